From an optimization exercise on the open Yosys and OpenROAD flow, aimed at small area and a short achievable clock period; shortcuts taken in it are not production practice. At most, simulation tests tie the RTL to the original design; equivalence was not proved. The runs stand in the order in which they began. Some may have run side by side, so a run need not build on the results above it, and the first need not be the original design. Some runs may be left out. An edit can pass the tests and still lose a function that they never use. No functional check of the RTL was part of runs 7, 10, 12, 19 to 21, 25, 27, 28 and 30. The clock input has no modelled driver; a real chip could not lean on it and would need a root buffer or a full tree. Power is estimated from default activity; no workload was simulated.

==> design/flow/design.v <==
module booth_mult_top (
  input  wire        clk,
  input  wire [15:0] x,
  input  wire [15:0] y,
  output reg  [31:0] p
);
  reg  [15:0] x_q, y_q;
  wire [31:0] p_d;
  always @(posedge clk) begin
    x_q <= x;
    y_q <= y;
    p   <= p_d;
  end
  booth_mult u_mult (.p(p_d), .x(x_q), .y(y_q));
endmodule

`timescale 1ns/1ps
module booth_mult (p, x, y);
parameter width=16;
parameter N = 16/2;
input	[width-1:0]		x, y;
output	[width+width-1:0]	p;
  reg [2:0] cc[N-1:0];
  reg [width+1:0] pp[N-1:0];
  reg [width+width-1:0] spp[N-1:0];
  reg [width+width-1:0] prod;
  wire [width:0] inv_x;
  integer kk,ii;
assign inv_x = {~x[width-1],~x}+1;
always @ (x or y or inv_x)
begin
  cc[0] = {y[1],y[0],1'b0};
  for(kk=1;kk<N;kk=kk+1)
    cc[kk] = {y[2*kk+1],y[2*kk],y[2*kk-1]};
  for(kk=0;kk<N;kk=kk+1)
  begin
    case(cc[kk]) 
      3'b001 , 3'b010 : pp[kk] = {x[width-1],x[width-1],x};
      3'b011 : pp[kk] = {x[width-1],x,1'b0};
      3'b100 : pp[kk] = {inv_x,1'b0};
      3'b101 , 3'b110 : pp[kk] = {inv_x[width],inv_x};
      default : pp[kk] = 0;
    endcase
    spp[kk] = $signed(pp[kk]);
    for(ii=0;ii<kk;ii=ii+1)
      spp[kk] = {spp[kk],2'b00};  
  end  
  prod = spp[0];
  for(kk=1;kk<N;kk=kk+1)
    prod = prod + spp[kk];
end
assign p = prod;
endmodule
==> design/flow/run.sh <==
#!/bin/bash
# synth_recipe.tcl (not shown) runs the flow's synth.tcl, then flattens the netlist and writes it again
# the make line also repeats each setting of config.mk as NAME=value (left out here)
make -C /OpenROAD-flow-scripts/flow DESIGN_CONFIG=/design/flow/config.mk WORK_HOME=/design/flow/orfs CLKGATE_MAP_FILE= SYNTH_SCRIPT=/design/flow/synth_recipe.tcl finish
==> design/flow/config.mk <==
export PLATFORM = sky130hd
export DESIGN_NAME = booth_mult_top
export DESIGN_NICKNAME = booth_mult_top
export VERILOG_FILES = /design/flow/design.v
export SDC_FILE = /design/flow/constraint.sdc
export NUM_CORES = 4
export LEC_CHECK = 0
export CAP_MARGIN = 20
export CORE_MARGIN = 2
export CORE_UTILIZATION = 40
export SLEW_MARGIN = 20
==> design/flow/constraint.sdc <==
create_clock -name core_clock -period 8.5 [get_ports {clk}]
set_input_delay 1.7000 -clock core_clock [delete_from_list [all_inputs] [get_ports {clk}]]
set_output_delay 1.7000 -clock core_clock [all_outputs]
set_load 0.01 [all_outputs]
==> results.sh, run 1 <==
export IMPL_outcome="no timing/DRC/antenna violations"
export IMPL_synth_top_cell_area_share_pct=18.3
export IMPL_worstSetupEndpoint="p[24]"
export IMPL_rr_worst_depth=31
export IMPL_antenna_cells=0
export IMPL_antenna_found_initial=0
export IMPL_synth_most_common_cell="inv_1"
export IMPL_synth_async_sr_flop_share_pct=0
export IMPL_start_util_pct=40.6
export IMPL_critical_path_top_delay_family="adder cells"
export IMPL_std_cell_rows=61
export IMPL_drive_above_1_share_pct=10.2
export IMPL_critPathLaunch="x_q[0]"
export IMPL_worst_path_stages=31
export IMPL_track_usage_pct=29.3
export IMPL_crit_fanout=5
export IMPL_fmax_mhz=123
export IMPL_final_nets=1742
export IMPL_design_die_area_mm2=0.0296
export IMPL_synth_largest_area_cell="fa_1"
export IMPL_finalWorstSetupSlack_ns=0.401
export IMPL_crit_buf_inv=5
export IMPL_die_x_um=172
export IMPL_routedWlPerCell_um=22.1
export IMPL_cap_violations=0
export IMPL_synth_commonest_cells="161 x inv_1, 136 x nand2_1, 126 x o21ai_0, 114 x nor2_1, 109 x a21oi_1"
export IMPL_synth_area_leaders="fa_1 18%, dfxtp_1 11%, ha_1 6.8%"
export IMPL_fin_area_mm2=0.0131
export IMPL_via_count=11700
export IMPL_dp_hpwl_mm=32.5
export IMPL_cts_made_buffers=9
export IMPL_syn_area_per_cell_um2=7.57
export IMPL_nFillCells=2849
export IMPL_root_buffer="clkbuf_16"
export IMPL_slew_headroom_pct=27.3
export IMPL_fp_dieH_um=172
export IMPL_drtIter0Drc=1276
export IMPL_clk_pin_slew_ns=0.06
export IMPL_io_buffers=64
export IMPL_final_hold_viol_count=0
export IMPL_grt_max_degree=48
export IMPL_required_ns=8.78
export IMPL_grt_ovfl_total=0
export IMPL_yosysSeqAreaShare_pct=11.4
export IMPL_postPlaceCellArea_mm2=0.0127
export IMPL_synth_distinct_cells=73
export IMPL_cts_tree="yes"
export IMPL_coreArea_mm2=0.0278
export IMPL_cp_slowest_cell="fa_1"
export IMPL_htreeDepth=3
export IMPL_reg2reg_slack_ns=0.40
export IMPL_cts_sinks=64
export IMPL_period_needed_ns=8.10
export IMPL_powerDensity_mw_per_mm2=440
export IMPL_final_antenna_net_count=0
export IMPL_critical_path_max_stage_delay_ns=0.57
export IMPL_finalSetupViolations=0
export IMPL_hp_class="reg2reg"
export IMPL_ios=65
export IMPL_clockBufferDepth=2
export IMPL_vias_per_cell=6.05
export IMPL_fin_worst_skew_ns=0.0106
export IMPL_timing_rr_start="x_q[0]"
export IMPL_areaGrowthSynthToFinish_pct=15.9
export IMPL_pre_cts_ws_ns=0.0823
export IMPL_final_max_slew_viol_count=0
export IMPL_first_pass_iters=6
export IMPL_cpMostUsedCell="fa_1"
export IMPL_synth_ff_latch_count=64
export IMPL_grt_pass1_vias=11100
export IMPL_cp_start_kind="flip-flop"
export IMPL_synthFlopType="dfxtp_1"
export IMPL_power_leakage_nw=5.81
export IMPL_vdd_ir_drop_worst_mv=0.304
export IMPL_rsz0062_at_grt="no"
export IMPL_critical_path_class="reg2reg"
export IMPL_r2r_end="p[24]"
export IMPL_synth_enable_flop_cells=0
export IMPL_tns_ns=0
export IMPL_tightest_slew_ns=1.09
export IMPL_drc_errors=0
export IMPL_grt_pass1_wl_mm=65.2
export IMPL_endpoint_kind="flip-flop"
export IMPL_arrival_ns=8.38
export IMPL_synthCells=1491
export IMPL_holdCritStartpoint="x_q[1]"
export IMPL_timing_final_crit_share_pct=95.3
export IMPL_place_congestion=1.00
export IMPL_synth_area_mm2=0.0113
export IMPL_clock_latency_ns=0.35
export IMPL_totalWireLength_mm=42.6
export IMPL_ys_warn_count=5
layout make-up:
class / count / area [um^2] / share of cell area [%]
Clock buffer: 11 / 233 / 1.78
Clock inverter: 4 / 70.1 / 0.536
Inverter: 164 / 616 / 4.71
Multi-Input combinational cell: 1137 / 8960 / 68.6
Sequential cell: 64 / 1280 / 9.83
Tap cell: 378 / 473 / 3.62
Timing Repair Buffer: 169 / 1430 / 10.9
repair_timing:
item | 4_1_cts | 5_1_grt
endpoints found under the hold margin | 0 | 0
hold buffers | 0 | 0
endpoints found under the setup margin | 0 | 6
setup buffers | 0 | 1
gates resized for setup | 0 | 15
placed cells by master, fill, tap and decap left out, drive strengths merged, types with 11 or more instances in the layout:
| cell type | count |
|---|---|
| xor2 | 33 |
| a221o | 21 |
| o211ai | 11 |
| o22ai | 32 |
| a21oi | 110 |
| nor2 | 114 |
| clkdlybuf4s50 | 64 |
| inv | 161 |
| o21ai | 128 |
| clkbuf | 11 |
| dfxtp | 64 |
| mux2i | 13 |
| ha | 61 |
| nand2 | 136 |
| a21o | 31 |
| xnor2 | 83 |
| buf | 105 |
| a211oi | 11 |
| a22oi | 24 |
| fa | 103 |
| nor3 | 17 |
| a221oi | 58 |
power by group:
group | total, mW | switching (mW) | leakage (nW) | internal (mW)
clock | 0.411 | 0.156 | 0.149 | 0.255
combinational | 4.84 | 2.61 | 5.12 | 2.23
sequential | 0.493 | 0.0347 | 0.540 | 0.458
total | 5.75 | 2.80 | 5.81 | 2.94
how the worst min path moves through the flow:
stage                     cells past startpoint    to  slack, ns
after floorplan                               2  p[0]       0.68
after global placement                        1  p[1]       0.56
after detailed placement                      1  p[1]       0.57
after CTS                                     1  p[1]       0.58
after global routing                          1  p[1]       0.63
final                                         1  p[1]       0.57
logic make-up after synthesis:
kind of cell / synth area share [%]
mux: 1.45
compound gates: 29.5
flops: 11.4
xor+xnor: 9.14
fa+ha+maj: 25.0
buf+inv: 9.85
simple gates: 13.7
flip-flops by register name, summed over array words and instances (netlist names):
register / flops
p: 32
x_q: 16
y_q: 16
per-stage QoR:
stage | utilization, % | power, mW | cells | hold WS (ns)
6_report | 47.0 | 5.75 | 1927 | 0.572
5_1_grt | 47.0 | 6.39 | 1927 | 0.625
4_1_cts | 46.8 | 5.76 | 1926 | 0.577
3_5_place_dp | 45.7 | 5.33 | 1911 | 0.565
3_3_place_gp | 45.7 | 5.24 | 1911 | 0.556
2_1_floorplan | - | 4.00 | 1491 | 0.684
layer usage:
layer,global-route usage (%),vias to the layer above,part of all wire [%]
met5,0,-,0
met4,12.4,0,4.2
met3,6.41,137,11
met2,45.3,730,43
met1,39.4,5490,42
li1,-,5298,-
==> run 2, diff against run 1 <==
==> design/flow/design.v (replaced) <==
module booth_mult_top (
  input  wire        clk,
  input  wire [15:0] x,
  input  wire [15:0] y,
  output reg  [31:0] p
);
  reg  [15:0] x_q, y_q;
  wire [31:0] p_d;
  always @(posedge clk) begin
    x_q <= x;
    y_q <= y;
    p   <= p_d;
  end
  booth_mult u_mult (.p(p_d), .x(x_q), .y(y_q));
endmodule

module booth_mult (p, x, y);
input  [15:0] x, y;
output [31:0] p;
wire pp0_0;
wire pp0_1;
wire pp0_2;
wire pp0_3;
wire pp0_4;
wire pp0_5;
wire pp0_6;
wire pp0_7;
wire pp0_8;
wire pp0_9;
wire pp0_10;
wire pp0_11;
wire pp0_12;
wire pp0_13;
wire pp0_14;
wire pp0_15;
wire pp1_0;
wire pp1_1;
wire pp1_2;
wire pp1_3;
wire pp1_4;
wire pp1_5;
wire pp1_6;
wire pp1_7;
wire pp1_8;
wire pp1_9;
wire pp1_10;
wire pp1_11;
wire pp1_12;
wire pp1_13;
wire pp1_14;
wire pp1_15;
wire pp2_0;
wire pp2_1;
wire pp2_2;
wire pp2_3;
wire pp2_4;
wire pp2_5;
wire pp2_6;
wire pp2_7;
wire pp2_8;
wire pp2_9;
wire pp2_10;
wire pp2_11;
wire pp2_12;
wire pp2_13;
wire pp2_14;
wire pp2_15;
wire pp3_0;
wire pp3_1;
wire pp3_2;
wire pp3_3;
wire pp3_4;
wire pp3_5;
wire pp3_6;
wire pp3_7;
wire pp3_8;
wire pp3_9;
wire pp3_10;
wire pp3_11;
wire pp3_12;
wire pp3_13;
wire pp3_14;
wire pp3_15;
wire pp4_0;
wire pp4_1;
wire pp4_2;
wire pp4_3;
wire pp4_4;
wire pp4_5;
wire pp4_6;
wire pp4_7;
wire pp4_8;
wire pp4_9;
wire pp4_10;
wire pp4_11;
wire pp4_12;
wire pp4_13;
wire pp4_14;
wire pp4_15;
wire pp5_0;
wire pp5_1;
wire pp5_2;
wire pp5_3;
wire pp5_4;
wire pp5_5;
wire pp5_6;
wire pp5_7;
wire pp5_8;
wire pp5_9;
wire pp5_10;
wire pp5_11;
wire pp5_12;
wire pp5_13;
wire pp5_14;
wire pp5_15;
wire pp6_0;
wire pp6_1;
wire pp6_2;
wire pp6_3;
wire pp6_4;
wire pp6_5;
wire pp6_6;
wire pp6_7;
wire pp6_8;
wire pp6_9;
wire pp6_10;
wire pp6_11;
wire pp6_12;
wire pp6_13;
wire pp6_14;
wire pp6_15;
wire pp7_0;
wire pp7_1;
wire pp7_2;
wire pp7_3;
wire pp7_4;
wire pp7_5;
wire pp7_6;
wire pp7_7;
wire pp7_8;
wire pp7_9;
wire pp7_10;
wire pp7_11;
wire pp7_12;
wire pp7_13;
wire pp7_14;
wire pp7_15;
wire pp8_0;
wire pp8_1;
wire pp8_2;
wire pp8_3;
wire pp8_4;
wire pp8_5;
wire pp8_6;
wire pp8_7;
wire pp8_8;
wire pp8_9;
wire pp8_10;
wire pp8_11;
wire pp8_12;
wire pp8_13;
wire pp8_14;
wire pp8_15;
wire pp9_0;
wire pp9_1;
wire pp9_2;
wire pp9_3;
wire pp9_4;
wire pp9_5;
wire pp9_6;
wire pp9_7;
wire pp9_8;
wire pp9_9;
wire pp9_10;
wire pp9_11;
wire pp9_12;
wire pp9_13;
wire pp9_14;
wire pp9_15;
wire pp10_0;
wire pp10_1;
wire pp10_2;
wire pp10_3;
wire pp10_4;
wire pp10_5;
wire pp10_6;
wire pp10_7;
wire pp10_8;
wire pp10_9;
wire pp10_10;
wire pp10_11;
wire pp10_12;
wire pp10_13;
wire pp10_14;
wire pp10_15;
wire pp11_0;
wire pp11_1;
wire pp11_2;
wire pp11_3;
wire pp11_4;
wire pp11_5;
wire pp11_6;
wire pp11_7;
wire pp11_8;
wire pp11_9;
wire pp11_10;
wire pp11_11;
wire pp11_12;
wire pp11_13;
wire pp11_14;
wire pp11_15;
wire pp12_0;
wire pp12_1;
wire pp12_2;
wire pp12_3;
wire pp12_4;
wire pp12_5;
wire pp12_6;
wire pp12_7;
wire pp12_8;
wire pp12_9;
wire pp12_10;
wire pp12_11;
wire pp12_12;
wire pp12_13;
wire pp12_14;
wire pp12_15;
wire pp13_0;
wire pp13_1;
wire pp13_2;
wire pp13_3;
wire pp13_4;
wire pp13_5;
wire pp13_6;
wire pp13_7;
wire pp13_8;
wire pp13_9;
wire pp13_10;
wire pp13_11;
wire pp13_12;
wire pp13_13;
wire pp13_14;
wire pp13_15;
wire pp14_0;
wire pp14_1;
wire pp14_2;
wire pp14_3;
wire pp14_4;
wire pp14_5;
wire pp14_6;
wire pp14_7;
wire pp14_8;
wire pp14_9;
wire pp14_10;
wire pp14_11;
wire pp14_12;
wire pp14_13;
wire pp14_14;
wire pp14_15;
wire pp15_0;
wire pp15_1;
wire pp15_2;
wire pp15_3;
wire pp15_4;
wire pp15_5;
wire pp15_6;
wire pp15_7;
wire pp15_8;
wire pp15_9;
wire pp15_10;
wire pp15_11;
wire pp15_12;
wire pp15_13;
wire pp15_14;
wire pp15_15;
wire s1;
wire c2;
wire s3;
wire c4;
wire s5;
wire c6;
wire s7;
wire c8;
wire s9;
wire c10;
wire s11;
wire c12;
wire s13;
wire c14;
wire s15;
wire c16;
wire s17;
wire c18;
wire s19;
wire c20;
wire s21;
wire c22;
wire s23;
wire c24;
wire s25;
wire c26;
wire s27;
wire c28;
wire s29;
wire c30;
wire s31;
wire c32;
wire s33;
wire c34;
wire s35;
wire c36;
wire s37;
wire c38;
wire s39;
wire c40;
wire s41;
wire c42;
wire s43;
wire c44;
wire s45;
wire c46;
wire s47;
wire c48;
wire s49;
wire c50;
wire s51;
wire c52;
wire s53;
wire c54;
wire s55;
wire c56;
wire s57;
wire c58;
wire s59;
wire c60;
wire s61;
wire c62;
wire s63;
wire c64;
wire s65;
wire c66;
wire s67;
wire c68;
wire s69;
wire c70;
wire s71;
wire c72;
wire s73;
wire c74;
wire s75;
wire c76;
wire s77;
wire c78;
wire s79;
wire c80;
wire s81;
wire c82;
wire s83;
wire c84;
wire s85;
wire c86;
wire s87;
wire c88;
wire s89;
wire c90;
wire s91;
wire c92;
wire s93;
wire c94;
wire s95;
wire c96;
wire s97;
wire c98;
wire s99;
wire c100;
wire s101;
wire c102;
wire s103;
wire c104;
wire s105;
wire c106;
wire s107;
wire c108;
wire s109;
wire c110;
wire s111;
wire c112;
wire s113;
wire c114;
wire s115;
wire c116;
wire s117;
wire c118;
wire s119;
wire c120;
wire s121;
wire c122;
wire s123;
wire c124;
wire s125;
wire c126;
wire s127;
wire c128;
wire s129;
wire c130;
wire s131;
wire c132;
wire s133;
wire c134;
wire s135;
wire c136;
wire s137;
wire c138;
wire s139;
wire c140;
wire s141;
wire c142;
wire s143;
wire c144;
wire s145;
wire c146;
wire s147;
wire c148;
wire s149;
wire c150;
wire s151;
wire c152;
wire s153;
wire c154;
wire s155;
wire c156;
wire s157;
wire c158;
wire s159;
wire c160;
wire s161;
wire c162;
wire s163;
wire c164;
wire s165;
wire c166;
wire s167;
wire c168;
wire s169;
wire c170;
wire s171;
wire c172;
wire s173;
wire c174;
wire s175;
wire c176;
wire s177;
wire c178;
wire s179;
wire c180;
wire s181;
wire c182;
wire s183;
wire c184;
wire s185;
wire c186;
wire s187;
wire c188;
wire s189;
wire c190;
wire s191;
wire c192;
wire s193;
wire c194;
wire s195;
wire c196;
wire s197;
wire c198;
wire s199;
wire c200;
wire s201;
wire c202;
wire s203;
wire c204;
wire s205;
wire c206;
wire s207;
wire c208;
wire s209;
wire c210;
wire s211;
wire c212;
wire s213;
wire c214;
wire s215;
wire c216;
wire s217;
wire c218;
wire s219;
wire c220;
wire s221;
wire c222;
wire s223;
wire c224;
wire s225;
wire c226;
wire s227;
wire c228;
wire s229;
wire c230;
wire s231;
wire c232;
wire s233;
wire c234;
wire s235;
wire c236;
wire s237;
wire c238;
wire s239;
wire c240;
wire s241;
wire c242;
wire s243;
wire c244;
wire s245;
wire c246;
wire s247;
wire c248;
wire s249;
wire c250;
wire s251;
wire c252;
wire s253;
wire c254;
wire s255;
wire c256;
wire s257;
wire c258;
wire s259;
wire c260;
wire s261;
wire c262;
wire s263;
wire c264;
wire s265;
wire c266;
wire s267;
wire c268;
wire s269;
wire c270;
wire s271;
wire c272;
wire s273;
wire c274;
wire s275;
wire c276;
wire s277;
wire c278;
wire s279;
wire c280;
wire s281;
wire c282;
wire s283;
wire c284;
wire s285;
wire c286;
wire s287;
wire c288;
wire s289;
wire c290;
wire s291;
wire c292;
wire s293;
wire c294;
wire s295;
wire c296;
wire s297;
wire c298;
wire s299;
wire c300;
wire s301;
wire c302;
wire s303;
wire c304;
wire s305;
wire c306;
wire s307;
wire c308;
wire s309;
wire c310;
wire s311;
wire c312;
wire s313;
wire c314;
wire s315;
wire c316;
wire s317;
wire c318;
wire s319;
wire c320;
wire s321;
wire c322;
wire s323;
wire c324;
wire s325;
wire c326;
wire s327;
wire c328;
wire s329;
wire c330;
wire s331;
wire c332;
wire s333;
wire c334;
wire s335;
wire c336;
wire s337;
wire c338;
wire s339;
wire c340;
wire s341;
wire c342;
wire s343;
wire c344;
wire s345;
wire c346;
wire s347;
wire c348;
wire s349;
wire c350;
wire s351;
wire c352;
wire s353;
wire c354;
wire s355;
wire c356;
wire s357;
wire c358;
wire s359;
wire c360;
wire s361;
wire c362;
wire s363;
wire c364;
wire s365;
wire c366;
wire s367;
wire c368;
wire s369;
wire c370;
wire s371;
wire c372;
wire s373;
wire c374;
wire s375;
wire c376;
wire s377;
wire c378;
wire s379;
wire c380;
wire s381;
wire c382;
wire s383;
wire c384;
wire s385;
wire c386;
wire s387;
wire c388;
wire s389;
wire c390;
wire s391;
wire c392;
wire s393;
wire c394;
wire s395;
wire c396;
wire s397;
wire c398;
wire s399;
wire c400;
wire s401;
wire c402;
wire s403;
wire c404;
wire s405;
wire c406;
wire s407;
wire c408;
wire s409;
wire c410;
wire s411;
wire c412;
wire s413;
wire c414;
wire s415;
wire c416;
wire s417;
wire c418;
wire s419;
wire c420;
assign pp0_0 = x[0] & y[0];
assign pp0_1 = x[1] & y[0];
assign pp0_2 = x[2] & y[0];
assign pp0_3 = x[3] & y[0];
assign pp0_4 = x[4] & y[0];
assign pp0_5 = x[5] & y[0];
assign pp0_6 = x[6] & y[0];
assign pp0_7 = x[7] & y[0];
assign pp0_8 = x[8] & y[0];
assign pp0_9 = x[9] & y[0];
assign pp0_10 = x[10] & y[0];
assign pp0_11 = x[11] & y[0];
assign pp0_12 = x[12] & y[0];
assign pp0_13 = x[13] & y[0];
assign pp0_14 = x[14] & y[0];
assign pp0_15 = ~(x[15] & y[0]);
assign pp1_0 = x[0] & y[1];
assign pp1_1 = x[1] & y[1];
assign pp1_2 = x[2] & y[1];
assign pp1_3 = x[3] & y[1];
assign pp1_4 = x[4] & y[1];
assign pp1_5 = x[5] & y[1];
assign pp1_6 = x[6] & y[1];
assign pp1_7 = x[7] & y[1];
assign pp1_8 = x[8] & y[1];
assign pp1_9 = x[9] & y[1];
assign pp1_10 = x[10] & y[1];
assign pp1_11 = x[11] & y[1];
assign pp1_12 = x[12] & y[1];
assign pp1_13 = x[13] & y[1];
assign pp1_14 = x[14] & y[1];
assign pp1_15 = ~(x[15] & y[1]);
assign pp2_0 = x[0] & y[2];
assign pp2_1 = x[1] & y[2];
assign pp2_2 = x[2] & y[2];
assign pp2_3 = x[3] & y[2];
assign pp2_4 = x[4] & y[2];
assign pp2_5 = x[5] & y[2];
assign pp2_6 = x[6] & y[2];
assign pp2_7 = x[7] & y[2];
assign pp2_8 = x[8] & y[2];
assign pp2_9 = x[9] & y[2];
assign pp2_10 = x[10] & y[2];
assign pp2_11 = x[11] & y[2];
assign pp2_12 = x[12] & y[2];
assign pp2_13 = x[13] & y[2];
assign pp2_14 = x[14] & y[2];
assign pp2_15 = ~(x[15] & y[2]);
assign pp3_0 = x[0] & y[3];
assign pp3_1 = x[1] & y[3];
assign pp3_2 = x[2] & y[3];
assign pp3_3 = x[3] & y[3];
assign pp3_4 = x[4] & y[3];
assign pp3_5 = x[5] & y[3];
assign pp3_6 = x[6] & y[3];
assign pp3_7 = x[7] & y[3];
assign pp3_8 = x[8] & y[3];
assign pp3_9 = x[9] & y[3];
assign pp3_10 = x[10] & y[3];
assign pp3_11 = x[11] & y[3];
assign pp3_12 = x[12] & y[3];
assign pp3_13 = x[13] & y[3];
assign pp3_14 = x[14] & y[3];
assign pp3_15 = ~(x[15] & y[3]);
assign pp4_0 = x[0] & y[4];
assign pp4_1 = x[1] & y[4];
assign pp4_2 = x[2] & y[4];
assign pp4_3 = x[3] & y[4];
assign pp4_4 = x[4] & y[4];
assign pp4_5 = x[5] & y[4];
assign pp4_6 = x[6] & y[4];
assign pp4_7 = x[7] & y[4];
assign pp4_8 = x[8] & y[4];
assign pp4_9 = x[9] & y[4];
assign pp4_10 = x[10] & y[4];
assign pp4_11 = x[11] & y[4];
assign pp4_12 = x[12] & y[4];
assign pp4_13 = x[13] & y[4];
assign pp4_14 = x[14] & y[4];
assign pp4_15 = ~(x[15] & y[4]);
assign pp5_0 = x[0] & y[5];
assign pp5_1 = x[1] & y[5];
assign pp5_2 = x[2] & y[5];
assign pp5_3 = x[3] & y[5];
assign pp5_4 = x[4] & y[5];
assign pp5_5 = x[5] & y[5];
assign pp5_6 = x[6] & y[5];
assign pp5_7 = x[7] & y[5];
assign pp5_8 = x[8] & y[5];
assign pp5_9 = x[9] & y[5];
assign pp5_10 = x[10] & y[5];
assign pp5_11 = x[11] & y[5];
assign pp5_12 = x[12] & y[5];
assign pp5_13 = x[13] & y[5];
assign pp5_14 = x[14] & y[5];
assign pp5_15 = ~(x[15] & y[5]);
assign pp6_0 = x[0] & y[6];
assign pp6_1 = x[1] & y[6];
assign pp6_2 = x[2] & y[6];
assign pp6_3 = x[3] & y[6];
assign pp6_4 = x[4] & y[6];
assign pp6_5 = x[5] & y[6];
assign pp6_6 = x[6] & y[6];
assign pp6_7 = x[7] & y[6];
assign pp6_8 = x[8] & y[6];
assign pp6_9 = x[9] & y[6];
assign pp6_10 = x[10] & y[6];
assign pp6_11 = x[11] & y[6];
assign pp6_12 = x[12] & y[6];
assign pp6_13 = x[13] & y[6];
assign pp6_14 = x[14] & y[6];
assign pp6_15 = ~(x[15] & y[6]);
assign pp7_0 = x[0] & y[7];
assign pp7_1 = x[1] & y[7];
assign pp7_2 = x[2] & y[7];
assign pp7_3 = x[3] & y[7];
assign pp7_4 = x[4] & y[7];
assign pp7_5 = x[5] & y[7];
assign pp7_6 = x[6] & y[7];
assign pp7_7 = x[7] & y[7];
assign pp7_8 = x[8] & y[7];
assign pp7_9 = x[9] & y[7];
assign pp7_10 = x[10] & y[7];
assign pp7_11 = x[11] & y[7];
assign pp7_12 = x[12] & y[7];
assign pp7_13 = x[13] & y[7];
assign pp7_14 = x[14] & y[7];
assign pp7_15 = ~(x[15] & y[7]);
assign pp8_0 = x[0] & y[8];
assign pp8_1 = x[1] & y[8];
assign pp8_2 = x[2] & y[8];
assign pp8_3 = x[3] & y[8];
assign pp8_4 = x[4] & y[8];
assign pp8_5 = x[5] & y[8];
assign pp8_6 = x[6] & y[8];
assign pp8_7 = x[7] & y[8];
assign pp8_8 = x[8] & y[8];
assign pp8_9 = x[9] & y[8];
assign pp8_10 = x[10] & y[8];
assign pp8_11 = x[11] & y[8];
assign pp8_12 = x[12] & y[8];
assign pp8_13 = x[13] & y[8];
assign pp8_14 = x[14] & y[8];
assign pp8_15 = ~(x[15] & y[8]);
assign pp9_0 = x[0] & y[9];
assign pp9_1 = x[1] & y[9];
assign pp9_2 = x[2] & y[9];
assign pp9_3 = x[3] & y[9];
assign pp9_4 = x[4] & y[9];
assign pp9_5 = x[5] & y[9];
assign pp9_6 = x[6] & y[9];
assign pp9_7 = x[7] & y[9];
assign pp9_8 = x[8] & y[9];
assign pp9_9 = x[9] & y[9];
assign pp9_10 = x[10] & y[9];
assign pp9_11 = x[11] & y[9];
assign pp9_12 = x[12] & y[9];
assign pp9_13 = x[13] & y[9];
assign pp9_14 = x[14] & y[9];
assign pp9_15 = ~(x[15] & y[9]);
assign pp10_0 = x[0] & y[10];
assign pp10_1 = x[1] & y[10];
assign pp10_2 = x[2] & y[10];
assign pp10_3 = x[3] & y[10];
assign pp10_4 = x[4] & y[10];
assign pp10_5 = x[5] & y[10];
assign pp10_6 = x[6] & y[10];
assign pp10_7 = x[7] & y[10];
assign pp10_8 = x[8] & y[10];
assign pp10_9 = x[9] & y[10];
assign pp10_10 = x[10] & y[10];
assign pp10_11 = x[11] & y[10];
assign pp10_12 = x[12] & y[10];
assign pp10_13 = x[13] & y[10];
assign pp10_14 = x[14] & y[10];
assign pp10_15 = ~(x[15] & y[10]);
assign pp11_0 = x[0] & y[11];
assign pp11_1 = x[1] & y[11];
assign pp11_2 = x[2] & y[11];
assign pp11_3 = x[3] & y[11];
assign pp11_4 = x[4] & y[11];
assign pp11_5 = x[5] & y[11];
assign pp11_6 = x[6] & y[11];
assign pp11_7 = x[7] & y[11];
assign pp11_8 = x[8] & y[11];
assign pp11_9 = x[9] & y[11];
assign pp11_10 = x[10] & y[11];
assign pp11_11 = x[11] & y[11];
assign pp11_12 = x[12] & y[11];
assign pp11_13 = x[13] & y[11];
assign pp11_14 = x[14] & y[11];
assign pp11_15 = ~(x[15] & y[11]);
assign pp12_0 = x[0] & y[12];
assign pp12_1 = x[1] & y[12];
assign pp12_2 = x[2] & y[12];
assign pp12_3 = x[3] & y[12];
assign pp12_4 = x[4] & y[12];
assign pp12_5 = x[5] & y[12];
assign pp12_6 = x[6] & y[12];
assign pp12_7 = x[7] & y[12];
assign pp12_8 = x[8] & y[12];
assign pp12_9 = x[9] & y[12];
assign pp12_10 = x[10] & y[12];
assign pp12_11 = x[11] & y[12];
assign pp12_12 = x[12] & y[12];
assign pp12_13 = x[13] & y[12];
assign pp12_14 = x[14] & y[12];
assign pp12_15 = ~(x[15] & y[12]);
assign pp13_0 = x[0] & y[13];
assign pp13_1 = x[1] & y[13];
assign pp13_2 = x[2] & y[13];
assign pp13_3 = x[3] & y[13];
assign pp13_4 = x[4] & y[13];
assign pp13_5 = x[5] & y[13];
assign pp13_6 = x[6] & y[13];
assign pp13_7 = x[7] & y[13];
assign pp13_8 = x[8] & y[13];
assign pp13_9 = x[9] & y[13];
assign pp13_10 = x[10] & y[13];
assign pp13_11 = x[11] & y[13];
assign pp13_12 = x[12] & y[13];
assign pp13_13 = x[13] & y[13];
assign pp13_14 = x[14] & y[13];
assign pp13_15 = ~(x[15] & y[13]);
assign pp14_0 = x[0] & y[14];
assign pp14_1 = x[1] & y[14];
assign pp14_2 = x[2] & y[14];
assign pp14_3 = x[3] & y[14];
assign pp14_4 = x[4] & y[14];
assign pp14_5 = x[5] & y[14];
assign pp14_6 = x[6] & y[14];
assign pp14_7 = x[7] & y[14];
assign pp14_8 = x[8] & y[14];
assign pp14_9 = x[9] & y[14];
assign pp14_10 = x[10] & y[14];
assign pp14_11 = x[11] & y[14];
assign pp14_12 = x[12] & y[14];
assign pp14_13 = x[13] & y[14];
assign pp14_14 = x[14] & y[14];
assign pp14_15 = ~(x[15] & y[14]);
assign pp15_0 = ~(x[0] & y[15]);
assign pp15_1 = ~(x[1] & y[15]);
assign pp15_2 = ~(x[2] & y[15]);
assign pp15_3 = ~(x[3] & y[15]);
assign pp15_4 = ~(x[4] & y[15]);
assign pp15_5 = ~(x[5] & y[15]);
assign pp15_6 = ~(x[6] & y[15]);
assign pp15_7 = ~(x[7] & y[15]);
assign pp15_8 = ~(x[8] & y[15]);
assign pp15_9 = ~(x[9] & y[15]);
assign pp15_10 = ~(x[10] & y[15]);
assign pp15_11 = ~(x[11] & y[15]);
assign pp15_12 = ~(x[12] & y[15]);
assign pp15_13 = ~(x[13] & y[15]);
assign pp15_14 = ~(x[14] & y[15]);
assign pp15_15 = x[15] & y[15];
assign s1 = pp0_13 ^ pp1_12;
assign c2 = pp0_13 & pp1_12;
assign s3 = pp0_14 ^ pp1_13 ^ pp2_12;
assign c4 = (pp0_14 & pp1_13) | (pp0_14 & pp2_12) | (pp1_13 & pp2_12);
assign s5 = pp3_11 ^ pp4_10;
assign c6 = pp3_11 & pp4_10;
assign s7 = pp0_15 ^ pp1_14 ^ pp2_13;
assign c8 = (pp0_15 & pp1_14) | (pp0_15 & pp2_13) | (pp1_14 & pp2_13);
assign s9 = pp3_12 ^ pp4_11 ^ pp5_10;
assign c10 = (pp3_12 & pp4_11) | (pp3_12 & pp5_10) | (pp4_11 & pp5_10);
assign s11 = pp6_9 ^ pp7_8;
assign c12 = pp6_9 & pp7_8;
assign s13 = pp1_15 ^ pp2_14 ^ pp3_13;
assign c14 = (pp1_15 & pp2_14) | (pp1_15 & pp3_13) | (pp2_14 & pp3_13);
assign s15 = pp4_12 ^ pp5_11 ^ pp6_10;
assign c16 = (pp4_12 & pp5_11) | (pp4_12 & pp6_10) | (pp5_11 & pp6_10);
assign s17 = pp7_9 ^ pp8_8 ^ pp9_7;
assign c18 = (pp7_9 & pp8_8) | (pp7_9 & pp9_7) | (pp8_8 & pp9_7);
assign s19 = pp2_15 ^ pp3_14 ^ pp4_13;
assign c20 = (pp2_15 & pp3_14) | (pp2_15 & pp4_13) | (pp3_14 & pp4_13);
assign s21 = pp5_12 ^ pp6_11 ^ pp7_10;
assign c22 = (pp5_12 & pp6_11) | (pp5_12 & pp7_10) | (pp6_11 & pp7_10);
assign s23 = pp3_15 ^ pp4_14 ^ pp5_13;
assign c24 = (pp3_15 & pp4_14) | (pp3_15 & pp5_13) | (pp4_14 & pp5_13);
assign s25 = pp0_9 ^ pp1_8;
assign c26 = pp0_9 & pp1_8;
assign s27 = pp0_10 ^ pp1_9 ^ pp2_8;
assign c28 = (pp0_10 & pp1_9) | (pp0_10 & pp2_8) | (pp1_9 & pp2_8);
assign s29 = pp3_7 ^ pp4_6;
assign c30 = pp3_7 & pp4_6;
assign s31 = pp0_11 ^ pp1_10 ^ pp2_9;
assign c32 = (pp0_11 & pp1_10) | (pp0_11 & pp2_9) | (pp1_10 & pp2_9);
assign s33 = pp3_8 ^ pp4_7 ^ pp5_6;
assign c34 = (pp3_8 & pp4_7) | (pp3_8 & pp5_6) | (pp4_7 & pp5_6);
assign s35 = pp6_5 ^ pp7_4;
assign c36 = pp6_5 & pp7_4;
assign s37 = pp0_12 ^ pp1_11 ^ pp2_10;
assign c38 = (pp0_12 & pp1_11) | (pp0_12 & pp2_10) | (pp1_11 & pp2_10);
assign s39 = pp3_9 ^ pp4_8 ^ pp5_7;
assign c40 = (pp3_9 & pp4_8) | (pp3_9 & pp5_7) | (pp4_8 & pp5_7);
assign s41 = pp6_6 ^ pp7_5 ^ pp8_4;
assign c42 = (pp6_6 & pp7_5) | (pp6_6 & pp8_4) | (pp7_5 & pp8_4);
assign s43 = pp9_3 ^ pp10_2;
assign c44 = pp9_3 & pp10_2;
assign s45 = pp2_11 ^ pp3_10 ^ pp4_9;
assign c46 = (pp2_11 & pp3_10) | (pp2_11 & pp4_9) | (pp3_10 & pp4_9);
assign s47 = pp5_8 ^ pp6_7 ^ pp7_6;
assign c48 = (pp5_8 & pp6_7) | (pp5_8 & pp7_6) | (pp6_7 & pp7_6);
assign s49 = pp8_5 ^ pp9_4 ^ pp10_3;
assign c50 = (pp8_5 & pp9_4) | (pp8_5 & pp10_3) | (pp9_4 & pp10_3);
assign s51 = pp11_2 ^ pp12_1 ^ pp13_0;
assign c52 = (pp11_2 & pp12_1) | (pp11_2 & pp13_0) | (pp12_1 & pp13_0);
assign s53 = pp5_9 ^ pp6_8 ^ pp7_7;
assign c54 = (pp5_9 & pp6_8) | (pp5_9 & pp7_7) | (pp6_8 & pp7_7);
assign s55 = pp8_6 ^ pp9_5 ^ pp10_4;
assign c56 = (pp8_6 & pp9_5) | (pp8_6 & pp10_4) | (pp9_5 & pp10_4);
assign s57 = pp11_3 ^ pp12_2 ^ pp13_1;
assign c58 = (pp11_3 & pp12_2) | (pp11_3 & pp13_1) | (pp12_2 & pp13_1);
assign s59 = pp14_0 ^ s3 ^ s5;
assign c60 = (pp14_0 & s3) | (pp14_0 & s5) | (s3 & s5);
assign s61 = pp8_7 ^ pp9_6 ^ pp10_5;
assign c62 = (pp8_7 & pp9_6) | (pp8_7 & pp10_5) | (pp9_6 & pp10_5);
assign s63 = pp11_4 ^ pp12_3 ^ pp13_2;
assign c64 = (pp11_4 & pp12_3) | (pp11_4 & pp13_2) | (pp12_3 & pp13_2);
assign s65 = pp14_1 ^ pp15_0 ^ s7;
assign c66 = (pp14_1 & pp15_0) | (pp14_1 & s7) | (pp15_0 & s7);
assign s67 = s9 ^ s11 ^ c4;
assign c68 = (s9 & s11) | (s9 & c4) | (s11 & c4);
assign s69 = pp10_6 ^ pp11_5 ^ pp12_4;
assign c70 = (pp10_6 & pp11_5) | (pp10_6 & pp12_4) | (pp11_5 & pp12_4);
assign s71 = pp13_3 ^ pp14_2 ^ pp15_1;
assign c72 = (pp13_3 & pp14_2) | (pp13_3 & pp15_1) | (pp14_2 & pp15_1);
assign s73 = 1'b1 ^ s13 ^ s15;
assign c74 = (1'b1 & s13) | (1'b1 & s15) | (s13 & s15);
assign s75 = s17 ^ c8 ^ c10;
assign c76 = (s17 & c8) | (s17 & c10) | (c8 & c10);
assign s77 = pp8_9 ^ pp9_8 ^ pp10_7;
assign c78 = (pp8_9 & pp9_8) | (pp8_9 & pp10_7) | (pp9_8 & pp10_7);
assign s79 = pp11_6 ^ pp12_5 ^ pp13_4;
assign c80 = (pp11_6 & pp12_5) | (pp11_6 & pp13_4) | (pp12_5 & pp13_4);
assign s81 = pp14_3 ^ pp15_2 ^ s19;
assign c82 = (pp14_3 & pp15_2) | (pp14_3 & s19) | (pp15_2 & s19);
assign s83 = s21 ^ c14 ^ c16;
assign c84 = (s21 & c14) | (s21 & c16) | (c14 & c16);
assign s85 = pp6_12 ^ pp7_11 ^ pp8_10;
assign c86 = (pp6_12 & pp7_11) | (pp6_12 & pp8_10) | (pp7_11 & pp8_10);
assign s87 = pp9_9 ^ pp10_8 ^ pp11_7;
assign c88 = (pp9_9 & pp10_8) | (pp9_9 & pp11_7) | (pp10_8 & pp11_7);
assign s89 = pp12_6 ^ pp13_5 ^ pp14_4;
assign c90 = (pp12_6 & pp13_5) | (pp12_6 & pp14_4) | (pp13_5 & pp14_4);
assign s91 = pp15_3 ^ s23 ^ c20;
assign c92 = (pp15_3 & s23) | (pp15_3 & c20) | (s23 & c20);
assign s93 = pp4_15 ^ pp5_14 ^ pp6_13;
assign c94 = (pp4_15 & pp5_14) | (pp4_15 & pp6_13) | (pp5_14 & pp6_13);
assign s95 = pp7_12 ^ pp8_11 ^ pp9_10;
assign c96 = (pp7_12 & pp8_11) | (pp7_12 & pp9_10) | (pp8_11 & pp9_10);
assign s97 = pp10_9 ^ pp11_8 ^ pp12_7;
assign c98 = (pp10_9 & pp11_8) | (pp10_9 & pp12_7) | (pp11_8 & pp12_7);
assign s99 = pp13_6 ^ pp14_5 ^ pp15_4;
assign c100 = (pp13_6 & pp14_5) | (pp13_6 & pp15_4) | (pp14_5 & pp15_4);
assign s101 = pp5_15 ^ pp6_14 ^ pp7_13;
assign c102 = (pp5_15 & pp6_14) | (pp5_15 & pp7_13) | (pp6_14 & pp7_13);
assign s103 = pp8_12 ^ pp9_11 ^ pp10_10;
assign c104 = (pp8_12 & pp9_11) | (pp8_12 & pp10_10) | (pp9_11 & pp10_10);
assign s105 = pp11_9 ^ pp12_8 ^ pp13_7;
assign c106 = (pp11_9 & pp12_8) | (pp11_9 & pp13_7) | (pp12_8 & pp13_7);
assign s107 = pp6_15 ^ pp7_14 ^ pp8_13;
assign c108 = (pp6_15 & pp7_14) | (pp6_15 & pp8_13) | (pp7_14 & pp8_13);
assign s109 = pp9_12 ^ pp10_11 ^ pp11_10;
assign c110 = (pp9_12 & pp10_11) | (pp9_12 & pp11_10) | (pp10_11 & pp11_10);
assign s111 = pp7_15 ^ pp8_14 ^ pp9_13;
assign c112 = (pp7_15 & pp8_14) | (pp7_15 & pp9_13) | (pp8_14 & pp9_13);
assign s113 = pp0_6 ^ pp1_5;
assign c114 = pp0_6 & pp1_5;
assign s115 = pp0_7 ^ pp1_6 ^ pp2_5;
assign c116 = (pp0_7 & pp1_6) | (pp0_7 & pp2_5) | (pp1_6 & pp2_5);
assign s117 = pp3_4 ^ pp4_3;
assign c118 = pp3_4 & pp4_3;
assign s119 = pp0_8 ^ pp1_7 ^ pp2_6;
assign c120 = (pp0_8 & pp1_7) | (pp0_8 & pp2_6) | (pp1_7 & pp2_6);
assign s121 = pp3_5 ^ pp4_4 ^ pp5_3;
assign c122 = (pp3_5 & pp4_4) | (pp3_5 & pp5_3) | (pp4_4 & pp5_3);
assign s123 = pp6_2 ^ pp7_1;
assign c124 = pp6_2 & pp7_1;
assign s125 = pp2_7 ^ pp3_6 ^ pp4_5;
assign c126 = (pp2_7 & pp3_6) | (pp2_7 & pp4_5) | (pp3_6 & pp4_5);
assign s127 = pp5_4 ^ pp6_3 ^ pp7_2;
assign c128 = (pp5_4 & pp6_3) | (pp5_4 & pp7_2) | (pp6_3 & pp7_2);
assign s129 = pp8_1 ^ pp9_0 ^ s25;
assign c130 = (pp8_1 & pp9_0) | (pp8_1 & s25) | (pp9_0 & s25);
assign s131 = pp5_5 ^ pp6_4 ^ pp7_3;
assign c132 = (pp5_5 & pp6_4) | (pp5_5 & pp7_3) | (pp6_4 & pp7_3);
assign s133 = pp8_2 ^ pp9_1 ^ pp10_0;
assign c134 = (pp8_2 & pp9_1) | (pp8_2 & pp10_0) | (pp9_1 & pp10_0);
assign s135 = s27 ^ s29 ^ c26;
assign c136 = (s27 & s29) | (s27 & c26) | (s29 & c26);
assign s137 = pp8_3 ^ pp9_2 ^ pp10_1;
assign c138 = (pp8_3 & pp9_2) | (pp8_3 & pp10_1) | (pp9_2 & pp10_1);
assign s139 = pp11_0 ^ s31 ^ s33;
assign c140 = (pp11_0 & s31) | (pp11_0 & s33) | (s31 & s33);
assign s141 = s35 ^ c28 ^ c30;
assign c142 = (s35 & c28) | (s35 & c30) | (c28 & c30);
assign s143 = pp11_1 ^ pp12_0 ^ s37;
assign c144 = (pp11_1 & pp12_0) | (pp11_1 & s37) | (pp12_0 & s37);
assign s145 = s39 ^ s41 ^ s43;
assign c146 = (s39 & s41) | (s39 & s43) | (s41 & s43);
assign s147 = c32 ^ c34 ^ c36;
assign c148 = (c32 & c34) | (c32 & c36) | (c34 & c36);
assign s149 = s1 ^ s45 ^ s47;
assign c150 = (s1 & s45) | (s1 & s47) | (s45 & s47);
assign s151 = s49 ^ s51 ^ c38;
assign c152 = (s49 & s51) | (s49 & c38) | (s51 & c38);
assign s153 = c40 ^ c42 ^ c44;
assign c154 = (c40 & c42) | (c40 & c44) | (c42 & c44);
assign s155 = c2 ^ s53 ^ s55;
assign c156 = (c2 & s53) | (c2 & s55) | (s53 & s55);
assign s157 = s57 ^ s59 ^ c46;
assign c158 = (s57 & s59) | (s57 & c46) | (s59 & c46);
assign s159 = c48 ^ c50 ^ c52;
assign c160 = (c48 & c50) | (c48 & c52) | (c50 & c52);
assign s161 = c6 ^ s61 ^ s63;
assign c162 = (c6 & s61) | (c6 & s63) | (s61 & s63);
assign s163 = s65 ^ s67 ^ c54;
assign c164 = (s65 & s67) | (s65 & c54) | (s67 & c54);
assign s165 = c56 ^ c58 ^ c60;
assign c166 = (c56 & c58) | (c56 & c60) | (c58 & c60);
assign s167 = c12 ^ s69 ^ s71;
assign c168 = (c12 & s69) | (c12 & s71) | (s69 & s71);
assign s169 = s73 ^ s75 ^ c62;
assign c170 = (s73 & s75) | (s73 & c62) | (s75 & c62);
assign s171 = c64 ^ c66 ^ c68;
assign c172 = (c64 & c66) | (c64 & c68) | (c66 & c68);
assign s173 = c18 ^ s77 ^ s79;
assign c174 = (c18 & s77) | (c18 & s79) | (s77 & s79);
assign s175 = s81 ^ s83 ^ c70;
assign c176 = (s81 & s83) | (s81 & c70) | (s83 & c70);
assign s177 = c72 ^ c74 ^ c76;
assign c178 = (c72 & c74) | (c72 & c76) | (c74 & c76);
assign s179 = c22 ^ s85 ^ s87;
assign c180 = (c22 & s85) | (c22 & s87) | (s85 & s87);
assign s181 = s89 ^ s91 ^ c78;
assign c182 = (s89 & s91) | (s89 & c78) | (s91 & c78);
assign s183 = c80 ^ c82 ^ c84;
assign c184 = (c80 & c82) | (c80 & c84) | (c82 & c84);
assign s185 = c24 ^ s93 ^ s95;
assign c186 = (c24 & s93) | (c24 & s95) | (s93 & s95);
assign s187 = s97 ^ s99 ^ c86;
assign c188 = (s97 & s99) | (s97 & c86) | (s99 & c86);
assign s189 = c88 ^ c90 ^ c92;
assign c190 = (c88 & c90) | (c88 & c92) | (c90 & c92);
assign s191 = pp14_6 ^ pp15_5 ^ s101;
assign c192 = (pp14_6 & pp15_5) | (pp14_6 & s101) | (pp15_5 & s101);
assign s193 = s103 ^ s105 ^ c94;
assign c194 = (s103 & s105) | (s103 & c94) | (s105 & c94);
assign s195 = c96 ^ c98 ^ c100;
assign c196 = (c96 & c98) | (c96 & c100) | (c98 & c100);
assign s197 = pp12_9 ^ pp13_8 ^ pp14_7;
assign c198 = (pp12_9 & pp13_8) | (pp12_9 & pp14_7) | (pp13_8 & pp14_7);
assign s199 = pp15_6 ^ s107 ^ s109;
assign c200 = (pp15_6 & s107) | (pp15_6 & s109) | (s107 & s109);
assign s201 = c102 ^ c104 ^ c106;
assign c202 = (c102 & c104) | (c102 & c106) | (c104 & c106);
assign s203 = pp10_12 ^ pp11_11 ^ pp12_10;
assign c204 = (pp10_12 & pp11_11) | (pp10_12 & pp12_10) | (pp11_11 & pp12_10);
assign s205 = pp13_9 ^ pp14_8 ^ pp15_7;
assign c206 = (pp13_9 & pp14_8) | (pp13_9 & pp15_7) | (pp14_8 & pp15_7);
assign s207 = s111 ^ c108 ^ c110;
assign c208 = (s111 & c108) | (s111 & c110) | (c108 & c110);
assign s209 = pp8_15 ^ pp9_14 ^ pp10_13;
assign c210 = (pp8_15 & pp9_14) | (pp8_15 & pp10_13) | (pp9_14 & pp10_13);
assign s211 = pp11_12 ^ pp12_11 ^ pp13_10;
assign c212 = (pp11_12 & pp12_11) | (pp11_12 & pp13_10) | (pp12_11 & pp13_10);
assign s213 = pp14_9 ^ pp15_8 ^ c112;
assign c214 = (pp14_9 & pp15_8) | (pp14_9 & c112) | (pp15_8 & c112);
assign s215 = pp9_15 ^ pp10_14 ^ pp11_13;
assign c216 = (pp9_15 & pp10_14) | (pp9_15 & pp11_13) | (pp10_14 & pp11_13);
assign s217 = pp12_12 ^ pp13_11 ^ pp14_10;
assign c218 = (pp12_12 & pp13_11) | (pp12_12 & pp14_10) | (pp13_11 & pp14_10);
assign s219 = pp10_15 ^ pp11_14 ^ pp12_13;
assign c220 = (pp10_15 & pp11_14) | (pp10_15 & pp12_13) | (pp11_14 & pp12_13);
assign s221 = pp0_4 ^ pp1_3;
assign c222 = pp0_4 & pp1_3;
assign s223 = pp0_5 ^ pp1_4 ^ pp2_3;
assign c224 = (pp0_5 & pp1_4) | (pp0_5 & pp2_3) | (pp1_4 & pp2_3);
assign s225 = pp3_2 ^ pp4_1;
assign c226 = pp3_2 & pp4_1;
assign s227 = pp2_4 ^ pp3_3 ^ pp4_2;
assign c228 = (pp2_4 & pp3_3) | (pp2_4 & pp4_2) | (pp3_3 & pp4_2);
assign s229 = pp5_1 ^ pp6_0 ^ s113;
assign c230 = (pp5_1 & pp6_0) | (pp5_1 & s113) | (pp6_0 & s113);
assign s231 = pp5_2 ^ pp6_1 ^ pp7_0;
assign c232 = (pp5_2 & pp6_1) | (pp5_2 & pp7_0) | (pp6_1 & pp7_0);
assign s233 = s115 ^ s117 ^ c114;
assign c234 = (s115 & s117) | (s115 & c114) | (s117 & c114);
assign s235 = pp8_0 ^ s119 ^ s121;
assign c236 = (pp8_0 & s119) | (pp8_0 & s121) | (s119 & s121);
assign s237 = s123 ^ c116 ^ c118;
assign c238 = (s123 & c116) | (s123 & c118) | (c116 & c118);
assign s239 = s125 ^ s127 ^ s129;
assign c240 = (s125 & s127) | (s125 & s129) | (s127 & s129);
assign s241 = c120 ^ c122 ^ c124;
assign c242 = (c120 & c122) | (c120 & c124) | (c122 & c124);
assign s243 = s131 ^ s133 ^ s135;
assign c244 = (s131 & s133) | (s131 & s135) | (s133 & s135);
assign s245 = c126 ^ c128 ^ c130;
assign c246 = (c126 & c128) | (c126 & c130) | (c128 & c130);
assign s247 = s137 ^ s139 ^ s141;
assign c248 = (s137 & s139) | (s137 & s141) | (s139 & s141);
assign s249 = c132 ^ c134 ^ c136;
assign c250 = (c132 & c134) | (c132 & c136) | (c134 & c136);
assign s251 = s143 ^ s145 ^ s147;
assign c252 = (s143 & s145) | (s143 & s147) | (s145 & s147);
assign s253 = c138 ^ c140 ^ c142;
assign c254 = (c138 & c140) | (c138 & c142) | (c140 & c142);
assign s255 = s149 ^ s151 ^ s153;
assign c256 = (s149 & s151) | (s149 & s153) | (s151 & s153);
assign s257 = c144 ^ c146 ^ c148;
assign c258 = (c144 & c146) | (c144 & c148) | (c146 & c148);
assign s259 = s155 ^ s157 ^ s159;
assign c260 = (s155 & s157) | (s155 & s159) | (s157 & s159);
assign s261 = c150 ^ c152 ^ c154;
assign c262 = (c150 & c152) | (c150 & c154) | (c152 & c154);
assign s263 = s161 ^ s163 ^ s165;
assign c264 = (s161 & s163) | (s161 & s165) | (s163 & s165);
assign s265 = c156 ^ c158 ^ c160;
assign c266 = (c156 & c158) | (c156 & c160) | (c158 & c160);
assign s267 = s167 ^ s169 ^ s171;
assign c268 = (s167 & s169) | (s167 & s171) | (s169 & s171);
assign s269 = c162 ^ c164 ^ c166;
assign c270 = (c162 & c164) | (c162 & c166) | (c164 & c166);
assign s271 = s173 ^ s175 ^ s177;
assign c272 = (s173 & s175) | (s173 & s177) | (s175 & s177);
assign s273 = c168 ^ c170 ^ c172;
assign c274 = (c168 & c170) | (c168 & c172) | (c170 & c172);
assign s275 = s179 ^ s181 ^ s183;
assign c276 = (s179 & s181) | (s179 & s183) | (s181 & s183);
assign s277 = c174 ^ c176 ^ c178;
assign c278 = (c174 & c176) | (c174 & c178) | (c176 & c178);
assign s279 = s185 ^ s187 ^ s189;
assign c280 = (s185 & s187) | (s185 & s189) | (s187 & s189);
assign s281 = c180 ^ c182 ^ c184;
assign c282 = (c180 & c182) | (c180 & c184) | (c182 & c184);
assign s283 = s191 ^ s193 ^ s195;
assign c284 = (s191 & s193) | (s191 & s195) | (s193 & s195);
assign s285 = c186 ^ c188 ^ c190;
assign c286 = (c186 & c188) | (c186 & c190) | (c188 & c190);
assign s287 = s197 ^ s199 ^ s201;
assign c288 = (s197 & s199) | (s197 & s201) | (s199 & s201);
assign s289 = c192 ^ c194 ^ c196;
assign c290 = (c192 & c194) | (c192 & c196) | (c194 & c196);
assign s291 = s203 ^ s205 ^ s207;
assign c292 = (s203 & s205) | (s203 & s207) | (s205 & s207);
assign s293 = c198 ^ c200 ^ c202;
assign c294 = (c198 & c200) | (c198 & c202) | (c200 & c202);
assign s295 = s209 ^ s211 ^ s213;
assign c296 = (s209 & s211) | (s209 & s213) | (s211 & s213);
assign s297 = c204 ^ c206 ^ c208;
assign c298 = (c204 & c206) | (c204 & c208) | (c206 & c208);
assign s299 = pp15_9 ^ s215 ^ s217;
assign c300 = (pp15_9 & s215) | (pp15_9 & s217) | (s215 & s217);
assign s301 = c210 ^ c212 ^ c214;
assign c302 = (c210 & c212) | (c210 & c214) | (c212 & c214);
assign s303 = pp13_12 ^ pp14_11 ^ pp15_10;
assign c304 = (pp13_12 & pp14_11) | (pp13_12 & pp15_10) | (pp14_11 & pp15_10);
assign s305 = s219 ^ c216 ^ c218;
assign c306 = (s219 & c216) | (s219 & c218) | (c216 & c218);
assign s307 = pp11_15 ^ pp12_14 ^ pp13_13;
assign c308 = (pp11_15 & pp12_14) | (pp11_15 & pp13_13) | (pp12_14 & pp13_13);
assign s309 = pp14_12 ^ pp15_11 ^ c220;
assign c310 = (pp14_12 & pp15_11) | (pp14_12 & c220) | (pp15_11 & c220);
assign s311 = pp12_15 ^ pp13_14 ^ pp14_13;
assign c312 = (pp12_15 & pp13_14) | (pp12_15 & pp14_13) | (pp13_14 & pp14_13);
assign s313 = pp0_3 ^ pp1_2;
assign c314 = pp0_3 & pp1_2;
assign s315 = pp2_2 ^ pp3_1 ^ pp4_0;
assign c316 = (pp2_2 & pp3_1) | (pp2_2 & pp4_0) | (pp3_1 & pp4_0);
assign s317 = pp5_0 ^ s223 ^ s225;
assign c318 = (pp5_0 & s223) | (pp5_0 & s225) | (s223 & s225);
assign s319 = s227 ^ s229 ^ c224;
assign c320 = (s227 & s229) | (s227 & c224) | (s229 & c224);
assign s321 = s231 ^ s233 ^ c228;
assign c322 = (s231 & s233) | (s231 & c228) | (s233 & c228);
assign s323 = s235 ^ s237 ^ c232;
assign c324 = (s235 & s237) | (s235 & c232) | (s237 & c232);
assign s325 = s239 ^ s241 ^ c236;
assign c326 = (s239 & s241) | (s239 & c236) | (s241 & c236);
assign s327 = s243 ^ s245 ^ c240;
assign c328 = (s243 & s245) | (s243 & c240) | (s245 & c240);
assign s329 = s247 ^ s249 ^ c244;
assign c330 = (s247 & s249) | (s247 & c244) | (s249 & c244);
assign s331 = s251 ^ s253 ^ c248;
assign c332 = (s251 & s253) | (s251 & c248) | (s253 & c248);
assign s333 = s255 ^ s257 ^ c252;
assign c334 = (s255 & s257) | (s255 & c252) | (s257 & c252);
assign s335 = s259 ^ s261 ^ c256;
assign c336 = (s259 & s261) | (s259 & c256) | (s261 & c256);
assign s337 = s263 ^ s265 ^ c260;
assign c338 = (s263 & s265) | (s263 & c260) | (s265 & c260);
assign s339 = s267 ^ s269 ^ c264;
assign c340 = (s267 & s269) | (s267 & c264) | (s269 & c264);
assign s341 = s271 ^ s273 ^ c268;
assign c342 = (s271 & s273) | (s271 & c268) | (s273 & c268);
assign s343 = s275 ^ s277 ^ c272;
assign c344 = (s275 & s277) | (s275 & c272) | (s277 & c272);
assign s345 = s279 ^ s281 ^ c276;
assign c346 = (s279 & s281) | (s279 & c276) | (s281 & c276);
assign s347 = s283 ^ s285 ^ c280;
assign c348 = (s283 & s285) | (s283 & c280) | (s285 & c280);
assign s349 = s287 ^ s289 ^ c284;
assign c350 = (s287 & s289) | (s287 & c284) | (s289 & c284);
assign s351 = s291 ^ s293 ^ c288;
assign c352 = (s291 & s293) | (s291 & c288) | (s293 & c288);
assign s353 = s295 ^ s297 ^ c292;
assign c354 = (s295 & s297) | (s295 & c292) | (s297 & c292);
assign s355 = s299 ^ s301 ^ c296;
assign c356 = (s299 & s301) | (s299 & c296) | (s301 & c296);
assign s357 = s303 ^ s305 ^ c300;
assign c358 = (s303 & s305) | (s303 & c300) | (s305 & c300);
assign s359 = s307 ^ s309 ^ c304;
assign c360 = (s307 & s309) | (s307 & c304) | (s309 & c304);
assign s361 = pp15_12 ^ s311 ^ c308;
assign c362 = (pp15_12 & s311) | (pp15_12 & c308) | (s311 & c308);
assign s363 = pp13_15 ^ pp14_14 ^ pp15_13;
assign c364 = (pp13_15 & pp14_14) | (pp13_15 & pp15_13) | (pp14_14 & pp15_13);
assign s365 = pp0_2 ^ pp1_1;
assign c366 = pp0_2 & pp1_1;
assign s367 = pp2_1 ^ pp3_0 ^ s313;
assign c368 = (pp2_1 & pp3_0) | (pp2_1 & s313) | (pp3_0 & s313);
assign s369 = s221 ^ s315 ^ c314;
assign c370 = (s221 & s315) | (s221 & c314) | (s315 & c314);
assign s371 = c222 ^ s317 ^ c316;
assign c372 = (c222 & s317) | (c222 & c316) | (s317 & c316);
assign s373 = c226 ^ s319 ^ c318;
assign c374 = (c226 & s319) | (c226 & c318) | (s319 & c318);
assign s375 = c230 ^ s321 ^ c320;
assign c376 = (c230 & s321) | (c230 & c320) | (s321 & c320);
assign s377 = c234 ^ s323 ^ c322;
assign c378 = (c234 & s323) | (c234 & c322) | (s323 & c322);
assign s379 = c238 ^ s325 ^ c324;
assign c380 = (c238 & s325) | (c238 & c324) | (s325 & c324);
assign s381 = c242 ^ s327 ^ c326;
assign c382 = (c242 & s327) | (c242 & c326) | (s327 & c326);
assign s383 = c246 ^ s329 ^ c328;
assign c384 = (c246 & s329) | (c246 & c328) | (s329 & c328);
assign s385 = c250 ^ s331 ^ c330;
assign c386 = (c250 & s331) | (c250 & c330) | (s331 & c330);
assign s387 = c254 ^ s333 ^ c332;
assign c388 = (c254 & s333) | (c254 & c332) | (s333 & c332);
assign s389 = c258 ^ s335 ^ c334;
assign c390 = (c258 & s335) | (c258 & c334) | (s335 & c334);
assign s391 = c262 ^ s337 ^ c336;
assign c392 = (c262 & s337) | (c262 & c336) | (s337 & c336);
assign s393 = c266 ^ s339 ^ c338;
assign c394 = (c266 & s339) | (c266 & c338) | (s339 & c338);
assign s395 = c270 ^ s341 ^ c340;
assign c396 = (c270 & s341) | (c270 & c340) | (s341 & c340);
assign s397 = c274 ^ s343 ^ c342;
assign c398 = (c274 & s343) | (c274 & c342) | (s343 & c342);
assign s399 = c278 ^ s345 ^ c344;
assign c400 = (c278 & s345) | (c278 & c344) | (s345 & c344);
assign s401 = c282 ^ s347 ^ c346;
assign c402 = (c282 & s347) | (c282 & c346) | (s347 & c346);
assign s403 = c286 ^ s349 ^ c348;
assign c404 = (c286 & s349) | (c286 & c348) | (s349 & c348);
assign s405 = c290 ^ s351 ^ c350;
assign c406 = (c290 & s351) | (c290 & c350) | (s351 & c350);
assign s407 = c294 ^ s353 ^ c352;
assign c408 = (c294 & s353) | (c294 & c352) | (s353 & c352);
assign s409 = c298 ^ s355 ^ c354;
assign c410 = (c298 & s355) | (c298 & c354) | (s355 & c354);
assign s411 = c302 ^ s357 ^ c356;
assign c412 = (c302 & s357) | (c302 & c356) | (s357 & c356);
assign s413 = c306 ^ s359 ^ c358;
assign c414 = (c306 & s359) | (c306 & c358) | (s359 & c358);
assign s415 = c310 ^ s361 ^ c360;
assign c416 = (c310 & s361) | (c310 & c360) | (s361 & c360);
assign s417 = c312 ^ s363 ^ c362;
assign c418 = (c312 & s363) | (c312 & c362) | (s363 & c362);
assign s419 = pp14_15 ^ pp15_14 ^ c364;
assign c420 = (pp14_15 & pp15_14) | (pp14_15 & c364) | (pp15_14 & c364);
wire [31:0] ra = {1'b1, pp15_15, s419, s417, s415, s413, s411, s409, s407, s405, s403, s401, s399, s397, s395, s393, s391, s389, s387, s385, s383, s381, s379, s377, s375, s373, s371, s369, s367, pp2_0, pp0_1, pp0_0};
wire [31:0] rb = {1'b0, c420, c418, c416, c414, c412, c410, c408, c406, c404, c402, c400, c398, c396, c394, c392, c390, c388, c386, c384, c382, c380, c378, c376, c374, c372, c370, c368, c366, s365, pp1_0, 1'b0};
assign p = ra + rb;
endmodule
==> run 2 against run 1 <==
Maximum frequency rose by 39%. Clock skew rose by 0.00086 ns. Hold slack improved by 0.11 ns. Worst setup slack improved by 2.3 ns. Synthesized cell count fell by 36%. Non-clock buffer count fell by 102. Die area fell by 18%. Via count fell by 44%. Utilization fell by 1.3 points. Critical path depth fell by 15. Critical path type unchanged. Critical endpoint is now p[31]. Highest routed layer unchanged.
==> results.sh, run 2 <==
export IMPL_fin_worst_skew_ns=0.0114
export IMPL_critical_path_max_stage_delay_ns=0.78
export IMPL_critical_path_top_delay_family="adder cells"
export IMPL_synth_xor_area_share_pct=2.67
export IMPL_clk_pin_slew_ns=0.07
export IMPL_postPlaceCellArea_mm2=0.0100
export IMPL_yosys_area_share_simple_pct=19.3
export IMPL_totalWireLength_mm=22.8
export IMPL_fp_dieH_um=156
export IMPL_post_route_util_pct=45.8
export IMPL_ios=65
export IMPL_design_die_area_mm2=0.0242
export IMPL_timing_rr_start="x_q[12]"
export IMPL_grt_pass1_vias=7310
export IMPL_ys_warn_count=1
export IMPL_synth_area_leaders="fa_1 43%, dfxtp_1 14%, and2_1 12%"
export IMPL_coreArea_mm2=0.0226
export IMPL_syn_area_per_cell_um2=9.57
export IMPL_regMostFlops="p"
export IMPL_cts_made_buffers=9
export IMPL_finalSetupViolations=0
export IMPL_die_x_um=156
export IMPL_synth_top_family_by_area="adder cells"
export IMPL_routedWlPerCell_um=17.7
export IMPL_endpoint_kind="flip-flop"
export IMPL_final_common_cell="fa_1"
export IMPL_synth_largest_area_cell="fa_1"
export IMPL_drive_above_1_share_pct=2.99
export IMPL_tightest_slew_ns=0.860
export IMPL_areaGrowthSynthToFinish_pct=12.4
export IMPL_min_to="p[0]"
export IMPL_slew_headroom_pct=42.6
export IMPL_fmax_mhz=171
export IMPL_final_max_slew_viol_count=0
export IMPL_rr_worst_depth=16
export IMPL_final_antenna_net_count=0
export IMPL_via_count=6517
export IMPL_synth_most_common_cell="fa_1"
export IMPL_vias_per_cell=5.06
export IMPL_timing_final_crit_share_pct=68.8
export IMPL_synthCells=961
export IMPL_synth_ff_latch_count=64
export IMPL_drtIter0Drc=231
export IMPL_cts_tree="yes"
export IMPL_antenna_found_initial=0
export IMPL_grt_max_degree=17
export IMPL_root_buffer="clkbuf_16"
export IMPL_track_usage_pct=20.9
export IMPL_path_cells="nand2_1, fa_1, fa_1, inv_1, fa_1, fa_1, fa_1, fa_1, ha_1, a21oi_1, nor2b_1, o21ai_0, a311oi_1, a21oi_1, nor2_1, a211oi_1"
export IMPL_period_needed_ns=5.85
export IMPL_crit_fanout=16
export IMPL_cts_sinks=64
export IMPL_start_util_pct=40.7
export IMPL_ctsHoldBuffers=0
export IMPL_crit_buf_inv=1
export IMPL_clockBufferDepth=2
export IMPL_cap_violations=0
export IMPL_clock_latency_ns=0.35
export IMPL_final_nets=1274
export IMPL_dp_hpwl_mm=17.3
export IMPL_synth_commonest_cells="196 x fa_1, 181 x and2_1, 177 x inv_1, 101 x nand2_1, 64 x dfxtp_1"
export IMPL_synth_top_cell_area_share_pct=42.7
export IMPL_synthAdderAreaFrac_pct=48.8
export IMPL_std_cell_rows=55
export IMPL_outcome="no timing/DRC/antenna violations"
export IMPL_reg2reg_slack_ns=2.65
export IMPL_grt_ovfl_total=0
export IMPL_cts_setup_buffers=0
export IMPL_pre_cts_ws_ns=2.69
export IMPL_hp_class="reg2reg"
export IMPL_synth_async_sr_flop_share_pct=0
export IMPL_yosysSeqAreaShare_pct=13.9
export IMPL_fin_area_mm2=0.0103
export IMPL_largest_reg_flops=32
export IMPL_layout_common_cells="196 x fa_1, 181 x and2_1, 177 x inv_1"
export IMPL_synth_compound_area_share_pct=6.02
export IMPL_finalWorstSetupSlack_ns=2.65
export IMPL_antenna_cells=0
export IMPL_grt_pass1_wl_mm=38.7
export IMPL_synthFlopType="dfxtp_1"
export IMPL_cp_start_kind="flip-flop"
export IMPL_hold_path_cell_count=2
export IMPL_synth_enable_flop_cells=0
export IMPL_synthMuxAreaShare_pct=0
export IMPL_cts_resized=0
export IMPL_synth_distinct_cells=49
export IMPL_synth_area_mm2=0.00919
export IMPL_arrival_ns=6.10
export IMPL_r2r_end="p[31]"
export IMPL_place_congestion=0.861
export IMPL_cp_slowest_cell="dfxtp_1"
export IMPL_holdCritStartpoint="x_q[0]"
export IMPL_htreeDepth=3
export IMPL_tns_ns=0
export IMPL_final_hold_viol_count=0
export IMPL_drc_errors=0
export IMPL_cpMostUsedCell="fa_1"
export IMPL_first_pass_iters=4
export IMPL_critical_path_class="reg2reg"
export IMPL_io_buffers=64
export IMPL_required_ns=8.76
export IMPL_rsz0062_at_grt="no"
export IMPL_largestRegisters="p x32, x_q x16, y_q x16"
## run 2: changes by cell type after synthesis, sizes merged, moves of 64 or more
cell and delta:
xnor2 -64, nor2 -98, fa +93, and2 +173, a21oi -75, o21ai -110
clkbuf -70
## run 2: per-stage QoR
step,instances,hold WS (ns)
5_1_grt,1289,0.720
6_report,1289,0.679
3_3_place_gp,1274,0.678
3_5_place_dp,1274,0.675
4_1_cts,1289,0.682
2_1_floorplan,961,0.504
## run 2: cell type report
class                   instances  area, um^2
inverters                     177         664
clock inverters                 4        53.8
fillers                      2185       12200
clock buffers                  11         253
multi-input cells             681        7060
repair buffers                 67         663
flip-flops and latches         64        1280
well taps                     285         357
## run 2: worst max path at each step
stage	start	endpoint	cells past startpoint
finish	x_q[12]	p[31]	16
global route	y_q[8]	p[31]	17
floorplan	y_q[7]	p[29]	18
CTS	y_q[8]	p[31]	17
detailed placement	y_q[8]	p[31]	17
global placement	y_q[8]	p[31]	17
## run 2: tightest hold or removal path, delay by kind of cell, from the launching register on
family,cells,cell delay (ns)
buf+inv,1,0.19
flops,1,0.29
simple gates,1,0.15
## run 2: logic make-up after synthesis
kind of cell	after synthesis
buffers and inverters	216
AOI/OAI and AO/OA	82
and+or+nand+nor	330
xor gates and xnor gates	28
DFF	64
adders and majority gates	241
## run 2: metal layers
metal | track usage (%) | share of wire, %
met2 | 37.2 | 52
met3 | 2.69 | 4.4
met5 | 0 | 0
met1 | 26.3 | 41
met4 | 7.12 | 3.0
Power of run 2 is not shown: the default activity estimate is doubtful for this run.
==> run 3, diff against run 2 <==
==> design/flow/design.v (replaced) <==
module booth_mult_top (
  input  wire        clk,
  input  wire [15:0] x,
  input  wire [15:0] y,
  output reg  [31:0] p
);
  reg  [15:0] x_q, y_q;
  wire [31:0] p_d;
  always @(posedge clk) begin
    x_q <= x;
    y_q <= y;
    p   <= p_d;
  end
  booth_mult u_mult (.p(p_d), .x(x_q), .y(y_q));
endmodule

module booth_mult (p, x, y);
input  [15:0] x, y;
output [31:0] p;
wire one0;
wire two0;
wire neg0;
wire pp0_0;
wire pp0_1;
wire pp0_2;
wire pp0_3;
wire pp0_4;
wire pp0_5;
wire pp0_6;
wire pp0_7;
wire pp0_8;
wire pp0_9;
wire pp0_10;
wire pp0_11;
wire pp0_12;
wire pp0_13;
wire pp0_14;
wire pp0_15;
wire pp0_16;
wire s0;
wire one1;
wire two1;
wire neg1;
wire pp1_0;
wire pp1_1;
wire pp1_2;
wire pp1_3;
wire pp1_4;
wire pp1_5;
wire pp1_6;
wire pp1_7;
wire pp1_8;
wire pp1_9;
wire pp1_10;
wire pp1_11;
wire pp1_12;
wire pp1_13;
wire pp1_14;
wire pp1_15;
wire pp1_16;
wire one2;
wire two2;
wire neg2;
wire pp2_0;
wire pp2_1;
wire pp2_2;
wire pp2_3;
wire pp2_4;
wire pp2_5;
wire pp2_6;
wire pp2_7;
wire pp2_8;
wire pp2_9;
wire pp2_10;
wire pp2_11;
wire pp2_12;
wire pp2_13;
wire pp2_14;
wire pp2_15;
wire pp2_16;
wire one3;
wire two3;
wire neg3;
wire pp3_0;
wire pp3_1;
wire pp3_2;
wire pp3_3;
wire pp3_4;
wire pp3_5;
wire pp3_6;
wire pp3_7;
wire pp3_8;
wire pp3_9;
wire pp3_10;
wire pp3_11;
wire pp3_12;
wire pp3_13;
wire pp3_14;
wire pp3_15;
wire pp3_16;
wire one4;
wire two4;
wire neg4;
wire pp4_0;
wire pp4_1;
wire pp4_2;
wire pp4_3;
wire pp4_4;
wire pp4_5;
wire pp4_6;
wire pp4_7;
wire pp4_8;
wire pp4_9;
wire pp4_10;
wire pp4_11;
wire pp4_12;
wire pp4_13;
wire pp4_14;
wire pp4_15;
wire pp4_16;
wire one5;
wire two5;
wire neg5;
wire pp5_0;
wire pp5_1;
wire pp5_2;
wire pp5_3;
wire pp5_4;
wire pp5_5;
wire pp5_6;
wire pp5_7;
wire pp5_8;
wire pp5_9;
wire pp5_10;
wire pp5_11;
wire pp5_12;
wire pp5_13;
wire pp5_14;
wire pp5_15;
wire pp5_16;
wire one6;
wire two6;
wire neg6;
wire pp6_0;
wire pp6_1;
wire pp6_2;
wire pp6_3;
wire pp6_4;
wire pp6_5;
wire pp6_6;
wire pp6_7;
wire pp6_8;
wire pp6_9;
wire pp6_10;
wire pp6_11;
wire pp6_12;
wire pp6_13;
wire pp6_14;
wire pp6_15;
wire pp6_16;
wire one7;
wire two7;
wire neg7;
wire pp7_0;
wire pp7_1;
wire pp7_2;
wire pp7_3;
wire pp7_4;
wire pp7_5;
wire pp7_6;
wire pp7_7;
wire pp7_8;
wire pp7_9;
wire pp7_10;
wire pp7_11;
wire pp7_12;
wire pp7_13;
wire pp7_14;
wire pp7_15;
wire pp7_16;
wire s1;
wire c2;
wire s3;
wire c4;
wire s5;
wire c6;
wire s7;
wire c8;
wire s9;
wire c10;
wire s11;
wire c12;
wire s13;
wire c14;
wire s15;
wire c16;
wire s17;
wire c18;
wire s19;
wire c20;
wire s21;
wire c22;
wire s23;
wire c24;
wire s25;
wire c26;
wire s27;
wire c28;
wire s29;
wire c30;
wire s31;
wire c32;
wire s33;
wire c34;
wire s35;
wire c36;
wire s37;
wire c38;
wire s39;
wire c40;
wire s41;
wire c42;
wire s43;
wire c44;
wire s45;
wire c46;
wire s47;
wire c48;
wire s49;
wire c50;
wire s51;
wire c52;
wire s53;
wire c54;
wire s55;
wire c56;
wire s57;
wire c58;
wire s59;
wire c60;
wire s61;
wire c62;
wire s63;
wire c64;
wire s65;
wire c66;
wire s67;
wire c68;
wire s69;
wire c70;
wire s71;
wire c72;
wire s73;
wire c74;
wire s75;
wire c76;
wire s77;
wire c78;
wire s79;
wire c80;
wire s81;
wire c82;
wire s83;
wire c84;
wire s85;
wire c86;
wire s87;
wire c88;
wire s89;
wire c90;
wire s91;
wire c92;
wire s93;
wire c94;
wire s95;
wire c96;
wire s97;
wire c98;
wire s99;
wire c100;
wire s101;
wire c102;
wire s103;
wire c104;
wire s105;
wire c106;
wire s107;
wire c108;
wire s109;
wire c110;
wire s111;
wire c112;
wire s113;
wire c114;
wire s115;
wire c116;
wire s117;
wire c118;
wire s119;
wire c120;
wire s121;
wire c122;
wire s123;
wire c124;
wire s125;
wire c126;
wire s127;
wire c128;
wire s129;
wire c130;
wire s131;
wire c132;
wire s133;
wire c134;
wire s135;
wire c136;
wire s137;
wire c138;
wire s139;
wire c140;
wire s141;
wire c142;
wire s143;
wire c144;
wire s145;
wire c146;
wire s147;
wire c148;
wire s149;
wire c150;
wire s151;
wire c152;
wire s153;
wire c154;
wire s155;
wire c156;
wire s157;
wire c158;
wire s159;
wire c160;
wire s161;
wire c162;
wire s163;
wire c164;
wire s165;
wire c166;
wire s167;
wire c168;
wire s169;
wire c170;
wire s171;
wire c172;
wire s173;
wire c174;
wire s175;
wire c176;
wire s177;
wire c178;
wire s179;
wire c180;
wire s181;
wire c182;
wire s183;
wire c184;
wire s185;
wire c186;
wire s187;
wire c188;
wire s189;
wire c190;
wire s191;
wire c192;
wire s193;
wire c194;
wire s195;
wire c196;
wire s197;
wire c198;
wire s199;
wire c200;
wire s201;
wire c202;
wire s203;
wire c204;
wire s205;
wire c206;
wire s207;
wire c208;
wire s209;
wire c210;
wire s211;
wire c212;
wire s213;
wire c214;
wire s215;
wire c216;
wire s217;
wire c218;
wire s219;
wire c220;
wire s221;
wire c222;
wire s223;
wire c224;
wire s225;
wire c226;
assign one0 = y[0] ^ 1'b0;
assign two0 = (y[1] & ~y[0] & ~1'b0) | (~y[1] & y[0] & 1'b0);
assign neg0 = y[1];
assign pp0_0 = (x[0] & one0) ^ neg0;
assign pp0_1 = ((x[1] & one0) | (x[0] & two0)) ^ neg0;
assign pp0_2 = ((x[2] & one0) | (x[1] & two0)) ^ neg0;
assign pp0_3 = ((x[3] & one0) | (x[2] & two0)) ^ neg0;
assign pp0_4 = ((x[4] & one0) | (x[3] & two0)) ^ neg0;
assign pp0_5 = ((x[5] & one0) | (x[4] & two0)) ^ neg0;
assign pp0_6 = ((x[6] & one0) | (x[5] & two0)) ^ neg0;
assign pp0_7 = ((x[7] & one0) | (x[6] & two0)) ^ neg0;
assign pp0_8 = ((x[8] & one0) | (x[7] & two0)) ^ neg0;
assign pp0_9 = ((x[9] & one0) | (x[8] & two0)) ^ neg0;
assign pp0_10 = ((x[10] & one0) | (x[9] & two0)) ^ neg0;
assign pp0_11 = ((x[11] & one0) | (x[10] & two0)) ^ neg0;
assign pp0_12 = ((x[12] & one0) | (x[11] & two0)) ^ neg0;
assign pp0_13 = ((x[13] & one0) | (x[12] & two0)) ^ neg0;
assign pp0_14 = ((x[14] & one0) | (x[13] & two0)) ^ neg0;
assign pp0_15 = ((x[15] & one0) | (x[14] & two0)) ^ neg0;
assign pp0_16 = ~(((x[15] & one0) | (x[15] & two0)) ^ neg0);
assign s0 = ~pp0_16;
assign one1 = y[2] ^ y[1];
assign two1 = (y[3] & ~y[2] & ~y[1]) | (~y[3] & y[2] & y[1]);
assign neg1 = y[3];
assign pp1_0 = (x[0] & one1) ^ neg1;
assign pp1_1 = ((x[1] & one1) | (x[0] & two1)) ^ neg1;
assign pp1_2 = ((x[2] & one1) | (x[1] & two1)) ^ neg1;
assign pp1_3 = ((x[3] & one1) | (x[2] & two1)) ^ neg1;
assign pp1_4 = ((x[4] & one1) | (x[3] & two1)) ^ neg1;
assign pp1_5 = ((x[5] & one1) | (x[4] & two1)) ^ neg1;
assign pp1_6 = ((x[6] & one1) | (x[5] & two1)) ^ neg1;
assign pp1_7 = ((x[7] & one1) | (x[6] & two1)) ^ neg1;
assign pp1_8 = ((x[8] & one1) | (x[7] & two1)) ^ neg1;
assign pp1_9 = ((x[9] & one1) | (x[8] & two1)) ^ neg1;
assign pp1_10 = ((x[10] & one1) | (x[9] & two1)) ^ neg1;
assign pp1_11 = ((x[11] & one1) | (x[10] & two1)) ^ neg1;
assign pp1_12 = ((x[12] & one1) | (x[11] & two1)) ^ neg1;
assign pp1_13 = ((x[13] & one1) | (x[12] & two1)) ^ neg1;
assign pp1_14 = ((x[14] & one1) | (x[13] & two1)) ^ neg1;
assign pp1_15 = ((x[15] & one1) | (x[14] & two1)) ^ neg1;
assign pp1_16 = ~(((x[15] & one1) | (x[15] & two1)) ^ neg1);
assign one2 = y[4] ^ y[3];
assign two2 = (y[5] & ~y[4] & ~y[3]) | (~y[5] & y[4] & y[3]);
assign neg2 = y[5];
assign pp2_0 = (x[0] & one2) ^ neg2;
assign pp2_1 = ((x[1] & one2) | (x[0] & two2)) ^ neg2;
assign pp2_2 = ((x[2] & one2) | (x[1] & two2)) ^ neg2;
assign pp2_3 = ((x[3] & one2) | (x[2] & two2)) ^ neg2;
assign pp2_4 = ((x[4] & one2) | (x[3] & two2)) ^ neg2;
assign pp2_5 = ((x[5] & one2) | (x[4] & two2)) ^ neg2;
assign pp2_6 = ((x[6] & one2) | (x[5] & two2)) ^ neg2;
assign pp2_7 = ((x[7] & one2) | (x[6] & two2)) ^ neg2;
assign pp2_8 = ((x[8] & one2) | (x[7] & two2)) ^ neg2;
assign pp2_9 = ((x[9] & one2) | (x[8] & two2)) ^ neg2;
assign pp2_10 = ((x[10] & one2) | (x[9] & two2)) ^ neg2;
assign pp2_11 = ((x[11] & one2) | (x[10] & two2)) ^ neg2;
assign pp2_12 = ((x[12] & one2) | (x[11] & two2)) ^ neg2;
assign pp2_13 = ((x[13] & one2) | (x[12] & two2)) ^ neg2;
assign pp2_14 = ((x[14] & one2) | (x[13] & two2)) ^ neg2;
assign pp2_15 = ((x[15] & one2) | (x[14] & two2)) ^ neg2;
assign pp2_16 = ~(((x[15] & one2) | (x[15] & two2)) ^ neg2);
assign one3 = y[6] ^ y[5];
assign two3 = (y[7] & ~y[6] & ~y[5]) | (~y[7] & y[6] & y[5]);
assign neg3 = y[7];
assign pp3_0 = (x[0] & one3) ^ neg3;
assign pp3_1 = ((x[1] & one3) | (x[0] & two3)) ^ neg3;
assign pp3_2 = ((x[2] & one3) | (x[1] & two3)) ^ neg3;
assign pp3_3 = ((x[3] & one3) | (x[2] & two3)) ^ neg3;
assign pp3_4 = ((x[4] & one3) | (x[3] & two3)) ^ neg3;
assign pp3_5 = ((x[5] & one3) | (x[4] & two3)) ^ neg3;
assign pp3_6 = ((x[6] & one3) | (x[5] & two3)) ^ neg3;
assign pp3_7 = ((x[7] & one3) | (x[6] & two3)) ^ neg3;
assign pp3_8 = ((x[8] & one3) | (x[7] & two3)) ^ neg3;
assign pp3_9 = ((x[9] & one3) | (x[8] & two3)) ^ neg3;
assign pp3_10 = ((x[10] & one3) | (x[9] & two3)) ^ neg3;
assign pp3_11 = ((x[11] & one3) | (x[10] & two3)) ^ neg3;
assign pp3_12 = ((x[12] & one3) | (x[11] & two3)) ^ neg3;
assign pp3_13 = ((x[13] & one3) | (x[12] & two3)) ^ neg3;
assign pp3_14 = ((x[14] & one3) | (x[13] & two3)) ^ neg3;
assign pp3_15 = ((x[15] & one3) | (x[14] & two3)) ^ neg3;
assign pp3_16 = ~(((x[15] & one3) | (x[15] & two3)) ^ neg3);
assign one4 = y[8] ^ y[7];
assign two4 = (y[9] & ~y[8] & ~y[7]) | (~y[9] & y[8] & y[7]);
assign neg4 = y[9];
assign pp4_0 = (x[0] & one4) ^ neg4;
assign pp4_1 = ((x[1] & one4) | (x[0] & two4)) ^ neg4;
assign pp4_2 = ((x[2] & one4) | (x[1] & two4)) ^ neg4;
assign pp4_3 = ((x[3] & one4) | (x[2] & two4)) ^ neg4;
assign pp4_4 = ((x[4] & one4) | (x[3] & two4)) ^ neg4;
assign pp4_5 = ((x[5] & one4) | (x[4] & two4)) ^ neg4;
assign pp4_6 = ((x[6] & one4) | (x[5] & two4)) ^ neg4;
assign pp4_7 = ((x[7] & one4) | (x[6] & two4)) ^ neg4;
assign pp4_8 = ((x[8] & one4) | (x[7] & two4)) ^ neg4;
assign pp4_9 = ((x[9] & one4) | (x[8] & two4)) ^ neg4;
assign pp4_10 = ((x[10] & one4) | (x[9] & two4)) ^ neg4;
assign pp4_11 = ((x[11] & one4) | (x[10] & two4)) ^ neg4;
assign pp4_12 = ((x[12] & one4) | (x[11] & two4)) ^ neg4;
assign pp4_13 = ((x[13] & one4) | (x[12] & two4)) ^ neg4;
assign pp4_14 = ((x[14] & one4) | (x[13] & two4)) ^ neg4;
assign pp4_15 = ((x[15] & one4) | (x[14] & two4)) ^ neg4;
assign pp4_16 = ~(((x[15] & one4) | (x[15] & two4)) ^ neg4);
assign one5 = y[10] ^ y[9];
assign two5 = (y[11] & ~y[10] & ~y[9]) | (~y[11] & y[10] & y[9]);
assign neg5 = y[11];
assign pp5_0 = (x[0] & one5) ^ neg5;
assign pp5_1 = ((x[1] & one5) | (x[0] & two5)) ^ neg5;
assign pp5_2 = ((x[2] & one5) | (x[1] & two5)) ^ neg5;
assign pp5_3 = ((x[3] & one5) | (x[2] & two5)) ^ neg5;
assign pp5_4 = ((x[4] & one5) | (x[3] & two5)) ^ neg5;
assign pp5_5 = ((x[5] & one5) | (x[4] & two5)) ^ neg5;
assign pp5_6 = ((x[6] & one5) | (x[5] & two5)) ^ neg5;
assign pp5_7 = ((x[7] & one5) | (x[6] & two5)) ^ neg5;
assign pp5_8 = ((x[8] & one5) | (x[7] & two5)) ^ neg5;
assign pp5_9 = ((x[9] & one5) | (x[8] & two5)) ^ neg5;
assign pp5_10 = ((x[10] & one5) | (x[9] & two5)) ^ neg5;
assign pp5_11 = ((x[11] & one5) | (x[10] & two5)) ^ neg5;
assign pp5_12 = ((x[12] & one5) | (x[11] & two5)) ^ neg5;
assign pp5_13 = ((x[13] & one5) | (x[12] & two5)) ^ neg5;
assign pp5_14 = ((x[14] & one5) | (x[13] & two5)) ^ neg5;
assign pp5_15 = ((x[15] & one5) | (x[14] & two5)) ^ neg5;
assign pp5_16 = ~(((x[15] & one5) | (x[15] & two5)) ^ neg5);
assign one6 = y[12] ^ y[11];
assign two6 = (y[13] & ~y[12] & ~y[11]) | (~y[13] & y[12] & y[11]);
assign neg6 = y[13];
assign pp6_0 = (x[0] & one6) ^ neg6;
assign pp6_1 = ((x[1] & one6) | (x[0] & two6)) ^ neg6;
assign pp6_2 = ((x[2] & one6) | (x[1] & two6)) ^ neg6;
assign pp6_3 = ((x[3] & one6) | (x[2] & two6)) ^ neg6;
assign pp6_4 = ((x[4] & one6) | (x[3] & two6)) ^ neg6;
assign pp6_5 = ((x[5] & one6) | (x[4] & two6)) ^ neg6;
assign pp6_6 = ((x[6] & one6) | (x[5] & two6)) ^ neg6;
assign pp6_7 = ((x[7] & one6) | (x[6] & two6)) ^ neg6;
assign pp6_8 = ((x[8] & one6) | (x[7] & two6)) ^ neg6;
assign pp6_9 = ((x[9] & one6) | (x[8] & two6)) ^ neg6;
assign pp6_10 = ((x[10] & one6) | (x[9] & two6)) ^ neg6;
assign pp6_11 = ((x[11] & one6) | (x[10] & two6)) ^ neg6;
assign pp6_12 = ((x[12] & one6) | (x[11] & two6)) ^ neg6;
assign pp6_13 = ((x[13] & one6) | (x[12] & two6)) ^ neg6;
assign pp6_14 = ((x[14] & one6) | (x[13] & two6)) ^ neg6;
assign pp6_15 = ((x[15] & one6) | (x[14] & two6)) ^ neg6;
assign pp6_16 = ~(((x[15] & one6) | (x[15] & two6)) ^ neg6);
assign one7 = y[14] ^ y[13];
assign two7 = (y[15] & ~y[14] & ~y[13]) | (~y[15] & y[14] & y[13]);
assign neg7 = y[15];
assign pp7_0 = (x[0] & one7) ^ neg7;
assign pp7_1 = ((x[1] & one7) | (x[0] & two7)) ^ neg7;
assign pp7_2 = ((x[2] & one7) | (x[1] & two7)) ^ neg7;
assign pp7_3 = ((x[3] & one7) | (x[2] & two7)) ^ neg7;
assign pp7_4 = ((x[4] & one7) | (x[3] & two7)) ^ neg7;
assign pp7_5 = ((x[5] & one7) | (x[4] & two7)) ^ neg7;
assign pp7_6 = ((x[6] & one7) | (x[5] & two7)) ^ neg7;
assign pp7_7 = ((x[7] & one7) | (x[6] & two7)) ^ neg7;
assign pp7_8 = ((x[8] & one7) | (x[7] & two7)) ^ neg7;
assign pp7_9 = ((x[9] & one7) | (x[8] & two7)) ^ neg7;
assign pp7_10 = ((x[10] & one7) | (x[9] & two7)) ^ neg7;
assign pp7_11 = ((x[11] & one7) | (x[10] & two7)) ^ neg7;
assign pp7_12 = ((x[12] & one7) | (x[11] & two7)) ^ neg7;
assign pp7_13 = ((x[13] & one7) | (x[12] & two7)) ^ neg7;
assign pp7_14 = ((x[14] & one7) | (x[13] & two7)) ^ neg7;
assign pp7_15 = ((x[15] & one7) | (x[14] & two7)) ^ neg7;
assign pp7_16 = ~(((x[15] & one7) | (x[15] & two7)) ^ neg7);
assign s1 = pp0_10 ^ pp1_8;
assign c2 = pp0_10 & pp1_8;
assign s3 = pp0_11 ^ pp1_9;
assign c4 = pp0_11 & pp1_9;
assign s5 = pp0_12 ^ pp1_10 ^ pp2_8;
assign c6 = (pp0_12 & pp1_10) | (pp0_12 & pp2_8) | (pp1_10 & pp2_8);
assign s7 = pp3_6 ^ pp4_4;
assign c8 = pp3_6 & pp4_4;
assign s9 = pp0_13 ^ pp1_11 ^ pp2_9;
assign c10 = (pp0_13 & pp1_11) | (pp0_13 & pp2_9) | (pp1_11 & pp2_9);
assign s11 = pp3_7 ^ pp4_5;
assign c12 = pp3_7 & pp4_5;
assign s13 = pp0_14 ^ pp1_12 ^ pp2_10;
assign c14 = (pp0_14 & pp1_12) | (pp0_14 & pp2_10) | (pp1_12 & pp2_10);
assign s15 = pp3_8 ^ pp4_6 ^ pp5_4;
assign c16 = (pp3_8 & pp4_6) | (pp3_8 & pp5_4) | (pp4_6 & pp5_4);
assign s17 = pp6_2 ^ pp7_0;
assign c18 = pp6_2 & pp7_0;
assign s19 = pp0_15 ^ pp1_13 ^ pp2_11;
assign c20 = (pp0_15 & pp1_13) | (pp0_15 & pp2_11) | (pp1_13 & pp2_11);
assign s21 = pp3_9 ^ pp4_7 ^ pp5_5;
assign c22 = (pp3_9 & pp4_7) | (pp3_9 & pp5_5) | (pp4_7 & pp5_5);
assign s23 = pp6_3 ^ pp7_1;
assign c24 = pp6_3 & pp7_1;
assign s25 = s0 ^ pp1_14 ^ pp2_12;
assign c26 = (s0 & pp1_14) | (s0 & pp2_12) | (pp1_14 & pp2_12);
assign s27 = pp3_10 ^ pp4_8 ^ pp5_6;
assign c28 = (pp3_10 & pp4_8) | (pp3_10 & pp5_6) | (pp4_8 & pp5_6);
assign s29 = pp6_4 ^ pp7_2;
assign c30 = pp6_4 & pp7_2;
assign s31 = s0 ^ pp1_15 ^ pp2_13;
assign c32 = (s0 & pp1_15) | (s0 & pp2_13) | (pp1_15 & pp2_13);
assign s33 = pp3_11 ^ pp4_9 ^ pp5_7;
assign c34 = (pp3_11 & pp4_9) | (pp3_11 & pp5_7) | (pp4_9 & pp5_7);
assign s35 = pp6_5 ^ pp7_3;
assign c36 = pp6_5 & pp7_3;
assign s37 = pp0_16 ^ pp1_16 ^ pp2_14;
assign c38 = (pp0_16 & pp1_16) | (pp0_16 & pp2_14) | (pp1_16 & pp2_14);
assign s39 = pp3_12 ^ pp4_10 ^ pp5_8;
assign c40 = (pp3_12 & pp4_10) | (pp3_12 & pp5_8) | (pp4_10 & pp5_8);
assign s41 = pp6_6 ^ pp7_4;
assign c42 = pp6_6 & pp7_4;
assign s43 = pp2_15 ^ pp3_13 ^ pp4_11;
assign c44 = (pp2_15 & pp3_13) | (pp2_15 & pp4_11) | (pp3_13 & pp4_11);
assign s45 = pp5_9 ^ pp6_7 ^ pp7_5;
assign c46 = (pp5_9 & pp6_7) | (pp5_9 & pp7_5) | (pp6_7 & pp7_5);
assign s47 = pp2_16 ^ pp3_14 ^ pp4_12;
assign c48 = (pp2_16 & pp3_14) | (pp2_16 & pp4_12) | (pp3_14 & pp4_12);
assign s49 = pp3_15 ^ pp4_13;
assign c50 = pp3_15 & pp4_13;
assign s51 = pp0_6 ^ pp1_4;
assign c52 = pp0_6 & pp1_4;
assign s53 = pp0_7 ^ pp1_5;
assign c54 = pp0_7 & pp1_5;
assign s55 = pp0_8 ^ pp1_6 ^ pp2_4;
assign c56 = (pp0_8 & pp1_6) | (pp0_8 & pp2_4) | (pp1_6 & pp2_4);
assign s57 = pp3_2 ^ pp4_0;
assign c58 = pp3_2 & pp4_0;
assign s59 = pp0_9 ^ pp1_7 ^ pp2_5;
assign c60 = (pp0_9 & pp1_7) | (pp0_9 & pp2_5) | (pp1_7 & pp2_5);
assign s61 = pp3_3 ^ pp4_1;
assign c62 = pp3_3 & pp4_1;
assign s63 = pp2_6 ^ pp3_4 ^ pp4_2;
assign c64 = (pp2_6 & pp3_4) | (pp2_6 & pp4_2) | (pp3_4 & pp4_2);
assign s65 = pp5_0 ^ neg5 ^ s1;
assign c66 = (pp5_0 & neg5) | (pp5_0 & s1) | (neg5 & s1);
assign s67 = pp2_7 ^ pp3_5 ^ pp4_3;
assign c68 = (pp2_7 & pp3_5) | (pp2_7 & pp4_3) | (pp3_5 & pp4_3);
assign s69 = pp5_1 ^ s3 ^ c2;
assign c70 = (pp5_1 & s3) | (pp5_1 & c2) | (s3 & c2);
assign s71 = pp5_2 ^ pp6_0 ^ neg6;
assign c72 = (pp5_2 & pp6_0) | (pp5_2 & neg6) | (pp6_0 & neg6);
assign s73 = s5 ^ s7 ^ c4;
assign c74 = (s5 & s7) | (s5 & c4) | (s7 & c4);
assign s75 = pp5_3 ^ pp6_1 ^ s9;
assign c76 = (pp5_3 & pp6_1) | (pp5_3 & s9) | (pp6_1 & s9);
assign s77 = s11 ^ c6 ^ c8;
assign c78 = (s11 & c6) | (s11 & c8) | (c6 & c8);
assign s79 = neg7 ^ s13 ^ s15;
assign c80 = (neg7 & s13) | (neg7 & s15) | (s13 & s15);
assign s81 = s17 ^ c10 ^ c12;
assign c82 = (s17 & c10) | (s17 & c12) | (c10 & c12);
assign s83 = s19 ^ s21 ^ s23;
assign c84 = (s19 & s21) | (s19 & s23) | (s21 & s23);
assign s85 = c14 ^ c16 ^ c18;
assign c86 = (c14 & c16) | (c14 & c18) | (c16 & c18);
assign s87 = s25 ^ s27 ^ s29;
assign c88 = (s25 & s27) | (s25 & s29) | (s27 & s29);
assign s89 = c20 ^ c22 ^ c24;
assign c90 = (c20 & c22) | (c20 & c24) | (c22 & c24);
assign s91 = s31 ^ s33 ^ s35;
assign c92 = (s31 & s33) | (s31 & s35) | (s33 & s35);
assign s93 = c26 ^ c28 ^ c30;
assign c94 = (c26 & c28) | (c26 & c30) | (c28 & c30);
assign s95 = s37 ^ s39 ^ s41;
assign c96 = (s37 & s39) | (s37 & s41) | (s39 & s41);
assign s97 = c32 ^ c34 ^ c36;
assign c98 = (c32 & c34) | (c32 & c36) | (c34 & c36);
assign s99 = 1'b1 ^ s43 ^ s45;
assign c100 = (1'b1 & s43) | (1'b1 & s45) | (s43 & s45);
assign s101 = c38 ^ c40 ^ c42;
assign c102 = (c38 & c40) | (c38 & c42) | (c40 & c42);
assign s103 = pp5_10 ^ pp6_8 ^ pp7_6;
assign c104 = (pp5_10 & pp6_8) | (pp5_10 & pp7_6) | (pp6_8 & pp7_6);
assign s105 = s47 ^ c44 ^ c46;
assign c106 = (s47 & c44) | (s47 & c46) | (c44 & c46);
assign s107 = pp5_11 ^ pp6_9 ^ pp7_7;
assign c108 = (pp5_11 & pp6_9) | (pp5_11 & pp7_7) | (pp6_9 & pp7_7);
assign s109 = 1'b1 ^ s49 ^ c48;
assign c110 = (1'b1 & s49) | (1'b1 & c48) | (s49 & c48);
assign s111 = pp3_16 ^ pp4_14 ^ pp5_12;
assign c112 = (pp3_16 & pp4_14) | (pp3_16 & pp5_12) | (pp4_14 & pp5_12);
assign s113 = pp6_10 ^ pp7_8 ^ c50;
assign c114 = (pp6_10 & pp7_8) | (pp6_10 & c50) | (pp7_8 & c50);
assign s115 = pp4_15 ^ pp5_13 ^ pp6_11;
assign c116 = (pp4_15 & pp5_13) | (pp4_15 & pp6_11) | (pp5_13 & pp6_11);
assign s117 = ~pp7_9;
assign c118 = pp7_9;
assign s119 = pp4_16 ^ pp5_14 ^ pp6_12;
assign c120 = (pp4_16 & pp5_14) | (pp4_16 & pp6_12) | (pp5_14 & pp6_12);
assign s121 = pp5_15 ^ pp6_13;
assign c122 = pp5_15 & pp6_13;
assign s123 = pp0_4 ^ pp1_2;
assign c124 = pp0_4 & pp1_2;
assign s125 = pp0_5 ^ pp1_3;
assign c126 = pp0_5 & pp1_3;
assign s127 = pp2_2 ^ pp3_0 ^ neg3;
assign c128 = (pp2_2 & pp3_0) | (pp2_2 & neg3) | (pp3_0 & neg3);
assign s129 = pp2_3 ^ pp3_1 ^ s53;
assign c130 = (pp2_3 & pp3_1) | (pp2_3 & s53) | (pp3_1 & s53);
assign s131 = neg4 ^ s55 ^ s57;
assign c132 = (neg4 & s55) | (neg4 & s57) | (s55 & s57);
assign s133 = s59 ^ s61 ^ c56;
assign c134 = (s59 & s61) | (s59 & c56) | (s61 & c56);
assign s135 = s63 ^ s65 ^ c60;
assign c136 = (s63 & s65) | (s63 & c60) | (s65 & c60);
assign s137 = s67 ^ s69 ^ c64;
assign c138 = (s67 & s69) | (s67 & c64) | (s69 & c64);
assign s139 = s71 ^ s73 ^ c68;
assign c140 = (s71 & s73) | (s71 & c68) | (s73 & c68);
assign s141 = s75 ^ s77 ^ c72;
assign c142 = (s75 & s77) | (s75 & c72) | (s77 & c72);
assign s143 = s79 ^ s81 ^ c76;
assign c144 = (s79 & s81) | (s79 & c76) | (s81 & c76);
assign s145 = s83 ^ s85 ^ c80;
assign c146 = (s83 & s85) | (s83 & c80) | (s85 & c80);
assign s147 = s87 ^ s89 ^ c84;
assign c148 = (s87 & s89) | (s87 & c84) | (s89 & c84);
assign s149 = s91 ^ s93 ^ c88;
assign c150 = (s91 & s93) | (s91 & c88) | (s93 & c88);
assign s151 = s95 ^ s97 ^ c92;
assign c152 = (s95 & s97) | (s95 & c92) | (s97 & c92);
assign s153 = s99 ^ s101 ^ c96;
assign c154 = (s99 & s101) | (s99 & c96) | (s101 & c96);
assign s155 = s103 ^ s105 ^ c100;
assign c156 = (s103 & s105) | (s103 & c100) | (s105 & c100);
assign s157 = s107 ^ s109 ^ c104;
assign c158 = (s107 & s109) | (s107 & c104) | (s109 & c104);
assign s159 = s111 ^ s113 ^ c108;
assign c160 = (s111 & s113) | (s111 & c108) | (s113 & c108);
assign s161 = s115 ^ s117 ^ c112;
assign c162 = (s115 & s117) | (s115 & c112) | (s117 & c112);
assign s163 = pp7_10 ^ s119 ^ c116;
assign c164 = (pp7_10 & s119) | (pp7_10 & c116) | (s119 & c116);
assign s165 = pp7_11 ^ 1'b1 ^ s121;
assign c166 = (pp7_11 & 1'b1) | (pp7_11 & s121) | (1'b1 & s121);
assign s167 = pp5_16 ^ pp6_14 ^ pp7_12;
assign c168 = (pp5_16 & pp6_14) | (pp5_16 & pp7_12) | (pp6_14 & pp7_12);
assign s169 = pp6_15 ^ pp7_13;
assign c170 = pp6_15 & pp7_13;
assign s171 = pp0_2 ^ pp1_0;
assign c172 = pp0_2 & pp1_0;
assign s173 = pp0_3 ^ pp1_1;
assign c174 = pp0_3 & pp1_1;
assign s175 = pp2_0 ^ neg2 ^ s123;
assign c176 = (pp2_0 & neg2) | (pp2_0 & s123) | (neg2 & s123);
assign s177 = pp2_1 ^ s125 ^ c124;
assign c178 = (pp2_1 & s125) | (pp2_1 & c124) | (s125 & c124);
assign s179 = s51 ^ s127 ^ c126;
assign c180 = (s51 & s127) | (s51 & c126) | (s127 & c126);
assign s181 = c52 ^ s129 ^ c128;
assign c182 = (c52 & s129) | (c52 & c128) | (s129 & c128);
assign s183 = c54 ^ s131 ^ c130;
assign c184 = (c54 & s131) | (c54 & c130) | (s131 & c130);
assign s185 = c58 ^ s133 ^ c132;
assign c186 = (c58 & s133) | (c58 & c132) | (s133 & c132);
assign s187 = c62 ^ s135 ^ c134;
assign c188 = (c62 & s135) | (c62 & c134) | (s135 & c134);
assign s189 = c66 ^ s137 ^ c136;
assign c190 = (c66 & s137) | (c66 & c136) | (s137 & c136);
assign s191 = c70 ^ s139 ^ c138;
assign c192 = (c70 & s139) | (c70 & c138) | (s139 & c138);
assign s193 = c74 ^ s141 ^ c140;
assign c194 = (c74 & s141) | (c74 & c140) | (s141 & c140);
assign s195 = c78 ^ s143 ^ c142;
assign c196 = (c78 & s143) | (c78 & c142) | (s143 & c142);
assign s197 = c82 ^ s145 ^ c144;
assign c198 = (c82 & s145) | (c82 & c144) | (s145 & c144);
assign s199 = c86 ^ s147 ^ c146;
assign c200 = (c86 & s147) | (c86 & c146) | (s147 & c146);
assign s201 = c90 ^ s149 ^ c148;
assign c202 = (c90 & s149) | (c90 & c148) | (s149 & c148);
assign s203 = c94 ^ s151 ^ c150;
assign c204 = (c94 & s151) | (c94 & c150) | (s151 & c150);
assign s205 = c98 ^ s153 ^ c152;
assign c206 = (c98 & s153) | (c98 & c152) | (s153 & c152);
assign s207 = c102 ^ s155 ^ c154;
assign c208 = (c102 & s155) | (c102 & c154) | (s155 & c154);
assign s209 = c106 ^ s157 ^ c156;
assign c210 = (c106 & s157) | (c106 & c156) | (s157 & c156);
assign s211 = c110 ^ s159 ^ c158;
assign c212 = (c110 & s159) | (c110 & c158) | (s159 & c158);
assign s213 = c114 ^ s161 ^ c160;
assign c214 = (c114 & s161) | (c114 & c160) | (s161 & c160);
assign s215 = c118 ^ s163 ^ c162;
assign c216 = (c118 & s163) | (c118 & c162) | (s163 & c162);
assign s217 = c120 ^ s165 ^ c164;
assign c218 = (c120 & s165) | (c120 & c164) | (s165 & c164);
assign s219 = c122 ^ s167 ^ c166;
assign c220 = (c122 & s167) | (c122 & c166) | (s167 & c166);
assign s221 = 1'b1 ^ s169 ^ c168;
assign c222 = (1'b1 & s169) | (1'b1 & c168) | (s169 & c168);
assign s223 = pp6_16 ^ pp7_14 ^ c170;
assign c224 = (pp6_16 & pp7_14) | (pp6_16 & c170) | (pp7_14 & c170);
assign s225 = ~pp7_15;
assign c226 = pp7_15;
wire [31:0] ra = {1'b1, pp7_16, s225, s223, s221, s219, s217, s215, s213, s211, s209, s207, s205, s203, s201, s199, s197, s195, s193, s191, s189, s187, s185, s183, s181, s179, s177, s175, s173, neg1, pp0_1, pp0_0};
wire [31:0] rb = {1'b0, c226, c224, c222, c220, c218, c216, c214, c212, c210, c208, c206, c204, c202, c200, c198, c196, c194, c192, c190, c188, c186, c184, c182, c180, c178, c176, c174, c172, s171, 1'b0, neg0};
assign p = ra + rb;
endmodule
==> run 3 against run 2 <==
Final cell count increased by 21%. Worst setup slack got worse by 0.43 ns. First-iteration DRC count increased to 3.4 times the previous value. Register-to-register slack got worse by 0.43 ns. Design area increased by 1.4%. Clock skew about the same. Global-route usage increased by 3.4 points. Via count increased by 41%. Non-clock buffer count increased by 27. Die area increased by 2.9%. Critical path type unchanged. Sequential share of layout area decreased by 0.15 points.
==> results.sh, run 3 <==
export IMPL_synthCells=1276
export IMPL_timing_final_crit_share_pct=73.9
export IMPL_syn_area_per_cell_um2=7.42
export IMPL_synth_commonest_cells="149 x nand2_1, 147 x a21oi_1, 127 x nor2_1, 120 x clkbuf_1, 93 x inv_1"
export IMPL_cts_sinks=64
export IMPL_finalSetupViolations=0
export IMPL_synth_ff_latch_count=64
export IMPL_regMostFlops="p"
export IMPL_grt_max_degree=62
export IMPL_tns_ns=0
export IMPL_largestRegisters="p x32, x_q x16, y_q x16"
export IMPL_synth_top_cell_area_share_pct=17.6
export IMPL_clock_latency_ns=0.35
export IMPL_cts_setup_buffers=0
export IMPL_drtIter0Drc=778
export IMPL_yosysSeqAreaShare_pct=13.5
export IMPL_crit_fanout=22
export IMPL_fin_worst_skew_ns=0.0115
export IMPL_synth_most_common_cell="nand2_1"
export IMPL_cts_tree="yes"
export IMPL_grt_ovfl_total=0
export IMPL_cts_resized=0
export IMPL_drc_errors=0
export IMPL_cap_violations=0
export IMPL_via_count=9185
export IMPL_ctsHoldBuffers=0
export IMPL_synth_distinct_cells=64
export IMPL_synth_area_mm2=0.00947
export IMPL_io_buffers=64
export IMPL_synth_largest_area_cell="fa_1"
export IMPL_synth_async_sr_flop_share_pct=0
export IMPL_fin_area_mm2=0.0105
export IMPL_fp_dieH_um=158
export IMPL_htreeDepth=3
export IMPL_design_die_area_mm2=0.0249
export IMPL_ios=65
export IMPL_critical_path_class="reg2reg"
export IMPL_synthFlopType="dfxtp_1"
export IMPL_clockBufferDepth=2
export IMPL_grt_pass1_vias=8641
export IMPL_vias_per_cell=5.90
export IMPL_arrival_ns=6.55
export IMPL_endpoint_kind="flip-flop"
export IMPL_cp_start_kind="flip-flop"
export IMPL_slew_headroom_pct=28.8
export IMPL_totalWireLength_mm=29.2
export IMPL_clk_pin_slew_ns=0.07
export IMPL_ys_warn_count=1
export IMPL_outcome="no timing/DRC/antenna violations"
export IMPL_synth_area_leaders="fa_1 18%, dfxtp_1 14%, a21oi_1 7.8%"
export IMPL_grt_pass1_wl_mm=47.0
export IMPL_die_x_um=158
export IMPL_layout_common_cells="149 x nand2_1, 147 x a21oi_1, 126 x nor2_1"
export IMPL_place_congestion=0.916
export IMPL_first_pass_iters=5
export IMPL_start_util_pct=40.6
export IMPL_routedWlPerCell_um=18.7
export IMPL_final_nets=1403
export IMPL_antenna_found_initial=0
export IMPL_synth_enable_flop_cells=0
export IMPL_rsz0062_at_grt="no"
export IMPL_final_hold_viol_count=0
export IMPL_hp_class="reg2reg"
export IMPL_largest_reg_flops=32
export IMPL_postPlaceCellArea_mm2=0.0101
export IMPL_period_needed_ns=6.28
export IMPL_post_route_util_pct=44.9
export IMPL_track_usage_pct=24.3
export IMPL_required_ns=8.77
export IMPL_drive_above_1_share_pct=5.90
export IMPL_areaGrowthSynthToFinish_pct=10.7
export IMPL_std_cell_rows=56
export IMPL_coreArea_mm2=0.0233
export IMPL_tightest_slew_ns=1.07
export IMPL_final_common_cell="nand2_1"
export IMPL_cts_made_buffers=9
export IMPL_antenna_cells=0
export IMPL_dp_hpwl_mm=20.8
export IMPL_fmax_mhz=159
export IMPL_root_buffer="clkbuf_16"
export IMPL_final_antenna_net_count=0
export IMPL_final_max_slew_viol_count=0
==> run 3: cell type report <==
type | count | area [um^2]
Fill cell | 2344 | 12900
Multi-Input combinational cell | 970 | 7250
Sequential cell | 64 | 1280
Timing Repair Buffer | 94 | 866
Tap cell | 319 | 399
Inverter | 93 | 349
Clock buffer | 9 | 225
Clock inverter | 7 | 103
==> run 3: worst paths after layout <==
path / startpoint / endpoint / slack [ns] / cells past startpoint
worst min-delay path: y_q[1] / p[0] / 0.73 / 2
worst max register to register: y_q[5] / p[30] / 2.22 / 19
worst min register to register: y_q[1] / p[0] / 0.73 / 2
worst max-delay path: y_q[5] / p[30] / 2.22 / 19
==> run 3: cell families after synthesis <==
group                    Yosys count  share of synthesized area (%)
multiplexers                      25                           2.79
AND/OR/NAND/NOR                  333                           14.7
AO/OA/AOI/OAI                    420                           29.1
adder cells (fa/ha/maj)          149                           26.0
XOR/XNOR                          43                           3.98
buffers and inverters            242                           9.90
flip-flops                        64                           13.5
==> run 3: routing by layer <==
layer | vias to the layer above | GRT usage (%) | wire length, um | part of all wire (%)
met5 | - | 0 | 0 | 0
met1 | 4415 | 32.3 | 12800 | 44
li1 | 4364 | - | - | -
met2 | 348 | 39.3 | 13400 | 46
met3 | 58 | 3.53 | 1880 | 6.5
met4 | 0 | 10.2 | 1080 | 3.7
==> run 3: stage by stage <==
stage	hold WS, ns	setup slack, ns	cells
after floorplan	0.601	3.04	1276
after global placement	0.725	2.38	1539
after detailed placement	0.723	2.26	1539
after CTS	0.744	2.22	1555
after global routing	0.764	1.76	1556
final	0.730	2.22	1556
==> run 3: critical path, cell delays in order (launching register included) <==
cell	delay (ns)
dfxtp_1	0.80
buf_4	0.30
xor2_1	0.18
and2_1	0.50
a22oi_1	0.11
o21ai_0	0.17
fa_1	0.46
fa_1	0.51
inv_1	0.05
fa_1	0.55
inv_1	0.06
fa_1	0.49
inv_1	0.04
ha_1	0.44
nand4_2	0.18
or4_4	0.52
a211oi_1	0.28
o311ai_1	0.18
a31oi_1	0.22
xor2_1	0.15
Power of run 3 is not shown: the default activity estimate is doubtful for this run.
==> run 4, diff against run 3 <==
==> design/flow/design.v: back to that of run 2 <==
--- a/design/flow/config.mk
+++ b/design/flow/config.mk
@@ -8,4 +8,5 @@
 export CAP_MARGIN = 20
 export CORE_MARGIN = 2
 export CORE_UTILIZATION = 40
+export SETUP_SLACK_MARGIN = 3
 export SLEW_MARGIN = 20
==> run 4 against run 3 <==
Sequential share of layout area increased by 0.50 points. Clock skew rose by 0.00082 ns. Register-to-register slack gained 0.99 ns. First-iteration DRC count is 72% lower. Final cell count down 16%. Sequential cell count unchanged. Wire length shrank 21%. Synthesized cell count decreased by 25%. Hold slack worse by 0.055 ns.
==> results.sh, run 4 <==
export IMPL_use_met2_pct=37.4
export IMPL_synthCells=961
export IMPL_die_x_um=156
export IMPL_synthFlopType="dfxtp_1"
export IMPL_fin_worst_skew_ns=0.0123
export IMPL_clock_latency_ns=0.35
export IMPL_critical_path_class="reg2reg"
export IMPL_cts_tree="yes"
export IMPL_ys_warn_count=1
export IMPL_final_max_slew_viol_count=0
export IMPL_largestRegisters="p x32, x_q x16, y_q x16"
export IMPL_rr_worst_depth=17
export IMPL_synth_largest_area_cell="fa_1"
export IMPL_synth_area_leaders="fa_1 43%, dfxtp_1 14%, and2_1 12%"
export IMPL_worstSetupEndpoint="p[29]"
export IMPL_place_congestion=0.861
export IMPL_yosysSeqAreaShare_pct=13.9
export IMPL_largest_reg_flops=32
export IMPL_post_route_util_pct=47.4
export IMPL_fp_dieH_um=156
export IMPL_design_die_area_mm2=0.0242
export IMPL_synth_distinct_cells=49
export IMPL_r2r_end="p[29]"
export IMPL_drc_errors=0
export IMPL_antenna_cells=0
export IMPL_synth_commonest_cells="196 x fa_1, 181 x and2_1, 177 x inv_1, 101 x nand2_1, 64 x dfxtp_1"
export IMPL_grt_pass1_wl_mm=38.8
export IMPL_cts_made_buffers=9
export IMPL_reg2reg_slack_ns=3.21
export IMPL_outcome="no timing/DRC/antenna violations"
export IMPL_grt_use_met1_pct=26.3
export IMPL_clk_pin_slew_ns=0.07
export IMPL_dp_cells=1274
export IMPL_synth_top_cell_area_share_pct=42.7
export IMPL_ctsHoldBuffers=0
export IMPL_period_needed_ns=5.29
export IMPL_via_count=6573
export IMPL_slew_headroom_pct=54.8
export IMPL_drive_above_1_share_pct=9.25
export IMPL_arrival_ns=5.58
export IMPL_cap_violations=0
export IMPL_clockBufferDepth=2
export IMPL_fmax_mhz=189
export IMPL_final_antenna_net_count=0
export IMPL_synth_async_sr_flop_share_pct=0
export IMPL_layout_common_cells="196 x fa_1, 181 x and2_1, 177 x inv_1"
export IMPL_track_usage_pct=21.0
export IMPL_tns_ns=0
export IMPL_rsz0062_at_grt="yes"
export IMPL_dp_hpwl_mm=17.3
export IMPL_htreeDepth=3
export IMPL_coreArea_mm2=0.0226
export IMPL_layoutNonFillerInstCount=1312
export IMPL_grt_pass1_vias=7339
export IMPL_required_ns=8.78
export IMPL_ios=65
export IMPL_synth_ff_latch_count=64
export IMPL_final_common_cell="fa_1"
export IMPL_hp_class="reg2reg"
export IMPL_final_hold_viol_count=0
export IMPL_grt_max_degree=17
export IMPL_cts_sinks=64
export IMPL_final_seq_area_mm2=0.00136
export IMPL_timing_rr_start="x_q[9]"
export IMPL_crit_fanout=9
export IMPL_timing_final_crit_share_pct=62.3
export IMPL_grt_ovfl_total=0
export IMPL_first_pass_iters=4
export IMPL_totalWireLength_mm=23.1
export IMPL_std_cell_rows=55
export IMPL_drtIter0Drc=221
export IMPL_multi_input_area_mm2=0.00714
export IMPL_finalSetupViolations=0
export IMPL_io_buffers=64
export IMPL_critPathLaunch="x_q[9]"
export IMPL_regMostFlops="p"
export IMPL_start_util_pct=40.7
export IMPL_synth_area_mm2=0.00919
export IMPL_vias_per_cell=5.01
export IMPL_tightest_slew_ns=0.677
export IMPL_nFillCells=2168
export IMPL_areaGrowthSynthToFinish_pct=16.3
export IMPL_syn_area_per_cell_um2=9.57
export IMPL_synth_most_common_cell="fa_1"
export IMPL_cp_start_kind="flip-flop"
export IMPL_antenna_found_initial=0
export IMPL_endpoint_kind="flip-flop"
export IMPL_grt_util_met3_pct=2.64
export IMPL_synth_enable_flop_cells=0
export IMPL_root_buffer="clkbuf_16"
export IMPL_final_nets=1297
export IMPL_busiest_layer="met2"
export IMPL_routedWlPerCell_um=17.6
run 4: changes by cell type in the layout (fill, tap and decap cells not counted), sizes merged, moves of 71 or more:
cell,previous run,this run
inv,96,177
fa,83,196
nor2,127,16
and2,13,182
a21oi,148,35
a221oi,71,0
run 4: how the worst min path moves through the flow:
| stage | slack, ns | from | endpoint | cells past startpoint |
|---|---|---|---|---|
| floorplan | 0.50 | y_q[0] | p[0] | 1 |
| global placement | 0.68 | x_q[0] | p[0] | 2 |
| detailed placement | 0.68 | x_q[0] | p[0] | 2 |
| CTS | 0.68 | y_q[0] | p[0] | 1 |
| global route | 0.72 | x_q[0] | p[0] | 2 |
| finish | 0.68 | x_q[0] | p[0] | 2 |
run 4: area by class of cell:
type                       instances  share of cell area, %
timing repair buffer              90                   8.05
inverter                         177                   6.21
clock buffer                      11                   2.36
tap                              285                   3.33
sequential                        64                   12.7
multi-input combinational        681                   66.8
clock inverter                     4                  0.503
run 4: critical path, cell delays in order, from the launching register on:
cell      delay, ns
dfxtp_4        0.38
and2_1         0.18
fa_1           0.53
inv_1          0.07
fa_1           0.53
inv_1          0.05
fa_1           0.53
fa_1           0.45
fa_1           0.51
fa_1           0.54
ha_2           0.32
a21oi_2        0.17
o21ai_1        0.11
nor2b_4        0.15
a211oi_4       0.21
o31ai_4        0.15
a41oi_2        0.23
xnor2_1        0.13
run 4: stage by stage:
stage	cell area (um^2)	setup slack (ns)	hold WS, ns
2_1_floorplan	9190	3.26	0.504
5_1_grt	10700	2.95	0.720
6_report	10700	3.21	0.675
3_3_place_gp	10000	2.69	0.678
3_5_place_dp	10000	2.69	0.675
4_1_cts	10400	3.03	0.678
run 4: routing by layer:
layer | vias up | wire, um | part of all wire (%)
met5 | - | 0 | 0
met4 | 0 | 741 | 3.2
met3 | 39 | 843 | 3.7
met2 | 145 | 12100 | 52
met1 | 3391 | 9460 | 41
li1 | 2998 | - | -
run 4: repair_timing:
item                                   in CTS  in global routing
setup endpoints to repair                  11                 13
gates cloned                                0                  0
endpoints found under the hold margin       0                  0
buffers inserted                            0                 23
pin swaps                                   1                  0
gates resized for setup                    26                 40
run 4: cells by family (layout without fill, tap and decap cells):
group | count (synthesis) | in the layout | synth area share [%]
XOR/XNOR | 28 | 28 | 2.67
adder cells (fa/ha/maj) | 241 | 241 | 48.8
AND/OR/NAND/NOR | 330 | 330 | 19.3
buffers and inverters | 216 | 282 | 9.25
AO/OA/AOI/OAI | 82 | 82 | 6.02
flip-flops | 64 | 64 | 13.9
Power of run 4 is left out: the tool's default activity adds up to more than one toggle a clock period on the data nets, which glitch-free logic cannot reach.
==> run 5, diff against run 4 <==
--- a/design/flow/config.mk
+++ b/design/flow/config.mk
@@ -5,6 +5,7 @@
 export SDC_FILE = /design/flow/constraint.sdc
 export NUM_CORES = 4
 export LEC_CHECK = 0
+export ABC_AREA = 1
 export CAP_MARGIN = 20
 export CORE_MARGIN = 2
 export CORE_UTILIZATION = 40
==> run 5 against run 4 <==
Synthesized area grew 11%. Hold slack lost 0.059 ns. Clock skew shrank 0.0029 ns. Sequential share of layout area shrank 1.1 points. First-iteration DRC count grew 110%. Critical path type unchanged. Register-to-register slack gained 0.12 ns. Largest cell class unchanged. Maximum frequency grew 2.4%. Wire length grew 14%. Design area grew 6.0%.
==> results.sh, run 5 <==
export IMPL_cap_violations=0
export IMPL_track_usage_pct=21.9
export IMPL_grt_pass1_vias=8485
export IMPL_via_count=7984
export IMPL_nFillCells=2594
export IMPL_synth_area_leaders="fa_1 39%, inv_1 16%, nand2_1 16%"
export IMPL_grt_ovfl_total=0
export IMPL_cts_tree="yes"
export IMPL_synth_async_sr_flop_share_pct=0
export IMPL_vias_per_cell=4.57
export IMPL_io_buffers=64
export IMPL_design_die_area_mm2=0.0267
export IMPL_critical_path_class="reg2reg"
export IMPL_routedWlPerCell_um=15.1
export IMPL_clk_pin_slew_ns=0.06
export IMPL_synth_enable_flop_cells=0
export IMPL_coreArea_mm2=0.0251
export IMPL_endpoint_kind="flip-flop"
export IMPL_ys_warn_count=1
export IMPL_std_cell_rows=58
export IMPL_cts_setup_buffers=0
export IMPL_yosysSeqAreaShare_pct=12.6
export IMPL_drc_errors=0
export IMPL_multi_input_area_mm2=0.00699
export IMPL_antenna_found_initial=0
export IMPL_required_ns=8.74
export IMPL_rsz0062_at_grt="no"
export IMPL_final_common_cell="inv_1"
export IMPL_crit_fanout=16
export IMPL_place_congestion=0.869
export IMPL_r2r_end="p[28]"
export IMPL_min_to="p[0]"
export IMPL_synth_top_cell_area_share_pct=38.5
export IMPL_syn_area_per_cell_um2=7.29
export IMPL_clockBufferDepth=2
export IMPL_final_max_slew_viol_count=0
export IMPL_start_util_pct=40.6
export IMPL_totalWireLength_mm=26.4
export IMPL_synth_distinct_cells=22
export IMPL_root_buffer="clkbuf_16"
export IMPL_synth_area_mm2=0.0102
export IMPL_rr_worst_depth=18
export IMPL_synth_commonest_cells="443 x inv_1, 439 x nand2_1, 196 x fa_1, 64 x clkbuf_1, 64 x dfxtp_1"
export IMPL_tns_ns=0
export IMPL_drive_above_1_share_pct=5.37
export IMPL_hold_path_cell_count=2
export IMPL_arrival_ns=5.41
export IMPL_die_x_um=164
export IMPL_fp_dieH_um=164
export IMPL_cp_start_kind="flip-flop"
export IMPL_final_antenna_net_count=0
export IMPL_fin_worst_skew_ns=0.00939
export IMPL_grt_pass1_wl_mm=44.6
export IMPL_outcome="no timing/DRC/antenna violations"
export IMPL_layout_common_cells="443 x inv_1, 439 x nand2_1, 196 x fa_1"
export IMPL_grt_max_degree=17
export IMPL_largest_reg_flops=32
export IMPL_synth_most_common_cell="inv_1"
export IMPL_cts_made_buffers=9
export IMPL_tightest_slew_ns=0.846
export IMPL_period_needed_ns=5.17
export IMPL_areaGrowthSynthToFinish_pct=11.3
export IMPL_holdCritStartpoint="y_q[0]"
export IMPL_finalSetupViolations=0
export IMPL_timing_final_crit_share_pct=60.8
export IMPL_synth_ff_latch_count=64
export IMPL_final_seq_area_mm2=0.00132
export IMPL_final_nets=1685
export IMPL_fmax_mhz=193
export IMPL_ios=65
export IMPL_final_hold_viol_count=0
export IMPL_synthCells=1397
export IMPL_hp_class="reg2reg"
export IMPL_largestRegisters="p x32, x_q x16, y_q x16"
export IMPL_reg2reg_slack_ns=3.33
export IMPL_cts_sinks=64
export IMPL_synth_largest_area_cell="fa_1"
export IMPL_regMostFlops="p"
export IMPL_slew_headroom_pct=43.5
export IMPL_antenna_cells=0
export IMPL_first_pass_iters=5
export IMPL_clock_latency_ns=0.35
export IMPL_htreeDepth=3
export IMPL_timing_rr_start="x_q[15]"
export IMPL_synthFlopType="dfxtp_1"
export IMPL_drtIter0Drc=460
export IMPL_dp_hpwl_mm=20.4
## run 5: cell types whose count changed after synthesis, sizes merged, moves of 14 or more
cell,previous run,this run
nand2,101,456
inv,177,446
and2,182,0
clkbuf,34,64
nor2,16,41
nand3,6,28
xnor2,19,0
o21ai,18,1
a21oi,35,21
## run 5: final cells by class
cell class / count / area share (%)
Clock buffer: 12 / 2.26
Multi-Input combinational cell: 823 / 61.6
Inverter: 446 / 14.8
Sequential cell: 64 / 11.6
Timing Repair Buffer: 67 / 5.85
Clock inverter: 4 / 0.254
Tap cell: 330 / 3.64
## run 5: logic make-up after synthesis
family                     after synthesis  synth area share, %
buffers and inverters                  510                 18.8
AOI/OAI and AO/OA                       26                 1.49
xor gates and xnor gates                15                 1.29
DFF                                     64                 12.6
and+or+nand+nor                        541                 21.8
adders and majority gates              241                 44.1
## run 5: stage by stage
step / setup WS, ns / instance area (um^2) / hold slack [ns] / utilization, % / instances
after floorplan: 3.40 / 10200 / 0.567 / - / 1397
after global placement: 2.99 / 11000 / 0.722 / 43.9 / 1730
after detailed placement: 2.94 / 11000 / 0.738 / 43.9 / 1730
after CTS: 3.02 / 11300 / 0.748 / 45.0 / 1746
after global routing: 3.00 / 11300 / 0.672 / 45.2 / 1746
final: 3.33 / 11300 / 0.616 / 45.2 / 1746
## run 5: worst max-delay path, cell delays in order, from the launching register on
cell,delay (ns)
dfxtp_2,0.54
nand2_1,0.13
fa_1,0.55
inv_1,0.05
fa_1,0.49
inv_1,0.05
fa_1,0.49
fa_1,0.51
fa_1,0.58
fa_1,0.42
ha_1,0.38
nand2_2,0.14
inv_1,0.05
a21oi_1,0.21
nand2_1,0.11
a21oi_1,0.17
nand2_1,0.07
nand2_1,0.06
nand2_1,0.04
## run 5: per-layer routing
metal / GRT usage [%] / routed length [um]
met1: 28.1 / 11200
met2: 39.1 / 13100
met3: 2.74 / 1590
met4: 5.42 / 457
met5: 0 / 0
## run 5: how the worst max path moves through the flow
| stage | startpoint | endpoint | slack, ns | cells after the start |
|---|---|---|---|---|
| 2_1_floorplan | x_q[15] | p[28] | 3.40 | 20 |
| 3_3_place_gp | x_q[12] | p[24] | 2.99 | 16 |
| 3_5_place_dp | x_q[12] | p[24] | 2.94 | 16 |
| 4_1_cts | x_q[11] | p[24] | 3.02 | 16 |
| 5_1_grt | y_q[0] | p[24] | 3.00 | 16 |
| 6_report | x_q[15] | p[28] | 3.33 | 18 |
## run 5: what timing repair did
action | in CTS | in global routing
gates cloned | 0 | 0
pin swaps | 0 | 0
resized for setup | 3 | 20
endpoints found under the setup margin | 6 | 17
hold buffers | 0 | 0
Power of run 5 is left out for the same reason.
==> run 6, diff against run 5 <==
--- a/design/flow/config.mk
+++ b/design/flow/config.mk
@@ -5,9 +5,8 @@
 export SDC_FILE = /design/flow/constraint.sdc
 export NUM_CORES = 4
 export LEC_CHECK = 0
-export ABC_AREA = 1
 export CAP_MARGIN = 20
 export CORE_MARGIN = 2
 export CORE_UTILIZATION = 40
-export SETUP_SLACK_MARGIN = 3
+export SETUP_SLACK_MARGIN = 4
 export SLEW_MARGIN = 20
==> run 6 against run 5 <==
Sequential share of layout area is 0.23 points higher. Final cell count is 22% lower. Count of clock-buffer cells in the layout is 3 lower. Still clean. Design area is 2.0% higher. Non-clock buffer count is 73 higher. Critical path type unchanged. Clock skew is 0.0020 ns lower.
==> results.sh, run 6 <==
export IMPL_outcome="no timing/DRC/antenna violations"
export IMPL_ios=65
export IMPL_antenna_found_initial=0
export IMPL_clockBufferDepth=2
export IMPL_critical_path_class="reg2reg"
export IMPL_rsz0062_at_grt="yes"
export IMPL_root_buffer="clkbuf_16"
export IMPL_nFillCells=2122
export IMPL_fin_worst_skew_ns=0.00736
export IMPL_final_common_cell="fa_1"
export IMPL_grt_ovfl_total=0
export IMPL_grt_pass1_vias=7545
export IMPL_cp_slowest_cell="fa_1"
export IMPL_final_max_slew_viol_count=0
export IMPL_synth_async_sr_flop_share_pct=0
export IMPL_synth_ff_latch_count=64
export IMPL_synthFlopType="dfxtp_1"
export IMPL_coreArea_mm2=0.0226
export IMPL_ys_warn_count=1
export IMPL_layoutNonFillerInstCount=1363
export IMPL_drtIter0Drc=299
export IMPL_die_x_um=156
export IMPL_largest_reg_flops=32
export IMPL_synth_compound_area_share_pct=6.02
export IMPL_design_die_area_mm2=0.0242
export IMPL_yosysSeqAreaShare_pct=13.9
export IMPL_crit_buf_inv=2
export IMPL_antenna_cells=0
export IMPL_tightest_slew_ns=0.664
export IMPL_synth_commonest_cells="196 x fa_1, 181 x and2_1, 177 x inv_1, 101 x nand2_1, 64 x dfxtp_1"
export IMPL_period_needed_ns=5.17
export IMPL_required_ns=8.74
export IMPL_first_pass_iters=4
export IMPL_grt_max_degree=17
export IMPL_routedWlPerCell_um=17.6
export IMPL_cts_made_buffers=9
export IMPL_synth_enable_flop_cells=0
export IMPL_io_buffers=64
export IMPL_fmax_mhz=193
export IMPL_cts_tree="yes"
export IMPL_synthMuxAreaShare_pct=0
export IMPL_layout_common_cells="190 x fa_1, 173 x and2_1, 168 x inv_1"
export IMPL_via_count=6804
export IMPL_finalSetupViolations=0
export IMPL_timing_final_crit_share_pct=60.8
export IMPL_clock_latency_ns=0.35
export IMPL_syn_area_per_cell_um2=9.57
export IMPL_synth_area_leaders="fa_1 43%, dfxtp_1 14%, and2_1 12%"
export IMPL_clk_pin_slew_ns=0.06
export IMPL_critical_path_max_stage_delay_ns=0.57
export IMPL_synth_xor_area_share_pct=2.67
export IMPL_final_seq_area_mm2=0.00137
export IMPL_std_cell_rows=55
export IMPL_synth_top_family_by_area="adder cells"
export IMPL_crit_fanout=7
export IMPL_synthAdderAreaFrac_pct=48.8
export IMPL_arrival_ns=5.41
export IMPL_synthCells=961
export IMPL_slew_headroom_pct=55.7
export IMPL_track_usage_pct=21.4
export IMPL_areaGrowthSynthToFinish_pct=25.8
export IMPL_endpoint_kind="flip-flop"
export IMPL_cts_sinks=64
export IMPL_synth_distinct_cells=49
export IMPL_cap_violations=0
export IMPL_start_util_pct=40.7
export IMPL_cp_start_kind="flip-flop"
export IMPL_largestRegisters="p x32, x_q x16, y_q x16"
export IMPL_regMostFlops="p"
export IMPL_totalWireLength_mm=24.0
export IMPL_dp_hpwl_mm=17.4
export IMPL_tns_ns=0
export IMPL_dp_cells=1276
export IMPL_yosys_area_share_simple_pct=19.3
export IMPL_drive_above_1_share_pct=19.9
export IMPL_critical_path_top_delay_family="adder cells"
export IMPL_ctsHoldBuffers=0
export IMPL_place_congestion=0.815
export IMPL_fp_dieH_um=156
export IMPL_grt_pass1_wl_mm=39.4
export IMPL_drc_errors=0
export IMPL_synth_top_cell_area_share_pct=42.7
export IMPL_htreeDepth=3
export IMPL_multi_input_area_mm2=0.00756
export IMPL_synth_area_mm2=0.00919
export IMPL_final_nets=1347
export IMPL_path_cells="and2_4, fa_1, inv_2, fa_1, inv_2, fa_1, fa_2, fa_2, fa_2, ha_4, nand4_1, o31ai_4, a41oi_2, xnor2_1"
export IMPL_final_antenna_net_count=0
export IMPL_synth_largest_area_cell="fa_1"
export IMPL_final_hold_viol_count=0
export IMPL_synth_most_common_cell="fa_1"
export IMPL_vias_per_cell=4.99
export IMPL_hp_class="reg2reg"
[run 6: cell count changes in the layout (fill, tap and decap cells not counted), moves of 20 or more]
cell / delta
and2_1: +173
buf_4: +60
inv_1: -275
nand2_1: -348
nand3_1: -20
nor2_1: -25
[run 6: layer usage]
metal	track usage, %	routed length [um]
met1	25.4	9690
met4	8.69	907
met3	4.67	1200
met5	0	0
met2	37.8	12200
[run 6: worst reg2reg max path, stage by stage, from the launching register on]
cell	delay, ns
dfxtp_4	0.37
and2_4	0.16
fa_1	0.51
inv_2	0.05
fa_1	0.57
inv_2	0.05
fa_1	0.52
fa_2	0.45
fa_2	0.55
fa_2	0.45
ha_4	0.31
nand4_1	0.23
o31ai_4	0.48
a41oi_2	0.18
xnor2_1	0.15
[run 6: kinds of logic after synthesis]
logic type               Yosys count
AO/OA/AOI/OAI                     82
XOR/XNOR                          28
adder cells (fa/ha/maj)          241
buffers and inverters            216
flip-flops                        64
AND/OR/NAND/NOR                  330
[run 6: cell type report]
type                       instances  area share [%]
clock buffer                       9            1.95
clock inverter                     7            1.08
inverter                         177            5.74
multi-input combinational        681            65.3
sequential                        64            11.8
tap                              285            3.08
timing repair buffer             140            11.0
[run 6: per-stage QoR]
step / hold slack (ns) / setup slack [ns] / util [%] / area, um^2
6_report: 0.633 / 3.33 / 51.2 / 11600
5_1_grt: 0.679 / 3.21 / 51.2 / 11600
4_1_cts: 0.644 / 3.29 / 49.4 / 11200
3_5_place_dp: 0.641 / 2.74 / 45.1 / 10200
3_3_place_gp: 0.633 / 2.78 / 45.1 / 10200
2_1_floorplan: 0.480 / 3.63 / - / 9470
[run 6: path summary, 6_finish.rpt]
check / from / end / slack (ns) / cells past startpoint
min: x_q[0] / p[0] / 0.63 / 1
max reg2reg: y_q[4] / p[29] / 3.33 / 14
max: y_q[4] / p[29] / 3.33 / 14
min reg2reg: x_q[0] / p[0] / 0.63 / 1
[run 6: timing repair]
action                                  CTS  global route
resized for setup                        79            57
endpoints found under the hold margin     0             0
gates cloned                              0             0
endpoints found under the setup margin   21            21
setup buffers                            48            23
pin swaps                                33            46
Power of run 6 is left out for the same reason.
==> run 7: too many edits to list; what changed since run 6 <==
design/flow/design.v: 1375 -> 1231 lines; modules unchanged: 1
  booth_mult: edited, 1359 -> 1203 lines, shown in part
  mfa: new, 6 lines
  mha: new, 6 lines
==> module booth_mult as of run 7, first 143 of 1203 lines <==
module booth_mult (p, x, y);
input  [15:0] x, y;
output [31:0] p;
wire pp0_0;
wire pp0_1;
wire pp0_2;
wire pp0_3;
wire pp0_4;
wire pp0_5;
wire pp0_6;
wire pp0_7;
wire pp0_8;
wire pp0_9;
wire pp0_10;
wire pp0_11;
wire pp0_12;
wire pp0_13;
wire pp0_14;
wire pp0_15;
wire pp1_0;
wire pp1_1;
wire pp1_2;
wire pp1_3;
wire pp1_4;
wire pp1_5;
wire pp1_6;
wire pp1_7;
wire pp1_8;
wire pp1_9;
wire pp1_10;
wire pp1_11;
wire pp1_12;
wire pp1_13;
wire pp1_14;
wire pp1_15;
wire pp2_0;
wire pp2_1;
wire pp2_2;
wire pp2_3;
wire pp2_4;
wire pp2_5;
wire pp2_6;
wire pp2_7;
wire pp2_8;
wire pp2_9;
wire pp2_10;
wire pp2_11;
wire pp2_12;
wire pp2_13;
wire pp2_14;
wire pp2_15;
wire pp3_0;
wire pp3_1;
wire pp3_2;
wire pp3_3;
wire pp3_4;
wire pp3_5;
wire pp3_6;
wire pp3_7;
wire pp3_8;
wire pp3_9;
wire pp3_10;
wire pp3_11;
wire pp3_12;
wire pp3_13;
wire pp3_14;
wire pp3_15;
wire pp4_0;
wire pp4_1;
wire pp4_2;
wire pp4_3;
wire pp4_4;
wire pp4_5;
wire pp4_6;
wire pp4_7;
wire pp4_8;
wire pp4_9;
wire pp4_10;
wire pp4_11;
wire pp4_12;
wire pp4_13;
wire pp4_14;
wire pp4_15;
wire pp5_0;
wire pp5_1;
wire pp5_2;
wire pp5_3;
wire pp5_4;
wire pp5_5;
wire pp5_6;
wire pp5_7;
wire pp5_8;
wire pp5_9;
wire pp5_10;
wire pp5_11;
wire pp5_12;
wire pp5_13;
wire pp5_14;
wire pp5_15;
wire pp6_0;
wire pp6_1;
wire pp6_2;
wire pp6_3;
wire pp6_4;
wire pp6_5;
wire pp6_6;
wire pp6_7;
wire pp6_8;
wire pp6_9;
wire pp6_10;
wire pp6_11;
wire pp6_12;
wire pp6_13;
wire pp6_14;
wire pp6_15;
wire pp7_0;
wire pp7_1;
wire pp7_2;
wire pp7_3;
wire pp7_4;
wire pp7_5;
wire pp7_6;
wire pp7_7;
wire pp7_8;
wire pp7_9;
wire pp7_10;
wire pp7_11;
wire pp7_12;
wire pp7_13;
wire pp7_14;
wire pp7_15;
wire pp8_0;
wire pp8_1;
wire pp8_2;
wire pp8_3;
wire pp8_4;
wire pp8_5;
wire pp8_6;
wire pp8_7;
wire pp8_8;
wire pp8_9;
wire pp8_10;
wire pp8_11;
==> module mfa as of run 7 <==
module mfa (a, b, c, s, co);
input a, b, c;
output s, co;
assign s = a ^ b ^ c;
assign co = (a & b) | (a & c) | (b & c);
endmodule
==> module mha as of run 7 <==
module mha (a, b, s, co);
input a, b;
output s, co;
assign s = a ^ b;
assign co = a & b;
endmodule
--- a/design/flow/config.mk
+++ b/design/flow/config.mk
@@ -8,5 +8,6 @@
 export CAP_MARGIN = 20
 export CORE_MARGIN = 2
 export CORE_UTILIZATION = 40
-export SETUP_SLACK_MARGIN = 4
+export SETUP_SLACK_MARGIN = 3
 export SLEW_MARGIN = 20
+export SYNTH_HIERARCHICAL = 1
==> run 7 against run 6 <==
Synthesized area fell by 7.2%. Clock skew fell by 0.0025 ns. Global-route usage barely moved. Sequential share of layout area rose by 2.0 points. Still clean on timing, DRC and antenna.
==> results.sh, run 7 <==
export IMPL_cts_sinks=64
export IMPL_root_buffer="clkbuf_16"
export IMPL_totalWireLength_mm=22.1
export IMPL_hp_class="reg2reg"
export IMPL_drive_above_1_share_pct=7.16
export IMPL_die_x_um=150
export IMPL_routedWlPerCell_um=19.3
export IMPL_drtIter0Drc=389
export IMPL_synthCells=823
export IMPL_fp_dieH_um=150
export IMPL_largest_reg_flops=32
export IMPL_io_buffers=64
export IMPL_fmax_mhz=190
export IMPL_final_nets=1151
export IMPL_grt_pass1_wl_mm=36.3
export IMPL_design_die_area_mm2=0.0225
export IMPL_tightest_slew_ns=0.657
export IMPL_syn_area_per_cell_um2=10.4
export IMPL_synth_area_leaders="fa_1 47%, dfxtp_1 15%, nand2_1 11%"
export IMPL_synth_area_mm2=0.00853
export IMPL_synth_commonest_cells="239 x nand2_1, 202 x fa_1, 64 x dfxtp_1, 54 x ha_1, 50 x and2_1"
export IMPL_drt_met1_wl_mm=8.66
export IMPL_dr_wl_met2_mm=11.0
export IMPL_clock_latency_ns=0.35
export IMPL_rsz0062_at_grt="yes"
export IMPL_tns_ns=0
export IMPL_clockBufferDepth=2
export IMPL_first_pass_iters=5
export IMPL_place_congestion=0.865
export IMPL_coreArea_mm2=0.0210
export IMPL_synth_async_sr_flop_share_pct=0
export IMPL_synth_ff_latch_count=64
export IMPL_synth_top_cell_area_share_pct=47.4
export IMPL_final_max_slew_viol_count=0
export IMPL_htreeDepth=3
export IMPL_largestRegisters="p x32, x_q x16, y_q x16"
export IMPL_synth_distinct_cells=50
export IMPL_ys_warn_count=7
export IMPL_synth_enable_flop_cells=0
export IMPL_critical_path_class="reg2reg"
export IMPL_start_util_pct=40.7
export IMPL_cap_violations=0
export IMPL_std_cell_rows=53
export IMPL_vias_per_cell=5.26
export IMPL_clk_pin_slew_ns=0.05
export IMPL_yosysSeqAreaShare_pct=15.0
export IMPL_crit_fanout=16
export IMPL_cts_made_buffers=9
export IMPL_grt_pass1_vias=6709
export IMPL_regMostFlops="p"
export IMPL_grt_ovfl_total=0
export IMPL_endpoint_kind="flip-flop"
export IMPL_cp_start_kind="flip-flop"
export IMPL_areaGrowthSynthToFinish_pct=14.0
export IMPL_final_common_cell="nand2_1"
export IMPL_antenna_cells=0
export IMPL_finalSetupViolations=0
export IMPL_slew_headroom_pct=55.9
export IMPL_synthFlopType="dfxtp_1"
export IMPL_final_antenna_net_count=0
export IMPL_outcome="no timing/DRC/antenna violations"
export IMPL_track_usage_pct=21.5
export IMPL_grt_max_degree=17
export IMPL_timing_final_crit_share_pct=61.9
export IMPL_drc_errors=0
export IMPL_via_count=6003
export IMPL_synth_largest_area_cell="fa_1"
export IMPL_antenna_found_initial=0
export IMPL_fin_worst_skew_ns=0.00482
export IMPL_top_layer="met4"
export IMPL_reg2reg_slack_ns=3.24
export IMPL_period_needed_ns=5.26
export IMPL_layout_common_cells="239 x nand2_1, 202 x fa_1, 64 x clkdlybuf4s50_1"
export IMPL_synth_most_common_cell="nand2_1"
export IMPL_dp_hpwl_mm=17.4
export IMPL_wl_met3_mm=1.59
export IMPL_final_hold_viol_count=0
export IMPL_ios=65
export IMPL_cts_tree="yes"
export IMPL_arrival_ns=5.55
export IMPL_required_ns=8.78
==> run 7: cell count changes in the layout (fill, tap and decap cells not counted), moves of 12 or more <==
| cell | before | now |
|---|---|---|
| dfxtp_2 | 4 | 23 |
| fa_1 | 190 | 202 |
| inv_1 | 168 | 24 |
| ha_1 | 29 | 53 |
| nand2_1 | 91 | 239 |
| and2_1 | 173 | 50 |
| buf_4 | 63 | 0 |
| dfxtp_4 | 22 | 9 |
| buf_6 | 12 | 0 |
| ha_4 | 13 | 0 |
==> run 7: routing by layer <==
layer  up-vias  GRT usage, %
met5         -             0
met1      3050          27.3
met4         0          8.25
met2       233          35.6
met3        45          4.97
li1       2675             -
==> run 7: critical path, cell delays in order, from the launching register on <==
cell	delay (ns)
dfxtp_2	0.52
nand2_1	0.13
fa_1	0.47
fa_1	0.57
fa_1	0.44
fa_1	0.40
fa_1	0.51
fa_1	0.41
ha_1	0.40
a21o_4	0.28
a2111oi_4	0.30
a22o_2	0.22
o221a_1	0.21
o2111ai_1	0.10
nand2_1	0.10
xor2_1	0.14
==> run 7: timing repair <==
item                                   CTS  global route
pin swaps                                0             1
setup endpoints to repair                9            16
hold buffers                             0             0
buffers inserted                         0             0
gates resized for setup                  9            33
endpoints found under the hold margin    0             0
==> run 7: worst paths after layout <==
| kind | startpoint | endpoint | cells after the start |
|---|---|---|---|
| max | y_q[13] | p[30] | 15 |
| min | x_q[0] | p[0] | 1 |
| max reg2reg | y_q[13] | p[30] | 15 |
| min reg2reg | x_q[0] | p[0] | 1 |
==> run 7: area by class of cell <==
| class | instances | area (um^2) |
|---|---|---|
| repair buffers | 64 | 641 |
| clock buffers | 11 | 243 |
| fillers | 2024 | 11200 |
| well taps | 275 | 344 |
| multi-input cells | 699 | 7020 |
| clock inverters | 4 | 45.0 |
| inverters | 24 | 90.1 |
| flip-flops and latches | 64 | 1340 |
==> run 7: logic make-up (layout without fill, tap and decap cells) <==
family / Yosys count / in the layout / synth area share (%)
compound gates: 82 / 82 / 7.06
xor+xnor: 28 / 28 / 2.88
fa+ha+maj: 256 / 256 / 55.3
buf+inv: 65 / 103 / 2.96
flops: 64 / 64 / 15.0
other cells: 1 / 6 / 0.0440
simple gates: 327 / 327 / 16.7
==> run 7: per-module statistics from Yosys (local to each module, per instance) <==
| module | copies in the design | flip-flops and latches |
|---|---|---|
| mha | 15 | 0 |
| booth_mult | 1 | 0 |
| booth_mult_top | 1 | 64 |
| mfa | 201 | 0 |
==> run 7: through the flow <==
step | hold WS, ns | utilization, % | instance area (um^2) | cells | setup slack, ns
after global placement | 0.766 | 44.7 | 9370 | 1126 | 2.90
after CTS | 0.773 | 46.1 | 9670 | 1141 | 3.00
after detailed placement | 0.766 | 44.7 | 9370 | 1126 | 2.85
after floorplan | 0.501 | - | 8550 | 828 | 3.32
final | 0.633 | 46.4 | 9720 | 1141 | 3.24
after global routing | 0.652 | 46.4 | 9720 | 1141 | 3.00
Power of run 7 is left out for the same reason.
==> run 8, diff against run 7 <==
==> design/flow/design.v (replaced) <==
module booth_mult_top (
  input  wire        clk,
  input  wire [15:0] x,
  input  wire [15:0] y,
  output reg  [31:0] p
);
  reg  [15:0] x_q, y_q;
  wire [31:0] p_d;
  always @(posedge clk) begin
    x_q <= x;
    y_q <= y;
    p   <= p_d;
  end
  booth_mult u_mult (.p(p_d), .x(x_q), .y(y_q));
endmodule

module booth_mult (p, x, y);
input  [15:0] x, y;
output [31:0] p;
wire one0;
wire two0;
wire neg0;
wire pp0_0;
wire pp0_1;
wire pp0_2;
wire pp0_3;
wire pp0_4;
wire pp0_5;
wire pp0_6;
wire pp0_7;
wire pp0_8;
wire pp0_9;
wire pp0_10;
wire pp0_11;
wire pp0_12;
wire pp0_13;
wire pp0_14;
wire pp0_15;
wire pp0_16;
wire nneg0_16;
wire one1;
wire two1;
wire neg1;
wire pp1_0;
wire pp1_1;
wire pp1_2;
wire pp1_3;
wire pp1_4;
wire pp1_5;
wire pp1_6;
wire pp1_7;
wire pp1_8;
wire pp1_9;
wire pp1_10;
wire pp1_11;
wire pp1_12;
wire pp1_13;
wire pp1_14;
wire pp1_15;
wire pp1_16;
wire nneg1_16;
wire one2;
wire two2;
wire neg2;
wire pp2_0;
wire pp2_1;
wire pp2_2;
wire pp2_3;
wire pp2_4;
wire pp2_5;
wire pp2_6;
wire pp2_7;
wire pp2_8;
wire pp2_9;
wire pp2_10;
wire pp2_11;
wire pp2_12;
wire pp2_13;
wire pp2_14;
wire pp2_15;
wire pp2_16;
wire nneg2_16;
wire one3;
wire two3;
wire neg3;
wire pp3_0;
wire pp3_1;
wire pp3_2;
wire pp3_3;
wire pp3_4;
wire pp3_5;
wire pp3_6;
wire pp3_7;
wire pp3_8;
wire pp3_9;
wire pp3_10;
wire pp3_11;
wire pp3_12;
wire pp3_13;
wire pp3_14;
wire pp3_15;
wire pp3_16;
wire nneg3_16;
wire one4;
wire two4;
wire neg4;
wire pp4_0;
wire pp4_1;
wire pp4_2;
wire pp4_3;
wire pp4_4;
wire pp4_5;
wire pp4_6;
wire pp4_7;
wire pp4_8;
wire pp4_9;
wire pp4_10;
wire pp4_11;
wire pp4_12;
wire pp4_13;
wire pp4_14;
wire pp4_15;
wire pp4_16;
wire nneg4_16;
wire one5;
wire two5;
wire neg5;
wire pp5_0;
wire pp5_1;
wire pp5_2;
wire pp5_3;
wire pp5_4;
wire pp5_5;
wire pp5_6;
wire pp5_7;
wire pp5_8;
wire pp5_9;
wire pp5_10;
wire pp5_11;
wire pp5_12;
wire pp5_13;
wire pp5_14;
wire pp5_15;
wire pp5_16;
wire nneg5_16;
wire one6;
wire two6;
wire neg6;
wire pp6_0;
wire pp6_1;
wire pp6_2;
wire pp6_3;
wire pp6_4;
wire pp6_5;
wire pp6_6;
wire pp6_7;
wire pp6_8;
wire pp6_9;
wire pp6_10;
wire pp6_11;
wire pp6_12;
wire pp6_13;
wire pp6_14;
wire pp6_15;
wire pp6_16;
wire nneg6_16;
wire one7;
wire two7;
wire neg7;
wire pp7_0;
wire pp7_1;
wire pp7_2;
wire pp7_3;
wire pp7_4;
wire pp7_5;
wire pp7_6;
wire pp7_7;
wire pp7_8;
wire pp7_9;
wire pp7_10;
wire pp7_11;
wire pp7_12;
wire pp7_13;
wire pp7_14;
wire pp7_15;
wire pp7_16;
wire nneg7_16;
wire s1;
wire c2;
wire s3;
wire c4;
wire s5;
wire c6;
wire s7;
wire c8;
wire s9;
wire c10;
wire s11;
wire c12;
wire s13;
wire c14;
wire s15;
wire c16;
wire s17;
wire c18;
wire s19;
wire c20;
wire s21;
wire c22;
wire s23;
wire c24;
wire s25;
wire c26;
wire s27;
wire c28;
wire s29;
wire c30;
wire s31;
wire c32;
wire s33;
wire c34;
wire s35;
wire c36;
wire s37;
wire c38;
wire s39;
wire c40;
wire s41;
wire c42;
wire s43;
wire c44;
wire s45;
wire c46;
wire s47;
wire c48;
wire s49;
wire c50;
wire s51;
wire c52;
wire s53;
wire c54;
wire s55;
wire c56;
wire s57;
wire c58;
wire s59;
wire c60;
wire s61;
wire c62;
wire s63;
wire c64;
wire s65;
wire c66;
wire s67;
wire c68;
wire s69;
wire c70;
wire s71;
wire c72;
wire s73;
wire c74;
wire s75;
wire c76;
wire s77;
wire c78;
wire s79;
wire c80;
wire s81;
wire c82;
wire s83;
wire c84;
wire s85;
wire c86;
wire s87;
wire c88;
wire s89;
wire c90;
wire s91;
wire c92;
wire s93;
wire c94;
wire s95;
wire c96;
wire s97;
wire c98;
wire s99;
wire c100;
wire s101;
wire c102;
wire s103;
wire c104;
wire s105;
wire c106;
wire s107;
wire c108;
wire s109;
wire c110;
wire s111;
wire c112;
wire s113;
wire c114;
wire s115;
wire c116;
wire s117;
wire c118;
wire s119;
wire c120;
wire s121;
wire c122;
wire s123;
wire c124;
wire s125;
wire c126;
wire s127;
wire c128;
wire s129;
wire c130;
wire s131;
wire c132;
wire s133;
wire c134;
wire s135;
wire c136;
wire s137;
wire c138;
wire s139;
wire c140;
wire s141;
wire c142;
wire s143;
wire c144;
wire s145;
wire c146;
wire s147;
wire c148;
wire s149;
wire c150;
wire s151;
wire c152;
wire s153;
wire c154;
wire s155;
wire c156;
wire s157;
wire c158;
wire s159;
wire c160;
wire s161;
wire c162;
wire s163;
wire c164;
wire s165;
wire c166;
wire s167;
wire c168;
wire s169;
wire c170;
wire s171;
wire c172;
wire s173;
wire c174;
wire s175;
wire c176;
wire s177;
wire c178;
wire s179;
wire c180;
wire s181;
wire c182;
wire s183;
wire c184;
wire s185;
wire c186;
wire s187;
wire c188;
wire s189;
wire c190;
wire s191;
wire c192;
wire s193;
wire c194;
wire s195;
wire c196;
wire s197;
wire c198;
wire s199;
wire c200;
wire s201;
wire c202;
wire s203;
wire c204;
wire s205;
wire c206;
wire s207;
wire c208;
wire s209;
wire c210;
wire s211;
wire c212;
wire s213;
wire c214;
wire s215;
wire c216;
wire s217;
wire c218;
wire s219;
wire c220;
wire s221;
wire c222;
wire s223;
wire c224;
mbenc ue0 (.y2(y[1]), .y1(y[0]), .y0(1'b0), .one(one0), .two(two0), .neg(neg0));
assign pp0_0 = ((x[0] & one0) | (1'b0 & two0)) ^ neg0;
mbpp up0_1 (.a(x[1]), .b(x[0]), .one(one0), .two(two0), .neg(neg0), .pp(pp0_1));
mbpp up0_2 (.a(x[2]), .b(x[1]), .one(one0), .two(two0), .neg(neg0), .pp(pp0_2));
mbpp up0_3 (.a(x[3]), .b(x[2]), .one(one0), .two(two0), .neg(neg0), .pp(pp0_3));
mbpp up0_4 (.a(x[4]), .b(x[3]), .one(one0), .two(two0), .neg(neg0), .pp(pp0_4));
mbpp up0_5 (.a(x[5]), .b(x[4]), .one(one0), .two(two0), .neg(neg0), .pp(pp0_5));
mbpp up0_6 (.a(x[6]), .b(x[5]), .one(one0), .two(two0), .neg(neg0), .pp(pp0_6));
mbpp up0_7 (.a(x[7]), .b(x[6]), .one(one0), .two(two0), .neg(neg0), .pp(pp0_7));
mbpp up0_8 (.a(x[8]), .b(x[7]), .one(one0), .two(two0), .neg(neg0), .pp(pp0_8));
mbpp up0_9 (.a(x[9]), .b(x[8]), .one(one0), .two(two0), .neg(neg0), .pp(pp0_9));
mbpp up0_10 (.a(x[10]), .b(x[9]), .one(one0), .two(two0), .neg(neg0), .pp(pp0_10));
mbpp up0_11 (.a(x[11]), .b(x[10]), .one(one0), .two(two0), .neg(neg0), .pp(pp0_11));
mbpp up0_12 (.a(x[12]), .b(x[11]), .one(one0), .two(two0), .neg(neg0), .pp(pp0_12));
mbpp up0_13 (.a(x[13]), .b(x[12]), .one(one0), .two(two0), .neg(neg0), .pp(pp0_13));
mbpp up0_14 (.a(x[14]), .b(x[13]), .one(one0), .two(two0), .neg(neg0), .pp(pp0_14));
mbpp up0_15 (.a(x[15]), .b(x[14]), .one(one0), .two(two0), .neg(neg0), .pp(pp0_15));
assign nneg0_16 = ~neg0;
mbpp up0_16 (.a(x[15]), .b(x[15]), .one(one0), .two(two0), .neg(nneg0_16), .pp(pp0_16));
mbenc ue1 (.y2(y[3]), .y1(y[2]), .y0(y[1]), .one(one1), .two(two1), .neg(neg1));
assign pp1_0 = ((x[0] & one1) | (1'b0 & two1)) ^ neg1;
mbpp up1_1 (.a(x[1]), .b(x[0]), .one(one1), .two(two1), .neg(neg1), .pp(pp1_1));
mbpp up1_2 (.a(x[2]), .b(x[1]), .one(one1), .two(two1), .neg(neg1), .pp(pp1_2));
mbpp up1_3 (.a(x[3]), .b(x[2]), .one(one1), .two(two1), .neg(neg1), .pp(pp1_3));
mbpp up1_4 (.a(x[4]), .b(x[3]), .one(one1), .two(two1), .neg(neg1), .pp(pp1_4));
mbpp up1_5 (.a(x[5]), .b(x[4]), .one(one1), .two(two1), .neg(neg1), .pp(pp1_5));
mbpp up1_6 (.a(x[6]), .b(x[5]), .one(one1), .two(two1), .neg(neg1), .pp(pp1_6));
mbpp up1_7 (.a(x[7]), .b(x[6]), .one(one1), .two(two1), .neg(neg1), .pp(pp1_7));
mbpp up1_8 (.a(x[8]), .b(x[7]), .one(one1), .two(two1), .neg(neg1), .pp(pp1_8));
mbpp up1_9 (.a(x[9]), .b(x[8]), .one(one1), .two(two1), .neg(neg1), .pp(pp1_9));
mbpp up1_10 (.a(x[10]), .b(x[9]), .one(one1), .two(two1), .neg(neg1), .pp(pp1_10));
mbpp up1_11 (.a(x[11]), .b(x[10]), .one(one1), .two(two1), .neg(neg1), .pp(pp1_11));
mbpp up1_12 (.a(x[12]), .b(x[11]), .one(one1), .two(two1), .neg(neg1), .pp(pp1_12));
mbpp up1_13 (.a(x[13]), .b(x[12]), .one(one1), .two(two1), .neg(neg1), .pp(pp1_13));
mbpp up1_14 (.a(x[14]), .b(x[13]), .one(one1), .two(two1), .neg(neg1), .pp(pp1_14));
mbpp up1_15 (.a(x[15]), .b(x[14]), .one(one1), .two(two1), .neg(neg1), .pp(pp1_15));
assign nneg1_16 = ~neg1;
mbpp up1_16 (.a(x[15]), .b(x[15]), .one(one1), .two(two1), .neg(nneg1_16), .pp(pp1_16));
mbenc ue2 (.y2(y[5]), .y1(y[4]), .y0(y[3]), .one(one2), .two(two2), .neg(neg2));
assign pp2_0 = ((x[0] & one2) | (1'b0 & two2)) ^ neg2;
mbpp up2_1 (.a(x[1]), .b(x[0]), .one(one2), .two(two2), .neg(neg2), .pp(pp2_1));
mbpp up2_2 (.a(x[2]), .b(x[1]), .one(one2), .two(two2), .neg(neg2), .pp(pp2_2));
mbpp up2_3 (.a(x[3]), .b(x[2]), .one(one2), .two(two2), .neg(neg2), .pp(pp2_3));
mbpp up2_4 (.a(x[4]), .b(x[3]), .one(one2), .two(two2), .neg(neg2), .pp(pp2_4));
mbpp up2_5 (.a(x[5]), .b(x[4]), .one(one2), .two(two2), .neg(neg2), .pp(pp2_5));
mbpp up2_6 (.a(x[6]), .b(x[5]), .one(one2), .two(two2), .neg(neg2), .pp(pp2_6));
mbpp up2_7 (.a(x[7]), .b(x[6]), .one(one2), .two(two2), .neg(neg2), .pp(pp2_7));
mbpp up2_8 (.a(x[8]), .b(x[7]), .one(one2), .two(two2), .neg(neg2), .pp(pp2_8));
mbpp up2_9 (.a(x[9]), .b(x[8]), .one(one2), .two(two2), .neg(neg2), .pp(pp2_9));
mbpp up2_10 (.a(x[10]), .b(x[9]), .one(one2), .two(two2), .neg(neg2), .pp(pp2_10));
mbpp up2_11 (.a(x[11]), .b(x[10]), .one(one2), .two(two2), .neg(neg2), .pp(pp2_11));
mbpp up2_12 (.a(x[12]), .b(x[11]), .one(one2), .two(two2), .neg(neg2), .pp(pp2_12));
mbpp up2_13 (.a(x[13]), .b(x[12]), .one(one2), .two(two2), .neg(neg2), .pp(pp2_13));
mbpp up2_14 (.a(x[14]), .b(x[13]), .one(one2), .two(two2), .neg(neg2), .pp(pp2_14));
mbpp up2_15 (.a(x[15]), .b(x[14]), .one(one2), .two(two2), .neg(neg2), .pp(pp2_15));
assign nneg2_16 = ~neg2;
mbpp up2_16 (.a(x[15]), .b(x[15]), .one(one2), .two(two2), .neg(nneg2_16), .pp(pp2_16));
mbenc ue3 (.y2(y[7]), .y1(y[6]), .y0(y[5]), .one(one3), .two(two3), .neg(neg3));
assign pp3_0 = ((x[0] & one3) | (1'b0 & two3)) ^ neg3;
mbpp up3_1 (.a(x[1]), .b(x[0]), .one(one3), .two(two3), .neg(neg3), .pp(pp3_1));
mbpp up3_2 (.a(x[2]), .b(x[1]), .one(one3), .two(two3), .neg(neg3), .pp(pp3_2));
mbpp up3_3 (.a(x[3]), .b(x[2]), .one(one3), .two(two3), .neg(neg3), .pp(pp3_3));
mbpp up3_4 (.a(x[4]), .b(x[3]), .one(one3), .two(two3), .neg(neg3), .pp(pp3_4));
mbpp up3_5 (.a(x[5]), .b(x[4]), .one(one3), .two(two3), .neg(neg3), .pp(pp3_5));
mbpp up3_6 (.a(x[6]), .b(x[5]), .one(one3), .two(two3), .neg(neg3), .pp(pp3_6));
mbpp up3_7 (.a(x[7]), .b(x[6]), .one(one3), .two(two3), .neg(neg3), .pp(pp3_7));
mbpp up3_8 (.a(x[8]), .b(x[7]), .one(one3), .two(two3), .neg(neg3), .pp(pp3_8));
mbpp up3_9 (.a(x[9]), .b(x[8]), .one(one3), .two(two3), .neg(neg3), .pp(pp3_9));
mbpp up3_10 (.a(x[10]), .b(x[9]), .one(one3), .two(two3), .neg(neg3), .pp(pp3_10));
mbpp up3_11 (.a(x[11]), .b(x[10]), .one(one3), .two(two3), .neg(neg3), .pp(pp3_11));
mbpp up3_12 (.a(x[12]), .b(x[11]), .one(one3), .two(two3), .neg(neg3), .pp(pp3_12));
mbpp up3_13 (.a(x[13]), .b(x[12]), .one(one3), .two(two3), .neg(neg3), .pp(pp3_13));
mbpp up3_14 (.a(x[14]), .b(x[13]), .one(one3), .two(two3), .neg(neg3), .pp(pp3_14));
mbpp up3_15 (.a(x[15]), .b(x[14]), .one(one3), .two(two3), .neg(neg3), .pp(pp3_15));
assign nneg3_16 = ~neg3;
mbpp up3_16 (.a(x[15]), .b(x[15]), .one(one3), .two(two3), .neg(nneg3_16), .pp(pp3_16));
mbenc ue4 (.y2(y[9]), .y1(y[8]), .y0(y[7]), .one(one4), .two(two4), .neg(neg4));
assign pp4_0 = ((x[0] & one4) | (1'b0 & two4)) ^ neg4;
mbpp up4_1 (.a(x[1]), .b(x[0]), .one(one4), .two(two4), .neg(neg4), .pp(pp4_1));
mbpp up4_2 (.a(x[2]), .b(x[1]), .one(one4), .two(two4), .neg(neg4), .pp(pp4_2));
mbpp up4_3 (.a(x[3]), .b(x[2]), .one(one4), .two(two4), .neg(neg4), .pp(pp4_3));
mbpp up4_4 (.a(x[4]), .b(x[3]), .one(one4), .two(two4), .neg(neg4), .pp(pp4_4));
mbpp up4_5 (.a(x[5]), .b(x[4]), .one(one4), .two(two4), .neg(neg4), .pp(pp4_5));
mbpp up4_6 (.a(x[6]), .b(x[5]), .one(one4), .two(two4), .neg(neg4), .pp(pp4_6));
mbpp up4_7 (.a(x[7]), .b(x[6]), .one(one4), .two(two4), .neg(neg4), .pp(pp4_7));
mbpp up4_8 (.a(x[8]), .b(x[7]), .one(one4), .two(two4), .neg(neg4), .pp(pp4_8));
mbpp up4_9 (.a(x[9]), .b(x[8]), .one(one4), .two(two4), .neg(neg4), .pp(pp4_9));
mbpp up4_10 (.a(x[10]), .b(x[9]), .one(one4), .two(two4), .neg(neg4), .pp(pp4_10));
mbpp up4_11 (.a(x[11]), .b(x[10]), .one(one4), .two(two4), .neg(neg4), .pp(pp4_11));
mbpp up4_12 (.a(x[12]), .b(x[11]), .one(one4), .two(two4), .neg(neg4), .pp(pp4_12));
mbpp up4_13 (.a(x[13]), .b(x[12]), .one(one4), .two(two4), .neg(neg4), .pp(pp4_13));
mbpp up4_14 (.a(x[14]), .b(x[13]), .one(one4), .two(two4), .neg(neg4), .pp(pp4_14));
mbpp up4_15 (.a(x[15]), .b(x[14]), .one(one4), .two(two4), .neg(neg4), .pp(pp4_15));
assign nneg4_16 = ~neg4;
mbpp up4_16 (.a(x[15]), .b(x[15]), .one(one4), .two(two4), .neg(nneg4_16), .pp(pp4_16));
mbenc ue5 (.y2(y[11]), .y1(y[10]), .y0(y[9]), .one(one5), .two(two5), .neg(neg5));
assign pp5_0 = ((x[0] & one5) | (1'b0 & two5)) ^ neg5;
mbpp up5_1 (.a(x[1]), .b(x[0]), .one(one5), .two(two5), .neg(neg5), .pp(pp5_1));
mbpp up5_2 (.a(x[2]), .b(x[1]), .one(one5), .two(two5), .neg(neg5), .pp(pp5_2));
mbpp up5_3 (.a(x[3]), .b(x[2]), .one(one5), .two(two5), .neg(neg5), .pp(pp5_3));
mbpp up5_4 (.a(x[4]), .b(x[3]), .one(one5), .two(two5), .neg(neg5), .pp(pp5_4));
mbpp up5_5 (.a(x[5]), .b(x[4]), .one(one5), .two(two5), .neg(neg5), .pp(pp5_5));
mbpp up5_6 (.a(x[6]), .b(x[5]), .one(one5), .two(two5), .neg(neg5), .pp(pp5_6));
mbpp up5_7 (.a(x[7]), .b(x[6]), .one(one5), .two(two5), .neg(neg5), .pp(pp5_7));
mbpp up5_8 (.a(x[8]), .b(x[7]), .one(one5), .two(two5), .neg(neg5), .pp(pp5_8));
mbpp up5_9 (.a(x[9]), .b(x[8]), .one(one5), .two(two5), .neg(neg5), .pp(pp5_9));
mbpp up5_10 (.a(x[10]), .b(x[9]), .one(one5), .two(two5), .neg(neg5), .pp(pp5_10));
mbpp up5_11 (.a(x[11]), .b(x[10]), .one(one5), .two(two5), .neg(neg5), .pp(pp5_11));
mbpp up5_12 (.a(x[12]), .b(x[11]), .one(one5), .two(two5), .neg(neg5), .pp(pp5_12));
mbpp up5_13 (.a(x[13]), .b(x[12]), .one(one5), .two(two5), .neg(neg5), .pp(pp5_13));
mbpp up5_14 (.a(x[14]), .b(x[13]), .one(one5), .two(two5), .neg(neg5), .pp(pp5_14));
mbpp up5_15 (.a(x[15]), .b(x[14]), .one(one5), .two(two5), .neg(neg5), .pp(pp5_15));
assign nneg5_16 = ~neg5;
mbpp up5_16 (.a(x[15]), .b(x[15]), .one(one5), .two(two5), .neg(nneg5_16), .pp(pp5_16));
mbenc ue6 (.y2(y[13]), .y1(y[12]), .y0(y[11]), .one(one6), .two(two6), .neg(neg6));
assign pp6_0 = ((x[0] & one6) | (1'b0 & two6)) ^ neg6;
mbpp up6_1 (.a(x[1]), .b(x[0]), .one(one6), .two(two6), .neg(neg6), .pp(pp6_1));
mbpp up6_2 (.a(x[2]), .b(x[1]), .one(one6), .two(two6), .neg(neg6), .pp(pp6_2));
mbpp up6_3 (.a(x[3]), .b(x[2]), .one(one6), .two(two6), .neg(neg6), .pp(pp6_3));
mbpp up6_4 (.a(x[4]), .b(x[3]), .one(one6), .two(two6), .neg(neg6), .pp(pp6_4));
mbpp up6_5 (.a(x[5]), .b(x[4]), .one(one6), .two(two6), .neg(neg6), .pp(pp6_5));
mbpp up6_6 (.a(x[6]), .b(x[5]), .one(one6), .two(two6), .neg(neg6), .pp(pp6_6));
mbpp up6_7 (.a(x[7]), .b(x[6]), .one(one6), .two(two6), .neg(neg6), .pp(pp6_7));
mbpp up6_8 (.a(x[8]), .b(x[7]), .one(one6), .two(two6), .neg(neg6), .pp(pp6_8));
mbpp up6_9 (.a(x[9]), .b(x[8]), .one(one6), .two(two6), .neg(neg6), .pp(pp6_9));
mbpp up6_10 (.a(x[10]), .b(x[9]), .one(one6), .two(two6), .neg(neg6), .pp(pp6_10));
mbpp up6_11 (.a(x[11]), .b(x[10]), .one(one6), .two(two6), .neg(neg6), .pp(pp6_11));
mbpp up6_12 (.a(x[12]), .b(x[11]), .one(one6), .two(two6), .neg(neg6), .pp(pp6_12));
mbpp up6_13 (.a(x[13]), .b(x[12]), .one(one6), .two(two6), .neg(neg6), .pp(pp6_13));
mbpp up6_14 (.a(x[14]), .b(x[13]), .one(one6), .two(two6), .neg(neg6), .pp(pp6_14));
mbpp up6_15 (.a(x[15]), .b(x[14]), .one(one6), .two(two6), .neg(neg6), .pp(pp6_15));
assign nneg6_16 = ~neg6;
mbpp up6_16 (.a(x[15]), .b(x[15]), .one(one6), .two(two6), .neg(nneg6_16), .pp(pp6_16));
mbenc ue7 (.y2(y[15]), .y1(y[14]), .y0(y[13]), .one(one7), .two(two7), .neg(neg7));
assign pp7_0 = ((x[0] & one7) | (1'b0 & two7)) ^ neg7;
mbpp up7_1 (.a(x[1]), .b(x[0]), .one(one7), .two(two7), .neg(neg7), .pp(pp7_1));
mbpp up7_2 (.a(x[2]), .b(x[1]), .one(one7), .two(two7), .neg(neg7), .pp(pp7_2));
mbpp up7_3 (.a(x[3]), .b(x[2]), .one(one7), .two(two7), .neg(neg7), .pp(pp7_3));
mbpp up7_4 (.a(x[4]), .b(x[3]), .one(one7), .two(two7), .neg(neg7), .pp(pp7_4));
mbpp up7_5 (.a(x[5]), .b(x[4]), .one(one7), .two(two7), .neg(neg7), .pp(pp7_5));
mbpp up7_6 (.a(x[6]), .b(x[5]), .one(one7), .two(two7), .neg(neg7), .pp(pp7_6));
mbpp up7_7 (.a(x[7]), .b(x[6]), .one(one7), .two(two7), .neg(neg7), .pp(pp7_7));
mbpp up7_8 (.a(x[8]), .b(x[7]), .one(one7), .two(two7), .neg(neg7), .pp(pp7_8));
mbpp up7_9 (.a(x[9]), .b(x[8]), .one(one7), .two(two7), .neg(neg7), .pp(pp7_9));
mbpp up7_10 (.a(x[10]), .b(x[9]), .one(one7), .two(two7), .neg(neg7), .pp(pp7_10));
mbpp up7_11 (.a(x[11]), .b(x[10]), .one(one7), .two(two7), .neg(neg7), .pp(pp7_11));
mbpp up7_12 (.a(x[12]), .b(x[11]), .one(one7), .two(two7), .neg(neg7), .pp(pp7_12));
mbpp up7_13 (.a(x[13]), .b(x[12]), .one(one7), .two(two7), .neg(neg7), .pp(pp7_13));
mbpp up7_14 (.a(x[14]), .b(x[13]), .one(one7), .two(two7), .neg(neg7), .pp(pp7_14));
mbpp up7_15 (.a(x[15]), .b(x[14]), .one(one7), .two(two7), .neg(neg7), .pp(pp7_15));
assign nneg7_16 = ~neg7;
mbpp up7_16 (.a(x[15]), .b(x[15]), .one(one7), .two(two7), .neg(nneg7_16), .pp(pp7_16));
mha us1 (.a(neg5), .b(pp0_10), .s(s1), .co(c2));
mha us3 (.a(pp0_11), .b(pp1_9), .s(s3), .co(c4));
mfa us5 (.a(neg6), .b(pp0_12), .c(pp1_10), .s(s5), .co(c6));
mha us7 (.a(pp2_8), .b(pp3_6), .s(s7), .co(c8));
mfa us9 (.a(pp0_13), .b(pp1_11), .c(pp2_9), .s(s9), .co(c10));
mha us11 (.a(pp3_7), .b(pp4_5), .s(s11), .co(c12));
mfa us13 (.a(neg7), .b(pp0_14), .c(pp1_12), .s(s13), .co(c14));
mfa us15 (.a(pp2_10), .b(pp3_8), .c(pp4_6), .s(s15), .co(c16));
mha us17 (.a(pp5_4), .b(pp6_2), .s(s17), .co(c18));
mfa us19 (.a(pp0_15), .b(pp1_13), .c(pp2_11), .s(s19), .co(c20));
mfa us21 (.a(pp3_9), .b(pp4_7), .c(pp5_5), .s(s21), .co(c22));
mha us23 (.a(pp6_3), .b(pp7_1), .s(s23), .co(c24));
assign s25 = ~(pp0_16 ^ pp1_14);
assign c26 = pp0_16 | pp1_14;
mfa us27 (.a(pp2_12), .b(pp3_10), .c(pp4_8), .s(s27), .co(c28));
mfa us29 (.a(pp5_6), .b(pp6_4), .c(pp7_2), .s(s29), .co(c30));
assign s31 = ~(pp1_15 ^ pp2_13);
assign c32 = pp1_15 | pp2_13;
mfa us33 (.a(pp3_11), .b(pp4_9), .c(pp5_7), .s(s33), .co(c34));
mha us35 (.a(pp6_5), .b(pp7_3), .s(s35), .co(c36));
mfa us37 (.a(pp1_16), .b(pp2_14), .c(pp3_12), .s(s37), .co(c38));
mfa us39 (.a(pp4_10), .b(pp5_8), .c(pp6_6), .s(s39), .co(c40));
assign s41 = ~(pp2_15 ^ pp3_13);
assign c42 = pp2_15 | pp3_13;
mha us43 (.a(pp4_11), .b(pp5_9), .s(s43), .co(c44));
mfa us45 (.a(pp2_16), .b(pp3_14), .c(pp4_12), .s(s45), .co(c46));
mha us47 (.a(1'b1), .b(pp3_15), .s(s47), .co(c48));
mha us49 (.a(neg3), .b(pp0_6), .s(s49), .co(c50));
mha us51 (.a(pp0_7), .b(pp1_5), .s(s51), .co(c52));
mfa us53 (.a(neg4), .b(pp0_8), .c(pp1_6), .s(s53), .co(c54));
mha us55 (.a(pp2_4), .b(pp3_2), .s(s55), .co(c56));
mfa us57 (.a(pp0_9), .b(pp1_7), .c(pp2_5), .s(s57), .co(c58));
mha us59 (.a(pp3_3), .b(pp4_1), .s(s59), .co(c60));
mfa us61 (.a(pp1_8), .b(pp2_6), .c(pp3_4), .s(s61), .co(c62));
mfa us63 (.a(pp4_2), .b(pp5_0), .c(s1), .s(s63), .co(c64));
mfa us65 (.a(pp2_7), .b(pp3_5), .c(pp4_3), .s(s65), .co(c66));
mfa us67 (.a(pp5_1), .b(c2), .c(s3), .s(s67), .co(c68));
mfa us69 (.a(pp4_4), .b(pp5_2), .c(pp6_0), .s(s69), .co(c70));
mfa us71 (.a(c4), .b(s7), .c(s5), .s(s71), .co(c72));
mfa us73 (.a(pp5_3), .b(pp6_1), .c(c8), .s(s73), .co(c74));
mfa us75 (.a(s11), .b(c6), .c(s9), .s(s75), .co(c76));
mfa us77 (.a(pp7_0), .b(c12), .c(s17), .s(s77), .co(c78));
mfa us79 (.a(c10), .b(s13), .c(s15), .s(s79), .co(c80));
mfa us81 (.a(c18), .b(s23), .c(c14), .s(s81), .co(c82));
mfa us83 (.a(c16), .b(s19), .c(s21), .s(s83), .co(c84));
mfa us85 (.a(c24), .b(c20), .c(c22), .s(s85), .co(c86));
mfa us87 (.a(s25), .b(s27), .c(s29), .s(s87), .co(c88));
mfa us89 (.a(s35), .b(c26), .c(c28), .s(s89), .co(c90));
mfa us91 (.a(c30), .b(s31), .c(s33), .s(s91), .co(c92));
mfa us93 (.a(pp7_4), .b(c36), .c(c32), .s(s93), .co(c94));
mfa us95 (.a(c34), .b(s37), .c(s39), .s(s95), .co(c96));
mfa us97 (.a(pp6_7), .b(pp7_5), .c(s43), .s(s97), .co(c98));
mfa us99 (.a(c38), .b(c40), .c(s41), .s(s99), .co(c100));
mfa us101 (.a(pp5_10), .b(pp6_8), .c(pp7_6), .s(s101), .co(c102));
mfa us103 (.a(c44), .b(c42), .c(s45), .s(s103), .co(c104));
mfa us105 (.a(pp4_13), .b(pp5_11), .c(pp6_9), .s(s105), .co(c106));
mfa us107 (.a(pp7_7), .b(s47), .c(c46), .s(s107), .co(c108));
mfa us109 (.a(pp3_16), .b(pp4_14), .c(pp5_12), .s(s109), .co(c110));
mfa us111 (.a(pp6_10), .b(pp7_8), .c(c48), .s(s111), .co(c112));
assign s113 = ~(pp4_15 ^ pp5_13);
assign c114 = pp4_15 | pp5_13;
mha us115 (.a(pp6_11), .b(pp7_9), .s(s115), .co(c116));
mfa us117 (.a(pp4_16), .b(pp5_14), .c(pp6_12), .s(s117), .co(c118));
mha us119 (.a(1'b1), .b(pp5_15), .s(s119), .co(c120));
mha us121 (.a(neg2), .b(pp0_4), .s(s121), .co(c122));
mha us123 (.a(pp0_5), .b(pp1_3), .s(s123), .co(c124));
mfa us125 (.a(pp1_4), .b(pp2_2), .c(pp3_0), .s(s125), .co(c126));
mfa us127 (.a(pp2_3), .b(pp3_1), .c(c50), .s(s127), .co(c128));
mfa us129 (.a(pp4_0), .b(c52), .c(s55), .s(s129), .co(c130));
mfa us131 (.a(c56), .b(s59), .c(c54), .s(s131), .co(c132));
mfa us133 (.a(c60), .b(c58), .c(s61), .s(s133), .co(c134));
mfa us135 (.a(c62), .b(s65), .c(c64), .s(s135), .co(c136));
mfa us137 (.a(c66), .b(s69), .c(c68), .s(s137), .co(c138));
mfa us139 (.a(c70), .b(s73), .c(c72), .s(s139), .co(c140));
mfa us141 (.a(c74), .b(s77), .c(c76), .s(s141), .co(c142));
mfa us143 (.a(c78), .b(c80), .c(s81), .s(s143), .co(c144));
mfa us145 (.a(c82), .b(c84), .c(s85), .s(s145), .co(c146));
mfa us147 (.a(c86), .b(c88), .c(s89), .s(s147), .co(c148));
mfa us149 (.a(c90), .b(c92), .c(s93), .s(s149), .co(c150));
mfa us151 (.a(s97), .b(c94), .c(c96), .s(s151), .co(c152));
mfa us153 (.a(s101), .b(c98), .c(c100), .s(s153), .co(c154));
mfa us155 (.a(c102), .b(s105), .c(c104), .s(s155), .co(c156));
mfa us157 (.a(c106), .b(s109), .c(s111), .s(s157), .co(c158));
mfa us159 (.a(s115), .b(c110), .c(s113), .s(s159), .co(c160));
mfa us161 (.a(pp7_10), .b(c116), .c(c114), .s(s161), .co(c162));
mfa us163 (.a(pp6_13), .b(pp7_11), .c(s119), .s(s163), .co(c164));
mfa us165 (.a(pp5_16), .b(pp6_14), .c(pp7_12), .s(s165), .co(c166));
mha us167 (.a(1'b1), .b(pp6_15), .s(s167), .co(c168));
mha us169 (.a(neg1), .b(pp0_2), .s(s169), .co(c170));
mha us171 (.a(pp0_3), .b(pp1_1), .s(s171), .co(c172));
mfa us173 (.a(pp1_2), .b(pp2_0), .c(s121), .s(s173), .co(c174));
mfa us175 (.a(pp2_1), .b(c122), .c(s123), .s(s175), .co(c176));
mfa us177 (.a(c124), .b(s49), .c(s125), .s(s177), .co(c178));
mfa us179 (.a(s51), .b(c126), .c(s127), .s(s179), .co(c180));
mfa us181 (.a(s53), .b(c128), .c(s129), .s(s181), .co(c182));
mfa us183 (.a(s57), .b(c130), .c(s131), .s(s183), .co(c184));
mfa us185 (.a(s63), .b(c132), .c(s133), .s(s185), .co(c186));
mfa us187 (.a(s67), .b(c134), .c(s135), .s(s187), .co(c188));
mfa us189 (.a(s71), .b(c136), .c(s137), .s(s189), .co(c190));
mfa us191 (.a(s75), .b(c138), .c(s139), .s(s191), .co(c192));
mfa us193 (.a(s79), .b(c140), .c(s141), .s(s193), .co(c194));
mfa us195 (.a(s83), .b(c142), .c(s143), .s(s195), .co(c196));
mfa us197 (.a(s87), .b(c144), .c(s145), .s(s197), .co(c198));
mfa us199 (.a(s91), .b(c146), .c(s147), .s(s199), .co(c200));
mfa us201 (.a(s95), .b(c148), .c(s149), .s(s201), .co(c202));
mfa us203 (.a(s99), .b(c150), .c(s151), .s(s203), .co(c204));
mfa us205 (.a(s103), .b(c152), .c(s153), .s(s205), .co(c206));
mfa us207 (.a(s107), .b(c154), .c(s155), .s(s207), .co(c208));
mfa us209 (.a(c108), .b(s157), .c(c156), .s(s209), .co(c210));
mfa us211 (.a(c112), .b(s159), .c(c158), .s(s211), .co(c212));
mfa us213 (.a(s117), .b(c160), .c(s161), .s(s213), .co(c214));
mfa us215 (.a(c118), .b(s163), .c(c162), .s(s215), .co(c216));
mfa us217 (.a(c120), .b(s165), .c(c164), .s(s217), .co(c218));
mfa us219 (.a(pp7_13), .b(s167), .c(c166), .s(s219), .co(c220));
mfa us221 (.a(pp6_16), .b(pp7_14), .c(c168), .s(s221), .co(c222));
mha us223 (.a(1'b1), .b(pp7_15), .s(s223), .co(c224));
wire [31:0] ra = {1'b1, pp7_16, s223, s221, s219, s217, s215, s213, s211, s209, s207, s205, s203, s201, s199, s197, s195, s193, s191, s189, s187, s185, s183, s181, s179, s177, s175, s173, s171, pp1_0, pp0_1, neg0};
wire [31:0] rb = {1'b0, c224, c222, c220, c218, c216, c214, c212, c210, c208, c206, c204, c202, c200, c198, c196, c194, c192, c190, c188, c186, c184, c182, c180, c178, c176, c174, c172, c170, s169, 1'b0, pp0_0};
assign p = ra + rb;
endmodule
module mfa (a, b, c, s, co);
input a, b, c;
output s, co;
assign s = a ^ b ^ c;
assign co = (a & b) | (a & c) | (b & c);
endmodule
module mbenc (y2, y1, y0, one, two, neg);
input y2, y1, y0;
output one, two, neg;
assign one = y1 ^ y0;
assign two = (y2 & ~y1 & ~y0) | (~y2 & y1 & y0);
assign neg = y2;
endmodule
module mbpp (a, b, one, two, neg, pp);
input a, b, one, two, neg;
output pp;
assign pp = ((a & one) | (b & two)) ^ neg;
endmodule
module mha (a, b, s, co);
input a, b;
output s, co;
assign s = a ^ b;
assign co = a & b;
endmodule
==> run 8 against run 7 <==
Count of clock-buffer cells in the layout is 2 lower. Final cell count increased by 3.9%. Highest routed layer unchanged. Register-to-register slack hardly changed. Worst setup slack gained 0.0042 ns. Wire length rose by 1.3%. Synthesized cell count shrank 4.0%. Critical path type unchanged.
==> results.sh, run 8 <==
export IMPL_slew_headroom_pct=21.1
export IMPL_required_ns=8.75
export IMPL_clk_pin_slew_ns=0.07
export IMPL_via_count=6529
export IMPL_first_pass_iters=5
export IMPL_drt_met1_wl_mm=10.9
export IMPL_final_seq_area_mm2=0.00128
export IMPL_final_antenna_net_count=0
export IMPL_synthCells=790
export IMPL_start_util_pct=40.7
export IMPL_wl_met3_mm=1.09
export IMPL_io_buffers=64
export IMPL_syn_area_per_cell_um2=10.8
export IMPL_tightest_slew_ns=1.18
export IMPL_design_die_area_mm2=0.0225
export IMPL_place_congestion=0.850
export IMPL_fin_area_mm2=0.0104
export IMPL_root_buffer="clkbuf_16"
export IMPL_critical_path_class="reg2reg"
export IMPL_synth_distinct_cells=63
export IMPL_yosysSeqAreaShare_pct=15.0
export IMPL_tns_ns=0
export IMPL_arrival_ns=5.51
export IMPL_finalSetupViolations=0
export IMPL_cts_made_buffers=9
export IMPL_postPlaceCellArea_mm2=0.00967
export IMPL_final_max_slew_viol_count=0
export IMPL_synth_largest_area_cell="fa_1"
export IMPL_timing_final_crit_share_pct=61.9
export IMPL_cts_tree="yes"
export IMPL_synth_top_cell_area_share_pct=20.4
export IMPL_drc_errors=0
export IMPL_path_cells="buf_8, nand2b_1, o22ai_4, buf_4, a22oi_2, xnor2_1, fa_1, fa_1, fa_1, fa_1, ha_1, nand2_1, o21ai_0, nor4_1, a311o_1, a2111oi_2"
export IMPL_clock_latency_ns=0.35
export IMPL_std_cell_rows=53
export IMPL_dp_hpwl_mm=16.1
export IMPL_r2r_end="p[22]"
export IMPL_cp_slowest_cell="fa_1"
export IMPL_endpoint_kind="flip-flop"
export IMPL_synthFlopType="dfxtp_1"
export IMPL_layout_common_cells="146 x xnor2_1, 128 x a22oi_2, 87 x fa_1"
export IMPL_synth_commonest_cells="149 x xnor2_1, 128 x a22oi_2, 87 x fa_1, 64 x dfxtp_1, 56 x ha_1"
export IMPL_ys_warn_count=7
export IMPL_grt_ovfl_total=0
export IMPL_ios=65
export IMPL_cp_start_kind="flip-flop"
export IMPL_synth_area_mm2=0.00853
export IMPL_antenna_cells=0
export IMPL_crit_fanout=20
export IMPL_min_to="p[0]"
export IMPL_grt_pass1_wl_mm=36.1
export IMPL_final_nets=1082
export IMPL_largest_reg_flops=32
export IMPL_synth_most_common_cell="xnor2_1"
export IMPL_pre_cts_ws_ns=2.56
export IMPL_regMostFlops="p"
export IMPL_cts_sinks=64
export IMPL_period_needed_ns=5.26
export IMPL_fin_worst_skew_ns=0.0152
export IMPL_routedWlPerCell_um=18.9
export IMPL_drive_above_1_share_pct=26.7
export IMPL_coreArea_mm2=0.0210
export IMPL_synth_area_leaders="fa_1 20%, a22oi_2 19%, xnor2_1 15%"
export IMPL_largestRegisters="p x32, x_q x16, y_q x16"
export IMPL_outcome="no timing/DRC/antenna violations"
export IMPL_hold_path_cell_count=2
export IMPL_totalWireLength_mm=22.3
export IMPL_die_x_um=150
export IMPL_synth_ff_latch_count=64
export IMPL_dr_wl_met2_mm=9.91
export IMPL_reg2reg_slack_ns=3.24
export IMPL_cpMostUsedCell="fa_1"
export IMPL_htreeDepth=3
export IMPL_holdCritStartpoint="y_q[1]"
export IMPL_clockBufferDepth=2
export IMPL_vias_per_cell=5.51
export IMPL_grt_pass1_vias=6305
export IMPL_synth_enable_flop_cells=0
export IMPL_timing_rr_start="y_q[5]"
export IMPL_final_hold_viol_count=0
export IMPL_rr_worst_depth=16
export IMPL_top_layer="met4"
export IMPL_synth_async_sr_flop_share_pct=0
export IMPL_critical_path_max_stage_delay_ns=0.53
export IMPL_areaGrowthSynthToFinish_pct=21.6
export IMPL_drtIter0Drc=563
export IMPL_grt_max_degree=25
export IMPL_rsz0062_at_grt="yes"
export IMPL_multi_input_area_mm2=0.00721
export IMPL_finalWorstSetupSlack_ns=3.24
export IMPL_nFillCells=1983
export IMPL_fp_dieH_um=150
export IMPL_track_usage_pct=20.7
export IMPL_fmax_mhz=190
export IMPL_antenna_found_initial=0
export IMPL_final_common_cell="xnor2_1"
export IMPL_hp_class="reg2reg"
export IMPL_cap_violations=0
run 8: cell types whose count changed after synthesis, moves of 16 or more:
cell      previous run  this run
a22oi_2              0       128
and2_1              50         2
clkbuf_1            39         4
fa_1               202        87
nand2_1            239        40
nor2_1              10        26
xnor2_1             15       149
run 8: cell families after synthesis:
group | count (synthesis) | synth area share [%]
AOI/OAI and AO/OA | 247 | 29.5
xor gates and xnor gates | 165 | 17.0
adders and majority gates | 143 | 28.6
and+or+nand+nor | 120 | 7.10
DFF | 64 | 15.0
buffers and inverters | 49 | 2.66
other | 2 | 0.0881
run 8: worst max-delay path, delay by kind of cell, from the launching register on:
| kind | cells | cell delay [ns] |
|---|---|---|
| adders and majority gates | 5 | 2.32 |
| AOI/OAI and AO/OA | 5 | 1.32 |
| buffers and inverters | 2 | 0.47 |
| DFF | 1 | 0.45 |
| and+or+nand+nor | 3 | 0.37 |
| xor gates and xnor gates | 1 | 0.23 |
run 8: how the worst max path moves through the flow:
stage,start,end,slack [ns],cells past startpoint
floorplan,y_q[5],p[28],3.05,14
global placement,y_q[9],p[28],2.72,16
detailed placement,y_q[9],p[22],2.56,15
CTS,y_q[9],p[28],3.00,17
global route,y_q[5],p[22],2.98,16
finish,y_q[5],p[22],3.24,16
run 8: Yosys stat by module (local to each module, per instance):
module,flops+latches,cell area (um^2),times used
mfa,0,20.0,87
mbenc,0,38.8,8
booth_mult_top,64,1280,1
mbpp,0,21.3,128
mha,0,12.5,21
booth_mult,0,2210,1
run 8: final cells by class:
class / instances / area share, %
Clock inverter: 6 / 0.591
Inverter: 34 / 1.23
Sequential cell: 64 / 12.4
Clock buffer: 9 / 2.17
Tap cell: 275 / 3.32
Multi-Input combinational cell: 682 / 69.5
Timing Repair Buffer: 115 / 10.8
run 8: stage by stage:
stage	util, %	std cells	hold WS (ns)
4_1_cts	48.6	1173	0.753
3_5_place_dp	46.2	1142	0.740
2_1_floorplan	-	795	0.753
3_3_place_gp	46.1	1142	0.739
5_1_grt	49.5	1185	0.718
6_report	49.5	1185	0.680
run 8: metal layers:
layer	global-route usage [%]	vias to the layer above
li1	-	3095
met1	31.1	3212
met2	30.5	196
met3	3.08	26
met4	6.42	0
met5	0	-
run 8: timing repair:
action                     CTS  global route
setup endpoints to repair   13            13
setup buffers               16            12
hold buffers                 0             0
pin swaps                    5             1
gates resized for setup      9            15
Power of run 8 is not shown: the default activity estimate is doubtful for this run.
==> run 9, diff against run 8 <==
==> design/flow/flow/run.sh (new file) <==
#!/bin/bash
bash standard.sh > standard.log 2>&1
==> design/flow/standard.sh (new file) <==
#!/bin/bash
# synth_recipe.tcl (not shown) runs the flow's synth.tcl, then flattens the netlist and writes it again
# the make line also repeats each setting of config.mk as NAME=value (left out here)
make -C /OpenROAD-flow-scripts/flow DESIGN_CONFIG=/design/flow/config.mk WORK_HOME=/design/flow/orfs CLKGATE_MAP_FILE= SYNTH_SCRIPT=/design/flow/synth_recipe.tcl "${@:-finish}"
removed: design/flow/run.sh
==> run 9 against run 8 <==
Critical path type unchanged. Sequential share of layout area stayed put. Register-to-register slack hardly changed. Via count stayed put. Design area stayed put.
==> results.sh, run 9 <==
export IMPL_grt_max_degree=25
export IMPL_final_common_cell="xnor2_1"
export IMPL_period_needed_ns=5.26
export IMPL_synth_commonest_cells="149 x xnor2_1, 128 x a22oi_2, 87 x fa_1, 64 x dfxtp_1, 56 x ha_1"
export IMPL_totalWireLength_mm=22.3
export IMPL_fmax_mhz=190
export IMPL_routedWlPerCell_um=18.9
export IMPL_synth_top_cell_area_share_pct=20.4
export IMPL_clk_pin_slew_ns=0.07
export IMPL_antenna_found_initial=0
export IMPL_final_antenna_net_count=0
export IMPL_required_ns=8.75
export IMPL_cts_made_buffers=9
export IMPL_drtIter0Drc=563
export IMPL_fp_dieH_um=150
export IMPL_final_hold_viol_count=0
export IMPL_ios=65
export IMPL_reg2reg_slack_ns=3.24
export IMPL_cts_sinks=64
export IMPL_cts_tree="yes"
export IMPL_cp_start_kind="flip-flop"
export IMPL_largestRegisters="p x32, x_q x16, y_q x16"
export IMPL_antenna_cells=0
export IMPL_via_count=6529
export IMPL_vias_per_cell=5.51
export IMPL_tns_ns=0
export IMPL_yosysSeqAreaShare_pct=15.0
export IMPL_drive_above_1_share_pct=26.7
export IMPL_areaGrowthSynthToFinish_pct=21.6
export IMPL_synth_enable_flop_cells=0
export IMPL_synth_ff_latch_count=64
export IMPL_timing_final_crit_share_pct=61.9
export IMPL_hp_class="reg2reg"
export IMPL_outcome="no timing/DRC/antenna violations"
export IMPL_die_x_um=150
export IMPL_place_congestion=0.850
export IMPL_coreArea_mm2=0.0210
export IMPL_first_pass_iters=5
export IMPL_drc_errors=0
export IMPL_synth_async_sr_flop_share_pct=0
export IMPL_root_buffer="clkbuf_16"
export IMPL_fin_worst_skew_ns=0.0152
export IMPL_dp_hpwl_mm=16.1
export IMPL_synthFlopType="dfxtp_1"
export IMPL_htreeDepth=3
export IMPL_regMostFlops="p"
export IMPL_synth_area_mm2=0.00853
export IMPL_grt_pass1_wl_mm=36.1
export IMPL_design_die_area_mm2=0.0225
export IMPL_final_nets=1082
export IMPL_synth_most_common_cell="xnor2_1"
export IMPL_ctsHoldBuffers=0
export IMPL_grt_ovfl_total=0
export IMPL_holdWs_ns=0.680
export IMPL_clock_latency_ns=0.35
export IMPL_std_cell_rows=53
export IMPL_grt_pass1_vias=6305
export IMPL_critical_path_class="reg2reg"
export IMPL_rsz0062_at_grt="yes"
export IMPL_pre_cts_ws_ns=2.56
export IMPL_largest_reg_flops=32
export IMPL_synth_area_leaders="fa_1 20%, a22oi_2 19%, xnor2_1 15%"
export IMPL_tightest_slew_ns=1.18
export IMPL_cap_violations=0
export IMPL_post_route_util_pct=49.5
export IMPL_crit_fanout=20
export IMPL_ys_warn_count=7
export IMPL_synthCells=790
export IMPL_synth_largest_area_cell="fa_1"
export IMPL_start_util_pct=40.7
export IMPL_clockBufferDepth=2
export IMPL_endpoint_kind="flip-flop"
export IMPL_layout_common_cells="146 x xnor2_1, 128 x a22oi_2, 87 x fa_1"
export IMPL_syn_area_per_cell_um2=10.8
export IMPL_synth_distinct_cells=63
export IMPL_track_usage_pct=20.7
export IMPL_finalWorstSetupSlack_ns=3.24
export IMPL_arrival_ns=5.51
export IMPL_final_max_slew_viol_count=0
export IMPL_finalSetupViolations=0
export IMPL_io_buffers=64
export IMPL_slew_headroom_pct=21.1
-- run 9: modules after synthesis (local to each module, per instance) --
module | copies in the design | flops+latches
mbpp | 128 | 0
booth_mult | 1 | 0
mbenc | 8 | 0
mha | 21 | 0
mfa | 87 | 0
booth_mult_top | 1 | 64
-- run 9: routing by layer --
| layer | track usage (%) | vias up | wire length [um] | part of all wire [%] |
|---|---|---|---|---|
| met3 | 3.08 | 26 | 1090 | 4.9 |
| met4 | 6.42 | 0 | 489 | 2.2 |
| li1 | - | 3095 | - | - |
| met1 | 31.1 | 3212 | 10900 | 49 |
| met5 | 0 | - | 0 | 0 |
| met2 | 30.5 | 196 | 9910 | 44 |
-- run 9: stage by stage --
step	std cells	cell area, um^2
floorplan	795	8540
global placement	1142	9660
detailed placement	1142	9670
CTS	1173	10200
global route	1185	10400
finish	1185	10400
-- run 9: final cells by class --
cell class,count,area [um^2]
Fill cell,1983,10600
Multi-Input combinational cell,682,7210
Sequential cell,64,1280
Timing Repair Buffer,115,1120
Tap cell,275,344
Clock buffer,9,225
Inverter,34,128
Clock inverter,6,61.3
-- run 9: path summary, 6_finish.rpt --
| kind | from | endpoint | cells past startpoint |
|---|---|---|---|
| worst max-delay path | y_q[5] | p[22] | 16 |
| worst min register to register | y_q[1] | p[0] | 2 |
| worst min-delay path | y_q[1] | p[0] | 2 |
| worst max register to register | y_q[5] | p[22] | 16 |
-- run 9: kinds of logic after synthesis --
logic type / share of synthesized area (%)
flops: 15.0
buf+inv: 2.66
other cells: 0.0881
compound gates: 29.5
simple gates: 7.10
xor+xnor: 17.0
fa+ha+maj: 28.6
-- run 9: repair_timing --
action	4_1_cts	5_1_grt
endpoints found under the setup margin	13	13
buffers inserted	16	12
gates resized for setup	9	15
pin swaps	5	1
-- run 9: worst max-delay path: stages, from the launching register on --
cell,delay [ns]
dfxtp_1,0.45
buf_8,0.28
nand2b_1,0.14
o22ai_4,0.21
buf_4,0.19
a22oi_2,0.06
xnor2_1,0.23
fa_1,0.51
fa_1,0.45
fa_1,0.53
fa_1,0.42
ha_1,0.41
nand2_1,0.13
o21ai_0,0.48
nor4_1,0.10
a311o_1,0.35
a2111oi_2,0.22
Power of run 9 is not shown: the default activity estimate is doubtful for this run.
==> run 10, diff against run 9 <==
==> design/flow/design.v: back to that of run 7 <==
==> design/flow/flow/run.sh (replaced) <==
#!/bin/bash
# Standard ORFS layout with two changes: no half-adder cells (extract_fa
# finds only full adders; half adders are left to abc as plain gates), and
# port buffers of the smallest buffer cell.
export DONT_USE_CELLS="sky130_fd_sc_hd__ha_1 sky130_fd_sc_hd__ha_2 sky130_fd_sc_hd__ha_4"
export BUFFER_PORTS_ARGS="-buffer_cell sky130_fd_sc_hd__buf_1"
bash standard.sh > standard.log 2>&1
==> run 10 against run 9 <==
Hold slack worse by 0.014 ns. Sequential share of layout area increased by 2.0 points. First-iteration DRC count down 29%. Design area decreased by 10%. Sequential cell count stayed put. Register-to-register slack lost 0.02 ns. Clock skew shrank 0.0093 ns. Maximum frequency shrank 0.36%. Count of clock-buffer cells in the layout is 4 higher. Final cell count is 3.6% lower. Via count fell by 6.7%. Synthesized area about the same. Critical path type unchanged. Largest cell class unchanged.
==> results.sh, run 10 <==
export IMPL_grt_pass1_wl_mm=35.2
export IMPL_root_buffer="clkbuf_16"
export IMPL_layout_common_cells="239 x nand2_1, 202 x fa_1, 64 x buf_1"
export IMPL_cts_made_buffers=9
export IMPL_ys_warn_count=7
export IMPL_largest_reg_flops=32
export IMPL_period_needed_ns=5.28
export IMPL_drc_errors=0
export IMPL_synth_commonest_cells="239 x nand2_1, 202 x fa_1, 64 x dfxtp_1, 54 x ha_1, 50 x and2_1"
export IMPL_htreeDepth=3
export IMPL_grt_max_degree=17
export IMPL_outcome="no timing/DRC/antenna violations"
export IMPL_tightest_slew_ns=0.775
export IMPL_synth_async_sr_flop_share_pct=0
export IMPL_cts_setup_buffers=0
export IMPL_final_antenna_net_count=0
export IMPL_fp_dieH_um=150
export IMPL_track_usage_pct=20.9
export IMPL_cp_slowest_cell="fa_1"
export IMPL_clock_latency_ns=0.34
export IMPL_design_die_area_mm2=0.0225
export IMPL_areaGrowthSynthToFinish_pct=9.42
export IMPL_endpoint_kind="flip-flop"
export IMPL_cp_start_kind="flip-flop"
export IMPL_arrival_ns=5.56
export IMPL_fmax_mhz=189
export IMPL_crit_fanout=16
export IMPL_coreArea_mm2=0.0210
export IMPL_ios=65
export IMPL_multi_input_area_mm2=0.00701
export IMPL_synth_enable_flop_cells=0
export IMPL_finalSetupViolations=0
export IMPL_grt_pass1_vias=6481
export IMPL_final_hold_viol_count=0
export IMPL_yosysSeqAreaShare_pct=15.0
export IMPL_synthFlopType="dfxtp_1"
export IMPL_cts_sinks=64
export IMPL_rsz0062_at_grt="yes"
export IMPL_critical_path_max_stage_delay_ns=0.58
export IMPL_cts_tree="yes"
export IMPL_tns_ns=0
export IMPL_nFillCells=2091
export IMPL_fin_worst_skew_ns=0.00587
export IMPL_synth_distinct_cells=50
export IMPL_synth_ff_latch_count=64
export IMPL_drive_above_1_share_pct=7.04
export IMPL_syn_area_per_cell_um2=10.4
export IMPL_reg2reg_slack_ns=3.22
export IMPL_clk_pin_slew_ns=0.06
export IMPL_clockBufferDepth=2
export IMPL_required_ns=8.78
export IMPL_place_congestion=0.864
export IMPL_cpMostUsedCell="fa_1"
export IMPL_synth_area_mm2=0.00853
export IMPL_synth_most_common_cell="nand2_1"
export IMPL_path_cells="nand2_1, fa_1, fa_1, fa_1, fa_1, fa_1, fa_1, ha_1, a21o_4, a2111oi_4, a22o_2, o221a_1, o2111ai_1, nand2_1, xor2_1"
export IMPL_final_common_cell="nand2_1"
export IMPL_via_count=6090
export IMPL_cap_violations=0
export IMPL_dp_hpwl_mm=16.8
export IMPL_antenna_found_initial=0
export IMPL_synth_area_leaders="fa_1 47%, dfxtp_1 15%, nand2_1 11%"
export IMPL_synth_top_cell_area_share_pct=47.4
export IMPL_regMostFlops="p"
export IMPL_first_pass_iters=5
export IMPL_final_seq_area_mm2=0.00134
export IMPL_vias_per_cell=5.33
export IMPL_largestRegisters="p x32, x_q x16, y_q x16"
export IMPL_grt_ovfl_total=0
export IMPL_antenna_cells=0
export IMPL_std_cell_rows=53
export IMPL_start_util_pct=40.7
export IMPL_drtIter0Drc=400
export IMPL_critical_path_class="reg2reg"
export IMPL_io_buffers=64
export IMPL_synth_largest_area_cell="fa_1"
export IMPL_timing_final_crit_share_pct=62.1
export IMPL_hp_class="reg2reg"
export IMPL_totalWireLength_mm=21.9
export IMPL_final_max_slew_viol_count=0
export IMPL_ctsHoldBuffers=0
export IMPL_slew_headroom_pct=47.9
export IMPL_die_x_um=150
export IMPL_post_route_util_pct=44.5
export IMPL_final_nets=1151
export IMPL_routedWlPerCell_um=19.2
export IMPL_synthCells=823
## run 10: cell types whose count changed after synthesis, moves of 8 or more
cell,before,now
a22oi_2,128,0
buf_4,8,0
clkbuf_1,4,39
nand2b_1,11,2
nand2_1,40,239
o22ai_2,8,0
a211oi_1,8,0
and2_1,2,50
o21ai_0,20,6
inv_1,34,24
xnor2_1,149,15
nor2_1,26,10
fa_1,87,202
## run 10: per-module statistics from Yosys (local to each module, per instance)
module,area [um^2],copies in the design,flip-flops and latches
booth_mult,3040,1,0
booth_mult_top,1280,1,64
mfa,20.0,201,0
mha,12.5,15,0
## run 10: repair_timing
action,in CTS,in global routing
resized for setup,9,32
pin swaps,0,0
setup endpoints to repair,6,13
## run 10: path summary, 6_finish.rpt
kind            to  startpoint  cells after the start
max          p[30]     y_q[13]                     15
min reg2reg   p[0]      x_q[0]                      1
min           p[0]      x_q[0]                      1
max reg2reg  p[30]     y_q[13]                     15
## run 10: area by class of cell
cell class              instances  share of cell area [%]
clock buffers                  13                    2.79
clock inverters                 3                   0.429
inverters                      24                   0.965
multi-input cells             699                    75.2
flip-flops and latches         64                    14.4
well taps                     275                    3.69
repair buffers                 64                    2.57
## run 10: critical path: cells and delay by family (launching register included)
family	cells	cell delay [ns]
flip-flops	1	0.53
adder cells (fa/ha/maj)	7	3.19
AND/OR/NAND/NOR	2	0.25
XOR/XNOR	1	0.14
AO/OA/AOI/OAI	5	1.10
## run 10: routing by layer
layer,wire [um],track usage [%],vias to the layer above
met1,9020,27.8,3153
met2,10900,34.2,221
li1,-,-,2683
met5,0,0,-
met3,1280,3.14,33
met4,688,8.44,0
## run 10: cells by family after synthesis
kind of cell,share of synthesized area [%]
adders and majority gates,55.3
DFF,15.0
AOI/OAI and AO/OA,7.06
and+or+nand+nor,16.7
xor gates and xnor gates,2.88
other,0.0440
buffers and inverters,2.96
## run 10: metrics by stage
stage	setup slack, ns	hold WS (ns)	cell area, um^2	std cells
2_1_floorplan	3.32	0.501	8550	828
3_3_place_gp	2.95	0.814	8970	1126
3_5_place_dp	2.92	0.816	8970	1126
4_1_cts	3.02	0.830	9280	1142
5_1_grt	2.97	0.691	9330	1142
6_report	3.22	0.666	9330	1142
Power of run 10 is not shown: default switching activity piles up to over one toggle a cycle in this logic, so the estimate is an artifact.
==> run 11, diff against run 10 <==
==> design/flow/design.v: back to that of run 8 <==
==> design/flow/flow/run.sh (replaced) <==
#!/bin/bash
# Standard ORFS layout with three changes: no half-adder cells (extract_fa
# finds only full adders), port buffers of the smallest buffer cell, and
# every combinational cell set to its smallest size before the floorplan's
# timing repair sizes up what the clock period needs.
export DONT_USE_CELLS="sky130_fd_sc_hd__ha_1 sky130_fd_sc_hd__ha_2 sky130_fd_sc_hd__ha_4"
export BUFFER_PORTS_ARGS="-buffer_cell sky130_fd_sc_hd__buf_1"
export PRE_FLOORPLAN_TCL=$PWD/flow/downsize.tcl
bash standard.sh > standard.log 2>&1
==> design/flow/flow/downsize.tcl (new file) <==
# Set every combinational cell to the smallest-area cell of its footprint
# (same function); the flow's repair steps then size up what timing needs.
set n 0
foreach inst [get_cells *] {
  set lc [get_lib_cells -of_objects $inst]
  set name [get_name $lc]
  if {![regexp {^(sky130_fd_sc_hd__[a-z0-9]+)_[0-9]+$} $name -> base]} { continue }
  if {[regexp {df|dl|sdf|tap|conb|clkbuf_16|decap|fill} $base]} { continue }
  set best $name
  set best_area [get_property $lc area]
  foreach c [get_lib_cells ${base}_*] {
    set cn [get_name $c]
    if {![regexp "^${base}_\[0-9\]+\$" $cn]} { continue }
    if {[info exists ::env(DONT_USE_CELLS)] && [lsearch -exact $::env(DONT_USE_CELLS) $cn] >= 0} { continue }
    if {[regexp {lpflow|probe} $cn]} { continue }
    set a [get_property $c area]
    if {$a < $best_area} { set best $cn; set best_area $a }
  }
  if {$best ne $name} {
    replace_cell $inst [get_lib_cells $best]
    incr n
  }
}
puts "downsize: replaced $n cells"
==> run 11 against run 10 <==
Critical path depth up 1. Wire length down 4.2%. Largest cell class unchanged. Critical path type unchanged. Global-route usage increased by 0.30 points. Utilization grew 2.8 points. Highest routed layer unchanged. Via count rose by 4.3%. Non-clock buffer count rose by 25. Clock skew grew 0.0027 ns. Sequential cell count unchanged. Final cell count down 2.0%. Hold slack gained 0.12 ns. Worst setup slack better by 0.10 ns.
==> results.sh, run 11 <==
export IMPL_final_antenna_net_count=0
export IMPL_clk_pin_slew_ns=0.06
export IMPL_final_max_slew_viol_count=0
export IMPL_arrival_ns=5.40
export IMPL_cap_violations=0
export IMPL_grt_pass1_vias=6132
export IMPL_htreeDepth=3
export IMPL_clockBufferDepth=2
export IMPL_dp_hpwl_mm=15.2
export IMPL_finalSetupViolations=0
export IMPL_cp_start_kind="flip-flop"
export IMPL_layout_common_cells="148 x xnor2_1, 129 x a22oi_1, 87 x fa_1"
export IMPL_std_cell_rows=50
export IMPL_endpoint_kind="flip-flop"
export IMPL_final_seq_area_mm2=0.00129
export IMPL_drc_errors=0
export IMPL_track_usage_pct=21.2
export IMPL_multi_input_area_mm2=0.00635
export IMPL_timing_rr_start="y_q[11]"
export IMPL_fmax_mhz=193
export IMPL_outcome="no timing/DRC/antenna violations"
export IMPL_final_common_cell="xnor2_1"
export IMPL_grt_ovfl_total=0
export IMPL_place_congestion=0.838
export IMPL_die_x_um=143
export IMPL_tns_ns=0
export IMPL_final_hold_viol_count=0
export IMPL_via_count=6351
export IMPL_wl_met3_mm=1.52
export IMPL_start_util_pct=40.9
export IMPL_timing_final_crit_share_pct=60.9
export IMPL_grt_max_degree=25
export IMPL_rsz0062_at_grt="yes"
export IMPL_critPathLaunch="y_q[11]"
export IMPL_routedWlPerCell_um=18.8
export IMPL_holdCritStartpoint="y_q[1]"
export IMPL_largest_reg_flops=32
export IMPL_grt_pass1_wl_mm=33.5
export IMPL_worstSetupEndpoint="p[27]"
export IMPL_tightest_slew_ns=0.846
export IMPL_cts_tree="yes"
export IMPL_crit_fanout=23
export IMPL_design_die_area_mm2=0.0203
export IMPL_ys_warn_count=7
export IMPL_vias_per_cell=5.68
export IMPL_required_ns=8.72
export IMPL_totalWireLength_mm=21.0
export IMPL_drive_above_1_share_pct=6.55
export IMPL_ios=65
export IMPL_drtIter0Drc=722
export IMPL_fin_worst_skew_ns=0.00857
export IMPL_critical_path_class="reg2reg"
export IMPL_largestRegisters="p x32, x_q x16, y_q x16"
export IMPL_coreArea_mm2=0.0188
export IMPL_hp_class="reg2reg"
export IMPL_first_pass_iters=6
export IMPL_rr_worst_depth=16
export IMPL_r2r_end="p[27]"
export IMPL_drt_met1_wl_mm=10.1
export IMPL_root_buffer="clkbuf_16"
export IMPL_dr_wl_met2_mm=9.11
export IMPL_clock_latency_ns=0.35
export IMPL_antenna_found_initial=0
export IMPL_final_nets=1056
export IMPL_io_buffers=64
export IMPL_slew_headroom_pct=43.5
export IMPL_fp_dieH_um=143
export IMPL_cts_sinks=64
export IMPL_antenna_cells=0
export IMPL_period_needed_ns=5.18
export IMPL_top_layer="met4"
export IMPL_synthCells=790
export IMPL_cts_made_buffers=9
export IMPL_nFillCells=1821
export IMPL_regMostFlops="p"
export IMPL_reg2reg_slack_ns=3.32
==> run 11: worst min path at each step <==
stage / end / slack (ns) / cells past startpoint
2_1_floorplan: p[0] / 0.83 / 4
3_3_place_gp: p[0] / 0.89 / 3
3_5_place_dp: p[0] / 0.89 / 3
4_1_cts: p[0] / 0.67 / 1
5_1_grt: p[0] / 0.81 / 2
6_report: p[0] / 0.79 / 2
==> run 11: metal layers <==
metal | GRT usage, % | up-vias
li1 | - | 3041
met1 | 30.9 | 3018
met2 | 31.8 | 270
met3 | 4.48 | 22
met4 | 5.52 | 0
met5 | 0 | -
==> run 11: cell type report <==
type / count / area share (%)
well taps: 234 / 3.29
repair buffers: 89 / 5.39
multi-input cells: 682 / 71.4
clock buffers: 9 / 2.53
inverters: 34 / 1.44
clock inverters: 7 / 1.41
flip-flops and latches: 64 / 14.5
==> run 11: what timing repair did <==
action | in CTS | in global routing
endpoints found under the setup margin | 21 | 13
setup buffers | 0 | 7
cloned | 0 | 0
endpoints found under the hold margin | 0 | 0
pin swaps | 0 | 4
resized for setup | 11 | 16
hold buffers | 0 | 0
==> run 11: worst max-delay path, cell delays in order (launching register included) <==
cell,delay [ns]
dfxtp_1,0.30
buf_4,0.35
nand2b_1,0.10
o22ai_1,0.15
buf_4,0.27
a22oi_1,0.12
xnor2_1,0.21
fa_1,0.46
fa_1,0.46
fa_1,0.54
fa_1,0.41
ha_1,0.40
and4_1,0.28
and3_1,0.21
o211ai_1,0.19
and3_1,0.24
a2111oi_0,0.34
==> run 11: stage by stage <==
step,setup slack (ns),instances,util [%],cell area [um^2],hold slack [ns]
after floorplan,3.46,795,-,7700,0.826
after global placement,1.93,1096,44.3,8310,0.893
after detailed placement,1.88,1096,44.3,8320,0.892
after CTS,3.06,1112,46.5,8720,0.668
after global routing,2.92,1119,47.4,8890,0.807
final,3.32,1119,47.4,8890,0.787
Power of run 11 is left out for the same reason.
==> run 12, diff against run 11 <==
==> design/flow/design.v: back to that of run 7 <==
==> design/flow/flow/run.sh (replaced) <==
#!/bin/bash
# Standard ORFS layout (standard.sh) with these changes:
# - no half-adder cells: extract_fa finds only full adders, half adders are
#   left to abc as plain gates;
# - port buffers of the smallest buffer cell;
# - every combinational cell set to its smallest size before the
#   floorplan's timing repair sizes up what the clock period needs;
export DONT_USE_CELLS="sky130_fd_sc_hd__ha_1 sky130_fd_sc_hd__ha_2 sky130_fd_sc_hd__ha_4"
export BUFFER_PORTS_ARGS="-buffer_cell sky130_fd_sc_hd__buf_1"
export PRE_FLOORPLAN_TCL=$PWD/flow/downsize.tcl
export POST_CTS_TCL=$PWD/flow/skew.tcl
export SKEW_CHAIN="dlygate4sd3_1 dlygate4sd3_1 dlygate4sd1_1 clkbuf_16"
export SKEW_REGS='^p\\?\[([1-9][0-9])\\?\]'
bash standard.sh > standard.log 2>&1
==> design/flow/flow/skew.tcl (new file) <==
set block [ord::get_db_block]
set db [ord::get_db]
set chain $::env(SKEW_CHAIN)
set regs_re $::env(SKEW_REGS)

# the clock root: the net of the clock port
set clk_port [$block findBTerm clk]
set root_net [$clk_port getNet]

set sinks {}
set sx 0; set sy 0
foreach inst [$block getInsts] {
  if {[regexp $regs_re [$inst getName]]} {
    lappend sinks $inst
    set loc [$inst getLocation]
    set sx [expr {$sx + [lindex $loc 0]}]
    set sy [expr {$sy + [lindex $loc 1]}]
  }
}
set n [llength $sinks]
if {$n == 0} { error "skew: no registers match $regs_re" }
set cx [expr {$sx / $n}]; set cy [expr {$sy / $n}]
puts "skew: $n registers, chain $chain"

# place the chain between the clock port and the sinks' centre
set pl [$clk_port getBBox]
set px [expr {([$pl xMin] + [$pl xMax]) / 2}]
set py [expr {([$pl yMin] + [$pl yMax]) / 2}]
set prev $root_net
set k 0
set len [llength $chain]
foreach cell $chain {
  set master [$db findMaster sky130_fd_sc_hd__$cell]
  if {$master eq "NULL"} { error "skew: no master $cell" }
  set inst [odb::dbInst_create $block $master skew_buf_$k]
  set f [expr {double($k + 1) / $len}]
  $inst setLocation [expr {int($px + ($cx - $px) * $f)}] [expr {int($py + ($cy - $py) * $f)}]
  $inst setPlacementStatus PLACED
  set a [$inst findITerm A]
  $a connect $prev
  set out [odb::dbNet_create $block skew_net_$k]
  $out setSigType CLOCK
  [$inst findITerm X] connect $out
  set prev $out
  incr k
}
foreach inst $sinks {
  set ck [$inst findITerm CLK]
  $ck disconnect
  $ck connect $prev
}
# remove clock tree buffers left without loads
foreach inst [$block getInsts] {
  if {![string match clkbuf* [[$inst getMaster] getName]] && ![string match *clkbuf* [[$inst getMaster] getName]]} { continue }
  set x [$inst findITerm X]
  if {$x eq "NULL"} { continue }
  set net [$x getNet]
  if {$net eq "NULL"} { continue }
  if {[llength [$net getITerms]] == 1 && [llength [$net getBTerms]] == 0} {
    puts "skew: removing unloaded [$inst getName]"
    set in [[$inst findITerm A] getNet]
    odb::dbInst_destroy $inst
    odb::dbNet_destroy $net
  }
}

detailed_placement
estimate_parasitics -placement
report_clock_latency
repair_timing_helper
detailed_placement
check_placement -verbose
estimate_parasitics -placement
report_worst_slack -max
report_worst_slack -min
==> run 12 against run 11 <==
Sequential share of layout area fell by 0.62 points. Final cell count increased by 3.8%. Maximum frequency up 12%. Still clean on timing, DRC and antenna. Largest cell class unchanged. Global-route usage shrank 0.42 points. Via count fell by 5.0%. Wire length up 2.2%. Critical endpoint is now p[28]. Synthesized cell count rose by 4.2%. Critical path depth down 2. First-iteration DRC count is 54% lower. Worst setup slack better by 0.55 ns.
==> results.sh, run 12 <==
export IMPL_outcome="no timing/DRC/antenna violations"
export IMPL_final_seq_area_mm2=0.00131
export IMPL_multi_input_area_mm2=0.00694
export IMPL_coreArea_mm2=0.0209
export IMPL_dp_hpwl_mm=16.8
export IMPL_synthCells=823
export IMPL_place_congestion=0.899
export IMPL_layout_common_cells="239 x nand2_1, 202 x fa_1, 64 x buf_1"
export IMPL_endpoint_kind="flip-flop"
export IMPL_final_nets=1171
export IMPL_fp_dieH_um=149
export IMPL_start_util_pct=40.4
export IMPL_ys_warn_count=7
export IMPL_required_ns=10.13
export IMPL_cpMostUsedCell="fa_1"
export IMPL_cts_sinks=64
export IMPL_grt_pass1_vias=6420
export IMPL_fin_worst_skew_ns=1.36
export IMPL_track_usage_pct=20.7
export IMPL_regMostFlops="p"
export IMPL_nFillCells=2009
export IMPL_routedWlPerCell_um=18.5
export IMPL_fmax_mhz=216
export IMPL_design_die_area_mm2=0.0223
export IMPL_vias_per_cell=5.19
export IMPL_post_route_util_pct=45.1
export IMPL_via_count=6032
export IMPL_drive_above_1_share_pct=4.51
export IMPL_final_max_slew_viol_count=0
export IMPL_period_needed_ns=4.63
export IMPL_totalWireLength_mm=21.5
export IMPL_drc_errors=0
export IMPL_ios=65
export IMPL_cap_violations=0
export IMPL_crit_fanout=16
export IMPL_final_antenna_net_count=0
export IMPL_finalWorstSetupSlack_ns=3.87
export IMPL_cts_tree="yes"
export IMPL_tightest_slew_ns=0.786
export IMPL_path_cells="nand2_1, fa_1, fa_1, fa_1, fa_1, fa_1, ha_1, a21oi_1, a21bo_2, a21oi_1, o2111ai_1, a31oi_1, xor2_1, dlygate4sd3_1"
export IMPL_slew_headroom_pct=47.5
export IMPL_tns_ns=0
export IMPL_pre_cts_ws_ns=2.69
export IMPL_std_cell_rows=53
export IMPL_clk_pin_slew_ns=0.09
export IMPL_grt_pass1_wl_mm=35.0
export IMPL_largestRegisters="p x32, x_q x16, y_q x16"
export IMPL_cp_slowest_cell="dfxtp_1"
export IMPL_hp_class="reg2reg"
export IMPL_cp_start_kind="flip-flop"
export IMPL_critical_path_max_stage_delay_ns=0.80
export IMPL_final_hold_viol_count=0
export IMPL_io_buffers=64
export IMPL_grt_max_degree=23
export IMPL_timing_final_crit_share_pct=54.5
export IMPL_finalSetupViolations=0
export IMPL_grt_ovfl_total=0
export IMPL_rsz0062_at_grt="no"
export IMPL_final_common_cell="nand2_1"
export IMPL_arrival_ns=6.26
export IMPL_first_pass_iters=5
export IMPL_die_x_um=149
export IMPL_critical_path_class="reg2reg"
export IMPL_antenna_found_initial=1
export IMPL_largest_reg_flops=32
export IMPL_clock_latency_ns=1.68
export IMPL_drtIter0Drc=334
run 12: cell count changes in the layout (fill, tap and decap cells not counted), sizes merged, moves of 18 or more:
| cell | before | now |
|---|---|---|
| buf | 89 | 64 |
| dlygate4sd3 | 0 | 18 |
| a22oi | 129 | 0 |
| o21ai | 28 | 10 |
| and2 | 4 | 50 |
| xnor2 | 149 | 15 |
| fa | 87 | 202 |
| nand2 | 41 | 239 |
run 12: stage by stage:
step	std cells	hold WS, ns	area [um^2]
global route	1162	0.106	9430
floorplan	828	0.501	8460
finish	1162	0.0490	9430
global placement	1126	0.821	8890
detailed placement	1126	0.815	8890
run 12: path summary, 6_finish.rpt:
kind	from	slack, ns	depth (start not counted)	end
min	y_q[15]	0.05	5	p[26]
max	x_q[9]	3.87	14	p[28]
min reg2reg	y_q[15]	0.05	5	p[26]
max reg2reg	x_q[9]	3.87	14	p[28]
run 12: metal layers:
| metal | GRT usage [%] | part of all wire [%] | up-vias |
|---|---|---|---|
| met1 | 27.3 | 40 | 3073 |
| met4 | 7.14 | 2.5 | 0 |
| met2 | 34.8 | 51 | 200 |
| met3 | 3.58 | 6.0 | 39 |
| met5 | 0 | 0 | - |
| li1 | - | - | 2720 |
run 12: final cells by class, without the clock buffers:
type,count,area share [%]
multi-input cells,699,73.6
plain buffers,4,0.571
well taps,275,3.65
flip-flops and latches,64,13.9
clock inverters,3,0.451
inverters,24,0.955
repair buffers,80,4.25
diodes,1,0.0265
run 12: critical path, delay by kind of cell (launching register included):
kind                       cells  cell delay (ns)
AOI/OAI and AO/OA              5             1.46
DFF                            1             0.80
and+or+nand+nor                1             0.19
adders and majority gates      6             2.75
buffers and inverters          1             0.55
xor gates and xnor gates       1             0.16
Power of run 12 is left out for the same reason.
==> run 13, diff against run 12 <==
==> design/flow/design.v: back to that of run 8 <==
==> run 13 against run 12 <==
Worst setup slack worse by 0.11 ns. Register-to-register slack worse by 0.11 ns. Wire length is 1.8% lower. Via count is 6.6% higher. Synthesized cell count is 4.0% lower. Critical endpoint is now p[31]. Critical path depth is 5 higher. Still clean on timing, DRC and antenna. Utilization is 1.9 points higher.
==> results.sh, run 13 <==
export IMPL_drive_above_1_share_pct=5.18
export IMPL_rr_worst_depth=19
export IMPL_final_nets=1059
export IMPL_arrival_ns=6.40
export IMPL_required_ns=10.16
export IMPL_drc_errors=0
export IMPL_final_hold_viol_count=0
export IMPL_std_cell_rows=50
export IMPL_grt_ovfl_total=0
export IMPL_path_cells="dlygate4sd3_1, buf_4, nand2b_1, o22ai_1, buf_4, a22oi_1, xnor2_1, fa_1, fa_1, fa_1, fa_1, ha_1, and4_1, and3_1, a21o_1, nor3_1, a21boi_1, a41oi_1, dlygate4sd3_1"
export IMPL_finalSetupViolations=0
export IMPL_min_to="p[30]"
export IMPL_grt_use_met1_pct=30.8
export IMPL_fmax_mhz=211
export IMPL_regMostFlops="p"
export IMPL_dp_hpwl_mm=15.2
export IMPL_use_met2_pct=32.0
export IMPL_holdCritStartpoint="y_q[14]"
export IMPL_track_usage_pct=21.4
export IMPL_coreArea_mm2=0.0188
export IMPL_timing_final_crit_share_pct=55.7
export IMPL_fin_area_mm2=0.00884
export IMPL_synthCells=790
export IMPL_ys_warn_count=7
export IMPL_start_util_pct=40.9
export IMPL_grt_max_degree=25
export IMPL_ios=65
export IMPL_cap_violations=0
export IMPL_final_max_slew_viol_count=0
export IMPL_place_congestion=0.838
export IMPL_cp_start_kind="flip-flop"
export IMPL_busiest_layer="met2"
export IMPL_cpMostUsedCell="fa_1"
export IMPL_crit_fanout=23
export IMPL_die_x_um=143
export IMPL_grt_pass1_vias=6210
export IMPL_drtIter0Drc=550
export IMPL_io_buffers=64
export IMPL_antenna_found_initial=0
export IMPL_tns_ns=0
export IMPL_design_die_area_mm2=0.0203
export IMPL_postPlaceCellArea_mm2=0.00832
export IMPL_r2r_end="p[31]"
export IMPL_antenna_cells=0
export IMPL_largest_reg_flops=32
export IMPL_tightest_slew_ns=0.871
export IMPL_reg2reg_slack_ns=3.76
export IMPL_layout_common_cells="149 x xnor2_1, 129 x a22oi_1, 87 x fa_1"
export IMPL_holdWs_ns=0.105
export IMPL_nFillCells=1833
export IMPL_clock_latency_ns=1.71
export IMPL_cp_slowest_cell="dlygate4sd3_1"
export IMPL_via_count=6431
export IMPL_cts_sinks=64
export IMPL_fp_dieH_um=143
export IMPL_fin_worst_skew_ns=1.37
export IMPL_vias_per_cell=5.73
export IMPL_grt_util_met3_pct=5.15
export IMPL_routedWlPerCell_um=18.8
export IMPL_critical_path_class="reg2reg"
export IMPL_grt_pass1_wl_mm=34.0
export IMPL_first_pass_iters=5
export IMPL_critical_path_max_stage_delay_ns=0.56
export IMPL_largestRegisters="p x32, x_q x16, y_q x16"
export IMPL_endpoint_kind="flip-flop"
export IMPL_totalWireLength_mm=21.1
export IMPL_clk_pin_slew_ns=0.09
export IMPL_slew_headroom_pct=41.9
export IMPL_final_common_cell="xnor2_1"
export IMPL_rsz0062_at_grt="no"
export IMPL_hp_class="reg2reg"
export IMPL_outcome="no timing/DRC/antenna violations"
export IMPL_cts_tree="yes"
export IMPL_period_needed_ns=4.74
export IMPL_hold_path_cell_count=8
export IMPL_timing_rr_start="y_q[13]"
export IMPL_final_antenna_net_count=0
## run 13: worst max-delay path by stage
stage                     cells after the start  slack, ns  endpoint    start
after floorplan                              14       3.46     p[28]   y_q[3]
after global placement                       14       1.93     p[27]   y_q[1]
after detailed placement                     14       1.88     p[27]   y_q[3]
after global routing                         19       3.44     p[31]  y_q[13]
final                                        19       3.76     p[31]  y_q[13]
## run 13: area by class of cell, without the clock buffers
class                   count  area, um^2  area share, %
multi-input cells         682        6290           71.2
flip-flops and latches     64        1290           14.6
repair buffers             88         435           4.93
well taps                 234         293           3.31
inverters                  34         128           1.44
clock inverters             7         125           1.42
plain buffers               4        53.8          0.609
## run 13: layer usage
| metal | vias to the layer above | routed length (um) |
|---|---|---|
| li1 | 3048 | - |
| met1 | 3037 | 10000 |
| met2 | 304 | 9000 |
| met3 | 42 | 1660 |
| met4 | 0 | 417 |
| met5 | - | 0 |
## run 13: per-stage QoR
stage                     setup slack (ns)  cells  utilization, %
final                                 3.76   1122            47.1
after detailed placement              1.88   1096            44.3
after global placement                1.93   1096            44.3
after floorplan                       3.46    795               -
after global routing                  3.44   1122            47.1
## run 13: worst max-delay path: cells and delay by family (launching register included)
kind	cells	cell delay, ns
AO/OA/AOI/OAI	5	0.80
XOR/XNOR	1	0.18
adder cells (fa/ha/maj)	5	2.25
buffers and inverters	4	1.73
flip-flops	1	0.30
AND/OR/NAND/NOR	4	0.77
Power of run 13 is left out for the same reason.
==> run 14, diff against run 13 <==
==> design/flow/flow/run.sh (replaced) <==
#!/bin/bash
# Standard ORFS layout (standard.sh) with these changes:
# - no half-adder cells: extract_fa finds only full adders, half adders are
#   left to abc as plain gates (ha cells added to DONT_USE_CELLS);
# - port buffers of the smallest buffer cell;
# - every combinational cell set to its smallest size before the
#   floorplan's timing repair sizes up what the clock period needs
#   (flow/downsize.tcl);
PLATFORM_DONT_USE="sky130_fd_sc_hd__probe_p_8 sky130_fd_sc_hd__probec_p_8 sky130_fd_sc_hd__lpflow_bleeder_1 sky130_fd_sc_hd__lpflow_clkbufkapwr_1 sky130_fd_sc_hd__lpflow_clkbufkapwr_16 sky130_fd_sc_hd__lpflow_clkbufkapwr_2 sky130_fd_sc_hd__lpflow_clkbufkapwr_4 sky130_fd_sc_hd__lpflow_clkbufkapwr_8 sky130_fd_sc_hd__lpflow_clkinvkapwr_1 sky130_fd_sc_hd__lpflow_clkinvkapwr_16 sky130_fd_sc_hd__lpflow_clkinvkapwr_2 sky130_fd_sc_hd__lpflow_clkinvkapwr_4 sky130_fd_sc_hd__lpflow_clkinvkapwr_8 sky130_fd_sc_hd__lpflow_decapkapwr_12 sky130_fd_sc_hd__lpflow_decapkapwr_3 sky130_fd_sc_hd__lpflow_decapkapwr_4 sky130_fd_sc_hd__lpflow_decapkapwr_6 sky130_fd_sc_hd__lpflow_decapkapwr_8 sky130_fd_sc_hd__lpflow_inputiso0n_1 sky130_fd_sc_hd__lpflow_inputiso0p_1 sky130_fd_sc_hd__lpflow_inputiso1n_1 sky130_fd_sc_hd__lpflow_inputiso1p_1 sky130_fd_sc_hd__lpflow_inputisolatch_1 sky130_fd_sc_hd__lpflow_isobufsrc_1 sky130_fd_sc_hd__lpflow_isobufsrc_16 sky130_fd_sc_hd__lpflow_isobufsrc_2 sky130_fd_sc_hd__lpflow_isobufsrc_4 sky130_fd_sc_hd__lpflow_isobufsrc_8 sky130_fd_sc_hd__lpflow_isobufsrckapwr_16 sky130_fd_sc_hd__lpflow_lsbuf_lh_hl_isowell_tap_1 sky130_fd_sc_hd__lpflow_lsbuf_lh_hl_isowell_tap_2 sky130_fd_sc_hd__lpflow_lsbuf_lh_hl_isowell_tap_4 sky130_fd_sc_hd__lpflow_lsbuf_lh_isowell_4 sky130_fd_sc_hd__lpflow_lsbuf_lh_isowell_tap_1 sky130_fd_sc_hd__lpflow_lsbuf_lh_isowell_tap_2 sky130_fd_sc_hd__lpflow_lsbuf_lh_isowell_tap_4"
HA="sky130_fd_sc_hd__ha_1 sky130_fd_sc_hd__ha_2 sky130_fd_sc_hd__ha_4"
export BUFFER_PORTS_ARGS="-buffer_cell sky130_fd_sc_hd__buf_1"
export PRE_FLOORPLAN_TCL=$PWD/flow/downsize.tcl
export POST_CTS_TCL=$PWD/flow/skew2.tcl
export SKEW_STAGES="${SKEW_STAGES:-dlygate4sd1_1 dlygate4sd1_1 dlygate4sd1_1 dlygate4sd1_1 dlygate4sd1_1 dlygate4sd1_1 dlygate4sd1_1 dlygate4sd1_1}"
export SKEW_TAPBUF=${SKEW_TAPBUF:-clkbuf_8}
export SKEW_HOLD_MIN=${SKEW_HOLD_MIN:-0.05}
export SKEW_PAD_ALLOW=${SKEW_PAD_ALLOW:-1.0}
export SKEW_PAD_CELL=${SKEW_PAD_CELL:-dlygate4sd3_1}
export SKEW_REGS="${SKEW_REGS:-^p\\\\?\\[}"
bash standard.sh "DONT_USE_CELLS=$PLATFORM_DONT_USE $HA" finish > standard.log 2>&1
==> design/flow/flow/skew2.tcl (new file) <==
set block [ord::get_db_block]
set db [ord::get_db]
set stage_cells $::env(SKEW_STAGES)
set tapbuf $::env(SKEW_TAPBUF)
set regs_re $::env(SKEW_REGS)
set hold_min $::env(SKEW_HOLD_MIN)
set pad_allow $::env(SKEW_PAD_ALLOW)
set pad_cell $::env(SKEW_PAD_CELL)

set clk_port [$block findBTerm clk]
set root_net [$clk_port getNet]

set sinks {}
set sx 0; set sy 0
foreach inst [$block getInsts] {
  if {[regexp $regs_re [$inst getName]]} {
    lappend sinks $inst
    set loc [$inst getLocation]
    set sx [expr {$sx + [lindex $loc 0]}]
    set sy [expr {$sy + [lindex $loc 1]}]
  }
}
set n [llength $sinks]
if {$n == 0} { error "skew: no registers match $regs_re" }
set cx [expr {$sx / $n}]; set cy [expr {$sy / $n}]
set pl [$clk_port getBBox]
set px [expr {([$pl xMin] + [$pl xMax]) / 2}]
set py [expr {([$pl yMin] + [$pl yMax]) / 2}]

proc new_cell {cell name x y in_net} {
  set block [ord::get_db_block]
  set master [[ord::get_db] findMaster sky130_fd_sc_hd__$cell]
  if {$master eq "NULL"} { error "skew: no master $cell" }
  set inst [odb::dbInst_create $block $master $name]
  $inst setLocation [expr {int($x)}] [expr {int($y)}]
  $inst setPlacementStatus PLACED
  [$inst findITerm A] connect $in_net
  set out [odb::dbNet_create $block ${name}_net]
  $out setSigType CLOCK
  [$inst findITerm X] connect $out
  return [list $inst $out]
}

# chain and taps; tap j hangs after j stages
set taps {}
set prev $root_net
set len [llength $stage_cells]
for {set j 0} {$j <= $len} {incr j} {
  if {$j > 0} {
    set f [expr {double($j) / ($len + 1)}]
    lassign [new_cell [lindex $stage_cells [expr {$j - 1}]] skew_dly_$j \
      [expr {$px + ($cx - $px) * $f}] [expr {$py + ($cy - $py) * $f}] $prev] inst prev
  }
  lassign [new_cell $tapbuf skew_tap_$j $cx $cy $prev] tinst tnet
  lappend taps [list $tinst $tnet]
}
detailed_placement
estimate_parasitics -placement

proc reg_slacks {inst} {
  set name [$inst getName]
  set d [get_pins -of_objects [get_cells $name] -filter "direction == input"]
  set dpin ""
  foreach p $d { if {[get_property $p lib_pin_name] eq "D"} { set dpin $p } }
  set qpin ""
  foreach p [get_pins -of_objects [get_cells $name] -filter "direction == output"] { set qpin $p }
  return [list [get_property $dpin slack_max] [get_property $dpin slack_min] [get_property $qpin slack_max]]
}

set moved 0
foreach inst $sinks {
  set ck [$inst findITerm CLK]
  set orig [$ck getNet]
  lassign [reg_slacks $inst] s0 h0 o0
  set best_net $orig
  set best [expr {min($s0, $o0)}]
  set best_desc "tree"
  set j 0
  foreach t $taps {
    lassign $t tinst tnet
    $ck disconnect
    $ck connect $tnet
    estimate_parasitics -placement
    lassign [reg_slacks $inst] s h o
    set v [expr {min($s, $o)}]
    if {$h >= $hold_min - $pad_allow && $v > $best + 0.01} {
      set best $v; set best_net $tnet; set best_desc "tap $j"
    }
    incr j
  }
  $ck disconnect
  $ck connect $best_net
  puts "skew: [$inst getName] -> $best_desc (slack [format %.3f $best], was [format %.3f [expr {min($s0, $o0)}]])"
}

# make up missing hold slack on short paths: put a delay cell in front of the
# input pin, on the register's shortest path, that has the most setup slack
set ws [worst_slack -max]
puts "skew: worst setup slack after taps [format %.3f $ws]"
set npad 0
proc dpin_of {inst} {
  foreach p [get_pins -of_objects [get_cells [$inst getName]] -filter "direction == input"] {
    if {[get_property $p lib_pin_name] eq "D"} { return $p }
  }
}
set pad_master [$db findMaster sky130_fd_sc_hd__$pad_cell]
foreach inst $sinks {
  set dpin [dpin_of $inst]
  for {set it 0} {$it < 12} {incr it} {
    set h [get_property $dpin slack_min]
    if {$h >= $hold_min} { break }
    set path [lindex [find_timing_paths -path_delay min -to $dpin -group_path_count 1] 0]
    set cand ""; set cand_s -1e9
    foreach pt [get_property $path points] {
      set pin [get_property $pt pin]
      if {[get_property $pin direction] ne "input"} { continue }
      if {[get_property $pin is_clock]} { continue }
      set sm [get_property $pin slack_max]
      if {$sm > $cand_s + 0.05} { set cand $pin; set cand_s $sm }
    }
    if {$cand eq "" || $cand_s < $ws + 0.7} {
      puts "skew: [$inst getName] hold [format %.3f $h], no pin to pad"
      break
    }
    set iname [get_name [get_cells -of_objects $cand]]
    set pname [get_property $cand lib_pin_name]
    set oinst [$block findInst $iname]
    set it_ [$oinst findITerm $pname]
    set net [$it_ getNet]
    set pi [odb::dbInst_create $block $pad_master skew_pad_$npad]
    set loc [$oinst getLocation]
    $pi setLocation [lindex $loc 0] [lindex $loc 1]
    $pi setPlacementStatus PLACED
    set nn [odb::dbNet_create $block skew_pad_${npad}_net]
    $it_ disconnect
    [$pi findITerm A] connect $net
    [$pi findITerm X] connect $nn
    $it_ connect $nn
    incr npad
    estimate_parasitics -placement
    puts "skew: [$inst getName] hold [format %.3f $h]: pad before $iname/$pname (setup slack [format %.3f $cand_s])"
  }
}
puts "skew: $npad pad cells"
# drop unused taps and chain ends, and clock buffers left without loads
set changed 1
while {$changed} {
  set changed 0
  foreach inst [$block getInsts] {
    set x [$inst findITerm X]
    if {$x eq "NULL"} { continue }
    set mname [[$inst getMaster] getName]
    if {![regexp {clkbuf|dlygate|clkdlybuf} $mname]} { continue }
    set net [$x getNet]
    if {$net eq "NULL"} { continue }
    if {[llength [$net getITerms]] == 1 && [llength [$net getBTerms]] == 0} {
      puts "skew: removing unloaded [$inst getName]"
      odb::dbInst_destroy $inst
      odb::dbNet_destroy $net
      set changed 1
    }
  }
}
detailed_placement
estimate_parasitics -placement
report_worst_slack -max
report_worst_slack -min
repair_timing_helper
detailed_placement
check_placement -verbose
estimate_parasitics -placement
report_worst_slack -max
report_worst_slack -min
removed: design/flow/flow/skew.tcl
==> run 14 against run 13 <==
Hold slack better by 0.11 ns. Global-route usage up 3.9 points. Maximum frequency up 11%. First-iteration DRC count up 12%. Synthesized cell count down 2.3%. Sequential cell count unchanged. Design area up 20%. Final cell count up 9.2%. Die area down 1.7%. Utilization up 10 points. Critical endpoint is now p[25].
==> results.sh, run 14 <==
export IMPL_slew_headroom_pct=47.1
export IMPL_fp_dieH_um=141
export IMPL_rsz0062_at_grt="no"
export IMPL_finalSetupViolations=0
export IMPL_wl_met3_mm=2.08
export IMPL_track_usage_pct=25.3
export IMPL_start_util_pct=40.6
export IMPL_r2r_end="p[25]"
export IMPL_place_congestion=0.833
export IMPL_via_count=6923
export IMPL_holdCritStartpoint="y_q[13]"
export IMPL_final_nets=1105
export IMPL_cap_violations=0
export IMPL_grt_max_degree=25
export IMPL_cp_start_kind="flip-flop"
export IMPL_path_cells="a22oi_1, xnor2_1, fa_1, fa_1, fa_1, fa_2, maj3_2, a21oi_1, o21ai_1, maj3_1, o21ai_2, o31ai_2, maj3_1, maj3_2, a221oi_2, xor2_1"
export IMPL_top_layer="met4"
export IMPL_ys_warn_count=7
export IMPL_endpoint_kind="flip-flop"
export IMPL_tightest_slew_ns=0.793
export IMPL_critical_path_top_delay_family="adder cells"
export IMPL_cpMostUsedCell="fa_1"
export IMPL_timing_final_crit_share_pct=50.2
export IMPL_synthCells=772
export IMPL_dp_hpwl_mm=14.6
export IMPL_reg2reg_slack_ns=4.23
export IMPL_layout_common_cells="169 x xnor2_1, 108 x a22oi_1, 76 x buf_4"
export IMPL_vias_per_cell=5.65
export IMPL_final_max_slew_viol_count=0
export IMPL_grt_pass1_vias=7086
export IMPL_drive_above_1_share_pct=26.9
export IMPL_design_die_area_mm2=0.0200
export IMPL_drt_met1_wl_mm=10.5
export IMPL_crit_buf_inv=0
export IMPL_totalWireLength_mm=24.4
export IMPL_timing_rr_start="x_q[13]"
export IMPL_first_pass_iters=7
export IMPL_cts_sinks=64
export IMPL_cp_slowest_cell="dfxtp_1"
export IMPL_arrival_ns=5.96
export IMPL_clk_pin_slew_ns=0.08
export IMPL_clock_latency_ns=1.75
export IMPL_drtIter0Drc=617
export IMPL_largestRegisters="p x32, x_q x16, y_q x16"
export IMPL_fmax_mhz=234
export IMPL_cts_tree="yes"
export IMPL_rr_worst_depth=16
export IMPL_final_hold_viol_count=0
export IMPL_dr_wl_met2_mm=10.9
export IMPL_routedWlPerCell_um=19.9
export IMPL_die_x_um=141
export IMPL_coreArea_mm2=0.0186
export IMPL_critical_path_max_stage_delay_ns=0.82
export IMPL_hp_class="reg2reg"
export IMPL_min_to="p[30]"
export IMPL_crit_fanout=16
export IMPL_drc_errors=0
export IMPL_ios=65
export IMPL_antenna_found_initial=1
export IMPL_final_common_cell="xnor2_1"
export IMPL_hold_path_cell_count=7
export IMPL_period_needed_ns=4.27
export IMPL_regMostFlops="p"
export IMPL_tns_ns=0
export IMPL_std_cell_rows=50
export IMPL_required_ns=10.19
export IMPL_final_antenna_net_count=0
export IMPL_largest_reg_flops=32
export IMPL_fin_worst_skew_ns=1.41
export IMPL_grt_ovfl_total=0
export IMPL_outcome="no timing/DRC/antenna violations"
export IMPL_grt_pass1_wl_mm=39.1
export IMPL_io_buffers=64
export IMPL_critical_path_class="reg2reg"
[run 14: area by class of cell, without the clock buffers]
cell class / count / area, um^2
tap: 234 / 293
clock inverter: 6 / 43.8
fill: 1600 / 7940
sequential: 64 / 1330
timing repair buffer: 169 / 1310
multi-input combinational: 685 / 6920
inverter: 13 / 48.8
buffer: 43 / 447
antenna: 1 / 2.50
[run 14: layer usage]
layer	up-vias	GRT usage, %
met3	66	5.87
met5	-	0
met2	334	39.3
met1	3339	34.1
li1	3184	-
met4	0	10.7
[run 14: worst reg2reg max path: cells and delay by family (launching register included)]
family / cells / cell delay [ns]
XOR/XNOR: 2 / 0.35
adder cells (fa/ha/maj): 8 / 3.47
AO/OA/AOI/OAI: 6 / 0.98
flip-flops: 1 / 0.82
[run 14: worst max-delay path by stage]
stage,from,to,slack (ns),depth (start not counted)
5_1_grt,y_q[9],p[30],4.07,21
2_1_floorplan,y_q[1],p[25],3.02,18
6_report,x_q[13],p[25],4.23,16
3_3_place_gp,y_q[1],p[25],1.90,18
3_5_place_dp,y_q[1],p[25],1.89,18
[run 14: stage by stage]
stage          hold WS [ns]  instances  worst slack, ns  area [um^2]  util, %
3_5_place_dp          0.725       1060             1.89         8640     46.5
2_1_floorplan         0.764        781             3.02         8210        -
5_1_grt               0.217       1225             4.07        10600     57.3
3_3_place_gp          0.715       1060             1.90         8640     46.5
6_report              0.216       1225             4.23        10600     57.3
Power of run 14 is not shown: the default activity estimate is doubtful for this run.
==> run 15, diff against run 14 <==
==> design/flow/flow/run.sh (replaced) <==
#!/bin/bash
# Standard ORFS layout (standard.sh) with these changes:
# - port buffers of the smallest buffer cell;
# - every combinational cell set to its smallest size before the
#   floorplan's timing repair sizes up what the clock period needs
#   (flow/downsize.tcl);
export BUFFER_PORTS_ARGS="-buffer_cell sky130_fd_sc_hd__buf_1"
export PRE_FLOORPLAN_TCL=$PWD/flow/downsize.tcl
export POST_CTS_TCL=$PWD/flow/skew3.tcl
export SKEW_STAGES="${SKEW_STAGES:-dlygate4sd1_1 dlygate4sd1_1 dlygate4sd1_1 dlygate4sd1_1 dlygate4sd1_1 dlygate4sd1_1 dlygate4sd1_1 dlygate4sd1_1}"
export SKEW_TAPBUF=${SKEW_TAPBUF:-clkbuf_8}
export SKEW_HOLD_MIN=${SKEW_HOLD_MIN:-0.05}
export SKEW_PAD_ALLOW=${SKEW_PAD_ALLOW:-1.0}
export SKEW_SLACK_GIVE=${SKEW_SLACK_GIVE:-0.05}
export SKEW_PAD_CELL=${SKEW_PAD_CELL:-dlygate4sd3_1}
export SKEW_REGS="${SKEW_REGS:-^p\\\\?\\[}"
bash standard.sh finish > standard.log 2>&1
==> design/flow/flow/skew3.tcl (new file) <==
set block [ord::get_db_block]
set db [ord::get_db]
set stage_cells $::env(SKEW_STAGES)
set tapbuf $::env(SKEW_TAPBUF)
set regs_re $::env(SKEW_REGS)
set hold_min $::env(SKEW_HOLD_MIN)
set pad_allow $::env(SKEW_PAD_ALLOW)
set pad_cell $::env(SKEW_PAD_CELL)

set clk_port [$block findBTerm clk]
set root_net [$clk_port getNet]

set sinks {}
set sx 0; set sy 0
foreach inst [$block getInsts] {
  if {[regexp $regs_re [$inst getName]]} {
    lappend sinks $inst
    set loc [$inst getLocation]
    set sx [expr {$sx + [lindex $loc 0]}]
    set sy [expr {$sy + [lindex $loc 1]}]
  }
}
set n [llength $sinks]
if {$n == 0} { error "skew: no registers match $regs_re" }
set cx [expr {$sx / $n}]; set cy [expr {$sy / $n}]
set pl [$clk_port getBBox]
set px [expr {([$pl xMin] + [$pl xMax]) / 2}]
set py [expr {([$pl yMin] + [$pl yMax]) / 2}]

proc new_cell {cell name x y in_net} {
  set block [ord::get_db_block]
  set master [[ord::get_db] findMaster sky130_fd_sc_hd__$cell]
  if {$master eq "NULL"} { error "skew: no master $cell" }
  set inst [odb::dbInst_create $block $master $name]
  $inst setLocation [expr {int($x)}] [expr {int($y)}]
  $inst setPlacementStatus PLACED
  [$inst findITerm A] connect $in_net
  set out [odb::dbNet_create $block ${name}_net]
  $out setSigType CLOCK
  [$inst findITerm X] connect $out
  return [list $inst $out]
}

# chain and taps; tap j hangs after j stages
set taps {}
set prev $root_net
set len [llength $stage_cells]
for {set j 0} {$j <= $len} {incr j} {
  if {$j > 0} {
    set f [expr {double($j) / ($len + 1)}]
    lassign [new_cell [lindex $stage_cells [expr {$j - 1}]] skew_dly_$j \
      [expr {$px + ($cx - $px) * $f}] [expr {$py + ($cy - $py) * $f}] $prev] inst prev
  }
  lassign [new_cell $tapbuf skew_tap_$j $cx $cy $prev] tinst tnet
  lappend taps [list $tinst $tnet]
}
detailed_placement
estimate_parasitics -placement

proc reg_slacks {inst} {
  set name [$inst getName]
  set d [get_pins -of_objects [get_cells $name] -filter "direction == input"]
  set dpin ""
  foreach p $d { if {[get_property $p lib_pin_name] eq "D"} { set dpin $p } }
  set qpin ""
  foreach p [get_pins -of_objects [get_cells $name] -filter "direction == output"] { set qpin $p }
  return [list [get_property $dpin slack_max] [get_property $dpin slack_min] [get_property $qpin slack_max]]
}

# slacks of every register at every tap (tap -1: the CTS tree)
array set S {}
foreach inst $sinks {
  set ck [$inst findITerm CLK]
  set orig [$ck getNet]
  set nm [$inst getName]
  set S($nm,nets) [list $orig]
  lassign [reg_slacks $inst] s h o
  set S($nm,vals) [list [list $s $h $o]]
  foreach t $taps {
    lassign $t tinst tnet
    $ck disconnect
    $ck connect $tnet
    estimate_parasitics -placement
    lappend S($nm,nets) $tnet
    lappend S($nm,vals) [list {*}[reg_slacks $inst]]
  }
  $ck disconnect
  $ck connect $orig
}
estimate_parasitics -placement
# the slack every register can reach (hold made up by pads within pad_allow)
set V 1e9
foreach inst $sinks {
  set nm [$inst getName]
  set b -1e9
  foreach v $S($nm,vals) {
    lassign $v s h o
    if {$h >= $hold_min - $pad_allow} { set b [expr {max($b, min($s, $o))}] }
  }
  set V [expr {min($V, $b)}]
}
set V [expr {$V - $::env(SKEW_SLACK_GIVE)}]
puts "skew: slack every register can reach: [format %.3f $V]"
# each register: the earliest clock that reaches V without pads, else the
# one that reaches V with the most hold slack
foreach inst $sinks {
  set nm [$inst getName]
  set choice -1
  set i 0
  foreach v $S($nm,vals) {
    lassign $v s h o
    if {min($s, $o) >= $V && $h >= $hold_min} { set choice $i; break }
    incr i
  }
  if {$choice < 0} {
    set bh -1e9; set i 0
    foreach v $S($nm,vals) {
      lassign $v s h o
      if {min($s, $o) >= $V && $h > $bh} { set bh $h; set choice $i }
      incr i
    }
  }
  if {$choice < 0} { set choice 0 }
  set ck [$inst findITerm CLK]
  $ck disconnect
  $ck connect [lindex $S($nm,nets) $choice]
  lassign [lindex $S($nm,vals) $choice] s h o
  puts "skew: $nm -> [expr {$choice == 0 ? "tree" : "tap [expr {$choice - 1}]"}] setup [format %.3f $s] out [format %.3f $o] hold [format %.3f $h]"
}
estimate_parasitics -placement
# make up missing hold slack on short paths: put a delay cell in front of the
# input pin, on the register's shortest path, that has the most setup slack
set ws [worst_slack -max]
puts "skew: worst setup slack after taps [format %.3f $ws]"
set npad 0
proc dpin_of {inst} {
  foreach p [get_pins -of_objects [get_cells [$inst getName]] -filter "direction == input"] {
    if {[get_property $p lib_pin_name] eq "D"} { return $p }
  }
}
set pad_master [$db findMaster sky130_fd_sc_hd__$pad_cell]
foreach inst $sinks {
  set dpin [dpin_of $inst]
  for {set it 0} {$it < 12} {incr it} {
    set h [get_property $dpin slack_min]
    if {$h >= $hold_min} { break }
    set path [lindex [find_timing_paths -path_delay min -to $dpin -group_path_count 1] 0]
    set cand ""; set cand_s -1e9
    foreach pt [get_property $path points] {
      set pin [get_property $pt pin]
      if {[get_property $pin direction] ne "input"} { continue }
      if {[get_property $pin is_clock]} { continue }
      set sm [get_property $pin slack_max]
      if {$sm > $cand_s + 0.05} { set cand $pin; set cand_s $sm }
    }
    if {$cand eq "" || $cand_s < $ws + 0.6} {
      puts "skew: [$inst getName] hold [format %.3f $h], no pin to pad"
      break
    }
    set iname [get_name [get_cells -of_objects $cand]]
    set pname [get_property $cand lib_pin_name]
    set oinst [$block findInst $iname]
    set it_ [$oinst findITerm $pname]
    set net [$it_ getNet]
    set pi [odb::dbInst_create $block $pad_master skew_pad_$npad]
    set loc [$oinst getLocation]
    $pi setLocation [lindex $loc 0] [lindex $loc 1]
    $pi setPlacementStatus PLACED
    set nn [odb::dbNet_create $block skew_pad_${npad}_net]
    $it_ disconnect
    [$pi findITerm A] connect $net
    [$pi findITerm X] connect $nn
    $it_ connect $nn
    incr npad
    estimate_parasitics -placement
    puts "skew: [$inst getName] hold [format %.3f $h]: pad before $iname/$pname (setup slack [format %.3f $cand_s])"
  }
}
puts "skew: $npad pad cells"
# drop unused taps and chain ends, and clock buffers left without loads
set changed 1
while {$changed} {
  set changed 0
  foreach inst [$block getInsts] {
    set x [$inst findITerm X]
    if {$x eq "NULL"} { continue }
    set mname [[$inst getMaster] getName]
    if {![regexp {clkbuf|dlygate|clkdlybuf} $mname]} { continue }
    set net [$x getNet]
    if {$net eq "NULL"} { continue }
    if {[llength [$net getITerms]] == 1 && [llength [$net getBTerms]] == 0} {
      puts "skew: removing unloaded [$inst getName]"
      odb::dbInst_destroy $inst
      odb::dbNet_destroy $net
      set changed 1
    }
  }
}
detailed_placement
estimate_parasitics -placement
report_worst_slack -max
report_worst_slack -min
repair_timing_helper
detailed_placement
check_placement -verbose
estimate_parasitics -placement
report_worst_slack -max
report_worst_slack -min
removed: design/flow/flow/skew2.tcl
==> run 15 against run 14 <==
Via count down 6.0%. Hold slack got worse by 0.055 ns. Clock skew grew 0.034 ns. Wire length is 11% lower. Die area increased by 1.8%. Register-to-register slack improved by 0.11 ns. Global-route usage shrank 3.3 points. First-iteration DRC count is 3.9% lower. Design area decreased by 16%. Sequential cell count unchanged. Critical path depth decreased by 2. Worst setup slack better by 0.11 ns. Highest routed layer is now met5.
==> results.sh, run 15 <==
export IMPL_std_cell_rows=50
export IMPL_largest_reg_flops=32
export IMPL_layout_common_cells="149 x xnor2_1, 129 x a22oi_1, 87 x fa_1"
export IMPL_final_antenna_net_count=0
export IMPL_fmax_mhz=240
export IMPL_finalSetupViolations=0
export IMPL_fp_dieH_um=143
export IMPL_design_die_area_mm2=0.0203
export IMPL_hp_class="reg2reg"
export IMPL_io_buffers=64
export IMPL_drtIter0Drc=593
export IMPL_grt_max_degree=25
export IMPL_period_needed_ns=4.16
export IMPL_drc_errors=0
export IMPL_reg2reg_slack_ns=4.34
export IMPL_via_count=6507
export IMPL_rr_worst_depth=14
export IMPL_tns_ns=0
export IMPL_synthCells=790
export IMPL_final_nets=1071
export IMPL_slew_headroom_pct=41.4
export IMPL_die_x_um=143
export IMPL_crit_fanout=23
export IMPL_cp_start_kind="flip-flop"
export IMPL_critical_path_class="reg2reg"
export IMPL_fin_worst_skew_ns=1.45
export IMPL_timing_rr_start="y_q[3]"
export IMPL_timing_final_crit_share_pct=49.0
export IMPL_cpMostUsedCell="fa_1"
export IMPL_antenna_found_initial=2
export IMPL_arrival_ns=5.01
export IMPL_nFillCells=1809
export IMPL_multi_input_area_mm2=0.00629
export IMPL_first_pass_iters=6
export IMPL_clock_latency_ns=1.79
export IMPL_largestRegisters="p x32, x_q x16, y_q x16"
export IMPL_final_hold_viol_count=0
export IMPL_critical_path_max_stage_delay_ns=0.58
export IMPL_cp_slowest_cell="dfxtp_4"
export IMPL_grt_ovfl_total=0
export IMPL_routedWlPerCell_um=19.3
export IMPL_track_usage_pct=22.1
export IMPL_rsz0062_at_grt="no"
export IMPL_ios=65
export IMPL_clk_pin_slew_ns=0.10
export IMPL_grt_pass1_vias=6345
export IMPL_tightest_slew_ns=0.879
export IMPL_antenna_cells=0
export IMPL_final_seq_area_mm2=0.00129
export IMPL_cap_violations=0
export IMPL_cts_sinks=64
export IMPL_cts_tree="yes"
export IMPL_drive_above_1_share_pct=5.44
export IMPL_endpoint_kind="flip-flop"
export IMPL_grt_pass1_wl_mm=34.7
export IMPL_vias_per_cell=5.74
export IMPL_coreArea_mm2=0.0188
export IMPL_start_util_pct=40.9
export IMPL_critPathLaunch="y_q[3]"
export IMPL_required_ns=9.35
export IMPL_place_congestion=0.838
export IMPL_path_cells="nand2b_1, o22ai_2, a22oi_1, xnor2_1, fa_1, fa_1, fa_1, ha_1, nand2_1, nor3_1, a21oi_1, a211oi_1, nor2_1, xnor2_1"
export IMPL_final_common_cell="xnor2_1"
export IMPL_totalWireLength_mm=21.8
export IMPL_ys_warn_count=7
export IMPL_final_max_slew_viol_count=0
export IMPL_hold_path_cell_count=6
export IMPL_outcome="no timing/DRC/antenna violations"
export IMPL_dp_hpwl_mm=15.2
export IMPL_worstSetupEndpoint="p[16]"
export IMPL_r2r_end="p[16]"
export IMPL_regMostFlops="p"
## run 15: cell types whose count changed in the layout (fill, tap and decap cells not counted), sizes merged, moves of 8 or more
cell / delta
a31oi: -9
and2: -22
and3: +8
buf: -86
dlygate4sd3: -18
ha: +56
inv: +23
maj3: -20
nand2: +16
o21ai: +15
xnor2: -30
xor2: -33
## run 15: routing by layer
| metal | part of all wire, % | global-route usage (%) | up-vias |
|---|---|---|---|
| li1 | - | - | 3070 |
| met1 | 47 | 31.1 | 3105 |
| met2 | 42 | 32.8 | 292 |
| met3 | 7.9 | 5.92 | 38 |
| met4 | 2.3 | 7.19 | 2 |
| met5 | 0.046 | 0 | - |
## run 15: worst min path at each step
stage / startpoint / endpoint
finish: y_q[13] / p[31]
global route: y_q[15] / p[27]
detailed placement: x_q[0] / p[0]
global placement: x_q[0] / p[0]
floorplan: x_q[0] / p[0]
## run 15: cell type report, without the clock buffers
type / count / share of cell area, %
multi-input cells: 682 / 70.2
clock inverters: 7 / 1.40
inverters: 34 / 1.43
well taps: 234 / 3.27
plain buffers: 22 / 2.57
repair buffers: 82 / 4.19
flip-flops and latches: 64 / 14.4
## run 15: per-stage QoR
step | cells | hold slack [ns] | setup slack, ns | util, % | cell area (um^2)
finish | 1134 | 0.162 | 4.34 | 47.7 | 8950
detailed placement | 1096 | 0.892 | 1.88 | 44.3 | 8320
global route | 1134 | 0.271 | 4.02 | 47.7 | 8950
global placement | 1096 | 0.893 | 1.93 | 44.3 | 8310
floorplan | 795 | 0.826 | 3.46 | - | 7700
## run 15: worst max-delay path, delay by kind of cell, from the launching register on
kind	cells	cell delay, ns
AO/OA/AOI/OAI	4	1.29
adder cells (fa/ha/maj)	4	1.81
AND/OR/NAND/NOR	4	0.66
flip-flops	1	0.58
XOR/XNOR	2	0.33
Power of run 15 is left out: the tool's default activity adds up to more than one toggle a clock period on the data nets, which glitch-free logic cannot reach.
==> run 16, diff against run 15 <==
--- a/design/flow/config.mk
+++ b/design/flow/config.mk
@@ -8,6 +8,6 @@
 export CAP_MARGIN = 20
 export CORE_MARGIN = 2
 export CORE_UTILIZATION = 40
-export SETUP_SLACK_MARGIN = 3
+export SETUP_SLACK_MARGIN = 2
 export SLEW_MARGIN = 20
 export SYNTH_HIERARCHICAL = 1
==> run 16 against run 15 <==
Wire length increased by 2.7%. Maximum frequency is 2.1% lower. Die area is the same. Largest cell class unchanged. First-iteration DRC count fell by 7.8%. Sequential share of layout area fell by 0.55 points. Synthesized cell count stayed put. Critical endpoint is now p[28].
==> results.sh, run 16 <==
export IMPL_outcome="no timing/DRC/antenna violations"
export IMPL_crit_buf_inv=1
export IMPL_clock_latency_ns=2.08
export IMPL_fmax_mhz=235
export IMPL_rsz0062_at_grt="no"
export IMPL_regMostFlops="p"
export IMPL_synthCells=790
export IMPL_critical_path_class="reg2out"
export IMPL_hold_path_cell_count=9
export IMPL_drc_errors=0
export IMPL_endpoint_kind="output port"
export IMPL_fp_dieH_um=143
export IMPL_slew_headroom_pct=36.5
export IMPL_track_usage_pct=22.7
export IMPL_pre_cts_ws_ns=1.88
export IMPL_min_to="p[27]"
export IMPL_timing_final_crit_share_pct=50.0
export IMPL_cts_sinks=64
export IMPL_die_x_um=143
export IMPL_via_count=6615
export IMPL_tns_ns=0
export IMPL_timing_rr_start="y_q[3]"
export IMPL_grt_pass1_wl_mm=35.8
export IMPL_hp_class="reg2reg"
export IMPL_crit_fanout=1
export IMPL_start_util_pct=40.9
export IMPL_final_hold_viol_count=0
export IMPL_cp_start_kind="flip-flop"
export IMPL_required_ns=6.80
export IMPL_drive_above_1_share_pct=5.35
export IMPL_ys_warn_count=7
export IMPL_finalSetupViolations=0
export IMPL_std_cell_rows=50
export IMPL_r2r_end="p[22]"
export IMPL_antenna_cells=0
export IMPL_tightest_slew_ns=0.943
export IMPL_rr_worst_depth=14
export IMPL_critical_path_top_delay_family="flip-flops"
export IMPL_holdCritStartpoint="y_q[15]"
export IMPL_critical_path_max_stage_delay_ns=0.32
export IMPL_cts_tree="yes"
export IMPL_cp_slowest_cell="dfxtp_1"
export IMPL_design_die_area_mm2=0.0203
export IMPL_grt_max_degree=25
export IMPL_antenna_found_initial=3
export IMPL_dp_hpwl_mm=15.2
export IMPL_routedWlPerCell_um=19.2
export IMPL_nFillCells=1782
export IMPL_totalWireLength_mm=22.4
export IMPL_grt_pass1_vias=6573
export IMPL_io_buffers=64
export IMPL_reg2reg_slack_ns=4.28
export IMPL_final_max_slew_viol_count=0
export IMPL_first_pass_iters=5
export IMPL_layout_common_cells="149 x xnor2_1, 129 x a22oi_1, 87 x fa_1"
export IMPL_final_antenna_net_count=0
export IMPL_fin_worst_skew_ns=1.74
export IMPL_largestRegisters="p x32, x_q x16, y_q x16"
export IMPL_path_cells="buf_1"
export IMPL_arrival_ns=2.55
export IMPL_grt_ovfl_total=0
export IMPL_coreArea_mm2=0.0188
export IMPL_period_needed_ns=4.25
export IMPL_largest_reg_flops=32
export IMPL_place_congestion=0.838
export IMPL_final_common_cell="xnor2_1"
export IMPL_drtIter0Drc=547
export IMPL_finalWorstSetupSlack_ns=4.25
export IMPL_clk_pin_slew_ns=0.07
export IMPL_cap_violations=0
export IMPL_vias_per_cell=5.66
export IMPL_ios=65
export IMPL_final_nets=1105
[run 16: how the worst max path moves through the flow]
stage | start | endpoint | slack, ns | cells after the start
after floorplan | y_q[3] | p[28] | 3.46 | 14
after detailed placement | y_q[3] | p[27] | 1.88 | 14
after global placement | y_q[1] | p[27] | 1.93 | 14
final | p[28] | p[28] | 4.25 | 1
after global routing | y_q[3] | p[22] | 3.80 | 14
[run 16: layer usage]
layer / share of wire [%] / global-route usage [%] / vias to the layer above
met3: 8.0 / 6.49 / 46
met2: 43 / 34.4 / 274
met5: 0.058 / 0 / -
met4: 2.6 / 7.66 / 2
li1: - / - / 3136
met1: 46 / 31.2 / 3157
[run 16: cell type report, without the clock buffers]
type	count	area, um^2	share of cell area (%)
plain buffers	56	573	6.18
repair buffers	82	375	4.05
well taps	234	293	3.16
clock inverters	7	125	1.35
inverters	34	128	1.38
multi-input cells	682	6270	67.6
flip-flops and latches	64	1280	13.8
[run 16: per-stage QoR]
stage	utilization, %	cell area, um^2	hold slack (ns)	std cells
floorplan	-	7700	0.826	795
global placement	44.3	8310	0.893	1096
detailed placement	44.3	8320	0.892	1096
global route	49.4	9270	0.264	1168
finish	49.4	9270	0.152	1168
Power of run 16 is left out for the same reason.
==> run 17, diff against run 16 <==
--- a/design/flow/design.v
+++ b/design/flow/design.v
@@ -679,7 +679,203 @@
 mha us223 (.a(1'b1), .b(pp7_15), .s(s223), .co(c224));
 wire [31:0] ra = {1'b1, pp7_16, s223, s221, s219, s217, s215, s213, s211, s209, s207, s205, s203, s201, s199, s197, s195, s193, s191, s189, s187, s185, s183, s181, s179, s177, s175, s173, s171, pp1_0, pp0_1, neg0};
 wire [31:0] rb = {1'b0, c224, c222, c220, c218, c216, c214, c212, c210, c208, c206, c204, c202, c200, c198, c196, c194, c192, c190, c188, c186, c184, c182, c180, c178, c176, c174, c172, c170, s169, 1'b0, pp0_0};
-assign p = ra + rb;
+wire fg0 = neg0 & pp0_0;
+wire ft0 = neg0 ^ pp0_0;
+wire fg1 = pp0_1 & 1'b0;
+wire ft1 = pp0_1 ^ 1'b0;
+wire fg2 = pp1_0 & s169;
+wire ft2 = pp1_0 ^ s169;
+wire fg3 = s171 & c170;
+wire ft3 = s171 ^ c170;
+wire fg4 = s173 & c172;
+wire ft4 = s173 ^ c172;
+wire fg5 = s175 & c174;
+wire ft5 = s175 ^ c174;
+wire fg6 = s177 & c176;
+wire ft6 = s177 ^ c176;
+wire fg7 = s179 & c178;
+wire ft7 = s179 ^ c178;
+wire fg8 = s181 & c180;
+wire ft8 = s181 ^ c180;
+wire fg9 = s183 & c182;
+wire ft9 = s183 ^ c182;
+wire fg10 = s185 & c184;
+wire ft10 = s185 ^ c184;
+wire fg11 = s187 & c186;
+wire ft11 = s187 ^ c186;
+wire fg12 = s189 & c188;
+wire ft12 = s189 ^ c188;
+wire fg13 = s191 & c190;
+wire ft13 = s191 ^ c190;
+wire fg14 = s193 & c192;
+wire ft14 = s193 ^ c192;
+wire fg15 = s195 & c194;
+wire ft15 = s195 ^ c194;
+wire fg16 = s197 & c196;
+wire ft16 = s197 ^ c196;
+wire fg17 = s199 & c198;
+wire ft17 = s199 ^ c198;
+wire fg18 = s201 & c200;
+wire ft18 = s201 ^ c200;
+wire fg19 = s203 & c202;
+wire ft19 = s203 ^ c202;
+wire fg20 = s205 & c204;
+wire ft20 = s205 ^ c204;
+wire fg21 = s207 & c206;
+wire ft21 = s207 ^ c206;
+wire fg22 = s209 & c208;
+wire ft22 = s209 ^ c208;
+wire fg23 = s211 & c210;
+wire ft23 = s211 ^ c210;
+wire fg24 = s213 & c212;
+wire ft24 = s213 ^ c212;
+wire fg25 = s215 & c214;
+wire ft25 = s215 ^ c214;
+wire fg26 = s217 & c216;
+wire ft26 = s217 ^ c216;
+wire fg27 = s219 & c218;
+wire ft27 = s219 ^ c218;
+wire fg28 = s221 & c220;
+wire ft28 = s221 ^ c220;
+wire fg29 = s223 & c222;
+wire ft29 = s223 ^ c222;
+wire fg30 = pp7_16 & c224;
+wire ft30 = pp7_16 ^ c224;
+wire fg31 = 1'b1 & 1'b0;
+wire ft31 = 1'b1 ^ 1'b0;
+wire fG1 = fg1 | (ft1 & fg0);
+wire fP1 = ft1 & ft0;
+wire fG2 = fg2 | (ft2 & fG1);
+wire fP2 = ft2 & fP1;
+wire fG3 = fg3 | (ft3 & fG2);
+wire fP3 = ft3 & fP2;
+wire fG4 = fg4 | (ft4 & fG3);
+wire fP4 = ft4 & fP3;
+wire fG5 = fg5 | (ft5 & fG4);
+wire fP5 = ft5 & fP4;
+wire fG6 = fg6 | (ft6 & fG5);
+wire fP6 = ft6 & fP5;
+wire fG7 = fg8 | (ft8 & fg7);
+wire fP7 = ft8 & ft7;
+wire fG8 = fg10 | (ft10 & fg9);
+wire fP8 = ft10 & ft9;
+wire fG9 = fg12 | (ft12 & fg11);
+wire fP9 = ft12 & ft11;
+wire fG10 = fg14 | (ft14 & fg13);
+wire fP10 = ft14 & ft13;
+wire fG11 = fg16 | (ft16 & fg15);
+wire fP11 = ft16 & ft15;
+wire fG12 = fg18 | (ft18 & fg17);
+wire fP12 = ft18 & ft17;
+wire fG13 = fg20 | (ft20 & fg19);
+wire fP13 = ft20 & ft19;
+wire fG14 = fg22 | (ft22 & fg21);
+wire fP14 = ft22 & ft21;
+wire fG15 = fg24 | (ft24 & fg23);
+wire fP15 = ft24 & ft23;
+wire fG16 = fg26 | (ft26 & fg25);
+wire fP16 = ft26 & ft25;
+wire fG17 = fg28 | (ft28 & fg27);
+wire fP17 = ft28 & ft27;
+wire fG18 = fg30 | (ft30 & fg29);
+wire fP18 = ft30 & ft29;
+wire fG19 = fg7 | (ft7 & fG6);
+wire fP19 = ft7 & fP6;
+wire fG20 = fG7 | (fP7 & fG6);
+wire fP20 = fP7 & fP6;
+wire fG21 = fg11 | (ft11 & fG8);
+wire fP21 = ft11 & fP8;
+wire fG22 = fG9 | (fP9 & fG8);
+wire fP22 = fP9 & fP8;
+wire fG23 = fg15 | (ft15 & fG10);
+wire fP23 = ft15 & fP10;
+wire fG24 = fG11 | (fP11 & fG10);
+wire fP24 = fP11 & fP10;
+wire fG25 = fg19 | (ft19 & fG12);
+wire fP25 = ft19 & fP12;
+wire fG26 = fG13 | (fP13 & fG12);
+wire fP26 = fP13 & fP12;
+wire fG27 = fg23 | (ft23 & fG14);
+wire fP27 = ft23 & fP14;
+wire fG28 = fG15 | (fP15 & fG14);
+wire fP28 = fP15 & fP14;
+wire fG29 = fg27 | (ft27 & fG16);
+wire fP29 = ft27 & fP16;
+wire fG30 = fG17 | (fP17 & fG16);
+wire fP30 = fP17 & fP16;
+wire fG31 = fg31 | (ft31 & fG18);
+wire fP31 = ft31 & fP18;
+wire fG32 = fg9 | (ft9 & fG20);
+wire fP32 = ft9 & fP20;
+wire fG33 = fG8 | (fP8 & fG20);
+wire fP33 = fP8 & fP20;
+wire fG34 = fG21 | (fP21 & fG20);
+wire fP34 = fP21 & fP20;
+wire fG35 = fG22 | (fP22 & fG20);
+wire fP35 = fP22 & fP20;
+wire fG36 = fg17 | (ft17 & fG24);
+wire fP36 = ft17 & fP24;
+wire fG37 = fG12 | (fP12 & fG24);
+wire fP37 = fP12 & fP24;
+wire fG38 = fG25 | (fP25 & fG24);
+wire fP38 = fP25 & fP24;
+wire fG39 = fG26 | (fP26 & fG24);
+wire fP39 = fP26 & fP24;
+wire fG40 = fg25 | (ft25 & fG28);
+wire fP40 = ft25 & fP28;
+wire fG41 = fG16 | (fP16 & fG28);
+wire fP41 = fP16 & fP28;
+wire fG42 = fG29 | (fP29 & fG28);
+wire fP42 = fP29 & fP28;
+wire fG43 = fG30 | (fP30 & fG28);
+wire fP43 = fP30 & fP28;
+wire fG44 = fg13 | (ft13 & fG35);
+wire fP44 = ft13 & fP35;
+wire fG45 = fG10 | (fP10 & fG35);
+wire fP45 = fP10 & fP35;
+wire fG46 = fG23 | (fP23 & fG35);
+wire fP46 = fP23 & fP35;
+wire fG47 = fG24 | (fP24 & fG35);
+wire fP47 = fP24 & fP35;
+wire fG48 = fG36 | (fP36 & fG35);
+wire fP48 = fP36 & fP35;
+wire fG49 = fG37 | (fP37 & fG35);
+wire fP49 = fP37 & fP35;
+wire fG50 = fG38 | (fP38 & fG35);
+wire fP50 = fP38 & fP35;
+wire fG51 = fG39 | (fP39 & fG35);
+wire fP51 = fP39 & fP35;
+wire fG52 = fg29 | (ft29 & fG43);
+wire fP52 = ft29 & fP43;
+wire fG53 = fG18 | (fP18 & fG43);
+wire fP53 = fP18 & fP43;
+wire fG54 = fG31 | (fP31 & fG43);
+wire fP54 = fP31 & fP43;
+wire fG55 = fg21 | (ft21 & fG51);
+wire fP55 = ft21 & fP51;
+wire fG56 = fG14 | (fP14 & fG51);
+wire fP56 = fP14 & fP51;
+wire fG57 = fG27 | (fP27 & fG51);
+wire fP57 = fP27 & fP51;
+wire fG58 = fG28 | (fP28 & fG51);
+wire fP58 = fP28 & fP51;
+wire fG59 = fG40 | (fP40 & fG51);
+wire fP59 = fP40 & fP51;
+wire fG60 = fG41 | (fP41 & fG51);
+wire fP60 = fP41 & fP51;
+wire fG61 = fG42 | (fP42 & fG51);
+wire fP61 = fP42 & fP51;
+wire fG62 = fG43 | (fP43 & fG51);
+wire fP62 = fP43 & fP51;
+wire fG63 = fG52 | (fP52 & fG51);
+wire fP63 = fP52 & fP51;
+wire fG64 = fG53 | (fP53 & fG51);
+wire fP64 = fP53 & fP51;
+wire fG65 = fG54 | (fP54 & fG51);
+wire fP65 = fP54 & fP51;
+wire [31:0] carry = {fG64, fG63, fG62, fG61, fG60, fG59, fG58, fG57, fG56, fG55, fG51, fG50, fG49, fG48, fG47, fG46, fG45, fG44, fG35, fG34, fG33, fG32, fG20, fG19, fG6, fG5, fG4, fG3, fG2, fG1, fg0, 1'b0};
+wire [31:0] tt = {ft31, ft30, ft29, ft28, ft27, ft26, ft25, ft24, ft23, ft22, ft21, ft20, ft19, ft18, ft17, ft16, ft15, ft14, ft13, ft12, ft11, ft10, ft9, ft8, ft7, ft6, ft5, ft4, ft3, ft2, ft1, ft0};
+assign p = tt ^ carry;
 endmodule
 module mfa (a, b, c, s, co);
 input a, b, c;
--- a/design/flow/config.mk
+++ b/design/flow/config.mk
@@ -8,6 +8,6 @@
 export CAP_MARGIN = 20
 export CORE_MARGIN = 2
 export CORE_UTILIZATION = 40
-export SETUP_SLACK_MARGIN = 2
+export SETUP_SLACK_MARGIN = 3
 export SLEW_MARGIN = 20
 export SYNTH_HIERARCHICAL = 1
==> run 17 against run 16 <==
Final cell count is 15% lower. Synthesized cell count fell by 18%. Largest cell class unchanged. First-iteration DRC count fell by 46%. Die area is 9.6% lower. Highest routed layer unchanged. Via count fell by 16%. Still clean. Register-to-register slack improved by 0.08 ns. Sequential cell count unchanged.
==> results.sh, run 17 <==
export IMPL_rr_worst_depth=16
export IMPL_final_hold_viol_count=0
export IMPL_track_usage_pct=22.9
export IMPL_via_count=5566
export IMPL_routedWlPerCell_um=19.5
export IMPL_drc_errors=0
export IMPL_grt_pass1_wl_mm=32.1
export IMPL_hp_class="reg2reg"
export IMPL_regMostFlops="p"
export IMPL_coreArea_mm2=0.0171
export IMPL_post_route_util_pct=48.7
export IMPL_grt_ovfl_total=0
export IMPL_final_antenna_net_count=0
export IMPL_timing_rr_start="y_q[9]"
export IMPL_holdWs_ns=0.162
export IMPL_die_x_um=136
export IMPL_antenna_found_initial=1
export IMPL_totalWireLength_mm=19.4
export IMPL_outcome="no timing/DRC/antenna violations"
export IMPL_crit_fanout=23
export IMPL_vias_per_cell=5.59
export IMPL_fin_worst_skew_ns=1.35
export IMPL_rsz0062_at_grt="no"
export IMPL_nFillCells=1577
export IMPL_drtIter0Drc=297
export IMPL_antenna_cells=0
export IMPL_fmax_mhz=242
export IMPL_critPathLaunch="y_q[9]"
export IMPL_tns_ns=0
export IMPL_ys_warn_count=7
export IMPL_critical_path_class="reg2reg"
export IMPL_layout_common_cells="145 x xnor2_1, 128 x a22oi_1, 96 x fa_1"
export IMPL_ios=65
export IMPL_grt_max_degree=25
export IMPL_arrival_ns=5.50
export IMPL_std_cell_rows=48
export IMPL_final_nets=944
export IMPL_clock_latency_ns=1.69
export IMPL_timing_final_crit_share_pct=48.7
export IMPL_cts_tree="yes"
export IMPL_cap_violations=0
export IMPL_cts_sinks=64
export IMPL_final_max_slew_viol_count=0
export IMPL_drive_above_1_share_pct=6.23
export IMPL_r2r_end="p[25]"
export IMPL_worstSetupEndpoint="p[25]"
export IMPL_dp_cells=945
export IMPL_clk_pin_slew_ns=0.08
export IMPL_endpoint_kind="flip-flop"
export IMPL_place_congestion=0.904
export IMPL_slew_headroom_pct=38.4
export IMPL_start_util_pct=40.4
export IMPL_final_common_cell="xnor2_1"
export IMPL_period_needed_ns=4.14
export IMPL_fp_dieH_um=136
export IMPL_required_ns=9.86
export IMPL_grt_pass1_vias=6041
export IMPL_tightest_slew_ns=0.923
export IMPL_largestRegisters="p x32, x_q x16, y_q x16"
export IMPL_first_pass_iters=5
export IMPL_synthCells=646
export IMPL_dp_hpwl_mm=13.0
export IMPL_layoutNonFillerInstCount=995
export IMPL_reg2reg_slack_ns=4.36
export IMPL_io_buffers=64
export IMPL_finalSetupViolations=0
export IMPL_largest_reg_flops=32
export IMPL_cp_start_kind="flip-flop"
export IMPL_design_die_area_mm2=0.0184
==> run 17: worst min-delay path by stage <==
stage / cells past startpoint / start / to
2_1_floorplan: 2 / x_q[0] / p[0]
3_3_place_gp: 1 / x_q[0] / p[0]
3_5_place_dp: 1 / x_q[0] / p[0]
5_1_grt: 6 / y_q[15] / p[22]
6_report: 6 / y_q[15] / p[22]
==> run 17: per-stage QoR <==
stage / instance area [um^2] / setup WS (ns)
6_report: 8340 / 4.36
5_1_grt: 8340 / 4.11
3_5_place_dp: 7580 / 1.69
3_3_place_gp: 7530 / 1.84
2_1_floorplan: 6940 / 3.22
==> run 17: cell type report, without the clock buffers <==
type                    count  area, um^2  area share [%]
multi-input cells         545        5670            68.0
plain buffers              34         353            4.23
flip-flops and latches     64        1280            15.4
clock inverters             6        43.8           0.525
inverters                  33         124            1.49
well taps                 225         282            3.38
repair buffers             78         345            4.14
==> run 17: critical path, cell delays in order, from the launching register on <==
cell and delay, ns:
dfxtp_1 0.30, buf_4 0.40, nand2b_1 0.16, o22ai_4 0.46, a22oi_1 0.15, xnor2_1 0.24
fa_1 0.51, fa_1 0.43, fa_1 0.53, fa_1 0.41, ha_1 0.35, a21oi_1 0.15
o21ai_1 0.10, a32oi_1 0.28, nand2_1 0.16, a311oi_1 0.34, xnor2_1 0.15
==> run 17: metal layers <==
layer	global-route usage (%)	part of all wire, %
met1	27.9	40
met2	38.5	49
met3	5.42	7.0
met4	10.6	4.1
met5	0	0.067
Power of run 17 is not shown: the default activity estimate is doubtful for this run.
==> run 18, diff against run 17 <==
--- a/design/flow/flow/skew3.tcl
+++ b/design/flow/flow/skew3.tcl
@@ -41,6 +41,26 @@
   return [list $inst $out]
 }
 
+if {[info exists ::env(SKEW_XYBUF)] && $::env(SKEW_XYBUF) ne ""} {
+  set ox 0; set oy 0; set others {}
+  foreach inst [$block getInsts] {
+    if {[lsearch -exact $sinks $inst] >= 0} { continue }
+    set ck [$inst findITerm CLK]
+    if {$ck eq "NULL"} { continue }
+    if {![regexp {df} [[$inst getMaster] getName]]} { continue }
+    lappend others $inst
+    set loc [$inst getLocation]
+    set ox [expr {$ox + [lindex $loc 0]}]; set oy [expr {$oy + [lindex $loc 1]}]
+  }
+  set no [llength $others]
+  lassign [new_cell $::env(SKEW_XYBUF) skew_xy [expr {$ox / $no}] [expr {$oy / $no}] $root_net] xyinst xynet
+  foreach inst [concat $others $sinks] {
+    set ck [$inst findITerm CLK]
+    $ck disconnect
+    $ck connect $xynet
+  }
+  puts "skew: $no registers and the $n product registers moved to one clock buffer"
+}
 # chain and taps; tap j hangs after j stages
 set taps {}
 set prev $root_net
@@ -177,23 +197,36 @@
   }
 }
 puts "skew: $npad pad cells"
-# drop unused taps and chain ends, and clock buffers left without loads
+# drop unused taps and chain ends, clock buffers left without loads, and
+# the dummy loads CTS hung on the tree it built
 set changed 1
 while {$changed} {
   set changed 0
   foreach inst [$block getInsts] {
-    set x [$inst findITerm X]
-    if {$x eq "NULL"} { continue }
     set mname [[$inst getMaster] getName]
-    if {![regexp {clkbuf|dlygate|clkdlybuf} $mname]} { continue }
-    set net [$x getNet]
-    if {$net eq "NULL"} { continue }
-    if {[llength [$net getITerms]] == 1 && [llength [$net getBTerms]] == 0} {
-      puts "skew: removing unloaded [$inst getName]"
-      odb::dbInst_destroy $inst
-      odb::dbNet_destroy $net
-      set changed 1
-    }
+    if {![regexp {clkbuf|dlygate|clkdlybuf|clkinv|bufinv|__inv_|__buf_} $mname]} { continue }
+    set outs {}
+    foreach it [$inst getITerms] {
+      if {[$it isOutputSignal]} { lappend outs $it }
+    }
+    if {[llength $outs] != 1} { continue }
+    set net [[lindex $outs 0] getNet]
+    set dead 0
+    if {$net eq "NULL"} {
+      set dead 1
+    } elseif {[llength [$net getITerms]] == 1 && [llength [$net getBTerms]] == 0} {
+      set dead 1
+    }
+    if {!$dead} { continue }
+    set onclk 0
+    foreach it [$inst getITerms] {
+      if {[$it isInputSignal] && [$it getNet] ne "NULL" && [[$it getNet] getSigType] eq "CLOCK"} { set onclk 1 }
+    }
+    if {!$onclk && ![string match skew_* [$inst getName]]} { continue }
+    puts "skew: removing unloaded [$inst getName]"
+    odb::dbInst_destroy $inst
+    if {$net ne "NULL"} { odb::dbNet_destroy $net }
+    set changed 1
   }
 }
 detailed_placement
==> run 18 against run 17 <==
Sequential cell count did not move. Maximum frequency grew 0.48%. Global-route usage is 0.27 points lower. Wire length shrank 0.97%. Critical path depth did not move. Worst setup slack better by 0.020 ns.
==> results.sh, run 18 <==
export IMPL_antenna_found_initial=1
export IMPL_die_x_um=136
export IMPL_period_needed_ns=4.12
export IMPL_final_hold_viol_count=0
export IMPL_ys_warn_count=7
export IMPL_regMostFlops="p"
export IMPL_routedWlPerCell_um=19.5
export IMPL_fp_dieH_um=136
export IMPL_pre_cts_ws_ns=1.69
export IMPL_tightest_slew_ns=0.912
export IMPL_grt_ovfl_total=0
export IMPL_largest_reg_flops=32
export IMPL_grt_pass1_wl_mm=31.9
export IMPL_ios=65
export IMPL_drtIter0Drc=303
export IMPL_dp_hpwl_mm=13.0
export IMPL_path_cells="buf_4, nand2_1, o22ai_4, a22oi_1, xnor2_1, fa_1, fa_1, fa_1, fa_1, ha_1, a21oi_1, o21ai_1, a32oi_1, nand2_1, a311oi_1, xnor2_1"
export IMPL_endpoint_kind="flip-flop"
export IMPL_fmax_mhz=243
export IMPL_postPlaceCellArea_mm2=0.00758
export IMPL_outcome="no timing/DRC/antenna violations"
export IMPL_tns_ns=0
export IMPL_vias_per_cell=5.62
export IMPL_place_congestion=0.904
export IMPL_finalWorstSetupSlack_ns=4.38
export IMPL_start_util_pct=40.4
export IMPL_arrival_ns=5.47
export IMPL_antenna_cells=0
export IMPL_coreArea_mm2=0.0171
export IMPL_timing_final_crit_share_pct=48.4
export IMPL_final_common_cell="xnor2_1"
export IMPL_totalWireLength_mm=19.2
export IMPL_critical_path_class="reg2reg"
export IMPL_cpMostUsedCell="fa_1"
export IMPL_cts_sinks=64
export IMPL_fin_worst_skew_ns=1.38
export IMPL_via_count=5546
export IMPL_layout_common_cells="145 x xnor2_1, 128 x a22oi_1, 96 x fa_1"
export IMPL_largestRegisters="p x32, x_q x16, y_q x16"
export IMPL_hp_class="reg2reg"
export IMPL_critical_path_max_stage_delay_ns=0.53
export IMPL_rsz0062_at_grt="no"
export IMPL_grt_max_degree=25
export IMPL_nFillCells=1583
export IMPL_synthCells=646
export IMPL_fin_area_mm2=0.00823
export IMPL_cap_violations=0
export IMPL_final_nets=942
export IMPL_grt_pass1_vias=5995
export IMPL_cp_slowest_cell="fa_1"
export IMPL_drive_above_1_share_pct=5.12
export IMPL_finalSetupViolations=0
export IMPL_drc_errors=0
export IMPL_design_die_area_mm2=0.0184
export IMPL_first_pass_iters=5
export IMPL_clock_latency_ns=1.69
export IMPL_io_buffers=64
export IMPL_slew_headroom_pct=39.1
export IMPL_final_max_slew_viol_count=0
export IMPL_cp_start_kind="flip-flop"
export IMPL_crit_fanout=23
export IMPL_final_antenna_net_count=0
export IMPL_std_cell_rows=48
export IMPL_required_ns=9.85
export IMPL_clk_pin_slew_ns=0.08
export IMPL_track_usage_pct=22.6
## run 18: path summary, 6_finish.rpt
path / startpoint / to / slack (ns) / cells past startpoint
hold / removal: y_q[15] / p[22] / 0.14 / 6
setup / recovery: y_q[9] / p[25] / 4.38 / 16
setup reg to reg: y_q[9] / p[25] / 4.38 / 16
hold reg to reg: y_q[15] / p[22] / 0.14 / 6
## run 18: area by class of cell, without the clock buffers
cell class	count	area, um^2	share of cell area (%)
flip-flops and latches	64	1280	15.6
well taps	225	282	3.42
inverters	33	124	1.51
repair buffers	78	345	4.20
plain buffers	34	353	4.29
multi-input cells	545	5670	68.9
## run 18: metrics by stage
step / instances / hold slack (ns) / util, %
floorplan: 651 / 0.712 / -
global placement: 945 / 0.823 / 44.0
detailed placement: 945 / 0.810 / 44.3
global route: 986 / 0.129 / 48.1
finish: 986 / 0.136 / 48.1
## run 18: critical path, delay by kind of cell, from the launching register on
kind | cells | cell delay [ns]
AO/OA/AOI/OAI | 6 | 1.51
AND/OR/NAND/NOR | 2 | 0.34
adder cells (fa/ha/maj) | 5 | 2.21
XOR/XNOR | 2 | 0.37
buffers and inverters | 1 | 0.40
flip-flops | 1 | 0.31
## run 18: metal layers
metal	wire, um	vias to the layer above	share of wire (%)	track usage (%)
met5	0	-	0	0
met4	689	0	3.6	9.20
met3	1410	49	7.3	4.94
met2	9660	235	50	38.6
met1	7480	2755	39	27.8
li1	-	2507	-	-
Power of run 18 is not shown: the default activity estimate is doubtful for this run.
==> run 19, diff against run 18 <==
--- a/design/flow/design.v
+++ b/design/flow/design.v
@@ -409,7 +409,9 @@
 wire c222;
 wire s223;
 wire c224;
-mbenc ue0 (.y2(y[1]), .y1(y[0]), .y0(1'b0), .one(one0), .two(two0), .neg(neg0));
+assign one0 = y[0] ^ 1'b0;
+assign two0 = (y[1] & ~y[0] & ~1'b0) | (~y[1] & y[0] & 1'b0);
+assign neg0 = y[1];
 assign pp0_0 = ((x[0] & one0) | (1'b0 & two0)) ^ neg0;
 mbpp up0_1 (.a(x[1]), .b(x[0]), .one(one0), .two(two0), .neg(neg0), .pp(pp0_1));
 mbpp up0_2 (.a(x[2]), .b(x[1]), .one(one0), .two(two0), .neg(neg0), .pp(pp0_2));
@@ -587,7 +589,8 @@
 assign c42 = pp2_15 | pp3_13;
 mha us43 (.a(pp4_11), .b(pp5_9), .s(s43), .co(c44));
 mfa us45 (.a(pp2_16), .b(pp3_14), .c(pp4_12), .s(s45), .co(c46));
-mha us47 (.a(1'b1), .b(pp3_15), .s(s47), .co(c48));
+assign s47 = ~pp3_15;
+assign c48 = pp3_15;
 mha us49 (.a(neg3), .b(pp0_6), .s(s49), .co(c50));
 mha us51 (.a(pp0_7), .b(pp1_5), .s(s51), .co(c52));
 mfa us53 (.a(neg4), .b(pp0_8), .c(pp1_6), .s(s53), .co(c54));
@@ -624,7 +627,8 @@
 assign c114 = pp4_15 | pp5_13;
 mha us115 (.a(pp6_11), .b(pp7_9), .s(s115), .co(c116));
 mfa us117 (.a(pp4_16), .b(pp5_14), .c(pp6_12), .s(s117), .co(c118));
-mha us119 (.a(1'b1), .b(pp5_15), .s(s119), .co(c120));
+assign s119 = ~pp5_15;
+assign c120 = pp5_15;
 mha us121 (.a(neg2), .b(pp0_4), .s(s121), .co(c122));
 mha us123 (.a(pp0_5), .b(pp1_3), .s(s123), .co(c124));
 mfa us125 (.a(pp1_4), .b(pp2_2), .c(pp3_0), .s(s125), .co(c126));
@@ -648,7 +652,8 @@
 mfa us161 (.a(pp7_10), .b(c116), .c(c114), .s(s161), .co(c162));
 mfa us163 (.a(pp6_13), .b(pp7_11), .c(s119), .s(s163), .co(c164));
 mfa us165 (.a(pp5_16), .b(pp6_14), .c(pp7_12), .s(s165), .co(c166));
-mha us167 (.a(1'b1), .b(pp6_15), .s(s167), .co(c168));
+assign s167 = ~pp6_15;
+assign c168 = pp6_15;
 mha us169 (.a(neg1), .b(pp0_2), .s(s169), .co(c170));
 mha us171 (.a(pp0_3), .b(pp1_1), .s(s171), .co(c172));
 mfa us173 (.a(pp1_2), .b(pp2_0), .c(s121), .s(s173), .co(c174));
@@ -676,7 +681,8 @@
 mfa us217 (.a(c120), .b(s165), .c(c164), .s(s217), .co(c218));
 mfa us219 (.a(pp7_13), .b(s167), .c(c166), .s(s219), .co(c220));
 mfa us221 (.a(pp6_16), .b(pp7_14), .c(c168), .s(s221), .co(c222));
-mha us223 (.a(1'b1), .b(pp7_15), .s(s223), .co(c224));
+assign s223 = ~pp7_15;
+assign c224 = pp7_15;
 wire [31:0] ra = {1'b1, pp7_16, s223, s221, s219, s217, s215, s213, s211, s209, s207, s205, s203, s201, s199, s197, s195, s193, s191, s189, s187, s185, s183, s181, s179, s177, s175, s173, s171, pp1_0, pp0_1, neg0};
 wire [31:0] rb = {1'b0, c224, c222, c220, c218, c216, c214, c212, c210, c208, c206, c204, c202, c200, c198, c196, c194, c192, c190, c188, c186, c184, c182, c180, c178, c176, c174, c172, c170, s169, 1'b0, pp0_0};
 wire fg0 = neg0 & pp0_0;
--- a/design/flow/flow/skew3.tcl
+++ b/design/flow/flow/skew3.tcl
@@ -121,18 +121,20 @@
 }
 set V [expr {$V - $::env(SKEW_SLACK_GIVE)}]
 puts "skew: slack every register can reach: [format %.3f $V]"
-# each register: the earliest clock that reaches V without pads, else the
-# one that reaches V with the most hold slack
+# each register: the clock that balances its input and output slack best
+# without pads, if that reaches V; else the one that reaches V with the
+# most hold slack (the fewest pads)
 foreach inst $sinks {
   set nm [$inst getName]
-  set choice -1
+  set choice -1; set bv -1e9
   set i 0
   foreach v $S($nm,vals) {
     lassign $v s h o
-    if {min($s, $o) >= $V && $h >= $hold_min} { set choice $i; break }
+    if {$h >= $hold_min && min($s, $o) > $bv + 0.005} { set bv [expr {min($s, $o)}]; set choice $i }
     incr i
   }
-  if {$choice < 0} {
+  if {$bv < $V} {
+    set choice -1
     set bh -1e9; set i 0
     foreach v $S($nm,vals) {
       lassign $v s h o
--- a/design/flow/config.mk
+++ b/design/flow/config.mk
@@ -8,6 +8,7 @@
 export CAP_MARGIN = 20
 export CORE_MARGIN = 2
 export CORE_UTILIZATION = 40
+export CTS_BUF_LIST = sky130_fd_sc_hd__clkbuf_8
 export SETUP_SLACK_MARGIN = 3
 export SLEW_MARGIN = 20
 export SYNTH_HIERARCHICAL = 1
==> run 19 against run 18 <==
Still clean on timing, DRC and antenna. Via count grew 1.1%. Register-to-register slack lost 0.03 ns. First-iteration DRC count grew 59%. Sequential cell count is the same. Wire length grew 3.0%. Maximum frequency shrank 0.60%. Utilization grew 1.3 points. Hold slack lost 0.033 ns. Final cell count grew 0.30%.
==> results.sh, run 19 <==
export IMPL_outcome="no timing/DRC/antenna violations"
export IMPL_clk_pin_slew_ns=0.09
export IMPL_coreArea_mm2=0.0167
export IMPL_min_to="p[22]"
export IMPL_hp_class="reg2reg"
export IMPL_drc_errors=0
export IMPL_totalWireLength_mm=19.8
export IMPL_io_buffers=64
export IMPL_r2r_end="p[30]"
export IMPL_multi_input_area_mm2=0.00556
export IMPL_largest_reg_flops=32
export IMPL_cap_violations=0
export IMPL_final_nets=946
export IMPL_endpoint_kind="flip-flop"
export IMPL_final_max_slew_viol_count=0
export IMPL_layout_common_cells="146 x xnor2_1, 128 x a22oi_1, 96 x fa_1"
export IMPL_timing_rr_start="y_q[7]"
export IMPL_final_seq_area_mm2=0.00129
export IMPL_finalSetupViolations=0
export IMPL_clock_latency_ns=1.71
export IMPL_antenna_found_initial=2
export IMPL_critical_path_class="reg2reg"
export IMPL_finalWorstSetupSlack_ns=4.36
export IMPL_drive_above_1_share_pct=8.59
export IMPL_hold_path_cell_count=6
export IMPL_design_die_area_mm2=0.0182
export IMPL_regMostFlops="p"
export IMPL_fmax_mhz=241
export IMPL_cts_sinks=64
export IMPL_post_route_util_pct=49.4
export IMPL_start_util_pct=41.1
export IMPL_die_x_um=135
export IMPL_routedWlPerCell_um=20.0
export IMPL_via_count=5609
export IMPL_track_usage_pct=23.2
export IMPL_drtIter0Drc=483
export IMPL_synthCells=640
export IMPL_slew_headroom_pct=42.7
export IMPL_grt_ovfl_total=0
export IMPL_fp_dieH_um=135
export IMPL_grt_pass1_vias=6149
export IMPL_timing_final_crit_share_pct=48.7
export IMPL_ys_warn_count=7
export IMPL_arrival_ns=5.74
export IMPL_nFillCells=1578
export IMPL_first_pass_iters=5
export IMPL_crit_fanout=23
export IMPL_pre_cts_ws_ns=1.84
export IMPL_ios=65
export IMPL_fin_worst_skew_ns=1.41
export IMPL_holdCritStartpoint="y_q[15]"
export IMPL_grt_max_degree=25
export IMPL_cp_start_kind="flip-flop"
export IMPL_place_congestion=0.902
export IMPL_final_common_cell="xnor2_1"
export IMPL_reg2reg_slack_ns=4.36
export IMPL_vias_per_cell=5.67
export IMPL_grt_pass1_wl_mm=32.8
export IMPL_tightest_slew_ns=0.859
export IMPL_dp_hpwl_mm=13.3
export IMPL_final_antenna_net_count=0
export IMPL_tns_ns=0
export IMPL_std_cell_rows=47
export IMPL_period_needed_ns=4.14
export IMPL_final_hold_viol_count=0
export IMPL_rr_worst_depth=17
export IMPL_rsz0062_at_grt="no"
export IMPL_largestRegisters="p x32, x_q x16, y_q x16"
export IMPL_required_ns=10.10
run 19: worst max-delay path: stages (launching register included):
cell	delay (ns)
dfxtp_1	0.31
buf_4	0.38
nand2b_1	0.16
o22ai_4	0.30
a22oi_1	0.13
xnor2_1	0.19
fa_1	0.54
fa_1	0.41
fa_1	0.53
fa_1	0.41
ha_1	0.36
a21oi_1	0.17
o21ai_0	0.13
a32oi_1	0.29
a21oi_1	0.20
o41ai_4	0.45
nor3_1	0.10
a311o_1	0.33
run 19: per-stage QoR:
| step | cell area, um^2 | hold slack (ns) | std cells |
|---|---|---|---|
| 6_report | 8240 | 0.103 | 989 |
| 5_1_grt | 8240 | 0.0782 | 989 |
| 3_5_place_dp | 7500 | 0.784 | 929 |
| 3_3_place_gp | 7470 | 0.774 | 928 |
| 2_1_floorplan | 6890 | 0.747 | 640 |
run 19: how the worst max path moves through the flow:
| stage | slack (ns) | cells after the start | endpoint | from |
|---|---|---|---|---|
| global placement | 1.93 | 16 | p[30] | y_q[7] |
| global route | 4.18 | 18 | p[30] | y_q[7] |
| floorplan | 3.08 | 15 | p[30] | y_q[9] |
| detailed placement | 1.84 | 17 | p[30] | y_q[5] |
| finish | 4.36 | 17 | p[30] | y_q[7] |
run 19: cell type report, without the clock buffers:
cell class,instances,area share [%]
Multi-Input combinational cell,530,67.5
Sequential cell,64,15.6
Timing Repair Buffer,105,7.48
Buffer,26,3.35
Tap cell,220,3.34
Inverter,37,1.68
Antenna cell,1,0.0304
run 19: per-layer routing:
metal  routed length (um)  vias to the layer above  global-route usage, %
li1                     -                     2519                      -
met1                 8070                     2767                   29.1
met4                  844                        2                   10.3
met2                 9540                      257                   38.4
met3                 1350                       64                   4.99
met5                   13                        -                      0
Power of run 19 is not shown: the default activity estimate is doubtful for this run.
==> run 20, diff against run 19 <==
--- a/design/flow/config.mk
+++ b/design/flow/config.mk
@@ -8,7 +8,6 @@
 export CAP_MARGIN = 20
 export CORE_MARGIN = 2
 export CORE_UTILIZATION = 40
-export CTS_BUF_LIST = sky130_fd_sc_hd__clkbuf_8
 export SETUP_SLACK_MARGIN = 3
 export SLEW_MARGIN = 20
 export SYNTH_HIERARCHICAL = 1
==> run 20 against run 19 <==
Wire length up 0.51%. Maximum frequency up 1.3%. Sequential cell count unchanged. First-iteration DRC count down 16%. Design area up 1.1%. Highest routed layer is now met4.
==> results.sh, run 20 <==
export IMPL_outcome="no timing/DRC/antenna violations"
export IMPL_grt_max_degree=25
export IMPL_cts_sinks=64
export IMPL_rsz0062_at_grt="no"
export IMPL_final_hold_viol_count=0
export IMPL_grt_pass1_vias=6183
export IMPL_start_util_pct=41.1
export IMPL_rr_worst_depth=18
export IMPL_routedWlPerCell_um=20.1
export IMPL_first_pass_iters=6
export IMPL_crit_buf_inv=2
export IMPL_path_cells="buf_4, nand2_1, o22ai_2, buf_6, a22oi_1, xnor2_1, fa_1, fa_1, fa_1, fa_1, ha_1, a21oi_1, o21ai_0, a32oi_1, a21oi_1, o41ai_4, nor3_1, a311o_1"
export IMPL_crit_fanout=23
export IMPL_drt_met1_wl_mm=8.05
export IMPL_critical_path_class="reg2reg"
export IMPL_die_x_um=135
export IMPL_min_to="p[22]"
export IMPL_arrival_ns=5.73
export IMPL_antenna_found_initial=1
export IMPL_top_layer="met4"
export IMPL_drive_above_1_share_pct=8.57
export IMPL_finalSetupViolations=0
export IMPL_finalWorstSetupSlack_ns=4.41
export IMPL_cpMostUsedCell="fa_1"
export IMPL_final_nets=948
export IMPL_reg2reg_slack_ns=4.41
export IMPL_hold_path_cell_count=6
export IMPL_coreArea_mm2=0.0167
export IMPL_slew_headroom_pct=41.2
export IMPL_drtIter0Drc=407
export IMPL_design_die_area_mm2=0.0182
export IMPL_io_buffers=64
export IMPL_dr_wl_met2_mm=9.62
export IMPL_wl_met3_mm=1.31
export IMPL_critical_path_max_stage_delay_ns=0.53
export IMPL_cp_slowest_cell="fa_1"
export IMPL_critical_path_top_delay_family="adder cells"
export IMPL_layout_common_cells="146 x xnor2_1, 128 x a22oi_1, 96 x fa_1"
export IMPL_place_congestion=0.902
export IMPL_clock_latency_ns=1.75
export IMPL_timing_final_crit_share_pct=48.1
export IMPL_cap_violations=0
export IMPL_tns_ns=0
export IMPL_pre_cts_ws_ns=1.84
export IMPL_endpoint_kind="flip-flop"
export IMPL_std_cell_rows=47
export IMPL_final_max_slew_viol_count=0
export IMPL_period_needed_ns=4.09
export IMPL_largestRegisters="p x32, x_q x16, y_q x16"
export IMPL_final_antenna_net_count=0
export IMPL_cp_start_kind="flip-flop"
export IMPL_fp_dieH_um=135
export IMPL_required_ns=10.14
export IMPL_grt_ovfl_total=0
export IMPL_drc_errors=0
export IMPL_timing_rr_start="y_q[7]"
export IMPL_track_usage_pct=23.3
export IMPL_ios=65
export IMPL_r2r_end="p[30]"
export IMPL_hp_class="reg2reg"
export IMPL_holdCritStartpoint="y_q[15]"
export IMPL_fin_worst_skew_ns=1.46
export IMPL_holdWs_ns=0.0570
export IMPL_ys_warn_count=7
export IMPL_vias_per_cell=5.63
export IMPL_regMostFlops="p"
export IMPL_via_count=5581
export IMPL_dp_hpwl_mm=13.3
export IMPL_clk_pin_slew_ns=0.07
export IMPL_post_route_util_pct=49.9
export IMPL_fmax_mhz=245
export IMPL_totalWireLength_mm=19.9
export IMPL_synthCells=640
export IMPL_largest_reg_flops=32
export IMPL_tightest_slew_ns=0.880
export IMPL_final_common_cell="xnor2_1"
export IMPL_grt_pass1_wl_mm=32.9
==> run 20: cell count changes in the layout (fill, tap and decap cells not counted), sizes merged <==
cell	change
dlygate4sd3	+2
==> run 20: worst reg2reg max path, cell delays in order, from the launching register on <==
cell     delay, ns
dfxtp_1       0.30
buf_4         0.38
nand2_1       0.12
o22ai_2       0.17
buf_6         0.21
a22oi_1       0.11
xnor2_1       0.24
fa_1          0.49
fa_1          0.41
fa_1          0.53
fa_1          0.41
ha_1          0.36
a21oi_1       0.18
o21ai_0       0.13
a32oi_1       0.30
a21oi_1       0.20
o41ai_4       0.44
nor3_1        0.10
a311o_1       0.33
==> run 20: worst max-delay path by stage <==
stage | startpoint | endpoint | cells past startpoint
after floorplan | y_q[9] | p[30] | 15
after global placement | y_q[7] | p[30] | 16
after detailed placement | y_q[5] | p[30] | 17
after global routing | y_q[7] | p[30] | 18
final | y_q[7] | p[30] | 18
==> run 20: area by class of cell, without the clock buffers <==
type	count	area [um^2]
Antenna cell	1	2.50
Buffer	28	297
Fill cell	1557	8370
Inverter	37	139
Multi-Input combinational cell	530	5560
Sequential cell	64	1290
Tap cell	220	275
Timing Repair Buffer	105	617
==> run 20: metal layers <==
layer  track usage (%)  up-vias
met5                 0        -
met4              10.9        0
met2              39.0      217
met1              28.4     2780
li1                  -     2521
met3              5.63       63
==> run 20: per-stage QoR <==
stage,instance area [um^2],std cells
3_3_place_gp,7470,928
5_1_grt,8330,991
2_1_floorplan,6890,640
6_report,8330,991
3_5_place_dp,7500,929
Power of run 20 is not shown: the default activity estimate is doubtful for this run.
==> run 21, diff against run 20 <==
--- a/design/flow/config.mk
+++ b/design/flow/config.mk
@@ -8,6 +8,6 @@
 export CAP_MARGIN = 20
 export CORE_MARGIN = 2
 export CORE_UTILIZATION = 40
-export SETUP_SLACK_MARGIN = 3
+export SETUP_SLACK_MARGIN = 3.5
 export SLEW_MARGIN = 20
 export SYNTH_HIERARCHICAL = 1
==> run 21 against run 20 <==
Clock skew fell by 0.26 ns. Global-route usage grew 1.4 points. Utilization grew 4.8 points. Sequential share of layout area is 1.1 points lower. Hold slack better by 0.051 ns. Critical path type unchanged.
==> results.sh, run 21 <==
export IMPL_outcome="no timing/DRC/antenna violations"
export IMPL_start_util_pct=41.1
export IMPL_synthCells=640
export IMPL_final_hold_viol_count=0
export IMPL_final_antenna_net_count=0
export IMPL_track_usage_pct=24.7
export IMPL_grt_max_degree=25
export IMPL_final_max_slew_viol_count=0
export IMPL_largest_reg_flops=32
export IMPL_largestRegisters="p x32, x_q x16, y_q x16"
export IMPL_ios=65
export IMPL_timing_rr_start="y_q[9]"
export IMPL_totalWireLength_mm=21.2
export IMPL_design_die_area_mm2=0.0182
export IMPL_grt_ovfl_total=0
export IMPL_cp_start_kind="flip-flop"
export IMPL_dp_hpwl_mm=12.8
export IMPL_dr_wl_met2_mm=10.5
export IMPL_nFillCells=1467
export IMPL_min_to="p[27]"
export IMPL_drtIter0Drc=471
export IMPL_drt_met1_wl_mm=8.15
export IMPL_crit_fanout=5
export IMPL_top_layer="met5"
export IMPL_die_x_um=135
export IMPL_fp_dieH_um=135
export IMPL_r2r_end="p[30]"
export IMPL_vias_per_cell=5.77
export IMPL_pre_cts_ws_ns=2.41
export IMPL_std_cell_rows=47
export IMPL_drive_above_1_share_pct=19.1
export IMPL_endpoint_kind="flip-flop"
export IMPL_holdCritStartpoint="y_q[13]"
export IMPL_tightest_slew_ns=0.833
export IMPL_fin_worst_skew_ns=1.20
export IMPL_io_buffers=64
export IMPL_rr_worst_depth=18
export IMPL_antenna_found_initial=4
export IMPL_rsz0062_at_grt="no"
export IMPL_routedWlPerCell_um=20.5
export IMPL_hp_class="reg2reg"
export IMPL_tns_ns=0
export IMPL_dp_cells=922
export IMPL_final_common_cell="xnor2_1"
export IMPL_finalWorstSetupSlack_ns=4.52
export IMPL_place_congestion=0.861
export IMPL_critical_path_class="reg2reg"
export IMPL_grt_pass1_wl_mm=34.6
export IMPL_cap_violations=0
export IMPL_wl_met3_mm=1.78
export IMPL_regMostFlops="p"
export IMPL_clk_pin_slew_ns=0.12
export IMPL_multi_input_area_mm2=0.00583
export IMPL_grt_pass1_vias=6448
export IMPL_required_ns=9.89
export IMPL_final_seq_area_mm2=0.00131
export IMPL_fmax_mhz=251
export IMPL_post_route_util_pct=54.6
export IMPL_clock_latency_ns=1.50
export IMPL_slew_headroom_pct=44.4
export IMPL_period_needed_ns=3.98
export IMPL_via_count=5974
export IMPL_arrival_ns=5.37
export IMPL_layoutNonFillerInstCount=1035
export IMPL_timing_final_crit_share_pct=46.8
export IMPL_final_nets=991
export IMPL_drc_errors=0
export IMPL_reg2reg_slack_ns=4.52
export IMPL_hold_path_cell_count=6
export IMPL_cts_sinks=64
export IMPL_coreArea_mm2=0.0167
export IMPL_first_pass_iters=5
export IMPL_layout_common_cells="146 x xnor2_1, 128 x a22oi_1, 91 x fa_1"
export IMPL_finalSetupViolations=0
export IMPL_ys_warn_count=7
run 21: cell count changes in the layout (fill, tap and decap cells not counted), sizes merged:
| cell | before | now |
|---|---|---|
| bufbuf | 0 | 5 |
| buf | 105 | 152 |
| o22ai | 7 | 8 |
| dlygate4sd1 | 5 | 4 |
| dlygate4sd3 | 17 | 8 |
| diode | 1 | 2 |
run 21: worst max path at each step:
stage               startpoint  slack, ns  endpoint
floorplan              y_q[11]       3.51     p[30]
global placement        y_q[7]       2.31     p[30]
detailed placement      y_q[7]       2.41     p[30]
global route            y_q[3]       4.39     p[30]
finish                  y_q[9]       4.52     p[30]
run 21: area by class of cell, without the clock buffers:
cell class	instances	share of cell area (%)
Buffer	17	2.02
Inverter	37	1.52
Sequential cell	64	14.3
Timing Repair Buffer	157	13.3
Antenna cell	2	0.0548
Tap cell	220	3.02
Multi-Input combinational cell	531	63.9
run 21: layer usage:
layer / global-route usage [%] / vias to the layer above
met5: 0 / -
met4: 11.3 / 2
met3: 5.97 / 70
met2: 41.6 / 298
met1: 29.9 / 2979
li1: - / 2625
run 21: per-stage QoR:
| step | hold slack [ns] | cell area [um^2] |
|---|---|---|
| after floorplan | 0.700 | 7040 |
| after global placement | 0.666 | 7530 |
| after detailed placement | 0.689 | 7540 |
| after global routing | 0.163 | 9120 |
| final | 0.108 | 9130 |
run 21: critical path, cell delays in order, from the launching register on:
cell and delay (ns):
dfxtp_2 0.38, buf_12 0.14, nand2b_2 0.12, o22ai_4 0.29
buf_4 0.21, a22oi_1 0.08, xnor2_1 0.22, fa_1 0.48
fa_1 0.40, fa_1 0.55, fa_1 0.45, ha_1 0.33
nand3_1 0.11, nor3_2 0.07, a32oi_2 0.25, a21oi_2 0.12
o41ai_4 0.41, nor3_1 0.10, a311o_1 0.35
Power of run 21 is not shown: the default activity estimate is doubtful for this run.
==> run 22, diff against run 21 <==
==> design/flow/design.v: back to that of run 17 <==
--- a/design/flow/flow/run.sh
+++ b/design/flow/flow/run.sh
@@ -11,6 +11,7 @@
 export SKEW_TAPBUF=${SKEW_TAPBUF:-clkbuf_8}
 export SKEW_HOLD_MIN=${SKEW_HOLD_MIN:-0.05}
 export SKEW_PAD_ALLOW=${SKEW_PAD_ALLOW:-1.0}
+export SKEW_PUSH=${SKEW_PUSH:-0.2}
 export SKEW_SLACK_GIVE=${SKEW_SLACK_GIVE:-0.05}
 export SKEW_PAD_CELL=${SKEW_PAD_CELL:-dlygate4sd3_1}
 export SKEW_REGS="${SKEW_REGS:-^p\\\\?\\[}"
--- a/design/flow/flow/skew3.tcl
+++ b/design/flow/flow/skew3.tcl
@@ -235,6 +235,14 @@
 estimate_parasitics -placement
 report_worst_slack -max
 report_worst_slack -min
+if {[info exists ::env(SKEW_PUSH)] && $::env(SKEW_PUSH) > 0} {
+  # push setup past what the skew reached, with the usual repair moves
+  set ws [worst_slack -max]
+  repair_timing -setup -setup_margin [expr {$ws + $::env(SKEW_PUSH)}] -skip_last_gasp
+  detailed_placement
+  estimate_parasitics -placement
+  report_worst_slack -max
+}
 repair_timing_helper
 detailed_placement
 check_placement -verbose
--- a/design/flow/config.mk
+++ b/design/flow/config.mk
@@ -8,6 +8,6 @@
 export CAP_MARGIN = 20
 export CORE_MARGIN = 2
 export CORE_UTILIZATION = 40
-export SETUP_SLACK_MARGIN = 3.5
+export SETUP_SLACK_MARGIN = 3
 export SLEW_MARGIN = 20
 export SYNTH_HIERARCHICAL = 1
==> run 22 against run 21 <==
Still clean on timing, DRC and antenna. Wire length fell by 6.2%. Utilization down 5.1 points. Via count decreased by 4.6%. Register-to-register slack lost 0.23 ns. Maximum frequency decreased by 5.4%. Global-route usage decreased by 1.3 points. Sequential cell count stayed put. Design area is 7.1% lower. Die area increased by 0.73%. Critical path depth up 1. Critical endpoint is now p[29]. Largest cell class unchanged.
==> results.sh, run 22 <==
export IMPL_outcome="no timing/DRC/antenna violations"
export IMPL_track_usage_pct=23.4
export IMPL_grt_ovfl_total=0
export IMPL_grt_max_degree=25
export IMPL_design_die_area_mm2=0.0184
export IMPL_hp_class="reg2reg"
export IMPL_critPathLaunch="y_q[15]"
export IMPL_r2r_end="p[29]"
export IMPL_first_pass_iters=5
export IMPL_routedWlPerCell_um=19.8
export IMPL_drtIter0Drc=391
export IMPL_totalWireLength_mm=19.9
export IMPL_timing_rr_start="y_q[15]"
export IMPL_drive_above_1_share_pct=8.82
export IMPL_critical_path_class="reg2reg"
export IMPL_cap_violations=0
export IMPL_clock_latency_ns=1.74
export IMPL_reg2reg_slack_ns=4.29
export IMPL_start_util_pct=40.4
export IMPL_cp_start_kind="flip-flop"
export IMPL_grt_pass1_vias=6203
export IMPL_fp_dieH_um=136
export IMPL_tightest_slew_ns=0.899
export IMPL_ys_warn_count=7
export IMPL_slew_headroom_pct=40.0
export IMPL_grt_pass1_wl_mm=32.8
export IMPL_rsz0062_at_grt="no"
export IMPL_layout_common_cells="145 x xnor2_1, 128 x a22oi_1, 96 x fa_1"
export IMPL_largest_reg_flops=32
export IMPL_vias_per_cell=5.65
export IMPL_ios=65
export IMPL_finalSetupViolations=0
export IMPL_endpoint_kind="flip-flop"
export IMPL_regMostFlops="p"
export IMPL_pre_cts_ws_ns=1.69
export IMPL_crit_fanout=20
export IMPL_via_count=5697
export IMPL_die_x_um=136
export IMPL_final_nets=963
export IMPL_drc_errors=0
export IMPL_largestRegisters="p x32, x_q x16, y_q x16"
export IMPL_rr_worst_depth=19
export IMPL_final_antenna_net_count=0
export IMPL_nFillCells=1561
export IMPL_postPlaceCellArea_mm2=0.00758
export IMPL_finalWorstSetupSlack_ns=4.29
export IMPL_fmax_mhz=238
export IMPL_cts_sinks=64
export IMPL_worstSetupEndpoint="p[29]"
export IMPL_required_ns=10.17
export IMPL_period_needed_ns=4.21
export IMPL_clk_pin_slew_ns=0.12
export IMPL_antenna_found_initial=2
export IMPL_fin_area_mm2=0.00848
export IMPL_final_max_slew_viol_count=0
export IMPL_tns_ns=0
export IMPL_timing_final_crit_share_pct=49.5
export IMPL_final_hold_viol_count=0
export IMPL_dp_hpwl_mm=13.0
export IMPL_coreArea_mm2=0.0171
export IMPL_fin_worst_skew_ns=1.45
export IMPL_arrival_ns=5.88
export IMPL_synthCells=646
export IMPL_std_cell_rows=48
export IMPL_final_common_cell="xnor2_1"
export IMPL_place_congestion=0.904
export IMPL_io_buffers=64
## run 22: worst min path at each step
stage / start / to / cells past startpoint
finish: y_q[13] / p[25] / 6
global route: y_q[13] / p[25] / 6
detailed placement: x_q[0] / p[0] / 1
global placement: x_q[0] / p[0] / 1
floorplan: x_q[0] / p[0] / 2
## run 22: critical path: stages (launching register included)
cell	delay, ns
dfxtp_1	0.30
dlygate4sd3_1	0.55
buf_4	0.28
nand2b_1	0.09
o22ai_1	0.15
buf_4	0.24
a22oi_1	0.13
xnor2_1	0.26
fa_1	0.47
fa_1	0.41
fa_1	0.43
fa_1	0.46
ha_1	0.38
inv_1	0.08
nor3_1	0.29
nand4_1	0.20
a21oi_2	0.35
o41ai_4	0.15
o21bai_1	0.17
xor2_1	0.16
## run 22: cell type report, without the clock buffers
cell class	instances	area (um^2)	share of cell area [%]
tap	225	282	3.32
multi-input combinational	545	5680	67.0
timing repair buffer	90	497	5.86
buffer	44	457	5.39
sequential	64	1290	15.2
antenna	1	2.50	0.0295
inverter	33	124	1.46
## run 22: layer usage
| metal | wire length, um | GRT usage (%) | up-vias |
|---|---|---|---|
| met2 | 10000 | 40.5 | 249 |
| li1 | - | - | 2550 |
| met1 | 7670 | 27.9 | 2837 |
| met4 | 825 | 10.4 | 0 |
| met3 | 1410 | 5.05 | 61 |
| met5 | 0 | 0 | - |
## run 22: per-stage QoR
stage | util, % | std cells | hold WS (ns)
after floorplan | - | 651 | 0.712
after global placement | 44.0 | 945 | 0.823
after detailed placement | 44.3 | 945 | 0.810
after global routing | 49.5 | 1008 | 0.0918
final | 49.5 | 1008 | 0.100
Power of run 22 is not shown: the default activity estimate is doubtful for this run.
==> run 23, diff against run 22 <==
--- a/design/flow/flow/run.sh
+++ b/design/flow/flow/run.sh
@@ -11,7 +11,7 @@
 export SKEW_TAPBUF=${SKEW_TAPBUF:-clkbuf_8}
 export SKEW_HOLD_MIN=${SKEW_HOLD_MIN:-0.05}
 export SKEW_PAD_ALLOW=${SKEW_PAD_ALLOW:-1.0}
-export SKEW_PUSH=${SKEW_PUSH:-0.2}
+export SKEW_BIG_TAP_LOADS=${SKEW_BIG_TAP_LOADS:-10}
 export SKEW_SLACK_GIVE=${SKEW_SLACK_GIVE:-0.05}
 export SKEW_PAD_CELL=${SKEW_PAD_CELL:-dlygate4sd3_1}
 export SKEW_REGS="${SKEW_REGS:-^p\\\\?\\[}"
--- a/design/flow/flow/skew3.tcl
+++ b/design/flow/flow/skew3.tcl
@@ -148,6 +148,16 @@
   $ck connect [lindex $S($nm,nets) $choice]
   lassign [lindex $S($nm,vals) $choice] s h o
   puts "skew: $nm -> [expr {$choice == 0 ? "tree" : "tap [expr {$choice - 1}]"}] setup [format %.3f $s] out [format %.3f $o] hold [format %.3f $h]"
+}
+estimate_parasitics -placement
+# a tap buffer that drives many registers gets the largest clock buffer
+foreach t $taps {
+  lassign $t tinst tnet
+  set nl [expr {[llength [$tnet getITerms]] - 1}]
+  if {$nl > $::env(SKEW_BIG_TAP_LOADS)} {
+    $tinst swapMaster [$db findMaster sky130_fd_sc_hd__clkbuf_16]
+    puts "skew: [$tinst getName] drives $nl registers: clkbuf_16"
+  }
 }
 estimate_parasitics -placement
 # make up missing hold slack on short paths: put a delay cell in front of the
--- a/design/flow/config.mk
+++ b/design/flow/config.mk
@@ -7,7 +7,8 @@
 export LEC_CHECK = 0
 export CAP_MARGIN = 20
 export CORE_MARGIN = 2
-export CORE_UTILIZATION = 40
+export CORE_UTILIZATION = 70
+export PLACE_DENSITY = 0.8
 export SETUP_SLACK_MARGIN = 3
 export SLEW_MARGIN = 20
 export SYNTH_HIERARCHICAL = 1
==> run 23 against run 22 <==
Still clean. Utilization grew 33 points. Sequential cell count is the same. Global-route usage grew 15 points. Final cell count shrank 11%. Sequential share of layout area grew 0.98 points. Via count shrank 0.39%. Die area shrank 42%. Worst setup slack lost 0.36 ns. Clock skew grew 0.076 ns. Critical endpoint unchanged. Largest cell class unchanged. Highest routed layer unchanged.
==> results.sh, run 23 <==
export IMPL_grt_pass1_vias=5792
export IMPL_vias_per_cell=6.34
export IMPL_via_count=5675
export IMPL_std_cell_rows=36
export IMPL_ios=65
export IMPL_path_cells="dlygate4sd3_1, buf_4, nand2b_1, o22ai_4, a22oi_1, xnor2_1, fa_1, fa_1, fa_1, fa_1, ha_1, a21oi_1, o21ai_1, a32oi_1, a21oi_1, o41ai_2, o21bai_1, xor2_1"
export IMPL_critical_path_top_delay_family="adder cells"
export IMPL_final_common_cell="xnor2_1"
export IMPL_holdCritStartpoint="y_q[13]"
export IMPL_critical_path_class="reg2reg"
export IMPL_busiest_layer="met2"
export IMPL_cp_slowest_cell="o41ai_2"
export IMPL_required_ns=10.19
export IMPL_grt_pass1_wl_mm=30.5
export IMPL_tightest_slew_ns=0.837
export IMPL_track_usage_pct=38.2
export IMPL_final_nets=943
export IMPL_layout_common_cells="145 x xnor2_1, 128 x a22oi_1, 96 x fa_1"
export IMPL_fp_dieH_um=103
export IMPL_arrival_ns=6.26
export IMPL_period_needed_ns=4.57
export IMPL_finalSetupViolations=0
export IMPL_slew_headroom_pct=44.1
export IMPL_grt_max_degree=25
export IMPL_critical_path_max_stage_delay_ns=0.60
export IMPL_cpMostUsedCell="fa_1"
export IMPL_synthCells=646
export IMPL_crit_fanout=23
export IMPL_tns_ns=0
export IMPL_critPathLaunch="y_q[11]"
export IMPL_grt_use_met1_pct=48.0
export IMPL_final_hold_viol_count=0
export IMPL_ys_warn_count=7
export IMPL_coreArea_mm2=0.00968
export IMPL_clock_latency_ns=1.80
export IMPL_final_antenna_net_count=0
export IMPL_clk_pin_slew_ns=0.07
export IMPL_cap_violations=0
export IMPL_endpoint_kind="flip-flop"
export IMPL_largestRegisters="p x32, x_q x16, y_q x16"
export IMPL_outcome="no timing/DRC/antenna violations"
export IMPL_drc_errors=0
export IMPL_cp_start_kind="flip-flop"
export IMPL_io_buffers=64
export IMPL_start_util_pct=71.5
export IMPL_die_x_um=103
export IMPL_drtIter0Drc=588
export IMPL_antenna_cells=0
export IMPL_totalWireLength_mm=19.3
export IMPL_timing_rr_start="y_q[11]"
export IMPL_dp_hpwl_mm=12.7
export IMPL_grt_ovfl_total=0
export IMPL_regMostFlops="p"
export IMPL_rsz0062_at_grt="no"
export IMPL_first_pass_iters=7
export IMPL_fmax_mhz=219
export IMPL_antenna_found_initial=1
export IMPL_cts_sinks=64
export IMPL_drive_above_1_share_pct=5.12
export IMPL_use_met2_pct=64.8
export IMPL_crit_buf_inv=2
export IMPL_hp_class="reg2reg"
export IMPL_largest_reg_flops=32
export IMPL_final_max_slew_viol_count=0
export IMPL_timing_final_crit_share_pct=53.8
export IMPL_design_die_area_mm2=0.0107
export IMPL_routedWlPerCell_um=21.6
export IMPL_fin_worst_skew_ns=1.52
export IMPL_place_congestion=0.908
export IMPL_grt_util_met3_pct=6.12
[run 23: final cells by class, without the clock buffers]
class	count	area [um^2]
inverter	33	124
fill	588	1740
buffer	27	298
timing repair buffer	87	418
multi-input combinational	545	5570
sequential	64	1280
tap	133	166
[run 23: worst min-delay path, cell delays in order (launching register included)]
cell	delay, ns
dfxtp_1	0.30
buf_4	0.25
xnor2_1	0.26
fa_1	0.21
fa_1	0.18
ha_1	0.16
nor2_1	0.06
xnor2_1	0.11
[run 23: metrics by stage]
step	hold slack (ns)	worst slack (ns)	util, %	std cells	area, um^2
2_1_floorplan	0.712	3.22	-	651	6940
3_3_place_gp	0.863	2.18	77.0	858	7450
3_5_place_dp	0.893	2.27	77.1	858	7470
5_1_grt	0.126	3.67	82.1	895	7950
6_report	0.0700	3.93	82.1	895	7950
[run 23: worst paths after layout]
path,endpoint,slack [ns],cells past startpoint
max,p[29],3.93,18
min,p[24],0.07,7
max reg2reg,p[29],3.93,18
min reg2reg,p[24],0.07,7
[run 23: per-layer routing]
metal  routed length, um  vias to the layer above
li1                    -                     2510
met1                7260                     2747
met2                9440                      334
met3                1550                       84
met4                1040                        0
met5                   0                        -
Power of run 23 is not shown: the default activity estimate is doubtful for this run.
==> run 24, diff against run 23 <==
--- a/design/flow/config.mk
+++ b/design/flow/config.mk
@@ -7,8 +7,7 @@
 export LEC_CHECK = 0
 export CAP_MARGIN = 20
 export CORE_MARGIN = 2
-export CORE_UTILIZATION = 70
-export PLACE_DENSITY = 0.8
+export CORE_UTILIZATION = 60
 export SETUP_SLACK_MARGIN = 3
 export SLEW_MARGIN = 20
 export SYNTH_HIERARCHICAL = 1
==> run 24 against run 23 <==
First-iteration DRC count shrank 9.7%. Utilization shrank 9.3 points. Critical path depth shrank 1.
==> results.sh, run 24 <==
export IMPL_outcome="no timing/DRC/antenna violations"
export IMPL_timing_final_crit_share_pct=48.6
export IMPL_regMostFlops="p"
export IMPL_endpoint_kind="flip-flop"
export IMPL_dp_hpwl_mm=12.7
export IMPL_critPathLaunch="y_q[9]"
export IMPL_path_cells="buf_4, nand2_1, o22ai_4, a22oi_1, xnor2_1, fa_1, fa_1, fa_1, fa_1, ha_1, a21oi_1, o21ai_1, a32oi_1, a21oi_2, o41ai_4, o21bai_1, xor2_1"
export IMPL_post_route_util_pct=72.7
export IMPL_rsz0062_at_grt="no"
export IMPL_cp_start_kind="flip-flop"
export IMPL_required_ns=10.17
export IMPL_holdCritStartpoint="y_q[15]"
export IMPL_final_max_slew_viol_count=0
export IMPL_nFillCells=850
export IMPL_critical_path_max_stage_delay_ns=0.54
export IMPL_timing_rr_start="y_q[9]"
export IMPL_place_congestion=0.898
export IMPL_first_pass_iters=6
export IMPL_final_hold_viol_count=0
export IMPL_ys_warn_count=7
export IMPL_track_usage_pct=33.8
export IMPL_period_needed_ns=4.13
export IMPL_design_die_area_mm2=0.0124
export IMPL_grt_max_degree=25
export IMPL_grt_ovfl_total=0
export IMPL_clk_pin_slew_ns=0.07
export IMPL_cp_slowest_cell="fa_1"
export IMPL_worstSetupEndpoint="p[29]"
export IMPL_drc_errors=0
export IMPL_std_cell_rows=39
export IMPL_fmax_mhz=242
export IMPL_largest_reg_flops=32
export IMPL_synthCells=646
export IMPL_reg2reg_slack_ns=4.37
export IMPL_clock_latency_ns=1.76
export IMPL_cts_sinks=64
export IMPL_totalWireLength_mm=19.9
export IMPL_coreArea_mm2=0.0113
export IMPL_io_buffers=64
export IMPL_tns_ns=0
export IMPL_die_x_um=111
export IMPL_tightest_slew_ns=0.897
export IMPL_finalSetupViolations=0
export IMPL_routedWlPerCell_um=21.6
export IMPL_final_common_cell="xnor2_1"
export IMPL_slew_headroom_pct=40.1
export IMPL_fp_dieH_um=111
export IMPL_arrival_ns=5.80
export IMPL_ios=65
export IMPL_via_count=5749
export IMPL_layout_common_cells="145 x xnor2_1, 128 x a22oi_1, 96 x fa_1"
export IMPL_crit_fanout=23
export IMPL_drtIter0Drc=531
export IMPL_cap_violations=0
export IMPL_largestRegisters="p x32, x_q x16, y_q x16"
export IMPL_start_util_pct=61.1
export IMPL_vias_per_cell=6.24
export IMPL_final_nets=958
export IMPL_grt_pass1_wl_mm=32.6
export IMPL_hp_class="reg2reg"
export IMPL_fin_worst_skew_ns=1.47
export IMPL_r2r_end="p[29]"
export IMPL_cpMostUsedCell="fa_1"
export IMPL_grt_pass1_vias=6205
export IMPL_final_antenna_net_count=0
export IMPL_holdWs_ns=0.0721
export IMPL_antenna_found_initial=1
export IMPL_hold_path_cell_count=7
export IMPL_rr_worst_depth=17
export IMPL_drive_above_1_share_pct=5.53
export IMPL_critical_path_class="reg2reg"
[run 24: final cells by class, without the clock buffers]
type                            instances  area (um^2)  area share (%)
Timing Repair Buffer                   86          405            4.92
Sequential cell                        64         1280            15.6
Tap cell                              143          179            2.17
Multi-Input combinational cell        545         5620            68.2
Inverter                               33          124            1.50
Antenna cell                            1         2.50          0.0304
Buffer                                 42          448            5.44
[run 24: routing by layer]
layer	wire, um	GRT usage [%]	vias up	part of all wire (%)
met5	0	0	-	0
met4	959	17.2	0	4.8
met3	1520	7.40	76	7.7
met2	9570	54.9	271	48
met1	7810	42.8	2860	39
li1	-	-	2542	-
[run 24: worst min-delay path by stage]
| stage | end | slack (ns) |
|---|---|---|
| final | p[24] | 0.07 |
| after global routing | p[24] | 0.12 |
| after detailed placement | p[0] | 0.88 |
| after global placement | p[1] | 0.89 |
| after floorplan | p[0] | 0.71 |
[run 24: worst max-delay path: cells and delay by family (launching register included)]
family,cells,cell delay [ns]
buffers and inverters,1,0.38
XOR/XNOR,2,0.42
AND/OR/NAND/NOR,1,0.18
AO/OA/AOI/OAI,8,1.96
adder cells (fa/ha/maj),5,2.25
flip-flops,1,0.30
[run 24: through the flow]
step | std cells | setup slack, ns | instance area (um^2)
6_report | 921 | 4.37 | 8240
5_1_grt | 921 | 4.16 | 8240
3_5_place_dp | 867 | 2.02 | 7470
3_3_place_gp | 867 | 2.18 | 7460
2_1_floorplan | 651 | 3.22 | 6940
Power of run 24 is not shown: the default activity estimate is doubtful for this run.
==> run 25, diff against run 24 <==
--- a/design/flow/design.v
+++ b/design/flow/design.v
@@ -20,6 +20,9 @@
 wire one0;
 wire two0;
 wire neg0;
+wire oneb0;
+wire twob0;
+wire negb0;
 wire pp0_0;
 wire pp0_1;
 wire pp0_2;
@@ -41,6 +44,9 @@
 wire one1;
 wire two1;
 wire neg1;
+wire oneb1;
+wire twob1;
+wire negb1;
 wire pp1_0;
 wire pp1_1;
 wire pp1_2;
@@ -62,6 +68,9 @@
 wire one2;
 wire two2;
 wire neg2;
+wire oneb2;
+wire twob2;
+wire negb2;
 wire pp2_0;
 wire pp2_1;
 wire pp2_2;
@@ -83,6 +92,9 @@
 wire one3;
 wire two3;
 wire neg3;
+wire oneb3;
+wire twob3;
+wire negb3;
 wire pp3_0;
 wire pp3_1;
 wire pp3_2;
@@ -104,6 +116,9 @@
 wire one4;
 wire two4;
 wire neg4;
+wire oneb4;
+wire twob4;
+wire negb4;
 wire pp4_0;
 wire pp4_1;
 wire pp4_2;
@@ -125,6 +140,9 @@
 wire one5;
 wire two5;
 wire neg5;
+wire oneb5;
+wire twob5;
+wire negb5;
 wire pp5_0;
 wire pp5_1;
 wire pp5_2;
@@ -146,6 +164,9 @@
 wire one6;
 wire two6;
 wire neg6;
+wire oneb6;
+wire twob6;
+wire negb6;
 wire pp6_0;
 wire pp6_1;
 wire pp6_2;
@@ -167,6 +188,9 @@
 wire one7;
 wire two7;
 wire neg7;
+wire oneb7;
+wire twob7;
+wire negb7;
 wire pp7_0;
 wire pp7_1;
 wire pp7_2;
@@ -410,6 +434,7 @@
 wire s223;
 wire c224;
 mbenc ue0 (.y2(y[1]), .y1(y[0]), .y0(1'b0), .one(one0), .two(two0), .neg(neg0));
+mbenc ueb0 (.y2(y[1]), .y1(y[0]), .y0(1'b0), .one(oneb0), .two(twob0), .neg(negb0));
 assign pp0_0 = ((x[0] & one0) | (1'b0 & two0)) ^ neg0;
 mbpp up0_1 (.a(x[1]), .b(x[0]), .one(one0), .two(two0), .neg(neg0), .pp(pp0_1));
 mbpp up0_2 (.a(x[2]), .b(x[1]), .one(one0), .two(two0), .neg(neg0), .pp(pp0_2));
@@ -419,16 +444,17 @@
 mbpp up0_6 (.a(x[6]), .b(x[5]), .one(one0), .two(two0), .neg(neg0), .pp(pp0_6));
 mbpp up0_7 (.a(x[7]), .b(x[6]), .one(one0), .two(two0), .neg(neg0), .pp(pp0_7));
 mbpp up0_8 (.a(x[8]), .b(x[7]), .one(one0), .two(two0), .neg(neg0), .pp(pp0_8));
-mbpp up0_9 (.a(x[9]), .b(x[8]), .one(one0), .two(two0), .neg(neg0), .pp(pp0_9));
-mbpp up0_10 (.a(x[10]), .b(x[9]), .one(one0), .two(two0), .neg(neg0), .pp(pp0_10));
-mbpp up0_11 (.a(x[11]), .b(x[10]), .one(one0), .two(two0), .neg(neg0), .pp(pp0_11));
-mbpp up0_12 (.a(x[12]), .b(x[11]), .one(one0), .two(two0), .neg(neg0), .pp(pp0_12));
-mbpp up0_13 (.a(x[13]), .b(x[12]), .one(one0), .two(two0), .neg(neg0), .pp(pp0_13));
-mbpp up0_14 (.a(x[14]), .b(x[13]), .one(one0), .two(two0), .neg(neg0), .pp(pp0_14));
-mbpp up0_15 (.a(x[15]), .b(x[14]), .one(one0), .two(two0), .neg(neg0), .pp(pp0_15));
+mbpp up0_9 (.a(x[9]), .b(x[8]), .one(oneb0), .two(twob0), .neg(neg0), .pp(pp0_9));
+mbpp up0_10 (.a(x[10]), .b(x[9]), .one(oneb0), .two(twob0), .neg(neg0), .pp(pp0_10));
+mbpp up0_11 (.a(x[11]), .b(x[10]), .one(oneb0), .two(twob0), .neg(neg0), .pp(pp0_11));
+mbpp up0_12 (.a(x[12]), .b(x[11]), .one(oneb0), .two(twob0), .neg(neg0), .pp(pp0_12));
+mbpp up0_13 (.a(x[13]), .b(x[12]), .one(oneb0), .two(twob0), .neg(neg0), .pp(pp0_13));
+mbpp up0_14 (.a(x[14]), .b(x[13]), .one(oneb0), .two(twob0), .neg(neg0), .pp(pp0_14));
+mbpp up0_15 (.a(x[15]), .b(x[14]), .one(oneb0), .two(twob0), .neg(neg0), .pp(pp0_15));
 assign nneg0_16 = ~neg0;
-mbpp up0_16 (.a(x[15]), .b(x[15]), .one(one0), .two(two0), .neg(nneg0_16), .pp(pp0_16));
+mbpp up0_16 (.a(x[15]), .b(x[15]), .one(oneb0), .two(twob0), .neg(nneg0_16), .pp(pp0_16));
 mbenc ue1 (.y2(y[3]), .y1(y[2]), .y0(y[1]), .one(one1), .two(two1), .neg(neg1));
+mbenc ueb1 (.y2(y[3]), .y1(y[2]), .y0(y[1]), .one(oneb1), .two(twob1), .neg(negb1));
 assign pp1_0 = ((x[0] & one1) | (1'b0 & two1)) ^ neg1;
 mbpp up1_1 (.a(x[1]), .b(x[0]), .one(one1), .two(two1), .neg(neg1), .pp(pp1_1));
 mbpp up1_2 (.a(x[2]), .b(x[1]), .one(one1), .two(two1), .neg(neg1), .pp(pp1_2));
@@ -438,16 +464,17 @@
 mbpp up1_6 (.a(x[6]), .b(x[5]), .one(one1), .two(two1), .neg(neg1), .pp(pp1_6));
 mbpp up1_7 (.a(x[7]), .b(x[6]), .one(one1), .two(two1), .neg(neg1), .pp(pp1_7));
 mbpp up1_8 (.a(x[8]), .b(x[7]), .one(one1), .two(two1), .neg(neg1), .pp(pp1_8));
-mbpp up1_9 (.a(x[9]), .b(x[8]), .one(one1), .two(two1), .neg(neg1), .pp(pp1_9));
-mbpp up1_10 (.a(x[10]), .b(x[9]), .one(one1), .two(two1), .neg(neg1), .pp(pp1_10));
-mbpp up1_11 (.a(x[11]), .b(x[10]), .one(one1), .two(two1), .neg(neg1), .pp(pp1_11));
-mbpp up1_12 (.a(x[12]), .b(x[11]), .one(one1), .two(two1), .neg(neg1), .pp(pp1_12));
-mbpp up1_13 (.a(x[13]), .b(x[12]), .one(one1), .two(two1), .neg(neg1), .pp(pp1_13));
-mbpp up1_14 (.a(x[14]), .b(x[13]), .one(one1), .two(two1), .neg(neg1), .pp(pp1_14));
-mbpp up1_15 (.a(x[15]), .b(x[14]), .one(one1), .two(two1), .neg(neg1), .pp(pp1_15));
+mbpp up1_9 (.a(x[9]), .b(x[8]), .one(oneb1), .two(twob1), .neg(neg1), .pp(pp1_9));
+mbpp up1_10 (.a(x[10]), .b(x[9]), .one(oneb1), .two(twob1), .neg(neg1), .pp(pp1_10));
+mbpp up1_11 (.a(x[11]), .b(x[10]), .one(oneb1), .two(twob1), .neg(neg1), .pp(pp1_11));
+mbpp up1_12 (.a(x[12]), .b(x[11]), .one(oneb1), .two(twob1), .neg(neg1), .pp(pp1_12));
+mbpp up1_13 (.a(x[13]), .b(x[12]), .one(oneb1), .two(twob1), .neg(neg1), .pp(pp1_13));
+mbpp up1_14 (.a(x[14]), .b(x[13]), .one(oneb1), .two(twob1), .neg(neg1), .pp(pp1_14));
+mbpp up1_15 (.a(x[15]), .b(x[14]), .one(oneb1), .two(twob1), .neg(neg1), .pp(pp1_15));
 assign nneg1_16 = ~neg1;
-mbpp up1_16 (.a(x[15]), .b(x[15]), .one(one1), .two(two1), .neg(nneg1_16), .pp(pp1_16));
+mbpp up1_16 (.a(x[15]), .b(x[15]), .one(oneb1), .two(twob1), .neg(nneg1_16), .pp(pp1_16));
 mbenc ue2 (.y2(y[5]), .y1(y[4]), .y0(y[3]), .one(one2), .two(two2), .neg(neg2));
+mbenc ueb2 (.y2(y[5]), .y1(y[4]), .y0(y[3]), .one(oneb2), .two(twob2), .neg(negb2));
 assign pp2_0 = ((x[0] & one2) | (1'b0 & two2)) ^ neg2;
 mbpp up2_1 (.a(x[1]), .b(x[0]), .one(one2), .two(two2), .neg(neg2), .pp(pp2_1));
 mbpp up2_2 (.a(x[2]), .b(x[1]), .one(one2), .two(two2), .neg(neg2), .pp(pp2_2));
@@ -457,16 +484,17 @@
 mbpp up2_6 (.a(x[6]), .b(x[5]), .one(one2), .two(two2), .neg(neg2), .pp(pp2_6));
 mbpp up2_7 (.a(x[7]), .b(x[6]), .one(one2), .two(two2), .neg(neg2), .pp(pp2_7));
 mbpp up2_8 (.a(x[8]), .b(x[7]), .one(one2), .two(two2), .neg(neg2), .pp(pp2_8));
-mbpp up2_9 (.a(x[9]), .b(x[8]), .one(one2), .two(two2), .neg(neg2), .pp(pp2_9));
-mbpp up2_10 (.a(x[10]), .b(x[9]), .one(one2), .two(two2), .neg(neg2), .pp(pp2_10));
-mbpp up2_11 (.a(x[11]), .b(x[10]), .one(one2), .two(two2), .neg(neg2), .pp(pp2_11));
-mbpp up2_12 (.a(x[12]), .b(x[11]), .one(one2), .two(two2), .neg(neg2), .pp(pp2_12));
-mbpp up2_13 (.a(x[13]), .b(x[12]), .one(one2), .two(two2), .neg(neg2), .pp(pp2_13));
-mbpp up2_14 (.a(x[14]), .b(x[13]), .one(one2), .two(two2), .neg(neg2), .pp(pp2_14));
-mbpp up2_15 (.a(x[15]), .b(x[14]), .one(one2), .two(two2), .neg(neg2), .pp(pp2_15));
+mbpp up2_9 (.a(x[9]), .b(x[8]), .one(oneb2), .two(twob2), .neg(neg2), .pp(pp2_9));
+mbpp up2_10 (.a(x[10]), .b(x[9]), .one(oneb2), .two(twob2), .neg(neg2), .pp(pp2_10));
+mbpp up2_11 (.a(x[11]), .b(x[10]), .one(oneb2), .two(twob2), .neg(neg2), .pp(pp2_11));
+mbpp up2_12 (.a(x[12]), .b(x[11]), .one(oneb2), .two(twob2), .neg(neg2), .pp(pp2_12));
+mbpp up2_13 (.a(x[13]), .b(x[12]), .one(oneb2), .two(twob2), .neg(neg2), .pp(pp2_13));
+mbpp up2_14 (.a(x[14]), .b(x[13]), .one(oneb2), .two(twob2), .neg(neg2), .pp(pp2_14));
+mbpp up2_15 (.a(x[15]), .b(x[14]), .one(oneb2), .two(twob2), .neg(neg2), .pp(pp2_15));
 assign nneg2_16 = ~neg2;
-mbpp up2_16 (.a(x[15]), .b(x[15]), .one(one2), .two(two2), .neg(nneg2_16), .pp(pp2_16));
+mbpp up2_16 (.a(x[15]), .b(x[15]), .one(oneb2), .two(twob2), .neg(nneg2_16), .pp(pp2_16));
 mbenc ue3 (.y2(y[7]), .y1(y[6]), .y0(y[5]), .one(one3), .two(two3), .neg(neg3));
+mbenc ueb3 (.y2(y[7]), .y1(y[6]), .y0(y[5]), .one(oneb3), .two(twob3), .neg(negb3));
 assign pp3_0 = ((x[0] & one3) | (1'b0 & two3)) ^ neg3;
 mbpp up3_1 (.a(x[1]), .b(x[0]), .one(one3), .two(two3), .neg(neg3), .pp(pp3_1));
 mbpp up3_2 (.a(x[2]), .b(x[1]), .one(one3), .two(two3), .neg(neg3), .pp(pp3_2));
@@ -476,16 +504,17 @@
 mbpp up3_6 (.a(x[6]), .b(x[5]), .one(one3), .two(two3), .neg(neg3), .pp(pp3_6));
 mbpp up3_7 (.a(x[7]), .b(x[6]), .one(one3), .two(two3), .neg(neg3), .pp(pp3_7));
 mbpp up3_8 (.a(x[8]), .b(x[7]), .one(one3), .two(two3), .neg(neg3), .pp(pp3_8));
-mbpp up3_9 (.a(x[9]), .b(x[8]), .one(one3), .two(two3), .neg(neg3), .pp(pp3_9));
-mbpp up3_10 (.a(x[10]), .b(x[9]), .one(one3), .two(two3), .neg(neg3), .pp(pp3_10));
-mbpp up3_11 (.a(x[11]), .b(x[10]), .one(one3), .two(two3), .neg(neg3), .pp(pp3_11));
-mbpp up3_12 (.a(x[12]), .b(x[11]), .one(one3), .two(two3), .neg(neg3), .pp(pp3_12));
-mbpp up3_13 (.a(x[13]), .b(x[12]), .one(one3), .two(two3), .neg(neg3), .pp(pp3_13));
-mbpp up3_14 (.a(x[14]), .b(x[13]), .one(one3), .two(two3), .neg(neg3), .pp(pp3_14));
-mbpp up3_15 (.a(x[15]), .b(x[14]), .one(one3), .two(two3), .neg(neg3), .pp(pp3_15));
+mbpp up3_9 (.a(x[9]), .b(x[8]), .one(oneb3), .two(twob3), .neg(neg3), .pp(pp3_9));
+mbpp up3_10 (.a(x[10]), .b(x[9]), .one(oneb3), .two(twob3), .neg(neg3), .pp(pp3_10));
+mbpp up3_11 (.a(x[11]), .b(x[10]), .one(oneb3), .two(twob3), .neg(neg3), .pp(pp3_11));
+mbpp up3_12 (.a(x[12]), .b(x[11]), .one(oneb3), .two(twob3), .neg(neg3), .pp(pp3_12));
+mbpp up3_13 (.a(x[13]), .b(x[12]), .one(oneb3), .two(twob3), .neg(neg3), .pp(pp3_13));
+mbpp up3_14 (.a(x[14]), .b(x[13]), .one(oneb3), .two(twob3), .neg(neg3), .pp(pp3_14));
+mbpp up3_15 (.a(x[15]), .b(x[14]), .one(oneb3), .two(twob3), .neg(neg3), .pp(pp3_15));
 assign nneg3_16 = ~neg3;
-mbpp up3_16 (.a(x[15]), .b(x[15]), .one(one3), .two(two3), .neg(nneg3_16), .pp(pp3_16));
+mbpp up3_16 (.a(x[15]), .b(x[15]), .one(oneb3), .two(twob3), .neg(nneg3_16), .pp(pp3_16));
 mbenc ue4 (.y2(y[9]), .y1(y[8]), .y0(y[7]), .one(one4), .two(two4), .neg(neg4));
+mbenc ueb4 (.y2(y[9]), .y1(y[8]), .y0(y[7]), .one(oneb4), .two(twob4), .neg(negb4));
 assign pp4_0 = ((x[0] & one4) | (1'b0 & two4)) ^ neg4;
 mbpp up4_1 (.a(x[1]), .b(x[0]), .one(one4), .two(two4), .neg(neg4), .pp(pp4_1));
 mbpp up4_2 (.a(x[2]), .b(x[1]), .one(one4), .two(two4), .neg(neg4), .pp(pp4_2));
@@ -495,16 +524,17 @@
 mbpp up4_6 (.a(x[6]), .b(x[5]), .one(one4), .two(two4), .neg(neg4), .pp(pp4_6));
 mbpp up4_7 (.a(x[7]), .b(x[6]), .one(one4), .two(two4), .neg(neg4), .pp(pp4_7));
 mbpp up4_8 (.a(x[8]), .b(x[7]), .one(one4), .two(two4), .neg(neg4), .pp(pp4_8));
-mbpp up4_9 (.a(x[9]), .b(x[8]), .one(one4), .two(two4), .neg(neg4), .pp(pp4_9));
-mbpp up4_10 (.a(x[10]), .b(x[9]), .one(one4), .two(two4), .neg(neg4), .pp(pp4_10));
-mbpp up4_11 (.a(x[11]), .b(x[10]), .one(one4), .two(two4), .neg(neg4), .pp(pp4_11));
-mbpp up4_12 (.a(x[12]), .b(x[11]), .one(one4), .two(two4), .neg(neg4), .pp(pp4_12));
-mbpp up4_13 (.a(x[13]), .b(x[12]), .one(one4), .two(two4), .neg(neg4), .pp(pp4_13));
-mbpp up4_14 (.a(x[14]), .b(x[13]), .one(one4), .two(two4), .neg(neg4), .pp(pp4_14));
-mbpp up4_15 (.a(x[15]), .b(x[14]), .one(one4), .two(two4), .neg(neg4), .pp(pp4_15));
+mbpp up4_9 (.a(x[9]), .b(x[8]), .one(oneb4), .two(twob4), .neg(neg4), .pp(pp4_9));
+mbpp up4_10 (.a(x[10]), .b(x[9]), .one(oneb4), .two(twob4), .neg(neg4), .pp(pp4_10));
+mbpp up4_11 (.a(x[11]), .b(x[10]), .one(oneb4), .two(twob4), .neg(neg4), .pp(pp4_11));
+mbpp up4_12 (.a(x[12]), .b(x[11]), .one(oneb4), .two(twob4), .neg(neg4), .pp(pp4_12));
+mbpp up4_13 (.a(x[13]), .b(x[12]), .one(oneb4), .two(twob4), .neg(neg4), .pp(pp4_13));
+mbpp up4_14 (.a(x[14]), .b(x[13]), .one(oneb4), .two(twob4), .neg(neg4), .pp(pp4_14));
+mbpp up4_15 (.a(x[15]), .b(x[14]), .one(oneb4), .two(twob4), .neg(neg4), .pp(pp4_15));
 assign nneg4_16 = ~neg4;
-mbpp up4_16 (.a(x[15]), .b(x[15]), .one(one4), .two(two4), .neg(nneg4_16), .pp(pp4_16));
+mbpp up4_16 (.a(x[15]), .b(x[15]), .one(oneb4), .two(twob4), .neg(nneg4_16), .pp(pp4_16));
 mbenc ue5 (.y2(y[11]), .y1(y[10]), .y0(y[9]), .one(one5), .two(two5), .neg(neg5));
+mbenc ueb5 (.y2(y[11]), .y1(y[10]), .y0(y[9]), .one(oneb5), .two(twob5), .neg(negb5));
 assign pp5_0 = ((x[0] & one5) | (1'b0 & two5)) ^ neg5;
 mbpp up5_1 (.a(x[1]), .b(x[0]), .one(one5), .two(two5), .neg(neg5), .pp(pp5_1));
 mbpp up5_2 (.a(x[2]), .b(x[1]), .one(one5), .two(two5), .neg(neg5), .pp(pp5_2));
@@ -514,16 +544,17 @@
 mbpp up5_6 (.a(x[6]), .b(x[5]), .one(one5), .two(two5), .neg(neg5), .pp(pp5_6));
 mbpp up5_7 (.a(x[7]), .b(x[6]), .one(one5), .two(two5), .neg(neg5), .pp(pp5_7));
 mbpp up5_8 (.a(x[8]), .b(x[7]), .one(one5), .two(two5), .neg(neg5), .pp(pp5_8));
-mbpp up5_9 (.a(x[9]), .b(x[8]), .one(one5), .two(two5), .neg(neg5), .pp(pp5_9));
-mbpp up5_10 (.a(x[10]), .b(x[9]), .one(one5), .two(two5), .neg(neg5), .pp(pp5_10));
-mbpp up5_11 (.a(x[11]), .b(x[10]), .one(one5), .two(two5), .neg(neg5), .pp(pp5_11));
-mbpp up5_12 (.a(x[12]), .b(x[11]), .one(one5), .two(two5), .neg(neg5), .pp(pp5_12));
-mbpp up5_13 (.a(x[13]), .b(x[12]), .one(one5), .two(two5), .neg(neg5), .pp(pp5_13));
-mbpp up5_14 (.a(x[14]), .b(x[13]), .one(one5), .two(two5), .neg(neg5), .pp(pp5_14));
-mbpp up5_15 (.a(x[15]), .b(x[14]), .one(one5), .two(two5), .neg(neg5), .pp(pp5_15));
+mbpp up5_9 (.a(x[9]), .b(x[8]), .one(oneb5), .two(twob5), .neg(neg5), .pp(pp5_9));
+mbpp up5_10 (.a(x[10]), .b(x[9]), .one(oneb5), .two(twob5), .neg(neg5), .pp(pp5_10));
+mbpp up5_11 (.a(x[11]), .b(x[10]), .one(oneb5), .two(twob5), .neg(neg5), .pp(pp5_11));
+mbpp up5_12 (.a(x[12]), .b(x[11]), .one(oneb5), .two(twob5), .neg(neg5), .pp(pp5_12));
+mbpp up5_13 (.a(x[13]), .b(x[12]), .one(oneb5), .two(twob5), .neg(neg5), .pp(pp5_13));
+mbpp up5_14 (.a(x[14]), .b(x[13]), .one(oneb5), .two(twob5), .neg(neg5), .pp(pp5_14));
+mbpp up5_15 (.a(x[15]), .b(x[14]), .one(oneb5), .two(twob5), .neg(neg5), .pp(pp5_15));
 assign nneg5_16 = ~neg5;
-mbpp up5_16 (.a(x[15]), .b(x[15]), .one(one5), .two(two5), .neg(nneg5_16), .pp(pp5_16));
+mbpp up5_16 (.a(x[15]), .b(x[15]), .one(oneb5), .two(twob5), .neg(nneg5_16), .pp(pp5_16));
 mbenc ue6 (.y2(y[13]), .y1(y[12]), .y0(y[11]), .one(one6), .two(two6), .neg(neg6));
+mbenc ueb6 (.y2(y[13]), .y1(y[12]), .y0(y[11]), .one(oneb6), .two(twob6), .neg(negb6));
 assign pp6_0 = ((x[0] & one6) | (1'b0 & two6)) ^ neg6;
 mbpp up6_1 (.a(x[1]), .b(x[0]), .one(one6), .two(two6), .neg(neg6), .pp(pp6_1));
 mbpp up6_2 (.a(x[2]), .b(x[1]), .one(one6), .two(two6), .neg(neg6), .pp(pp6_2));
@@ -533,16 +564,17 @@
 mbpp up6_6 (.a(x[6]), .b(x[5]), .one(one6), .two(two6), .neg(neg6), .pp(pp6_6));
 mbpp up6_7 (.a(x[7]), .b(x[6]), .one(one6), .two(two6), .neg(neg6), .pp(pp6_7));
 mbpp up6_8 (.a(x[8]), .b(x[7]), .one(one6), .two(two6), .neg(neg6), .pp(pp6_8));
-mbpp up6_9 (.a(x[9]), .b(x[8]), .one(one6), .two(two6), .neg(neg6), .pp(pp6_9));
-mbpp up6_10 (.a(x[10]), .b(x[9]), .one(one6), .two(two6), .neg(neg6), .pp(pp6_10));
-mbpp up6_11 (.a(x[11]), .b(x[10]), .one(one6), .two(two6), .neg(neg6), .pp(pp6_11));
-mbpp up6_12 (.a(x[12]), .b(x[11]), .one(one6), .two(two6), .neg(neg6), .pp(pp6_12));
-mbpp up6_13 (.a(x[13]), .b(x[12]), .one(one6), .two(two6), .neg(neg6), .pp(pp6_13));
-mbpp up6_14 (.a(x[14]), .b(x[13]), .one(one6), .two(two6), .neg(neg6), .pp(pp6_14));
-mbpp up6_15 (.a(x[15]), .b(x[14]), .one(one6), .two(two6), .neg(neg6), .pp(pp6_15));
+mbpp up6_9 (.a(x[9]), .b(x[8]), .one(oneb6), .two(twob6), .neg(neg6), .pp(pp6_9));
+mbpp up6_10 (.a(x[10]), .b(x[9]), .one(oneb6), .two(twob6), .neg(neg6), .pp(pp6_10));
+mbpp up6_11 (.a(x[11]), .b(x[10]), .one(oneb6), .two(twob6), .neg(neg6), .pp(pp6_11));
+mbpp up6_12 (.a(x[12]), .b(x[11]), .one(oneb6), .two(twob6), .neg(neg6), .pp(pp6_12));
+mbpp up6_13 (.a(x[13]), .b(x[12]), .one(oneb6), .two(twob6), .neg(neg6), .pp(pp6_13));
+mbpp up6_14 (.a(x[14]), .b(x[13]), .one(oneb6), .two(twob6), .neg(neg6), .pp(pp6_14));
+mbpp up6_15 (.a(x[15]), .b(x[14]), .one(oneb6), .two(twob6), .neg(neg6), .pp(pp6_15));
 assign nneg6_16 = ~neg6;
-mbpp up6_16 (.a(x[15]), .b(x[15]), .one(one6), .two(two6), .neg(nneg6_16), .pp(pp6_16));
+mbpp up6_16 (.a(x[15]), .b(x[15]), .one(oneb6), .two(twob6), .neg(nneg6_16), .pp(pp6_16));
 mbenc ue7 (.y2(y[15]), .y1(y[14]), .y0(y[13]), .one(one7), .two(two7), .neg(neg7));
+mbenc ueb7 (.y2(y[15]), .y1(y[14]), .y0(y[13]), .one(oneb7), .two(twob7), .neg(negb7));
 assign pp7_0 = ((x[0] & one7) | (1'b0 & two7)) ^ neg7;
 mbpp up7_1 (.a(x[1]), .b(x[0]), .one(one7), .two(two7), .neg(neg7), .pp(pp7_1));
 mbpp up7_2 (.a(x[2]), .b(x[1]), .one(one7), .two(two7), .neg(neg7), .pp(pp7_2));
@@ -552,15 +584,15 @@
 mbpp up7_6 (.a(x[6]), .b(x[5]), .one(one7), .two(two7), .neg(neg7), .pp(pp7_6));
 mbpp up7_7 (.a(x[7]), .b(x[6]), .one(one7), .two(two7), .neg(neg7), .pp(pp7_7));
 mbpp up7_8 (.a(x[8]), .b(x[7]), .one(one7), .two(two7), .neg(neg7), .pp(pp7_8));
-mbpp up7_9 (.a(x[9]), .b(x[8]), .one(one7), .two(two7), .neg(neg7), .pp(pp7_9));
-mbpp up7_10 (.a(x[10]), .b(x[9]), .one(one7), .two(two7), .neg(neg7), .pp(pp7_10));
-mbpp up7_11 (.a(x[11]), .b(x[10]), .one(one7), .two(two7), .neg(neg7), .pp(pp7_11));
-mbpp up7_12 (.a(x[12]), .b(x[11]), .one(one7), .two(two7), .neg(neg7), .pp(pp7_12));
-mbpp up7_13 (.a(x[13]), .b(x[12]), .one(one7), .two(two7), .neg(neg7), .pp(pp7_13));
-mbpp up7_14 (.a(x[14]), .b(x[13]), .one(one7), .two(two7), .neg(neg7), .pp(pp7_14));
-mbpp up7_15 (.a(x[15]), .b(x[14]), .one(one7), .two(two7), .neg(neg7), .pp(pp7_15));
+mbpp up7_9 (.a(x[9]), .b(x[8]), .one(oneb7), .two(twob7), .neg(neg7), .pp(pp7_9));
+mbpp up7_10 (.a(x[10]), .b(x[9]), .one(oneb7), .two(twob7), .neg(neg7), .pp(pp7_10));
+mbpp up7_11 (.a(x[11]), .b(x[10]), .one(oneb7), .two(twob7), .neg(neg7), .pp(pp7_11));
+mbpp up7_12 (.a(x[12]), .b(x[11]), .one(oneb7), .two(twob7), .neg(neg7), .pp(pp7_12));
+mbpp up7_13 (.a(x[13]), .b(x[12]), .one(oneb7), .two(twob7), .neg(neg7), .pp(pp7_13));
+mbpp up7_14 (.a(x[14]), .b(x[13]), .one(oneb7), .two(twob7), .neg(neg7), .pp(pp7_14));
+mbpp up7_15 (.a(x[15]), .b(x[14]), .one(oneb7), .two(twob7), .neg(neg7), .pp(pp7_15));
 assign nneg7_16 = ~neg7;
-mbpp up7_16 (.a(x[15]), .b(x[15]), .one(one7), .two(two7), .neg(nneg7_16), .pp(pp7_16));
+mbpp up7_16 (.a(x[15]), .b(x[15]), .one(oneb7), .two(twob7), .neg(nneg7_16), .pp(pp7_16));
 mha us1 (.a(neg5), .b(pp0_10), .s(s1), .co(c2));
 mha us3 (.a(pp0_11), .b(pp1_9), .s(s3), .co(c4));
 mfa us5 (.a(neg6), .b(pp0_12), .c(pp1_10), .s(s5), .co(c6));
--- a/design/flow/config.mk
+++ b/design/flow/config.mk
@@ -7,7 +7,7 @@
 export LEC_CHECK = 0
 export CAP_MARGIN = 20
 export CORE_MARGIN = 2
-export CORE_UTILIZATION = 60
+export CORE_UTILIZATION = 40
 export SETUP_SLACK_MARGIN = 3
 export SLEW_MARGIN = 20
 export SYNTH_HIERARCHICAL = 1
==> run 25 against run 24 <==
Still clean. Clock skew increased by 0.11 ns. Utilization decreased by 25 points. Wire length decreased by 4.1%. Sequential cell count unchanged. Hold slack got worse by 0.014 ns. Worst setup slack got worse by 0.46 ns. Maximum frequency decreased by 10%.
==> results.sh, run 25 <==
export IMPL_place_congestion=0.906
export IMPL_cts_sinks=64
export IMPL_antenna_found_initial=0
export IMPL_final_antenna_net_count=0
export IMPL_path_cells="dlygate4sd3_1, buf_4, nand2b_1, o22ai_1, a22oi_1, xnor2_1, fa_1, fa_1, fa_1, fa_1, ha_1, a21oi_1, o21ai_1, a32oi_1, a21oi_2, o41ai_4, nand2_1, a21oi_1"
export IMPL_design_die_area_mm2=0.0189
export IMPL_rsz0062_at_grt="no"
export IMPL_routedWlPerCell_um=18.8
export IMPL_vias_per_cell=5.59
export IMPL_finalSetupViolations=0
export IMPL_via_count=5660
export IMPL_final_nets=967
export IMPL_syn_area_per_cell_um2=10.5
export IMPL_timing_final_crit_share_pct=54.1
export IMPL_ios=65
export IMPL_clk_pin_slew_ns=0.08
export IMPL_ys_warn_count=7
export IMPL_cpMostUsedCell="fa_1"
export IMPL_areaGrowthSynthToFinish_pct=16.7
export IMPL_fmax_mhz=218
export IMPL_grt_pass1_vias=5920
export IMPL_slew_headroom_pct=46.1
export IMPL_layout_common_cells="145 x xnor2_1, 128 x a22oi_1, 96 x fa_1"
export IMPL_tns_ns=0
export IMPL_regMostFlops="p"
export IMPL_synthCells=678
export IMPL_critical_path_max_stage_delay_ns=0.58
export IMPL_cap_violations=0
export IMPL_final_hold_viol_count=0
export IMPL_clock_latency_ns=1.86
export IMPL_synth_area_mm2=0.00712
export IMPL_tightest_slew_ns=0.807
export IMPL_hp_class="reg2reg"
export IMPL_endpoint_kind="flip-flop"
export IMPL_outcome="no timing/DRC/antenna violations"
export IMPL_period_needed_ns=4.59
export IMPL_grt_max_degree=29
export IMPL_multi_input_area_mm2=0.00583
export IMPL_dp_hpwl_mm=13.6
export IMPL_drive_above_1_share_pct=4.45
export IMPL_crit_fanout=28
export IMPL_drc_errors=0
export IMPL_largestRegisters="p x32, x_q x16, y_q x16"
export IMPL_die_x_um=137
export IMPL_final_max_slew_viol_count=0
export IMPL_grt_ovfl_total=0
export IMPL_std_cell_rows=48
export IMPL_nFillCells=1567
export IMPL_fp_dieH_um=137
export IMPL_fin_worst_skew_ns=1.58
export IMPL_cp_start_kind="flip-flop"
export IMPL_grt_pass1_wl_mm=30.8
export IMPL_totalWireLength_mm=19.0
export IMPL_first_pass_iters=5
export IMPL_required_ns=10.07
export IMPL_cp_slowest_cell="o22ai_1"
export IMPL_coreArea_mm2=0.0174
export IMPL_io_buffers=64
export IMPL_final_seq_area_mm2=0.00129
export IMPL_largest_reg_flops=32
export IMPL_drtIter0Drc=357
export IMPL_final_common_cell="xnor2_1"
export IMPL_arrival_ns=6.17
export IMPL_track_usage_pct=21.3
export IMPL_start_util_pct=41.0
export IMPL_critical_path_class="reg2reg"
-- run 25: metal layers --
| layer | GRT usage (%) | routed length (um) | share of wire [%] | vias to the layer above |
|---|---|---|---|---|
| li1 | - | - | - | 2601 |
| met3 | 4.08 | 1130 | 5.9 | 49 |
| met2 | 36.8 | 9430 | 50 | 211 |
| met1 | 26.3 | 7840 | 41 | 2799 |
| met4 | 8.19 | 641 | 3.4 | 0 |
| met5 | 0 | 0 | 0 | - |
-- run 25: final timing paths --
check | depth (start not counted) | start | endpoint | slack [ns]
worst max register to register | 18 | y_q[13] | p[31] | 3.91
worst min-delay path | 6 | y_q[15] | p[27] | 0.06
worst min register to register | 6 | y_q[15] | p[27] | 0.06
worst max-delay path | 18 | y_q[13] | p[31] | 3.91
-- run 25: critical path, delay by kind of cell (launching register included) --
family	cells	cell delay [ns]
AOI/OAI and AO/OA	8	2.04
xor gates and xnor gates	1	0.20
adders and majority gates	5	2.22
buffers and inverters	2	0.92
DFF	1	0.30
and+or+nand+nor	2	0.19
-- run 25: layout make-up, without the clock buffers --
type	instances	area share (%)
antenna	2	0.0602
inverter	33	1.49
tap	225	3.39
timing repair buffer	72	3.69
buffer	32	4.19
sequential	64	15.5
multi-input combinational	580	70.2
-- run 25: metrics by stage --
stage / utilization [%] / hold slack, ns / instances / setup slack (ns) / cell area, um^2
after floorplan: - / 0.712 / 686 / 3.22 / 7150
final: 47.9 / 0.0583 / 1013 / 3.91 / 8310
after global placement: 44.3 / 0.864 / 973 / 2.24 / 7690
after global routing: 47.9 / 0.0900 / 1011 / 3.57 / 8310
after detailed placement: 44.3 / 0.858 / 973 / 1.97 / 7690
Power of run 25 is not shown: the default activity estimate is doubtful for this run.
==> run 26, diff against run 25 <==
==> design/flow/design.v: back to that of run 17 <==
--- a/design/flow/flow/skew3.tcl
+++ b/design/flow/flow/skew3.tcl
@@ -171,9 +171,9 @@
   }
 }
 set pad_master [$db findMaster sky130_fd_sc_hd__$pad_cell]
-foreach inst $sinks {
+foreach inst [concat $sinks $sinks] {
   set dpin [dpin_of $inst]
-  for {set it 0} {$it < 12} {incr it} {
+  for {set it 0} {$it < 40} {incr it} {
     set h [get_property $dpin slack_min]
     if {$h >= $hold_min} { break }
     set path [lindex [find_timing_paths -path_delay min -to $dpin -group_path_count 1] 0]
==> run 26 against run 25 <==
Still clean on timing, DRC and antenna. Maximum frequency increased by 14%. Highest routed layer unchanged. Critical path depth is 1 lower. First-iteration DRC count fell by 9.8%.
==> results.sh, run 26 <==
export IMPL_outcome="no timing/DRC/antenna violations"
export IMPL_pre_cts_ws_ns=1.69
export IMPL_fmax_mhz=247
export IMPL_via_count=5569
export IMPL_slew_headroom_pct=40.2
export IMPL_period_needed_ns=4.05
export IMPL_drive_above_1_share_pct=5.05
export IMPL_io_buffers=64
export IMPL_cap_violations=0
export IMPL_layout_common_cells="145 x xnor2_1, 128 x a22oi_1, 96 x fa_1"
export IMPL_drc_errors=0
export IMPL_largest_reg_flops=32
export IMPL_regMostFlops="p"
export IMPL_critical_path_max_stage_delay_ns=0.53
export IMPL_clock_latency_ns=1.72
export IMPL_finalSetupViolations=0
export IMPL_vias_per_cell=5.58
export IMPL_track_usage_pct=23.2
export IMPL_endpoint_kind="flip-flop"
export IMPL_critical_path_class="reg2reg"
export IMPL_final_hold_viol_count=0
export IMPL_final_max_slew_viol_count=0
export IMPL_hp_class="reg2reg"
export IMPL_cpMostUsedCell="fa_1"
export IMPL_critPathLaunch="y_q[9]"
export IMPL_std_cell_rows=48
export IMPL_totalWireLength_mm=19.7
export IMPL_arrival_ns=5.66
export IMPL_required_ns=10.11
export IMPL_cp_start_kind="flip-flop"
export IMPL_path_cells="buf_4, nand2b_1, o22ai_4, a22oi_1, xnor2_1, fa_1, fa_1, fa_1, fa_1, ha_1, a21oi_1, o21ai_1, a32oi_1, a21oi_2, o41ai_4, o21bai_1, xor2_1"
export IMPL_antenna_found_initial=1
export IMPL_final_nets=953
export IMPL_grt_pass1_wl_mm=32.5
export IMPL_synthCells=646
export IMPL_grt_pass1_vias=6163
export IMPL_first_pass_iters=6
export IMPL_tightest_slew_ns=0.896
export IMPL_tns_ns=0
export IMPL_fp_dieH_um=136
export IMPL_fin_worst_skew_ns=1.43
export IMPL_cp_slowest_cell="fa_1"
export IMPL_holdCritStartpoint="y_q[13]"
export IMPL_cts_sinks=64
export IMPL_place_congestion=0.904
export IMPL_drtIter0Drc=322
export IMPL_timing_final_crit_share_pct=47.6
export IMPL_start_util_pct=40.4
export IMPL_rsz0062_at_grt="no"
export IMPL_critical_path_top_delay_family="adder cells"
export IMPL_design_die_area_mm2=0.0184
export IMPL_dp_hpwl_mm=13.0
export IMPL_ios=65
export IMPL_ys_warn_count=7
export IMPL_finalWorstSetupSlack_ns=4.45
export IMPL_die_x_um=136
export IMPL_nFillCells=1571
export IMPL_largestRegisters="p x32, x_q x16, y_q x16"
export IMPL_crit_fanout=23
export IMPL_final_antenna_net_count=0
export IMPL_grt_max_degree=25
export IMPL_coreArea_mm2=0.0171
export IMPL_clk_pin_slew_ns=0.08
export IMPL_timing_rr_start="y_q[9]"
export IMPL_crit_buf_inv=1
export IMPL_routedWlPerCell_um=19.8
export IMPL_final_common_cell="xnor2_1"
export IMPL_grt_ovfl_total=0
-- run 26: cell count changes in the layout (fill, tap and decap cells not counted), moves of 5 or more --
| cell | before | now |
|---|---|---|
| xor2_1 | 20 | 11 |
| nand2_1 | 31 | 23 |
| nand2b_1 | 18 | 10 |
| buf_4 | 6 | 14 |
| o22ai_2 | 7 | 1 |
| dlygate4sd3_1 | 22 | 35 |
| o22ai_1 | 8 | 3 |
-- run 26: through the flow --
stage	util, %	hold WS, ns	instance area (um^2)	cells
after floorplan	-	0.712	6940	651
after global placement	44.0	0.823	7530	945
after detailed placement	44.3	0.810	7580	945
after global routing	48.7	0.0977	8340	998
final	48.7	0.131	8340	998
-- run 26: path summary, 6_finish.rpt --
path | to | slack [ns] | cells past startpoint
max | p[29] | 4.45 | 17
min | p[25] | 0.13 | 6
max reg2reg | p[29] | 4.45 | 17
min reg2reg | p[25] | 0.13 | 6
-- run 26: layout make-up, without the clock buffers --
| class | count | area [um^2] | area share, % |
|---|---|---|---|
| flip-flops and latches | 64 | 1280 | 15.4 |
| inverters | 33 | 124 | 1.48 |
| plain buffers | 46 | 488 | 5.85 |
| multi-input cells | 545 | 5670 | 67.9 |
| diodes | 1 | 2.50 | 0.0300 |
| repair buffers | 78 | 345 | 4.14 |
| well taps | 225 | 282 | 3.37 |
-- run 26: routing by layer --
metal	vias to the layer above	global-route usage, %	share of wire (%)
met2	240	40.3	51
met3	49	5.09	7.7
met1	2752	27.6	38
li1	2528	-	-
met5	-	0	0
met4	0	9.95	3.4
-- run 26: worst register-to-register path, stage by stage, from the launching register on --
cell and delay, ns:
dfxtp_1 0.30, buf_4 0.40, nand2b_1 0.17, o22ai_4 0.46, a22oi_1 0.16, xnor2_1 0.23, fa_1 0.53, fa_1 0.46
fa_1 0.43, fa_1 0.46, ha_1 0.36, a21oi_1 0.15, o21ai_1 0.10, a32oi_1 0.28, a21oi_2 0.15, o41ai_4 0.43
o21bai_1 0.12, xor2_1 0.15
Power of run 26 is not shown: the default activity estimate is doubtful for this run.
==> run 27, diff against run 26 <==
==> design/flow/design.v: back to that of run 25 <==
==> run 27 against run 26 <==
Still clean. Design area is 0.39% lower. Final cell count rose by 1.5%. Critical path depth rose by 1. Wire length down 3.5%. Via count up 1.6%. Hold slack worse by 0.072 ns. First-iteration DRC count increased by 11%. Highest routed layer unchanged. Die area increased by 2.8%. Register-to-register slack lost 0.55 ns. Global-route usage fell by 1.8 points. Utilization shrank 0.86 points.
==> results.sh, run 27 <==
export IMPL_outcome="no timing/DRC/antenna violations"
export IMPL_place_congestion=0.906
export IMPL_hold_path_cell_count=6
export IMPL_areaGrowthSynthToFinish_pct=16.7
export IMPL_track_usage_pct=21.3
export IMPL_synth_area_mm2=0.00712
export IMPL_tns_ns=0
export IMPL_largestRegisters="p x32, x_q x16, y_q x16"
export IMPL_vias_per_cell=5.59
export IMPL_std_cell_rows=48
export IMPL_cts_sinks=64
export IMPL_layout_common_cells="145 x xnor2_1, 128 x a22oi_1, 96 x fa_1"
export IMPL_r2r_end="p[31]"
export IMPL_synthCells=678
export IMPL_holdCritStartpoint="y_q[15]"
export IMPL_cap_violations=0
export IMPL_totalWireLength_mm=19.0
export IMPL_syn_area_per_cell_um2=10.5
export IMPL_largest_reg_flops=32
export IMPL_grt_pass1_wl_mm=30.8
export IMPL_arrival_ns=6.17
export IMPL_drtIter0Drc=357
export IMPL_coreArea_mm2=0.0174
export IMPL_period_needed_ns=4.59
export IMPL_required_ns=10.07
export IMPL_drive_above_1_share_pct=4.45
export IMPL_clock_latency_ns=1.86
export IMPL_via_count=5660
export IMPL_ys_warn_count=7
export IMPL_tightest_slew_ns=0.807
export IMPL_die_x_um=137
export IMPL_io_buffers=64
export IMPL_layoutNonFillerInstCount=1013
export IMPL_finalSetupViolations=0
export IMPL_final_common_cell="xnor2_1"
export IMPL_dp_hpwl_mm=13.6
export IMPL_grt_ovfl_total=0
export IMPL_hp_class="reg2reg"
export IMPL_start_util_pct=41.0
export IMPL_reg2reg_slack_ns=3.91
export IMPL_grt_pass1_vias=5920
export IMPL_routedWlPerCell_um=18.8
export IMPL_final_max_slew_viol_count=0
export IMPL_ios=65
export IMPL_dp_cells=973
export IMPL_rr_worst_depth=18
export IMPL_rsz0062_at_grt="no"
export IMPL_endpoint_kind="flip-flop"
export IMPL_fin_worst_skew_ns=1.58
export IMPL_timing_final_crit_share_pct=54.1
export IMPL_first_pass_iters=5
export IMPL_fp_dieH_um=137
export IMPL_crit_fanout=28
export IMPL_critical_path_class="reg2reg"
export IMPL_fmax_mhz=218
export IMPL_final_nets=967
export IMPL_min_to="p[27]"
export IMPL_drc_errors=0
export IMPL_slew_headroom_pct=46.1
export IMPL_final_hold_viol_count=0
export IMPL_design_die_area_mm2=0.0189
export IMPL_cp_start_kind="flip-flop"
export IMPL_antenna_found_initial=0
export IMPL_grt_max_degree=29
export IMPL_timing_rr_start="y_q[13]"
export IMPL_clk_pin_slew_ns=0.08
export IMPL_regMostFlops="p"
export IMPL_final_antenna_net_count=0
==> run 27: per-layer routing <==
| layer | up-vias | wire length [um] | part of all wire (%) | GRT usage (%) |
|---|---|---|---|---|
| met5 | - | 0 | 0 | 0 |
| met4 | 0 | 641 | 3.4 | 8.19 |
| met3 | 49 | 1130 | 5.9 | 4.08 |
| met2 | 211 | 9430 | 50 | 36.8 |
| met1 | 2799 | 7840 | 41 | 26.3 |
| li1 | 2601 | - | - | - |
==> run 27: metrics by stage <==
stage	hold slack (ns)	cell area, um^2	setup slack (ns)	util [%]
6_report	0.0583	8310	3.91	47.9
5_1_grt	0.0900	8310	3.57	47.9
3_5_place_dp	0.858	7690	1.97	44.3
3_3_place_gp	0.864	7690	2.24	44.3
2_1_floorplan	0.712	7150	3.22	-
==> run 27: worst max-delay path: stages, from the launching register on <==
cell	delay (ns)
dfxtp_1	0.30
dlygate4sd3_1	0.54
buf_4	0.38
nand2b_1	0.10
o22ai_1	0.58
a22oi_1	0.17
xnor2_1	0.20
fa_1	0.44
fa_1	0.46
fa_1	0.54
fa_1	0.42
ha_1	0.36
a21oi_1	0.16
o21ai_1	0.10
a32oi_1	0.29
a21oi_2	0.16
o41ai_4	0.45
nand2_1	0.09
a21oi_1	0.13
==> run 27: worst max path at each step <==
| stage | startpoint | end | slack, ns | depth (start not counted) |
|---|---|---|---|---|
| 2_1_floorplan | y_q[3] | p[29] | 3.22 | 15 |
| 5_1_grt | y_q[13] | p[31] | 3.57 | 18 |
| 3_5_place_dp | y_q[1] | p[29] | 1.97 | 19 |
| 3_3_place_gp | y_q[1] | p[29] | 2.24 | 19 |
| 6_report | y_q[13] | p[31] | 3.91 | 18 |
==> run 27: area by class of cell, without the clock buffers <==
cell class	count	area [um^2]
Fill cell	1567	9050
Timing Repair Buffer	72	307
Sequential cell	64	1290
Inverter	33	124
Multi-Input combinational cell	580	5830
Antenna cell	2	5.00
Tap cell	225	282
Buffer	32	348
Power of run 27 is not shown: the default activity estimate is doubtful for this run.
==> run 28, diff against run 27 <==
--- a/design/flow/flow/skew3.tcl
+++ b/design/flow/flow/skew3.tcl
@@ -165,49 +165,56 @@
 set ws [worst_slack -max]
 puts "skew: worst setup slack after taps [format %.3f $ws]"
 set npad 0
+set ws [worst_slack -max]
 proc dpin_of {inst} {
   foreach p [get_pins -of_objects [get_cells [$inst getName]] -filter "direction == input"] {
     if {[get_property $p lib_pin_name] eq "D"} { return $p }
   }
 }
+proc pad_all {} {
+  global sinks hold_min block db pad_cell npad ws pad_master
+  set pad_master [$db findMaster sky130_fd_sc_hd__$pad_cell]
+  foreach inst [concat $sinks $sinks] {
+    set dpin [dpin_of $inst]
+    for {set it 0} {$it < 40} {incr it} {
+      set h [get_property $dpin slack_min]
+      if {$h >= $hold_min} { break }
+      set path [lindex [find_timing_paths -path_delay min -to $dpin -group_path_count 1] 0]
+      set cand ""; set cand_s -1e9
+      foreach pt [get_property $path points] {
+        set pin [get_property $pt pin]
+        if {[get_property $pin direction] ne "input"} { continue }
+        if {[get_property $pin is_clock]} { continue }
+        set sm [get_property $pin slack_max]
+        if {$sm > $cand_s + 0.05} { set cand $pin; set cand_s $sm }
+      }
+      if {$cand eq "" || $cand_s < $ws + 0.6} {
+        puts "skew: [$inst getName] hold [format %.3f $h], no pin to pad"
+        break
+      }
+      set iname [get_name [get_cells -of_objects $cand]]
+      set pname [get_property $cand lib_pin_name]
+      set oinst [$block findInst $iname]
+      set it_ [$oinst findITerm $pname]
+      set net [$it_ getNet]
+      set pi [odb::dbInst_create $block $pad_master skew_pad_$npad]
+      set loc [$oinst getLocation]
+      $pi setLocation [lindex $loc 0] [lindex $loc 1]
+      $pi setPlacementStatus PLACED
+      set nn [odb::dbNet_create $block skew_pad_${npad}_net]
+      $it_ disconnect
+      [$pi findITerm A] connect $net
+      [$pi findITerm X] connect $nn
+      $it_ connect $nn
+      incr npad
+      estimate_parasitics -placement
+      puts "skew: [$inst getName] hold [format %.3f $h]: pad before $iname/$pname (setup slack [format %.3f $cand_s])"
+    }
+  }
+
+}
 set pad_master [$db findMaster sky130_fd_sc_hd__$pad_cell]
-foreach inst [concat $sinks $sinks] {
-  set dpin [dpin_of $inst]
-  for {set it 0} {$it < 40} {incr it} {
-    set h [get_property $dpin slack_min]
-    if {$h >= $hold_min} { break }
-    set path [lindex [find_timing_paths -path_delay min -to $dpin -group_path_count 1] 0]
-    set cand ""; set cand_s -1e9
-    foreach pt [get_property $path points] {
-      set pin [get_property $pt pin]
-      if {[get_property $pin direction] ne "input"} { continue }
-      if {[get_property $pin is_clock]} { continue }
-      set sm [get_property $pin slack_max]
-      if {$sm > $cand_s + 0.05} { set cand $pin; set cand_s $sm }
-    }
-    if {$cand eq "" || $cand_s < $ws + 0.6} {
-      puts "skew: [$inst getName] hold [format %.3f $h], no pin to pad"
-      break
-    }
-    set iname [get_name [get_cells -of_objects $cand]]
-    set pname [get_property $cand lib_pin_name]
-    set oinst [$block findInst $iname]
-    set it_ [$oinst findITerm $pname]
-    set net [$it_ getNet]
-    set pi [odb::dbInst_create $block $pad_master skew_pad_$npad]
-    set loc [$oinst getLocation]
-    $pi setLocation [lindex $loc 0] [lindex $loc 1]
-    $pi setPlacementStatus PLACED
-    set nn [odb::dbNet_create $block skew_pad_${npad}_net]
-    $it_ disconnect
-    [$pi findITerm A] connect $net
-    [$pi findITerm X] connect $nn
-    $it_ connect $nn
-    incr npad
-    estimate_parasitics -placement
-    puts "skew: [$inst getName] hold [format %.3f $h]: pad before $iname/$pname (setup slack [format %.3f $cand_s])"
-  }
-}
+pad_all
 puts "skew: $npad pad cells"
 # drop unused taps and chain ends, clock buffers left without loads, and
 # the dummy loads CTS hung on the tree it built
@@ -243,6 +250,10 @@
 }
 detailed_placement
 estimate_parasitics -placement
+pad_all
+detailed_placement
+estimate_parasitics -placement
+puts "skew: $npad pad cells after the second pass"
 report_worst_slack -max
 report_worst_slack -min
 if {[info exists ::env(SKEW_PUSH)] && $::env(SKEW_PUSH) > 0} {
==> run 28 against run 27 <==
The flow now stops in clock tree synthesis. Synthesized area stayed put. Synthesized cell count stayed put.
==> results.sh, run 28 <==
export IMPL_error_line="Error: cts.tcl, 90 can't read \"db\": no such variable"
export IMPL_outcome="aborted with a tool error"
export IMPL_lastStage="clock tree synthesis"
export IMPL_ios=65
export IMPL_fp_dieH_um=137
export IMPL_synth_area_mm2=0.00712
export IMPL_synthCells=678
export IMPL_syn_area_per_cell_um2=10.5
export IMPL_start_util_pct=41.0
export IMPL_die_x_um=137
export IMPL_io_buffers=64
export IMPL_std_cell_rows=48
export IMPL_dp_hpwl_mm=13.6
export IMPL_place_congestion=0.906
export IMPL_ys_warn_count=7
[run 28: worst max-delay path by stage]
stage | from | to | slack (ns) | depth (start not counted)
detailed placement | y_q[1] | p[29] | 1.97 | 19
global placement | y_q[1] | p[29] | 2.24 | 19
floorplan | y_q[3] | p[29] | 3.22 | 15
[run 28: per-stage QoR]
step	instances	hold WS, ns	util (%)	area, um^2	worst slack, ns
after floorplan	686	0.712	-	7150	3.22
after global placement	973	0.864	44.3	7690	2.24
after detailed placement	973	0.858	44.3	7690	1.97
==> run 29, diff against run 28 <==
==> design/flow/design.v: back to that of run 17 <==
==> run 29 against run 28 <==
The flow again stops in clock tree synthesis. Synthesized cell count fell by 4.7%.
==> results.sh, run 29 <==
export IMPL_io_buffers=64
export IMPL_ys_warn_count=7
export IMPL_lastStage="clock tree synthesis"
export IMPL_dp_cells=945
export IMPL_std_cell_rows=48
export IMPL_outcome="aborted with a tool error"
export IMPL_dp_hpwl_mm=13.0
export IMPL_pre_cts_ws_ns=1.69
export IMPL_die_x_um=136
export IMPL_error_line="Error: cts.tcl, 90 can't read \"db\": no such variable"
export IMPL_place_congestion=0.904
export IMPL_start_util_pct=40.4
export IMPL_ios=65
export IMPL_fp_dieH_um=136
export IMPL_synthCells=646
[run 29: worst max path at each step]
stage / from / endpoint / slack [ns] / depth (start not counted)
floorplan: y_q[9] / p[29] / 3.22 / 15
global placement: y_q[1] / p[29] / 1.84 / 19
detailed placement: y_q[1] / p[29] / 1.69 / 19
[run 29: stage by stage]
step	utilization, %	area (um^2)
3_3_place_gp	44.0	7530
2_1_floorplan	-	6940
3_5_place_dp	44.3	7580
==> run 30, diff against run 29 <==
==> design/flow/design.v: back to that of run 25 <==
--- a/design/flow/flow/skew3.tcl
+++ b/design/flow/flow/skew3.tcl
@@ -171,9 +171,9 @@
     if {[get_property $p lib_pin_name] eq "D"} { return $p }
   }
 }
-proc pad_all {} {
-  global sinks hold_min block db pad_cell npad ws pad_master
-  set pad_master [$db findMaster sky130_fd_sc_hd__$pad_cell]
+proc pad_all {sinks hold_min pad_master npadvar ws} {
+  upvar 1 $npadvar npad
+  set block [ord::get_db_block]
   foreach inst [concat $sinks $sinks] {
     set dpin [dpin_of $inst]
     for {set it 0} {$it < 40} {incr it} {
@@ -214,7 +214,7 @@
 
 }
 set pad_master [$db findMaster sky130_fd_sc_hd__$pad_cell]
-pad_all
+pad_all $sinks $hold_min $pad_master npad $ws
 puts "skew: $npad pad cells"
 # drop unused taps and chain ends, clock buffers left without loads, and
 # the dummy loads CTS hung on the tree it built
@@ -250,7 +250,7 @@
 }
 detailed_placement
 estimate_parasitics -placement
-pad_all
+pad_all $sinks $hold_min $pad_master npad $ws
 detailed_placement
 estimate_parasitics -placement
 puts "skew: $npad pad cells after the second pass"
==> run 30 against run 29 <==
Synthesized cell count up 5.0%. Now clean on timing, DRC and antenna.
==> results.sh, run 30 <==
export IMPL_syn_area_per_cell_um2=10.5
export IMPL_period_needed_ns=4.09
export IMPL_drtIter0Drc=421
export IMPL_layout_common_cells="145 x xnor2_1, 128 x a22oi_1, 96 x fa_1"
export IMPL_slew_headroom_pct=44.1
export IMPL_std_cell_rows=48
export IMPL_final_common_cell="xnor2_1"
export IMPL_layoutNonFillerInstCount=1017
export IMPL_track_usage_pct=21.5
export IMPL_critical_path_top_delay_family="flip-flops"
export IMPL_largest_reg_flops=32
export IMPL_finalWorstSetupSlack_ns=4.41
export IMPL_timing_rr_start="y_q[3]"
export IMPL_cap_violations=0
export IMPL_place_congestion=0.906
export IMPL_start_util_pct=41.0
export IMPL_drive_above_1_share_pct=4.43
export IMPL_endpoint_kind="output port"
export IMPL_pre_cts_ws_ns=1.97
export IMPL_crit_buf_inv=1
export IMPL_synth_area_mm2=0.00712
export IMPL_clk_pin_slew_ns=0.08
export IMPL_io_buffers=64
export IMPL_critPathLaunch="p[30]"
export IMPL_design_die_area_mm2=0.0189
export IMPL_tns_ns=0
export IMPL_rr_worst_depth=17
export IMPL_grt_ovfl_total=0
export IMPL_critical_path_max_stage_delay_ns=0.32
export IMPL_critical_path_class="reg2out"
export IMPL_cts_sinks=64
export IMPL_grt_pass1_vias=5941
export IMPL_path_cells="buf_1"
export IMPL_fin_worst_skew_ns=1.64
export IMPL_routedWlPerCell_um=18.8
export IMPL_required_ns=6.80
export IMPL_rsz0062_at_grt="no"
export IMPL_crit_fanout=1
export IMPL_cp_slowest_cell="dfxtp_1"
export IMPL_coreArea_mm2=0.0174
export IMPL_outcome="no timing/DRC/antenna violations"
export IMPL_finalSetupViolations=0
export IMPL_first_pass_iters=6
export IMPL_cp_start_kind="flip-flop"
export IMPL_timing_final_crit_share_pct=48.1
export IMPL_antenna_found_initial=0
export IMPL_final_max_slew_viol_count=0
export IMPL_arrival_ns=2.39
export IMPL_grt_max_degree=29
export IMPL_final_nets=971
export IMPL_hold_path_cell_count=6
export IMPL_tightest_slew_ns=0.838
export IMPL_via_count=5687
export IMPL_ys_warn_count=7
export IMPL_final_hold_viol_count=0
export IMPL_clock_latency_ns=1.92
export IMPL_dp_hpwl_mm=13.6
export IMPL_totalWireLength_mm=19.1
export IMPL_hp_class="reg2reg"
export IMPL_largestRegisters="p x32, x_q x16, y_q x16"
export IMPL_worst_path_stages=1
export IMPL_fmax_mhz=244
export IMPL_regMostFlops="p"
export IMPL_grt_pass1_wl_mm=31.0
export IMPL_fp_dieH_um=137
export IMPL_holdWs_ns=0.0610
export IMPL_die_x_um=137
export IMPL_drc_errors=0
export IMPL_dp_cells=973
export IMPL_final_antenna_net_count=0
export IMPL_areaGrowthSynthToFinish_pct=17.3
export IMPL_vias_per_cell=5.59
export IMPL_ios=65
export IMPL_synthCells=678
export IMPL_holdCritStartpoint="y_q[15]"
[run 30: stage by stage]
stage / cell area (um^2) / util (%)
2_1_floorplan: 7150 / -
3_3_place_gp: 7690 / 44.3
3_5_place_dp: 7690 / 44.3
5_1_grt: 8350 / 48.1
6_report: 8350 / 48.1
[run 30: cell type report, without the clock buffers]
class	count	area (um^2)
Fill cell	1559	9010
Multi-Input combinational cell	580	5830
Sequential cell	64	1290
Buffer	37	398
Timing Repair Buffer	71	297
Tap cell	225	282
Inverter	33	124
Antenna cell	2	5.00
[run 30: final timing paths]
check | end | slack (ns)
max | p[30] | 4.41
min | p[25] | 0.06
max reg2reg | p[31] | 4.41
min reg2reg | p[25] | 0.06
[run 30: per-layer routing]
layer / track usage [%] / part of all wire (%) / vias up
met2: 36.8 / 49 / 253
met4: 8.42 / 3.6 / 0
met5: 0 / 0 / -
li1: - / - / 2609
met3: 4.12 / 7.4 / 49
met1: 26.6 / 40 / 2776
Power of run 30 is not shown: the default activity estimate is doubtful for this run.
==> run 31, diff against run 30 <==
==> design/flow/design.v: back to that of run 17 <==
==> run 31 against run 30 <==
Worst setup slack gained 0.017 ns. Maximum frequency grew 0.41%. Sequential cell count is the same. Final cell count shrank 1.5%. Sequential share of layout area shrank 0.090 points. Largest cell class unchanged. First-iteration DRC count shrank 33%. Design area grew 0.39%. Clock skew shrank 0.20 ns.
==> results.sh, run 31 <==
export IMPL_regMostFlops="p"
export IMPL_synthCells=646
export IMPL_rsz0062_at_grt="no"
export IMPL_drc_errors=0
export IMPL_tightest_slew_ns=0.917
export IMPL_grt_ovfl_total=0
export IMPL_io_buffers=64
export IMPL_largestRegisters="p x32, x_q x16, y_q x16"
export IMPL_place_congestion=0.904
export IMPL_hp_class="reg2reg"
export IMPL_drive_above_1_share_pct=5.03
export IMPL_track_usage_pct=23.2
export IMPL_finalSetupViolations=0
export IMPL_required_ns=10.12
export IMPL_cap_violations=0
export IMPL_tns_ns=0
export IMPL_coreArea_mm2=0.0171
export IMPL_fp_dieH_um=136
export IMPL_routedWlPerCell_um=19.9
export IMPL_cts_sinks=64
export IMPL_path_cells="buf_4, nand2b_1, o22ai_4, a22oi_1, xnor2_1, fa_1, fa_1, fa_1, fa_1, ha_1, a21oi_1, o21ai_1, a32oi_1, a21oi_2, o41ai_4, o21bai_1, xor2_1"
export IMPL_die_x_um=136
export IMPL_via_count=5612
export IMPL_final_hold_viol_count=0
export IMPL_critical_path_class="reg2reg"
export IMPL_drtIter0Drc=284
export IMPL_cp_start_kind="flip-flop"
export IMPL_cpMostUsedCell="fa_1"
export IMPL_dp_hpwl_mm=13.0
export IMPL_fmax_mhz=245
export IMPL_slew_headroom_pct=38.8
export IMPL_timing_final_crit_share_pct=48.0
export IMPL_period_needed_ns=4.08
export IMPL_grt_max_degree=25
export IMPL_ios=65
export IMPL_final_antenna_net_count=0
export IMPL_ys_warn_count=7
export IMPL_arrival_ns=5.70
export IMPL_critical_path_top_delay_family="adder cells"
export IMPL_critical_path_max_stage_delay_ns=0.53
export IMPL_first_pass_iters=6
export IMPL_grt_pass1_vias=6176
export IMPL_vias_per_cell=5.60
export IMPL_fin_worst_skew_ns=1.43
export IMPL_antenna_found_initial=1
export IMPL_std_cell_rows=48
export IMPL_totalWireLength_mm=19.9
export IMPL_largest_reg_flops=32
export IMPL_endpoint_kind="flip-flop"
export IMPL_final_common_cell="xnor2_1"
export IMPL_grt_pass1_wl_mm=32.6
export IMPL_clk_pin_slew_ns=0.08
export IMPL_final_max_slew_viol_count=0
export IMPL_layout_common_cells="145 x xnor2_1, 128 x a22oi_1, 96 x fa_1"
export IMPL_crit_fanout=23
export IMPL_crit_buf_inv=1
export IMPL_clock_latency_ns=1.73
export IMPL_start_util_pct=40.4
export IMPL_design_die_area_mm2=0.0184
export IMPL_cp_slowest_cell="fa_1"
export IMPL_outcome="no timing/DRC/antenna violations"
export IMPL_final_nets=957
==> run 31: final cells by class, without the clock buffers <==
type | count | area [um^2]
tap | 225 | 282
antenna | 1 | 2.50
multi-input combinational | 545 | 5670
fill | 1567 | 8730
timing repair buffer | 78 | 345
sequential | 64 | 1280
inverter | 33 | 124
buffer | 50 | 528
==> run 31: worst paths after layout <==
check | start | end | slack [ns] | cells after the start
worst min-delay path | y_q[13] | p[23] | 0.16 | 6
worst max register to register | y_q[9] | p[29] | 4.42 | 17
worst min register to register | y_q[13] | p[23] | 0.16 | 6
worst max-delay path | y_q[9] | p[29] | 4.42 | 17
==> run 31: per-layer routing <==
layer | vias to the layer above | wire [um] | track usage [%]
met4 | 0 | 736 | 9.90
met2 | 232 | 10100 | 40.3
met3 | 59 | 1380 | 5.09
li1 | 2536 | - | -
met5 | - | 0 | 0
met1 | 2785 | 7710 | 27.9
==> run 31: worst min-delay path: cells and delay by family, from the launching register on <==
family / cells / cell delay [ns]
buffers and inverters: 1 / 0.23
DFF: 1 / 0.29
adders and majority gates: 3 / 0.63
xor gates and xnor gates: 2 / 0.38
==> run 31: per-stage QoR <==
stage	hold WS, ns	setup WS [ns]	utilization (%)	cells	cell area [um^2]
after floorplan	0.712	3.22	-	651	6940
after global placement	0.823	1.84	44.0	945	7530
after detailed placement	0.810	1.69	44.3	945	7580
after global routing	0.151	4.23	49.0	1002	8380
final	0.157	4.42	49.0	1002	8380
Power of run 31 is not shown: the default activity estimate is doubtful for this run.
==> run 32, diff against run 31 <==
--- a/design/flow/flow/run.sh
+++ b/design/flow/flow/run.sh
@@ -7,7 +7,7 @@
 export BUFFER_PORTS_ARGS="-buffer_cell sky130_fd_sc_hd__buf_1"
 export PRE_FLOORPLAN_TCL=$PWD/flow/downsize.tcl
 export POST_CTS_TCL=$PWD/flow/skew3.tcl
-export SKEW_STAGES="${SKEW_STAGES:-dlygate4sd1_1 dlygate4sd1_1 dlygate4sd1_1 dlygate4sd1_1 dlygate4sd1_1 dlygate4sd1_1 dlygate4sd1_1 dlygate4sd1_1}"
+export SKEW_STAGES="${SKEW_STAGES:-clkbuf_1 clkbuf_1 clkbuf_1 clkbuf_1 clkbuf_1 clkbuf_1 clkbuf_1 clkbuf_1 clkbuf_1 clkbuf_1 clkbuf_1 clkbuf_1 clkbuf_1 clkbuf_1 clkbuf_1 clkbuf_1 clkbuf_1 clkbuf_1}"
 export SKEW_TAPBUF=${SKEW_TAPBUF:-clkbuf_8}
 export SKEW_HOLD_MIN=${SKEW_HOLD_MIN:-0.05}
 export SKEW_PAD_ALLOW=${SKEW_PAD_ALLOW:-1.0}
==> run 32 against run 31 <==
Still clean. Die area did not move. Clock skew rose by 0.049 ns. Final cell count fell by 1.8%. Critical path depth did not move. Via count fell by 1.5%. Critical endpoint is now p[31]. Largest cell class unchanged.
==> results.sh, run 32 <==
export IMPL_outcome="no timing/DRC/antenna violations"
export IMPL_routedWlPerCell_um=20.3
export IMPL_drtIter0Drc=310
export IMPL_busiest_layer="met2"
export IMPL_design_die_area_mm2=0.0184
export IMPL_io_buffers=64
export IMPL_drc_errors=0
export IMPL_timing_final_crit_share_pct=48.3
export IMPL_grt_use_met1_pct=27.8
export IMPL_pre_cts_ws_ns=1.69
export IMPL_rsz0062_at_grt="no"
export IMPL_clock_latency_ns=1.78
export IMPL_tns_ns=0
export IMPL_grt_pass1_vias=6035
export IMPL_antenna_found_initial=0
export IMPL_die_x_um=136
export IMPL_synthCells=646
export IMPL_grt_ovfl_total=0
export IMPL_layout_common_cells="145 x xnor2_1, 128 x a22oi_1, 96 x fa_1"
export IMPL_grt_pass1_wl_mm=32.5
export IMPL_slew_headroom_pct=39.6
export IMPL_final_nets=940
export IMPL_first_pass_iters=7
export IMPL_tightest_slew_ns=0.905
export IMPL_ios=65
export IMPL_cp_start_kind="flip-flop"
export IMPL_final_max_slew_viol_count=0
export IMPL_regMostFlops="p"
export IMPL_dp_hpwl_mm=13.0
export IMPL_antenna_cells=0
export IMPL_nFillCells=1593
export IMPL_hold_path_cell_count=5
export IMPL_rr_worst_depth=17
export IMPL_multi_input_area_mm2=0.00567
export IMPL_final_common_cell="xnor2_1"
export IMPL_required_ns=10.06
export IMPL_hp_class="reg2reg"
export IMPL_period_needed_ns=4.11
export IMPL_via_count=5528
export IMPL_fp_dieH_um=136
export IMPL_finalSetupViolations=0
export IMPL_largestRegisters="p x32, x_q x16, y_q x16"
export IMPL_clk_pin_slew_ns=0.08
export IMPL_coreArea_mm2=0.0171
export IMPL_place_congestion=0.904
export IMPL_vias_per_cell=5.62
export IMPL_post_route_util_pct=47.8
export IMPL_fin_worst_skew_ns=1.48
export IMPL_fmax_mhz=244
export IMPL_ys_warn_count=7
export IMPL_final_seq_area_mm2=0.00128
export IMPL_grt_max_degree=25
export IMPL_cts_sinks=64
export IMPL_arrival_ns=5.67
export IMPL_grt_util_met3_pct=5.54
export IMPL_track_usage_pct=23.2
export IMPL_start_util_pct=40.4
export IMPL_largest_reg_flops=32
export IMPL_final_hold_viol_count=0
export IMPL_finalWorstSetupSlack_ns=4.39
export IMPL_final_antenna_net_count=0
export IMPL_reg2reg_slack_ns=4.39
export IMPL_crit_fanout=23
export IMPL_critical_path_class="reg2reg"
export IMPL_cap_violations=0
export IMPL_use_met2_pct=40.2
export IMPL_endpoint_kind="flip-flop"
export IMPL_std_cell_rows=48
export IMPL_drive_above_1_share_pct=5.27
export IMPL_totalWireLength_mm=20.0
-- run 32: cell type report, without the clock buffers --
| type | count | area share (%) |
|---|---|---|
| multi-input cells | 545 | 69.3 |
| flip-flops and latches | 64 | 15.7 |
| repair buffers | 78 | 4.22 |
| plain buffers | 33 | 4.04 |
| well taps | 225 | 3.44 |
| inverters | 33 | 1.51 |
-- run 32: worst max-delay path, cell delays in order, from the launching register on --
cell and delay (ns):
dfxtp_1 0.30, buf_4 0.40, nand2b_1 0.16, o22ai_4 0.48
a22oi_1 0.16, xnor2_1 0.23, fa_1 0.52, fa_1 0.46
fa_1 0.43, fa_1 0.46, ha_1 0.35, a21oi_1 0.15
o21ai_1 0.10, a32oi_1 0.28, a21oi_2 0.16, o41ai_4 0.43
nand2_1 0.10, a21oi_1 0.15
-- run 32: through the flow --
step	std cells	area [um^2]	hold WS, ns
final	984	8180	0.168
after floorplan	651	6940	0.712
after global placement	945	7530	0.823
after global routing	984	8180	0.116
after detailed placement	945	7580	0.810
-- run 32: metal layers --
metal	share of wire, %	vias to the layer above
met2	51	223
met3	6.9	57
li1	-	2500
met1	38	2748
met4	3.7	0
met5	0	-
-- run 32: final timing paths --
path,startpoint,to
hold / removal,y_q[1],p[13]
setup / recovery,y_q[9],p[31]
setup reg to reg,y_q[9],p[31]
hold reg to reg,y_q[1],p[13]
Power of run 32 is not shown: the default activity estimate is doubtful for this run.
==> run 33, diff against run 32 <==
--- a/design/flow/config.mk
+++ b/design/flow/config.mk
@@ -8,6 +8,6 @@
 export CAP_MARGIN = 20
 export CORE_MARGIN = 2
 export CORE_UTILIZATION = 40
-export SETUP_SLACK_MARGIN = 3
+export SETUP_SLACK_MARGIN = 2.5
 export SLEW_MARGIN = 20
 export SYNTH_HIERARCHICAL = 1
==> run 33 against run 32 <==
Still clean on timing, DRC and antenna. Worst setup slack lost 0.32 ns. Sequential share of layout area shrank 0.46 points. First-iteration DRC count grew 23%. Global-route usage grew 1.0 points. Design area grew 2.8%. Final cell count grew 3.4%. Sequential cell count is the same. Critical path depth grew 2. Synthesized cell count is the same.
==> results.sh, run 33 <==
export IMPL_synthCells=646
export IMPL_fmax_mhz=226
export IMPL_final_max_slew_viol_count=0
export IMPL_ys_warn_count=7
export IMPL_endpoint_kind="flip-flop"
export IMPL_track_usage_pct=24.3
export IMPL_critical_path_top_delay_family="compound AO/OA/AOI/OAI gates"
export IMPL_largestRegisters="p x32, x_q x16, y_q x16"
export IMPL_clock_latency_ns=1.79
export IMPL_routedWlPerCell_um=20.6
export IMPL_start_util_pct=40.4
export IMPL_grt_ovfl_total=0
export IMPL_first_pass_iters=5
export IMPL_design_die_area_mm2=0.0184
export IMPL_cpMostUsedCell="fa_1"
export IMPL_critical_path_class="reg2reg"
export IMPL_fin_worst_skew_ns=1.50
export IMPL_tns_ns=0
export IMPL_cts_sinks=64
export IMPL_final_hold_viol_count=0
export IMPL_crit_fanout=21
export IMPL_place_congestion=0.904
export IMPL_layout_common_cells="145 x xnor2_1, 128 x a22oi_1, 96 x fa_1"
export IMPL_hp_class="reg2reg"
export IMPL_worst_path_stages=19
export IMPL_final_seq_area_mm2=0.00128
export IMPL_drc_errors=0
export IMPL_largest_reg_flops=32
export IMPL_final_common_cell="xnor2_1"
export IMPL_coreArea_mm2=0.0171
export IMPL_totalWireLength_mm=20.9
export IMPL_r2r_end="p[29]"
export IMPL_reg2reg_slack_ns=4.07
export IMPL_cp_slowest_cell="dfxtp_2"
export IMPL_timing_rr_start="y_q[1]"
export IMPL_clk_pin_slew_ns=0.07
export IMPL_grt_max_degree=25
export IMPL_tightest_slew_ns=0.954
export IMPL_critPathLaunch="y_q[1]"
export IMPL_dp_hpwl_mm=13.0
export IMPL_path_cells="nand2b_1, o22ai_2, a22oi_1, xnor2_1, ha_1, inv_1, fa_1, inv_1, fa_1, fa_1, fa_1, fa_1, a211oi_1, o211ai_1, nand4_1, a21oi_1, o41ai_2, o21bai_1, xor2_1"
export IMPL_outcome="no timing/DRC/antenna violations"
export IMPL_multi_input_area_mm2=0.00557
export IMPL_grt_pass1_vias=6240
export IMPL_via_count=5753
export IMPL_cap_violations=0
export IMPL_die_x_um=136
export IMPL_regMostFlops="p"
export IMPL_critical_path_max_stage_delay_ns=0.68
export IMPL_worstSetupEndpoint="p[29]"
export IMPL_drive_above_1_share_pct=4.80
export IMPL_vias_per_cell=5.66
export IMPL_drtIter0Drc=380
export IMPL_antenna_found_initial=0
export IMPL_finalSetupViolations=0
export IMPL_timing_final_crit_share_pct=52.1
export IMPL_nFillCells=1552
export IMPL_antenna_cells=0
export IMPL_period_needed_ns=4.43
export IMPL_std_cell_rows=48
export IMPL_grt_pass1_wl_mm=33.9
export IMPL_required_ns=10.18
export IMPL_arrival_ns=6.11
export IMPL_fp_dieH_um=136
export IMPL_ios=65
export IMPL_final_antenna_net_count=0
export IMPL_crit_buf_inv=2
export IMPL_rr_worst_depth=19
export IMPL_io_buffers=64
export IMPL_final_nets=973
export IMPL_cp_start_kind="flip-flop"
export IMPL_rsz0062_at_grt="no"
export IMPL_slew_headroom_pct=36.4
[run 33: worst min path at each step]
| stage | slack [ns] | cells after the start | start | end |
|---|---|---|---|---|
| after floorplan | 0.71 | 2 | x_q[0] | p[0] |
| final | 0.22 | 7 | y_q[13] | p[19] |
| after global placement | 0.82 | 1 | x_q[0] | p[0] |
| after global routing | 0.12 | 6 | y_q[13] | p[14] |
| after detailed placement | 0.81 | 1 | x_q[0] | p[0] |
[run 33: final cells by class, without the clock buffers]
cell class | instances | area share, %
inverter | 33 | 1.47
timing repair buffer | 78 | 4.10
sequential | 64 | 15.2
tap | 225 | 3.35
multi-input combinational | 545 | 66.2
buffer | 66 | 7.85
[run 33: per-layer routing]
| layer | wire length (um) | part of all wire [%] | up-vias | GRT usage [%] |
|---|---|---|---|---|
| met5 | 0 | 0 | - | 0 |
| met4 | 954 | 4.6 | 0 | 11.6 |
| met3 | 1800 | 8.6 | 65 | 5.84 |
| met2 | 10400 | 50 | 284 | 41.5 |
| met1 | 7770 | 37 | 2835 | 28.8 |
| li1 | - | - | 2569 | - |
[run 33: tightest hold or removal path: stages, from the launching register on]
cell	delay [ns]
dfxtp_1	0.30
buf_4	0.23
xnor2_1	0.26
fa_1	0.21
fa_1	0.19
fa_1	0.16
ha_1	0.21
xor2_1	0.09
[run 33: per-stage QoR]
stage	area, um^2	std cells	worst slack [ns]	util [%]	hold WS [ns]
2_1_floorplan	6940	651	3.22	-	0.712
3_3_place_gp	7530	945	1.84	44.0	0.823
3_5_place_dp	7580	945	1.69	44.3	0.810
5_1_grt	8410	1017	3.89	49.2	0.121
6_report	8410	1017	4.07	49.2	0.222
Power of run 33 is not shown: the default activity estimate is doubtful for this run.

-- port drivers added, routing unchanged --
Ports are ideal in the flow. The routed layouts listed here were re-timed in OpenROAD.
Step 1, drivers: a clkbuf_16 drives clk and a buf_2 each remaining input, both assumed.
Step 2, shift: input delay + t, output delay - t, t = (earliest + latest rising clock arrival at the registers) / 2. This alone moves slack from input paths to output paths.
Slacks: ideal ports / drivers / drivers and shift; pairs: ideal ports / drivers.
run	shift t [ns]	setup slack, ns	hold WS [ns]	latest minus earliest clock arrival (ns)	slew at the worst register clock pin (ns)	worst slew at a driven data input, ns
run 1	0.400	0.401 / 0.401 / 0.401	0.572 / 0.572 / 0.572	0.011 / 0.011	0.06 / 0.06	0.03
run 2	0.389	2.653 / 2.653 / 2.653	0.679 / 0.679 / 0.679	0.012 / 0.011	0.07 / 0.07	0.04
run 3	0.392	2.219 / 2.219 / 2.219	0.730 / 0.730 / 0.730	0.012 / 0.012	0.07 / 0.07	0.04
run 4	0.390	3.208 / 3.208 / 3.208	0.675 / 0.675 / 0.675	0.013 / 0.013	0.07 / 0.07	0.04
run 5	0.390	3.329 / 3.329 / 3.329	0.616 / 0.616 / 0.616	0.010 / 0.010	0.06 / 0.06	0.03
run 6	0.395	3.329 / 3.329 / 3.329	0.633 / 0.633 / 0.633	0.009 / 0.008	0.06 / 0.06	0.04
run 7	0.392	3.235 / 3.235 / 3.235	0.633 / 0.633 / 0.633	0.005 / 0.005	0.05 / 0.05	0.04
run 8	0.391	3.239 / 3.239 / 3.239	0.680 / 0.680 / 0.680	0.015 / 0.016	0.07 / 0.07	0.04
run 9	0.391	3.239 / 3.239 / 3.239	0.680 / 0.680 / 0.680	0.015 / 0.016	0.07 / 0.07	0.04
run 10	0.383	3.220 / 3.220 / 3.220	0.666 / 0.666 / 0.666	0.006 / 0.006	0.06 / 0.06	0.03
run 11	0.385	3.323 / 3.323 / 3.323	0.787 / 0.787 / 0.787	0.010 / 0.010	0.06 / 0.06	0.03
run 12	1.046	3.869 / 3.869 / 3.869	0.049 / 0.049 / 0.049	1.362 / 1.361	0.09 / 0.09	0.03
run 13	1.071	3.764 / 3.764 / 3.764	0.105 / 0.105 / 0.105	1.372 / 1.372	0.09 / 0.09	0.03
run 14	0.991	4.230 / 4.230 / 4.230	0.216 / 0.216 / 0.216	1.632 / 1.632	0.08 / 0.08	0.03
run 15	1.111	4.338 / 4.339 / 4.339	0.162 / 0.161 / 0.161	1.447 / 1.447	0.10 / 0.10	0.03
run 16	1.258	4.247 / 4.201 / 4.281	0.152 / 0.152 / 0.152	1.738 / 1.738	0.10 / 0.10	0.03
run 17	1.060	4.363 / 4.363 / 4.363	0.162 / 0.162 / 0.162	1.358 / 1.358	0.08 / 0.08	0.03
run 18	1.042	4.383 / 4.383 / 4.383	0.136 / 0.136 / 0.136	1.387 / 1.388	0.08 / 0.08	0.03
run 19	0.961	4.358 / 4.358 / 4.358	0.103 / 0.103 / 0.103	1.583 / 1.583	0.11 / 0.11	0.05
run 20	0.992	4.412 / 4.412 / 4.412	0.057 / 0.057 / 0.057	1.621 / 1.620	0.11 / 0.11	0.05
run 21	0.866	4.519 / 4.519 / 4.519	0.108 / 0.108 / 0.108	1.371 / 1.370	0.12 / 0.12	0.03
run 22	0.981	4.293 / 4.293 / 4.293	0.100 / 0.100 / 0.100	1.622 / 1.622	0.12 / 0.12	0.04
run 23	1.004	3.930 / 3.930 / 3.930	0.070 / 0.070 / 0.070	1.679 / 1.679	0.09 / 0.09	0.04
run 24	0.995	4.368 / 4.368 / 4.368	0.072 / 0.072 / 0.072	1.639 / 1.639	0.10 / 0.10	0.03
run 25	1.054	3.906 / 3.905 / 3.905	0.058 / 0.059 / 0.059	1.740 / 1.738	0.08 / 0.08	0.04
run 26	0.971	4.454 / 4.454 / 4.454	0.131 / 0.131 / 0.131	1.606 / 1.607	0.08 / 0.08	0.03
run 27	1.054	3.906 / 3.905 / 3.905	0.058 / 0.059 / 0.059	1.740 / 1.738	0.08 / 0.08	0.04
run 30	1.079	4.408 / 4.350 / 4.409	0.061 / 0.061 / 0.061	1.793 / 1.792	0.08 / 0.08	0.04
run 31	0.974	4.424 / 4.424 / 4.424	0.157 / 0.157 / 0.157	1.614 / 1.613	0.08 / 0.08	0.03
run 32	1.002	4.395 / 4.395 / 4.395	0.168 / 0.168 / 0.168	1.659 / 1.659	0.08 / 0.08	0.03
run 33	1.008	4.075 / 4.075 / 4.075	0.222 / 0.221 / 0.221	1.671 / 1.671	0.10 / 0.10	0.03
Clock arrivals are far apart in 20 of these runs, so t is only a midpoint there and step 2 fits no single register.
